Context: an optimization exercise on an open-source flow, tuned for small area and a short achievable clock period. The choices shown serve that exercise and are no tape-out recipe.
RTL that was checked went through simulation tests only; none was proved equivalent to the original.
The runs stand in the order in which they began. Some may have run side by side, so a run need not build on the results above it, and the first need not be the original design.
Some runs may be left out. An edit can pass the tests and still lose a function that they never use.
The RTL of runs 2 to 15, 20 to 28, 36, 37, 39 to 44, 46, 48, 53 and 54 was laid out without a check of its function.
Power and IR drop assume default switching activity.

`coefficients.mem`:
```
1111111111111101
1111111111101011
1111111111011010
1111111111001011
1111111111000101
1111111111010010
1111111111111010
0000000000111110
0000000010010011
0000000011011111
0000000100000010
0000000011011010
0000000001010001
1111111101101110
1111111001010110
1111110101010001
1111110010111110
1111110011111101
1111111001010110
0000000011100011
0000010010000000
0000100011000111
0000110100100100
0001000011101001
0001001101110111
0001010001011111
0001001101110111
0001000011101001
0000110100100100
0000100011000111
0000010010000000
0000000011100011
1111111001010110
1111110011111101
1111110010111110
1111110101010001
1111111001010110
1111111101101110
0000000001010001
0000000011011010
0000000100000010
0000000011011111
0000000010010011
0000000000111110
1111111111111010
1111111111010010
1111111111000101
1111111111001011
1111111111011010
1111111111101011
1111111111111101
```
`run.sh`:
```
#!/bin/bash
# synth_recipe.tcl (not shown) runs the flow's synth.tcl, then flattens the netlist and writes it again
# the make line also repeats each setting of config.mk as NAME=value (left out here)
make -C /OpenROAD-flow-scripts/flow DESIGN_CONFIG=/design/flow/config.mk WORK_HOME=/design/flow/orfs CLKGATE_MAP_FILE= SYNTH_SCRIPT=/design/flow/synth_recipe.tcl finish
```
`config.mk`:
```
export PLATFORM = sky130hd
export DESIGN_NAME = FIR_transposed
export DESIGN_NICKNAME = FIR_transposed
export VERILOG_FILES = /design/flow/design.v
export SDC_FILE = /design/flow/constraint.sdc
export NUM_CORES = 8
export LEC_CHECK = 0
export CAP_MARGIN = 20
export CORE_MARGIN = 2
export CORE_UTILIZATION = 40
export SETUP_SLACK_MARGIN = 0.5
export SLEW_MARGIN = 20
```
`design.v`:
```
module transposed_block(clk , reset ,normal_signal ,coeff,to_register, summed_signal);
	parameter N = 16;								 
 	input clk;
 	input reset;
 	input signed [N-1:0] normal_signal;
 	input signed [N-1:0] coeff;
 	input signed [2*N-1:0] to_register;
 	output signed [2*N-1:0] summed_signal;
	wire signed [2*N-1:0] mul;
	(* preserve_for_debug *) reg signed [2*N-1:0] delayed_signal;
	always@(posedge clk) begin 
	   if(!reset)
	       delayed_signal <= 0;
	   else 
	       delayed_signal <= to_register ;
	end 
	assign mul = coeff * normal_signal ;
	assign summed_signal = mul + delayed_signal ;
endmodule
module FIR_transposed(clk , reset , noisy_signal , filtered_real );
	parameter N = 16;								 
	parameter T = 51;								 
	input 					        clk ;
	input 					        reset;				   
	input 	signed [N-1:0] 		    noisy_signal;          
	output 	signed [N-1:0] 		filtered_real; 	   
	reg signed [N-1:0] coeff [0:T-1];
	wire signed [2*N-1:0] summed_signal [0:T-1];
	wire signed [2*N-1:0] to_register [0:T-2];
	assign summed_signal[0] = noisy_signal * coeff[T-1];
  genvar i;
  generate
    for (i = 0; i < T-1; i = i + 1) begin : gen_block  
     transposed_block O_FIR (
        .clk(clk),
        .reset(reset),
        .normal_signal(noisy_signal),
        .coeff(coeff[T-2-i]),
        .to_register(summed_signal[i]),    
        .summed_signal(summed_signal[i+1])   
      );
    end
  endgenerate
  wire [31:0] filtered_signal;
  assign filtered_signal = summed_signal[T-1];
  assign filtered_real = filtered_signal[31:16];
  initial begin 
    $readmemb("coefficients.mem" , coeff);
    end 
endmodule
```
`constraint.sdc`:
```
create_clock -name core_clock -period 13.0 [get_ports {clk}]
set_input_delay 2.6000 -clock core_clock [delete_from_list [all_inputs] [get_ports {clk}]]
set_output_delay 2.6000 -clock core_clock [all_outputs]
set_load 0.01 [all_outputs]
```
==> impl_metrics.ini, run 1 <==
[job]
cap_violations = 0

[timing]
fmax_mhz = 81.1
setup_viol = 0
rsz0062_at_grt = false
tightest_slew_ps = 1310
final_hold_viol_count = 0
finalSetupTns_ps = 0
finalCriticalPeriod_ps = 12330
skew_ps = 128
max_slew_margin = 0.125
slew_viol_final = 0
finalCritPeriodShare = 0.949

[synth]
netlist_area_um2 = 242000
ys_types = 102
netlist_top_cells_count = inv_1, ha_1, fa_1
synth_edf_count = 0
synth_flop_cell = dfxtp_1
synth_top_area_share = 0.329
ys_ff_latch = 1600
syn_avg_cell_area_um2 = 9.66
synthArstFlopShare = 0
ys_seq_area_frac = 0.132
synth_top_area_cell = fa_1
synth_area_leaders = fa_1, ha_1, dfxtp_1, inv_1, xnor2_1
ys_warn_count = 2
synth_most_common_cell = inv_1
netlist_instances = 25080

[placed_design]
hpwlAfterDp_mm = 802
routabilityCongestion = 1.04
port_buffers = 33

[drt]
drtAntennaViolNets = 0
wl_per_cell_um = 28.0
via_count = 176489
dr.pass1.iters = 6
via_per_inst = 5.22
drt_first_iter_violations = 15994
routed_wl_mm = 949
route.detailed.drc = 0

[final_layout]
largest_reg_flops = 1600
reg_top3 = gen_block.O_FIR.delayed_signal (1600)
area_growth_pct = 9.28
fin_nets = 33874
largest-register = gen_block.O_FIR.delayed_signal
nFillCells = 58296
drive_above_1_share = 0.0461

[cts]
cts.clk_slew.worst_paths_ps = 60
cts_tree = built
clkLatencyLatePin_ps = 1070
clkSinkCount = 1600
post_cts_buffers = 0
clockBufferDepth = 4
numCtsBuffers = 230
htreeDepth = 4
cts_root_buf = clkbuf_16

[min_path]
holdCritStartpoint = gen_block[21].O_FIR.delayed_signal[1]
min_to = gen_block[22].O_FIR.delayed_signal[1]
min_path_cells = 1
hp-class = reg -> reg

[floorplanning]
core-area_um2 = 603000
row_count = 285
start_util = 0.402
dieArea_um2 = 612000
die_x_um = 782
ioPinCount = 34
die_y_um = 782

[global_route]
grt_overflow = 0
grt.total_usage = 0.311
antenna_found_initial = 54
grt_pass1_vias = 176815
grt_max_degree = 131
grt_pass1_wl_mm = 1350

[critical_path]
cp_num_buf_inv = 8
path_class = in -> out
start_kind = input port
path_max_fanout = 8
cp_slowest_cell = fa_4
rr_endpoint = gen_block[14].O_FIR.delayed_signal[25]
end_kind = output pin
rrSetupSlack_ps = 6010
worstPathRequired_ps = 10400
reg2reg_depth = 19
worstPathArrival_ps = 9730
worstPathCellList = buf_4 -> fa_4 -> inv_4 -> fa_2 -> buf_4 -> fa_4 -> buf_4 -> inv_1 -> fa_1 -> fa_1 -> fa_1 -> ha_1 -> nand4_1 -> buf_4 -> nor2_1 -> o21ai_2 -> buf_4 -> nand2b_1 -> nor2_1 -> xnor2_1 -> clkdlybuf4s50_1
worst_path_dominant_cell_family = adder cells
r2r-start = gen_block[13].O_FIR.delayed_signal[15]
crit_top_cell = buf_4
critical-path-max-stage-delay_ps = 1010

[outcome]
status = finished clean
cell families after synthesis:
logic type	synth area share
fa+ha+maj	0.552
buf+inv	0.105
simple gates	0.0797
compound gates	0.0869
flops	0.132
xor+xnor	0.0431
mux	0.00116
placed cells by master, fill, tap and decap left out, types with 232 or more instances in the layout:
cell type  synthesis  layout
a21o_1           558     557
a21oi_1          934     878
and2_1           357     355
buf_4              0     398
clkbuf_16          0     232
dfxtp_1         1600    1600
fa_1            3980    3959
ha_1            4322    4290
inv_1           6553    6517
nand2_1          527     526
nor2_1          1533    1532
nor3_1           337     332
o21ai_0          558     503
xnor2_1          675     671
xor2_1           517     515
area by class of cell:
| type | count | area, um^2 | share of cell area |
|---|---|---|---|
| inverters | 6554 | 24600 | 0.0930 |
| flip-flops and latches | 1600 | 32000 | 0.121 |
| repair buffers | 453 | 3740 | 0.0141 |
| clock inverters | 101 | 1520 | 0.00576 |
| multi-input cells | 16715 | 186000 | 0.703 |
| clock buffers | 322 | 6600 | 0.0249 |
| diodes | 55 | 138 | 0.000520 |
| well taps | 8036 | 10100 | 0.0380 |
how the worst max path moves through the flow:
stage	startpoint	endpoint	slack (ps)	depth (start not counted)
floorplan	noisy_signal[3]	filtered_real[15]	-2500	21
global placement	noisy_signal[3]	filtered_real[15]	-620	28
detailed placement	noisy_signal[3]	filtered_real[15]	-480	28
CTS	noisy_signal[1]	filtered_real[15]	290	25
global route	noisy_signal[2]	filtered_real[8]	510	29
finish	noisy_signal[2]	filtered_real[2]	670	21
layer usage:
metal  global-route usage  up-vias  share of wire  routed length (um)
met5                    0        -        0.00011                 103
met4                0.135       16          0.054               51200
met3               0.0597     1028          0.079               75300
met2                0.453     6191           0.42              395000
met1                0.449    89209           0.45              427000
li1                     -    80045              -                   -
through the flow:
stage	setup slack, ps	hold WS [ps]	util	instances	instance area, um^2
4_1_cts	294	426	0.439	33780	265000
3_3_place_gp	-625	416	0.425	33357	256000
6_report	665	432	0.439	33836	265000
5_1_grt	510	444	0.439	33812	265000
2_1_floorplan	-2500	412	-	25080	243000
3_5_place_dp	-478	418	0.425	33357	256000
timing repair:
action / 4_1_cts / 5_1_grt
endpoints found under the hold margin: 0 / 0
resized for setup: 16 / 21
setup endpoints to repair: 13 / 12
cloned: 0 / 0
hold buffers: 0 / 0
pin swaps: 3 / 7
Power of run 1 is left out: the tool's default activity adds up to more than one toggle a clock period on the data nets, which glitch-free logic cannot reach.
--- run 2: outline of the changes from run 1 ---
design.v: 50 -> 9526 lines; modules unchanged: 0
  FA: new, 9 lines
  FIR_transposed: edited, 31 -> 9517 lines, shown in part
  removed: transposed_block
==> module FA as of run 2 <==
module FA(a, b, c, s, co);
  input a;
  input b;
  input c;
  output s;
  output co;
  assign s = a ^ b ^ c;
  assign co = (a & b) | (a & c) | (b & c);
endmodule
==> module FIR_transposed, changes in run 2, first 26 of 9547 lines <==
@@ -1,31 +1,9517 @@
-module FIR_transposed(clk , reset , noisy_signal , filtered_real );
-	parameter N = 16;								 
-	parameter T = 51;								 
-	input 					        clk ;
-	input 					        reset;				   
-	input 	signed [N-1:0] 		    noisy_signal;          
-	output 	signed [N-1:0] 		filtered_real; 	   
-	reg signed [N-1:0] coeff [0:T-1];
-	wire signed [2*N-1:0] summed_signal [0:T-1];
-	wire signed [2*N-1:0] to_register [0:T-2];
-	assign summed_signal[0] = noisy_signal * coeff[T-1];
-  genvar i;
-  generate
-    for (i = 0; i < T-1; i = i + 1) begin : gen_block  
-     transposed_block O_FIR (
-        .clk(clk),
-        .reset(reset),
-        .normal_signal(noisy_signal),
-        .coeff(coeff[T-2-i]),
-        .to_register(summed_signal[i]),    
-        .summed_signal(summed_signal[i+1])   
-      );
+module FIR_transposed(clk, reset, noisy_signal, filtered_real);
+  input clk;
+  input reset;
removed: coefficients.mem
--- a/config.mk
+++ b/config.mk
@@ -10,3 +10,4 @@
 export CORE_UTILIZATION = 40
 export SETUP_SLACK_MARGIN = 0.5
 export SLEW_MARGIN = 20
+export SYNTH_HIERARCHICAL = 1
==> run 2 against run 1 <==
Compared with the run above: still clean on timing, DRC and antenna; clock skew is 92 ps lower; final cell count down 74%; setup slack improved by 240 ps; worst hold slack lost 74 ps; design area down 70%; register-to-register slack got worse by 3200 ps; sequential cell count shrank 723; synthesized area fell by 70%; fmax grew 2.0%; utilization rose by 0.55 points; sequential share of layout area rose by 9.7 points.
==> impl_metrics.ini, run 2 <==
[outcome]
status = finished clean

[synth]
synth_fa_ha_area_frac = 0.545
netlist_area_um2 = 73000
synth_xor_area_frac = 0.0289
synth_edf_count = 0
synth_top_family_by_area = adder cells
synth_top_area_cell = fa_1
syn_avg_cell_area_um2 = 11.9
synthArstFlopShare = 0
netlist_instances = 6126
synth_most_common_cell = fa_1
synth_top_area_share = 0.468
synth_area_leaders = fa_1, dfxtp_1, ha_1, inv_1, nor2b_1
ys_warn_count = 7
synthMuxAreaShare = 0
synth_simple_gate_area_frac = 0.0937
netlist_top_cells_count = fa_1, inv_1, dfxtp_1
ys_seq_area_frac = 0.240
ys_types = 60
synth_compound_area_frac = 0.0369
synth_flop_cell = dfxtp_1
ys_ff_latch = 877

[timing]
finalCriticalPeriod_ps = 12100
rsz0062_at_grt = false
finalSetupTns_ps = 0
tightest_slew_ps = 1230
fmax_mhz = 82.7
slew_viol_final = 0
final_hold_viol_count = 0
finalCritPeriodShare = 0.931
skew_ps = 35.8
setup_viol = 0
whs_ps = 357
max_slew_margin = 0.172

[cts]
cts.clk_slew.worst_paths_ps = 70
post_cts_buffers = 0
cts_root_buf = clkbuf_16
clkLatencyLatePin_ps = 740
cts_tree = built
htreeDepth = 3
clkSinkCount = 877
post_cts_resized = 0
cts_hold_repair.buffers = 0
clockBufferDepth = 3
numCtsBuffers = 99

[critical_path]
worstPathRequired_ps = 10400
worstPathArrival_ps = 9500
path_max_fanout = 4
cp_slowest_cell = clkdlybuf4s50_1
critical-path-max-stage-delay_ps = 620
end_kind = output pin
path_class = in -> out
start_kind = input port

[placed_design]
routabilityCongestion = 0.977
placed_area_um2 = 77100
hpwlAfterDp_mm = 201
dp.cells = 8545
port_buffers = 33

[drt]
via_count = 43851
via_per_inst = 5.02
wl_per_cell_um = 26.5
dr.pass1.iters = 7
drtAntennaViolNets = 0
routed_wl_mm = 231
drt_first_iter_violations = 2951
route.detailed.drc = 0

[global_route]
grt_max_degree = 200
antenna_found_initial = 4
grt_overflow = 0
grt_pass1_wl_mm = 339
grt.total_usage = 0.258
grt_pass1_vias = 48857

[floorplanning]
start_util = 0.403
die_y_um = 431
dieArea_um2 = 186000
die_x_um = 431
core-area_um2 = 181000
ioPinCount = 34
row_count = 156

[final_layout]
fin_util = 0.445
final_area_um2 = 80500
area_growth_pct = 10.3
nFillCells = 16732
final_cell_mix = fa_1, inv_1, dfxtp_1, nand2_1, nor2b_1
fin_nets = 8452
final_cell_count_no_fill = 8727
layout_commonest_cell = fa_1
drive_above_1_share = 0.0543
reg_top3 = Sa (31), Ta (31), Sb (18)

[power]
p_per_area_nw_per_um2 = 130
power_leakage_uw = 0.0371
peakVddDrop_mv = 0.420

[min_path]
hp-class = reg -> reg

[job]
cap_violations = 0
run 2: cell type report:
cell class              instances  area [um^2]  area share
repair buffers                148         1210      0.0151
clock inverters                35          490     0.00609
flip-flops and latches        877        17600       0.218
diodes                          3         7.51   0.0000932
multi-input cells            4180        51700       0.642
clock buffers                 144         2940      0.0365
well taps                    2370         2970      0.0368
inverters                     970         3640      0.0452
run 2: worst max-delay path: cells and delay by family:
| kind | cells | cell delay [ps] |
|---|---|---|
| AO/OA/AOI/OAI | 15 | 3620 |
| buffers and inverters | 3 | 1290 |
| XOR/XNOR | 1 | 150 |
| AND/OR/NAND/NOR | 1 | 100 |
| adder cells (fa/ha/maj) | 5 | 1700 |
run 2: modules after synthesis, one instance, submodules excluded:
module	cells	cell area, um^2
FIR_transposed	4522	40900
FA	1	20.0
run 2: metal layers:
metal / wire length [um] / up-vias / global-route usage
met5: 12 / - / 0
met4: 10500 / 2 / 0.100
met2: 108000 / 1422 / 0.411
met3: 15400 / 414 / 0.0518
met1: 98000 / 23117 / 0.345
li1: - / 18896 / -
run 2: logic make-up after synthesis:
kind of cell	after synthesis
flip-flops	877
adder cells (fa/ha/maj)	2158
AO/OA/AOI/OAI	393
buffers and inverters	1069
AND/OR/NAND/NOR	1388
XOR/XNOR	241
run 2: worst paths after layout:
check | start | end | cells past startpoint | slack [ps]
worst max-delay path | noisy_signal[3] | filtered_real[15] | 25 | 900
worst min-delay path | h36[1] | h37[1] | 1 | 360
worst max register to register | h14[0] | Ta[23] | 27 | 2790
worst min register to register | h36[1] | h37[1] | 1 | 360
run 2: stage by stage:
| stage | setup slack [ps] | power [uW] |
|---|---|---|
| floorplan | 2740 | 5570 |
| global placement | 574 | 7600 |
| detailed placement | 625 | 7640 |
| CTS | 577 | 10600 |
| global route | 533 | 11100 |
| finish | 902 | 10500 |
run 2: report_power, final:
part	switching, uW	leakage [uW]	internal [uW]
clock network	1220	0.00167	1740
logic	2620	0.0284	2060
registers	53.5	0.00711	2790
==> run 3: too many edits to list; what changed since run 2 <==
design.v: 9526 -> 5011 lines; modules unchanged: 1
  HA: new, 8 lines
  RADD: new, 6 lines
  YADD: new, 8 lines, not shown
  INV: new, 5 lines
  FIR_transposed: edited, 9517 -> 4975 lines, shown in part
==> module HA as of run 3 <==
module HA(a, b, s, co);
  input a;
  input b;
  output s;
  output co;
  assign s = a ^ b;
  assign co = a & b;
endmodule
==> module RADD as of run 3 <==
module RADD(a, b, r);
  input [31:0] a;
  input [31:0] b;
  output [31:0] r;
  assign r = a + b + 32'h9fe03134;
endmodule
==> module INV as of run 3 <==
module INV(a, y);
  input a;
  output y;
  assign y = ~a;
endmodule
==> module FIR_transposed as of run 3, first 22 of 4975 lines <==
module FIR_transposed(clk, reset, noisy_signal, filtered_real);
  input clk;
  input reset;
  input signed [15:0] noisy_signal;
  output signed [15:0] filtered_real;
  wire [15:0] x = noisy_signal;
  wire x15n = ~x[15];
  reg [15:0] h1;
  reg [15:0] h2;
  reg [15:0] h3;
  reg [15:0] h4;
  reg [15:0] h5;
  reg [15:0] h6;
  reg [15:0] h7;
  reg [15:0] h8;
  reg [15:0] h9;
  reg [15:0] h10;
  reg [15:0] h11;
  reg [15:0] h12;
  reg [15:0] h13;
  reg [15:0] h14;
  reg [15:0] h15;
--- a/config.mk
+++ b/config.mk
@@ -5,9 +5,10 @@
 export SDC_FILE = /design/flow/constraint.sdc
 export NUM_CORES = 8
 export LEC_CHECK = 0
+export ABC_CLOCK_PERIOD_IN_PS = 2000
 export CAP_MARGIN = 20
 export CORE_MARGIN = 2
 export CORE_UTILIZATION = 40
-export SETUP_SLACK_MARGIN = 0.5
+export SETUP_SLACK_MARGIN = 5
 export SLEW_MARGIN = 20
 export SYNTH_HIERARCHICAL = 1
==> run 3 against run 2 <==
Compared with the run above: still clean on timing, DRC and antenna; non-clock buffer count decreased by 62; sequential share of layout area up 0.71 points; final cell count shrank 15%; clock power down 4%; synthesized cell count is 20% lower; worst hold slack improved by 9.0 ps; largest power group unchanged; highest routed layer is now met4.
==> impl_metrics.ini, run 3 <==
[final_layout]
area_growth_pct = 9.74
seq_share = 0.225
reg_top3 = Sa (31), T1a (31), T1b (17)
final_cell_mix = fa_1, dfxtp_1, nand2_1, nor2_1, inv_1
multi_input_area_um2 = 52500
nNonClkInverters = 299
final_cell_count_no_fill = 7377
buf_share = 0.00965
multi_input_area_share = 0.671
layout_commonest_cell = fa_1
clkCellAreaFrac = 0.0423
fin_nets = 7327
drive_above_1_share = 0.0927
final_area_um2 = 78200
seq_cell_count = 879
n_all_buffers = 86
nMultiInputCombCells = 3598
regArea_um2 = 17600
clkbuf_count = 127
fin_util = 0.443
antennaDiodeCount = 0
nFillCells = 16007
largestClassByArea = multi-input gates

[cts]
numCtsBuffers = 94
clkSinkCount = 879
cts_tree = built
htreeDepth = 3
clockBufferDepth = 3
clkLatencyLatePin_ps = 730
cts_hold_repair.buffers = 0
cts.clk_slew.worst_paths_ps = 60
cts_root_buf = clkbuf_16

[floorplanning]
start_util = 0.404
die_x_um = 426
core-area_um2 = 176000
dieArea_um2 = 182000
die_y_um = 426
tap_cells = 2340
row_count = 154
ioPinCount = 34

[critical_path]
crit_path_start = noisy_signal[15]
path_max_fanout = 6
worstPathArrival_ps = 5350
rrSetupSlack_ps = 5140
path_class = in -> out
r2r-start = h26[8]
start_kind = input port
end_kind = output pin
reg2reg_depth = 17
rr_endpoint = T1a[19]
cp-endpoint = filtered_real[13]
worstPathRequired_ps = 10400

[drt]
dr.pass1.iters = 5
via_count = 38111
wl_per_cell_um = 29.0
route.detailed.drc = 0
drtAntennaViolNets = 0
via_per_inst = 5.17
drt_first_iter_violations = 2868
routed_wl_mm = 214

[synth]
synth_top_area_share = 0.609
syn_avg_cell_area_um2 = 14.6
synth_flop_cell = dfxtp_1
synth_most_common_cell = fa_1
synth_edf_count = 0
ys_ff_latch = 879
synth_area_leaders = fa_1, dfxtp_1, ha_1, nand2_1, nor2_1
netlist_instances = 4876
netlist_area_um2 = 71300
synth_top_area_cell = fa_1
netlist_top_cells_count = fa_1, dfxtp_1, nand2_1
synthArstFlopShare = 0
ys_seq_area_frac = 0.247
ys_warn_count = 7
ys_types = 60

[job]
cap_violations = 0

[timing]
rsz0062_at_grt = true
tightest_slew_ps = 994
slew_viol_final = 0
final_hold_viol_count = 0
fmax_mhz = 126
whs_ps = 366
skew_ps = 47.0
setup_viol = 0
finalSetupTns_ps = 0
finalCriticalPeriod_ps = 7950
finalCritPeriodShare = 0.611
max_slew_margin = 0.336

[power]
peakVddDrop_mv = 0.339
power_leakage_uw = 0.0308
p_per_area_nw_per_um2 = 191

[global_route]
grt_pass1_vias = 44437
grt_overflow = 0
antenna_found_initial = 0
grt_pass1_wl_mm = 310
grt.total_usage = 0.244
grt_max_degree = 175

[placed_design]
routabilityCongestion = 0.995
port_buffers = 33
placed_area_um2 = 73500
hpwlAfterDp_mm = 180
dp.cells = 7159

[outcome]
status = finished clean

[min_path]
hp-class = reg -> reg
## run 3: critical path, stage by stage
cell	delay (ps)
buf_12	80
clkinvlp_4	110
buf_12	160
fa_1	580
ha_4	220
buf_6	130
a21oi_4	140
o21ai_4	90
o311ai_4	330
o22ai_4	160
buf_6	150
a221oi_4	270
xnor2_1	150
buf_2	160
## run 3: worst min-delay path by stage
| stage | start | to | slack (ps) | cells past startpoint |
|---|---|---|---|---|
| CTS | h36[11] | h37[11] | 370 | 1 |
| finish | h36[11] | h37[11] | 370 | 1 |
| detailed placement | h36[9] | h37[9] | 350 | 1 |
| global placement | h36[8] | h37[8] | 350 | 1 |
| floorplan | h36[0] | h37[0] | 350 | 1 |
| global route | h36[11] | h37[11] | 380 | 1 |
## run 3: through the flow
stage,total power [uW],setup WS [ps]
after floorplan,8700,4830
after global routing,16200,4900
after CTS,14300,4840
after detailed placement,11000,2970
after global placement,10900,2870
final,14900,5050
## run 3: where the power goes
group,internal [uW],switching [uW]
registers,2810,33.7
clock network,1650,1200
logic,4210,5040
## run 3: cell families after synthesis
| kind of cell | synth area share |
|---|---|
| buf+inv | 0.0329 |
| other cells | 0.0000526 |
| fa+ha+maj | 0.641 |
| xor+xnor | 0.00578 |
| flops | 0.247 |
| compound gates | 0.0178 |
| simple gates | 0.0554 |
## run 3: modules after synthesis, one instance, submodules excluded
| module | area [um^2] | flops+latches | cells inside | times used |
|---|---|---|---|---|
| FA | 20.0 | 0 | 1 | 2137 |
| FIR_transposed | 22700 | 879 | 2058 | 1 |
| HA | 12.5 | 0 | 1 | 92 |
| INV | 3.75 | 0 | 1 | 1 |
| RADD | 2420 | 0 | 329 | 1 |
| YADD | 2190 | 0 | 259 | 1 |
## run 3: routing by layer
layer	GRT usage	wire, um	vias to the layer above
li1	-	-	15005
met1	0.321	85400	21176
met2	0.381	99200	1425
met3	0.0589	16400	505
met4	0.116	12700	0
met5	0	0	-
## run 3: timing repair
item,in CTS,in global routing
gates cloned,1,1
buffers inserted,18,23
setup endpoints to repair,17,17
pin swaps,31,59
resized for setup,198,185
==> run 4, diff against run 3 <==
==> flow/run.sh (new file) <==
#!/bin/bash
# Standard layout with a larger setup-repair margin.
bash standard.sh SETUP_SLACK_MARGIN=6 finish > standard.log 2>&1
==> standard.sh (new file) <==
#!/bin/bash
# synth_recipe.tcl (not shown) runs the flow's synth.tcl, then flattens the netlist and writes it again
# the make line also repeats each setting of config.mk as NAME=value (left out here)
make -C /OpenROAD-flow-scripts/flow DESIGN_CONFIG=/design/flow/config.mk WORK_HOME=/design/flow/orfs CLKGATE_MAP_FILE= SYNTH_SCRIPT=/design/flow/synth_recipe.tcl "${@:-finish}"
removed: run.sh
==> run 4 against run 3 <==
Compared with the run above: global-route usage grew 0.83 points; utilization up 2.3 points; die area stayed put; combinational power up 8%; total power up 4.8%; sequential power is essentially flat; clock skew rose by 2.9 ps; fmax rose by 0.40%; count of clock-buffer cells in the layout is 7 lower; synthesized cell count unchanged; critical path type unchanged; critical endpoint is now filtered_real[14]; largest power group unchanged; highest routed layer is now met5.
==> impl_metrics.ini, run 4 <==
[floorplanning]
core-area_um2 = 176000
dieArea_um2 = 182000
start_util = 0.404
die_y_um = 426
row_count = 154
ioPinCount = 34
die_x_um = 426

[final_layout]
fin_nets = 7580
final_cell_count_no_fill = 7629
reg_top3 = Sa (31), T1a (31), T1b (17)
drive_above_1_share = 0.232
area_growth_pct = 15.4
layout_commonest_cell = fa_1
regArea_um2 = 17700
final_cell_mix = fa_1, dfxtp_1, nand2_1, nor2_1, fa_2
multi_input_area_um2 = 54000
nFillCells = 15580

[synth]
ys_types = 60
synth_top_area_cell = fa_1
synth_edf_count = 0
synthArstFlopShare = 0
netlist_instances = 4876
synth_flop_cell = dfxtp_1
synth_most_common_cell = fa_1
ys_warn_count = 7
synth_top_area_share = 0.609
syn_avg_cell_area_um2 = 14.6
netlist_area_um2 = 71300
netlist_top_cells_count = fa_1, dfxtp_1, nand2_1
ys_ff_latch = 879
synth_area_leaders = fa_1, dfxtp_1, ha_1, nand2_1, nor2_1
ys_seq_area_frac = 0.247

[timing]
setup_viol = 0
finalSetupTns_ps = 0
finalCriticalPeriod_ps = 7920
slew_viol_final = 0
max_slew_margin = 0.299
final_hold_viol_count = 0
skew_ps = 49.9
rsz0062_at_grt = true
finalCritPeriodShare = 0.609
fmax_mhz = 126
tightest_slew_ps = 1050

[critical_path]
end_kind = output pin
start_kind = input port
worstPathArrival_ps = 5320
path_class = in -> out
worst-path-stages = 14
crit_path_start = noisy_signal[15]
crit_top_cell = buf_12
cp_num_buf_inv = 5
worstPathRequired_ps = 10400
cp_slowest_cell = fa_1
worst_path_dominant_cell_family = adder cells
reg2reg_depth = 19
worstPathCellList = buf_12 -> clkinvlp_4 -> buf_12 -> buf_4 -> fa_1 -> ha_4 -> nand4_1 -> nor3_4 -> nand2_2 -> o211ai_4 -> a21oi_4 -> o31ai_2 -> xor2_1 -> buf_2
r2r-start = h25[8]
critical-path-max-stage-delay_ps = 520
path_max_fanout = 5

[min_path]
holdCritStartpoint = h36[6]
min_path_cells = 1
hp-class = reg -> reg

[power]
peakVddDrop_mv = 0.325
p_per_area_nw_per_um2 = 191
total_power_uw = 15700
power_leakage_uw = 0.0319

[drt]
wl_per_cell_um = 29.0
drt_first_iter_violations = 3188
drtAntennaViolNets = 0
dr.pass1.iters = 5
route.detailed.drc = 0
via_per_inst = 5.13
routed_wl_mm = 221
via_count = 39120

[cts]
clockBufferDepth = 3
cts.clk_slew.worst_paths_ps = 50
clkLatencyLatePin_ps = 730
htreeDepth = 3
clkSinkCount = 879
cts_hold_repair.buffers = 0
numCtsBuffers = 94
cts_root_buf = clkbuf_16
cts_tree = built

[global_route]
antenna_found_initial = 3
grt_pass1_vias = 45540
grt_pass1_wl_mm = 321
grt_overflow = 0
grt.total_usage = 0.252
grt_max_degree = 177

[placed_design]
dp.cells = 7158
port_buffers = 33
routabilityCongestion = 0.983
hpwlAfterDp_mm = 183

[job]
cap_violations = 0

[outcome]
status = finished clean
## run 4: cell counts after synthesis
No cell type changed its count.
## run 4: cell families after synthesis
| logic type | synth area share |
|---|---|
| flops | 0.247 |
| fa+ha+maj | 0.641 |
| buf+inv | 0.0329 |
| compound gates | 0.0178 |
| xor+xnor | 0.00578 |
| simple gates | 0.0554 |
| other cells | 0.0000526 |
## run 4: final cells by class
type | count | area share
antenna | 2 | 0.0000609
timing repair buffer | 339 | 0.0393
clock inverter | 52 | 0.00715
inverter | 298 | 0.0142
multi-input combinational | 3598 | 0.656
tap | 2340 | 0.0356
timing repair inverter | 1 | 0.0000913
sequential | 879 | 0.215
clock buffer | 120 | 0.0318
## run 4: worst paths after layout
kind | slack (ps) | endpoint
setup / recovery | 5080 | filtered_real[14]
hold / removal | 370 | h37[6]
setup reg to reg | 5650 | T1a[19]
hold reg to reg | 370 | h37[6]
## run 4: what timing repair did
action | CTS | global route
setup endpoints to repair | 37 | 32
gates resized for setup | 682 | 205
setup buffers | 207 | 89
pin swaps | 216 | 186
endpoints found under the hold margin | 0 | 0
gates cloned | 1 | 0
## run 4: layer usage
layer / vias to the layer above / routed length [um] / track usage
met2: 1483 / 105000 / 0.403
met5: - / 27 / 0
li1: 15534 / - / -
met1: 21613 / 88000 / 0.331
met4: 4 / 12500 / 0.118
met3: 486 / 15400 / 0.0525
## run 4: Yosys stat by module (local to each module, per instance)
module / copies in the design / cell area [um^2]
YADD: 1 / 2190
INV: 1 / 3.75
HA: 92 / 12.5
FIR_transposed: 1 / 22700
FA: 2137 / 20.0
RADD: 1 / 2420
## run 4: power breakdown
part	switching, uW	internal, uW
combinational	5330	4700
clock	1190	1600
sequential	37.1	2810
total	6560	9110
## run 4: per-stage QoR
| stage | cell area (um^2) | setup slack, ps | hold WS, ps | util |
|---|---|---|---|---|
| 2_1_floorplan | 71800 | 4830 | 351 | - |
| 3_3_place_gp | 73900 | 2890 | 353 | 0.419 |
| 3_5_place_dp | 73900 | 2880 | 355 | 0.419 |
| 4_1_cts | 80800 | 4990 | 368 | 0.458 |
| 5_1_grt | 82200 | 4980 | 379 | 0.466 |
| 6_report | 82200 | 5080 | 367 | 0.466 |
==> run 5, diff against run 4 <==
==> flow/run.sh (replaced) <==
#!/bin/bash
# Standard layout with a larger setup-repair margin.
bash standard.sh SETUP_SLACK_MARGIN=7 finish > standard.log 2>&1
==> run 5 against run 4 <==
Compared with the run above: clock power up 6%; first-iteration DRC count decreased by 1.8%; synthesized area stayed put; sequential share of layout area down 0.34 points; sequential cell count unchanged; sequential power about the same; synthesized cell count did not move; critical endpoint is now filtered_real[13]; final cell count up 0.35%; still clean on timing, DRC and antenna.
==> impl_metrics.ini, run 5 <==
[outcome]
status = finished clean

[final_layout]
antennaDiodeCount = 0
fin_util = 0.474
reg_top3 = Sa (31), T1a (31), T1b (17)
area_growth_pct = 17.5
fin_nets = 7605
final_cell_count_no_fill = 7656
final_cell_mix = fa_1, dfxtp_1, fa_2, nand2_1, nor2_1
layout_commonest_cell = fa_1
final_area_um2 = 83700
drive_above_1_share = 0.298
nFillCells = 15399

[power]
seqPwrFrac = 0.179
switchingPower_uw = 6580
total_power_uw = 15900
p_comb_uw = 10100
power_leader = combinational cells
clk-power_uw = 2950
netSwitchingFraction = 0.414
peakVddDrop_mv = 0.336
combPwrFrac = 0.635
internal_power_uw = 9300
power_leakage_uw = 0.0319
pwr-share-clk = 0.186
p_per_area_nw_per_um2 = 190
p_seq_uw = 2850

[floorplanning]
row_count = 154
start_util = 0.404
ioPinCount = 34
core-area_um2 = 176000
die_y_um = 426
die_x_um = 426
dieArea_um2 = 182000

[cts]
clockBufferDepth = 3
clkLatencyLatePin_ps = 720
cts_root_buf = clkbuf_16
cts_tree = built
clkSinkCount = 879
htreeDepth = 3
cts.clk_slew.worst_paths_ps = 70
cts_hold_repair.buffers = 0
numCtsBuffers = 96

[critical_path]
path_class = in -> out
rrSetupSlack_ps = 5720
worst_path_dominant_cell_family = compound AO/OA/AOI/OAI gates
path_max_fanout = 7
rr_endpoint = T1a[19]
end_kind = output pin
r2r-start = h12[4]
critical-path-max-stage-delay_ps = 590
worstPathRequired_ps = 10400
crit_path_start = noisy_signal[15]
cp_num_buf_inv = 5
cp_slowest_cell = fa_2
reg2reg_depth = 16
worstPathArrival_ps = 5300
start_kind = input port
worstPathCellList = buf_12 -> clkinvlp_4 -> buf_12 -> buf_12 -> fa_2 -> ha_4 -> a21o_1 -> a21o_1 -> a21o_1 -> a21oi_1 -> o21ai_0 -> a221oi_2 -> xnor2_1 -> buf_2

[drt]
route.detailed.drc = 0
drtAntennaViolNets = 0
routed_wl_mm = 220
drt_first_iter_violations = 3132
dr.pass1.iters = 7
wl_per_cell_um = 28.7
via_count = 38974
via_per_inst = 5.09

[synth]
synth_most_common_cell = fa_1
syn_avg_cell_area_um2 = 14.6
ys_seq_area_frac = 0.247
synth_top_area_share = 0.609
netlist_area_um2 = 71300
netlist_instances = 4876
synth_edf_count = 0
synthArstFlopShare = 0
ys_ff_latch = 879
synth_flop_cell = dfxtp_1
netlist_top_cells_count = fa_1, dfxtp_1, nand2_1
synth_top_area_cell = fa_1
synth_area_leaders = fa_1, dfxtp_1, ha_1, nand2_1, nor2_1
ys_types = 60
ys_warn_count = 7

[timing]
rsz0062_at_grt = true
finalCritPeriodShare = 0.608
fmax_mhz = 127
skew_ps = 45.6
finalCriticalPeriod_ps = 7900
final_hold_viol_count = 0
setup_viol = 0
setup_ws_ps = 5100
tightest_slew_ps = 944
max_slew_margin = 0.371
whs_ps = 362
slew_viol_final = 0
finalSetupTns_ps = 0

[job]
cap_violations = 0

[placed_design]
routabilityCongestion = 0.989
hpwlAfterDp_mm = 182
dp.cells = 7156
placed_area_um2 = 74500
port_buffers = 33
place_ws_ps = 2880

[global_route]
grt_pass1_wl_mm = 318
grt_overflow = 0
grt.total_usage = 0.251
grt_max_degree = 168
grt_pass1_vias = 45340
antenna_found_initial = 3

[min_path]
min_to = h37[11]
hp-class = reg -> reg
min_path_cells = 1
holdCritStartpoint = h36[11]
==> run 5: cell counts after synthesis <==
Identical to the previous run, type by type.
==> run 5: cells by family (layout without fill, tap and decap cells) <==
logic type / Yosys count / after routing / share of synthesized area
AO/OA/AOI/OAI: 173 / 173 / 0.0178
XOR/XNOR: 47 / 47 / 0.00578
adder cells (fa/ha/maj): 2351 / 2351 / 0.641
buffers and inverters: 416 / 839 / 0.0329
flip-flops: 879 / 879 / 0.247
other: 1 / 18 / 0.0000526
AND/OR/NAND/NOR: 1009 / 1009 / 0.0554
==> run 5: area by class of cell <==
class / instances / area [um^2] / area share
repair buffers: 362 / 3620 / 0.0433
flip-flops and latches: 879 / 17800 / 0.212
well taps: 2340 / 2930 / 0.0350
clock inverters: 49 / 683 / 0.00816
multi-input cells: 3598 / 54800 / 0.655
inverters: 298 / 1140 / 0.0136
repair inverters: 1 / 7.51 / 0.0000897
clock buffers: 129 / 2770 / 0.0331
==> run 5: timing repair <==
action | 4_1_cts | 5_1_grt
endpoints found under the setup margin | 77 | 71
cloned | 2 | 0
setup buffers | 219 | 101
resized for setup | 779 | 218
pin swaps | 287 | 223
==> run 5: routing by layer <==
layer,global-route usage,vias to the layer above,wire (um)
li1,-,15569,-
met1,0.325,21477,86100
met2,0.401,1438,105000
met3,0.0583,486,16500
met4,0.118,4,12600
met5,0,-,30
==> run 5: per-module statistics from Yosys, one instance, submodules excluded <==
module          copies in the design  cells inside  area [um^2]
FIR_transposed                     1          2058        22700
YADD                               1           259         2190
INV                                1             1         3.75
HA                                92             1         12.5
RADD                               1           329         2420
FA                              2137             1         20.0
==> run 5: how the worst max path moves through the flow <==
stage                     slack [ps]                end  cells past startpoint
after floorplan                 4840  filtered_real[15]                     11
after global routing            4980  filtered_real[13]                     19
after CTS                       5070  filtered_real[14]                     21
after global placement          2890  filtered_real[14]                     12
after detailed placement        2880  filtered_real[14]                     12
final                           5100  filtered_real[13]                     14
==> run 5: worst reg2reg max path, delay by kind of cell (launching register included) <==
family | cells | cell delay [ps]
AND/OR/NAND/NOR | 1 | 40
flip-flops | 1 | 330
adder cells (fa/ha/maj) | 15 | 6790
==> run 6, diff against run 5 <==
--- a/design.v
+++ b/design.v
@@ -29,6 +29,60 @@
   wire [31:0] t = r + u + v;
   assign y = t[31:16];
 endmodule
+module YSEL(r, x, y);
+  input [31:0] r;
+  input [15:0] x;
+  output [15:0] y;
+  wire [15:0] d;
+  XOR2M u_d0 (.a(x[0]), .b(1'b1), .y(d[0]));
+  genvar i;
+  generate
+    for (i = 1; i < 16; i = i + 1) begin : g_d
+      XOR2M u_d (.a(x[i]), .b(x[i-1]), .y(d[i]));
+    end
+  endgenerate
+  wire [15:0] s = r[15:0] ^ d;
+  wire [15:0] xm1 = {x[14:0], 1'b1};
+  wire [15:0] c = (r[15:0] & ~x) | (r[15:0] & ~xm1) | (~x & ~xm1);
+  wire [15:0] A = s;
+  wire [15:0] B = {c[14:0], 1'b0};
+  wire [15:0] g0 = A & B;
+  wire [15:0] p0 = A | B;
+  wire [7:0] g1, p1;
+  wire [3:0] g2, p2;
+  wire [1:0] g3, p3;
+  generate
+    for (i = 0; i < 8; i = i + 1) begin : l1
+      assign g1[i] = g0[2*i+1] | (p0[2*i+1] & g0[2*i]);
+      assign p1[i] = p0[2*i+1] & p0[2*i];
+    end
+    for (i = 0; i < 4; i = i + 1) begin : l2
+      assign g2[i] = g1[2*i+1] | (p1[2*i+1] & g1[2*i]);
+      assign p2[i] = p1[2*i+1] & p1[2*i];
+    end
+    for (i = 0; i < 2; i = i + 1) begin : l3
+      assign g3[i] = g2[2*i+1] | (p2[2*i+1] & g2[2*i]);
+      assign p3[i] = p2[2*i+1] & p2[2*i];
+    end
+  endgenerate
+  wire b = g3[1] | (p3[1] & g3[0]);
+  wire a = c[15];
+  wire e = ~x[15];
+  wire [15:0] rh = r[31:16];
+  wire [15:0] qm2 = rh - 16'd2;
+  wire [15:0] qm1 = rh - 16'd1;
+  wire [15:0] qp1 = rh + 16'd1;
+  wire [15:0] qp2 = rh + 16'd2;
+  wire [15:0] t0 = e ? (a ? qm1 : qm2) : (a ? qp1 : rh);
+  wire [15:0] t1 = e ? (a ? rh : qm1) : (a ? qp2 : qp1);
+  assign y = b ? t1 : t0;
+endmodule
+module XOR2M(a, b, y);
+  input a;
+  input b;
+  output y;
+  assign y = a ^ b;
+endmodule
 module INV(a, y);
   input a;
   output y;
@@ -5004,8 +5058,7 @@
   wire [31:0] sb = {1'b0, ~Sb[30], 1'b0, 1'b0, 1'b0, 1'b0, 1'b0, 1'b0, Sb[23], Sb[22], ~Sb[21], 1'b0, ~Sb[19], ~Sb[18], Sb[17], 1'b0, ~Sb[15], Sb[14], 1'b0, 1'b0, 1'b0, ~Sb[10], Sb[9], Sb[8], Sb[7], 1'b0, 1'b0, Sb[4], Sb[3], 1'b0, Sb[1], 1'b0};
   wire [31:0] r;
   RADD u_radd (.a(sa), .b(sb), .r(r));
-  wire [31:0] xn = ~{{16{x[15]}}, x};
   wire [15:0] y;
-  YADD u_yadd (.r(r), .u(xn), .v({xn[30:0], 1'b0}), .y(y));
+  YSEL u_ysel (.r(r), .x(x), .y(y));
   assign filtered_real = y;
 endmodule
==> run 6 against run 5 <==
Compared with the run above: non-clock buffer count down 60; clock power down 3%; sequential power about the same; critical path type unchanged; register-to-register slack worse by 80 ps; largest power group unchanged.
==> impl_metrics.ini, run 6 <==
[synth]
ys_types = 73
synth_top_area_share = 0.602
synth_compound_area_frac = 0.0203
synth_flop_cell = dfxtp_1
synthArstFlopShare = 0
synth_simple_gate_area_frac = 0.0584
syn_avg_cell_area_um2 = 14.4
netlist_top_cells_count = fa_1, dfxtp_1, nand2_1
ys_warn_count = 7
synth_fa_ha_area_frac = 0.632
ys_seq_area_frac = 0.248
netlist_area_um2 = 71100
synthMuxAreaShare = 0.000282
ys_ff_latch = 879
synth_top_family_by_area = adder cells
synth_edf_count = 0
synth_xor_area_frac = 0.00961
netlist_instances = 4919
synth_top_area_cell = fa_1
synth_area_leaders = fa_1, dfxtp_1, ha_1, nand2_1, nor2_1
synth_most_common_cell = fa_1

[final_layout]
drive_above_1_share = 0.263
layout_commonest_cell = fa_1
area_growth_pct = 15.2
multi_input_area_um2 = 54000
fin_nets = 7515
nFillCells = 15542
regArea_um2 = 17700
final_cell_mix = fa_1, dfxtp_1, fa_2, nand2_1, nor2_1
fin_util = 0.464
antennaDiodeCount = 0
reg_top3 = Sa (31), T1a (31), T1b (17)
final_area_um2 = 81900

[drt]
drtAntennaViolNets = 0
dr.pass1.iters = 5
routed_wl_mm = 219
wl_per_cell_um = 28.7
drt_first_iter_violations = 3483
route.detailed.drc = 0
via_per_inst = 5.19
via_count = 39554

[timing]
rsz0062_at_grt = true
finalSetupTns_ps = 0
finalCritPeriodShare = 0.625
tightest_slew_ps = 1070
slew_viol_final = 0
max_slew_margin = 0.290
setup_ws_ps = 4880
final_hold_viol_count = 0
setup_viol = 0
fmax_mhz = 123
finalCriticalPeriod_ps = 8120
skew_ps = 32.1

[job]
cap_violations = 0

[min_path]
hp-class = reg -> reg

[critical_path]
cp_num_buf_inv = 6
worst_path_dominant_cell_family = buffers and inverters
worstPathArrival_ps = 5520
cp_slowest_cell = or3b_4
worstPathRequired_ps = 10400
worstPathCellList = buf_12 -> xor2_2 -> xnor2_1 -> or3b_4 -> maj3_2 -> maj3_2 -> a311o_1 -> o211ai_4 -> buf_6 -> buf_6 -> buf_16 -> buf_12 -> nand3_2 -> o2111ai_2 -> o41ai_2 -> buf_2
path_class = in -> out
start_kind = input port
path_max_fanout = 8
critical-path-max-stage-delay_ps = 410
end_kind = output pin

[placed_design]
place_ws_ps = 3500
routabilityCongestion = 0.962
placed_area_um2 = 74400
port_buffers = 33
hpwlAfterDp_mm = 181

[power]
peakVddDrop_mv = 0.420
power_leakage_uw = 0.0310
p_per_area_nw_per_um2 = 176
total_power_uw = 14400

[global_route]
grt_max_degree = 158
grt_pass1_vias = 45530
grt_pass1_wl_mm = 318
antenna_found_initial = 1
grt.total_usage = 0.249
grt_overflow = 0

[floorplanning]
die_x_um = 425
ioPinCount = 34
row_count = 154
core-area_um2 = 176000
die_y_um = 425
dieArea_um2 = 181000
start_util = 0.403

[cts]
cts_root_buf = clkbuf_16
clockBufferDepth = 3
cts_hold_repair.buffers = 0
cts_tree = built
clkSinkCount = 879
clkLatencyLatePin_ps = 730
cts.clk_slew.worst_paths_ps = 70
numCtsBuffers = 92
htreeDepth = 3

[outcome]
status = finished clean
[run 6: cell count changes after synthesis, sizes merged, moves of 6 or more]
cell,before,now
inv,298,263
fa,2168,2138
xor2,13,40
ha,183,158
nor2,448,464
clkbuf,3,16
maj3,0,12
o21ai,34,44
a211oi,9,16
a21o,26,20
nand4,17,11
nor3,6,12
[run 6: metal layers]
metal / share of wire / vias up / global-route usage / wire length [um]
met5: 0 / - / 0 / 0
met4: 0.051 / 0 / 0.102 / 11100
met3: 0.078 / 467 / 0.0490 / 17000
met2: 0.47 / 1617 / 0.398 / 103000
met1: 0.40 / 21820 / 0.333 / 87300
li1: - / 15650 / - / -
[run 6: final timing paths]
kind                   start          endpoint  slack, ps  cells past startpoint
max          noisy_signal[5]  filtered_real[2]       4880                     16
min                  h36[13]           h37[13]        360                      1
max reg2reg           h13[4]           T1a[19]       5640                     17
min reg2reg          h36[13]           h37[13]        360                      1
[run 6: area by class of cell]
class                           instances  area share
Inverter                              263      0.0122
Timing Repair Buffer                  302      0.0359
Multi-Input combinational cell       3663       0.659
Clock buffer                          121      0.0313
Sequential cell                       879       0.217
Clock inverter                         51     0.00891
Tap cell                             2340      0.0358
[run 6: where the power goes]
part           switching (uW)  internal [uW]  leakage, uW
Combinational            4600           4090       0.0223
Sequential               33.5           2810      0.00713
Clock                    1200           1650      0.00160
Total                    5830           8550       0.0310
[run 6: cell families (layout without fill, tap and decap cells)]
| logic type | count (synthesis) | in the layout |
|---|---|---|
| buffers and inverters | 393 | 737 |
| other | 1 | 17 |
| AND/OR/NAND/NOR | 1051 | 1051 |
| AO/OA/AOI/OAI | 207 | 207 |
| multiplexers | 2 | 2 |
| adder cells (fa/ha/maj) | 2308 | 2308 |
| XOR/XNOR | 78 | 78 |
| flip-flops | 879 | 879 |
[run 6: stage by stage]
step | instances | hold WS [ps]
finish | 7619 | 360
global route | 7619 | 380
CTS | 7542 | 356
detailed placement | 7195 | 355
global placement | 7195 | 354
floorplan | 4935 | 351
[run 6: timing repair]
item | in CTS | in global routing
resized for setup | 613 | 173
endpoints found under the setup margin | 76 | 71
buffers inserted | 171 | 76
gates cloned | 4 | 1
pin swaps | 238 | 137
==> run 7, diff against run 6 <==
==> run.sh (new file) <==
#!/bin/bash
# synth_recipe.tcl (not shown) runs the flow's synth.tcl, then flattens the netlist and writes it again
# the make line also repeats each setting of config.mk as NAME=value (left out here)
make -C /OpenROAD-flow-scripts/flow DESIGN_CONFIG=/design/flow/config.mk WORK_HOME=/design/flow/orfs CLKGATE_MAP_FILE= SYNTH_SCRIPT=/design/flow/synth_recipe.tcl finish
removed: flow/run.sh
removed: standard.sh
==> run 7 against run 6 <==
Compared with the run above: critical path type unchanged; total power shrank 2.5%; design area shrank 4.9%; via count shrank 0.66%; combinational power shrank 4.8%; wire length grew 6.0%; still clean; clock power grew 2%; global-route usage grew 1.6 points; register-to-register slack lost 540 ps.
==> impl_metrics.ini, run 7 <==
[power]
peakVddDrop_mv = 0.390
total_power_uw = 14000
power_leakage_uw = 0.0305
seqPwrFrac = 0.203
combPwrFrac = 0.590
internal_power_uw = 8320
p_per_area_nw_per_um2 = 180
netSwitchingFraction = 0.407
switchingPower_uw = 5700
pwr-share-clk = 0.207

[cts]
clockBufferDepth = 3
clkLatencyLatePin_ps = 750
htreeDepth = 3
clkSinkCount = 879
cts_tree = built
cts.clk_slew.worst_paths_ps = 70
cts_root_buf = clkbuf_16
numCtsBuffers = 95

[critical_path]
start_kind = input port
worstPathArrival_ps = 5410
worstPathCellList = buf_12 -> xor2_1 -> xnor2_1 -> or3b_4 -> maj3_2 -> maj3_2 -> a311o_1 -> o211ai_4 -> buf_12 -> buf_6 -> nor3_1 -> or2_4 -> a21o_1 -> buf_2
worstPathRequired_ps = 10400
path_class = in -> out
cp_num_buf_inv = 4
worst_path_dominant_cell_family = simple AND/OR/NAND/NOR gates
critical-path-max-stage-delay_ps = 400
path_max_fanout = 7
cp_slowest_cell = or3b_4
rrSetupSlack_ps = 5100
end_kind = output pin

[final_layout]
drive_above_1_share = 0.0918
area_growth_pct = 9.58
reg_top3 = Sa (31), T1a (31), T1b (17)
layout_commonest_cell = fa_1
antennaDiodeCount = 0
nFillCells = 15891
final_cell_mix = fa_1, dfxtp_1, nand2_1, nor2_1, inv_1
final_area_um2 = 77900
fin_nets = 7321

[floorplanning]
ioPinCount = 34
die_y_um = 425
dieArea_um2 = 181000
start_util = 0.403
core-area_um2 = 176000
die_x_um = 425
row_count = 154

[synth]
synthMuxAreaShare = 0.000282
synth_compound_area_frac = 0.0203
ys_ff_latch = 879
synth_fa_ha_area_frac = 0.632
synth_area_leaders = fa_1, dfxtp_1, ha_1, nand2_1, nor2_1
synth_top_area_share = 0.602
synth_top_family_by_area = adder cells
synth_top_area_cell = fa_1
ys_warn_count = 7
syn_avg_cell_area_um2 = 14.4
synth_edf_count = 0
ys_types = 73
synth_xor_area_frac = 0.00961
synth_most_common_cell = fa_1
synthArstFlopShare = 0
ys_seq_area_frac = 0.248
netlist_instances = 4919
netlist_top_cells_count = fa_1, dfxtp_1, nand2_1
synth_simple_gate_area_frac = 0.0584
synth_flop_cell = dfxtp_1
netlist_area_um2 = 71100

[timing]
finalSetupTns_ps = 0
finalCritPeriodShare = 0.616
final_hold_viol_count = 0
fmax_mhz = 125
whs_ps = 333
setup_viol = 0
tightest_slew_ps = 1060
max_slew_margin = 0.286
rsz0062_at_grt = true
skew_ps = 63.6
slew_viol_final = 0
finalCriticalPeriod_ps = 8010
setup_ws_ps = 4990

[global_route]
grt_pass1_vias = 45182
grt_pass1_wl_mm = 333
grt_overflow = 0
grt_max_degree = 169
antenna_found_initial = 4
grt.total_usage = 0.265

[drt]
drt_first_iter_violations = 3367
routed_wl_mm = 232
via_count = 39292
wl_per_cell_um = 31.2
drtAntennaViolNets = 0
route.detailed.drc = 0
via_per_inst = 5.29
dr.pass1.iters = 5

[min_path]
hp-class = reg -> reg

[outcome]
status = finished clean

[placed_design]
place_ws_ps = 3480
placed_area_um2 = 73300
routabilityCongestion = 1.02
hpwlAfterDp_mm = 197
port_buffers = 33

[job]
cap_violations = 0
==> run 7: cell counts after synthesis <==
No cell type changed its count.
==> run 7: area by class of cell <==
cell class,instances,area [um^2],share of cell area
clock inverters,44,602,0.00773
clock buffers,131,2760,0.0355
flip-flops and latches,879,17600,0.226
multi-input cells,3663,52000,0.668
well taps,2340,2930,0.0376
inverters,263,995,0.0128
repair buffers,105,937,0.0120
==> run 7: Yosys stat by module (local to each module, per instance) <==
module / cells / flip-flops and latches / times used
FIR_transposed: 2044 / 879 / 1
INV: 1 / 0 / 1
YSEL: 301 / 0 / 1
HA: 1 / 0 / 92
XOR2M: 1 / 0 / 15
RADD: 329 / 0 / 1
FA: 1 / 0 / 2137
==> run 7: power by group through the flow <==
stage / clock [uW] / sequential (uW) / combinational [uW]
after global routing: 3060 / 2850 / 9190
after detailed placement: 0 / 2910 / 7270
after CTS: 2950 / 2850 / 7890
after global placement: 0 / 2910 / 7220
after floorplan: 0 / 2890 / 5200
final: 2900 / 2850 / 8270
==> run 7: worst paths after layout <==
| check | cells after the start | startpoint | end |
|---|---|---|---|
| worst min register to register | 1 | h36[10] | h37[10] |
| worst max-delay path | 14 | noisy_signal[5] | filtered_real[10] |
| worst min-delay path | 1 | h36[10] | h37[10] |
| worst max register to register | 17 | h22[8] | T1a[21] |
==> run 7: kinds of logic after synthesis <==
kind of cell / count (synthesis)
adders and majority gates: 2308
DFF: 879
AOI/OAI and AO/OA: 207
and+or+nand+nor: 1051
muxes: 2
xor gates and xnor gates: 78
buffers and inverters: 393
other: 1
==> run 7: stage by stage <==
stage / cells / util
detailed placement: 7201 / 0.416
global placement: 7201 / 0.416
floorplan: 4935 / -
CTS: 7400 / 0.437
finish: 7425 / 0.442
global route: 7425 / 0.442
==> run 7: repair_timing <==
item,4_1_cts,5_1_grt
pin swaps,29,47
hold buffers,0,0
gates resized for setup,212,162
cloned,3,0
buffers inserted,21,25
setup endpoints to repair,18,21
==> run 7: per-layer routing <==
metal	global-route usage	vias up	wire length (um)
met5	0	-	41
met4	0.134	6	15000
met3	0.0532	545	17000
met2	0.426	1629	110000
met1	0.341	21878	89900
li1	-	15234	-
==> run 8, diff against run 7 <==
--- a/config.mk
+++ b/config.mk
@@ -5,7 +5,7 @@
 export SDC_FILE = /design/flow/constraint.sdc
 export NUM_CORES = 8
 export LEC_CHECK = 0
-export ABC_CLOCK_PERIOD_IN_PS = 2000
+export ABC_CLOCK_PERIOD_IN_PS = 500
 export CAP_MARGIN = 20
 export CORE_MARGIN = 2
 export CORE_UTILIZATION = 40
==> run 8 against run 7 <==
Compared with the run above: still clean on timing, DRC and antenna; clock skew is the same; design area is the same; synthesized area is the same; via count is the same; final cell count is the same; fmax is the same; sequential share of layout area is the same; non-clock buffer count is the same; sequential cell count is the same; combinational power is essentially flat; count of clock-buffer cells in the layout is the same; critical path depth is the same; largest power group unchanged.
==> impl_metrics.ini, run 8 <==
[final_layout]
reg_top3 = Sa (31), T1a (31), T1b (17)
layout_commonest_cell = fa_1
nFillCells = 15891
final_area_um2 = 77900
fin_nets = 7321
fin_util = 0.442
antennaDiodeCount = 0
drive_above_1_share = 0.0918
final_cell_mix = fa_1, dfxtp_1, nand2_1, nor2_1, inv_1
final_cell_count_no_fill = 7425
area_growth_pct = 9.58

[drt]
route.detailed.drc = 0
dr.pass1.iters = 5
via_per_inst = 5.29
via_count = 39292
drt_first_iter_violations = 3367
wl_per_cell_um = 31.2
routed_wl_mm = 232
drtAntennaViolNets = 0

[critical_path]
start_kind = input port
path_max_fanout = 7
cp_num_buf_inv = 4
path_class = in -> out
worst_path_dominant_cell_family = simple AND/OR/NAND/NOR gates
reg2reg_depth = 17
critical-path-max-stage-delay_ps = 400
worstPathRequired_ps = 10400
worst-path-stages = 14
end_kind = output pin
worstPathCellList = buf_12 -> xor2_1 -> xnor2_1 -> or3b_4 -> maj3_2 -> maj3_2 -> a311o_1 -> o211ai_4 -> buf_12 -> buf_6 -> nor3_1 -> or2_4 -> a21o_1 -> buf_2
cp_slowest_cell = or3b_4
worstPathArrival_ps = 5410

[floorplanning]
die_y_um = 425
ioPinCount = 34
dieArea_um2 = 181000
die_x_um = 425
core-area_um2 = 176000
start_util = 0.403
row_count = 154

[synth]
ys_warn_count = 7
synthArstFlopShare = 0
ys_types = 73
netlist_area_um2 = 71100
ys_ff_latch = 879
synth_edf_count = 0
netlist_instances = 4919
syn_avg_cell_area_um2 = 14.4
synth_top_area_cell = fa_1
netlist_top_cells_count = fa_1, dfxtp_1, nand2_1
synth_flop_cell = dfxtp_1
synth_area_leaders = fa_1, dfxtp_1, ha_1, nand2_1, nor2_1
ys_seq_area_frac = 0.248
synth_most_common_cell = fa_1
synth_top_area_share = 0.602

[placed_design]
placed_area_um2 = 73300
port_buffers = 33
routabilityCongestion = 1.02
place_ws_ps = 3480
hpwlAfterDp_mm = 197
dp.cells = 7201

[timing]
max_slew_margin = 0.286
setup_viol = 0
finalCriticalPeriod_ps = 8010
tightest_slew_ps = 1060
finalCritPeriodShare = 0.616
skew_ps = 63.6
finalSetupTns_ps = 0
fmax_mhz = 125
setup_ws_ps = 4990
rsz0062_at_grt = true
slew_viol_final = 0
final_hold_viol_count = 0

[cts]
clkSinkCount = 879
cts_root_buf = clkbuf_16
cts_tree = built
clockBufferDepth = 3
cts.clk_slew.worst_paths_ps = 70
clkLatencyLatePin_ps = 750
cts_hold_repair.buffers = 0
htreeDepth = 3
numCtsBuffers = 95

[global_route]
grt_pass1_wl_mm = 333
grt_pass1_vias = 45182
grt.total_usage = 0.265
grt_max_degree = 169
grt_overflow = 0
antenna_found_initial = 4

[power]
power_leakage_uw = 0.0305
p_per_area_nw_per_um2 = 180
peakVddDrop_mv = 0.390

[job]
cap_violations = 0

[min_path]
min_path_cells = 1
hp-class = reg -> reg

[outcome]
status = finished clean
run 8: cell counts in the layout (fill, tap and decap cells not counted):
No cell type changed its count.
run 8: timing repair:
item	in CTS	in global routing
pin swaps	29	47
resized for setup	212	162
endpoints found under the setup margin	18	21
gates cloned	3	0
setup buffers	21	25
run 8: final timing paths:
check | slack, ps | start | endpoint
worst max-delay path | 4990 | noisy_signal[5] | filtered_real[10]
worst min-delay path | 330 | h36[10] | h37[10]
worst max register to register | 5100 | h22[8] | T1a[21]
worst min register to register | 330 | h36[10] | h37[10]
run 8: kinds of logic (layout without fill, tap and decap cells):
group	Yosys count	in the layout	synth area share
AO/OA/AOI/OAI	207	207	0.0203
XOR/XNOR	78	78	0.00961
adder cells (fa/ha/maj)	2308	2308	0.632
buffers and inverters	393	543	0.0318
flip-flops	879	879	0.248
multiplexers	2	2	0.000282
other	1	17	0.0000528
AND/OR/NAND/NOR	1051	1051	0.0584
run 8: final cells by class:
cell class | instances | area [um^2] | area share
tap | 2340 | 2930 | 0.0376
timing repair buffer | 105 | 937 | 0.0120
inverter | 263 | 995 | 0.0128
clock buffer | 131 | 2760 | 0.0355
multi-input combinational | 3663 | 52000 | 0.668
clock inverter | 44 | 602 | 0.00773
sequential | 879 | 17600 | 0.226
run 8: through the flow:
stage | total power, uW | hold slack, ps
2_1_floorplan | 8100 | 351
3_3_place_gp | 10100 | 354
3_5_place_dp | 10200 | 358
4_1_cts | 13700 | 325
5_1_grt | 15100 | 346
6_report | 14000 | 333
run 8: where the power goes:
part           total (uW)  internal [uW]  switching, uW
clock network        2900           1680           1210
logic                8270           3820           4450
registers            2850           2810           33.6
run 8: metal layers:
metal | wire length, um | track usage | part of all wire
met1 | 89900 | 0.341 | 0.39
met2 | 110000 | 0.426 | 0.47
met3 | 17000 | 0.0532 | 0.074
met4 | 15000 | 0.134 | 0.065
met5 | 41 | 0 | 0.00018
==> run 9, diff against run 8 <==
--- a/config.mk
+++ b/config.mk
@@ -5,7 +5,7 @@
 export SDC_FILE = /design/flow/constraint.sdc
 export NUM_CORES = 8
 export LEC_CHECK = 0
-export ABC_CLOCK_PERIOD_IN_PS = 500
+export ABC_CLOCK_PERIOD_IN_PS = 1000
 export CAP_MARGIN = 20
 export CORE_MARGIN = 2
 export CORE_UTILIZATION = 40
==> run 9 against run 8 <==
Compared with the run above: fmax stayed put; non-clock buffer count is the same; setup slack unchanged; utilization did not move; die area unchanged; wire length unchanged; critical endpoint unchanged; register-to-register slack barely moved; global-route usage is the same.
==> impl_metrics.ini, run 9 <==
[global_route]
grt_pass1_wl_mm = 333
antenna_found_initial = 4
grt_overflow = 0
grt.total_usage = 0.265
grt_max_degree = 169
grt_pass1_vias = 45182

[drt]
via_count = 39292
route.detailed.drc = 0
routed_wl_mm = 232
drt_first_iter_violations = 3367
wl_per_cell_um = 31.2
drtAntennaViolNets = 0
dr.pass1.iters = 5
via_per_inst = 5.29

[placed_design]
port_buffers = 33
hpwlAfterDp_mm = 197
place_ws_ps = 3480
placed_area_um2 = 73300
dp.cells = 7201
routabilityCongestion = 1.02

[critical_path]
path_class = in -> out
path_max_fanout = 7
end_kind = output pin
worstPathCellList = buf_12 -> xor2_1 -> xnor2_1 -> or3b_4 -> maj3_2 -> maj3_2 -> a311o_1 -> o211ai_4 -> buf_12 -> buf_6 -> nor3_1 -> or2_4 -> a21o_1 -> buf_2
worstPathArrival_ps = 5410
cp_slowest_cell = or3b_4
worstPathRequired_ps = 10400
start_kind = input port
critical-path-max-stage-delay_ps = 400

[floorplanning]
row_count = 154
ioPinCount = 34
die_y_um = 425
die_x_um = 425
core-area_um2 = 176000
dieArea_um2 = 181000
start_util = 0.403

[synth]
netlist_top_cells_count = fa_1, dfxtp_1, nand2_1
ys_types = 73
synth_compound_area_frac = 0.0203
syn_avg_cell_area_um2 = 14.4
synth_flop_cell = dfxtp_1
synthMuxAreaShare = 0.000282
synth_fa_ha_area_frac = 0.632
synth_top_area_cell = fa_1
synthArstFlopShare = 0
synth_simple_gate_area_frac = 0.0584
synth_edf_count = 0
synth_xor_area_frac = 0.00961
netlist_instances = 4919
ys_warn_count = 7
synth_most_common_cell = fa_1
synth_top_family_by_area = adder cells
synth_top_area_share = 0.602
ys_seq_area_frac = 0.248
netlist_area_um2 = 71100
synth_area_leaders = fa_1, dfxtp_1, ha_1, nand2_1, nor2_1
ys_ff_latch = 879

[min_path]
hp-class = reg -> reg

[final_layout]
antennaDiodeCount = 0
final_cell_mix = fa_1, dfxtp_1, nand2_1, nor2_1, inv_1
nFillCells = 15891
drive_above_1_share = 0.0918
final_area_um2 = 77900
final_cell_count_no_fill = 7425
fin_nets = 7321
area_growth_pct = 9.58
fin_util = 0.442
layout_commonest_cell = fa_1
reg_top3 = Sa (31), T1a (31), T1b (17)

[timing]
setup_ws_ps = 4990
whs_ps = 333
skew_ps = 63.6
fmax_mhz = 125
slew_viol_final = 0
finalSetupTns_ps = 0
rsz0062_at_grt = true
finalCriticalPeriod_ps = 8010
finalCritPeriodShare = 0.616
setup_viol = 0
tightest_slew_ps = 1060
max_slew_margin = 0.286
final_hold_viol_count = 0

[cts]
clkLatencyLatePin_ps = 750
numCtsBuffers = 95
cts_tree = built
cts_root_buf = clkbuf_16
htreeDepth = 3
cts.clk_slew.worst_paths_ps = 70
clockBufferDepth = 3
clkSinkCount = 879

[outcome]
status = finished clean

[job]
cap_violations = 0

[power]
power_leakage_uw = 0.0305
peakVddDrop_mv = 0.390
p_per_area_nw_per_um2 = 180
total_power_uw = 14000
-- run 9: final timing paths --
path / start / to / slack (ps) / cells after the start
worst min-delay path: h36[10] / h37[10] / 330 / 1
worst max register to register: h22[8] / T1a[21] / 5100 / 17
worst max-delay path: noisy_signal[5] / filtered_real[10] / 4990 / 14
worst min register to register: h36[10] / h37[10] / 330 / 1
-- run 9: repair_timing --
item,4_1_cts,5_1_grt
endpoints found under the setup margin,18,21
hold buffers,0,0
buffers inserted,21,25
gates resized for setup,212,162
cloned,3,0
pin swaps,29,47
-- run 9: layout make-up --
type                    count  area (um^2)  area share
multi-input cells        3663        52000       0.668
flip-flops and latches    879        17600       0.226
repair buffers            105          937      0.0120
clock buffers             131         2760      0.0355
well taps                2340         2930      0.0376
inverters                 263          995      0.0128
clock inverters            44          602     0.00773
-- run 9: routing by layer --
| metal | vias to the layer above | GRT usage | share of wire |
|---|---|---|---|
| li1 | 15234 | - | - |
| met1 | 21878 | 0.341 | 0.39 |
| met2 | 1629 | 0.426 | 0.47 |
| met3 | 545 | 0.0532 | 0.074 |
| met4 | 6 | 0.134 | 0.065 |
| met5 | - | 0 | 0.00018 |
-- run 9: critical path, delay by kind of cell --
family / cells / cell delay [ps]
and+or+nand+nor: 3 / 670
AOI/OAI and AO/OA: 3 / 660
adders and majority gates: 2 / 630
buffers and inverters: 4 / 500
xor gates and xnor gates: 2 / 320
-- run 9: cells by family (layout without fill, tap and decap cells) --
family | Yosys count | count (layout)
AOI/OAI and AO/OA | 207 | 207
DFF | 879 | 879
adders and majority gates | 2308 | 2308
xor gates and xnor gates | 78 | 78
buffers and inverters | 393 | 543
muxes | 2 | 2
and+or+nand+nor | 1051 | 1051
other | 1 | 17
-- run 9: per-module statistics from Yosys (local to each module, per instance) --
module | times used | cells
HA | 92 | 1
FIR_transposed | 1 | 2044
XOR2M | 15 | 1
FA | 2137 | 1
INV | 1 | 1
RADD | 1 | 329
YSEL | 1 | 301
-- run 9: power breakdown --
part           switching (uW)  internal [uW]
Sequential               33.6           2810
Clock                    1210           1680
Combinational            4450           3820
Total                    5700           8320
==> run 10: too many edits to list; what changed since run 9 <==
design.v: 5064 -> 5487 lines; modules unchanged: 7
  G_INV: new, 5 lines
  G_XOR2: new, 6 lines
  G_XNOR2: new, 6 lines, not shown
  G_NAND2: new, 6 lines, not shown
  G_NOR2: new, 6 lines
  G_AOI21: new, 7 lines, not shown
  G_OAI21: new, 7 lines, not shown
  G_MUX2: new, 7 lines, not shown
  G_MUX4: new, 10 lines, not shown
  QCAND: new, 11 lines, not shown
  FIR_transposed: edited, 4974 -> 5326 lines, not shown
==> module G_INV as of run 10 <==
module G_INV(a, y);
  input a;
  output y;
  assign y = ~a;
endmodule
==> module G_XOR2 as of run 10 <==
module G_XOR2(a, b, y);
  input a;
  input b;
  output y;
  assign y = a ^ b;
endmodule
==> module G_NOR2 as of run 10 <==
module G_NOR2(a, b, y);
  input a;
  input b;
  output y;
  assign y = ~(a | b);
endmodule
--- a/config.mk
+++ b/config.mk
@@ -5,7 +5,7 @@
 export SDC_FILE = /design/flow/constraint.sdc
 export NUM_CORES = 8
 export LEC_CHECK = 0
-export ABC_CLOCK_PERIOD_IN_PS = 1000
+export ABC_CLOCK_PERIOD_IN_PS = 2000
 export CAP_MARGIN = 20
 export CORE_MARGIN = 2
 export CORE_UTILIZATION = 40
==> run 10 against run 9 <==
Compared with the run above: first-iteration DRC count rose by 4.8%; synthesized area rose by 1.1%; non-clock buffer count fell by 4; critical path type is now reg -> reg; critical endpoint is now T1a[19]; largest cell class unchanged.
==> impl_metrics.ini, run 10 <==
[synth]
synthArstFlopShare = 0
synth_most_common_cell = fa_1
netlist_instances = 4953
ys_ff_latch = 879
synth_top_area_cell = fa_1
netlist_top_cells_count = fa_1, dfxtp_1, nand2_1
ys_warn_count = 7
netlist_area_um2 = 71900
synth_edf_count = 0
synth_top_area_share = 0.596
synth_flop_cell = dfxtp_1
synth_area_leaders = fa_1, dfxtp_1, nand2_1, ha_1, nor2_1
ys_types = 58
ys_seq_area_frac = 0.245
syn_avg_cell_area_um2 = 14.5

[critical_path]
cp_slowest_cell = ha_1
worstPathArrival_ps = 8410
worst_path_dominant_cell_family = adder cells
crit_top_cell = fa_1
worstPathCellList = ha_1 -> fa_1 -> fa_1 -> fa_1 -> fa_1 -> fa_1 -> fa_1 -> fa_1 -> fa_1 -> fa_1 -> fa_1 -> fa_1 -> inv_1 -> fa_1 -> fa_1 -> fa_1 -> fa_1 -> nor2_1
end_kind = flop
start_kind = flop
path_class = reg -> reg
rrSetupSlack_ps = 5140
reg2reg_depth = 18
path_max_fanout = 4
critical-path-max-stage-delay_ps = 570
worst-path-stages = 18
cp_num_buf_inv = 1
worstPathRequired_ps = 13550

[power]
peakVddDrop_mv = 0.469
p_per_area_nw_per_um2 = 181
power_leakage_uw = 0.0307
total_power_uw = 14200

[drt]
dr.pass1.iters = 5
wl_per_cell_um = 29.7
route.detailed.drc = 0
drtAntennaViolNets = 0
routed_wl_mm = 222
via_count = 38890
via_per_inst = 5.21
drt_first_iter_violations = 3529

[final_layout]
final_area_um2 = 78400
fin_nets = 7344
final_cell_count_no_fill = 7460
layout_commonest_cell = fa_1
fin_util = 0.439
drive_above_1_share = 0.0896
area_growth_pct = 9.01
final_cell_mix = fa_1, dfxtp_1, nand2_1, nor2_1, inv_1
reg_top3 = Sa (31), T1a (31), T1b (17)

[timing]
setup_ws_ps = 5140
skew_ps = 42.0
fmax_mhz = 127
tightest_slew_ps = 1130
finalCritPeriodShare = 0.605
finalSetupTns_ps = 0
slew_viol_final = 0
setup_viol = 0
final_hold_viol_count = 0
rsz0062_at_grt = false
whs_ps = 350
max_slew_margin = 0.246
finalCriticalPeriod_ps = 7860

[floorplanning]
ioPinCount = 34
die_y_um = 428
start_util = 0.403
core-area_um2 = 178000
row_count = 155
die_x_um = 428
dieArea_um2 = 183000

[global_route]
grtUsageMet3 = 0.0620
grt_pass1_wl_mm = 320
use_met1 = 0.330
grt_overflow = 0
grt.total_usage = 0.248
antenna_found_initial = 0
grt_max_degree = 196
top_usage_layer = met2
grt_pass1_vias = 44504
grt_util_met2 = 0.390

[min_path]
min_path_cells = 1
hp-class = reg -> reg

[cts]
htreeDepth = 3
clkLatencyLatePin_ps = 740
clockBufferDepth = 3
clkSinkCount = 879
cts_tree = built
cts_root_buf = clkbuf_16
cts.clk_slew.worst_paths_ps = 60
numCtsBuffers = 93
cts_hold_repair.buffers = 0

[placed_design]
dp.cells = 7254
hpwlAfterDp_mm = 188
port_buffers = 33
place_ws_ps = 4600
placed_area_um2 = 74200
routabilityCongestion = 0.998

[outcome]
status = finished clean

[job]
cap_violations = 0
[run 10: cell types whose count changed in the layout (fill, tap and decap cells not counted), sizes merged, moves of 16 or more]
| cell | delta |
|---|---|
| a21oi | -19 |
| xnor2 | +24 |
| mux2 | +31 |
| mux4 | +32 |
| o21ai | -16 |
| nor2 | +19 |
| buf | -29 |
| nand2 | +27 |
[run 10: power by group]
group / leakage, uW / internal [uW] / total, uW / switching, uW
registers: 0.00712 / 2810 / 2860 / 41.7
clock network: 0.00156 / 1570 / 2750 / 1180
logic: 0.0221 / 4270 / 8550 / 4290
total: 0.0307 / 8650 / 14200 / 5510
[run 10: final timing paths]
check / start / endpoint
worst max register to register: h17[4] / T1a[19]
worst min-delay path: h36[9] / h37[9]
worst min register to register: h36[9] / h37[9]
worst max-delay path: h17[4] / T1a[19]
[run 10: what timing repair did]
item / CTS / global route
endpoints found under the setup margin: 17 / 18
pin swaps: 13 / 18
resized for setup: 82 / 143
cloned: 0 / 1
setup buffers: 7 / 28
[run 10: area by class of cell]
cell class | count | area [um^2]
sequential | 879 | 17600
inverter | 254 | 965
tap | 2355 | 2950
fill | 16083 | 100000
multi-input combinational | 3701 | 52700
antenna | 2 | 5.00
clock inverter | 40 | 498
clock buffer | 128 | 2690
timing repair buffer | 101 | 951
[run 10: per-layer routing]
metal  part of all wire  vias up
li1                   -    15317
met1               0.40    21487
met2               0.46     1633
met3              0.083      453
met4              0.050        0
met5                  0        -
[run 10: cell families (layout without fill, tap and decap cells)]
family / Yosys count / after routing / synth area share
fa+ha+maj: 2296 / 2296 / 0.623
simple gates: 1101 / 1101 / 0.0608
buf+inv: 389 / 523 / 0.0307
mux: 63 / 63 / 0.0165
xor+xnor: 114 / 114 / 0.0139
other cells: 1 / 19 / 0.0000522
flops: 879 / 879 / 0.245
compound gates: 110 / 110 / 0.0101
[run 10: worst reg2reg max path, stage by stage (launching register included)]
cell     delay, ps
dfxtp_1        310
ha_1           570
fa_1           530
fa_1           470
fa_1           450
fa_1           420
fa_1           430
fa_1           410
fa_1           410
fa_1           520
fa_1           440
fa_1           420
fa_1           520
inv_1           60
fa_1           420
fa_1           390
fa_1           390
fa_1           480
nor2_1          40
## Run 11: large edit since run 10, in outline
design.v: 5487 -> 5415 lines; modules unchanged: 16
  RADD: edited, 6 -> 6 lines
  FIR_transposed: edited, 5326 -> 5254 lines, shown in part
==> module RADD as of run 11 <==
module RADD(a, b, r);
  input [31:0] a;
  input [31:0] b;
  output [31:0] r;
  assign r = a + b + 32'ha0032461;
endmodule
==> module FIR_transposed, changes in run 11, first 60 of 7241 lines <==
@@ -428,58 +428,56 @@
   wire s734, c735;
   wire s736, c737;
   wire s738, c739;
-  wire n740;
-  wire s741, c742;
-  wire s743, c744;
-  wire s745, c746;
-  wire s747, c748;
-  wire s749, c750;
+  wire s740, c741;
+  wire s742, c743;
+  wire s744, c745;
+  wire s746, c747;
+  wire s748, c749;
+  wire n750;
   wire s751, c752;
   wire s753, c754;
-  wire n755;
-  wire s756, c757;
-  wire s758, c759;
-  wire s760, c761;
-  wire n762;
+  wire s755, c756;
+  wire s757, c758;
+  wire s759, c760;
+  wire s761, c762;
   wire s763, c764;
   wire s765, c766;
-  wire s767, c768;
-  wire s769, c770;
-  wire n771;
-  wire s772, c773;
-  wire s774, c775;
-  wire s776, c777;
-  wire n778;
+  wire n767;
+  wire s768, c769;
+  wire s770, c771;
+  wire n772;
+  wire s773, c774;
+  wire s775, c776;
+  wire s777, c778;
   wire s779, c780;
   wire s781, c782;
-  wire n783;
-  wire s784, c785;
-  wire n786;
-  wire s787, c788;
-  wire s789, c790;
-  wire s791, c792;
-  wire s793, c794;
-  wire s795, c796;
+  wire s783, c784;
+  wire s785, c786;
+  wire n787;
+  wire s788, c789;
+  wire s790, c791;
+  wire s792, c793;
+  wire s794, c795;
==> run 11 against run 10 <==
Compared with the run above: fmax is 0.76% lower; sequential cell count grew 5; count of clock-buffer cells in the layout decreased by 9; design area decreased by 1.0%; clock skew rose by 48 ps; largest cell class unchanged; non-clock buffer count up 1; via count about the same; setup slack worse by 60 ps; utilization fell by 0.31 points; sequential power up 6%; critical path depth is 1 lower; worst hold slack got worse by 9.2 ps.
==> impl_metrics.ini, run 11 <==
[synth]
synth_area_leaders = fa_1, dfxtp_1, nand2_1, ha_1, nor2_1
syn_avg_cell_area_um2 = 14.5
ys_types = 66
synthArstFlopShare = 0
ys_seq_area_frac = 0.248
ys_ff_latch = 884
synth_top_area_share = 0.593
netlist_instances = 4919
synth_most_common_cell = fa_1
netlist_top_cells_count = fa_1, dfxtp_1, nand2_1
netlist_area_um2 = 71300
synth_top_area_cell = fa_1
synth_edf_count = 0
synth_flop_cell = dfxtp_1
ys_warn_count = 7

[final_layout]
regArea_um2 = 17700
largest_reg_flops = 31
fin_util = 0.436
nFillCells = 16055
area_growth_pct = 8.68
largest-register = Sa
layout_commonest_cell = fa_1
reg_top3 = Sa (31), T1a (30), Sb (20)
final_cell_mix = fa_1, dfxtp_1, nand2_1, nor2_1, inv_1
drive_above_1_share = 0.0719
multi_input_area_um2 = 52100
fin_nets = 7274
final_cell_count_no_fill = 7420

[critical_path]
start_kind = flop
worstPathArrival_ps = 5320
worstPathRequired_ps = 10400
end_kind = output pin
path_class = reg -> out
path_max_fanout = 9

[cts]
clkSinkCount = 884
numCtsBuffers = 90
cts.clk_slew.worst_paths_ps = 70
clkLatencyLatePin_ps = 730
cts_tree = built
htreeDepth = 3
clockBufferDepth = 3
cts_root_buf = clkbuf_16
cts_hold_repair.buffers = 0

[outcome]
status = finished clean

[timing]
finalSetupTns_ps = 0
slew_viol_final = 0
max_slew_margin = 0.314
setup_ws_ps = 5080
setup_viol = 0
skew_ps = 89.5
tightest_slew_ps = 1030
fmax_mhz = 126
finalCriticalPeriod_ps = 7920
finalCritPeriodShare = 0.610
rsz0062_at_grt = true
final_hold_viol_count = 0

[power]
power_leakage_uw = 0.0307
p_per_area_nw_per_um2 = 267
total_power_uw = 20700
peakVddDrop_mv = 0.515

[placed_design]
routabilityCongestion = 0.977
port_buffers = 33
place_ws_ps = 4640
dp.cells = 7212
hpwlAfterDp_mm = 196

[drt]
route.detailed.drc = 0
dr.pass1.iters = 5
wl_per_cell_um = 30.5
drtAntennaViolNets = 0
via_per_inst = 5.24
drt_first_iter_violations = 3527
routed_wl_mm = 226
via_count = 38912

[floorplanning]
core-area_um2 = 178000
die_x_um = 426
ioPinCount = 34
start_util = 0.401
dieArea_um2 = 182000
die_y_um = 426
row_count = 155

[min_path]
hp-class = reg -> reg

[global_route]
antenna_found_initial = 3
grt_max_degree = 119
grt_pass1_vias = 44466
grt.total_usage = 0.260
grt_pass1_wl_mm = 328
grt_overflow = 0

[job]
cap_violations = 0
run 11: changes by cell type after synthesis, sizes merged, moves of 5 or more:
cell,previous run,this run
nor2,483,473
nor4,9,15
ha,158,152
dfxtp,879,884
inv,254,228
fa,2138,2113
run 11: critical path: stages (launching register included):
cell	delay [ps]
dfxtp_1	300
ha_1	280
ha_2	210
fa_2	400
a21o_1	220
a311o_1	390
a21oi_4	240
o31ai_4	140
a21o_1	230
xor2_4	180
buf_4	170
nor4_4	190
buf_6	190
nand4_1	100
xnor2_1	160
mux4_2	470
mux2_4	270
clkdlybuf4s50_1	480
run 11: cells by family after synthesis:
kind of cell             count (synthesis)  synth area share
other                                    1         0.0000526
AND/OR/NAND/NOR                       1108            0.0626
XOR/XNOR                               108            0.0133
AO/OA/AOI/OAI                          122            0.0120
buffers and inverters                  363            0.0271
flip-flops                             884             0.248
multiplexers                            68            0.0174
adder cells (fa/ha/maj)               2265             0.620
run 11: report_power, final:
group / switching (uW) / internal (uW) / total, uW
registers: 70.3 / 2950 / 3020
logic: 7930 / 7040 / 15000
clock network: 1170 / 1510 / 2690
total: 9170 / 11500 / 20700
run 11: final timing paths:
kind,startpoint,to,slack (ps),cells past startpoint
max,Sa[1],filtered_real[13],5080,17
min,h46[11],h47[11],340,1
max reg2reg,h12[12],T1a[20],5370,17
min reg2reg,h46[11],h47[11],340,1
run 11: per-layer routing:
metal / routed length, um / global-route usage
met5: 32 / 0
met4: 10800 / 0.102
met3: 16900 / 0.0509
met2: 104000 / 0.398
met1: 94600 / 0.366
run 11: repair_timing:
action | 4_1_cts | 5_1_grt
setup endpoints to repair | 16 | 16
buffers inserted | 33 | 8
gates cloned | 1 | 0
pin swaps | 19 | 6
resized for setup | 80 | 30
run 11: final cells by class:
class / instances / share of cell area
multi-input combinational: 3685 / 0.672
sequential: 884 / 0.228
tap: 2355 / 0.0380
clock buffer: 119 / 0.0321
inverter: 228 / 0.0112
timing repair buffer: 102 / 0.0110
clock inverter: 45 / 0.00762
antenna: 2 / 0.0000645
run 11: through the flow:
stage | hold WS, ps | area, um^2
final | 341 | 77500
after floorplan | 351 | 71400
after detailed placement | 355 | 73800
after global routing | 366 | 77500
after CTS | 338 | 77500
after global placement | 353 | 73800
==> run 12, diff against run 11 <==
==> flow/run.sh (new file) <==
#!/bin/bash
# Standard layout with a larger setup-repair margin.
bash standard.sh SETUP_SLACK_MARGIN=7 finish > standard.log 2>&1
==> standard.sh (new file) <==
#!/bin/bash
# synth_recipe.tcl (not shown) runs the flow's synth.tcl, then flattens the netlist and writes it again
# the make line also repeats each setting of config.mk as NAME=value (left out here)
make -C /OpenROAD-flow-scripts/flow DESIGN_CONFIG=/design/flow/config.mk WORK_HOME=/design/flow/orfs CLKGATE_MAP_FILE= SYNTH_SCRIPT=/design/flow/synth_recipe.tcl "${@:-finish}"
removed: run.sh
==> run 12 against run 11 <==
Compared with the run above: still clean on timing, DRC and antenna; fmax rose by 5.1%; utilization rose by 3.7 points; synthesized area did not move; synthesized cell count did not move; wire length rose by 3.5%; critical endpoint is now filtered_real[14]; first-iteration DRC count rose by 4.5%; critical path type unchanged; sequential cell count did not move; non-clock buffer count rose by 281; worst hold slack got worse by 7.5 ps.
==> impl_metrics.ini, run 12 <==
[synth]
synthArstFlopShare = 0
synth_top_area_share = 0.593
ys_ff_latch = 884
ys_types = 66
netlist_area_um2 = 71300
ys_warn_count = 7
synth_edf_count = 0
ys_seq_area_frac = 0.248
netlist_top_cells_count = fa_1, dfxtp_1, nand2_1
synth_area_leaders = fa_1, dfxtp_1, nand2_1, ha_1, nor2_1
synth_flop_cell = dfxtp_1
syn_avg_cell_area_um2 = 14.5
synth_top_area_cell = fa_1
synth_most_common_cell = fa_1
netlist_instances = 4919

[final_layout]
fin_nets = 7559
reg_top3 = Sa (31), T1a (30), Sb (20)
layout_commonest_cell = fa_1
final_cell_mix = fa_1, dfxtp_1, fa_2, nand2_1, nor2_1
fin_util = 0.473
area_growth_pct = 17.9
largest-register = Sa
drive_above_1_share = 0.314
antennaDiodeCount = 0
largest_reg_flops = 31

[cts]
clkLatencyLatePin_ps = 740
cts_tree = built
cts.clk_slew.worst_paths_ps = 60
clockBufferDepth = 3
cts_root_buf = clkbuf_16
numCtsBuffers = 92
clkSinkCount = 884
htreeDepth = 3
cts_hold_repair.buffers = 0

[drt]
dr.pass1.iters = 7
wl_per_cell_um = 30.4
drt_first_iter_violations = 3687
via_count = 40164
routed_wl_mm = 234
via_per_inst = 5.21
drtAntennaViolNets = 0
route.detailed.drc = 0

[timing]
final_hold_viol_count = 0
rsz0062_at_grt = true
finalCriticalPeriod_ps = 7540
finalSetupTns_ps = 0
tightest_slew_ps = 1030
fmax_mhz = 133
finalCritPeriodShare = 0.580
whs_ps = 333
setup_viol = 0
skew_ps = 64.2
slew_viol_final = 0
max_slew_margin = 0.316

[global_route]
antenna_found_initial = 1
grt_max_degree = 188
grt_overflow = 0
grt_pass1_wl_mm = 336
grt.total_usage = 0.267
grt_pass1_vias = 45738

[critical_path]
path_class = reg -> out
worstPathRequired_ps = 10400
reg2reg_depth = 16
end_kind = output pin
critical-path-max-stage-delay_ps = 470
worstPathCellList = ha_4 -> ha_4 -> fa_2 -> a21o_1 -> a311o_1 -> a21oi_4 -> buf_6 -> o21ai_4 -> xor2_4 -> buf_6 -> buf_6 -> ha_4 -> buf_4 -> nand2_1 -> nor4_4 -> xor2_1 -> mux4_2 -> mux2_4 -> buf_6
worstPathArrival_ps = 4940
start_kind = flop
path_max_fanout = 4
cp_slowest_cell = mux4_2
crit_top_cell = buf_6

[floorplanning]
die_x_um = 426
die_y_um = 426
start_util = 0.401
core-area_um2 = 178000
dieArea_um2 = 182000
row_count = 155
ioPinCount = 34

[outcome]
status = finished clean

[power]
power_leakage_uw = 0.0320
p_per_area_nw_per_um2 = 278
peakVddDrop_mv = 0.597

[min_path]
hp-class = reg -> reg
min_path_cells = 1

[job]
cap_violations = 0

[placed_design]
port_buffers = 33
hpwlAfterDp_mm = 197
routabilityCongestion = 0.957
[run 12: cell counts after synthesis]
Identical to the previous run, type by type.
[run 12: cell type report]
class	count	area [um^2]
sequential	884	17900
clock inverter	36	539
inverter	228	873
multi-input combinational	3687	55300
tap	2355	2950
clock buffer	136	2700
timing repair buffer	383	3890
fill	15386	93700
[run 12: logic make-up (layout without fill, tap and decap cells)]
family / Yosys count / in the layout / share of synthesized area
mux: 68 / 69 / 0.0174
simple gates: 1108 / 1108 / 0.0626
compound gates: 122 / 122 / 0.0120
buf+inv: 363 / 783 / 0.0271
fa+ha+maj: 2265 / 2265 / 0.620
other cells: 1 / 13 / 0.0000526
flops: 884 / 884 / 0.248
xor+xnor: 108 / 110 / 0.0133
[run 12: worst max-delay path: cells and delay by family (launching register included)]
family | cells | cell delay, ps
compound gates | 4 | 930
fa+ha+maj | 4 | 900
mux | 2 | 770
buf+inv | 5 | 650
xor+xnor | 2 | 390
flops | 1 | 330
simple gates | 2 | 260
[run 12: path summary, 6_finish.rpt]
kind | start | to | slack, ps
setup reg to reg | h40[12] | T1a[20] | 5950
hold / removal | h43[12] | h44[12] | 330
setup / recovery | Sb[1] | filtered_real[14] | 5460
hold reg to reg | h43[12] | h44[12] | 330
[run 12: layer usage]
layer	routed length, um	global-route usage
met1	97400	0.373
met2	107000	0.407
met3	17400	0.0539
met4	12600	0.116
met5	13	0
[run 12: repair_timing]
| item | 4_1_cts | 5_1_grt |
|---|---|---|
| resized for setup | 686 | 247 |
| setup buffers | 218 | 113 |
| setup endpoints to repair | 83 | 79 |
| cloned | 4 | 0 |
| pin swaps | 286 | 239 |
[run 12: per-stage QoR]
stage	std cells	worst slack [ps]	total power, uW	instance area (um^2)
2_1_floorplan	4931	6210	13600	72800
5_1_grt	7709	5330	25400	84100
3_5_place_dp	7202	4440	18100	75200
3_3_place_gp	7201	4500	17800	75200
6_report	7709	5460	23400	84100
4_1_cts	7596	5350	22700	82200
[run 12: power breakdown]
group | switching (uW) | internal, uW
registers | 69.1 | 2940
clock network | 1180 | 1600
logic | 8950 | 8640
==> run 13, diff against run 12 <==
==> run.sh (new file) <==
#!/bin/bash
# synth_recipe.tcl (not shown) runs the flow's synth.tcl, then flattens the netlist and writes it again
# the make line also repeats each setting of config.mk as NAME=value (left out here)
make -C /OpenROAD-flow-scripts/flow DESIGN_CONFIG=/design/flow/config.mk WORK_HOME=/design/flow/orfs CLKGATE_MAP_FILE= SYNTH_SCRIPT=/design/flow/synth_recipe.tcl finish
--- a/config.mk
+++ b/config.mk
@@ -9,6 +9,8 @@
 export CAP_MARGIN = 20
 export CORE_MARGIN = 2
 export CORE_UTILIZATION = 40
+export CTS_BUF_LIST = sky130_fd_sc_hd__clkbuf_4 sky130_fd_sc_hd__clkbuf_8
+export CTS_CLUSTER_SIZE = 20
 export SETUP_SLACK_MARGIN = 5
 export SLEW_MARGIN = 20
 export SYNTH_HIERARCHICAL = 1
removed: flow/run.sh
removed: standard.sh
==> run 13 against run 12 <==
Compared with the run above: fmax is 4.7% lower; design area decreased by 7.1%; sequential power about the same; still clean; die area stayed put; combinational power down 14%; total power down 10%; clock skew increased by 0.55 ps; via count down 1.7%; final cell count decreased by 2.3%; count of clock-buffer cells in the layout grew 82; register-to-register slack worse by 590 ps; critical path type unchanged; utilization decreased by 3.4 points.
==> impl_metrics.ini, run 13 <==
[final_layout]
multi_input_area_um2 = 52300
drive_above_1_share = 0.100
largest-register = Sa
layout_commonest_cell = fa_1
largest_reg_flops = 31
reg_top3 = Sa (31), T1a (30), Sb (20)
fin_nets = 7344
nFillCells = 16039
area_growth_pct = 9.48
final_area_um2 = 78100
regArea_um2 = 17700
final_cell_mix = fa_1, dfxtp_1, nand2_1, nor2_1, inv_1

[synth]
synth_fa_ha_area_frac = 0.620
synth_flop_cell = dfxtp_1
synth_simple_gate_area_frac = 0.0626
ys_warn_count = 7
synth_most_common_cell = fa_1
ys_seq_area_frac = 0.248
syn_avg_cell_area_um2 = 14.5
synth_xor_area_frac = 0.0133
synth_compound_area_frac = 0.0120
synth_area_leaders = fa_1, dfxtp_1, nand2_1, ha_1, nor2_1
synth_top_area_share = 0.593
netlist_top_cells_count = fa_1, dfxtp_1, nand2_1
synth_edf_count = 0
synth_top_family_by_area = adder cells
ys_types = 66
netlist_area_um2 = 71300
ys_ff_latch = 884
synthMuxAreaShare = 0.0174
netlist_instances = 4919
synthArstFlopShare = 0
synth_top_area_cell = fa_1

[critical_path]
path_max_fanout = 6
rr_endpoint = T1a[20]
worstPathRequired_ps = 10400
rrSetupSlack_ps = 5360
r2r-start = h12[4]
end_kind = output pin
start_kind = flop
path_class = reg -> out
crit_path_start = Sb[1]
worstPathArrival_ps = 5310
reg2reg_depth = 17
cp-endpoint = filtered_real[15]

[timing]
setup_viol = 0
finalCritPeriodShare = 0.608
whs_ps = 346
final_hold_viol_count = 0
slew_viol_final = 0
finalCriticalPeriod_ps = 7910
setup_ws_ps = 5090
rsz0062_at_grt = true
fmax_mhz = 126
finalSetupTns_ps = 0
tightest_slew_ps = 1030
skew_ps = 64.7
max_slew_margin = 0.315

[power]
peakVddDrop_mv = 0.505
power_leakage_uw = 0.0311
combPwrFrac = 0.725
seqPwrFrac = 0.144
switchingPower_uw = 9330
p_per_area_nw_per_um2 = 269
total_power_uw = 21000
netSwitchingFraction = 0.444
pwr-share-clk = 0.132
internal_power_uw = 11700

[drt]
drt_first_iter_violations = 3585
routed_wl_mm = 228
via_count = 39481
route.detailed.drc = 0
dr.pass1.iters = 6
via_per_inst = 5.24
drtAntennaViolNets = 0
wl_per_cell_um = 30.2

[cts]
cts_root_buf = clkbuf_8
clkLatencyLatePin_ps = 880
htreeDepth = 4
clockBufferDepth = 3
numCtsBuffers = 146
cts_hold_repair.buffers = 0
clkSinkCount = 884
cts.clk_slew.worst_paths_ps = 60
cts_tree = built

[global_route]
grt_overflow = 0
grt_pass1_wl_mm = 330
grt_pass1_vias = 45140
antenna_found_initial = 4
grt_max_degree = 119
grt.total_usage = 0.261

[floorplanning]
start_util = 0.401
die_y_um = 426
dieArea_um2 = 182000
die_x_um = 426
row_count = 155
core-area_um2 = 178000
ioPinCount = 34

[placed_design]
place_ws_ps = 4640
hpwlAfterDp_mm = 196
routabilityCongestion = 0.977
placed_area_um2 = 73800
port_buffers = 33

[outcome]
status = finished clean

[job]
cap_violations = 0

[min_path]
hp-class = reg -> reg
run 13: cell counts after synthesis:
No cell type changed its count.
run 13: layout make-up:
class	instances	share of cell area
flip-flops and latches	884	0.227
diodes	2	0.0000641
repair buffers	116	0.0123
inverters	228	0.0111
multi-input cells	3685	0.669
clock inverters	45	0.00774
clock buffers	218	0.0353
well taps	2355	0.0377
run 13: worst max-delay path: stages (launching register included):
cell	delay [ps]
dfxtp_1	300
ha_1	320
ha_4	190
fa_2	390
a21o_1	190
nand4_1	160
a21oi_4	120
a211oi_4	360
o21bai_4	140
xnor2_4	200
buf_4	170
nor4_4	270
buf_6	150
buf_4	130
buf_4	110
nand4_1	100
xnor2_1	160
mux4_2	500
mux2_4	280
clkdlybuf4s15_2	220
run 13: routing by layer:
layer / up-vias / wire, um / share of wire / track usage
li1: 15457 / - / - / -
met5: - / 23 / 0.00010 / 0
met2: 1524 / 104000 / 0.46 / 0.398
met1: 22069 / 96100 / 0.42 / 0.366
met3: 427 / 15900 / 0.070 / 0.0518
met4: 4 / 11100 / 0.049 / 0.110
run 13: cell families after synthesis:
group,count (synthesis)
adders and majority gates,2265
and+or+nand+nor,1108
DFF,884
buffers and inverters,363
AOI/OAI and AO/OA,122
xor gates and xnor gates,108
muxes,68
other,1
run 13: what timing repair did:
action,CTS,global route
hold endpoints to repair,0,0
buffers inserted,42,13
pin swaps,27,9
resized for setup,104,53
setup endpoints to repair,16,15
gates cloned,1,0
run 13: worst min path at each step:
stage / from / to / slack, ps / cells past startpoint
6_report: h7[15] / h8[15] / 350 / 1
5_1_grt: h48[1] / h49[1] / 370 / 1
4_1_cts: h7[15] / h8[15] / 350 / 1
3_5_place_dp: h48[1] / h49[1] / 350 / 1
3_3_place_gp: h48[3] / h49[3] / 350 / 1
2_1_floorplan: h22[0] / h23[0] / 350 / 1
run 13: through the flow:
step                std cells  utilization
floorplan                4931            -
global placement         7211        0.415
detailed placement       7212        0.415
CTS                      7518        0.438
global route             7532        0.439
finish                   7533        0.439
run 13: power by group through the flow:
stage	clock, uW	sequential [uW]	combinational [uW]
finish	2770	3020	15200
detailed placement	0	3070	14500
CTS	2820	3020	15200
global route	2940	3020	17100
floorplan	0	3040	10100
global placement	0	3070	14200
--- run 14: outline of the changes from run 13 ---
design.v: 5415 -> 5509 lines; modules unchanged: 17
  FIR_transposed: edited, 5254 -> 5348 lines, shown in part
==> module FIR_transposed, changes in run 14, first 11 of 268 lines <==
@@ -56,8 +56,6 @@
   reg [15:0] h49;
   reg [31:0] T1a;
   reg [31:0] T1b;
-  reg [31:0] Sa;
-  reg [31:0] Sb;
   wire s0, c1;
   wire s2, c3;
   wire s4, c5;
@@ -4835,8 +4833,6 @@
   wire [15:0] h49_d = {~(h48[15] | rb), ~(h48[14] & reset), ~(h48[13] & reset), ~(h48[12] & reset), ~(h48[11] & reset), ~(h48[10] & reset), ~(h48[9] & reset), ~(h48[8] & reset), ~(h48[7] & reset), ~(h48[6] & reset), ~(h48[5] & reset), ~(h48[4] & reset), ~(h48[3] & reset), ~(h48[2] & reset), ~(h48[1] & reset), ~(h48[0] & reset)};
--- a/config.mk
+++ b/config.mk
@@ -9,8 +9,6 @@
 export CAP_MARGIN = 20
 export CORE_MARGIN = 2
 export CORE_UTILIZATION = 40
-export CTS_BUF_LIST = sky130_fd_sc_hd__clkbuf_4 sky130_fd_sc_hd__clkbuf_8
-export CTS_CLUSTER_SIZE = 20
 export SETUP_SLACK_MARGIN = 5
 export SLEW_MARGIN = 20
 export SYNTH_HIERARCHICAL = 1
==> run 14 against run 13 <==
Compared with the run above: largest cell class unchanged; still clean; design area increased by 2.3%; setup slack worse by 670 ps; clock skew rose by 40 ps.
==> impl_metrics.ini, run 14 <==
[drt]
drtAntennaViolNets = 0
route.detailed.drc = 0
routed_wl_mm = 228
dr.pass1.iters = 5
wl_per_cell_um = 30.4
via_count = 39296
via_per_inst = 5.24
drt_first_iter_violations = 3373

[critical_path]
critical-path-max-stage-delay_ps = 740
start_kind = flop
worstPathCellList = ha_4 -> fa_2 -> fa_1 -> fa_1 -> fa_1 -> fa_1 -> fa_1 -> inv_1 -> fa_1 -> fa_1 -> fa_1 -> fa_1 -> fa_1 -> fa_1 -> inv_1 -> ha_1 -> ha_4 -> a211oi_2 -> o21bai_2 -> a211o_1 -> a211oi_2 -> o21ai_2 -> o211ai_1 -> and2_1
end_kind = flop
worstPathRequired_ps = 13650
worstPathArrival_ps = 9230
cp_slowest_cell = fa_2
reg2reg_depth = 24
path_max_fanout = 13
path_class = reg -> reg
crit_top_cell = fa_1

[synth]
ys_ff_latch = 865
netlist_top_cells_count = fa_1, dfxtp_1, nand2_1
synth_flop_cell = dfxtp_1
synth_edf_count = 0
syn_avg_cell_area_um2 = 14.4
ys_types = 65
ys_seq_area_frac = 0.243
synth_area_leaders = fa_1, dfxtp_1, ha_1, nand2_1, nor2_1
synthArstFlopShare = 0
synth_top_area_share = 0.594
netlist_area_um2 = 71200
netlist_instances = 4943
synth_top_area_cell = fa_1
synth_most_common_cell = fa_1
ys_warn_count = 7

[timing]
final_hold_viol_count = 0
fmax_mhz = 117
max_slew_margin = 0.241
finalCriticalPeriod_ps = 8580
setup_ws_ps = 4420
skew_ps = 105
whs_ps = 333
finalSetupTns_ps = 0
setup_viol = 0
tightest_slew_ps = 1140
rsz0062_at_grt = true
finalCritPeriodShare = 0.660
slew_viol_final = 0

[global_route]
grt_pass1_wl_mm = 328
antenna_found_initial = 5
grt_pass1_vias = 44671
grt_overflow = 0
grt_max_degree = 210
grt.total_usage = 0.260

[final_layout]
nFillCells = 15720
fin_nets = 7375
largest_reg_flops = 32
area_growth_pct = 12.3
layout_commonest_cell = fa_1
reg_top3 = R (32), T1a (30), T1b (19)
fin_util = 0.453
drive_above_1_share = 0.168
final_cell_mix = fa_1, dfxtp_1, nand2_1, nor2_1, fa_2
largest-register = R

[cts]
numCtsBuffers = 91
cts.clk_slew.worst_paths_ps = 60
htreeDepth = 3
cts_tree = built
clkSinkCount = 865
clockBufferDepth = 3
clkLatencyLatePin_ps = 720
cts_root_buf = clkbuf_16

[floorplanning]
ioPinCount = 34
die_x_um = 426
start_util = 0.403
die_y_um = 426
row_count = 154
dieArea_um2 = 181000
core-area_um2 = 176000

[min_path]
hp-class = reg -> reg
min_path_cells = 1

[placed_design]
routabilityCongestion = 0.973
port_buffers = 33
hpwlAfterDp_mm = 193
place_ws_ps = 3600

[job]
cap_violations = 0

[outcome]
status = finished clean
==> run 14: cell types whose count changed after synthesis, sizes merged, moves of 5 or more <==
cell | previous run | this run
and2 | 6 | 36
mux2 | 32 | 112
mux4 | 32 | 0
buf | 121 | 116
nand2 | 528 | 497
dfxtp | 884 | 865
inv | 228 | 245
nor2 | 473 | 453
==> run 14: worst max-delay path, delay by kind of cell (launching register included) <==
family / cells / cell delay [ps]
DFF: 1 / 400
AOI/OAI and AO/OA: 6 / 1170
and+or+nand+nor: 1 / 140
adders and majority gates: 15 / 6650
buffers and inverters: 2 / 140
==> run 14: kinds of logic after synthesis <==
family	share of synthesized area
other	0.0000527
muxes	0.0242
adders and majority gates	0.621
buffers and inverters	0.0231
xor gates and xnor gates	0.0133
DFF	0.243
AOI/OAI and AO/OA	0.0120
and+or+nand+nor	0.0629
==> run 14: final cells by class <==
| cell class | instances | area, um^2 | share of cell area |
|---|---|---|---|
| timing repair buffer | 176 | 1670 | 0.0209 |
| clock buffer | 125 | 2560 | 0.0321 |
| tap | 2340 | 2930 | 0.0366 |
| antenna | 1 | 2.50 | 0.0000313 |
| multi-input combinational | 3713 | 53900 | 0.674 |
| inverter | 245 | 932 | 0.0117 |
| sequential | 865 | 17400 | 0.218 |
| clock inverter | 37 | 515 | 0.00645 |
==> run 14: timing repair <==
action / in CTS / in global routing
setup buffers: 67 / 60
endpoints found under the setup margin: 40 / 39
pin swaps: 96 / 97
hold buffers: 0 / 0
hold endpoints to repair: 0 / 0
resized for setup: 301 / 142
==> run 14: path summary, 6_finish.rpt <==
kind            from  endpoint  slack, ps
max          h17[10]     R[31]       4420
min           h20[0]    h21[0]        330
max reg2reg  h17[10]     R[31]       4420
min reg2reg   h20[0]    h21[0]        330
==> run 14: routing by layer <==
metal	part of all wire	GRT usage	up-vias
li1	-	-	15482
met1	0.41	0.355	21839
met2	0.46	0.404	1522
met3	0.076	0.0553	445
met4	0.053	0.108	8
met5	0.00024	0	-
==> run 14: per-stage QoR <==
stage	cells	cell area [um^2]
6_report	7502	79900
5_1_grt	7501	79900
4_1_cts	7441	78800
3_5_place_dp	7212	74300
3_3_place_gp	7212	74300
2_1_floorplan	4955	71600
Power of run 14 is left out: the tool's default activity adds up to more than one toggle a clock period on the data nets, which glitch-free logic cannot reach.
==> run 15, diff against run 14 <==
==> flow/run.sh (new file) <==
#!/bin/bash
# Standard layout with a larger setup-repair margin.
bash standard.sh SETUP_SLACK_MARGIN=7 finish > standard.log 2>&1
==> standard.sh (new file) <==
#!/bin/bash
# synth_recipe.tcl (not shown) runs the flow's synth.tcl, then flattens the netlist and writes it again
# the make line also repeats each setting of config.mk as NAME=value (left out here)
make -C /OpenROAD-flow-scripts/flow DESIGN_CONFIG=/design/flow/config.mk WORK_HOME=/design/flow/orfs CLKGATE_MAP_FILE= SYNTH_SCRIPT=/design/flow/synth_recipe.tcl "${@:-finish}"
removed: run.sh
==> run 15 against run 14 <==
Compared with the run above: fmax fell by 0.28%; count of clock-buffer cells in the layout did not move; first-iteration DRC count increased by 7.4%; final cell count is 2.5% higher; critical path depth unchanged; synthesized cell count unchanged; global-route usage increased by 0.25 points; die area unchanged; clock skew is 34 ps lower; wire length rose by 0.86%; critical path type unchanged; critical endpoint is now R[27]; largest cell class unchanged.
==> impl_metrics.ini, run 15 <==
[outcome]
status = finished clean

[synth]
netlist_instances = 4943
netlist_area_um2 = 71200
synth_top_area_share = 0.594
synthArstFlopShare = 0
synth_area_leaders = fa_1, dfxtp_1, ha_1, nand2_1, nor2_1
synth_top_area_cell = fa_1
ys_warn_count = 7
synth_edf_count = 0
syn_avg_cell_area_um2 = 14.4
synth_flop_cell = dfxtp_1
synth_most_common_cell = fa_1
ys_types = 65
netlist_top_cells_count = fa_1, dfxtp_1, nand2_1
ys_seq_area_frac = 0.243
ys_ff_latch = 865

[final_layout]
seq_share = 0.209
seq_cell_count = 865
fin_nets = 7559
drive_above_1_share = 0.284
clkCellAreaFrac = 0.0376
layout_commonest_cell = fa_1
largestClassByArea = multi-input gates
clkbuf_count = 125
multi_input_area_um2 = 55300
largest-register = R
reg_top3 = R (32), T1a (30), T1b (19)
final_cell_mix = fa_1, dfxtp_1, fa_2, nand2_1, nor2_1
n_all_buffers = 361
nNonClkInverters = 245
nFillCells = 15338
fin_util = 0.474
area_growth_pct = 17.6
nMultiInputCombCells = 3713
regArea_um2 = 17500
multi_input_area_share = 0.660
largest_reg_flops = 32
buf_share = 0.0467
antennaDiodeCount = 2

[timing]
finalCriticalPeriod_ps = 8600
tightest_slew_ps = 1160
max_slew_margin = 0.227
final_hold_viol_count = 0
finalSetupTns_ps = 0
finalCritPeriodShare = 0.662
rsz0062_at_grt = true
setup_viol = 0
skew_ps = 71.4
fmax_mhz = 116
slew_viol_final = 0

[global_route]
antenna_found_initial = 5
grt_overflow = 0
grt_pass1_vias = 45882
grt_pass1_wl_mm = 332
grt_max_degree = 209
grt.total_usage = 0.262

[floorplanning]
die_y_um = 426
dieArea_um2 = 181000
tap_cells = 2340
ioPinCount = 34
core-area_um2 = 176000
die_x_um = 426
start_util = 0.403
row_count = 154

[drt]
via_per_inst = 5.24
drtAntennaViolNets = 0
via_count = 40284
wl_per_cell_um = 29.9
dr.pass1.iters = 5
routed_wl_mm = 230
drt_first_iter_violations = 3623
route.detailed.drc = 0

[cts]
cts_hold_repair.buffers = 0
cts_tree = built
clkLatencyLatePin_ps = 710
clkSinkCount = 865
cts_root_buf = clkbuf_16
cts.clk_slew.worst_paths_ps = 60
numCtsBuffers = 90
htreeDepth = 3
clockBufferDepth = 3

[placed_design]
port_buffers = 33
hpwlAfterDp_mm = 192
routabilityCongestion = 0.978

[job]
cap_violations = 0

[critical_path]
path_max_fanout = 5
end_kind = flop
start_kind = flop
worstPathRequired_ps = 13540
worstPathArrival_ps = 9150
path_class = reg -> reg

[min_path]
hp-class = reg -> reg
run 15: through the flow:
| step | setup WS (ps) | hold WS [ps] | cell area [um^2] | cells |
|---|---|---|---|---|
| after CTS | 4430 | 322 | 82300 | 7603 |
| after detailed placement | 3580 | 357 | 74900 | 7209 |
| after floorplan | 4790 | 351 | 72200 | 4955 |
| after global placement | 3610 | 354 | 74900 | 7209 |
| final | 4400 | 333 | 83700 | 7689 |
| after global routing | 4230 | 340 | 83700 | 7687 |
run 15: repair_timing:
action	in CTS	in global routing
buffers inserted	228	84
endpoints found under the setup margin	75	74
resized for setup	782	177
cloned	3	0
pin swaps	225	160
run 15: layer usage:
metal  vias up  part of all wire  GRT usage
met5         -           0.00024          0
met4         8             0.055      0.117
met3       446             0.079     0.0559
met2      1603              0.46      0.401
met1     22385              0.41      0.362
li1      15842                 -          -
run 15: critical path: stages, from the launching register on:
cell,delay [ps]
dfxtp_2,350
ha_2,200
fa_2,770
fa_1,500
fa_1,450
fa_1,410
fa_2,550
fa_2,450
fa_1,450
fa_2,550
fa_2,460
fa_2,420
fa_1,500
fa_1,510
inv_1,40
ha_1,280
inv_2,50
ha_4,160
a21oi_4,160
o21ai_2,90
or3_4,400
a211oi_4,290
o21ai_1,130
o211a_1,140
and2_1,130
run 15: final timing paths:
check	endpoint	cells past startpoint	slack, ps	startpoint
max	R[27]	24	4400	h17[5]
min	h8[11]	1	330	h7[11]
max reg2reg	R[27]	24	4400	h17[5]
min reg2reg	h8[11]	1	330	h7[11]
run 15: per-module statistics from Yosys (local to each module, per instance):
module	cells	cell area [um^2]
FIR_transposed	2026	21900
RADD	324	2430
QCAND	165	1160
FA	1	20.0
G_MUX2	1	15.0
HA	1	12.5
G_AOI21	1	8.76
G_XOR2	1	8.76
G_OAI21	1	5.00
G_INV	1	3.75
G_NAND2	1	3.75
G_NOR2	1	3.75
INV	1	3.75
run 15: cell families after synthesis:
family | count (synthesis) | share of synthesized area
compound gates | 122 | 0.0120
mux | 116 | 0.0242
buf+inv | 377 | 0.0231
fa+ha+maj | 2265 | 0.621
other cells | 1 | 0.0000527
xor+xnor | 108 | 0.0133
flops | 865 | 0.243
simple gates | 1089 | 0.0629
Power of run 15 is left out for the same reason.
==> run 16: too many edits to list; what changed since run 15 <==
design.v: 5509 -> 6066 lines; modules unchanged: 16
  RADD: edited, 6 -> 6 lines, not shown
  G_AND2: new, 6 lines
  G_OR2: new, 6 lines
  G_ANDN: new, 6 lines
  G_ORN: new, 6 lines
  G_AO21: new, 7 lines
  FIR_transposed: edited, 5348 -> 5874 lines, shown in part
==> module G_AND2 as of run 16 <==
module G_AND2(a, b, y);
  input a;
  input b;
  output y;
  assign y = a & b;
endmodule
==> module G_OR2 as of run 16 <==
module G_OR2(a, b, y);
  input a;
  input b;
  output y;
  assign y = a | b;
endmodule
==> module G_ANDN as of run 16 <==
module G_ANDN(a, b, y);
  input a;
  input b;
  output y;
  assign y = a & ~b;
endmodule
==> module G_ORN as of run 16 <==
module G_ORN(a, b, y);
  input a;
  input b;
  output y;
  assign y = a | ~b;
endmodule
==> module G_AO21 as of run 16 <==
module G_AO21(a1, a2, b1, y);
  input a1;
  input a2;
  input b1;
  output y;
  assign y = (a1 & a2) | b1;
endmodule
==> module FIR_transposed, changes in run 16, first 29 of 7205 lines <==
@@ -56,6 +56,8 @@
   reg [15:0] h49;
   reg [31:0] T1a;
   reg [31:0] T1b;
+  reg [31:0] Sa;
+  reg [31:0] Sb;
   wire s0, c1;
   wire s2, c3;
   wire s4, c5;
@@ -475,15 +477,15 @@
   wire s826, c827;
   wire s828, c829;
   wire s830, c831;
-  wire n832;
-  wire s833, c834;
-  wire s835, c836;
-  wire s837, c838;
-  wire s839, c840;
-  wire s841, c842;
-  wire s843, c844;
-  wire s845, c846;
-  wire s847, c848;
+  wire s832, c833;
+  wire s834, c835;
+  wire s836, c837;
+  wire s838, c839;
+  wire s840, c841;
+  wire s842, c843;
+  wire s844, c845;
==> run 16 against run 15 <==
Compared with the run above: count of clock-buffer cells in the layout grew 3; final cell count fell by 1.5%; utilization shrank 0.35 points; critical path type is now in -> out; critical path depth decreased by 11; sequential cell count grew 19; sequential share of layout area rose by 0.64 points; first-iteration DRC count shrank 13%.
==> impl_metrics.ini, run 16 <==
[outcome]
status = finished clean

[power]
internal_power_uw = 12600
pwr-share-clk = 0.130
p_seq_uw = 3030
power_leader = combinational cells
combPwrFrac = 0.729
clk-power_uw = 2790
seqPwrFrac = 0.141
p_comb_uw = 15700
p_per_area_nw_per_um2 = 259
switchingPower_uw = 8930
peakVddDrop_mv = 0.541
power_leakage_uw = 0.0316
netSwitchingFraction = 0.416

[cts]
numCtsBuffers = 92
cts_tree = built
clockBufferDepth = 3
cts_hold_repair.buffers = 0
clkSinkCount = 884
clkLatencyLatePin_ps = 720
cts_root_buf = clkbuf_16
htreeDepth = 3
cts.clk_slew.worst_paths_ps = 60

[synth]
ys_ff_latch = 884
syn_avg_cell_area_um2 = 14.6
netlist_area_um2 = 71000
netlist_top_cells_count = fa_1, dfxtp_1, nand2_1
synth_area_leaders = fa_1, dfxtp_1, nand2_1, nor2_1, mux2_4
synthArstFlopShare = 0
synth_flop_cell = dfxtp_1
ys_types = 39
synth_most_common_cell = fa_1
ys_seq_area_frac = 0.249
synth_top_area_cell = fa_1
netlist_instances = 4848
synth_top_area_share = 0.595
ys_warn_count = 7
synth_edf_count = 0

[drt]
drtAntennaViolNets = 0
dr.pass1.iters = 5
routed_wl_mm = 229
via_per_inst = 5.17
via_count = 39163
wl_per_cell_um = 30.3
route.detailed.drc = 0
drt_first_iter_violations = 3135

[global_route]
grt_max_degree = 184
grt_pass1_vias = 45653
grt_pass1_wl_mm = 333
grt.total_usage = 0.264
grt_overflow = 0
antenna_found_initial = 2

[final_layout]
area_growth_pct = 16.9
largest-register = Sa
nFillCells = 15187
fin_util = 0.471
final_cell_mix = fa_1, dfxtp_1, fa_2, nand2_1, nor2_1
regArea_um2 = 17900
reg_top3 = Sa (31), T1a (30), Sb (20)
drive_above_1_share = 0.316
fin_nets = 7377
largest_reg_flops = 31
layout_commonest_cell = fa_1
multi_input_area_um2 = 54800
final_area_um2 = 83000

[min_path]
min_to = h47[4]
min_path_cells = 1
hp-class = reg -> reg
holdCritStartpoint = h46[4]

[placed_design]
hpwlAfterDp_mm = 192
placed_area_um2 = 74900
port_buffers = 33
routabilityCongestion = 0.978

[floorplanning]
die_y_um = 425
row_count = 154
start_util = 0.403
ioPinCount = 34
dieArea_um2 = 181000
die_x_um = 425
core-area_um2 = 176000

[job]
cap_violations = 0

[timing]
setup_viol = 0
max_slew_margin = 0.322
finalSetupTns_ps = 0
whs_ps = 367
final_hold_viol_count = 0
skew_ps = 57.5
tightest_slew_ps = 1020
finalCritPeriodShare = 0.561
finalCriticalPeriod_ps = 7290
fmax_mhz = 137
rsz0062_at_grt = true
slew_viol_final = 0

[critical_path]
worstPathRequired_ps = 10400
path_max_fanout = 8
r2r-start = h1[12]
end_kind = output pin
reg2reg_depth = 16
path_class = in -> out
start_kind = input port
worstPathArrival_ps = 4690
rr_endpoint = Sa[17]
rrSetupSlack_ps = 5980
==> run 16: per-layer routing <==
metal  global-route usage  share of wire  vias up
met5                    0       0.000057        -
met1                0.368           0.42    21810
met3               0.0525          0.075      418
met2                0.407           0.46     1551
met4                0.109          0.050        2
li1                     -              -    15382
==> run 16: kinds of logic (layout without fill, tap and decap cells) <==
logic type | Yosys count | in the layout | share of synthesized area
adder cells (fa/ha/maj) | 2203 | 2203 | 0.611
AND/OR/NAND/NOR | 1124 | 1124 | 0.0655
flip-flops | 884 | 884 | 0.249
buffers and inverters | 288 | 668 | 0.0228
XOR/XNOR | 158 | 158 | 0.0195
multiplexers | 111 | 111 | 0.0235
AO/OA/AOI/OAI | 79 | 80 | 0.00814
other | 1 | 2 | 0.0000528
==> run 16: area by class of cell <==
| type | instances | area share |
|---|---|---|
| multi-input cells | 3677 | 0.661 |
| diodes | 1 | 0.0000302 |
| well taps | 2340 | 0.0353 |
| flip-flops and latches | 884 | 0.216 |
| repair buffers | 334 | 0.0415 |
| inverters | 167 | 0.00775 |
| clock inverters | 39 | 0.00690 |
| clock buffers | 128 | 0.0324 |
==> run 16: per-stage QoR <==
stage                     setup WS, ps  power [uW]  instances
after floorplan                   5810       13300       4848
after global placement            4490       16900       7131
after detailed placement          4450       17200       7131
after CTS                         5660       21300       7487
after global routing              5560       23500       7570
final                             5710       21500       7570
==> run 16: critical path, stage by stage <==
cell and delay [ps]:
buf_12 110, xor2_2 170, xor2_1 170, nor2_1 190
nor2_1 80, a21oi_2 210, o21ai_4 130, a21oi_2 200
buf_12 150, buf_16 130, buf_4 110, mux2_4 290
buf_6 120
==> run 16: worst max-delay path by stage <==
stage,startpoint,end,cells after the start
final,noisy_signal[3],filtered_real[11],13
after global routing,Sa[13],filtered_real[15],17
after CTS,Sb[1],filtered_real[7],20
after detailed placement,noisy_signal[6],filtered_real[15],11
after global placement,noisy_signal[6],filtered_real[13],11
after floorplan,noisy_signal[15],filtered_real[0],4
==> run 16: repair_timing <==
| item | 4_1_cts | 5_1_grt |
|---|---|---|
| endpoints found under the setup margin | 80 | 77 |
| setup buffers | 186 | 81 |
| pin swaps | 315 | 191 |
| resized for setup | 713 | 184 |
| cloned | 3 | 1 |
==> run 17, diff against run 16 <==
==> run.sh (new file) <==
#!/bin/bash
# synth_recipe.tcl (not shown) runs the flow's synth.tcl, then flattens the netlist and writes it again
# the make line also repeats each setting of config.mk as NAME=value (left out here)
make -C /OpenROAD-flow-scripts/flow DESIGN_CONFIG=/design/flow/config.mk WORK_HOME=/design/flow/orfs CLKGATE_MAP_FILE= SYNTH_SCRIPT=/design/flow/synth_recipe.tcl finish
removed: flow/run.sh
removed: standard.sh
==> run 17 against run 16 <==
Compared with the run above: final cell count shrank 3.3%; combinational power shrank 13%; synthesized cell count is the same; register-to-register slack lost 610 ps; highest routed layer unchanged.
==> impl_metrics.ini, run 17 <==
[outcome]
status = finished clean

[synth]
netlist_area_um2 = 71000
netlist_top_cells_count = fa_1, dfxtp_1, nand2_1
syn_avg_cell_area_um2 = 14.6
synth_top_area_share = 0.595
synth_edf_count = 0
synth_top_area_cell = fa_1
netlist_instances = 4848
ys_ff_latch = 884
synthArstFlopShare = 0
ys_warn_count = 7
synth_area_leaders = fa_1, dfxtp_1, nand2_1, nor2_1, mux2_4
synth_flop_cell = dfxtp_1
synth_most_common_cell = fa_1
ys_types = 39
ys_seq_area_frac = 0.249

[timing]
finalCriticalPeriod_ps = 7850
skew_ps = 81.7
setup_viol = 0
finalSetupTns_ps = 0
rsz0062_at_grt = true
max_slew_margin = 0.327
tightest_slew_ps = 1010
finalCritPeriodShare = 0.604
final_hold_viol_count = 0
setup_ws_ps = 5150
whs_ps = 295
slew_viol_final = 0
fmax_mhz = 127

[drt]
dr.pass1.iters = 5
routed_wl_mm = 220
drtAntennaViolNets = 0
via_per_inst = 5.20
wl_per_cell_um = 30.1
route.detailed.drc = 0
drt_first_iter_violations = 3581
via_count = 38115

[cts]
clockBufferDepth = 3
cts.clk_slew.worst_paths_ps = 70
cts_root_buf = clkbuf_16
numCtsBuffers = 93
htreeDepth = 3
clkSinkCount = 884
cts_hold_repair.buffers = 0
cts_tree = built
clkLatencyLatePin_ps = 730

[final_layout]
antennaDiodeCount = 0
drive_above_1_share = 0.0755
fin_util = 0.438
largest_reg_flops = 31
final_area_um2 = 77300
final_cell_count_no_fill = 7323
area_growth_pct = 8.85
fin_nets = 7124
final_cell_mix = fa_1, dfxtp_1, nand2_1, nor2_1, inv_1
nFillCells = 15825
reg_top3 = Sa (31), T1a (30), Sb (20)
largest-register = Sa
layout_commonest_cell = fa_1

[critical_path]
crit_path_start = noisy_signal[15]
end_kind = output pin
cp_slowest_cell = clkdlybuf4s50_1
critical-path-max-stage-delay_ps = 610
path_class = in -> out
worstPathCellList = clkdlybuf4s50_1 -> xor2_1 -> xor2_1 -> nor2_1 -> nor2_1 -> a21oi_2 -> o21ai_1 -> a21oi_2 -> buf_6 -> mux2_4 -> clkdlybuf4s50_1
path_max_fanout = 16
rrSetupSlack_ps = 5370
worstPathRequired_ps = 10400
start_kind = input port
r2r-start = h47[8]
worstPathArrival_ps = 5250

[placed_design]
dp.cells = 7135
placed_area_um2 = 73600
hpwlAfterDp_mm = 188
routabilityCongestion = 0.984
port_buffers = 33
place_ws_ps = 4500

[power]
total_power_uw = 19500
p_per_area_nw_per_um2 = 253
power_leakage_uw = 0.0308
peakVddDrop_mv = 0.344

[global_route]
grt.total_usage = 0.256
grt_pass1_wl_mm = 323
grt_overflow = 0
antenna_found_initial = 5
grt_pass1_vias = 44593
grt_max_degree = 124

[floorplanning]
ioPinCount = 34
die_y_um = 425
start_util = 0.403
core-area_um2 = 176000
die_x_um = 425
row_count = 154
dieArea_um2 = 181000

[min_path]
holdCritStartpoint = h48[5]
hp-class = reg -> reg

[job]
cap_violations = 0
-- run 17: logic make-up after synthesis --
family | count (synthesis) | synth area share
adders and majority gates | 2203 | 0.611
and+or+nand+nor | 1124 | 0.0655
DFF | 884 | 0.249
other | 1 | 0.0000528
xor gates and xnor gates | 158 | 0.0195
AOI/OAI and AO/OA | 79 | 0.00814
buffers and inverters | 288 | 0.0228
muxes | 111 | 0.0235
-- run 17: worst max-delay path: cells and delay by family --
family / cells / cell delay [ps]
AOI/OAI and AO/OA: 3 / 340
and+or+nand+nor: 2 / 230
buffers and inverters: 3 / 1360
xor gates and xnor gates: 2 / 310
muxes: 1 / 340
-- run 17: repair_timing --
action,CTS,global route
endpoints found under the setup margin,16,16
hold endpoints to repair,0,0
gates resized for setup,50,28
pin swaps,2,2
setup buffers,9,4
-- run 17: worst paths after layout --
path	end	depth (start not counted)
max	filtered_real[13]	11
min	h49[5]	1
max reg2reg	Sa[17]	16
min reg2reg	h49[5]	1
-- run 17: report_power, final --
part / internal, uW / switching [uW] / total [uW]
clock network: 1680 / 1210 / 2890
registers: 2930 / 103 / 3030
logic: 6780 / 6840 / 13600
-- run 17: layout make-up --
type	instances	area, um^2	share of cell area
multi-input cells	3676	51900	0.671
clock inverters	54	803	0.0104
clock buffers	121	2600	0.0337
flip-flops and latches	884	17700	0.229
inverters	167	634	0.00821
well taps	2340	2930	0.0379
repair buffers	81	729	0.00944
-- run 17: layer usage --
metal	track usage	wire (um)
met1	0.361	94200
met2	0.385	97900
met3	0.0504	16100
met4	0.112	12000
met5	0	36
-- run 17: Yosys stat by module, one instance, submodules excluded, excerpt --
module | flip-flops and latches | area [um^2]
G_INV | 0 | 3.75
G_OR2 | 0 | 6.26
FIR_transposed | 884 | 22500
G_ANDN | 0 | 13.8
G_AOI21 | 0 | 8.76
G_NOR2 | 0 | 3.75
QCAND | 0 | 1150
INV | 0 | 3.75
G_XOR2 | 0 | 8.76
G_AND2 | 0 | 6.26
G_AO21 | 0 | 7.51
G_OAI21 | 0 | 5.00
==> run 18, diff against run 17 <==
==> flow/run.sh (new file) <==
#!/bin/bash
# Standard layout with a larger setup-repair margin and power (size) recovery.
bash standard.sh SETUP_SLACK_MARGIN=7 RECOVER_POWER=100 finish > standard.log 2>&1
==> standard.sh (new file) <==
#!/bin/bash
# synth_recipe.tcl (not shown) runs the flow's synth.tcl, then flattens the netlist and writes it again
# the make line also repeats each setting of config.mk as NAME=value (left out here)
make -C /OpenROAD-flow-scripts/flow DESIGN_CONFIG=/design/flow/config.mk WORK_HOME=/design/flow/orfs CLKGATE_MAP_FILE= SYNTH_SCRIPT=/design/flow/synth_recipe.tcl "${@:-finish}"
removed: run.sh
==> run 18 against run 17 <==
Compared with the run above: sequential power about the same; wire length increased by 3.9%; sequential share of layout area decreased by 1.3 points; critical path depth decreased by 6; final cell count increased by 3.4%; design area increased by 7.0%; worst hold slack improved by 74 ps; non-clock buffer count increased by 253; setup slack got worse by 1100 ps; now fails the layout checks on capacitance limit, slew limit; global-route usage increased by 0.84 points.
==> impl_metrics.ini, run 18 <==
[outcome]
status = failed layout checks
so.violations = capacitance limit, slew limit

[final_layout]
final_cell_count_no_fill = 7570
largest-register = Sa
final_area_um2 = 82700
fin_nets = 7377
layout_commonest_cell = fa_1
largest_reg_flops = 31
reg_top3 = Sa (31), T1a (30), Sb (20)
nFillCells = 15239
area_growth_pct = 16.5
drive_above_1_share = 0.303
final_cell_mix = fa_1, dfxtp_1, fa_2, nand2_1, nor2_1

[timing]
slew_viol_final = 372
tightest_slew_ps = 4160
fmax_mhz = 111
whs_ps = 369
rsz0062_at_grt = true
setup_ws_ps = 4010
finalCritPeriodShare = 0.692
max_slew_margin = -1.78
finalSetupTns_ps = 0
finalCriticalPeriod_ps = 8990
skew_ps = 59.4
setup_viol = 0
final_hold_viol_count = 0

[synth]
ys_types = 39
ys_warn_count = 7
netlist_instances = 4848
synth_most_common_cell = fa_1
synth_edf_count = 0
synth_top_area_cell = fa_1
netlist_top_cells_count = fa_1, dfxtp_1, nand2_1
synth_top_area_share = 0.595
synthArstFlopShare = 0
synth_area_leaders = fa_1, dfxtp_1, nand2_1, nor2_1, mux2_4
ys_ff_latch = 884
synth_flop_cell = dfxtp_1
netlist_area_um2 = 71000
ys_seq_area_frac = 0.249
syn_avg_cell_area_um2 = 14.6

[global_route]
grt.total_usage = 0.264
grt_max_degree = 184
grt_pass1_wl_mm = 333
grt_pass1_vias = 45653
antenna_found_initial = 2
grt_overflow = 0

[drt]
via_per_inst = 5.16
via_count = 39089
dr.pass1.iters = 8
routed_wl_mm = 229
drtAntennaViolNets = 0
wl_per_cell_um = 30.2
drt_first_iter_violations = 3141
route.detailed.drc = 0

[cts]
cts_hold_repair.buffers = 0
numCtsBuffers = 92
cts_root_buf = clkbuf_16
clkLatencyLatePin_ps = 720
cts_tree = built
cts.clk_slew.worst_paths_ps = 60
clkSinkCount = 884
clockBufferDepth = 3
htreeDepth = 3

[power]
power_leakage_uw = 0.0316
switchingPower_uw = 8810
p_per_area_nw_per_um2 = 253
netSwitchingFraction = 0.420
pwr-share-clk = 0.133
combPwrFrac = 0.722
seqPwrFrac = 0.145
internal_power_uw = 12100
peakVddDrop_mv = 0.462

[floorplanning]
dieArea_um2 = 181000
die_x_um = 425
core-area_um2 = 176000
ioPinCount = 34
die_y_um = 425
start_util = 0.403
row_count = 154

[placed_design]
place_ws_ps = 4450
port_buffers = 33
placed_area_um2 = 74900
dp.cells = 7131
routabilityCongestion = 0.978
hpwlAfterDp_mm = 192

[critical_path]
end_kind = flop
worst_path_dominant_cell_family = buffers and inverters
rrSetupSlack_ps = 5320
path_class = in -> reg
path_max_fanout = 183
worstPathCellList = clkbuf_1 -> clkbuf_1 -> buf_12 -> buf_4 -> nand2_1
reg2reg_depth = 16
cp_num_buf_inv = 4
cp_slowest_cell = clkbuf_1
rr_endpoint = Sa[19]
worstPathArrival_ps = 9510
crit_top_cell = clkbuf_1
critical-path-max-stage-delay_ps = 2640
worstPathRequired_ps = 13520
worst-path-stages = 5
cp-endpoint = h31[3]
start_kind = input port
r2r-start = h40[12]
crit_path_start = reset

[job]
cap_violations = 5

[min_path]
min_path_cells = 1
hp-class = reg -> reg
## run 18: cell type report
| class | instances | area [um^2] | share of cell area |
|---|---|---|---|
| inverter | 167 | 643 | 0.00778 |
| antenna | 1 | 2.50 | 0.0000303 |
| multi-input combinational | 3677 | 54700 | 0.661 |
| sequential | 884 | 17900 | 0.216 |
| timing repair buffer | 334 | 3340 | 0.0404 |
| tap | 2340 | 2930 | 0.0354 |
| clock buffer | 128 | 2690 | 0.0325 |
| clock inverter | 39 | 573 | 0.00693 |
## run 18: timing repair
action                                 in CTS  in global routing
pin swaps                                 315                191
setup endpoints to repair                  80                 77
endpoints found under the hold margin       0                  0
setup buffers                             186                 81
gates cloned                                3                  1
resized for setup                         713                184
## run 18: routing by layer
layer / global-route usage / vias up / routed length, um
li1: - / 15379 / -
met1: 0.368 / 21724 / 95600
met2: 0.407 / 1560 / 105000
met3: 0.0525 / 424 / 17000
met4: 0.109 / 2 / 11600
met5: 0 / - / 13
## run 18: metrics by stage
step           total power (uW)  utilization
3_5_place_dp              17200        0.425
3_3_place_gp              16900        0.425
6_report                  20900        0.469
4_1_cts                   21300        0.463
5_1_grt                   22900        0.469
2_1_floorplan             13300            -
## run 18: worst min-delay path by stage
stage | from | end
final | h30[8] | h31[8]
after global placement | h48[9] | h49[9]
after global routing | h46[4] | h47[4]
after detailed placement | h30[8] | h31[8]
after CTS | h46[4] | h47[4]
after floorplan | h22[14] | h23[14]
## run 18: power groups by stage
| stage | logic (uW) | registers [uW] | clock network (uW) |
|---|---|---|---|
| 2_1_floorplan | 10300 | 3040 | 0 |
| 3_3_place_gp | 13800 | 3080 | 0 |
| 3_5_place_dp | 14100 | 3090 | 0 |
| 4_1_cts | 15400 | 3020 | 2830 |
| 5_1_grt | 16900 | 3050 | 2950 |
| 6_report | 15100 | 3040 | 2790 |
## run 18: cell families after synthesis
kind of cell / count (synthesis) / share of synthesized area
buffers and inverters: 288 / 0.0228
flip-flops: 884 / 0.249
other: 1 / 0.0000528
multiplexers: 111 / 0.0235
adder cells (fa/ha/maj): 2203 / 0.611
AO/OA/AOI/OAI: 79 / 0.00814
AND/OR/NAND/NOR: 1124 / 0.0655
XOR/XNOR: 158 / 0.0195
==> run 19, diff against run 18 <==
==> run.sh (new file) <==
#!/bin/bash
# synth_recipe.tcl (not shown) runs the flow's synth.tcl, then flattens the netlist and writes it again
# the make line also repeats each setting of config.mk as NAME=value (left out here)
make -C /OpenROAD-flow-scripts/flow DESIGN_CONFIG=/design/flow/config.mk WORK_HOME=/design/flow/orfs CLKGATE_MAP_FILE= SYNTH_SCRIPT=/design/flow/synth_recipe.tcl finish
--- a/config.mk
+++ b/config.mk
@@ -9,6 +9,6 @@
 export CAP_MARGIN = 20
 export CORE_MARGIN = 2
 export CORE_UTILIZATION = 40
-export SETUP_SLACK_MARGIN = 5
+export SETUP_SLACK_MARGIN = 0
 export SLEW_MARGIN = 20
 export SYNTH_HIERARCHICAL = 1
removed: flow/run.sh
removed: standard.sh
==> run 19 against run 18 <==
Compared with the run above: now clean on timing, DRC and antenna; die area unchanged; sequential power about the same; fmax decreased by 1.1%; sequential share of layout area increased by 1.4 points; first-iteration DRC count increased by 16%; combinational power decreased by 12%; critical endpoint is now filtered_real[13]; largest cell class unchanged.
==> impl_metrics.ini, run 19 <==
[outcome]
status = finished clean

[final_layout]
fin_nets = 7111
reg_top3 = Sa (31), T1a (30), Sb (20)
nFillCells = 15859
area_growth_pct = 8.40
layout_commonest_cell = fa_1
antennaDiodeCount = 0
regArea_um2 = 17700
multi_input_area_um2 = 51700
final_cell_mix = fa_1, dfxtp_1, nand2_1, nor2_1, inv_1
largest_reg_flops = 31
largest-register = Sa
drive_above_1_share = 0.0668

[min_path]
hp-class = reg -> reg
holdCritStartpoint = h48[5]

[global_route]
grt_pass1_wl_mm = 323
grt_util_met2 = 0.385
grt_max_degree = 124
grtUsageMet3 = 0.0521
grt.total_usage = 0.256
grt_overflow = 0
grt_pass1_vias = 44516
antenna_found_initial = 4
top_usage_layer = met2
use_met1 = 0.360

[cts]
cts_root_buf = clkbuf_16
clkSinkCount = 884
post_cts_resized = 0
cts_hold_repair.buffers = 0
clkLatencyLatePin_ps = 730
clockBufferDepth = 3
cts_tree = built
cts.clk_slew.worst_paths_ps = 70
post_cts_buffers = 0
numCtsBuffers = 93
htreeDepth = 3

[floorplanning]
die_y_um = 425
ioPinCount = 34
row_count = 154
die_x_um = 425
start_util = 0.403
dieArea_um2 = 181000
core-area_um2 = 176000

[critical_path]
reg2reg_depth = 17
r2r-start = h25[7]
start_kind = flop
worstPathCellList = and2_1 -> xor2_1 -> and2_1 -> a21o_1 -> a21o_1 -> a21o_1 -> a21o_1 -> xor2_1 -> ha_1 -> nand4_1 -> nor4_1 -> xor2_1 -> mux2_4 -> mux2_4 -> mux2_4 -> clkdlybuf4s50_1
end_kind = output pin
rrSetupSlack_ps = 5360
path_class = reg -> out
cp-endpoint = filtered_real[13]
crit_top_cell = a21o_1
critical-path-max-stage-delay_ps = 780
cp_slowest_cell = xor2_1
worstPathArrival_ps = 6490
path_max_fanout = 16
worstPathRequired_ps = 10400
crit_path_start = Sa[1]
rr_endpoint = T1a[18]

[drt]
via_per_inst = 5.22
drtAntennaViolNets = 0
via_count = 38150
route.detailed.drc = 0
routed_wl_mm = 220
wl_per_cell_um = 30.1
drt_first_iter_violations = 3637
dr.pass1.iters = 5

[synth]
synthArstFlopShare = 0
ys_seq_area_frac = 0.249
synth_compound_area_frac = 0.00814
ys_types = 39
ys_ff_latch = 884
synth_area_leaders = fa_1, dfxtp_1, nand2_1, nor2_1, mux2_4
synth_flop_cell = dfxtp_1
synth_fa_ha_area_frac = 0.611
synth_simple_gate_area_frac = 0.0655
netlist_area_um2 = 71000
synthMuxAreaShare = 0.0235
synth_top_family_by_area = adder cells
synth_most_common_cell = fa_1
synth_xor_area_frac = 0.0195
synth_edf_count = 0
netlist_instances = 4848
ys_warn_count = 7
syn_avg_cell_area_um2 = 14.6
synth_top_area_share = 0.595
synth_top_area_cell = fa_1
netlist_top_cells_count = fa_1, dfxtp_1, nand2_1

[power]
peakVddDrop_mv = 0.341
p_per_area_nw_per_um2 = 250
power_leakage_uw = 0.0307

[timing]
tightest_slew_ps = 1030
setup_viol = 0
finalCritPeriodShare = 0.699
finalCriticalPeriod_ps = 9090
slew_viol_final = 0
rsz0062_at_grt = false
skew_ps = 79.8
max_slew_margin = 0.312
final_hold_viol_count = 0
fmax_mhz = 110
whs_ps = 293
finalSetupTns_ps = 0

[placed_design]
hpwlAfterDp_mm = 188
port_buffers = 33
routabilityCongestion = 0.984

[job]
cap_violations = 0
[run 19: power breakdown]
part	internal, uW	switching, uW
clock	1680	1210
sequential	2930	101
combinational	6580	6710
[run 19: how the worst min path moves through the flow]
stage	endpoint	slack, ps	cells after the start
2_1_floorplan	h23[14]	350	1
3_3_place_gp	h49[3]	350	1
3_5_place_dp	h31[5]	350	1
4_1_cts	h49[5]	280	1
5_1_grt	h49[5]	320	1
6_report	h49[5]	290	1
[run 19: area by class of cell]
cell class	count	share of cell area
Multi-Input combinational cell	3676	0.672
Inverter	167	0.00824
Sequential cell	884	0.230
Timing Repair Buffer	68	0.00777
Clock buffer	121	0.0338
Tap cell	2340	0.0380
Clock inverter	54	0.0104
[run 19: worst max-delay path, delay by kind of cell, from the launching register on]
family	cells	cell delay (ps)
compound gates	4	1410
flops	1	340
mux	3	850
simple gates	4	1050
fa+ha+maj	1	440
buf+inv	1	490
xor+xnor	3	1150
[run 19: per-module statistics from Yosys, one instance, submodules excluded, excerpt]
module / copies in the design / flops+latches / cells
FA: 2112 / 0 / 1
G_AND2: 85 / 0 / 1
G_ANDN: 4 / 0 / 1
G_AO21: 62 / 0 / 1
G_AOI21: 5 / 0 / 1
G_INV: 8 / 0 / 1
G_MUX2: 111 / 0 / 1
G_NAND2: 34 / 0 / 1
G_NOR2: 40 / 0 / 1
G_OAI21: 9 / 0 / 1
G_OR2: 2 / 0 / 1
G_XNOR2: 7 / 0 / 1
G_XOR2: 97 / 0 / 1
HA: 86 / 0 / 1
QCAND: 1 / 0 / 164
[run 19: metrics by stage]
stage | std cells | util | total power, uW | area (um^2) | setup slack [ps]
final | 7310 | 0.437 | 19200 | 77000 | 3910
after global routing | 7310 | 0.437 | 21100 | 77000 | 3430
after CTS | 7310 | 0.437 | 19500 | 77000 | 3760
after detailed placement | 7135 | 0.417 | 16500 | 73600 | 4500
after global placement | 7135 | 0.417 | 16300 | 73600 | 4500
after floorplan | 4848 | - | 12900 | 71000 | 5430
[run 19: metal layers]
| metal | wire [um] | vias to the layer above |
|---|---|---|
| met5 | 22 | - |
| met4 | 12000 | 4 |
| met3 | 17500 | 495 |
| met2 | 97600 | 1614 |
| met1 | 92900 | 21180 |
| li1 | - | 14857 |
## Run 20: large edit since run 19, in outline
design.v: 6066 -> 6262 lines; modules unchanged: 22
  FIR_transposed: edited, 5874 -> 6070 lines, shown in part
==> module FIR_transposed, changes in run 20, first 68 of 8309 lines <==
@@ -54,6 +54,8 @@
   reg [15:0] h47;
   reg [15:0] h48;
   reg [15:0] h49;
+  reg [31:0] T2a;
+  reg [31:0] T2b;
   reg [31:0] T1a;
   reg [31:0] T1b;
   reg [31:0] Sa;
@@ -430,10 +432,10 @@
   wire s738, c739;
   wire s740, c741;
   wire s742, c743;
-  wire s744, c745;
-  wire s746, c747;
-  wire s748, c749;
-  wire n750;
+  wire n744;
+  wire s745, c746;
+  wire s747, c748;
+  wire s749, c750;
   wire s751, c752;
   wire s753, c754;
   wire s755, c756;
@@ -442,32 +444,31 @@
   wire s761, c762;
   wire s763, c764;
   wire s765, c766;
-  wire n767;
-  wire s768, c769;
-  wire s770, c771;
-  wire n772;
+  wire s767, c768;
+  wire s769, c770;
+  wire s771, c772;
   wire s773, c774;
-  wire s775, c776;
-  wire s777, c778;
-  wire s779, c780;
-  wire s781, c782;
+  wire n775;
+  wire s776, c777;
+  wire s778, c779;
+  wire s780, c781;
+  wire n782;
   wire s783, c784;
   wire s785, c786;
-  wire n787;
-  wire s788, c789;
-  wire s790, c791;
-  wire s792, c793;
-  wire s794, c795;
-  wire n796;
+  wire s787, c788;
+  wire s789, c790;
+  wire s791, c792;
+  wire s793, c794;
+  wire s795, c796;
   wire s797, c798;
   wire s799, c800;
   wire s801, c802;
-  wire n803;
-  wire s804, c805;
-  wire s806, c807;
-  wire s808, c809;
-  wire s810, c811;
-  wire s812, c813;
+  wire s803, c804;
==> run 20 against run 19 <==
Compared with the run above: wire length shrank 3.9%; still clean on timing, DRC and antenna; via count grew 0.54%; global-route usage shrank 1.8 points.
==> impl_metrics.ini, run 20 <==
[critical_path]
path_max_fanout = 16
start_kind = flop
r2r-start = h33[5]
worstPathArrival_ps = 6560
rrSetupSlack_ps = 5860
path_class = reg -> out
crit_path_start = Sb[3]
worstPathRequired_ps = 10400
reg2reg_depth = 15
end_kind = output pin

[timing]
final_hold_viol_count = 0
whs_ps = 312
setup_viol = 0
rsz0062_at_grt = false
max_slew_margin = 0.292
skew_ps = 70.1
finalCritPeriodShare = 0.705
slew_viol_final = 0
finalCriticalPeriod_ps = 9160
fmax_mhz = 109
tightest_slew_ps = 1060
finalSetupTns_ps = 0

[cts]
cts_hold_repair.buffers = 0
post_cts_buffers = 0
clockBufferDepth = 3
cts_root_buf = clkbuf_16
htreeDepth = 3
clkLatencyLatePin_ps = 750
clkSinkCount = 929
cts_tree = built
post_cts_resized = 0
cts.clk_slew.worst_paths_ps = 60
numCtsBuffers = 96

[synth]
ys_warn_count = 7
synth_flop_cell = dfxtp_1
synth_top_area_share = 0.585
synthArstFlopShare = 0
ys_seq_area_frac = 0.255
netlist_instances = 5034
netlist_top_cells_count = fa_1, dfxtp_1, nand2_1
synth_edf_count = 0
synth_area_leaders = fa_1, dfxtp_1, nand2_1, nor2_1, mux2_4
ys_ff_latch = 929
netlist_area_um2 = 72900
synth_top_area_cell = fa_1
synth_most_common_cell = fa_1
syn_avg_cell_area_um2 = 14.5
ys_types = 37

[global_route]
grt_pass1_wl_mm = 311
grt_max_degree = 179
grt_overflow = 0
antenna_found_initial = 2
grt.total_usage = 0.238
grt_pass1_vias = 44519

[floorplanning]
die_y_um = 431
core-area_um2 = 181000
row_count = 156
dieArea_um2 = 186000
ioPinCount = 34
die_x_um = 431
start_util = 0.403

[min_path]
hp-class = reg -> reg
min_path_cells = 1
holdCritStartpoint = h30[7]

[drt]
route.detailed.drc = 0
dr.pass1.iters = 5
via_count = 38355
routed_wl_mm = 212
via_per_inst = 5.10
wl_per_cell_um = 28.1
drt_first_iter_violations = 2986
drtAntennaViolNets = 0

[final_layout]
area_growth_pct = 7.98
final_cell_mix = fa_1, dfxtp_1, nand2_1, nor2_1, inv_1
nFillCells = 16282
fin_util = 0.435
antennaDiodeCount = 0
drive_above_1_share = 0.0631
reg_top3 = Sa (31), T1a (31), T2a (27)
fin_nets = 7315
layout_commonest_cell = fa_1
final_cell_count_no_fill = 7520

[job]
cap_violations = 0

[outcome]
status = finished clean

[placed_design]
hpwlAfterDp_mm = 183
dp.cells = 7346
routabilityCongestion = 0.948
port_buffers = 33
## run 20: cell types whose count changed in the layout (fill, tap and decap cells not counted), sizes merged, moves of 7 or more
cell,previous run,this run
a21o,62,72
clkbuf,121,133
dfxtp,884,929
fa,2112,2128
inv,172,227
nand2,513,554
nand4,17,8
nor2,464,481
nor4,10,3
xor2,111,121
## run 20: logic make-up (layout without fill, tap and decap cells)
family	after synthesis	count (layout)	share of synthesized area
mux	111	111	0.0229
fa+ha+maj	2223	2223	0.601
buf+inv	342	458	0.0257
compound gates	87	87	0.00876
simple gates	1175	1175	0.0665
flops	929	929	0.255
xor+xnor	167	167	0.0201
## run 20: path summary, 6_finish.rpt
path / endpoint
min: h31[7]
min reg2reg: h31[7]
max reg2reg: T1a[22]
max: filtered_real[15]
## run 20: worst max-delay path, stage by stage (launching register included)
cell	delay, ps
dfxtp_1	340
xnor2_1	220
xor2_1	280
and2_1	170
a21o_1	220
a21o_1	370
a21o_1	570
a21o_1	210
xor2_1	740
ha_1	390
nand4_1	250
nor2_1	420
nand4_1	160
xnor2_1	180
mux2_4	300
mux2_4	260
mux2_4	270
clkdlybuf4s50_1	480
## run 20: area by class of cell
cell class,instances,area [um^2],area share
Timing Repair Buffer,64,593,0.00754
Tap cell,2370,2970,0.0377
Multi-Input combinational cell,3763,52400,0.666
Sequential cell,929,18600,0.236
Clock inverter,41,510,0.00649
Clock buffer,133,2770,0.0352
Inverter,220,833,0.0106
## run 20: layer usage
layer  track usage  wire, um  vias up
met5       0.00781       197        -
met3        0.0596     16200      390
met2         0.383    101000     1338
met1         0.315     86300    21287
met4        0.0777      7870        2
li1              -         -    15338
## run 20: modules after synthesis (local to each module, per instance), a selection
module | flip-flops and latches | cells inside
G_OR2 | 0 | 1
FA | 0 | 1
G_AND2 | 0 | 1
HA | 0 | 1
INV | 0 | 1
G_ANDN | 0 | 1
G_XOR2 | 0 | 1
G_NOR2 | 0 | 1
## run 20: stage by stage
step	cell area, um^2	setup slack [ps]
CTS	78700	3700
detailed placement	75400	4500
finish	78700	3840
global route	78700	3240
floorplan	72900	5430
global placement	75400	4570
Power of run 20 is not shown: the default activity estimate is doubtful for this run.
==> run 21, diff against run 20 <==
==> flow/run.sh (new file) <==
#!/bin/bash
# Standard layout with a larger setup-repair margin.
bash standard.sh SETUP_SLACK_MARGIN=5.9 finish > standard.log 2>&1
==> standard.sh (new file) <==
#!/bin/bash
# synth_recipe.tcl (not shown) runs the flow's synth.tcl, then flattens the netlist and writes it again
# the make line also repeats each setting of config.mk as NAME=value (left out here)
make -C /OpenROAD-flow-scripts/flow DESIGN_CONFIG=/design/flow/config.mk WORK_HOME=/design/flow/orfs CLKGATE_MAP_FILE= SYNTH_SCRIPT=/design/flow/synth_recipe.tcl "${@:-finish}"
--- a/config.mk
+++ b/config.mk
@@ -9,6 +9,6 @@
 export CAP_MARGIN = 20
 export CORE_MARGIN = 2
 export CORE_UTILIZATION = 40
-export SETUP_SLACK_MARGIN = 0
+export SETUP_SLACK_MARGIN = 5
 export SLEW_MARGIN = 20
 export SYNTH_HIERARCHICAL = 1
removed: run.sh
==> run 21 against run 20 <==
Compared with the run above: synthesized cell count unchanged; clock skew decreased by 19 ps; worst hold slack better by 27 ps; count of clock-buffer cells in the layout rose by 2; wire length increased by 0.32%; register-to-register slack better by 150 ps; first-iteration DRC count up 5.3%; die area stayed put.
==> impl_metrics.ini, run 21 <==
[critical_path]
path_max_fanout = 6
r2r-start = h29[12]
rr_endpoint = T1a[22]
crit_path_start = Sb[4]
cp_slowest_cell = or4_4
worstPathArrival_ps = 5110
start_kind = flop
end_kind = output pin
rrSetupSlack_ps = 6010
critical-path-max-stage-delay_ps = 480
worst_path_dominant_cell_family = simple AND/OR/NAND/NOR gates
worstPathCellList = xor2_4 -> and2_4 -> a21o_1 -> a21o_1 -> a21o_4 -> a21o_4 -> buf_6 -> a21o_1 -> xor2_1 -> buf_6 -> buf_12 -> or4_4 -> or3_4 -> buf_6 -> xnor2_2 -> mux2_4 -> mux2_4 -> mux2_4 -> buf_6
crit_top_cell = buf_6
cp-endpoint = filtered_real[10]
reg2reg_depth = 15
worstPathRequired_ps = 10400
worst-path-stages = 19
cp_num_buf_inv = 5
path_class = reg -> out

[cts]
numCtsBuffers = 98
clockBufferDepth = 3
cts_root_buf = clkbuf_16
htreeDepth = 3
cts_tree = built
cts.clk_slew.worst_paths_ps = 70
clkSinkCount = 929
cts_hold_repair.buffers = 0
clkLatencyLatePin_ps = 750

[floorplanning]
ioPinCount = 34
row_count = 156
die_x_um = 431
core-area_um2 = 181000
die_y_um = 431
dieArea_um2 = 186000
start_util = 0.403

[synth]
ys_types = 37
synth_most_common_cell = fa_1
synthArstFlopShare = 0
netlist_instances = 5034
ys_seq_area_frac = 0.255
netlist_area_um2 = 72900
ys_warn_count = 7
synth_top_area_cell = fa_1
synth_edf_count = 0
synth_area_leaders = fa_1, dfxtp_1, nand2_1, nor2_1, mux2_4
ys_ff_latch = 929
syn_avg_cell_area_um2 = 14.5
synth_top_area_share = 0.585
netlist_top_cells_count = fa_1, dfxtp_1, nand2_1
synth_flop_cell = dfxtp_1

[timing]
slew_viol_final = 0
tightest_slew_ps = 968
fmax_mhz = 130
max_slew_margin = 0.354
rsz0062_at_grt = true
skew_ps = 50.6
finalCritPeriodShare = 0.593
finalCriticalPeriod_ps = 7710
setup_viol = 0
finalSetupTns_ps = 0
final_hold_viol_count = 0

[drt]
dr.pass1.iters = 5
drt_first_iter_violations = 3144
routed_wl_mm = 212
drtAntennaViolNets = 0
via_per_inst = 5.12
wl_per_cell_um = 27.9
via_count = 38935
route.detailed.drc = 0

[final_layout]
drive_above_1_share = 0.108
area_growth_pct = 10.3
layout_commonest_cell = fa_1
fin_nets = 7399
reg_top3 = Sa (31), T1a (31), T2a (27)
antennaDiodeCount = 0
final_cell_mix = fa_1, dfxtp_1, nand2_1, nor2_1, inv_1

[placed_design]
routabilityCongestion = 0.952
hpwlAfterDp_mm = 182
port_buffers = 33

[global_route]
grt_overflow = 0
grt_max_degree = 171
grt.total_usage = 0.238
antenna_found_initial = 0
grt_pass1_vias = 44964
grt_pass1_wl_mm = 312

[min_path]
hp-class = reg -> reg

[job]
cap_violations = 0

[outcome]
status = finished clean
## run 21: cell counts after synthesis
No cell type changed its count.
## run 21: kinds of logic after synthesis
| group | Yosys count | share of synthesized area |
|---|---|---|
| AO/OA/AOI/OAI | 87 | 0.00876 |
| XOR/XNOR | 167 | 0.0201 |
| adder cells (fa/ha/maj) | 2223 | 0.601 |
| buffers and inverters | 342 | 0.0257 |
| flip-flops | 929 | 0.255 |
| multiplexers | 111 | 0.0229 |
| AND/OR/NAND/NOR | 1175 | 0.0665 |
## run 21: worst min-delay path by stage
| stage | from | slack (ps) | cells after the start | end |
|---|---|---|---|---|
| global route | h31[5] | 350 | 1 | h32[5] |
| finish | T1a[30] | 340 | 1 | Sa[30] |
| CTS | h30[7] | 330 | 1 | h31[7] |
| detailed placement | h12[4] | 350 | 1 | h13[4] |
| floorplan | h12[0] | 350 | 1 | h13[0] |
| global placement | h30[3] | 350 | 1 | h31[3] |
## run 21: per-layer routing
metal  track usage  part of all wire  vias up
li1              -                 -    15495
met1         0.324              0.41    21636
met2         0.379              0.47     1397
met3        0.0464             0.072      407
met4        0.0888             0.044        0
met5             0                 0        -
## run 21: layout make-up
type / instances / area (um^2)
Clock buffer: 135 / 2810
Multi-Input combinational cell: 3763 / 53200
Clock inverter: 45 / 587
Fill cell: 16172 / 101000
Sequential cell: 929 / 18600
Inverter: 220 / 837
Timing Repair Buffer: 146 / 1370
Tap cell: 2370 / 2970
## run 21: what timing repair did
action                                 4_1_cts  5_1_grt
endpoints found under the hold margin        0        0
pin swaps                                   42       41
gates cloned                                 0        0
buffers inserted                            59       24
setup endpoints to repair                   16       24
gates resized for setup                    261      111
## run 21: per-stage QoR
| step | cells | setup WS (ps) | util | hold slack (ps) | area (um^2) |
|---|---|---|---|---|---|
| 2_1_floorplan | 5034 | 5810 | - | 351 | 72900 |
| 3_3_place_gp | 7344 | 4620 | 0.417 | 353 | 75400 |
| 3_5_place_dp | 7345 | 4480 | 0.417 | 355 | 75400 |
| 4_1_cts | 7584 | 5150 | 0.441 | 327 | 79700 |
| 5_1_grt | 7608 | 5120 | 0.444 | 346 | 80400 |
| 6_report | 7608 | 5290 | 0.444 | 339 | 80400 |
Power of run 21 is not shown: the default activity estimate is doubtful for this run.
==> run 22, diff against run 21 <==
==> flow/run.sh (replaced) <==
#!/bin/bash
# Standard layout with a larger setup-repair margin.
bash standard.sh SETUP_SLACK_MARGIN=6.3 finish > standard.log 2>&1
==> run 22 against run 21 <==
Compared with the run above: count of clock-buffer cells in the layout stayed put; non-clock buffer count up 58; wire length is 0.49% higher; critical path depth is the same; die area stayed put; fmax about the same; critical path type unchanged; critical endpoint unchanged.
==> impl_metrics.ini, run 22 <==
[final_layout]
final_area_um2 = 81600
fin_nets = 7457
fin_util = 0.451
final_cell_mix = fa_1, dfxtp_1, nand2_1, nor2_1, inv_1
final_cell_count_no_fill = 7667
layout_commonest_cell = fa_1
area_growth_pct = 11.9
drive_above_1_share = 0.161
nFillCells = 16070
reg_top3 = Sa (31), T1a (31), T2a (27)

[cts]
clockBufferDepth = 3
cts.clk_slew.worst_paths_ps = 70
numCtsBuffers = 98
cts_root_buf = clkbuf_16
clkLatencyLatePin_ps = 750
cts_tree = built
htreeDepth = 3
clkSinkCount = 929
cts_hold_repair.buffers = 0

[floorplanning]
core-area_um2 = 181000
ioPinCount = 34
row_count = 156
die_x_um = 431
die_y_um = 431
dieArea_um2 = 186000
start_util = 0.403

[global_route]
grt_overflow = 0
grt_max_degree = 171
grt_pass1_wl_mm = 313
grt_pass1_vias = 45071
antenna_found_initial = 1
grt.total_usage = 0.239

[synth]
synth_area_leaders = fa_1, dfxtp_1, nand2_1, nor2_1, mux2_4
netlist_area_um2 = 72900
synth_top_area_share = 0.585
netlist_instances = 5034
ys_seq_area_frac = 0.255
synthArstFlopShare = 0
synth_most_common_cell = fa_1
synth_top_area_cell = fa_1
synth_edf_count = 0
ys_types = 37
ys_warn_count = 7
syn_avg_cell_area_um2 = 14.5
netlist_top_cells_count = fa_1, dfxtp_1, nand2_1
synth_flop_cell = dfxtp_1
ys_ff_latch = 929

[drt]
route.detailed.drc = 0
drt_first_iter_violations = 3075
via_per_inst = 5.10
wl_per_cell_um = 27.8
routed_wl_mm = 213
wl_met1_mm = 87.1
via_count = 39116
dr.pass1.iters = 7
wl_met2_mm = 101
met3_length_mm = 15.8
routed.top_layer = met4
drtAntennaViolNets = 0

[timing]
rsz0062_at_grt = true
setup_viol = 0
finalSetupTns_ps = 0
fmax_mhz = 130
finalCriticalPeriod_ps = 7720
tightest_slew_ps = 962
final_hold_viol_count = 0
skew_ps = 50.7
finalCritPeriodShare = 0.594
whs_ps = 336
max_slew_margin = 0.358
slew_viol_final = 0
setup_ws_ps = 5280

[critical_path]
end_kind = output pin
crit_top_cell = buf_6
worstPathCellList = xor2_4 -> and2_4 -> a21o_1 -> a21o_1 -> a21o_4 -> a21o_4 -> buf_6 -> a21o_1 -> xor2_1 -> buf_6 -> buf_12 -> or4_4 -> or3_4 -> buf_6 -> xnor2_2 -> mux2_4 -> mux2_4 -> mux2_4 -> buf_6
cp_slowest_cell = or4_4
critical-path-max-stage-delay_ps = 480
path_class = reg -> out
worstPathRequired_ps = 10400
start_kind = flop
path_max_fanout = 6
worstPathArrival_ps = 5120

[placed_design]
hpwlAfterDp_mm = 182
placed_area_um2 = 75400
dp.cells = 7345
port_buffers = 33
routabilityCongestion = 0.952
place_ws_ps = 4480

[job]
cap_violations = 0

[outcome]
status = finished clean

[min_path]
hp-class = reg -> reg
==> run 22: cell counts after synthesis <==
Identical to the previous run, type by type.
==> run 22: worst paths after layout <==
kind | startpoint | endpoint | slack [ps] | depth (start not counted)
worst min-delay path | T1a[30] | Sa[30] | 340 | 1
worst max register to register | h22[9] | T1a[22] | 6350 | 14
worst max-delay path | Sb[4] | filtered_real[10] | 5280 | 19
worst min register to register | T1a[30] | Sa[30] | 340 | 1
==> run 22: what timing repair did <==
action / CTS / global route
resized for setup: 414 / 216
buffers inserted: 87 / 54
setup endpoints to repair: 37 / 31
pin swaps: 68 / 90
==> run 22: worst max-delay path, delay by kind of cell, from the launching register on <==
family          cells  cell delay (ps)
xor+xnor            3              460
simple gates        3             1090
buf+inv             5              650
compound gates      5              970
mux                 3              810
flops               1              370
==> run 22: routing by layer <==
layer | track usage | vias to the layer above
li1 | - | 15601
met1 | 0.324 | 21715
met5 | 0 | -
met4 | 0.0865 | 0
met3 | 0.0488 | 401
met2 | 0.380 | 1399
==> run 22: cell families after synthesis <==
kind of cell             Yosys count  share of synthesized area
XOR/XNOR                         167                     0.0201
adder cells (fa/ha/maj)         2223                      0.601
buffers and inverters            342                     0.0257
multiplexers                     111                     0.0229
AO/OA/AOI/OAI                     87                    0.00876
AND/OR/NAND/NOR                 1175                     0.0665
flip-flops                       929                      0.255
==> run 22: area by class of cell <==
type,instances,area [um^2],area share
Multi-Input combinational cell,3763,53700,0.658
Timing Repair Buffer,204,1970,0.0241
Antenna cell,1,2.50,0.0000307
Clock inverter,45,587,0.00719
Tap cell,2370,2970,0.0364
Inverter,220,837,0.0103
Clock buffer,135,2810,0.0345
Sequential cell,929,18700,0.230
==> run 22: modules after synthesis (local to each module, per instance), a selection <==
module	cell area [um^2]	times used	cells inside	flops+latches
FA	20.0	2128	1	0
G_ANDN	13.8	8	1	0
G_AO21	7.51	72	1	0
G_INV	3.75	8	1	0
G_MUX2	15.0	111	1	0
G_NOR2	3.75	40	1	0
G_OAI21	5.00	9	1	0
G_ORN	6.26	8	1	0
INV	3.75	1	1	0
Power of run 22 is not shown: the default activity estimate is doubtful for this run.
==> run 23: too many edits to list; what changed since run 22 <==
design.v: 6262 -> 6275 lines; modules unchanged: 22
  G_MUX2I: new, 7 lines
  QCANDN: new, 13 lines
  FIR_transposed: edited, 6070 -> 6063 lines, not shown
==> module G_MUX2I as of run 23 <==
module G_MUX2I(a0, a1, s, y);
  input a0;
  input a1;
  input s;
  output y;
  assign y = ~(s ? a1 : a0);
endmodule
==> module QCANDN as of run 23 <==
module QCANDN(rh, n0, np1, np2, nm1, nm2);
  input [15:0] rh;
  output [15:0] n0;
  output [15:0] np1;
  output [15:0] np2;
  output [15:0] nm1;
  output [15:0] nm2;
  assign n0 = ~rh;
  assign np1 = ~(rh + 16'd1);
  assign np2 = ~(rh + 16'd2);
  assign nm1 = ~(rh - 16'd1);
  assign nm2 = ~(rh - 16'd2);
endmodule
removed: flow/run.sh
removed: standard.sh
==> run.sh (new file) <==
#!/bin/bash
# synth_recipe.tcl (not shown) runs the flow's synth.tcl, then flattens the netlist and writes it again
# the make line also repeats each setting of config.mk as NAME=value (left out here)
make -C /OpenROAD-flow-scripts/flow DESIGN_CONFIG=/design/flow/config.mk WORK_HOME=/design/flow/orfs CLKGATE_MAP_FILE= SYNTH_SCRIPT=/design/flow/synth_recipe.tcl finish
==> run 23 against run 22 <==
Compared with the run above: critical path depth shrank 8; register-to-register slack got worse by 740 ps; clock skew is 13 ps higher; synthesized area decreased by 1.5%; first-iteration DRC count shrank 1.8%; utilization down 1.5 points; count of clock-buffer cells in the layout is the same; non-clock buffer count down 149; synthesized cell count shrank 0.52%; sequential cell count down 16; die area fell by 1.5%; largest cell class unchanged.
==> impl_metrics.ini, run 23 <==
[synth]
syn_avg_cell_area_um2 = 14.3
synth_area_leaders = fa_1, dfxtp_1, nand2_1, nor2_1, ha_1
netlist_instances = 5008
ys_warn_count = 7
netlist_top_cells_count = fa_1, dfxtp_1, nand2_1
synth_most_common_cell = fa_1
netlist_area_um2 = 71800
synth_top_area_cell = fa_1
synthArstFlopShare = 0
synth_flop_cell = dfxtp_1
synth_edf_count = 0
ys_seq_area_frac = 0.255
synth_top_area_share = 0.591
ys_types = 39
ys_ff_latch = 913

[timing]
final_hold_viol_count = 0
slew_viol_final = 0
skew_ps = 64.2
finalSetupTns_ps = 0
finalCriticalPeriod_ps = 7820
finalCritPeriodShare = 0.602
setup_viol = 0
rsz0062_at_grt = false
max_slew_margin = 0.305
tightest_slew_ps = 1040
fmax_mhz = 128
setup_ws_ps = 5180

[drt]
route.detailed.drc = 0
routed_wl_mm = 218
drtAntennaViolNets = 0
via_per_inst = 5.11
wl_per_cell_um = 29.2
drt_first_iter_violations = 3021
dr.pass1.iters = 5
via_count = 38246

[final_layout]
final_cell_mix = fa_1, dfxtp_1, nand2_1, nor2_1, inv_1
layout_commonest_cell = fa_1
seq_cell_count = 913
n_all_buffers = 55
drive_above_1_share = 0.0464
largestClassByArea = multi-input gates
nNonClkInverters = 264
fin_nets = 7273
multi_input_area_um2 = 51600
reg_top3 = R (32), T1a (31), T2a (30)
clkCellAreaFrac = 0.0444
nMultiInputCombCells = 3712
largest-register = R
multi_input_area_share = 0.663
nFillCells = 16136
seq_share = 0.235
clkbuf_count = 135
buf_share = 0.00634
area_growth_pct = 8.30
regArea_um2 = 18300
antennaDiodeCount = 3
largest_reg_flops = 32

[cts]
clkSinkCount = 913
htreeDepth = 3
cts.clk_slew.worst_paths_ps = 90
clockBufferDepth = 3
cts_root_buf = clkbuf_16
cts_tree = built
cts_hold_repair.buffers = 0
clkLatencyLatePin_ps = 760
numCtsBuffers = 98

[placed_design]
hpwlAfterDp_mm = 186
port_buffers = 33
routabilityCongestion = 0.999
place_ws_ps = 4500

[critical_path]
cp_slowest_cell = clkdlybuf4s50_1
rrSetupSlack_ps = 5610
worstPathRequired_ps = 10400
path_class = in -> out
start_kind = input port
path_max_fanout = 16
end_kind = output pin
worst_path_dominant_cell_family = buffers and inverters
worstPathArrival_ps = 5220
critical-path-max-stage-delay_ps = 560
cp_num_buf_inv = 3
worstPathCellList = clkdlybuf4s15_2 -> nand2_1 -> mux2_4 -> nor2_1 -> nor2_1 -> a21oi_2 -> o21ai_2 -> a21oi_2 -> buf_4 -> mux2i_1 -> clkdlybuf4s50_1

[global_route]
antenna_found_initial = 4
grt_max_degree = 148
grt_overflow = 0
grt_pass1_wl_mm = 323
grt_pass1_vias = 45339
grt.total_usage = 0.254

[floorplanning]
core-area_um2 = 178000
dieArea_um2 = 183000
start_util = 0.402
die_x_um = 428
die_y_um = 428
ioPinCount = 34
row_count = 155
tap_cells = 2355

[outcome]
status = finished clean

[min_path]
hp-class = reg -> reg

[job]
cap_violations = 0
[run 23: cell families after synthesis]
kind of cell | after synthesis | share of synthesized area
XOR/XNOR | 155 | 0.0189
AND/OR/NAND/NOR | 1151 | 0.0676
multiplexers | 111 | 0.0165
adder cells (fa/ha/maj) | 2211 | 0.607
flip-flops | 913 | 0.255
buffers and inverters | 383 | 0.0271
AO/OA/AOI/OAI | 84 | 0.00842
[run 23: path summary, 6_finish.rpt]
kind                         from           endpoint  depth (start not counted)
hold reg to reg           h42[14]            h43[14]                          1
setup reg to reg           h15[6]            T1a[23]                         17
hold / removal            h42[14]            h43[14]                          1
setup / recovery  noisy_signal[6]  filtered_real[15]                         11
[run 23: Yosys stat by module (local to each module, per instance), a selection]
module / cell area, um^2 / flip-flops and latches / cells
G_NAND2: 3.75 / 0 / 1
G_INV: 3.75 / 0 / 1
G_NOR2: 3.75 / 0 / 1
QCANDN: 1200 / 0 / 171
FIR_transposed: 23500 / 913 / 2161
G_ANDN: 13.8 / 0 / 1
FA: 20.0 / 0 / 1
G_XOR2: 8.76 / 0 / 1
[run 23: metal layers]
layer | track usage | up-vias | share of wire
met3 | 0.0639 | 339 | 0.079
li1 | - | 15244 | -
met1 | 0.338 | 21303 | 0.41
met5 | 0 | - | 0.00011
met2 | 0.408 | 1356 | 0.48
met4 | 0.0815 | 4 | 0.038
[run 23: worst reg2reg max path, stage by stage, from the launching register on]
cell     delay (ps)
dfxtp_1         330
ha_1            240
fa_1            410
fa_1            410
fa_1           1080
fa_1            570
fa_1            470
fa_1            400
fa_1            440
fa_1            410
fa_1            410
fa_1            400
fa_1            490
inv_1            50
fa_1            490
inv_1            70
fa_1            500
nor2_1           40
[run 23: per-stage QoR]
step / area (um^2) / util / instances / hold slack, ps
after floorplan: 71800 / - / 5008 / 351
after global placement: 74300 / 0.416 / 7299 / 353
after detailed placement: 74300 / 0.416 / 7299 / 355
after CTS: 77800 / 0.436 / 7479 / 304
after global routing: 77800 / 0.436 / 7480 / 339
final: 77800 / 0.436 / 7482 / 306
[run 23: repair_timing]
action / CTS / global route
endpoints found under the setup margin: 16 / 16
resized for setup: 28 / 13
buffers inserted: 0 / 0
Power of run 23 is not shown: the default activity estimate is doubtful for this run.
==> run 24, diff against run 23 <==
==> flow/run.sh (new file) <==
#!/bin/bash
# Standard layout with a larger setup-repair margin.
bash standard.sh SETUP_SLACK_MARGIN=5.8 finish > standard.log 2>&1
==> standard.sh (new file) <==
#!/bin/bash
# synth_recipe.tcl (not shown) runs the flow's synth.tcl, then flattens the netlist and writes it again
# the make line also repeats each setting of config.mk as NAME=value (left out here)
make -C /OpenROAD-flow-scripts/flow DESIGN_CONFIG=/design/flow/config.mk WORK_HOME=/design/flow/orfs CLKGATE_MAP_FILE= SYNTH_SCRIPT=/design/flow/synth_recipe.tcl "${@:-finish}"
removed: run.sh
==> run 24 against run 23 <==
Compared with the run above: count of clock-buffer cells in the layout unchanged; non-clock buffer count increased by 18; fmax increased by 9.9%; final cell count increased by 0.23%; via count about the same; register-to-register slack improved by 300 ps; global-route usage increased by 0.062 points; setup slack improved by 700 ps; largest cell class unchanged.
==> impl_metrics.ini, run 24 <==
[outcome]
status = finished clean

[synth]
netlist_area_um2 = 71800
synthArstFlopShare = 0
ys_types = 39
syn_avg_cell_area_um2 = 14.3
synth_flop_cell = dfxtp_1
ys_ff_latch = 913
netlist_top_cells_count = fa_1, dfxtp_1, nand2_1
ys_warn_count = 7
synth_top_area_cell = fa_1
synth_edf_count = 0
netlist_instances = 5008
ys_seq_area_frac = 0.255
synth_top_area_share = 0.591
synth_most_common_cell = fa_1
synth_area_leaders = fa_1, dfxtp_1, nand2_1, nor2_1, ha_1

[floorplanning]
core-area_um2 = 178000
start_util = 0.402
die_y_um = 428
die_x_um = 428
ioPinCount = 34
row_count = 155
dieArea_um2 = 183000

[critical_path]
start_kind = input port
path_class = in -> out
worstPathRequired_ps = 10400
r2r-start = h8[0]
reg2reg_depth = 16
rrSetupSlack_ps = 5910
rr_endpoint = T2a[18]
worstPathCellList = buf_6 -> nor2_1 -> mux2_4 -> nor2_1 -> nor2_2 -> a21oi_2 -> o21ai_4 -> a21oi_4 -> buf_12 -> buf_12 -> mux2i_1 -> clkdlybuf4s15_1
critical-path-max-stage-delay_ps = 270
end_kind = output pin
worstPathArrival_ps = 4520
path_max_fanout = 10
cp_slowest_cell = mux2_4

[final_layout]
fin_nets = 7291
largest-register = R
final_cell_mix = fa_1, dfxtp_1, nand2_1, nor2_1, inv_1
layout_commonest_cell = fa_1
fin_util = 0.440
reg_top3 = R (32), T1a (31), T2a (30)
area_growth_pct = 9.31
largest_reg_flops = 32
drive_above_1_share = 0.0828

[timing]
setup_viol = 0
setup_ws_ps = 5880
finalSetupTns_ps = 0
finalCritPeriodShare = 0.548
fmax_mhz = 140
max_slew_margin = 0.331
slew_viol_final = 0
final_hold_viol_count = 0
tightest_slew_ps = 1000
finalCriticalPeriod_ps = 7120
rsz0062_at_grt = true
skew_ps = 65.7

[min_path]
min_to = h43[14]
holdCritStartpoint = h42[14]
min_path_cells = 1
hp-class = reg -> reg

[cts]
cts_root_buf = clkbuf_16
cts.clk_slew.worst_paths_ps = 90
numCtsBuffers = 98
cts_tree = built
clkSinkCount = 913
clkLatencyLatePin_ps = 760
cts_hold_repair.buffers = 0
clockBufferDepth = 3
htreeDepth = 3

[placed_design]
routabilityCongestion = 0.999
place_ws_ps = 4500
hpwlAfterDp_mm = 186
port_buffers = 33

[global_route]
grt_overflow = 0
antenna_found_initial = 4
grt.total_usage = 0.254
grt_pass1_wl_mm = 324
grt_pass1_vias = 45431
grt_max_degree = 148

[drt]
wl_per_cell_um = 29.2
via_count = 38274
drt_first_iter_violations = 3036
route.detailed.drc = 0
via_per_inst = 5.10
dr.pass1.iters = 7
drtAntennaViolNets = 0
routed_wl_mm = 219

[job]
cap_violations = 0
[run 24: cell families (layout without fill, tap and decap cells)]
kind of cell | after synthesis | after routing | synth area share
compound gates | 84 | 84 | 0.00842
xor+xnor | 155 | 155 | 0.0189
fa+ha+maj | 2211 | 2211 | 0.607
buf+inv | 383 | 517 | 0.0271
flops | 913 | 913 | 0.255
mux | 111 | 111 | 0.0165
other cells | 0 | 2 | 0
simple gates | 1151 | 1151 | 0.0676
[run 24: layout make-up]
type / count / area [um^2]
clock inverters: 45 / 652
flip-flops and latches: 913 / 18300
multi-input cells: 3712 / 52000
well taps: 2355 / 2950
clock buffers: 135 / 2800
repair buffers: 73 / 746
fillers: 16061 / 99900
inverters: 264 / 998
diodes: 2 / 5.00
[run 24: timing repair]
| item | CTS | global route |
|---|---|---|
| resized for setup | 149 | 176 |
| pin swaps | 6 | 18 |
| endpoints found under the setup margin | 38 | 45 |
| buffers inserted | 4 | 11 |
| gates cloned | 3 | 0 |
[run 24: metal layers]
metal,part of all wire,global-route usage,vias to the layer above
li1,-,-,15286
met5,0.00011,0,-
met2,0.47,0.406,1288
met3,0.080,0.0654,359
met1,0.40,0.339,21337
met4,0.042,0.0875,4
[run 24: stage by stage]
step                      area, um^2  std cells  hold slack [ps]
after global routing           78500       7498              339
after detailed placement       74300       7299              355
final                          78500       7499              303
after global placement         74300       7299              353
after floorplan                71800       5008              351
after CTS                      78000       7486              304
[run 24: worst max-delay path by stage]
| stage | from | end | cells after the start |
|---|---|---|---|
| floorplan | noisy_signal[6] | filtered_real[0] | 8 |
| global placement | noisy_signal[7] | filtered_real[2] | 11 |
| detailed placement | noisy_signal[6] | filtered_real[15] | 11 |
| CTS | noisy_signal[7] | filtered_real[15] | 13 |
| global route | noisy_signal[4] | filtered_real[2] | 12 |
| finish | noisy_signal[4] | filtered_real[2] | 12 |
[run 24: worst max-delay path: cells and delay by family]
kind	cells	cell delay (ps)
buffers and inverters	4	700
AOI/OAI and AO/OA	3	490
muxes	2	450
and+or+nand+nor	3	280
Power of run 24 is not shown: the default activity estimate is doubtful for this run.
==> run 25, diff against run 24 <==
==> run.sh (new file) <==
#!/bin/bash
# synth_recipe.tcl (not shown) runs the flow's synth.tcl, then flattens the netlist and writes it again
# the make line also repeats each setting of config.mk as NAME=value (left out here)
make -C /OpenROAD-flow-scripts/flow DESIGN_CONFIG=/design/flow/config.mk WORK_HOME=/design/flow/orfs CLKGATE_MAP_FILE= SYNTH_SCRIPT=/design/flow/synth_recipe.tcl finish
--- a/config.mk
+++ b/config.mk
@@ -9,6 +9,8 @@
 export CAP_MARGIN = 20
 export CORE_MARGIN = 2
 export CORE_UTILIZATION = 40
+export CTS_CLUSTER_DIAMETER = 100
+export CTS_CLUSTER_SIZE = 22
 export SETUP_SLACK_MARGIN = 5
 export SLEW_MARGIN = 20
 export SYNTH_HIERARCHICAL = 1
removed: flow/run.sh
removed: standard.sh
==> run 25 against run 24 <==
Compared with the run above: synthesized cell count unchanged; register-to-register slack worse by 290 ps; fmax down 9.0%; worst hold slack better by 32 ps; critical endpoint is now filtered_real[15]; synthesized area unchanged; clock skew down 15 ps; via count down 1.4%; sequential cell count unchanged; final cell count down 1.7%.
==> impl_metrics.ini, run 25 <==
[final_layout]
layout_commonest_cell = fa_1
final_area_um2 = 75900
largest-register = R
nFillCells = 16328
reg_top3 = R (32), T1a (31), T2a (30)
fin_nets = 7228
drive_above_1_share = 0.0293
largest_reg_flops = 32
antennaDiodeCount = 0
final_cell_mix = fa_1, dfxtp_1, nand2_1, nor2_1, inv_1
area_growth_pct = 5.74
multi_input_area_um2 = 51600
regArea_um2 = 18300

[floorplanning]
dieArea_um2 = 183000
core-area_um2 = 178000
ioPinCount = 34
start_util = 0.402
die_x_um = 428
die_y_um = 428
row_count = 155

[drt]
routed.top_layer = met5
via_per_inst = 5.12
wl_met2_mm = 103
met3_length_mm = 16.5
route.detailed.drc = 0
dr.pass1.iters = 5
wl_per_cell_um = 29.3
drt_first_iter_violations = 3153
wl_met1_mm = 88.5
routed_wl_mm = 216
drtAntennaViolNets = 0
via_count = 37732

[global_route]
grt_max_degree = 148
grt.total_usage = 0.251
grt_overflow = 0
use_met1 = 0.339
grtUsageMet3 = 0.0568
antenna_found_initial = 2
top_usage_layer = met2
grt_pass1_wl_mm = 320
grt_pass1_vias = 44808
grt_util_met2 = 0.406

[timing]
setup_viol = 0
rsz0062_at_grt = false
finalCritPeriodShare = 0.602
finalSetupTns_ps = 0
max_slew_margin = 0.279
slew_viol_final = 0
finalCriticalPeriod_ps = 7820
final_hold_viol_count = 0
skew_ps = 50.7
fmax_mhz = 128
tightest_slew_ps = 1080

[critical_path]
path_class = in -> out
critical-path-max-stage-delay_ps = 560
worst_path_dominant_cell_family = buffers and inverters
worstPathRequired_ps = 10400
cp_num_buf_inv = 3
end_kind = output pin
path_max_fanout = 16
worstPathArrival_ps = 5220
rrSetupSlack_ps = 5620
cp_slowest_cell = clkdlybuf4s50_1
start_kind = input port
worstPathCellList = dlygate4sd2_1 -> nand2_1 -> mux2_4 -> nor2_1 -> nor2_1 -> a21oi_2 -> o21ai_1 -> a21oi_2 -> buf_4 -> mux2i_1 -> clkdlybuf4s50_1

[cts]
cts_root_buf = clkbuf_16
cts_hold_repair.buffers = 0
cts.clk_slew.worst_paths_ps = 90
post_cts_resized = 28
clockBufferDepth = 3
numCtsBuffers = 53
clkLatencyLatePin_ps = 720
cts_tree = built
htreeDepth = 2
post_cts_buffers = 0
clkSinkCount = 913

[synth]
ys_warn_count = 7
synth_edf_count = 0
synth_area_leaders = fa_1, dfxtp_1, nand2_1, nor2_1, ha_1
synth_most_common_cell = fa_1
netlist_instances = 5008
ys_types = 39
netlist_top_cells_count = fa_1, dfxtp_1, nand2_1
synth_top_area_cell = fa_1
synth_flop_cell = dfxtp_1
synth_top_area_share = 0.591
ys_ff_latch = 913
syn_avg_cell_area_um2 = 14.3
netlist_area_um2 = 71800
synthArstFlopShare = 0
ys_seq_area_frac = 0.255

[placed_design]
placed_area_um2 = 74300
hpwlAfterDp_mm = 186
port_buffers = 33
routabilityCongestion = 0.999

[job]
cap_violations = 0

[outcome]
status = finished clean

[min_path]
hp-class = reg -> reg
-- run 25: cell count changes in the layout (fill, tap and decap cells not counted), moves of 10 or more --
| cell | previous run | this run |
|---|---|---|
| fa_1 | 2031 | 2119 |
| fa_2 | 88 | 0 |
| clkbuf_16 | 99 | 53 |
| ha_1 | 56 | 92 |
| ha_2 | 31 | 0 |
| clkbuf_8 | 19 | 1 |
| clkbuf_1 | 17 | 1 |
| clkdlybuf4s50_1 | 0 | 16 |
| buf_4 | 34 | 20 |
| clkinv_2 | 10 | 0 |
| clkinvlp_4 | 10 | 0 |
-- run 25: cell families after synthesis --
logic type,Yosys count,share of synthesized area
AO/OA/AOI/OAI,84,0.00842
XOR/XNOR,155,0.0189
adder cells (fa/ha/maj),2211,0.607
buffers and inverters,383,0.0271
flip-flops,913,0.255
multiplexers,111,0.0165
AND/OR/NAND/NOR,1151,0.0676
-- run 25: per-module statistics from Yosys (local to each module, per instance), excerpt --
module	cells	area (um^2)
G_MUX2	1	15.0
G_NOR2	1	3.75
G_XNOR2	1	8.76
FIR_transposed	2161	23500
G_ORN	1	6.26
G_OAI21	1	5.00
G_NAND2	1	3.75
G_INV	1	3.75
G_ANDN	1	13.8
G_AOI21	1	8.76
QCANDN	171	1200
G_AND2	1	6.26
G_OR2	1	6.26
HA	1	12.5
-- run 25: final cells by class --
type / instances / area share
multi-input combinational: 3712 / 0.679
timing repair buffer: 55 / 0.00649
inverter: 264 / 0.0132
clock buffer: 55 / 0.0177
clock inverter: 18 / 0.00371
sequential: 913 / 0.241
tap: 2355 / 0.0388
-- run 25: through the flow --
stage / cells / utilization / hold WS (ps) / worst slack [ps]
detailed placement: 7299 / 0.416 / 355 / 4500
CTS: 7372 / 0.426 / 321 / 5020
global route: 7372 / 0.426 / 360 / 5000
floorplan: 5008 / - / 351 / 6020
global placement: 7299 / 0.416 / 353 / 4560
finish: 7372 / 0.426 / 335 / 5180
-- run 25: path summary, 6_finish.rpt --
path,start,endpoint,depth (start not counted)
setup / recovery,noisy_signal[9],filtered_real[15],11
hold / removal,h20[5],h21[5],1
hold reg to reg,h20[5],h21[5],1
setup reg to reg,h15[6],T1a[23],17
Power of run 25 is not shown: the default activity estimate is doubtful for this run.
==> run 26, diff against run 25 <==
--- a/config.mk
+++ b/config.mk
@@ -9,8 +9,8 @@
 export CAP_MARGIN = 20
 export CORE_MARGIN = 2
 export CORE_UTILIZATION = 40
-export CTS_CLUSTER_DIAMETER = 100
-export CTS_CLUSTER_SIZE = 22
+export CTS_CLUSTER_DIAMETER = 60
+export CTS_CLUSTER_SIZE = 30
 export SETUP_SLACK_MARGIN = 5
 export SLEW_MARGIN = 20
 export SYNTH_HIERARCHICAL = 1
==> run 26 against run 25 <==
Compared with the run above: still clean on timing, DRC and antenna; non-clock buffer count is the same; register-to-register slack is essentially flat; count of clock-buffer cells in the layout grew 19; via count grew 0.35%; synthesized cell count is the same; sequential share of layout area shrank 0.39 points; critical path type unchanged.
==> impl_metrics.ini, run 26 <==
[global_route]
antenna_found_initial = 3
grt_overflow = 0
grt.total_usage = 0.252
grt_max_degree = 148
grt_pass1_wl_mm = 321
grt_pass1_vias = 44976

[cts]
clockBufferDepth = 3
post_cts_buffers = 0
cts.clk_slew.worst_paths_ps = 80
cts_hold_repair.buffers = 0
cts_root_buf = clkbuf_16
post_cts_resized = 28
numCtsBuffers = 73
clkLatencyLatePin_ps = 740
htreeDepth = 3
clkSinkCount = 913
cts_tree = built

[synth]
synth_xor_area_frac = 0.0189
synth_most_common_cell = fa_1
ys_ff_latch = 913
synth_edf_count = 0
synth_simple_gate_area_frac = 0.0676
netlist_top_cells_count = fa_1, dfxtp_1, nand2_1
synth_fa_ha_area_frac = 0.607
synthMuxAreaShare = 0.0165
synth_flop_cell = dfxtp_1
ys_types = 39
synthArstFlopShare = 0
synth_compound_area_frac = 0.00842
ys_seq_area_frac = 0.255
syn_avg_cell_area_um2 = 14.3
synth_top_area_cell = fa_1
synth_top_family_by_area = adder cells
netlist_instances = 5008
synth_area_leaders = fa_1, dfxtp_1, nand2_1, nor2_1, ha_1
synth_top_area_share = 0.591
ys_warn_count = 7
netlist_area_um2 = 71800

[critical_path]
end_kind = output pin
worstPathArrival_ps = 5190
cp_num_buf_inv = 3
cp_slowest_cell = clkdlybuf4s50_1
start_kind = input port
path_class = in -> out
worstPathCellList = clkdlybuf4s15_2 -> nand2_1 -> mux2_4 -> nor2_1 -> nor2_1 -> a21oi_2 -> o21ai_2 -> a21oi_2 -> buf_4 -> mux2i_1 -> clkdlybuf4s50_1
worst_path_dominant_cell_family = buffers and inverters
worstPathRequired_ps = 10400
path_max_fanout = 16
critical-path-max-stage-delay_ps = 560

[drt]
via_per_inst = 5.09
routed_wl_mm = 217
route.detailed.drc = 0
dr.pass1.iters = 5
wl_per_cell_um = 29.1
drtAntennaViolNets = 0
drt_first_iter_violations = 3091
via_count = 37864

[timing]
rsz0062_at_grt = false
finalCritPeriodShare = 0.600
final_hold_viol_count = 0
max_slew_margin = 0.269
skew_ps = 71.2
slew_viol_final = 0
finalCriticalPeriod_ps = 7790
tightest_slew_ps = 1100
setup_viol = 0
fmax_mhz = 128
finalSetupTns_ps = 0

[final_layout]
reg_top3 = R (32), T1a (31), T2a (30)
final_cell_mix = fa_1, dfxtp_1, nand2_1, nor2_1, inv_1
layout_commonest_cell = fa_1
drive_above_1_share = 0.0415
fin_nets = 7248
nFillCells = 16190
area_growth_pct = 7.48
largest-register = R
largest_reg_flops = 32

[placed_design]
port_buffers = 33
routabilityCongestion = 0.999
hpwlAfterDp_mm = 186

[floorplanning]
ioPinCount = 34
start_util = 0.402
dieArea_um2 = 183000
die_y_um = 428
core-area_um2 = 178000
die_x_um = 428
row_count = 155

[outcome]
status = finished clean

[job]
cap_violations = 0

[min_path]
hp-class = reg -> reg
==> run 26: final timing paths <==
| path | slack, ps | depth (start not counted) | endpoint | from |
|---|---|---|---|---|
| setup / recovery | 5210 | 11 | filtered_real[15] | noisy_signal[6] |
| hold / removal | 330 | 1 | h47[13] | h46[13] |
| setup reg to reg | 5610 | 17 | T1a[23] | h15[6] |
| hold reg to reg | 330 | 1 | h47[13] | h46[13] |
==> run 26: stage by stage <==
step | instances | hold WS (ps) | utilization | worst slack [ps] | instance area [um^2]
floorplan | 5008 | 351 | - | 6020 | 71800
global placement | 7299 | 353 | 0.416 | 4560 | 74300
detailed placement | 7299 | 355 | 0.416 | 4500 | 74300
CTS | 7434 | 323 | 0.433 | 5020 | 77200
global route | 7435 | 366 | 0.432 | 5010 | 77200
finish | 7436 | 328 | 0.433 | 5210 | 77200
==> run 26: Yosys stat by module, one instance, submodules excluded, excerpt <==
| module | area, um^2 | flops+latches | times used | cells inside |
|---|---|---|---|---|
| G_AO21 | 7.51 | 0 | 65 | 1 |
| G_ANDN | 13.8 | 0 | 4 | 1 |
| G_ORN | 6.26 | 0 | 5 | 1 |
| G_MUX2 | 15.0 | 0 | 15 | 1 |
| G_AND2 | 6.26 | 0 | 78 | 1 |
| G_OR2 | 6.26 | 0 | 3 | 1 |
| G_NAND2 | 3.75 | 0 | 35 | 1 |
| G_XNOR2 | 8.76 | 0 | 9 | 1 |
| INV | 3.75 | 0 | 1 | 1 |
| G_OAI21 | 5.00 | 0 | 9 | 1 |
| QCANDN | 1200 | 0 | 1 | 171 |
==> run 26: routing by layer <==
metal / track usage / vias to the layer above / part of all wire
met5: 0 / - / 0.00011
met4: 0.0853 / 4 / 0.040
met3: 0.0644 / 332 / 0.078
met2: 0.405 / 1268 / 0.48
met1: 0.335 / 21082 / 0.41
li1: - / 15178 / -
==> run 26: cell type report <==
type,count,area [um^2],share of cell area
antenna,2,5.00,0.0000649
clock inverter,61,1020,0.0132
sequential,913,18300,0.237
multi-input combinational,3712,51600,0.668
inverter,264,998,0.0129
clock buffer,74,1850,0.0240
tap,2355,2950,0.0382
timing repair buffer,55,489,0.00634
Power of run 26 is not shown: the default activity estimate is doubtful for this run.
==> run 27, diff against run 26 <==
--- a/config.mk
+++ b/config.mk
@@ -9,8 +9,8 @@
 export CAP_MARGIN = 20
 export CORE_MARGIN = 2
 export CORE_UTILIZATION = 40
-export CTS_CLUSTER_DIAMETER = 60
-export CTS_CLUSTER_SIZE = 30
+export CTS_CLUSTER_DIAMETER = 140
+export CTS_CLUSTER_SIZE = 25
 export SETUP_SLACK_MARGIN = 5
 export SLEW_MARGIN = 20
 export SYNTH_HIERARCHICAL = 1
==> run 27 against run 26 <==
Compared with the run above: largest cell class unchanged; count of clock-buffer cells in the layout down 28; synthesized cell count unchanged; worst hold slack worse by 21 ps; critical path depth unchanged; non-clock buffer count unchanged; clock skew up 28 ps; global-route usage down 0.17 points; design area down 2.0%; still clean.
==> impl_metrics.ini, run 27 <==
[floorplanning]
ioPinCount = 34
core-area_um2 = 178000
die_y_um = 428
row_count = 155
dieArea_um2 = 183000
die_x_um = 428
start_util = 0.402

[cts]
post_cts_buffers = 0
clkSinkCount = 913
clkLatencyLatePin_ps = 730
cts_root_buf = clkbuf_16
post_cts_resized = 28
cts.clk_slew.worst_paths_ps = 110
cts_tree = built
cts_hold_repair.buffers = 0
numCtsBuffers = 45
clockBufferDepth = 3
htreeDepth = 2

[final_layout]
largest_reg_flops = 32
layout_commonest_cell = fa_1
fin_nets = 7220
area_growth_pct = 5.33
nFillCells = 16344
fin_util = 0.424
largest-register = R
drive_above_1_share = 0.0262
reg_top3 = R (32), T1a (31), T2a (30)
final_cell_mix = fa_1, dfxtp_1, nand2_1, nor2_1, inv_1

[synth]
synthArstFlopShare = 0
netlist_instances = 5008
synth_flop_cell = dfxtp_1
synth_area_leaders = fa_1, dfxtp_1, nand2_1, nor2_1, ha_1
ys_types = 39
syn_avg_cell_area_um2 = 14.3
ys_warn_count = 7
netlist_top_cells_count = fa_1, dfxtp_1, nand2_1
synth_most_common_cell = fa_1
synth_top_area_share = 0.591
netlist_area_um2 = 71800
ys_ff_latch = 913
synth_edf_count = 0
synth_top_area_cell = fa_1
ys_seq_area_frac = 0.255

[job]
cap_violations = 0

[critical_path]
path_class = in -> out
start_kind = input port
path_max_fanout = 16
r2r-start = h15[6]
end_kind = output pin
worstPathArrival_ps = 5220
crit_path_start = noisy_signal[9]
worstPathRequired_ps = 10400

[drt]
routed_wl_mm = 216
dr.pass1.iters = 5
via_count = 37675
wl_per_cell_um = 29.4
drtAntennaViolNets = 0
drt_first_iter_violations = 3028
route.detailed.drc = 0
via_per_inst = 5.12

[min_path]
hp-class = reg -> reg
holdCritStartpoint = h46[13]

[timing]
skew_ps = 99.6
fmax_mhz = 128
finalCritPeriodShare = 0.602
max_slew_margin = 0.318
slew_viol_final = 0
rsz0062_at_grt = false
finalCriticalPeriod_ps = 7820
setup_viol = 0
whs_ps = 306
finalSetupTns_ps = 0
tightest_slew_ps = 1020
final_hold_viol_count = 0

[global_route]
grt_max_degree = 148
grt_pass1_wl_mm = 320
antenna_found_initial = 0
grt.total_usage = 0.251
grt_overflow = 0
grt_pass1_vias = 44686

[placed_design]
hpwlAfterDp_mm = 186
routabilityCongestion = 0.999
port_buffers = 33

[outcome]
status = finished clean
-- run 27: cell types whose count changed in the layout (fill, tap and decap cells not counted), moves of 3 or more --
cell,previous run,this run
clkinv_8,8,0
bufinv_16,4,0
inv_12,8,0
clkinv_4,4,0
inv_6,9,1
clkbuf_16,74,45
inv_8,9,1
clkinv_16,10,4
inv_16,5,2
-- run 27: cell families after synthesis --
family,Yosys count,share of synthesized area
AO/OA/AOI/OAI,84,0.00842
multiplexers,111,0.0165
flip-flops,913,0.255
XOR/XNOR,155,0.0189
adder cells (fa/ha/maj),2211,0.607
buffers and inverters,383,0.0271
AND/OR/NAND/NOR,1151,0.0676
-- run 27: metal layers --
metal	GRT usage	wire length, um	up-vias
met5	0	0	-
met4	0.0785	8240	0
met3	0.0569	16700	313
met2	0.405	103000	1324
met1	0.338	88400	20988
li1	-	-	15050
-- run 27: critical path: stages --
cell             delay, ps
dlygate4sd2_1          530
nand2_1                130
mux2_4                 290
nor2_1                 150
nor2_1                  80
a21oi_2                130
o21ai_1                 80
a21oi_2                110
buf_4                  300
mux2i_1                230
clkdlybuf4s50_1        560
-- run 27: area by class of cell --
| type | instances | area (um^2) | area share |
|---|---|---|---|
| multi-input cells | 3712 | 51600 | 0.682 |
| flip-flops and latches | 913 | 18300 | 0.242 |
| well taps | 2355 | 2950 | 0.0390 |
| clock buffers | 46 | 1140 | 0.0151 |
| inverters | 264 | 998 | 0.0132 |
| repair buffers | 55 | 493 | 0.00652 |
| clock inverters | 10 | 191 | 0.00253 |
| diodes | 1 | 2.50 | 0.0000331 |
-- run 27: path summary, 6_finish.rpt --
check                           end  slack, ps  depth (start not counted)
hold reg to reg             h47[13]        310                          1
setup / recovery  filtered_real[15]       5180                         11
hold / removal              h47[13]        310                          1
setup reg to reg            T1a[23]       5600                         17
-- run 27: per-stage QoR --
stage | setup WS (ps) | instances | area [um^2]
2_1_floorplan | 6020 | 5008 | 71800
5_1_grt | 5000 | 7355 | 75600
3_5_place_dp | 4500 | 7299 | 74300
3_3_place_gp | 4560 | 7299 | 74300
4_1_cts | 5020 | 7355 | 75600
6_report | 5180 | 7356 | 75600
Power of run 27 is not shown: the default activity estimate is doubtful for this run.
==> run 28, diff against run 27 <==
--- a/config.mk
+++ b/config.mk
@@ -8,9 +8,9 @@
 export ABC_CLOCK_PERIOD_IN_PS = 2000
 export CAP_MARGIN = 20
 export CORE_MARGIN = 2
-export CORE_UTILIZATION = 40
-export CTS_CLUSTER_DIAMETER = 140
-export CTS_CLUSTER_SIZE = 25
+export CORE_UTILIZATION = 55
+export CTS_CLUSTER_DIAMETER = 100
+export CTS_CLUSTER_SIZE = 22
 export SETUP_SLACK_MARGIN = 5
 export SLEW_MARGIN = 20
 export SYNTH_HIERARCHICAL = 1
==> run 28 against run 27 <==
Compared with the run above: still clean; worst hold slack better by 38 ps; clock skew down 35 ps; utilization up 15 points; non-clock buffer count up 1; global-route usage up 8.9 points; synthesized area unchanged; design area down 0.93%; critical path type unchanged; largest cell class unchanged.
==> impl_metrics.ini, run 28 <==
[cts]
clkLatencyLatePin_ps = 690
numCtsBuffers = 50
cts.clk_slew.worst_paths_ps = 90
clkSinkCount = 913
cts_tree = built
htreeDepth = 2
clockBufferDepth = 3
cts_root_buf = clkbuf_16

[drt]
drtAntennaViolNets = 0
route.detailed.drc = 0
routed_wl_mm = 210
via_count = 37784
met3_length_mm = 16.8
drt_first_iter_violations = 3039
wl_met1_mm = 81.7
wl_met2_mm = 99.3
wl_per_cell_um = 31.1
routed.top_layer = met5
dr.pass1.iters = 5
via_per_inst = 5.60

[synth]
synth_flop_cell = dfxtp_1
ys_types = 39
synth_top_area_share = 0.591
netlist_top_cells_count = fa_1, dfxtp_1, nand2_1
syn_avg_cell_area_um2 = 14.3
synth_area_leaders = fa_1, dfxtp_1, nand2_1, nor2_1, ha_1
netlist_area_um2 = 71800
ys_ff_latch = 913
ys_warn_count = 7
synthArstFlopShare = 0
synth_most_common_cell = fa_1
ys_seq_area_frac = 0.255
synth_top_area_cell = fa_1
synth_edf_count = 0
netlist_instances = 5008

[critical_path]
critical-path-max-stage-delay_ps = 560
worstPathArrival_ps = 5160
cp_num_buf_inv = 3
cp_slowest_cell = clkdlybuf4s50_1
start_kind = input port
worst_path_dominant_cell_family = buffers and inverters
path_class = in -> out
worstPathCellList = dlygate4sd2_1 -> nor2_1 -> mux2_4 -> nor2_1 -> nor2_1 -> a21oi_2 -> o21ai_1 -> a21oi_2 -> buf_6 -> mux2i_1 -> clkdlybuf4s50_1
worstPathRequired_ps = 10400
crit_top_cell = nor2_1
end_kind = output pin
path_max_fanout = 16

[timing]
setup_viol = 0
max_slew_margin = 0.316
finalCritPeriodShare = 0.597
setup_ws_ps = 5240
fmax_mhz = 129
finalCriticalPeriod_ps = 7760
final_hold_viol_count = 0
rsz0062_at_grt = false
tightest_slew_ps = 1030
skew_ps = 64.4
finalSetupTns_ps = 0
slew_viol_final = 0

[floorplanning]
start_util = 0.555
dieArea_um2 = 133000
core-area_um2 = 129000
die_x_um = 365
die_y_um = 365
row_count = 132
ioPinCount = 34

[final_layout]
layout_commonest_cell = fa_1
drive_above_1_share = 0.0274
fin_nets = 7226
reg_top3 = R (32), T1a (31), T2a (30)
largest-register = R
final_area_um2 = 74900
fin_util = 0.579
largest_reg_flops = 32
regArea_um2 = 18300
area_growth_pct = 4.35
final_cell_mix = fa_1, dfxtp_1, nand2_1, nor2_1, inv_1
multi_input_area_um2 = 51600
nFillCells = 10629

[global_route]
grt_max_degree = 153
grt.total_usage = 0.340
grt_overflow = 0
antenna_found_initial = 1
grt_pass1_vias = 44891
grt_pass1_wl_mm = 313

[placed_design]
place_ws_ps = 4720
port_buffers = 33
placed_area_um2 = 73500
routabilityCongestion = 1.01
hpwlAfterDp_mm = 181

[job]
cap_violations = 0

[outcome]
status = finished clean

[min_path]
hp-class = reg -> reg
[run 28: cell counts after synthesis]
No cell type changed its count.
[run 28: area by class of cell]
class	instances	share of cell area
multi-input combinational	3712	0.688
sequential	913	0.244
tap	1742	0.0291
clock buffer	52	0.0168
inverter	264	0.0133
timing repair buffer	56	0.00631
clock inverter	10	0.00209
antenna	1	0.0000334
[run 28: repair_timing]
item,in CTS,in global routing
endpoints found under the setup margin,16,16
setup buffers,0,0
endpoints found under the hold margin,0,0
hold buffers,0,0
resized for setup,22,24
[run 28: path summary, 6_finish.rpt]
path / from / end / slack [ps] / depth (start not counted)
worst max-delay path: noisy_signal[0] / filtered_real[14] / 5240 / 11
worst min-delay path: h22[9] / h23[9] / 340 / 1
worst max register to register: h19[4] / T2a[22] / 5690 / 15
worst min register to register: h22[9] / h23[9] / 340 / 1
[run 28: modules after synthesis (local to each module, per instance), excerpt]
module | area [um^2] | flip-flops and latches
G_AO21 | 7.51 | 0
FA | 20.0 | 0
G_AND2 | 6.26 | 0
G_INV | 3.75 | 0
G_ORN | 6.26 | 0
G_NOR2 | 3.75 | 0
[run 28: cell families after synthesis]
family	synth area share
xor+xnor	0.0189
compound gates	0.00842
buf+inv	0.0271
flops	0.255
mux	0.0165
fa+ha+maj	0.607
simple gates	0.0676
[run 28: per-stage QoR]
stage	cells	hold slack [ps]
floorplan	5008	351
global placement	6687	353
detailed placement	6687	355
CTS	6749	337
global route	6749	361
finish	6750	344
[run 28: per-layer routing]
metal  GRT usage  vias up
met5           0        -
met1       0.453    20828
met3      0.0770      443
met2       0.541     1445
li1            -    15066
met4       0.150        2
Power of run 28 is not shown: the default activity estimate is doubtful for this run.
--- run 29: outline of the changes from run 28 ---
design.v: 6275 -> 6281 lines; modules unchanged: 24
  FIR_transposed: edited, 6063 -> 6069 lines, not shown
removed: run.sh
==> flow/run.sh (new file) <==
#!/bin/bash
# Standard layout with a larger setup-repair margin.
bash standard.sh SETUP_SLACK_MARGIN=6.1 finish > standard.log 2>&1
==> standard.sh (new file) <==
#!/bin/bash
# synth_recipe.tcl (not shown) runs the flow's synth.tcl, then flattens the netlist and writes it again
# the make line also repeats each setting of config.mk as NAME=value (left out here)
make -C /OpenROAD-flow-scripts/flow DESIGN_CONFIG=/design/flow/config.mk WORK_HOME=/design/flow/orfs CLKGATE_MAP_FILE= SYNTH_SCRIPT=/design/flow/synth_recipe.tcl "${@:-finish}"
==> run 29 against run 28 <==
Compared with the run above: via count increased by 2.6%; non-clock buffer count up 126; global-route usage increased by 0.29 points; critical path depth is 2 higher; critical path type unchanged; critical endpoint is now filtered_real[15].
==> impl_metrics.ini, run 29 <==
[min_path]
hp-class = reg -> reg
holdCritStartpoint = h22[7]

[final_layout]
drive_above_1_share = 0.150
reg_top3 = R (32), T1a (31), T2a (30)
antennaDiodeCount = 0
regArea_um2 = 18300
largest_reg_flops = 32
largest-register = R
layout_commonest_cell = fa_1
multi_input_area_um2 = 53200
area_growth_pct = 8.60
final_cell_mix = fa_1, dfxtp_1, nand2_1, nor2_1, fa_2
nFillCells = 10300
fin_nets = 7358

[floorplanning]
start_util = 0.555
row_count = 132
die_x_um = 365
ioPinCount = 34
die_y_um = 365
core-area_um2 = 129000
dieArea_um2 = 133000

[drt]
route.detailed.drc = 0
via_count = 38777
drt_first_iter_violations = 3225
routed_wl_mm = 215
via_per_inst = 5.63
drtAntennaViolNets = 0
dr.pass1.iters = 5
wl_per_cell_um = 31.2

[global_route]
grt_pass1_vias = 44981
top_usage_layer = met2
grt_overflow = 0
grt.total_usage = 0.343
use_met1 = 0.452
grt_pass1_wl_mm = 314
grtUsageMet3 = 0.0844
antenna_found_initial = 0
grt_util_met2 = 0.551
grt_max_degree = 192

[cts]
cts_hold_repair.buffers = 0
clkLatencyLatePin_ps = 720
clkSinkCount = 913
numCtsBuffers = 52
cts_root_buf = clkbuf_16
htreeDepth = 2
cts.clk_slew.worst_paths_ps = 90
clockBufferDepth = 3
cts_tree = built

[timing]
fmax_mhz = 140
slew_viol_final = 0
final_hold_viol_count = 0
finalSetupTns_ps = 0
skew_ps = 60.5
rsz0062_at_grt = true
max_slew_margin = 0.293
setup_viol = 0
tightest_slew_ps = 1060
finalCriticalPeriod_ps = 7170
finalCritPeriodShare = 0.551
setup_ws_ps = 5830

[synth]
synth_fa_ha_area_frac = 0.607
ys_warn_count = 7
synthArstFlopShare = 0
synth_area_leaders = fa_1, dfxtp_1, nand2_1, nor2_1, ha_1
synth_most_common_cell = fa_1
ys_ff_latch = 913
ys_seq_area_frac = 0.254
ys_types = 39
synth_top_area_share = 0.591
netlist_instances = 5011
synth_top_family_by_area = adder cells
syn_avg_cell_area_um2 = 14.3
netlist_area_um2 = 71800
netlist_top_cells_count = fa_1, dfxtp_1, nand2_1
synth_edf_count = 0
synth_compound_area_frac = 0.00878
synth_flop_cell = dfxtp_1
synthMuxAreaShare = 0.0165
synth_xor_area_frac = 0.0189
synth_simple_gate_area_frac = 0.0676
synth_top_area_cell = fa_1

[critical_path]
end_kind = output pin
start_kind = input port
path_max_fanout = 10
worstPathArrival_ps = 4570
worstPathRequired_ps = 10400
r2r-start = h7[5]
path_class = in -> out
rrSetupSlack_ps = 6160
crit_path_start = noisy_signal[9]

[placed_design]
port_buffers = 33
hpwlAfterDp_mm = 181
place_ws_ps = 4400
routabilityCongestion = 1.00

[job]
cap_violations = 0

[outcome]
status = finished clean
[run 29: what timing repair did]
action,in CTS,in global routing
pin swaps,51,96
hold endpoints to repair,0,0
endpoints found under the setup margin,55,49
resized for setup,469,255
buffers inserted,55,72
cloned,2,1
[run 29: layout make-up]
| type | count | area share |
|---|---|---|
| Multi-Input combinational cell | 3716 | 0.682 |
| Sequential cell | 913 | 0.235 |
| Tap cell | 1742 | 0.0279 |
| Timing Repair Buffer | 182 | 0.0228 |
| Clock buffer | 52 | 0.0167 |
| Inverter | 264 | 0.0128 |
| Clock inverter | 16 | 0.00302 |
[run 29: metrics by stage]
stage / utilization / instances / hold WS, ps / instance area (um^2)
6_report: 0.602 / 6885 / 344 / 78000
5_1_grt: 0.602 / 6885 / 359 / 78000
4_1_cts: 0.591 / 6812 / 347 / 76500
3_5_place_dp: 0.568 / 6687 / 355 / 73600
3_3_place_gp: 0.568 / 6687 / 353 / 73600
2_1_floorplan: - / 5011 / 351 / 71800
[run 29: routing by layer]
metal | wire length [um] | share of wire | vias to the layer above
met5 | 0 | 0 | -
met4 | 11300 | 0.053 | 0
met1 | 82400 | 0.38 | 21502
met3 | 18400 | 0.086 | 421
met2 | 102000 | 0.48 | 1509
li1 | - | - | 15345
[run 29: worst paths after layout]
| kind | end | cells past startpoint |
|---|---|---|
| worst max-delay path | filtered_real[15] | 13 |
| worst min-delay path | h23[7] | 1 |
| worst max register to register | T1a[17] | 17 |
| worst min register to register | h23[7] | 1 |
[run 29: cell families after synthesis]
family | after synthesis
AO/OA/AOI/OAI | 87
XOR/XNOR | 155
adder cells (fa/ha/maj) | 2211
buffers and inverters | 383
flip-flops | 913
multiplexers | 111
AND/OR/NAND/NOR | 1151
[run 29: critical path, stage by stage]
cell and delay (ps):
buf_8 140, nor2_1 60, mux2_4 270, nor2_1 140
nor2_1 90, a21oi_2 230, o21ai_4 80, buf_12 140
a21oi_4 230, buf_6 150, buf_6 80, mux2i_1 180
buf_2 150
Power of run 29 is not shown: the default activity estimate is doubtful for this run.
==> run 30, diff against run 29 <==
==> flow/run.sh (replaced) <==
#!/bin/bash
# Standard layout with a larger setup-repair margin.
bash standard.sh SETUP_SLACK_MARGIN=5.8 finish > standard.log 2>&1
==> run 30 against run 29 <==
Compared with the run above: global-route usage fell by 0.19 points; synthesized cell count unchanged; die area is the same; wire length is 1.3% lower; design area fell by 2.9%; sequential cell count unchanged; first-iteration DRC count fell by 3.6%; synthesized area unchanged; register-to-register slack lost 220 ps; setup slack worse by 30 ps; largest cell class unchanged; highest routed layer is now met5.
==> impl_metrics.ini, run 30 <==
[synth]
ys_ff_latch = 913
ys_warn_count = 7
synth_top_area_cell = fa_1
netlist_area_um2 = 71800
ys_seq_area_frac = 0.254
syn_avg_cell_area_um2 = 14.3
synth_flop_cell = dfxtp_1
synth_area_leaders = fa_1, dfxtp_1, nand2_1, nor2_1, ha_1
ys_types = 39
synth_most_common_cell = fa_1
synth_edf_count = 0
synthArstFlopShare = 0
synth_top_area_share = 0.591
netlist_top_cells_count = fa_1, dfxtp_1, nand2_1
netlist_instances = 5011

[timing]
finalCriticalPeriod_ps = 7200
skew_ps = 62.9
rsz0062_at_grt = true
final_hold_viol_count = 0
tightest_slew_ps = 1060
finalCritPeriodShare = 0.554
setup_ws_ps = 5800
fmax_mhz = 139
setup_viol = 0
max_slew_margin = 0.294
slew_viol_final = 0
finalSetupTns_ps = 0

[drt]
drtAntennaViolNets = 0
route.detailed.drc = 0
wl_per_cell_um = 31.2
via_count = 37937
dr.pass1.iters = 5
drt_first_iter_violations = 3108
routed_wl_mm = 212
via_per_inst = 5.60

[cts]
cts.clk_slew.worst_paths_ps = 90
post_cts_resized = 164
cts_root_buf = clkbuf_16
cts_tree = built
htreeDepth = 2
clockBufferDepth = 3
numCtsBuffers = 52
clkSinkCount = 913
post_cts_buffers = 13
clkLatencyLatePin_ps = 720
cts_hold_repair.buffers = 0

[critical_path]
path_class = in -> out
start_kind = input port
worstPathRequired_ps = 10400
worstPathArrival_ps = 4600
path_max_fanout = 7
rrSetupSlack_ps = 5940
rr_endpoint = T2a[18]
reg2reg_depth = 16
end_kind = output pin
r2r-start = h3[9]

[floorplanning]
die_x_um = 365
row_count = 132
die_y_um = 365
dieArea_um2 = 133000
ioPinCount = 34
core-area_um2 = 129000
start_util = 0.555

[min_path]
holdCritStartpoint = h22[7]
min_path_cells = 1
hp-class = reg -> reg
min_to = h23[7]

[placed_design]
routabilityCongestion = 1.00
hpwlAfterDp_mm = 181
place_ws_ps = 4400
port_buffers = 33

[final_layout]
fin_nets = 7250
multi_input_area_um2 = 52000
fin_util = 0.585
nFillCells = 10521
largest_reg_flops = 32
regArea_um2 = 18300
drive_above_1_share = 0.0630
reg_top3 = R (32), T1a (31), T2a (30)
final_cell_mix = fa_1, dfxtp_1, nand2_1, nor2_1, inv_1
antennaDiodeCount = 0
largest-register = R
layout_commonest_cell = fa_1
area_growth_pct = 5.49

[global_route]
grtUsageMet3 = 0.0851
top_usage_layer = met2
grt_util_met2 = 0.554
grt.total_usage = 0.341
grt_pass1_wl_mm = 312
grt_max_degree = 192
grt_overflow = 0
antenna_found_initial = 1
grt_pass1_vias = 44527
use_met1 = 0.449

[job]
cap_violations = 0

[outcome]
status = finished clean
-- run 30: cells by family after synthesis --
group,share of synthesized area
flops,0.254
mux,0.0165
buf+inv,0.0271
compound gates,0.00878
fa+ha+maj,0.607
xor+xnor,0.0189
simple gates,0.0676
-- run 30: worst max path at each step --
stage	start	endpoint	cells after the start	slack, ps
floorplan	h6[9]	T1a[17]	15	6350
global placement	noisy_signal[5]	filtered_real[15]	10	4490
detailed placement	noisy_signal[6]	filtered_real[15]	10	4400
CTS	noisy_signal[15]	filtered_real[15]	14	5650
global route	noisy_signal[9]	filtered_real[15]	13	5750
finish	noisy_signal[9]	filtered_real[15]	13	5800
-- run 30: area by class of cell --
cell class                      instances  share of cell area
Multi-Input combinational cell       3715               0.686
Inverter                              264              0.0132
Timing Repair Buffer                   75              0.0102
Clock buffer                           52              0.0172
Tap cell                             1742              0.0288
Sequential cell                       913               0.241
Clock inverter                         16             0.00310
-- run 30: modules after synthesis (local to each module, per instance), excerpt --
module | times used | cells | cell area [um^2] | flops+latches
G_NAND2 | 35 | 1 | 3.75 | 0
QCANDN | 1 | 171 | 1200 | 0
G_XNOR2 | 9 | 1 | 8.76 | 0
G_INV | 11 | 1 | 3.75 | 0
FA | 2119 | 1 | 20.0 | 0
G_OAI21 | 9 | 1 | 5.00 | 0
G_ORN | 5 | 1 | 6.26 | 0
G_OR2 | 3 | 1 | 6.26 | 0
G_AND2 | 78 | 1 | 6.26 | 0
G_XOR2 | 94 | 1 | 8.76 | 0
-- run 30: routing by layer --
layer	wire length [um]	vias to the layer above
li1	-	15125
met1	81100	21038
met2	102000	1386
met3	18400	386
met4	10300	2
met5	13	-
-- run 30: through the flow --
step | cell area [um^2] | hold WS, ps | instances
CTS | 75400 | 347 | 6770
floorplan | 71800 | 351 | 5011
global route | 75800 | 356 | 6777
global placement | 73600 | 353 | 6687
finish | 75800 | 349 | 6777
detailed placement | 73600 | 355 | 6687
-- run 30: worst max-delay path, stage by stage --
cell	delay, ps
buf_12	110
xor2_2	170
xor2_1	180
nor2_2	160
o21ai_2	90
a21oi_2	240
o21ai_4	100
buf_12	150
a21oi_4	230
buf_6	140
buf_4	100
mux2i_1	180
buf_2	150
Power of run 30 is not shown: the default activity estimate is doubtful for this run.
==> run 31, diff against run 30 <==
==> run.sh (new file) <==
#!/bin/bash
# synth_recipe.tcl (not shown) runs the flow's synth.tcl, then flattens the netlist and writes it again
# the make line also repeats each setting of config.mk as NAME=value (left out here)
make -C /OpenROAD-flow-scripts/flow DESIGN_CONFIG=/design/flow/config.mk WORK_HOME=/design/flow/orfs CLKGATE_MAP_FILE= SYNTH_SCRIPT=/design/flow/synth_recipe.tcl finish
--- a/config.mk
+++ b/config.mk
@@ -11,6 +11,6 @@
 export CORE_UTILIZATION = 55
 export CTS_CLUSTER_DIAMETER = 100
 export CTS_CLUSTER_SIZE = 22
-export SETUP_SLACK_MARGIN = 5
+export SETUP_SLACK_MARGIN = 0
 export SLEW_MARGIN = 20
 export SYNTH_HIERARCHICAL = 1
removed: flow/run.sh
removed: standard.sh
==> run 31 against run 30 <==
Compared with the run above: still clean on timing, DRC and antenna; via count down 0.35%; synthesized area stayed put; wire length is 0.55% lower; register-to-register slack lost 290 ps; highest routed layer is now met4.
==> impl_metrics.ini, run 31 <==
[global_route]
grt_pass1_wl_mm = 311
grtUsageMet3 = 0.0865
grt_pass1_vias = 44456
antenna_found_initial = 0
grt_max_degree = 192
grt_overflow = 0
use_met1 = 0.446
top_usage_layer = met2
grt.total_usage = 0.340
grt_util_met2 = 0.552

[final_layout]
final_cell_mix = fa_1, dfxtp_1, nand2_1, nor2_1, inv_1
largest-register = R
drive_above_1_share = 0.0263
fin_nets = 7228
reg_top3 = R (32), T1a (31), T2a (30)
largest_reg_flops = 32
area_growth_pct = 4.55
layout_commonest_cell = fa_1

[cts]
htreeDepth = 2
cts_tree = built
cts_root_buf = clkbuf_16
post_cts_buffers = 0
cts.clk_slew.worst_paths_ps = 90
clockBufferDepth = 3
clkLatencyLatePin_ps = 720
cts_hold_repair.buffers = 0
post_cts_resized = 0
numCtsBuffers = 52
clkSinkCount = 913

[critical_path]
cp_num_buf_inv = 2
worstPathArrival_ps = 5950
worstPathRequired_ps = 10400
path_class = in -> out
start_kind = input port
worst_path_dominant_cell_family = buffers and inverters
end_kind = output pin
worstPathCellList = clkdlybuf4s50_1 -> xor2_1 -> xor2_1 -> nor2_1 -> nor2_1 -> nand2_1 -> o21ai_1 -> a21oi_2 -> mux2i_1 -> clkdlybuf4s50_1
cp_slowest_cell = clkdlybuf4s50_1
path_max_fanout = 10
critical-path-max-stage-delay_ps = 820

[timing]
finalCritPeriodShare = 0.658
finalSetupTns_ps = 0
setup_viol = 0
tightest_slew_ps = 1090
skew_ps = 65.4
final_hold_viol_count = 0
fmax_mhz = 117
finalCriticalPeriod_ps = 8550
slew_viol_final = 0
rsz0062_at_grt = false
max_slew_margin = 0.275

[drt]
drtAntennaViolNets = 0
wl_per_cell_um = 31.2
dr.pass1.iters = 7
route.detailed.drc = 0
routed_wl_mm = 211
drt_first_iter_violations = 2994
via_per_inst = 5.60
via_count = 37806

[placed_design]
port_buffers = 33
hpwlAfterDp_mm = 181
routabilityCongestion = 1.00

[floorplanning]
ioPinCount = 34
row_count = 132
die_y_um = 365
start_util = 0.555
dieArea_um2 = 133000
core-area_um2 = 129000
die_x_um = 365

[synth]
synth_most_common_cell = fa_1
synth_edf_count = 0
ys_ff_latch = 913
netlist_top_cells_count = fa_1, dfxtp_1, nand2_1
ys_types = 39
synth_flop_cell = dfxtp_1
synth_top_area_cell = fa_1
netlist_instances = 5011
ys_warn_count = 7
synth_top_area_share = 0.591
synthArstFlopShare = 0
syn_avg_cell_area_um2 = 14.3
netlist_area_um2 = 71800
ys_seq_area_frac = 0.254
synth_area_leaders = fa_1, dfxtp_1, nand2_1, nor2_1, ha_1

[min_path]
hp-class = reg -> reg

[outcome]
status = finished clean

[job]
cap_violations = 0
[run 31: cell counts after synthesis]
Identical to the previous run, type by type.
[run 31: layout make-up]
class                           count  area [um^2]
Sequential cell                   913        18300
Fill cell                       10554        54400
Timing Repair Buffer               53          493
Multi-Input combinational cell   3715        51600
Tap cell                         1742         2180
Antenna cell                        2         5.00
Clock inverter                     16          235
Clock buffer                       52         1300
Inverter                          264          998
[run 31: Yosys stat by module (local to each module, per instance), a selection]
module	flops+latches	area, um^2	cells inside	copies in the design
G_OR2	0	6.26	1	3
G_INV	0	3.75	1	11
G_XOR2	0	8.76	1	94
FA	0	20.0	1	2119
G_MUX2I	0	10.0	1	96
G_AO21	0	7.51	1	65
G_NOR2	0	3.75	1	40
G_MUX2	0	15.0	1	15
HA	0	12.5	1	87
FIR_transposed	913	23500	2161	1
G_NAND2	0	3.75	1	35
INV	0	3.75	1	1
[run 31: logic make-up after synthesis]
group | share of synthesized area
AOI/OAI and AO/OA | 0.00878
muxes | 0.0165
xor gates and xnor gates | 0.0189
and+or+nand+nor | 0.0676
buffers and inverters | 0.0271
adders and majority gates | 0.607
DFF | 0.254
[run 31: routing by layer]
layer  vias up  wire, um
met5         -         0
met4         0     10000
met3       365     18700
met2      1451    102000
met1     20905     80100
li1      15085         -
[run 31: final timing paths]
| kind | start | end | slack [ps] | depth (start not counted) |
|---|---|---|---|---|
| worst max register to register | h24[4] | R[30] | 5650 | 19 |
| worst min register to register | h22[7] | h23[7] | 350 | 1 |
| worst max-delay path | noisy_signal[7] | filtered_real[15] | 4450 | 10 |
| worst min-delay path | h22[7] | h23[7] | 350 | 1 |
[run 31: per-stage QoR]
step / hold WS [ps] / utilization / std cells / instance area, um^2 / setup WS, ps
detailed placement: 355 / 0.568 / 6687 / 73600 / 4400
floorplan: 351 / - / 5011 / 71800 / 6350
finish: 347 / 0.580 / 6757 / 75100 / 4450
global placement: 353 / 0.568 / 6687 / 73600 / 4490
CTS: 347 / 0.580 / 6755 / 75100 / 4400
global route: 357 / 0.580 / 6755 / 75100 / 4220
Power of run 31 is not shown: the default activity estimate is doubtful for this run.
==> run 32, diff against run 31 <==
==> flow/run.sh (new file) <==
#!/bin/bash
# Standard layout with a larger setup-repair margin.
bash standard.sh SETUP_SLACK_MARGIN=5.8 finish > standard.log 2>&1
==> standard.sh (new file) <==
#!/bin/bash
# synth_recipe.tcl (not shown) runs the flow's synth.tcl, then flattens the netlist and writes it again
# the make line also repeats each setting of config.mk as NAME=value (left out here)
make -C /OpenROAD-flow-scripts/flow DESIGN_CONFIG=/design/flow/config.mk WORK_HOME=/design/flow/orfs CLKGATE_MAP_FILE= SYNTH_SCRIPT=/design/flow/synth_recipe.tcl "${@:-finish}"
--- a/config.mk
+++ b/config.mk
@@ -8,9 +8,9 @@
 export ABC_CLOCK_PERIOD_IN_PS = 2000
 export CAP_MARGIN = 20
 export CORE_MARGIN = 2
-export CORE_UTILIZATION = 55
+export CORE_UTILIZATION = 65
 export CTS_CLUSTER_DIAMETER = 100
 export CTS_CLUSTER_SIZE = 22
-export SETUP_SLACK_MARGIN = 0
+export SETUP_SLACK_MARGIN = 5
 export SLEW_MARGIN = 20
 export SYNTH_HIERARCHICAL = 1
removed: run.sh
==> run 32 against run 31 <==
Compared with the run above: wire length is 1.4% lower; design area is 0.18% higher; synthesized area unchanged; count of clock-buffer cells in the layout stayed put; clock skew fell by 30 ps; non-clock buffer count is 18 higher; synthesized cell count unchanged; setup slack better by 1400 ps; worst hold slack better by 20 ps; global-route usage is 5.8 points higher; final cell count decreased by 3.8%.
==> impl_metrics.ini, run 32 <==
[critical_path]
path_class = reg -> reg
cp-endpoint = T2a[22]
reg2reg_depth = 15
end_kind = flop
path_max_fanout = 4
worstPathArrival_ps = 7630
crit_path_start = h16[13]
rrSetupSlack_ps = 5870
start_kind = flop
r2r-start = h16[13]
worstPathRequired_ps = 13490
rr_endpoint = T2a[22]

[placed_design]
placed_area_um2 = 73300
place_ws_ps = 4570
dp.cells = 6428
hpwlAfterDp_mm = 178
port_buffers = 33
routabilityCongestion = 1.03

[cts]
post_cts_resized = 136
cts_root_buf = clkbuf_16
cts.clk_slew.worst_paths_ps = 90
numCtsBuffers = 51
cts_tree = built
post_cts_buffers = 7
clkLatencyLatePin_ps = 680
cts_hold_repair.buffers = 0
clockBufferDepth = 3
clkSinkCount = 913
htreeDepth = 2

[drt]
drtAntennaViolNets = 0
routed_wl_mm = 208
via_count = 38494
route.detailed.drc = 0
drt_first_iter_violations = 3145
routed.top_layer = met5
met3_length_mm = 18.6
wl_per_cell_um = 31.9
wl_met1_mm = 77.0
wl_met2_mm = 97.8
via_per_inst = 5.92
dr.pass1.iters = 7

[synth]
synth_compound_area_frac = 0.00878
synth_edf_count = 0
netlist_area_um2 = 71800
syn_avg_cell_area_um2 = 14.3
ys_seq_area_frac = 0.254
synthArstFlopShare = 0
ys_types = 39
ys_warn_count = 7
ys_ff_latch = 913
synth_top_family_by_area = adder cells
synth_top_area_cell = fa_1
synthMuxAreaShare = 0.0165
netlist_instances = 5011
synth_area_leaders = fa_1, dfxtp_1, nand2_1, nor2_1, ha_1
netlist_top_cells_count = fa_1, dfxtp_1, nand2_1
synth_fa_ha_area_frac = 0.607
synth_flop_cell = dfxtp_1
synth_most_common_cell = fa_1
synth_simple_gate_area_frac = 0.0676
synth_top_area_share = 0.591
synth_xor_area_frac = 0.0189

[final_layout]
largest-register = R
multi_input_area_um2 = 52000
regArea_um2 = 18300
final_cell_mix = fa_1, dfxtp_1, nand2_1, nor2_1, inv_1
antennaDiodeCount = 0
fin_util = 0.688
reg_top3 = R (32), T1a (31), T2a (30)
area_growth_pct = 4.74
final_area_um2 = 75200
fin_nets = 7245
drive_above_1_share = 0.0583
final_cell_count_no_fill = 6502
largest_reg_flops = 32
layout_commonest_cell = fa_1
nFillCells = 7844

[timing]
max_slew_margin = 0.291
tightest_slew_ps = 1060
skew_ps = 35.1
rsz0062_at_grt = true
setup_ws_ps = 5870
setup_viol = 0
finalCriticalPeriod_ps = 7130
fmax_mhz = 140
whs_ps = 367
finalSetupTns_ps = 0
final_hold_viol_count = 0
slew_viol_final = 0
finalCritPeriodShare = 0.549

[floorplanning]
die_y_um = 336
dieArea_um2 = 113000
row_count = 121
start_util = 0.657
die_x_um = 336
core-area_um2 = 109000
ioPinCount = 34

[global_route]
grt_pass1_wl_mm = 309
grt.total_usage = 0.398
grt_pass1_vias = 45305
grt_overflow = 0
grt_max_degree = 105
antenna_found_initial = 2

[min_path]
hp-class = reg -> reg

[outcome]
status = finished clean

[job]
cap_violations = 0
==> run 32: cell count changes in the layout (fill, tap and decap cells not counted), moves of 9 or more <==
cell,change
fa_1,-82
clkdlybuf4s50_1,-31
fa_2,+82
buf_4,+19
ha_1,-29
ha_2,+24
buf_6,+9
==> run 32: Yosys stat by module, one instance, submodules excluded, a selection <==
| module | flip-flops and latches | cells inside | copies in the design |
|---|---|---|---|
| G_NOR2 | 0 | 1 | 40 |
| G_INV | 0 | 1 | 11 |
| HA | 0 | 1 | 87 |
| G_AO21 | 0 | 1 | 65 |
| G_AOI21 | 0 | 1 | 8 |
| G_MUX2 | 0 | 1 | 15 |
| FA | 0 | 1 | 2119 |
| G_OAI21 | 0 | 1 | 9 |
| G_ANDN | 0 | 1 | 4 |
| INV | 0 | 1 | 1 |
| G_ORN | 0 | 1 | 5 |
| G_XNOR2 | 0 | 1 | 9 |
| QCANDN | 0 | 171 | 1 |
| G_OR2 | 0 | 1 | 3 |
| G_XOR2 | 0 | 1 | 94 |
| G_AND2 | 0 | 1 | 78 |
==> run 32: worst min path at each step <==
stage	startpoint	to	slack, ps	depth (start not counted)
6_report	h46[4]	h47[4]	370	1
3_5_place_dp	h22[8]	h23[8]	350	1
3_3_place_gp	h20[0]	h21[0]	350	1
4_1_cts	h22[5]	h23[5]	360	1
2_1_floorplan	h4[0]	h5[0]	350	1
5_1_grt	h29[5]	h30[5]	370	1
==> run 32: final cells by class <==
class / instances / area share
tap: 1476 / 0.0245
timing repair buffer: 71 / 0.00852
clock buffer: 52 / 0.0171
multi-input combinational: 3715 / 0.691
inverter: 264 / 0.0133
clock inverter: 11 / 0.00213
sequential: 913 / 0.243
==> run 32: metal layers <==
layer / global-route usage / up-vias
met5: 0 / -
met4: 0.207 / 4
met2: 0.627 / 1635
met1: 0.518 / 21166
li1: - / 15147
met3: 0.103 / 542
==> run 32: critical path: stages (launching register included) <==
cell and delay [ps]:
dfxtp_1 380, ha_1 250, fa_1 910, fa_1 570
fa_1 520, fa_1 480, fa_1 430, fa_1 460
fa_1 430, fa_1 510, fa_1 490, inv_1 50
fa_1 450, fa_1 410, fa_1 500, nand2_1 130
Power of run 32 is not shown: the default activity estimate is doubtful for this run.
==> run 33, diff against run 32 <==
--- a/config.mk
+++ b/config.mk
@@ -8,7 +8,7 @@
 export ABC_CLOCK_PERIOD_IN_PS = 2000
 export CAP_MARGIN = 20
 export CORE_MARGIN = 2
-export CORE_UTILIZATION = 65
+export CORE_UTILIZATION = 75
 export CTS_CLUSTER_DIAMETER = 100
 export CTS_CLUSTER_SIZE = 22
 export SETUP_SLACK_MARGIN = 5
==> run 33 against run 32 <==
Compared with the run above: non-clock buffer count rose by 11; synthesized area did not move; global-route usage rose by 6.6 points; worst hold slack got worse by 24 ps; final cell count fell by 3.1%; wire length rose by 2.3%; count of clock-buffer cells in the layout did not move.
==> impl_metrics.ini, run 33 <==
[outcome]
status = finished clean

[synth]
netlist_instances = 5011
synth_top_area_cell = fa_1
netlist_area_um2 = 71800
synth_edf_count = 0
ys_types = 39
synth_area_leaders = fa_1, dfxtp_1, nand2_1, nor2_1, ha_1
ys_warn_count = 7
synth_flop_cell = dfxtp_1
ys_ff_latch = 913
synth_most_common_cell = fa_1
syn_avg_cell_area_um2 = 14.3
netlist_top_cells_count = fa_1, dfxtp_1, nand2_1
ys_seq_area_frac = 0.254
synth_top_area_share = 0.591
synthArstFlopShare = 0

[timing]
finalCritPeriodShare = 0.561
skew_ps = 67.9
rsz0062_at_grt = true
finalSetupTns_ps = 0
max_slew_margin = 0.211
setup_viol = 0
tightest_slew_ps = 1180
slew_viol_final = 0
final_hold_viol_count = 0
finalCriticalPeriod_ps = 7290
fmax_mhz = 137

[cts]
cts_tree = built
clkLatencyLatePin_ps = 690
cts_root_buf = clkbuf_16
htreeDepth = 2
cts.clk_slew.worst_paths_ps = 90
clockBufferDepth = 3
numCtsBuffers = 50
cts_hold_repair.buffers = 0
clkSinkCount = 913

[final_layout]
largest-register = R
reg_top3 = R (32), T1a (31), T2a (30)
largest_reg_flops = 32
fin_nets = 7255
area_growth_pct = 4.62
drive_above_1_share = 0.0645
final_cell_mix = fa_1, dfxtp_1, nand2_1, nor2_1, inv_1
layout_commonest_cell = fa_1

[floorplanning]
die_x_um = 313
row_count = 113
dieArea_um2 = 98300
die_y_um = 313
start_util = 0.756
ioPinCount = 34
core-area_um2 = 95000

[critical_path]
cp-endpoint = filtered_real[10]
rrSetupSlack_ps = 5880
reg2reg_depth = 16
path_max_fanout = 10
worstPathRequired_ps = 10400
rr_endpoint = T2a[18]
start_kind = input port
r2r-start = h3[9]
crit_top_cell = buf_6
worstPathArrival_ps = 4690
worstPathCellList = buf_6 -> xor2_2 -> xor2_1 -> nor2_1 -> o21ai_1 -> a21oi_2 -> o21ai_4 -> buf_12 -> a21oi_4 -> buf_6 -> buf_6 -> buf_6 -> buf_6 -> mux2i_1 -> buf_2
end_kind = output pin
critical-path-max-stage-delay_ps = 260
crit_path_start = noisy_signal[4]
path_class = in -> out
cp_slowest_cell = a21oi_4

[drt]
drtAntennaViolNets = 0
wl_met1_mm = 69.2
routed_wl_mm = 212
wl_met2_mm = 98.1
dr.pass1.iters = 5
via_count = 40128
route.detailed.drc = 0
routed.top_layer = met5
wl_per_cell_um = 33.7
via_per_inst = 6.37
drt_first_iter_violations = 4312
met3_length_mm = 24.9

[placed_design]
hpwlAfterDp_mm = 176
port_buffers = 33
routabilityCongestion = 1.04

[min_path]
min_path_cells = 1
holdCritStartpoint = h22[4]
hp-class = reg -> reg
min_to = h23[4]

[global_route]
grt.total_usage = 0.464
grt_max_degree = 200
grt_overflow = 0
grt_pass1_vias = 47317
grt_pass1_wl_mm = 313
antenna_found_initial = 1

[job]
cap_violations = 0
run 33: repair_timing:
action | in CTS | in global routing
setup buffers | 14 | 14
endpoints found under the setup margin | 37 | 39
pin swaps | 14 | 9
gates resized for setup | 159 | 154
gates cloned | 2 | 0
run 33: layout make-up:
cell class                      instances  area [um^2]
Sequential cell                       913        18300
Inverter                              264          998
Tap cell                             1265         1580
Antenna cell                            1         2.50
Fill cell                            5341        19900
Clock buffer                           52         1260
Clock inverter                          9          121
Multi-Input combinational cell       3715        52100
Timing Repair Buffer                   82          805
run 33: kinds of logic after synthesis:
family	after synthesis	synth area share
adders and majority gates	2211	0.607
and+or+nand+nor	1151	0.0676
DFF	913	0.254
buffers and inverters	383	0.0271
xor gates and xnor gates	155	0.0189
muxes	111	0.0165
AOI/OAI and AO/OA	87	0.00878
run 33: per-layer routing:
metal  vias up  global-route usage
li1      15168                   -
met1     21546               0.576
met2      2508               0.712
met3       904               0.143
met4         2               0.321
met5         -                   0
run 33: stage by stage:
step                      instances  hold slack [ps]  utilization  worst slack [ps]  instance area [um^2]
after detailed placement       6209              355        0.768              4590                 73000
final                          6301              342        0.791              5710                 75100
after floorplan                5011              351            -              6350                 71800
after CTS                      6286              340        0.786              5690                 74700
after global placement         6209              353        0.768              4630                 73000
after global routing           6300              359        0.791              5580                 75100
run 33: critical path, delay by kind of cell:
family / cells / cell delay, ps
muxes: 1 / 170
and+or+nand+nor: 1 / 160
AOI/OAI and AO/OA: 4 / 610
buffers and inverters: 7 / 800
xor gates and xnor gates: 2 / 340
run 33: Yosys stat by module, one instance, submodules excluded, a selection:
module / cell area, um^2 / flip-flops and latches / copies in the design
QCANDN: 1200 / 0 / 1
FA: 20.0 / 0 / 2119
G_MUX2I: 10.0 / 0 / 96
G_XNOR2: 8.76 / 0 / 9
G_XOR2: 8.76 / 0 / 94
G_AOI21: 8.76 / 0 / 8
G_AO21: 7.51 / 0 / 65
G_ORN: 6.26 / 0 / 5
G_AND2: 6.26 / 0 / 78
G_NAND2: 3.75 / 0 / 35
INV: 3.75 / 0 / 1
Power of run 33 is not shown: the default activity estimate is doubtful for this run.
--- run 34: outline of the changes from run 33 ---
design.v: 6281 -> 6279 lines; modules unchanged: 24
  FIR_transposed: edited, 6069 -> 6067 lines, not shown
--- a/config.mk
+++ b/config.mk
@@ -8,7 +8,7 @@
 export ABC_CLOCK_PERIOD_IN_PS = 2000
 export CAP_MARGIN = 20
 export CORE_MARGIN = 2
-export CORE_UTILIZATION = 75
+export CORE_UTILIZATION = 65
 export CTS_CLUSTER_DIAMETER = 100
 export CTS_CLUSTER_SIZE = 22
 export SETUP_SLACK_MARGIN = 5
==> run 34 against run 33 <==
Compared with the run above: global-route usage down 6.8 points; final cell count up 3.3%; utilization down 10 points; worst hold slack worse by 3.2 ps; synthesized cell count about the same; clock skew down 27 ps; sequential cell count unchanged; non-clock buffer count down 9; synthesized area down 0.10%.
==> impl_metrics.ini, run 34 <==
[critical_path]
crit_top_cell = fa_1
path_max_fanout = 5
path_class = reg -> reg
reg2reg_depth = 15
start_kind = flop
worstPathArrival_ps = 7640
worstPathRequired_ps = 13550
rr_endpoint = T1b[18]
end_kind = flop
cp-endpoint = T1b[18]
cp_slowest_cell = fa_1
rrSetupSlack_ps = 5900
cp_num_buf_inv = 1
crit_path_start = h27[12]
r2r-start = h27[12]
worst_path_dominant_cell_family = adder cells
critical-path-max-stage-delay_ps = 920
worstPathCellList = ha_2 -> fa_1 -> fa_1 -> fa_1 -> fa_1 -> fa_1 -> fa_1 -> fa_1 -> fa_1 -> fa_1 -> fa_1 -> inv_1 -> fa_1 -> fa_1 -> nand2_1
worst-path-stages = 15

[placed_design]
placed_area_um2 = 73200
routabilityCongestion = 1.03
port_buffers = 33
hpwlAfterDp_mm = 177

[drt]
dr.pass1.iters = 5
route.detailed.drc = 0
drt_first_iter_violations = 3266
routed_wl_mm = 206
drtAntennaViolNets = 0
via_count = 38370
via_per_inst = 5.90
wl_per_cell_um = 31.7

[floorplanning]
die_x_um = 336
dieArea_um2 = 113000
ioPinCount = 34
start_util = 0.657
row_count = 121
die_y_um = 336
core-area_um2 = 109000

[final_layout]
layout_commonest_cell = fa_1
fin_nets = 7245
largest-register = R
drive_above_1_share = 0.0569
final_area_um2 = 75300
reg_top3 = R (32), T1a (31), T2a (30)
area_growth_pct = 4.93
final_cell_mix = fa_1, dfxtp_1, nand2_1, nor2_1, inv_1
largest_reg_flops = 32

[timing]
final_hold_viol_count = 0
finalCriticalPeriod_ps = 7100
tightest_slew_ps = 1120
rsz0062_at_grt = false
max_slew_margin = 0.253
setup_viol = 0
finalCritPeriodShare = 0.546
finalSetupTns_ps = 0
slew_viol_final = 0
fmax_mhz = 141
skew_ps = 40.6

[cts]
numCtsBuffers = 50
cts.clk_slew.worst_paths_ps = 90
clkSinkCount = 913
cts_tree = built
htreeDepth = 2
clkLatencyLatePin_ps = 680
clockBufferDepth = 3
cts_root_buf = clkbuf_16

[synth]
synth_most_common_cell = fa_1
ys_warn_count = 7
synth_edf_count = 0
synth_top_area_cell = fa_1
synthArstFlopShare = 0
netlist_top_cells_count = fa_1, dfxtp_1, nand2_1
synth_area_leaders = fa_1, dfxtp_1, nand2_1, nor2_1, ha_1
netlist_instances = 5010
synth_flop_cell = dfxtp_1
ys_ff_latch = 913
synth_top_area_share = 0.591
ys_seq_area_frac = 0.255
netlist_area_um2 = 71800
ys_types = 38
syn_avg_cell_area_um2 = 14.3

[min_path]
hp-class = reg -> reg
holdCritStartpoint = h42[11]

[global_route]
grt_overflow = 0
grt_pass1_wl_mm = 307
grt.total_usage = 0.397
grt_pass1_vias = 44866
antenna_found_initial = 3
grt_max_degree = 165

[outcome]
status = finished clean

[job]
cap_violations = 0
## run 34: cell types whose count changed in the layout (fill, tap and decap cells not counted), sizes merged, moves of 2 or more
cell	change
clkbuf	+2
clkdlybuf4s15	-2
nand2	+4
xor2	-15
mux2i	+15
clkinv	+3
mux2	-15
inv	-3
dlygate4sd2	+9
buf	-14
nor2	-5
xnor2	+15
## run 34: worst min path at each step
stage          cells past startpoint       to  slack, ps
4_1_cts                            1  h43[11]        340
6_report                           1  h43[11]        340
5_1_grt                            1   h30[6]        360
3_3_place_gp                       1   h23[3]        350
3_5_place_dp                       1  h21[12]        350
2_1_floorplan                      1    h5[0]        350
## run 34: cell families after synthesis
logic type      Yosys count  synth area share
fa+ha+maj              2211             0.607
flops                   913             0.255
compound gates           87           0.00884
simple gates           1151            0.0677
mux                     111            0.0155
buf+inv                 382            0.0271
xor+xnor                155            0.0189
## run 34: per-layer routing
layer	vias up	share of wire	track usage
met3	594	0.095	0.110
li1	15130	-	-
met1	20904	0.37	0.515
met4	6	0.066	0.201
met5	-	0.00019	0
met2	1736	0.47	0.622
## run 34: layout make-up
cell class / instances / area, um^2
Antenna cell: 2 / 5.00
Clock buffer: 55 / 1290
Clock inverter: 10 / 148
Fill cell: 7792 / 33900
Inverter: 263 / 995
Multi-Input combinational cell: 3715 / 52000
Sequential cell: 913 / 18300
Tap cell: 1476 / 1850
Timing Repair Buffer: 73 / 698
## run 34: timing repair
item | CTS | global route
setup buffers | 10 | 4
gates resized for setup | 127 | 150
endpoints found under the setup margin | 38 | 42
pin swaps | 7 | 11
gates cloned | 2 | 0
endpoints found under the hold margin | 0 | 0
hold buffers | 0 | 0
## run 34: stage by stage
stage / std cells / utilization / setup WS [ps] / hold WS (ps)
final: 6507 / 0.690 / 5900 / 339
after global routing: 6505 / 0.690 / 5800 / 355
after detailed placement: 6424 / 0.670 / 4600 / 355
after floorplan: 5010 / - / 6350 / 351
after global placement: 6424 / 0.670 / 4650 / 353
after CTS: 6501 / 0.686 / 5710 / 342
Power of run 34 is not shown: the default activity estimate is doubtful for this run.
==> run 35, diff against run 34 <==
==> flow/run.sh (replaced) <==
#!/bin/bash
# Standard layout with a larger setup-repair margin.
bash standard.sh SETUP_SLACK_MARGIN=6.2 finish > standard.log 2>&1
==> run 35 against run 34 <==
Compared with the run above: still clean on timing, DRC and antenna; clock skew down 1.9 ps; worst hold slack better by 7.0 ps; sequential cell count unchanged; critical path depth down 2; register-to-register slack better by 230 ps; global-route usage up 0.54 points; fmax up 1.4%; utilization up 3.1 points; synthesized area unchanged; first-iteration DRC count up 2.3%; count of clock-buffer cells in the layout unchanged; highest routed layer unchanged.
==> impl_metrics.ini, run 35 <==
[outcome]
status = finished clean

[floorplanning]
die_y_um = 336
dieArea_um2 = 113000
die_x_um = 336
row_count = 121
ioPinCount = 34
start_util = 0.657
core-area_um2 = 109000

[synth]
synth_top_area_cell = fa_1
ys_ff_latch = 913
netlist_area_um2 = 71800
ys_seq_area_frac = 0.255
synth_area_leaders = fa_1, dfxtp_1, nand2_1, nor2_1, ha_1
syn_avg_cell_area_um2 = 14.3
netlist_instances = 5010
synth_flop_cell = dfxtp_1
synth_edf_count = 0
synth_top_area_share = 0.591
ys_types = 38
ys_warn_count = 7
netlist_top_cells_count = fa_1, dfxtp_1, nand2_1
synth_most_common_cell = fa_1
synthArstFlopShare = 0

[critical_path]
cp_slowest_cell = xnor2_1
rrSetupSlack_ps = 6130
worstPathCellList = buf_8 -> xor2_2 -> xnor2_1 -> nand2_1 -> a21oi_2 -> o21ai_2 -> a21oi_4 -> buf_12 -> o21ai_4 -> buf_6 -> buf_6 -> mux2i_1 -> buf_2
cp_num_buf_inv = 5
worst_path_dominant_cell_family = buffers and inverters
path_max_fanout = 10
start_kind = input port
rr_endpoint = T2a[18]
reg2reg_depth = 16
worstPathRequired_ps = 10400
worst-path-stages = 13
worstPathArrival_ps = 4400
critical-path-max-stage-delay_ps = 200
r2r-start = h34[13]
end_kind = output pin
path_class = in -> out
cp-endpoint = filtered_real[2]
crit_path_start = noisy_signal[6]
crit_top_cell = buf_6

[drt]
route.detailed.drc = 0
dr.pass1.iters = 5
wl_per_cell_um = 31.5
routed_wl_mm = 211
via_count = 39290
via_per_inst = 5.87
drtAntennaViolNets = 0
drt_first_iter_violations = 3341

[final_layout]
reg_top3 = R (32), T1a (31), T2a (30)
largest_reg_flops = 32
layout_commonest_cell = fa_1
final_cell_mix = fa_1, dfxtp_1, nand2_1, nor2_1, fa_2
drive_above_1_share = 0.180
nFillCells = 7389
antennaDiodeCount = 0
largest-register = R
fin_nets = 7433
area_growth_pct = 9.68

[min_path]
hp-class = reg -> reg
min_path_cells = 1

[cts]
clkLatencyLatePin_ps = 680
clockBufferDepth = 3
htreeDepth = 2
cts_hold_repair.buffers = 0
cts_tree = built
cts.clk_slew.worst_paths_ps = 90
numCtsBuffers = 50
cts_root_buf = clkbuf_16
clkSinkCount = 913

[timing]
finalSetupTns_ps = 0
final_hold_viol_count = 0
skew_ps = 38.7
max_slew_margin = 0.256
fmax_mhz = 143
finalCritPeriodShare = 0.538
finalCriticalPeriod_ps = 7000
rsz0062_at_grt = true
slew_viol_final = 0
setup_viol = 0
tightest_slew_ps = 1120

[job]
cap_violations = 0

[global_route]
grt_overflow = 0
grt_pass1_wl_mm = 311
use_met1 = 0.526
grt_max_degree = 165
grtUsageMet3 = 0.106
top_usage_layer = met2
grt.total_usage = 0.402
grt_util_met2 = 0.627
grt_pass1_vias = 45312
antenna_found_initial = 2

[placed_design]
hpwlAfterDp_mm = 177
routabilityCongestion = 1.03
port_buffers = 33
-- run 35: worst min-delay path by stage --
stage            start  endpoint  slack, ps
2_1_floorplan    h4[0]     h5[0]        350
3_3_place_gp    h22[3]    h23[3]        350
3_5_place_dp   h20[12]   h21[12]        350
4_1_cts        h42[11]   h43[11]        340
5_1_grt         h29[6]    h30[6]        360
6_report        h22[7]    h23[7]        350
-- run 35: final cells by class --
cell class | instances | area, um^2 | share of cell area
multi-input cells | 3716 | 53400 | 0.679
flip-flops and latches | 913 | 18400 | 0.234
repair buffers | 260 | 2610 | 0.0332
well taps | 1476 | 1850 | 0.0235
clock buffers | 55 | 1290 | 0.0164
inverters | 263 | 998 | 0.0127
clock inverters | 10 | 148 | 0.00188
-- run 35: metrics by stage --
step	std cells	util	worst slack (ps)	instance area, um^2	hold WS [ps]
final	6693	0.721	6000	78700	346
after CTS	6560	0.703	6030	76700	342
after detailed placement	6424	0.670	4600	73200	355
after global routing	6693	0.721	5880	78700	359
after global placement	6424	0.670	4650	73200	353
after floorplan	5010	-	6350	71800	351
-- run 35: per-layer routing --
| layer | share of wire | vias up |
|---|---|---|
| met1 | 0.36 | 21342 |
| li1 | - | 15508 |
| met2 | 0.47 | 1831 |
| met3 | 0.097 | 605 |
| met4 | 0.067 | 4 |
| met5 | 0.00013 | - |
-- run 35: cells by family after synthesis --
logic type	share of synthesized area
buffers and inverters	0.0271
flip-flops	0.255
XOR/XNOR	0.0189
adder cells (fa/ha/maj)	0.607
AND/OR/NAND/NOR	0.0677
AO/OA/AOI/OAI	0.00884
multiplexers	0.0155
-- run 35: per-module statistics from Yosys, one instance, submodules excluded, excerpt --
module   cells  flops+latches
G_NAND2      1              0
G_AOI21      1              0
G_AND2       1              0
G_ANDN       1              0
G_NOR2       1              0
G_OR2        1              0
G_AO21       1              0
G_MUX2I      1              0
-- run 35: repair_timing --
action	CTS	global route
setup endpoints to repair	64	50
gates resized for setup	609	244
gates cloned	3	0
buffers inserted	68	133
pin swaps	99	138
-- run 35: worst reg2reg max path: cells and delay by family (launching register included) --
family	cells	cell delay, ps
adder cells (fa/ha/maj)	13	6140
buffers and inverters	2	140
flip-flops	1	350
AND/OR/NAND/NOR	1	110
Power of run 35 is not shown: the default activity estimate is doubtful for this run.
==> run 36, diff against run 35 <==
--- a/design.v
+++ b/design.v
@@ -199,6 +199,32 @@
   assign nm1 = ~(rh - 16'd1);
   assign nm2 = ~(rh - 16'd2);
 endmodule
+module QCANDR(rh, n0, np1, np2, nm1, nm2);
+  input [15:0] rh;
+  output [15:0] n0;
+  output [15:0] np1;
+  output [15:0] np2;
+  output [15:0] nm1;
+  output [15:0] nm2;
+  wire [15:0] a;    
+  wire [15:0] z;    
+  assign a[0] = 1'b1;
+  assign z[0] = 1'b1;
+  assign a[1] = 1'b1;
+  assign z[1] = 1'b1;
+  genvar i;
+  generate
+    for (i = 2; i < 16; i = i + 1) begin : g_chain
+      assign a[i] = a[i-1] & rh[i-1];
+      assign z[i] = z[i-1] & ~rh[i-1];
+    end
+  endgenerate
+  assign n0 = ~rh;
+  assign np1 = ~(rh ^ {a[15:1] & {15{rh[0]}}, 1'b1});
+  assign np2 = ~(rh ^ {a[15:1], 1'b0});
+  assign nm1 = ~(rh ^ {z[15:1] & {15{~rh[0]}}, 1'b1});
+  assign nm2 = ~(rh ^ {z[15:1], 1'b0});
+endmodule
 module QCAND(rh, qp1, qp2, qm1, qm2);
   input [15:0] rh;
   output [15:0] qp1;
@@ -6098,7 +6124,7 @@
   G_OAI21 u_yq136 (.a1(yq132), .a2(yq130), .b1(yq131), .y(yq136));
   wire [15:0] rh = r[31:16];
   wire [15:0] n0, np1, np2, nm1, nm2;
-  QCANDN u_qc (.rh(rh), .n0(n0), .np1(np1), .np2(np2), .nm1(nm1), .nm2(nm2));
+  QCANDR u_qc (.rh(rh), .n0(n0), .np1(np1), .np2(np2), .nm1(nm1), .nm2(nm2));
   wire yq137;
   G_MUX2I u_yq137 (.a0(nm2[0]), .a1(n0[0]), .s(x[15]), .y(yq137));
   wire yq138;
==> flow/run.sh (replaced) <==
#!/bin/bash
# Standard layout with a larger setup-repair margin.
bash standard.sh SETUP_SLACK_MARGIN=5.9 finish > standard.log 2>&1
==> run 36 against run 35 <==
Compared with the run above: die area shrank 0.39%; clock skew grew 37 ps; critical path depth grew 4; worst hold slack lost 25 ps; non-clock buffer count shrank 150; utilization shrank 2.5 points; final cell count shrank 3.7%; register-to-register slack lost 130 ps; via count shrank 2.7%; design area shrank 3.6%; fmax shrank 2.9%; synthesized cell count shrank 0.98%.
==> impl_metrics.ini, run 36 <==
[synth]
ys_types = 22
synth_area_leaders = fa_1, dfxtp_1, nand2_1, nor2_1, ha_1
synth_top_area_cell = fa_1
synth_xor_area_frac = 0.0163
synthMuxAreaShare = 0.0155
synth_top_family_by_area = adder cells
netlist_top_cells_count = fa_1, dfxtp_1, nand2_1
ys_ff_latch = 913
synth_edf_count = 0
ys_seq_area_frac = 0.256
syn_avg_cell_area_um2 = 14.4
synth_compound_area_frac = 0.00849
synth_simple_gate_area_frac = 0.0633
synth_fa_ha_area_frac = 0.614
synth_flop_cell = dfxtp_1
synthArstFlopShare = 0
netlist_instances = 4961
netlist_area_um2 = 71500
ys_warn_count = 7
synth_most_common_cell = fa_1
synth_top_area_share = 0.594

[job]
cap_violations = 0

[critical_path]
crit_top_cell = buf_12
end_kind = output pin
start_kind = input port
cp_num_buf_inv = 9
cp_slowest_cell = xnor2_1
worstPathRequired_ps = 10400
worstPathArrival_ps = 4610
critical-path-max-stage-delay_ps = 190
path_max_fanout = 4
worst_path_dominant_cell_family = buffers and inverters
worstPathCellList = buf_12 -> buf_12 -> xor2_2 -> xnor2_1 -> buf_4 -> nor2_2 -> a21oi_2 -> o21ai_2 -> a21oi_4 -> buf_12 -> o21ai_4 -> buf_12 -> buf_6 -> buf_6 -> buf_6 -> mux2i_1 -> buf_2
path_class = in -> out

[global_route]
grt_overflow = 0
grt_pass1_wl_mm = 303
grt_max_degree = 181
grt_util_met2 = 0.613
grtUsageMet3 = 0.101
use_met1 = 0.516
grt.total_usage = 0.393
top_usage_layer = met2
grt_pass1_vias = 44449
antenna_found_initial = 0

[timing]
finalSetupTns_ps = 0
max_slew_margin = 0.347
finalCritPeriodShare = 0.555
whs_ps = 321
fmax_mhz = 139
setup_ws_ps = 5790
setup_viol = 0
final_hold_viol_count = 0
rsz0062_at_grt = true
slew_viol_final = 0
skew_ps = 75.2
finalCriticalPeriod_ps = 7210
tightest_slew_ps = 980

[final_layout]
largest_reg_flops = 32
regArea_um2 = 18300
drive_above_1_share = 0.0893
fin_util = 0.696
fin_nets = 7268
largest-register = R
multi_input_area_um2 = 52200
layout_commonest_cell = fa_1
area_growth_pct = 6.17
final_cell_mix = fa_1, dfxtp_1, nand2_1, nor2_1, inv_1
final_area_um2 = 75900
nFillCells = 7740
final_cell_count_no_fill = 6445
reg_top3 = R (32), T1a (31), T2a (30)

[floorplanning]
start_util = 0.656
row_count = 121
die_y_um = 336
ioPinCount = 34
core-area_um2 = 109000
die_x_um = 336
dieArea_um2 = 113000

[drt]
wl_per_cell_um = 31.8
wl_met2_mm = 96.2
via_per_inst = 5.93
via_count = 38222
drt_first_iter_violations = 2993
dr.pass1.iters = 5
wl_met1_mm = 74.7
routed.top_layer = met4
route.detailed.drc = 0
met3_length_mm = 19.6
drtAntennaViolNets = 0
routed_wl_mm = 205

[cts]
clkSinkCount = 913
clkLatencyLatePin_ps = 730
cts.clk_slew.worst_paths_ps = 80
cts_root_buf = clkbuf_16
htreeDepth = 2
cts_tree = built
numCtsBuffers = 51
clockBufferDepth = 3

[placed_design]
hpwlAfterDp_mm = 175
place_ws_ps = 4590
dp.cells = 6325
port_buffers = 33
placed_area_um2 = 72900
routabilityCongestion = 1.01

[outcome]
status = finished clean

[min_path]
hp-class = reg -> reg
## run 36: cell count changes in the layout (fill, tap and decap cells not counted), moves of 16 or more
cell	before	now
buf_4	171	61
buf_12	41	10
xnor2_1	73	51
ha_1	25	50
nand4_1	16	0
ha_2	27	51
dfxtp_2	55	11
dfxtp_1	848	900
fa_1	1702	1967
fa_2	417	152
ha_4	40	14
## run 36: Yosys stat by module, one instance, submodules excluded, excerpt
| module | cells | area, um^2 | flops+latches |
|---|---|---|---|
| FA | 1 | 20.0 | 0 |
| G_ANDN | 1 | 13.8 | 0 |
| HA | 1 | 12.5 | 0 |
| G_MUX2I | 1 | 10.0 | 0 |
| G_AOI21 | 1 | 8.76 | 0 |
| G_XNOR2 | 1 | 8.76 | 0 |
| G_XOR2 | 1 | 8.76 | 0 |
| G_AO21 | 1 | 7.51 | 0 |
| G_AND2 | 1 | 6.26 | 0 |
| G_OR2 | 1 | 6.26 | 0 |
| G_ORN | 1 | 6.26 | 0 |
| G_INV | 1 | 3.75 | 0 |
| INV | 1 | 3.75 | 0 |
| G_NAND2 | 1 | 3.75 | 0 |
## run 36: what timing repair did
item / 4_1_cts / 5_1_grt
resized for setup: 253 / 206
gates cloned: 2 / 1
endpoints found under the setup margin: 42 / 45
pin swaps: 19 / 28
hold buffers: 0 / 0
setup buffers: 20 / 27
## run 36: final timing paths
path,endpoint,slack [ps],from,cells after the start
setup / recovery,filtered_real[5],5790,noisy_signal[15],17
hold / removal,h21[7],320,h20[7],1
hold reg to reg,h21[7],320,h20[7],1
setup reg to reg,T2a[18],6000,h3[9],16
## run 36: cell families (layout without fill, tap and decap cells)
logic type      Yosys count  in the layout
other cells               0              1
xor+xnor                133            133
compound gates           82             83
fa+ha+maj              2234           2234
simple gates           1104           1104
flops                   913            913
buf+inv                 384            452
mux                     111            111
## run 36: cell type report
class,instances,area share
repair buffers,110,0.0142
flip-flops and latches,913,0.241
inverters,275,0.0137
clock buffers,52,0.0169
multi-input cells,3665,0.688
well taps,1414,0.0233
clock inverters,15,0.00313
diodes,1,0.0000330
Power of run 36 is left out: the tool's default activity adds up to more than one toggle a clock period on the data nets, which glitch-free logic cannot reach.
==> run 37, diff against run 36 <==
==> flow/run.sh (replaced) <==
#!/bin/bash
# Standard layout with a larger setup-repair margin.
bash standard.sh SETUP_SLACK_MARGIN=6.0 finish > standard.log 2>&1
==> run 37 against run 36 <==
Compared with the run above: critical path depth down 4; utilization up 0.74 points; sequential share of layout area down 0.22 points; setup slack better by 180 ps; wire length up 0.43%; global-route usage up 0.083 points.
==> impl_metrics.ini, run 37 <==
[outcome]
status = finished clean

[synth]
ys_seq_area_frac = 0.256
synth_top_area_share = 0.594
synth_edf_count = 0
netlist_instances = 4961
synth_top_area_cell = fa_1
synth_area_leaders = fa_1, dfxtp_1, nand2_1, nor2_1, ha_1
syn_avg_cell_area_um2 = 14.4
synth_most_common_cell = fa_1
ys_ff_latch = 913
ys_types = 22
ys_warn_count = 7
synthArstFlopShare = 0
synth_flop_cell = dfxtp_1
netlist_area_um2 = 71500
netlist_top_cells_count = fa_1, dfxtp_1, nand2_1

[final_layout]
reg_top3 = R (32), T1a (31), T2a (30)
layout_commonest_cell = fa_1
fin_nets = 7305
largest-register = R
area_growth_pct = 7.30
largest_reg_flops = 32
final_cell_count_no_fill = 6482
final_cell_mix = fa_1, dfxtp_1, nand2_1, nor2_1, inv_1
drive_above_1_share = 0.123

[global_route]
grt_pass1_vias = 44609
grt_pass1_wl_mm = 303
antenna_found_initial = 0
grt.total_usage = 0.394
grt_max_degree = 181
grt_overflow = 0

[cts]
numCtsBuffers = 51
cts_hold_repair.buffers = 0
cts.clk_slew.worst_paths_ps = 100
clkSinkCount = 913
cts_tree = built
htreeDepth = 2
cts_root_buf = clkbuf_16
clkLatencyLatePin_ps = 730
clockBufferDepth = 3

[critical_path]
worstPathRequired_ps = 10400
r2r-start = h40[6]
start_kind = input port
path_class = in -> out
worstPathArrival_ps = 4430
path_max_fanout = 6
crit_path_start = noisy_signal[4]
end_kind = output pin

[drt]
dr.pass1.iters = 7
wl_per_cell_um = 31.7
drtAntennaViolNets = 0
drt_first_iter_violations = 3165
via_count = 38358
via_per_inst = 5.92
routed_wl_mm = 206
route.detailed.drc = 0

[floorplanning]
row_count = 121
core-area_um2 = 109000
dieArea_um2 = 113000
die_x_um = 336
ioPinCount = 34
start_util = 0.656
die_y_um = 336

[placed_design]
port_buffers = 33
place_ws_ps = 4590
routabilityCongestion = 1.01
dp.cells = 6325
hpwlAfterDp_mm = 175

[timing]
final_hold_viol_count = 0
slew_viol_final = 0
whs_ps = 318
tightest_slew_ps = 1110
finalCriticalPeriod_ps = 7030
fmax_mhz = 142
setup_ws_ps = 5970
finalCritPeriodShare = 0.541
setup_viol = 0
rsz0062_at_grt = true
finalSetupTns_ps = 0
max_slew_margin = 0.259
skew_ps = 76.9

[job]
cap_violations = 0

[min_path]
holdCritStartpoint = h4[7]
hp-class = reg -> reg
run 37: cell counts after synthesis:
No cell type changed its count.
run 37: metal layers:
| metal | part of all wire | wire length [um] | vias to the layer above | GRT usage |
|---|---|---|---|---|
| met2 | 0.47 | 96400 | 1715 | 0.612 |
| met5 | 0 | 0 | - | 0 |
| met1 | 0.37 | 75100 | 21003 | 0.514 |
| met4 | 0.071 | 14600 | 0 | 0.213 |
| li1 | - | - | 15071 | - |
| met3 | 0.095 | 19600 | 569 | 0.102 |
run 37: final timing paths:
| kind | endpoint | slack, ps | cells past startpoint |
|---|---|---|---|
| worst max-delay path | filtered_real[11] | 5970 | 13 |
| worst min-delay path | h5[7] | 320 | 1 |
| worst max register to register | T1a[17] | 6060 | 16 |
| worst min register to register | h5[7] | 320 | 1 |
run 37: worst max-delay path, cell delays in order:
cell     delay (ps)
buf_12          120
xor2_4          180
xnor2_2         140
nor2_2          140
a21oi_2          70
o21ai_2         180
a21oi_4          50
buf_12          140
o21ai_4         250
buf_6           150
buf_6            80
mux2i_1         170
buf_2           150
run 37: layout make-up:
type | count | area [um^2]
clock inverters | 15 | 238
clock buffers | 52 | 1280
well taps | 1414 | 1770
diodes | 1 | 2.50
fillers | 7622 | 32300
inverters | 275 | 1040
repair buffers | 147 | 1400
multi-input cells | 3665 | 52600
flip-flops and latches | 913 | 18300
run 37: cell families after synthesis:
kind of cell	after synthesis	share of synthesized area
mux	111	0.0155
flops	913	0.256
simple gates	1104	0.0633
buf+inv	384	0.0270
compound gates	82	0.00849
xor+xnor	133	0.0163
fa+ha+maj	2234	0.614
run 37: metrics by stage:
step	utilization	cell area [um^2]
6_report	0.704	76700
5_1_grt	0.704	76700
4_1_cts	0.692	75400
3_5_place_dp	0.669	72900
3_3_place_gp	0.669	72900
2_1_floorplan	-	71500
run 37: timing repair:
action | in CTS | in global routing
setup buffers | 26 | 59
hold endpoints to repair | 0 | 0
endpoints found under the setup margin | 48 | 48
resized for setup | 375 | 253
cloned | 2 | 1
pin swaps | 39 | 64
Power of run 37 is not shown: the default activity estimate is doubtful for this run.
==> run 38, diff against run 37 <==
--- a/design.v
+++ b/design.v
@@ -199,32 +199,6 @@
   assign nm1 = ~(rh - 16'd1);
   assign nm2 = ~(rh - 16'd2);
 endmodule
-module QCANDR(rh, n0, np1, np2, nm1, nm2);
-  input [15:0] rh;
-  output [15:0] n0;
-  output [15:0] np1;
-  output [15:0] np2;
-  output [15:0] nm1;
-  output [15:0] nm2;
-  wire [15:0] a;    
-  wire [15:0] z;    
-  assign a[0] = 1'b1;
-  assign z[0] = 1'b1;
-  assign a[1] = 1'b1;
-  assign z[1] = 1'b1;
-  genvar i;
-  generate
-    for (i = 2; i < 16; i = i + 1) begin : g_chain
-      assign a[i] = a[i-1] & rh[i-1];
-      assign z[i] = z[i-1] & ~rh[i-1];
-    end
-  endgenerate
-  assign n0 = ~rh;
-  assign np1 = ~(rh ^ {a[15:1] & {15{rh[0]}}, 1'b1});
-  assign np2 = ~(rh ^ {a[15:1], 1'b0});
-  assign nm1 = ~(rh ^ {z[15:1] & {15{~rh[0]}}, 1'b1});
-  assign nm2 = ~(rh ^ {z[15:1], 1'b0});
-endmodule
 module QCAND(rh, qp1, qp2, qm1, qm2);
   input [15:0] rh;
   output [15:0] qp1;
@@ -6124,7 +6098,7 @@
   G_OAI21 u_yq136 (.a1(yq132), .a2(yq130), .b1(yq131), .y(yq136));
   wire [15:0] rh = r[31:16];
   wire [15:0] n0, np1, np2, nm1, nm2;
-  QCANDR u_qc (.rh(rh), .n0(n0), .np1(np1), .np2(np2), .nm1(nm1), .nm2(nm2));
+  QCANDN u_qc (.rh(rh), .n0(n0), .np1(np1), .np2(np2), .nm1(nm1), .nm2(nm2));
   wire yq137;
   G_MUX2I u_yq137 (.a0(nm2[0]), .a1(n0[0]), .s(x[15]), .y(yq137));
   wire yq138;
==> run 38 against run 37 <==
Compared with the run above: setup slack improved by 38 ps; wire length increased by 1.2%; sequential share of layout area increased by 0.080 points; die area increased by 0.39%; worst hold slack improved by 19 ps; critical path type unchanged; largest cell class unchanged; highest routed layer is now met5.
==> impl_metrics.ini, run 38 <==
[drt]
wl_met1_mm = 75.8
drt_first_iter_violations = 3331
via_per_inst = 5.89
drtAntennaViolNets = 0
via_count = 38613
wl_met2_mm = 97.4
dr.pass1.iters = 5
routed_wl_mm = 208
route.detailed.drc = 0
routed.top_layer = met5
met3_length_mm = 20.2
wl_per_cell_um = 31.8

[synth]
ys_warn_count = 7
netlist_instances = 5010
ys_seq_area_frac = 0.255
synth_area_leaders = fa_1, dfxtp_1, nand2_1, nor2_1, ha_1
ys_types = 38
netlist_top_cells_count = fa_1, dfxtp_1, nand2_1
synth_edf_count = 0
syn_avg_cell_area_um2 = 14.3
synth_most_common_cell = fa_1
synth_flop_cell = dfxtp_1
synth_top_area_share = 0.591
synth_top_area_cell = fa_1
ys_ff_latch = 913
netlist_area_um2 = 71800
synthArstFlopShare = 0

[floorplanning]
dieArea_um2 = 113000
row_count = 121
ioPinCount = 34
die_x_um = 336
core-area_um2 = 109000
start_util = 0.657
die_y_um = 336

[critical_path]
path_class = in -> out
cp_slowest_cell = xnor2_1
crit_top_cell = buf_12
end_kind = output pin
worstPathCellList = buf_12 -> buf_16 -> xor2_2 -> xnor2_1 -> nand2_1 -> a21oi_2 -> o21ai_2 -> a21oi_4 -> buf_12 -> buf_6 -> o21ai_4 -> buf_12 -> mux2i_1 -> buf_2
cp_num_buf_inv = 6
r2r-start = h41[4]
crit_path_start = noisy_signal[15]
critical-path-max-stage-delay_ps = 190
start_kind = input port
path_max_fanout = 4
worstPathArrival_ps = 4390
worst_path_dominant_cell_family = buffers and inverters
worstPathRequired_ps = 10400

[global_route]
grt_pass1_vias = 45048
grt_overflow = 0
use_met1 = 0.516
grt_util_met2 = 0.620
top_usage_layer = met2
grt_pass1_wl_mm = 308
grtUsageMet3 = 0.110
grt.total_usage = 0.398
grt_max_degree = 165
antenna_found_initial = 3

[final_layout]
drive_above_1_share = 0.104
largest_reg_flops = 32
antennaDiodeCount = 0
area_growth_pct = 6.45
largest-register = R
final_cell_mix = fa_1, dfxtp_1, nand2_1, nor2_1, inv_1
reg_top3 = R (32), T1a (31), T2a (30)
fin_nets = 7297
layout_commonest_cell = fa_1

[placed_design]
hpwlAfterDp_mm = 177
routabilityCongestion = 1.03
place_ws_ps = 4600
port_buffers = 33

[timing]
finalCriticalPeriod_ps = 6990
tightest_slew_ps = 1080
final_hold_viol_count = 0
skew_ps = 44.2
finalSetupTns_ps = 0
slew_viol_final = 0
setup_ws_ps = 6010
fmax_mhz = 143
finalCritPeriodShare = 0.538
max_slew_margin = 0.275
setup_viol = 0
rsz0062_at_grt = true

[min_path]
holdCritStartpoint = h42[11]
hp-class = reg -> reg

[cts]
clkSinkCount = 913
cts_root_buf = clkbuf_16
clockBufferDepth = 3
numCtsBuffers = 50
cts.clk_slew.worst_paths_ps = 90
cts_tree = built
htreeDepth = 2
clkLatencyLatePin_ps = 680
cts_hold_repair.buffers = 0

[job]
cap_violations = 0

[outcome]
status = finished clean
## run 38: changes by cell type in the layout (fill, tap and decap cells not counted), moves of 9 or more
cell and delta:
fa_1 +32, fa_2 -32, ha_2 -24, xnor2_1 +23, buf_4 -17, nand4_1 +16
ha_1 +11, inv_1 -11, nor3_1 +11, ha_4 -10, nand3_1 +10, nor2_1 +10
nor2b_1 -9
## run 38: cells by family after synthesis
kind of cell             Yosys count  share of synthesized area
adder cells (fa/ha/maj)         2211                      0.607
AND/OR/NAND/NOR                 1151                     0.0677
flip-flops                       913                      0.255
buffers and inverters            382                     0.0271
XOR/XNOR                         155                     0.0189
multiplexers                     111                     0.0155
AO/OA/AOI/OAI                     87                    0.00884
## run 38: final cells by class
class	count	area [um^2]
Clock buffer	55	1290
Clock inverter	10	148
Fill cell	7637	32800
Inverter	263	995
Multi-Input combinational cell	3716	52600
Sequential cell	913	18300
Tap cell	1476	1850
Timing Repair Buffer	124	1190
## run 38: per-module statistics from Yosys (local to each module, per instance), a selection
module,copies in the design,flip-flops and latches,cells inside
G_NOR2,35,0,1
INV,1,0,1
G_XNOR2,24,0,1
G_OR2,3,0,1
G_OAI21,8,0,1
G_AO21,65,0,1
FIR_transposed,1,913,2161
G_XOR2,79,0,1
QCANDN,1,0,171
G_ORN,6,0,1
G_MUX2I,111,0,1
G_ANDN,4,0,1
G_NAND2,39,0,1
G_INV,10,0,1
HA,87,0,1
FA,2119,0,1
## run 38: what timing repair did
item	CTS	global route
buffers inserted	18	47
cloned	2	1
pin swaps	27	45
endpoints found under the setup margin	50	50
resized for setup	325	196
## run 38: metrics by stage
stage / area, um^2 / util / hold slack, ps / std cells
after floorplan: 71800 / - / 351 / 5010
after global placement: 73200 / 0.670 / 353 / 6424
after detailed placement: 73200 / 0.670 / 355 / 6424
after CTS: 75300 / 0.690 / 342 / 6509
after global routing: 76400 / 0.700 / 358 / 6557
final: 76400 / 0.700 / 337 / 6557
## run 38: worst paths after layout
kind         slack (ps)  cells after the start          endpoint
max                6010                     14  filtered_real[9]
min                 340                      1           h43[11]
max reg2reg        6040                     16           T1a[17]
min reg2reg         340                      1           h43[11]
Power of run 38 is not shown: the default activity estimate is doubtful for this run.
==> run 39: too many edits to list; what changed since run 38 <==
design.v: 6279 -> 6743 lines; modules unchanged: 24
  QCANDR: new, 26 lines, not shown
  FIR_transposed: edited, 6067 -> 6505 lines, shown in part
==> module FIR_transposed, changes in run 39, first 66 of 9226 lines <==
@@ -426,123 +426,127 @@
   wire s730, c731;
   wire s732, c733;
   wire s734, c735;
-  wire n736;
-  wire s737, c738;
-  wire s739, c740;
-  wire s741, c742;
-  wire n743;
+  wire s736, c737;
+  wire s738, c739;
+  wire s740, c741;
+  wire s742, c743;
   wire s744, c745;
-  wire n746;
-  wire s747, c748;
-  wire s749, c750;
-  wire s751, c752;
-  wire s753, c754;
-  wire s755, c756;
-  wire n757;
+  wire s746, c747;
+  wire s748, c749;
+  wire s750, c751;
+  wire s752, c753;
+  wire s754, c755;
+  wire s756, c757;
   wire s758, c759;
   wire s760, c761;
-  wire n762;
-  wire s763, c764;
-  wire s765, c766;
-  wire s767, c768;
-  wire s769, c770;
+  wire s762, c763;
+  wire s764, c765;
+  wire s766, c767;
+  wire s768, c769;
+  wire n770;
   wire s771, c772;
-  wire s773, c774;
-  wire s775, c776;
-  wire s777, c778;
-  wire n779;
+  wire n773;
+  wire s774, c775;
+  wire s776, c777;
+  wire s778, c779;
   wire s780, c781;
   wire s782, c783;
   wire s784, c785;
-  wire s786, c787;
-  wire s788, c789;
+  wire n786;
+  wire s787, c788;
+  wire n789;
   wire s790, c791;
-  wire s792, c793;
-  wire s794, c795;
-  wire s796, c797;
-  wire s798, c799;
-  wire s800, c801;
-  wire s802, c803;
-  wire s804, c805;
+  wire n792;
+  wire s793, c794;
==> run 39 against run 38 <==
Compared with the run above: largest cell class unchanged; clock skew fell by 4.1 ps; critical path depth decreased by 1; critical endpoint is now filtered_real[14]; sequential cell count rose by 6; setup slack got worse by 56 ps; global-route usage rose by 2.2 points.
==> impl_metrics.ini, run 39 <==
[outcome]
status = finished clean

[synth]
synth_top_area_cell = fa_1
ys_ff_latch = 919
ys_seq_area_frac = 0.255
netlist_top_cells_count = fa_1, dfxtp_1, inv_1
netlist_area_um2 = 72000
synth_flop_cell = dfxtp_1
synthArstFlopShare = 0
ys_warn_count = 7
synth_area_leaders = fa_1, dfxtp_1, inv_1, nand2_1, nor2_1
synth_most_common_cell = fa_1
syn_avg_cell_area_um2 = 13.9
netlist_instances = 5191
synth_top_area_share = 0.577
synth_edf_count = 0
ys_types = 24

[cts]
clockBufferDepth = 3
cts.clk_slew.worst_paths_ps = 90
cts_tree = built
htreeDepth = 2
numCtsBuffers = 52
clkSinkCount = 919
cts_hold_repair.buffers = 0
clkLatencyLatePin_ps = 700
cts_root_buf = clkbuf_16

[floorplanning]
dieArea_um2 = 114000
die_y_um = 337
start_util = 0.653
core-area_um2 = 110000
die_x_um = 337
row_count = 122
ioPinCount = 34

[timing]
fmax_mhz = 142
finalCriticalPeriod_ps = 7050
tightest_slew_ps = 1020
final_hold_viol_count = 0
max_slew_margin = 0.318
setup_viol = 0
finalCritPeriodShare = 0.542
slew_viol_final = 0
finalSetupTns_ps = 0
rsz0062_at_grt = true
skew_ps = 40.1

[critical_path]
start_kind = input port
path_max_fanout = 4
end_kind = output pin
worstPathArrival_ps = 4450
rrSetupSlack_ps = 6060
worstPathRequired_ps = 10400
path_class = in -> out

[job]
cap_violations = 0

[final_layout]
area_growth_pct = 5.20
fin_nets = 7439
nFillCells = 7849
largest-register = R
regArea_um2 = 18400
largest_reg_flops = 32
multi_input_area_um2 = 51100
final_area_um2 = 75800
reg_top3 = R (32), T1a (31), T2a (31)
final_cell_mix = fa_1, dfxtp_1, inv_1, nand2_1, nor2_1
layout_commonest_cell = fa_1
drive_above_1_share = 0.0698

[drt]
via_per_inst = 5.83
routed_wl_mm = 223
wl_per_cell_um = 33.2
via_count = 39204
drtAntennaViolNets = 0
drt_first_iter_violations = 3261
dr.pass1.iters = 8
route.detailed.drc = 0

[global_route]
grt_max_degree = 203
grt.total_usage = 0.420
antenna_found_initial = 2
grt_overflow = 0
grt_pass1_wl_mm = 320
grt_pass1_vias = 44939

[placed_design]
hpwlAfterDp_mm = 193
routabilityCongestion = 1.05
placed_area_um2 = 73200
port_buffers = 33

[min_path]
hp-class = reg -> reg
==> run 39: cell count changes after synthesis, moves of 15 or more <==
cell / before / now
inv_1: 262 / 540
nand4_1: 16 / 0
buf_2: 22 / 7
buf_4: 60 / 8
nor2_1: 469 / 451
buf_6: 34 / 65
clkbuf_8: 0 / 28
fa_1: 2119 / 2075
nand2_1: 501 / 529
xnor2_1: 76 / 52
ha_1: 92 / 127
==> run 39: critical path: stages <==
cell and delay (ps):
buf_12 110, xor2_2 180, xnor2_1 140, nor2_1 150, a21oi_2 90, o21ai_4 170, a21oi_4 50, buf_12 150
o21ai_4 230, buf_6 140, buf_12 100, mux2i_1 160, buf_2 150
==> run 39: path summary, 6_finish.rpt <==
path                    from                end  cells past startpoint
max reg2reg          h30[12]            T2b[15]                     14
max          noisy_signal[3]  filtered_real[14]                     13
min                   h41[7]             h42[7]                      1
min reg2reg           h41[7]             h42[7]                      1
==> run 39: timing repair <==
| item | 4_1_cts | 5_1_grt |
|---|---|---|
| gates resized for setup | 277 | 139 |
| setup endpoints to repair | 46 | 41 |
| pin swaps | 34 | 32 |
| setup buffers | 20 | 9 |
| cloned | 0 | 1 |
==> run 39: area by class of cell <==
cell class / count / area share
flip-flops and latches: 919 / 0.243
multi-input cells: 3623 / 0.675
inverters: 540 / 0.0268
repair buffers: 83 / 0.0108
clock inverters: 13 / 0.00282
well taps: 1488 / 0.0246
diodes: 1 / 0.0000330
clock buffers: 52 / 0.0172
==> run 39: cell families after synthesis <==
kind of cell    after synthesis  synth area share
buf+inv                     650            0.0451
mux                         111            0.0154
flops                       919             0.255
fa+ha+maj                  2202             0.599
xor+xnor                    126            0.0153
simple gates               1105            0.0621
compound gates               78           0.00801
==> run 39: layer usage <==
metal / GRT usage / vias to the layer above / routed length (um)
met2: 0.668 / 1863 / 107000
met1: 0.517 / 21315 / 77100
met5: 0 / - / 0
met4: 0.278 / 0 / 19300
met3: 0.102 / 653 / 19600
li1: - / 15373 / -
==> run 39: stage by stage <==
stage	utilization	hold WS (ps)	cells	worst slack, ps
detailed placement	0.663	356	6623	4300
global route	0.687	372	6718	5840
CTS	0.682	358	6708	5980
floorplan	-	351	5191	6320
finish	0.687	353	6719	5950
global placement	0.663	353	6623	4330
Power of run 39 is not shown: the default activity estimate is doubtful for this run.
## Run 40: large edit since run 39, in outline
design.v: 6743 -> 6255 lines; modules unchanged: 25
  FIR_transposed: edited, 6505 -> 6017 lines, shown in part
==> module FIR_transposed, changes in run 40, first 68 of 8469 lines <==
@@ -454,52 +454,48 @@
   wire s784, c785;
   wire n786;
   wire s787, c788;
-  wire n789;
-  wire s790, c791;
-  wire n792;
+  wire s789, c790;
+  wire s791, c792;
   wire s793, c794;
   wire s795, c796;
   wire s797, c798;
   wire s799, c800;
   wire s801, c802;
   wire s803, c804;
-  wire n805;
-  wire s806, c807;
-  wire s808, c809;
-  wire s810, c811;
-  wire s812, c813;
-  wire n814;
+  wire s805, c806;
+  wire s807, c808;
+  wire s809, c810;
+  wire s811, c812;
+  wire s813, c814;
   wire s815, c816;
   wire s817, c818;
-  wire n819;
-  wire s820, c821;
-  wire n822;
+  wire s819, c820;
+  wire s821, c822;
   wire s823, c824;
   wire s825, c826;
-  wire n827;
-  wire s828, c829;
-  wire s830, c831;
-  wire s832, c833;
-  wire s834, c835;
-  wire s836, c837;
-  wire s838, c839;
-  wire s840, c841;
-  wire s842, c843;
-  wire s844, c845;
-  wire s846, c847;
-  wire s848, c849;
+  wire s827, c828;
+  wire s829, c830;
+  wire s831, c832;
+  wire s833, c834;
+  wire s835, c836;
+  wire s837, c838;
+  wire s839, c840;
+  wire s841, c842;
+  wire s843, c844;
+  wire s845, c846;
+  wire s847, c848;
+  wire n849;
   wire s850, c851;
   wire s852, c853;
-  wire s854, c855;
-  wire n856;
+  wire n854;
+  wire s855, c856;
   wire s857, c858;
-  wire n859;
-  wire s860, c861;
==> run 40 against run 39 <==
Compared with the run above: still clean; fmax fell by 0.23%; sequential share of layout area up 0.072 points; synthesized cell count down 4.7%; register-to-register slack about the same; synthesized area decreased by 1.8%; sequential cell count stayed put; critical path type unchanged.
==> impl_metrics.ini, run 40 <==
[outcome]
status = finished clean

[cts]
cts_root_buf = clkbuf_16
post_cts_buffers = 26
post_cts_resized = 337
clkSinkCount = 919
clockBufferDepth = 3
cts.clk_slew.worst_paths_ps = 90
numCtsBuffers = 54
clkLatencyLatePin_ps = 750
cts_tree = built
htreeDepth = 2
cts_hold_repair.buffers = 0

[floorplanning]
die_y_um = 334
start_util = 0.652
die_x_um = 334
core-area_um2 = 108000
ioPinCount = 34
row_count = 121
dieArea_um2 = 111000

[critical_path]
start_kind = input port
worstPathRequired_ps = 10400
rrSetupSlack_ps = 6060
end_kind = output pin
path_max_fanout = 8
worstPathArrival_ps = 4460
path_class = in -> out

[timing]
finalCriticalPeriod_ps = 7060
finalCritPeriodShare = 0.543
skew_ps = 78.1
rsz0062_at_grt = true
setup_viol = 0
whs_ps = 329
final_hold_viol_count = 0
max_slew_margin = 0.315
fmax_mhz = 142
setup_ws_ps = 5940
finalSetupTns_ps = 0
slew_viol_final = 0
tightest_slew_ps = 1030

[placed_design]
placed_area_um2 = 72300
port_buffers = 33
routabilityCongestion = 1.01
hpwlAfterDp_mm = 185
dp.cells = 6313
place_ws_ps = 4260

[drt]
via_per_inst = 5.95
drt_first_iter_violations = 3177
route.detailed.drc = 0
wl_per_cell_um = 33.2
drtAntennaViolNets = 0
dr.pass1.iters = 7
via_count = 38370
routed_wl_mm = 214

[final_layout]
final_cell_mix = fa_1, dfxtp_1, nand2_1, nor2_1, inv_1
drive_above_1_share = 0.105
area_growth_pct = 7.12
fin_nets = 7233
layout_commonest_cell = fa_1
reg_top3 = R (32), T1a (31), T2a (31)
nFillCells = 7565
final_cell_count_no_fill = 6449
largest_reg_flops = 32
fin_util = 0.699
final_area_um2 = 75800
largest-register = R

[global_route]
antenna_found_initial = 5
grt_max_degree = 175
grt_pass1_vias = 43789
grt_pass1_wl_mm = 309
grt_overflow = 0
grt.total_usage = 0.407

[synth]
ys_warn_count = 7
ys_ff_latch = 919
synth_flop_cell = dfxtp_1
synth_area_leaders = fa_1, dfxtp_1, nand2_1, nor2_1, ha_1
netlist_area_um2 = 70700
synth_top_area_share = 0.587
synthArstFlopShare = 0
netlist_top_cells_count = fa_1, dfxtp_1, nand2_1
netlist_instances = 4947
ys_types = 22
synth_most_common_cell = fa_1
synth_top_area_cell = fa_1
synth_edf_count = 0
syn_avg_cell_area_um2 = 14.3
ys_seq_area_frac = 0.260

[min_path]
hp-class = reg -> reg

[job]
cap_violations = 0
-- run 40: path summary, 6_finish.rpt --
kind | start | endpoint | cells after the start
worst min-delay path | h43[7] | h44[7] | 1
worst max register to register | h19[0] | T1a[14] | 15
worst min register to register | h43[7] | h44[7] | 1
worst max-delay path | noisy_signal[7] | filtered_real[14] | 13
-- run 40: kinds of logic (layout without fill, tap and decap cells) --
kind of cell	Yosys count	in the layout	share of synthesized area
flip-flops	919	919	0.260
AO/OA/AOI/OAI	82	83	0.00858
adder cells (fa/ha/maj)	2199	2199	0.609
XOR/XNOR	130	130	0.0161
other	0	1	0
multiplexers	111	111	0.0157
AND/OR/NAND/NOR	1106	1106	0.0637
buffers and inverters	400	486	0.0265
-- run 40: area by class of cell --
type	instances	area, um^2	area share
clock buffers	57	1380	0.0183
repair buffers	122	1120	0.0148
inverters	290	1100	0.0145
well taps	1414	1770	0.0234
clock inverters	17	277	0.00365
multi-input cells	3629	51600	0.682
flip-flops and latches	919	18500	0.244
diodes	1	2.50	0.0000330
-- run 40: layer usage --
layer  wire, um  global-route usage
met1      73500               0.501
met2     104000               0.653
met3      18300              0.0953
met4      18700               0.268
met5         46                   0
-- run 40: critical path, cell delays in order --
cell and delay (ps):
buf_16 120, xor2_4 180, xnor2_2 160, nand2_2 130, nand2_4 90, o21ai_4 180
a21oi_4 50, buf_12 160, o21ai_4 230, buf_6 140, buf_6 90, mux2i_1 160
buf_2 160
-- run 40: Yosys stat by module (local to each module, per instance), a selection --
module	area [um^2]	flops+latches	cells	copies in the design
G_OAI21	5.00	0	1	8
G_ANDN	13.8	0	1	2
G_AO21	7.51	0	1	65
G_NAND2	3.75	0	1	39
G_XOR2	8.76	0	1	78
FA	20.0	0	1	2074
G_INV	3.75	0	1	15
G_ORN	6.26	0	1	9
FIR_transposed	23600	919	2184	1
G_XNOR2	8.76	0	1	22
QCANDR	920	0	122	1
INV	3.75	0	1	1
G_NOR2	3.75	0	1	35
G_AOI21	8.76	0	1	9
G_MUX2I	10.0	0	1	111
G_OR2	6.26	0	1	3
Power of run 40 is not shown: the default activity estimate is doubtful for this run.
==> run 41, diff against run 40 <==
--- a/design.v
+++ b/design.v
@@ -6067,189 +6067,207 @@
   wire yq133;
   G_OAI21 u_yq133 (.a1(yq132), .a2(yq126), .b1(yq131), .y(yq133));
   wire yq134;
-  G_OAI21 u_yq134 (.a1(yq132), .a2(yq126), .b1(yq131), .y(yq134));
+  G_AOI21 u_yq134 (.a1(yq125), .a2(yq123), .b1(yq124), .y(yq134));
   wire yq135;
-  G_OAI21 u_yq135 (.a1(yq132), .a2(yq126), .b1(yq131), .y(yq135));
+  G_AOI21 u_yq135 (.a1(yq130), .a2(yq127), .b1(yq129), .y(yq135));
   wire yq136;
-  G_OAI21 u_yq136 (.a1(yq132), .a2(yq126), .b1(yq131), .y(yq136));
-  wire [15:0] rh = r[31:16];
-  wire [15:0] n0, np1, np2, nm1, nm2;
-  QCANDR u_qc (.rh(rh), .n0(n0), .np1(np1), .np2(np2), .nm1(nm1), .nm2(nm2));
+  G_NAND2 u_yq136 (.a(yq130), .b(yq128), .y(yq136));
   wire yq137;
-  G_MUX2I u_yq137 (.a0(nm2[0]), .a1(n0[0]), .s(x[15]), .y(yq137));
+  G_OAI21 u_yq137 (.a1(yq136), .a2(yq134), .b1(yq135), .y(yq137));
   wire yq138;
-  G_MUX2I u_yq138 (.a0(nm1[0]), .a1(np1[0]), .s(x[15]), .y(yq138));
+  G_AOI21 u_yq138 (.a1(yq125), .a2(yq123), .b1(yq124), .y(yq138));
   wire yq139;
-  G_MUX2I u_yq139 (.a0(n0[0]), .a1(np2[0]), .s(x[15]), .y(yq139));
+  G_AOI21 u_yq139 (.a1(yq130), .a2(yq127), .b1(yq129), .y(yq139));
   wire yq140;
-  G_MUX2I u_yq140 (.a0(yq138), .a1(yq137), .s(yq77), .y(yq140));
+  G_NAND2 u_yq140 (.a(yq130), .b(yq128), .y(yq140));
   wire yq141;
-  G_MUX2I u_yq141 (.a0(yq139), .a1(yq138), .s(yq77), .y(yq141));
-  G_MUX2I u_yo0 (.a0(yq140), .a1(yq141), .s(yq133), .y(y[0]));
+  G_OAI21 u_yq141 (.a1(yq140), .a2(yq138), .b1(yq139), .y(yq141));
   wire yq142;
-  G_MUX2I u_yq142 (.a0(nm2[1]), .a1(n0[1]), .s(x[15]), .y(yq142));
+  G_AOI21 u_yq142 (.a1(yq125), .a2(yq123), .b1(yq124), .y(yq142));
   wire yq143;
-  G_MUX2I u_yq143 (.a0(nm1[1]), .a1(np1[1]), .s(x[15]), .y(yq143));
+  G_AOI21 u_yq143 (.a1(yq130), .a2(yq127), .b1(yq129), .y(yq143));
   wire yq144;
-  G_MUX2I u_yq144 (.a0(n0[1]), .a1(np2[1]), .s(x[15]), .y(yq144));
+  G_NAND2 u_yq144 (.a(yq130), .b(yq128), .y(yq144));
   wire yq145;
-  G_MUX2I u_yq145 (.a0(yq143), .a1(yq142), .s(yq77), .y(yq145));
+  G_OAI21 u_yq145 (.a1(yq144), .a2(yq142), .b1(yq143), .y(yq145));
+  wire [15:0] rh = r[31:16];
+  wire [15:0] n0, np1, np2, nm1, nm2;
+  QCANDR u_qc (.rh(rh), .n0(n0), .np1(np1), .np2(np2), .nm1(nm1), .nm2(nm2));
   wire yq146;
-  G_MUX2I u_yq146 (.a0(yq144), .a1(yq143), .s(yq77), .y(yq146));
-  G_MUX2I u_yo1 (.a0(yq145), .a1(yq146), .s(yq133), .y(y[1]));
+  G_MUX2I u_yq146 (.a0(nm2[0]), .a1(n0[0]), .s(x[15]), .y(yq146));
   wire yq147;
-  G_MUX2I u_yq147 (.a0(nm2[2]), .a1(n0[2]), .s(x[15]), .y(yq147));
+  G_MUX2I u_yq147 (.a0(nm1[0]), .a1(np1[0]), .s(x[15]), .y(yq147));
   wire yq148;
-  G_MUX2I u_yq148 (.a0(nm1[2]), .a1(np1[2]), .s(x[15]), .y(yq148));
+  G_MUX2I u_yq148 (.a0(n0[0]), .a1(np2[0]), .s(x[15]), .y(yq148));
   wire yq149;
-  G_MUX2I u_yq149 (.a0(n0[2]), .a1(np2[2]), .s(x[15]), .y(yq149));
+  G_MUX2I u_yq149 (.a0(yq147), .a1(yq146), .s(yq77), .y(yq149));
   wire yq150;
   G_MUX2I u_yq150 (.a0(yq148), .a1(yq147), .s(yq77), .y(yq150));
+  G_MUX2I u_yo0 (.a0(yq149), .a1(yq150), .s(yq133), .y(y[0]));
   wire yq151;
-  G_MUX2I u_yq151 (.a0(yq149), .a1(yq148), .s(yq77), .y(yq151));
-  G_MUX2I u_yo2 (.a0(yq150), .a1(yq151), .s(yq133), .y(y[2]));
+  G_MUX2I u_yq151 (.a0(nm2[1]), .a1(n0[1]), .s(x[15]), .y(yq151));
   wire yq152;
-  G_MUX2I u_yq152 (.a0(nm2[3]), .a1(n0[3]), .s(x[15]), .y(yq152));
+  G_MUX2I u_yq152 (.a0(nm1[1]), .a1(np1[1]), .s(x[15]), .y(yq152));
   wire yq153;
-  G_MUX2I u_yq153 (.a0(nm1[3]), .a1(np1[3]), .s(x[15]), .y(yq153));
+  G_MUX2I u_yq153 (.a0(n0[1]), .a1(np2[1]), .s(x[15]), .y(yq153));
   wire yq154;
-  G_MUX2I u_yq154 (.a0(n0[3]), .a1(np2[3]), .s(x[15]), .y(yq154));
+  G_MUX2I u_yq154 (.a0(yq152), .a1(yq151), .s(yq77), .y(yq154));
   wire yq155;
   G_MUX2I u_yq155 (.a0(yq153), .a1(yq152), .s(yq77), .y(yq155));
+  G_MUX2I u_yo1 (.a0(yq154), .a1(yq155), .s(yq133), .y(y[1]));
   wire yq156;
-  G_MUX2I u_yq156 (.a0(yq154), .a1(yq153), .s(yq77), .y(yq156));
-  G_MUX2I u_yo3 (.a0(yq155), .a1(yq156), .s(yq133), .y(y[3]));
+  G_MUX2I u_yq156 (.a0(nm2[2]), .a1(n0[2]), .s(x[15]), .y(yq156));
   wire yq157;
-  G_MUX2I u_yq157 (.a0(nm2[4]), .a1(n0[4]), .s(x[15]), .y(yq157));
+  G_MUX2I u_yq157 (.a0(nm1[2]), .a1(np1[2]), .s(x[15]), .y(yq157));
   wire yq158;
-  G_MUX2I u_yq158 (.a0(nm1[4]), .a1(np1[4]), .s(x[15]), .y(yq158));
+  G_MUX2I u_yq158 (.a0(n0[2]), .a1(np2[2]), .s(x[15]), .y(yq158));
   wire yq159;
-  G_MUX2I u_yq159 (.a0(n0[4]), .a1(np2[4]), .s(x[15]), .y(yq159));
+  G_MUX2I u_yq159 (.a0(yq157), .a1(yq156), .s(yq77), .y(yq159));
   wire yq160;
   G_MUX2I u_yq160 (.a0(yq158), .a1(yq157), .s(yq77), .y(yq160));
+  G_MUX2I u_yo2 (.a0(yq159), .a1(yq160), .s(yq133), .y(y[2]));
   wire yq161;
-  G_MUX2I u_yq161 (.a0(yq159), .a1(yq158), .s(yq77), .y(yq161));
-  G_MUX2I u_yo4 (.a0(yq160), .a1(yq161), .s(yq134), .y(y[4]));
+  G_MUX2I u_yq161 (.a0(nm2[3]), .a1(n0[3]), .s(x[15]), .y(yq161));
   wire yq162;
-  G_MUX2I u_yq162 (.a0(nm2[5]), .a1(n0[5]), .s(x[15]), .y(yq162));
+  G_MUX2I u_yq162 (.a0(nm1[3]), .a1(np1[3]), .s(x[15]), .y(yq162));
   wire yq163;
-  G_MUX2I u_yq163 (.a0(nm1[5]), .a1(np1[5]), .s(x[15]), .y(yq163));
+  G_MUX2I u_yq163 (.a0(n0[3]), .a1(np2[3]), .s(x[15]), .y(yq163));
   wire yq164;
-  G_MUX2I u_yq164 (.a0(n0[5]), .a1(np2[5]), .s(x[15]), .y(yq164));
+  G_MUX2I u_yq164 (.a0(yq162), .a1(yq161), .s(yq77), .y(yq164));
   wire yq165;
   G_MUX2I u_yq165 (.a0(yq163), .a1(yq162), .s(yq77), .y(yq165));
+  G_MUX2I u_yo3 (.a0(yq164), .a1(yq165), .s(yq133), .y(y[3]));
   wire yq166;
-  G_MUX2I u_yq166 (.a0(yq164), .a1(yq163), .s(yq77), .y(yq166));
-  G_MUX2I u_yo5 (.a0(yq165), .a1(yq166), .s(yq134), .y(y[5]));
+  G_MUX2I u_yq166 (.a0(nm2[4]), .a1(n0[4]), .s(x[15]), .y(yq166));
   wire yq167;
-  G_MUX2I u_yq167 (.a0(nm2[6]), .a1(n0[6]), .s(x[15]), .y(yq167));
+  G_MUX2I u_yq167 (.a0(nm1[4]), .a1(np1[4]), .s(x[15]), .y(yq167));
   wire yq168;
-  G_MUX2I u_yq168 (.a0(nm1[6]), .a1(np1[6]), .s(x[15]), .y(yq168));
+  G_MUX2I u_yq168 (.a0(n0[4]), .a1(np2[4]), .s(x[15]), .y(yq168));
   wire yq169;
-  G_MUX2I u_yq169 (.a0(n0[6]), .a1(np2[6]), .s(x[15]), .y(yq169));
+  G_MUX2I u_yq169 (.a0(yq167), .a1(yq166), .s(yq77), .y(yq169));
   wire yq170;
   G_MUX2I u_yq170 (.a0(yq168), .a1(yq167), .s(yq77), .y(yq170));
+  G_MUX2I u_yo4 (.a0(yq169), .a1(yq170), .s(yq137), .y(y[4]));
   wire yq171;
-  G_MUX2I u_yq171 (.a0(yq169), .a1(yq168), .s(yq77), .y(yq171));
-  G_MUX2I u_yo6 (.a0(yq170), .a1(yq171), .s(yq134), .y(y[6]));
+  G_MUX2I u_yq171 (.a0(nm2[5]), .a1(n0[5]), .s(x[15]), .y(yq171));
   wire yq172;
-  G_MUX2I u_yq172 (.a0(nm2[7]), .a1(n0[7]), .s(x[15]), .y(yq172));
+  G_MUX2I u_yq172 (.a0(nm1[5]), .a1(np1[5]), .s(x[15]), .y(yq172));
   wire yq173;
-  G_MUX2I u_yq173 (.a0(nm1[7]), .a1(np1[7]), .s(x[15]), .y(yq173));
+  G_MUX2I u_yq173 (.a0(n0[5]), .a1(np2[5]), .s(x[15]), .y(yq173));
   wire yq174;
-  G_MUX2I u_yq174 (.a0(n0[7]), .a1(np2[7]), .s(x[15]), .y(yq174));
+  G_MUX2I u_yq174 (.a0(yq172), .a1(yq171), .s(yq77), .y(yq174));
   wire yq175;
   G_MUX2I u_yq175 (.a0(yq173), .a1(yq172), .s(yq77), .y(yq175));
+  G_MUX2I u_yo5 (.a0(yq174), .a1(yq175), .s(yq137), .y(y[5]));
   wire yq176;
-  G_MUX2I u_yq176 (.a0(yq174), .a1(yq173), .s(yq77), .y(yq176));
-  G_MUX2I u_yo7 (.a0(yq175), .a1(yq176), .s(yq134), .y(y[7]));
+  G_MUX2I u_yq176 (.a0(nm2[6]), .a1(n0[6]), .s(x[15]), .y(yq176));
   wire yq177;
-  G_MUX2I u_yq177 (.a0(nm2[8]), .a1(n0[8]), .s(x[15]), .y(yq177));
+  G_MUX2I u_yq177 (.a0(nm1[6]), .a1(np1[6]), .s(x[15]), .y(yq177));
   wire yq178;
-  G_MUX2I u_yq178 (.a0(nm1[8]), .a1(np1[8]), .s(x[15]), .y(yq178));
+  G_MUX2I u_yq178 (.a0(n0[6]), .a1(np2[6]), .s(x[15]), .y(yq178));
   wire yq179;
-  G_MUX2I u_yq179 (.a0(n0[8]), .a1(np2[8]), .s(x[15]), .y(yq179));
+  G_MUX2I u_yq179 (.a0(yq177), .a1(yq176), .s(yq77), .y(yq179));
   wire yq180;
   G_MUX2I u_yq180 (.a0(yq178), .a1(yq177), .s(yq77), .y(yq180));
+  G_MUX2I u_yo6 (.a0(yq179), .a1(yq180), .s(yq137), .y(y[6]));
   wire yq181;
-  G_MUX2I u_yq181 (.a0(yq179), .a1(yq178), .s(yq77), .y(yq181));
-  G_MUX2I u_yo8 (.a0(yq180), .a1(yq181), .s(yq135), .y(y[8]));
+  G_MUX2I u_yq181 (.a0(nm2[7]), .a1(n0[7]), .s(x[15]), .y(yq181));
   wire yq182;
-  G_MUX2I u_yq182 (.a0(nm2[9]), .a1(n0[9]), .s(x[15]), .y(yq182));
+  G_MUX2I u_yq182 (.a0(nm1[7]), .a1(np1[7]), .s(x[15]), .y(yq182));
   wire yq183;
-  G_MUX2I u_yq183 (.a0(nm1[9]), .a1(np1[9]), .s(x[15]), .y(yq183));
+  G_MUX2I u_yq183 (.a0(n0[7]), .a1(np2[7]), .s(x[15]), .y(yq183));
   wire yq184;
-  G_MUX2I u_yq184 (.a0(n0[9]), .a1(np2[9]), .s(x[15]), .y(yq184));
+  G_MUX2I u_yq184 (.a0(yq182), .a1(yq181), .s(yq77), .y(yq184));
   wire yq185;
   G_MUX2I u_yq185 (.a0(yq183), .a1(yq182), .s(yq77), .y(yq185));
+  G_MUX2I u_yo7 (.a0(yq184), .a1(yq185), .s(yq137), .y(y[7]));
   wire yq186;
-  G_MUX2I u_yq186 (.a0(yq184), .a1(yq183), .s(yq77), .y(yq186));
-  G_MUX2I u_yo9 (.a0(yq185), .a1(yq186), .s(yq135), .y(y[9]));
+  G_MUX2I u_yq186 (.a0(nm2[8]), .a1(n0[8]), .s(x[15]), .y(yq186));
   wire yq187;
-  G_MUX2I u_yq187 (.a0(nm2[10]), .a1(n0[10]), .s(x[15]), .y(yq187));
+  G_MUX2I u_yq187 (.a0(nm1[8]), .a1(np1[8]), .s(x[15]), .y(yq187));
   wire yq188;
-  G_MUX2I u_yq188 (.a0(nm1[10]), .a1(np1[10]), .s(x[15]), .y(yq188));
+  G_MUX2I u_yq188 (.a0(n0[8]), .a1(np2[8]), .s(x[15]), .y(yq188));
   wire yq189;
-  G_MUX2I u_yq189 (.a0(n0[10]), .a1(np2[10]), .s(x[15]), .y(yq189));
+  G_MUX2I u_yq189 (.a0(yq187), .a1(yq186), .s(yq77), .y(yq189));
   wire yq190;
   G_MUX2I u_yq190 (.a0(yq188), .a1(yq187), .s(yq77), .y(yq190));
+  G_MUX2I u_yo8 (.a0(yq189), .a1(yq190), .s(yq141), .y(y[8]));
   wire yq191;
-  G_MUX2I u_yq191 (.a0(yq189), .a1(yq188), .s(yq77), .y(yq191));
-  G_MUX2I u_yo10 (.a0(yq190), .a1(yq191), .s(yq135), .y(y[10]));
+  G_MUX2I u_yq191 (.a0(nm2[9]), .a1(n0[9]), .s(x[15]), .y(yq191));
   wire yq192;
-  G_MUX2I u_yq192 (.a0(nm2[11]), .a1(n0[11]), .s(x[15]), .y(yq192));
+  G_MUX2I u_yq192 (.a0(nm1[9]), .a1(np1[9]), .s(x[15]), .y(yq192));
   wire yq193;
-  G_MUX2I u_yq193 (.a0(nm1[11]), .a1(np1[11]), .s(x[15]), .y(yq193));
+  G_MUX2I u_yq193 (.a0(n0[9]), .a1(np2[9]), .s(x[15]), .y(yq193));
   wire yq194;
-  G_MUX2I u_yq194 (.a0(n0[11]), .a1(np2[11]), .s(x[15]), .y(yq194));
+  G_MUX2I u_yq194 (.a0(yq192), .a1(yq191), .s(yq77), .y(yq194));
   wire yq195;
   G_MUX2I u_yq195 (.a0(yq193), .a1(yq192), .s(yq77), .y(yq195));
+  G_MUX2I u_yo9 (.a0(yq194), .a1(yq195), .s(yq141), .y(y[9]));
   wire yq196;
-  G_MUX2I u_yq196 (.a0(yq194), .a1(yq193), .s(yq77), .y(yq196));
-  G_MUX2I u_yo11 (.a0(yq195), .a1(yq196), .s(yq135), .y(y[11]));
+  G_MUX2I u_yq196 (.a0(nm2[10]), .a1(n0[10]), .s(x[15]), .y(yq196));
   wire yq197;
-  G_MUX2I u_yq197 (.a0(nm2[12]), .a1(n0[12]), .s(x[15]), .y(yq197));
+  G_MUX2I u_yq197 (.a0(nm1[10]), .a1(np1[10]), .s(x[15]), .y(yq197));
   wire yq198;
-  G_MUX2I u_yq198 (.a0(nm1[12]), .a1(np1[12]), .s(x[15]), .y(yq198));
+  G_MUX2I u_yq198 (.a0(n0[10]), .a1(np2[10]), .s(x[15]), .y(yq198));
   wire yq199;
-  G_MUX2I u_yq199 (.a0(n0[12]), .a1(np2[12]), .s(x[15]), .y(yq199));
+  G_MUX2I u_yq199 (.a0(yq197), .a1(yq196), .s(yq77), .y(yq199));
   wire yq200;
   G_MUX2I u_yq200 (.a0(yq198), .a1(yq197), .s(yq77), .y(yq200));
+  G_MUX2I u_yo10 (.a0(yq199), .a1(yq200), .s(yq141), .y(y[10]));
   wire yq201;
-  G_MUX2I u_yq201 (.a0(yq199), .a1(yq198), .s(yq77), .y(yq201));
-  G_MUX2I u_yo12 (.a0(yq200), .a1(yq201), .s(yq136), .y(y[12]));
+  G_MUX2I u_yq201 (.a0(nm2[11]), .a1(n0[11]), .s(x[15]), .y(yq201));
   wire yq202;
-  G_MUX2I u_yq202 (.a0(nm2[13]), .a1(n0[13]), .s(x[15]), .y(yq202));
+  G_MUX2I u_yq202 (.a0(nm1[11]), .a1(np1[11]), .s(x[15]), .y(yq202));
   wire yq203;
-  G_MUX2I u_yq203 (.a0(nm1[13]), .a1(np1[13]), .s(x[15]), .y(yq203));
+  G_MUX2I u_yq203 (.a0(n0[11]), .a1(np2[11]), .s(x[15]), .y(yq203));
   wire yq204;
-  G_MUX2I u_yq204 (.a0(n0[13]), .a1(np2[13]), .s(x[15]), .y(yq204));
+  G_MUX2I u_yq204 (.a0(yq202), .a1(yq201), .s(yq77), .y(yq204));
   wire yq205;
   G_MUX2I u_yq205 (.a0(yq203), .a1(yq202), .s(yq77), .y(yq205));
+  G_MUX2I u_yo11 (.a0(yq204), .a1(yq205), .s(yq141), .y(y[11]));
   wire yq206;
-  G_MUX2I u_yq206 (.a0(yq204), .a1(yq203), .s(yq77), .y(yq206));
-  G_MUX2I u_yo13 (.a0(yq205), .a1(yq206), .s(yq136), .y(y[13]));
+  G_MUX2I u_yq206 (.a0(nm2[12]), .a1(n0[12]), .s(x[15]), .y(yq206));
   wire yq207;
-  G_MUX2I u_yq207 (.a0(nm2[14]), .a1(n0[14]), .s(x[15]), .y(yq207));
+  G_MUX2I u_yq207 (.a0(nm1[12]), .a1(np1[12]), .s(x[15]), .y(yq207));
   wire yq208;
-  G_MUX2I u_yq208 (.a0(nm1[14]), .a1(np1[14]), .s(x[15]), .y(yq208));
+  G_MUX2I u_yq208 (.a0(n0[12]), .a1(np2[12]), .s(x[15]), .y(yq208));
   wire yq209;
-  G_MUX2I u_yq209 (.a0(n0[14]), .a1(np2[14]), .s(x[15]), .y(yq209));
+  G_MUX2I u_yq209 (.a0(yq207), .a1(yq206), .s(yq77), .y(yq209));
   wire yq210;
   G_MUX2I u_yq210 (.a0(yq208), .a1(yq207), .s(yq77), .y(yq210));
+  G_MUX2I u_yo12 (.a0(yq209), .a1(yq210), .s(yq145), .y(y[12]));
   wire yq211;
-  G_MUX2I u_yq211 (.a0(yq209), .a1(yq208), .s(yq77), .y(yq211));
-  G_MUX2I u_yo14 (.a0(yq210), .a1(yq211), .s(yq136), .y(y[14]));
+  G_MUX2I u_yq211 (.a0(nm2[13]), .a1(n0[13]), .s(x[15]), .y(yq211));
   wire yq212;
-  G_MUX2I u_yq212 (.a0(nm2[15]), .a1(n0[15]), .s(x[15]), .y(yq212));
+  G_MUX2I u_yq212 (.a0(nm1[13]), .a1(np1[13]), .s(x[15]), .y(yq212));
   wire yq213;
-  G_MUX2I u_yq213 (.a0(nm1[15]), .a1(np1[15]), .s(x[15]), .y(yq213));
+  G_MUX2I u_yq213 (.a0(n0[13]), .a1(np2[13]), .s(x[15]), .y(yq213));
   wire yq214;
-  G_MUX2I u_yq214 (.a0(n0[15]), .a1(np2[15]), .s(x[15]), .y(yq214));
+  G_MUX2I u_yq214 (.a0(yq212), .a1(yq211), .s(yq77), .y(yq214));
   wire yq215;
   G_MUX2I u_yq215 (.a0(yq213), .a1(yq212), .s(yq77), .y(yq215));
+  G_MUX2I u_yo13 (.a0(yq214), .a1(yq215), .s(yq145), .y(y[13]));
   wire yq216;
-  G_MUX2I u_yq216 (.a0(yq214), .a1(yq213), .s(yq77), .y(yq216));
-  G_MUX2I u_yo15 (.a0(yq215), .a1(yq216), .s(yq136), .y(y[15]));
+  G_MUX2I u_yq216 (.a0(nm2[14]), .a1(n0[14]), .s(x[15]), .y(yq216));
+  wire yq217;
+  G_MUX2I u_yq217 (.a0(nm1[14]), .a1(np1[14]), .s(x[15]), .y(yq217));
+  wire yq218;
+  G_MUX2I u_yq218 (.a0(n0[14]), .a1(np2[14]), .s(x[15]), .y(yq218));
+  wire yq219;
+  G_MUX2I u_yq219 (.a0(yq217), .a1(yq216), .s(yq77), .y(yq219));
+  wire yq220;
+  G_MUX2I u_yq220 (.a0(yq218), .a1(yq217), .s(yq77), .y(yq220));
+  G_MUX2I u_yo14 (.a0(yq219), .a1(yq220), .s(yq145), .y(y[14]));
+  wire yq221;
+  G_MUX2I u_yq221 (.a0(nm2[15]), .a1(n0[15]), .s(x[15]), .y(yq221));
+  wire yq222;
+  G_MUX2I u_yq222 (.a0(nm1[15]), .a1(np1[15]), .s(x[15]), .y(yq222));
+  wire yq223;
+  G_MUX2I u_yq223 (.a0(n0[15]), .a1(np2[15]), .s(x[15]), .y(yq223));
+  wire yq224;
+  G_MUX2I u_yq224 (.a0(yq222), .a1(yq221), .s(yq77), .y(yq224));
+  wire yq225;
+  G_MUX2I u_yq225 (.a0(yq223), .a1(yq222), .s(yq77), .y(yq225));
+  G_MUX2I u_yo15 (.a0(yq224), .a1(yq225), .s(yq145), .y(y[15]));
   assign filtered_real = y;
 endmodule
==> run 41 against run 40 <==
Compared with the run above: design area grew 0.19%; final cell count grew 0.12%; highest routed layer is now met4; synthesized area is essentially flat; largest cell class unchanged; clock skew shrank 1.1 ps; critical path depth shrank 1.
==> impl_metrics.ini, run 41 <==
[outcome]
status = finished clean

[timing]
final_hold_viol_count = 0
finalCritPeriodShare = 0.541
finalCriticalPeriod_ps = 7040
setup_viol = 0
tightest_slew_ps = 991
max_slew_margin = 0.339
finalSetupTns_ps = 0
rsz0062_at_grt = true
slew_viol_final = 0
skew_ps = 77.1
fmax_mhz = 142

[job]
cap_violations = 0

[critical_path]
rrSetupSlack_ps = 6040
path_class = in -> out
reg2reg_depth = 14
worst-path-stages = 12
path_max_fanout = 7
critical-path-max-stage-delay_ps = 290
worstPathArrival_ps = 4440
worst_path_dominant_cell_family = buffers and inverters
cp_slowest_cell = o21ai_4
cp_num_buf_inv = 4
worstPathRequired_ps = 10400
end_kind = output pin
start_kind = input port
worstPathCellList = buf_12 -> xor2_4 -> xnor2_2 -> nor2_1 -> a21oi_2 -> o21ai_4 -> buf_6 -> a21oi_4 -> o21ai_4 -> buf_12 -> mux2i_4 -> buf_2

[final_layout]
reg_top3 = R (32), T1a (31), T2a (31)
final_cell_mix = fa_1, dfxtp_1, nand2_1, nor2_1, inv_1
area_growth_pct = 7.22
layout_commonest_cell = fa_1
regArea_um2 = 18500
largest_reg_flops = 32
multi_input_area_um2 = 51800
largest-register = R
fin_nets = 7240
drive_above_1_share = 0.107
nFillCells = 7619

[synth]
synth_flop_cell = dfxtp_1
netlist_instances = 4956
ys_seq_area_frac = 0.260
ys_ff_latch = 919
synth_edf_count = 0
syn_avg_cell_area_um2 = 14.3
synthArstFlopShare = 0
synth_top_area_cell = fa_1
ys_warn_count = 7
synth_most_common_cell = fa_1
synth_top_area_share = 0.587
netlist_area_um2 = 70800
ys_types = 22
netlist_top_cells_count = fa_1, dfxtp_1, nand2_1
synth_area_leaders = fa_1, dfxtp_1, nand2_1, nor2_1, ha_1

[cts]
cts_tree = built
clkSinkCount = 919
cts_hold_repair.buffers = 0
cts_root_buf = clkbuf_16
htreeDepth = 2
numCtsBuffers = 53
clockBufferDepth = 3
clkLatencyLatePin_ps = 730
cts.clk_slew.worst_paths_ps = 90

[drt]
dr.pass1.iters = 5
route.detailed.drc = 0
routed_wl_mm = 214
drtAntennaViolNets = 0
wl_per_cell_um = 33.2
via_per_inst = 5.96
drt_first_iter_violations = 3087
via_count = 38465

[global_route]
grt_max_degree = 166
use_met1 = 0.495
grt_pass1_wl_mm = 310
antenna_found_initial = 3
grtUsageMet3 = 0.0953
top_usage_layer = met2
grt_overflow = 0
grt.total_usage = 0.408
grt_pass1_vias = 44435
grt_util_met2 = 0.650

[placed_design]
port_buffers = 33
hpwlAfterDp_mm = 185
routabilityCongestion = 1.04

[min_path]
hp-class = reg -> reg
min_path_cells = 1

[floorplanning]
ioPinCount = 34
core-area_um2 = 108000
die_x_um = 334
start_util = 0.653
row_count = 121
die_y_um = 334
dieArea_um2 = 112000
[run 41: path summary, 6_finish.rpt]
check                  startpoint           endpoint
setup reg to reg           h35[7]            T1a[14]
hold reg to reg             h3[4]              h4[4]
hold / removal              h3[4]              h4[4]
setup / recovery  noisy_signal[3]  filtered_real[11]
[run 41: through the flow]
step	util	instances	cell area (um^2)	hold slack, ps	setup WS [ps]
final	0.700	6457	75900	331	5960
after floorplan	-	4956	70800	351	6020
after global placement	0.668	6327	72400	352	3980
after CTS	0.691	6429	74900	342	5980
after detailed placement	0.668	6328	72400	355	3950
after global routing	0.700	6455	75900	354	5900
[run 41: cell families after synthesis]
kind of cell,synth area share
and+or+nand+nor,0.0638
muxes,0.0157
buffers and inverters,0.0265
adders and majority gates,0.609
xor gates and xnor gates,0.0161
DFF,0.260
AOI/OAI and AO/OA,0.00932
[run 41: layout make-up]
type,count,area share
multi-input cells,3638,0.683
flip-flops and latches,919,0.243
well taps,1414,0.0233
clock buffers,59,0.0180
repair buffers,121,0.0148
inverters,290,0.0144
clock inverters,14,0.00330
diodes,2,0.0000659
[run 41: layer usage]
| metal | part of all wire | up-vias |
|---|---|---|
| met5 | 0 | - |
| met2 | 0.48 | 1775 |
| met3 | 0.083 | 737 |
| met4 | 0.096 | 0 |
| li1 | - | 15022 |
| met1 | 0.34 | 20931 |
[run 41: per-module statistics from Yosys, one instance, submodules excluded, excerpt]
module	cells	cell area, um^2	copies in the design	flops+latches
G_AO21	1	7.51	65	0
FIR_transposed	2184	23600	1	919
G_NAND2	1	3.75	42	0
G_AOI21	1	8.76	15	0
HA	1	12.5	97	0
G_ANDN	1	13.8	2	0
G_XOR2	1	8.76	78	0
QCANDR	122	920	1	0
G_OR2	1	6.26	3	0
G_NOR2	1	3.75	35	0
G_ORN	1	6.26	9	0
G_AND2	1	6.26	73	0
[run 41: timing repair]
item / CTS / global route
buffers inserted: 27 / 26
gates resized for setup: 373 / 206
cloned: 1 / 0
pin swaps: 34 / 57
setup endpoints to repair: 51 / 44
Power of run 41 is not shown: the default activity estimate is doubtful for this run.
--- run 42: outline of the changes from run 41 ---
design.v: 6273 -> 6305 lines; modules unchanged: 25
  FIR_transposed: edited, 6035 -> 6067 lines, not shown
==> run 42 against run 41 <==
Compared with the run above: still clean; sequential share of layout area fell by 0.18 points; critical path depth did not move; synthesized area rose by 0.15%; via count rose by 1.2%; non-clock buffer count rose by 45; global-route usage rose by 2.4 points; sequential cell count did not move; wire length rose by 5.0%; design area rose by 0.97%; worst hold slack improved by 8.6 ps; critical path type unchanged.
==> impl_metrics.ini, run 42 <==
[outcome]
status = finished clean

[timing]
max_slew_margin = 0.312
tightest_slew_ps = 1030
skew_ps = 47.0
slew_viol_final = 0
setup_viol = 0
finalSetupTns_ps = 0
rsz0062_at_grt = true
fmax_mhz = 141
final_hold_viol_count = 0
finalCritPeriodShare = 0.545
finalCriticalPeriod_ps = 7090

[cts]
numCtsBuffers = 54
clkLatencyLatePin_ps = 710
clockBufferDepth = 3
clkSinkCount = 919
cts.clk_slew.worst_paths_ps = 90
cts_root_buf = clkbuf_16
htreeDepth = 2
cts_tree = built

[critical_path]
start_kind = input port
cp-endpoint = filtered_real[11]
rrSetupSlack_ps = 6050
path_class = in -> out
path_max_fanout = 7
rr_endpoint = T2b[16]
r2r-start = h30[12]
crit_path_start = noisy_signal[3]
end_kind = output pin
reg2reg_depth = 16
worstPathArrival_ps = 4490
worstPathRequired_ps = 10400

[drt]
dr.pass1.iters = 5
via_count = 38936
routed_wl_mm = 225
drtAntennaViolNets = 0
route.detailed.drc = 0
wl_per_cell_um = 34.5
drt_first_iter_violations = 2969
via_per_inst = 5.97

[final_layout]
drive_above_1_share = 0.138
final_cell_mix = fa_1, dfxtp_1, nand2_1, nor2_1, inv_1
largest_reg_flops = 32
layout_commonest_cell = fa_1
area_growth_pct = 8.10
fin_nets = 7302
reg_top3 = R (32), T1a (31), T2a (31)
largest-register = R

[synth]
ys_ff_latch = 919
netlist_instances = 4972
synth_area_leaders = fa_1, dfxtp_1, nand2_1, nor2_1, ha_1
ys_seq_area_frac = 0.260
syn_avg_cell_area_um2 = 14.3
ys_warn_count = 7
netlist_area_um2 = 70900
ys_types = 22
synthArstFlopShare = 0
netlist_top_cells_count = fa_1, dfxtp_1, nand2_1
synth_most_common_cell = fa_1
synth_top_area_cell = fa_1
synth_top_area_share = 0.586
synth_flop_cell = dfxtp_1
synth_edf_count = 0

[floorplanning]
die_y_um = 334
row_count = 121
dieArea_um2 = 112000
start_util = 0.653
core-area_um2 = 109000
ioPinCount = 34
die_x_um = 334

[placed_design]
routabilityCongestion = 1.04
port_buffers = 33
hpwlAfterDp_mm = 194

[global_route]
grt_pass1_vias = 45386
grt_pass1_wl_mm = 325
grt.total_usage = 0.432
antenna_found_initial = 7
grt_overflow = 0
grt_max_degree = 202

[job]
cap_violations = 0

[min_path]
hp-class = reg -> reg
[run 42: changes by cell type after synthesis, sizes merged]
cell / previous run / this run
a21oi: 15 / 23
nand2: 534 / 538
o21ai: 8 / 12
[run 42: area by class of cell]
class                           instances  area, um^2
Sequential cell                       919       18500
Antenna cell                            3        7.51
Timing Repair Buffer                  166        1530
Clock inverter                         19         290
Multi-Input combinational cell       3654       52100
Tap cell                             1414        1770
Clock buffer                           54        1350
Inverter                              290        1100
Fill cell                            7438       31900
[run 42: how the worst min path moves through the flow]
stage / start / end / cells after the start / slack [ps]
after floorplan: h10[0] / h11[0] / 1 / 350
after global placement: h22[0] / h23[0] / 1 / 350
after detailed placement: h46[0] / h47[0] / 1 / 360
after CTS: h41[8] / h42[8] / 1 / 340
after global routing: h41[8] / h42[8] / 1 / 360
final: h41[8] / h42[8] / 1 / 340
[run 42: logic make-up after synthesis]
logic type / share of synthesized area
buf+inv: 0.0265
mux: 0.0157
compound gates: 0.0106
flops: 0.260
fa+ha+maj: 0.608
simple gates: 0.0639
xor+xnor: 0.0161
[run 42: metrics by stage]
step                hold slack (ps)  instances  setup WS [ps]  instance area, um^2  utilization
finish                          340       6519           5910                76600        0.706
global route                    356       6516           5830                76600        0.706
floorplan                       351       4972           6020                70900            -
detailed placement              355       6342           4190                72500        0.668
global placement                353       6342           4280                72500        0.668
CTS                             339       6471           5970                75600        0.696
[run 42: layer usage]
| metal | up-vias | part of all wire | global-route usage |
|---|---|---|---|
| met1 | 21325 | 0.33 | 0.496 |
| met4 | 10 | 0.11 | 0.366 |
| met2 | 1716 | 0.48 | 0.693 |
| met5 | - | 0.00031 | 0 |
| met3 | 706 | 0.077 | 0.0986 |
| li1 | 15179 | - | - |
[run 42: repair_timing]
item / CTS / global route
cloned: 3 / 0
setup endpoints to repair: 60 / 46
setup buffers: 53 / 45
hold buffers: 0 / 0
pin swaps: 58 / 84
gates resized for setup: 504 / 197
[run 42: critical path: stages]
cell,delay (ps)
buf_12,110
xor2_2,170
xnor2_1,140
nand2_1,110
nand2_1,70
o21ai_2,130
buf_6,200
buf_6,130
a21oi_2,60
o21ai_4,250
mux2i_2,310
buf_2,180
Power of run 42 is left out: the tool's default activity adds up to more than one toggle a clock period on the data nets, which glitch-free logic cannot reach.
==> run 43, diff against run 42 <==
==> design.v: back to that of run 40 <==
--- a/config.mk
+++ b/config.mk
@@ -9,8 +9,9 @@
 export CAP_MARGIN = 20
 export CORE_MARGIN = 2
 export CORE_UTILIZATION = 65
+export CTS_BUF_LIST = sky130_fd_sc_hd__clkbuf_8
 export CTS_CLUSTER_DIAMETER = 100
-export CTS_CLUSTER_SIZE = 22
+export CTS_CLUSTER_SIZE = 16
 export SETUP_SLACK_MARGIN = 5
 export SLEW_MARGIN = 20
 export SYNTH_HIERARCHICAL = 1
==> run 43 against run 42 <==
Compared with the run above: still clean on timing, DRC and antenna; synthesized cell count decreased by 0.50%; global-route usage decreased by 2.4 points; worst hold slack improved by 20 ps; sequential share of layout area rose by 0.26 points; critical path depth stayed put; critical endpoint is now filtered_real[10].
==> impl_metrics.ini, run 43 <==
[outcome]
status = finished clean

[final_layout]
final_cell_mix = fa_1, dfxtp_1, nand2_1, nor2_1, inv_1
nFillCells = 7579
regArea_um2 = 18500
largest-register = R
drive_above_1_share = 0.115
multi_input_area_um2 = 51900
area_growth_pct = 7.05
reg_top3 = R (32), T1a (31), T2a (31)
largest_reg_flops = 32
fin_nets = 7267
layout_commonest_cell = fa_1

[drt]
wl_per_cell_um = 33.1
via_count = 38485
dr.pass1.iters = 6
drt_first_iter_violations = 2982
drtAntennaViolNets = 0
route.detailed.drc = 0
routed_wl_mm = 214
via_per_inst = 5.94

[synth]
synth_edf_count = 0
synth_compound_area_frac = 0.00858
synth_simple_gate_area_frac = 0.0637
syn_avg_cell_area_um2 = 14.3
ys_seq_area_frac = 0.260
synth_xor_area_frac = 0.0161
synth_flop_cell = dfxtp_1
ys_types = 22
ys_ff_latch = 919
netlist_top_cells_count = fa_1, dfxtp_1, nand2_1
synth_top_family_by_area = adder cells
ys_warn_count = 7
synth_area_leaders = fa_1, dfxtp_1, nand2_1, nor2_1, ha_1
netlist_area_um2 = 70700
synthMuxAreaShare = 0.0157
netlist_instances = 4947
synthArstFlopShare = 0
synth_top_area_cell = fa_1
synth_most_common_cell = fa_1
synth_top_area_share = 0.587
synth_fa_ha_area_frac = 0.609

[floorplanning]
start_util = 0.652
die_y_um = 334
row_count = 121
ioPinCount = 34
core-area_um2 = 108000
dieArea_um2 = 111000
die_x_um = 334

[critical_path]
worstPathRequired_ps = 10400
worstPathArrival_ps = 4450
path_max_fanout = 8
start_kind = input port
path_class = in -> out
end_kind = output pin

[timing]
tightest_slew_ps = 1030
skew_ps = 71.2
final_hold_viol_count = 0
finalCriticalPeriod_ps = 7050
max_slew_margin = 0.312
finalCritPeriodShare = 0.542
setup_viol = 0
slew_viol_final = 0
finalSetupTns_ps = 0
rsz0062_at_grt = true
fmax_mhz = 142

[cts]
cts.clk_slew.worst_paths_ps = 100
clkSinkCount = 919
cts_tree = built
clockBufferDepth = 3
cts_hold_repair.buffers = 0
numCtsBuffers = 71
htreeDepth = 3
clkLatencyLatePin_ps = 790
cts_root_buf = clkbuf_8

[global_route]
grt_pass1_vias = 43963
grt_pass1_wl_mm = 309
grt.total_usage = 0.408
grt_overflow = 0
antenna_found_initial = 10
grt_max_degree = 175

[placed_design]
port_buffers = 33
routabilityCongestion = 1.01
hpwlAfterDp_mm = 185

[min_path]
hp-class = reg -> reg

[job]
cap_violations = 0
## run 43: worst paths after layout
check | from | to | slack, ps | cells after the start
max | noisy_signal[7] | filtered_real[10] | 5950 | 12
min | h26[11] | h27[11] | 360 | 1
max reg2reg | h35[3] | T2b[14] | 6080 | 15
min reg2reg | h26[11] | h27[11] | 360 | 1
## run 43: what timing repair did
item                       in CTS  in global routing
hold endpoints to repair        0                  0
gates cloned                    1                  0
gates resized for setup       366                245
pin swaps                      31                 84
setup endpoints to repair      47                 48
buffers inserted               20                 57
## run 43: through the flow
| stage | util | area (um^2) | instances | hold slack [ps] | setup slack [ps] |
|---|---|---|---|---|---|
| 3_5_place_dp | 0.667 | 72300 | 6313 | 355 | 4260 |
| 4_1_cts | 0.685 | 74300 | 6422 | 355 | 5950 |
| 2_1_floorplan | - | 70700 | 4947 | 351 | 6020 |
| 3_3_place_gp | 0.667 | 72300 | 6313 | 352 | 4290 |
| 6_report | 0.698 | 75700 | 6482 | 359 | 5950 |
| 5_1_grt | 0.698 | 75700 | 6482 | 359 | 5870 |
## run 43: worst max-delay path, cell delays in order
cell     delay [ps]
buf_16          130
xor2_4          180
xnor2_2         160
nand2_2         110
nand2_2          80
nor2_2          170
a21oi_4          90
buf_12          160
o21ai_4         210
buf_6           160
mux2i_4         240
buf_2           160
## run 43: per-module statistics from Yosys (local to each module, per instance), excerpt
module          flops+latches  cells
FIR_transposed            919   2184
G_AND2                      0      1
G_ANDN                      0      1
G_AOI21                     0      1
G_NAND2                     0      1
G_NOR2                      0      1
G_OAI21                     0      1
G_OR2                       0      1
G_ORN                       0      1
G_XNOR2                     0      1
G_XOR2                      0      1
## run 43: area by class of cell
cell class,count,share of cell area
repair buffers,139,0.0172
well taps,1414,0.0234
flip-flops and latches,919,0.244
inverters,290,0.0145
multi-input cells,3629,0.685
diodes,3,0.0000992
clock buffers,73,0.0133
clock inverters,15,0.00225
## run 43: layer usage
metal | vias to the layer above | track usage | part of all wire
li1 | 15026 | - | -
met1 | 21154 | 0.499 | 0.34
met2 | 1622 | 0.652 | 0.48
met3 | 665 | 0.0989 | 0.084
met4 | 18 | 0.269 | 0.088
met5 | - | 0.00695 | 0.0010
Power of run 43 is not shown: the default activity estimate is doubtful for this run.
## Run 44: large edit since run 43, in outline
design.v: 6255 -> 6167 lines; modules unchanged: 25
  FA1: new, 8 lines
  FIR_transposed: edited, 6017 -> 5921 lines, shown in part
==> module FA1 as of run 44 <==
module FA1(a, b, s, co);
  input a;
  input b;
  output s;
  output co;
  assign s = ~(a ^ b);
  assign co = a | b;
endmodule
==> module FIR_transposed, changes in run 44, first 38 of 2062 lines <==
@@ -2109,69 +2109,66 @@
   wire n3950;
   wire s3951, c3952;
   wire s3953, c3954;
-  wire n3955;
-  wire s3956, c3957;
-  wire n3958;
-  wire s3959, c3960;
-  wire n3961;
-  wire s3962, c3963;
-  wire s3964, c3965;
-  wire s3966, c3967;
-  wire s3968, c3969;
-  wire s3970, c3971;
-  wire n3972;
+  wire s3955, c3956;
+  wire n3957;
+  wire s3958, c3959;
+  wire n3960;
+  wire s3961, c3962;
+  wire s3963, c3964;
+  wire s3965, c3966;
+  wire s3967, c3968;
+  wire s3969, c3970;
+  wire s3971, c3972;
   wire s3973, c3974;
-  wire s3975, c3976;
-  wire n3977;
+  wire n3975;
+  wire s3976, c3977;
   wire s3978, c3979;
-  wire n3980;
-  wire s3981, c3982;
-  wire s3983, c3984;
-  wire n3985;
+  wire s3980, c3981;
+  wire s3982, c3983;
+  wire s3984, c3985;
--- a/config.mk
+++ b/config.mk
@@ -9,9 +9,8 @@
 export CAP_MARGIN = 20
 export CORE_MARGIN = 2
 export CORE_UTILIZATION = 65
-export CTS_BUF_LIST = sky130_fd_sc_hd__clkbuf_8
 export CTS_CLUSTER_DIAMETER = 100
-export CTS_CLUSTER_SIZE = 16
+export CTS_CLUSTER_SIZE = 22
 export SETUP_SLACK_MARGIN = 5
 export SLEW_MARGIN = 20
 export SYNTH_HIERARCHICAL = 1
==> run 44 against run 43 <==
Compared with the run above: register-to-register slack worse by 40 ps; synthesized area up 0.11%; first-iteration DRC count is 4.9% higher; sequential share of layout area is 0.091 points lower; critical path depth up 3; wire length down 4.1%; largest cell class unchanged.
==> impl_metrics.ini, run 44 <==
[outcome]
status = finished clean

[timing]
finalCriticalPeriod_ps = 7210
setup_ws_ps = 5790
slew_viol_final = 0
finalSetupTns_ps = 0
finalCritPeriodShare = 0.555
whs_ps = 358
max_slew_margin = 0.315
final_hold_viol_count = 0
fmax_mhz = 139
setup_viol = 0
tightest_slew_ps = 1030
skew_ps = 74.6
rsz0062_at_grt = true

[global_route]
grt_pass1_vias = 44670
grt_overflow = 0
grt.total_usage = 0.395
grt_max_degree = 171
antenna_found_initial = 1
grt_pass1_wl_mm = 303

[synth]
netlist_area_um2 = 70800
synth_edf_count = 0
netlist_instances = 4960
synth_top_area_share = 0.586
synth_most_common_cell = fa_1
netlist_top_cells_count = fa_1, dfxtp_1, nand2_1
synthArstFlopShare = 0
ys_seq_area_frac = 0.260
ys_types = 21
ys_warn_count = 7
ys_ff_latch = 919
synth_top_area_cell = fa_1
synth_area_leaders = fa_1, dfxtp_1, nand2_1, ha_1, nor2_1
syn_avg_cell_area_um2 = 14.3
synth_flop_cell = dfxtp_1

[final_layout]
final_cell_count_no_fill = 6471
largest-register = R
regArea_um2 = 18500
final_cell_mix = fa_1, dfxtp_1, nand2_1, nor2_1, inv_1
drive_above_1_share = 0.113
fin_util = 0.701
nFillCells = 7475
multi_input_area_um2 = 51600
largest_reg_flops = 32
layout_commonest_cell = fa_1
final_area_um2 = 76000
area_growth_pct = 7.38
reg_top3 = R (32), T1a (31), T2a (31)
fin_nets = 7274

[placed_design]
port_buffers = 33
place_ws_ps = 4240
placed_area_um2 = 72400
dp.cells = 6325
hpwlAfterDp_mm = 175
routabilityCongestion = 1.03

[floorplanning]
start_util = 0.653
core-area_um2 = 108000
ioPinCount = 34
die_x_um = 334
row_count = 121
die_y_um = 334
dieArea_um2 = 112000

[drt]
via_per_inst = 5.90
dr.pass1.iters = 5
via_count = 38155
drtAntennaViolNets = 0
routed_wl_mm = 206
wl_per_cell_um = 31.8
drt_first_iter_violations = 3129
route.detailed.drc = 0

[cts]
cts_hold_repair.buffers = 0
cts_tree = built
cts_root_buf = clkbuf_16
clkLatencyLatePin_ps = 720
clkSinkCount = 919
htreeDepth = 2
numCtsBuffers = 53
clockBufferDepth = 3
cts.clk_slew.worst_paths_ps = 90

[job]
cap_violations = 0

[critical_path]
crit_path_start = noisy_signal[6]
cp_slowest_cell = o21ai_4
worst_path_dominant_cell_family = buffers and inverters
path_class = in -> out
path_max_fanout = 4
worstPathArrival_ps = 4610
rrSetupSlack_ps = 6040
rr_endpoint = T2b[19]
cp-endpoint = filtered_real[10]
end_kind = output pin
cp_num_buf_inv = 7
critical-path-max-stage-delay_ps = 260
worst-path-stages = 15
worstPathCellList = buf_6 -> buf_12 -> buf_4 -> nor2_1 -> mux2i_1 -> nand2_2 -> nand2_4 -> o21ai_4 -> a21oi_4 -> buf_12 -> o21ai_4 -> buf_6 -> buf_6 -> mux2i_1 -> buf_2
start_kind = input port
r2r-start = h19[5]
crit_top_cell = buf_6
reg2reg_depth = 14
worstPathRequired_ps = 10400

[min_path]
hp-class = reg -> reg
-- run 44: changes by cell type after synthesis, sizes merged, moves of 2 or more --
cell    delta
and2       -6
nand2      -2
nor2b      +5
xor2      -20
ha        +20
a21o      -12
or2        -3
inv       +38
nand2b     -7
-- run 44: logic make-up (layout without fill, tap and decap cells) --
logic type / Yosys count / after routing / synth area share
flops: 919 / 919 / 0.260
other cells: 0 / 2 / 0
xor+xnor: 110 / 110 / 0.0136
fa+ha+maj: 2218 / 2218 / 0.612
buf+inv: 438 / 533 / 0.0285
mux: 111 / 111 / 0.0157
simple gates: 1094 / 1094 / 0.0631
compound gates: 70 / 70 / 0.00730
-- run 44: worst min path at each step --
stage	slack, ps	depth (start not counted)	start	end
final	360	1	h26[8]	h27[8]
after global routing	380	1	h26[8]	h27[8]
after CTS	360	1	h26[8]	h27[8]
after detailed placement	350	1	h32[8]	h33[8]
after global placement	350	1	h32[1]	h33[1]
after floorplan	350	1	h10[0]	h11[0]
-- run 44: repair_timing --
item / 4_1_cts / 5_1_grt
cloned: 2 / 0
pin swaps: 29 / 87
gates resized for setup: 361 / 227
setup endpoints to repair: 55 / 51
setup buffers: 26 / 44
-- run 44: metal layers --
| metal | vias to the layer above | GRT usage | wire length (um) | part of all wire |
|---|---|---|---|---|
| met1 | 20824 | 0.506 | 74400 | 0.36 |
| met2 | 1674 | 0.629 | 98100 | 0.48 |
| met3 | 630 | 0.0856 | 17300 | 0.084 |
| li1 | 15025 | - | - | - |
| met4 | 2 | 0.234 | 16000 | 0.078 |
| met5 | - | 0 | 11 | 0.000053 |
-- run 44: worst reg2reg max path, stage by stage (launching register included) --
cell	delay, ps
dfxtp_1	410
ha_4	200
fa_2	830
fa_1	530
fa_1	520
fa_1	610
fa_1	450
fa_1	590
fa_1	440
fa_1	420
fa_1	590
inv_1	120
fa_1	470
fa_1	500
nand2_1	100
-- run 44: cell type report --
type                    count  area share
clock buffers              55      0.0178
well taps                1414      0.0233
inverters                 328      0.0163
multi-input cells        3603       0.678
clock inverters            17     0.00402
repair buffers            133      0.0170
flip-flops and latches    919       0.243
diodes                      2   0.0000658
Power of run 44 is not shown: the default activity estimate is doubtful for this run.
--- run 45: outline of the changes from run 44 ---
design.v: 6167 -> 6266 lines; modules unchanged: 26
  FIR_transposed: edited, 5921 -> 6020 lines, not shown
==> flow/run.sh (replaced) <==
#!/bin/bash
# Standard layout with a larger setup-repair margin.
bash standard.sh SETUP_SLACK_MARGIN=6.15 finish > standard.log 2>&1
==> run 45 against run 44 <==
Compared with the run above: still clean; final cell count rose by 0.59%; via count rose by 0.94%; setup slack improved by 190 ps; wire length is 0.75% lower; non-clock buffer count is 44 higher; critical endpoint is now filtered_real[13].
==> impl_metrics.ini, run 45 <==
[critical_path]
path_max_fanout = 7
worstPathArrival_ps = 4420
worstPathRequired_ps = 10400
start_kind = input port
end_kind = output pin
path_class = in -> out

[final_layout]
antennaDiodeCount = 0
area_growth_pct = 7.73
multi_input_area_um2 = 52000
largest-register = R
reg_top3 = R (32), T1a (31), T2a (31)
largest_reg_flops = 32
nFillCells = 7506
final_cell_mix = fa_1, dfxtp_1, nand2_1, nor2_1, inv_1
drive_above_1_share = 0.147
fin_nets = 7296
layout_commonest_cell = fa_1
regArea_um2 = 18500
final_cell_count_no_fill = 6509

[synth]
synth_top_area_share = 0.582
synth_simple_gate_area_frac = 0.0641
synth_top_area_cell = fa_1
synth_flop_cell = dfxtp_1
ys_warn_count = 7
synth_area_leaders = fa_1, dfxtp_1, nand2_1, nor2_1, ha_1
synthArstFlopShare = 0
ys_types = 25
ys_seq_area_frac = 0.258
synthMuxAreaShare = 0.0156
netlist_area_um2 = 71200
synth_fa_ha_area_frac = 0.605
synth_most_common_cell = fa_1
netlist_instances = 4955
netlist_top_cells_count = fa_1, dfxtp_1, nand2_1
syn_avg_cell_area_um2 = 14.4
synth_compound_area_frac = 0.00852
synth_xor_area_frac = 0.0165
synth_top_family_by_area = adder cells
ys_ff_latch = 919
synth_edf_count = 0

[placed_design]
port_buffers = 33
dp.cells = 6319
hpwlAfterDp_mm = 174
place_ws_ps = 4540
routabilityCongestion = 1.02

[timing]
fmax_mhz = 142
setup_ws_ps = 5980
finalSetupTns_ps = 0
whs_ps = 361
final_hold_viol_count = 0
skew_ps = 41.6
max_slew_margin = 0.394
rsz0062_at_grt = true
finalCritPeriodShare = 0.540
slew_viol_final = 0
setup_viol = 0
finalCriticalPeriod_ps = 7020
tightest_slew_ps = 908

[global_route]
grt.total_usage = 0.388
antenna_found_initial = 3
grtUsageMet3 = 0.0852
grt_util_met2 = 0.624
use_met1 = 0.502
grt_pass1_vias = 44586
grt_max_degree = 100
grt_pass1_wl_mm = 301
top_usage_layer = met2
grt_overflow = 0

[drt]
drtAntennaViolNets = 0
wl_per_cell_um = 31.4
drt_first_iter_violations = 3289
via_count = 38514
wl_met1_mm = 74.9
dr.pass1.iters = 7
via_per_inst = 5.92
routed.top_layer = met5
met3_length_mm = 17.4
wl_met2_mm = 97.7
routed_wl_mm = 204
route.detailed.drc = 0

[cts]
numCtsBuffers = 54
clkLatencyLatePin_ps = 710
htreeDepth = 2
clkSinkCount = 919
cts_tree = built
cts_hold_repair.buffers = 0
cts_root_buf = clkbuf_16
cts.clk_slew.worst_paths_ps = 90
clockBufferDepth = 3

[floorplanning]
die_x_um = 335
start_util = 0.655
row_count = 121
core-area_um2 = 109000
ioPinCount = 34
dieArea_um2 = 112000
die_y_um = 335

[outcome]
status = finished clean

[min_path]
hp-class = reg -> reg

[job]
cap_violations = 0
==> run 45: kinds of logic (layout without fill, tap and decap cells) <==
group                    Yosys count  after routing
flip-flops                       919            919
XOR/XNOR                         134            134
buffers and inverters            400            539
adder cells (fa/ha/maj)         2199           2199
AND/OR/NAND/NOR                 1110           1110
AO/OA/AOI/OAI                     82             83
multiplexers                     111            111
==> run 45: worst max-delay path, cell delays in order <==
cell     delay (ps)
buf_6           120
xor2_1          160
xnor2_1         200
nor2_1           80
a21oi_2         220
o21ai_4         110
a21oi_4         180
buf_12          140
o21ai_4          80
buf_6           130
buf_6           110
mux2i_1         130
buf_2           140
==> run 45: path summary, 6_finish.rpt <==
kind,from,to,slack [ps],cells past startpoint
worst min-delay path,h41[12],h42[12],360,1
worst max-delay path,noisy_signal[7],filtered_real[13],5980,13
worst max register to register,h30[6],T2b[16],6180,14
worst min register to register,h41[12],h42[12],360,1
==> run 45: modules after synthesis, one instance, submodules excluded, a selection <==
module          copies in the design  cell area (um^2)
G_XNOR2                           24              8.76
G_AO21                            65              7.51
G_AND2                            75              6.26
G_OAI21                            8              5.00
HA                               101              12.5
G_NOR2                            34              3.75
FA                              2070              20.0
G_NAND2                           37              3.75
INV                                1              3.75
FIR_transposed                     1             24000
==> run 45: area by class of cell <==
| type | count | area share |
|---|---|---|
| Clock buffer | 57 | 0.0182 |
| Clock inverter | 15 | 0.00333 |
| Inverter | 290 | 0.0143 |
| Multi-Input combinational cell | 3637 | 0.678 |
| Sequential cell | 919 | 0.242 |
| Tap cell | 1414 | 0.0231 |
| Timing Repair Buffer | 177 | 0.0211 |
==> run 45: metrics by stage <==
stage,cell area (um^2),utilization
detailed placement,72400,0.666
global route,76700,0.706
floorplan,71300,-
CTS,75600,0.696
finish,76700,0.706
global placement,72400,0.666
==> run 45: what timing repair did <==
action / in CTS / in global routing
resized for setup: 501 / 201
hold endpoints to repair: 0 / 0
cloned: 0 / 1
buffers inserted: 63 / 54
endpoints found under the setup margin: 58 / 49
pin swaps: 85 / 78
Power of run 45 is not shown: the default activity estimate is doubtful for this run.
==> run 46: too many edits to list; what changed since run 45 <==
design.v: 6266 -> 6160 lines; modules unchanged: 26
  FIR_transposed: edited, 6020 -> 5914 lines, shown in part
==> module FIR_transposed, changes in run 46, first 58 of 2096 lines <==
@@ -2128,199 +2128,195 @@
   wire n3950;
   wire s3951, c3952;
   wire s3953, c3954;
-  wire n3955;
-  wire s3956, c3957;
-  wire n3958;
-  wire s3959, c3960;
+  wire s3955, c3956;
+  wire n3957;
+  wire s3958, c3959;
+  wire n3960;
   wire s3961, c3962;
   wire s3963, c3964;
   wire s3965, c3966;
   wire s3967, c3968;
   wire s3969, c3970;
-  wire n3971;
-  wire s3972, c3973;
-  wire s3974, c3975;
-  wire n3976;
-  wire s3977, c3978;
-  wire n3979;
+  wire s3971, c3972;
+  wire s3973, c3974;
+  wire n3975;
+  wire s3976, c3977;
+  wire s3978, c3979;
   wire s3980, c3981;
   wire s3982, c3983;
-  wire n3984;
-  wire s3985, c3986;
-  wire s3987, c3988;
-  wire n3989;
-  wire s3990, c3991;
-  wire n3992;
-  wire s3993, c3994;
-  wire s3995, c3996;
-  wire s3997, c3998;
-  wire n3999;
+  wire s3984, c3985;
+  wire s3986, c3987;
+  wire n3988;
+  wire s3989, c3990;
+  wire s3991, c3992;
+  wire n3993;
+  wire s3994, c3995;
+  wire s3996, c3997;
+  wire s3998, c3999;
   wire s4000, c4001;
   wire s4002, c4003;
   wire s4004, c4005;
   wire s4006, c4007;
   wire s4008, c4009;
   wire s4010, c4011;
-  wire s4012, c4013;
-  wire s4014, c4015;
+  wire n4012;
==> flow/run.sh (replaced) <==
#!/bin/bash
# Standard layout with a larger setup-repair margin.
bash standard.sh SETUP_SLACK_MARGIN=6.0 finish > standard.log 2>&1
==> run 46 against run 45 <==
Compared with the run above: global-route usage grew 1.7 points; critical path type unchanged; via count shrank 0.80%; count of clock-buffer cells in the layout shrank 3; sequential cell count is the same; utilization shrank 1.3 points; synthesized cell count grew 0.24%; die area is essentially flat.
==> impl_metrics.ini, run 46 <==
[synth]
synth_area_leaders = fa_1, dfxtp_1, nand2_1, ha_1, nor2_1
ys_types = 24
ys_seq_area_frac = 0.258
netlist_instances = 4967
ys_warn_count = 7
synthArstFlopShare = 0
syn_avg_cell_area_um2 = 14.3
synth_top_area_share = 0.582
netlist_top_cells_count = fa_1, dfxtp_1, nand2_1
synth_edf_count = 0
ys_ff_latch = 919
synth_flop_cell = dfxtp_1
synth_most_common_cell = fa_1
netlist_area_um2 = 71300
synth_top_area_cell = fa_1

[min_path]
hp-class = reg -> reg

[timing]
finalCriticalPeriod_ps = 7070
rsz0062_at_grt = true
max_slew_margin = 0.255
fmax_mhz = 141
skew_ps = 58.5
finalSetupTns_ps = 0
tightest_slew_ps = 1120
slew_viol_final = 0
setup_viol = 0
finalCritPeriodShare = 0.544
final_hold_viol_count = 0

[drt]
via_per_inst = 5.94
route.detailed.drc = 0
drtAntennaViolNets = 0
routed.top_layer = met4
wl_met2_mm = 104
via_count = 38204
wl_met1_mm = 73.7
met3_length_mm = 17.8
drt_first_iter_violations = 3215
routed_wl_mm = 214
wl_per_cell_um = 33.2
dr.pass1.iters = 6

[cts]
clkLatencyLatePin_ps = 730
cts_root_buf = clkbuf_16
cts.clk_slew.worst_paths_ps = 90
clkSinkCount = 919
numCtsBuffers = 53
cts_tree = built
clockBufferDepth = 3
htreeDepth = 2

[final_layout]
drive_above_1_share = 0.0978
reg_top3 = R (32), T1a (31), T2a (31)
area_growth_pct = 5.80
layout_commonest_cell = fa_1
largest-register = R
fin_nets = 7245
final_cell_mix = fa_1, dfxtp_1, nand2_1, nor2_1, inv_1
largest_reg_flops = 32

[critical_path]
worstPathArrival_ps = 4470
worstPathRequired_ps = 10400
end_kind = output pin
path_max_fanout = 7
critical-path-max-stage-delay_ps = 240
worstPathCellList = buf_6 -> xor2_2 -> xnor2_2 -> nand2_2 -> nand2_2 -> o21ai_2 -> a21oi_4 -> buf_12 -> o21ai_4 -> buf_6 -> mux2i_1 -> buf_2
cp_slowest_cell = o21ai_4
start_kind = input port
path_class = in -> out

[job]
cap_violations = 0

[global_route]
grtUsageMet3 = 0.0969
grt_max_degree = 178
grt_overflow = 0
grt_util_met2 = 0.652
grt_pass1_vias = 43711
use_met1 = 0.499
grt_pass1_wl_mm = 310
top_usage_layer = met2
grt.total_usage = 0.405
antenna_found_initial = 3

[floorplanning]
ioPinCount = 34
row_count = 121
die_x_um = 335
core-area_um2 = 109000
start_util = 0.655
die_y_um = 335
dieArea_um2 = 112000

[placed_design]
port_buffers = 33
routabilityCongestion = 1.03
hpwlAfterDp_mm = 185

[outcome]
status = finished clean
-- run 46: cells by family after synthesis --
group,count (synthesis),share of synthesized area
buffers and inverters,443,0.0347
muxes,111,0.0156
xor gates and xnor gates,109,0.0134
adders and majority gates,2221,0.608
AOI/OAI and AO/OA,73,0.00757
and+or+nand+nor,1091,0.0623
DFF,919,0.258
-- run 46: final cells by class --
type / instances / area, um^2
Timing Repair Buffer: 94 / 808
Multi-Input combinational cell: 3605 / 51500
Clock inverter: 17 / 251
Fill cell: 7708 / 33500
Clock buffer: 54 / 1340
Inverter: 333 / 1260
Tap cell: 1414 / 1770
Sequential cell: 919 / 18500
Antenna cell: 1 / 2.50
-- run 46: worst max-delay path, delay by kind of cell --
family / cells / cell delay (ps)
multiplexers: 1 / 230
AO/OA/AOI/OAI: 3 / 490
buffers and inverters: 4 / 620
AND/OR/NAND/NOR: 2 / 190
XOR/XNOR: 2 / 340
-- run 46: per-stage QoR --
step | hold WS [ps] | area (um^2) | instances | utilization | setup slack (ps)
3_5_place_dp | 355 | 72400 | 6328 | 0.665 | 4480
4_1_cts | 363 | 74400 | 6412 | 0.684 | 5920
6_report | 358 | 75400 | 6437 | 0.693 | 5930
3_3_place_gp | 353 | 72400 | 6328 | 0.665 | 4500
5_1_grt | 379 | 75400 | 6437 | 0.693 | 5890
2_1_floorplan | 351 | 71300 | 4967 | - | 5990
-- run 46: final timing paths --
path / from / to / slack, ps / cells past startpoint
setup / recovery: noisy_signal[6] / filtered_real[15] / 5930 / 12
hold / removal: h10[8] / h11[8] / 360 / 1
setup reg to reg: h6[12] / T2a[17] / 6010 / 14
hold reg to reg: h10[8] / h11[8] / 360 / 1
-- run 46: repair_timing --
action                     in CTS  in global routing
pin swaps                      31                 60
setup buffers                  13                 24
setup endpoints to repair      51                 43
gates resized for setup       295                215
hold buffers                    0                  0
-- run 46: Yosys stat by module (local to each module, per instance), excerpt --
module   copies in the design  flops+latches  cell area [um^2]  cells inside
G_AOI21                     9              0              8.76             1
FA1                        16              0              27.5             5
G_AND2                     75              0              6.26             1
G_ORN                       1              0              6.26             1
G_OAI21                     8              0              5.00             1
G_XNOR2                    15              0              8.76             1
Power of run 46 is not shown: the default activity estimate is doubtful for this run.
==> run 47, diff against run 46 <==
==> design.v: back to that of run 45 <==
==> run 47 against run 46 <==
Compared with the run above: utilization grew 0.50 points; count of clock-buffer cells in the layout is the same; final cell count grew 0.23%; wire length shrank 4.8%; sequential cell count is the same; synthesized area is essentially flat; first-iteration DRC count grew 6.6%; design area grew 0.59%; worst hold slack lost 11 ps; die area is essentially flat; critical path type unchanged; largest cell class unchanged.
==> impl_metrics.ini, run 47 <==
[outcome]
status = finished clean

[final_layout]
layout_commonest_cell = fa_1
fin_util = 0.698
largest_reg_flops = 32
largest-register = R
reg_top3 = R (32), T1a (31), T2a (31)
area_growth_pct = 6.49
drive_above_1_share = 0.113
final_cell_mix = fa_1, dfxtp_1, nand2_1, nor2_1, inv_1
fin_nets = 7239
nFillCells = 7583

[synth]
netlist_instances = 4955
synth_xor_area_frac = 0.0165
ys_seq_area_frac = 0.258
synthArstFlopShare = 0
synth_area_leaders = fa_1, dfxtp_1, nand2_1, nor2_1, ha_1
synth_compound_area_frac = 0.00852
synth_top_area_share = 0.582
synth_flop_cell = dfxtp_1
synth_simple_gate_area_frac = 0.0641
ys_warn_count = 7
synthMuxAreaShare = 0.0156
ys_types = 25
netlist_top_cells_count = fa_1, dfxtp_1, nand2_1
synth_top_area_cell = fa_1
ys_ff_latch = 919
synth_top_family_by_area = adder cells
syn_avg_cell_area_um2 = 14.4
synth_fa_ha_area_frac = 0.605
synth_most_common_cell = fa_1
synth_edf_count = 0
netlist_area_um2 = 71200

[drt]
route.detailed.drc = 0
via_per_inst = 5.93
via_count = 38283
routed_wl_mm = 203
drt_first_iter_violations = 3428
wl_per_cell_um = 31.5
dr.pass1.iters = 5
drtAntennaViolNets = 0

[timing]
setup_viol = 0
skew_ps = 57.3
fmax_mhz = 143
finalCritPeriodShare = 0.537
tightest_slew_ps = 1170
finalSetupTns_ps = 0
slew_viol_final = 0
final_hold_viol_count = 0
finalCriticalPeriod_ps = 6980
max_slew_margin = 0.218
rsz0062_at_grt = true

[floorplanning]
die_y_um = 335
row_count = 121
start_util = 0.655
die_x_um = 335
core-area_um2 = 109000
dieArea_um2 = 112000
ioPinCount = 34

[critical_path]
rrSetupSlack_ps = 6080
worstPathArrival_ps = 4380
start_kind = input port
cp_slowest_cell = a21oi_2
path_class = in -> out
critical-path-max-stage-delay_ps = 220
path_max_fanout = 7
cp-endpoint = filtered_real[4]
reg2reg_depth = 15
crit_path_start = noisy_signal[9]
r2r-start = h24[4]
worstPathRequired_ps = 10400
end_kind = output pin
worstPathCellList = buf_4 -> xor2_2 -> xnor2_1 -> nand2_1 -> a21oi_2 -> o21ai_4 -> a21oi_4 -> buf_12 -> o21ai_4 -> buf_4 -> mux2i_1 -> buf_2
rr_endpoint = T2a[15]

[global_route]
grt_max_degree = 157
grt_overflow = 0
grt.total_usage = 0.387
grt_pass1_wl_mm = 299
grt_pass1_vias = 43997
antenna_found_initial = 3

[job]
cap_violations = 0

[placed_design]
routabilityCongestion = 1.02
port_buffers = 33
hpwlAfterDp_mm = 175

[cts]
cts_tree = built
numCtsBuffers = 52
clkLatencyLatePin_ps = 720
clkSinkCount = 919
clockBufferDepth = 3
cts_hold_repair.buffers = 0
htreeDepth = 2
cts_root_buf = clkbuf_16
cts.clk_slew.worst_paths_ps = 90

[min_path]
hp-class = reg -> reg
holdCritStartpoint = h43[10]
[run 47: logic make-up (layout without fill, tap and decap cells)]
group           count (synthesis)  after routing
fa+ha+maj                    2199           2199
simple gates                 1110           1110
flops                         919            919
buf+inv                       400            481
xor+xnor                      134            134
mux                           111            111
compound gates                 82             82
other cells                     0              2
[run 47: what timing repair did]
item                                    in CTS  in global routing
resized for setup                          291                283
endpoints found under the setup margin      48                 46
pin swaps                                   34                 72
hold endpoints to repair                     0                  0
setup buffers                               19                 48
[run 47: worst min path at each step]
stage                          to  cells past startpoint  slack (ps)
after detailed placement   h33[0]                      1         350
after global placement     h47[7]                      1         350
final                     h44[10]                      1         350
after global routing      h42[12]                      1         370
after floorplan            h11[0]                      1         350
after CTS                 h44[10]                      1         350
[run 47: final cells by class]
cell class | instances | area, um^2 | area share
tap | 1414 | 1770 | 0.0233
timing repair buffer | 123 | 1100 | 0.0146
multi-input combinational | 3636 | 51800 | 0.683
clock inverter | 14 | 230 | 0.00304
antenna | 2 | 5.00 | 0.0000660
sequential | 919 | 18500 | 0.244
inverter | 290 | 1100 | 0.0145
clock buffer | 54 | 1310 | 0.0173
[run 47: worst max-delay path: cells and delay by family]
| family | cells | cell delay (ps) |
|---|---|---|
| AO/OA/AOI/OAI | 4 | 570 |
| multiplexers | 1 | 150 |
| XOR/XNOR | 2 | 350 |
| AND/OR/NAND/NOR | 1 | 120 |
| buffers and inverters | 4 | 590 |
[run 47: through the flow]
stage          setup slack, ps  area [um^2]  instances  hold WS (ps)
2_1_floorplan             5730        71300       4955           351
6_report                  6020        75800       6452           347
5_1_grt                   5950        75800       6450           366
3_3_place_gp              4560        72400       6315           352
3_5_place_dp              4540        72400       6315           355
4_1_cts                   6000        74500       6402           355
[run 47: routing by layer]
metal | GRT usage | wire, um | share of wire
met5 | 0 | 28 | 0.00014
met4 | 0.195 | 13400 | 0.066
met3 | 0.0819 | 17100 | 0.084
met2 | 0.617 | 96600 | 0.47
met1 | 0.511 | 76300 | 0.38
Power of run 47 is not shown: the default activity estimate is doubtful for this run.
==> run 48, diff against run 47 <==
--- a/design.v
+++ b/design.v
@@ -6079,188 +6079,184 @@
   G_OAI21 u_yq133 (.a1(yq132), .a2(yq126), .b1(yq131), .y(yq133));
   wire yq134;
   G_OAI21 u_yq134 (.a1(yq132), .a2(yq126), .b1(yq131), .y(yq134));
-  wire yq135;
-  G_OAI21 u_yq135 (.a1(yq132), .a2(yq126), .b1(yq131), .y(yq135));
-  wire yq136;
-  G_OAI21 u_yq136 (.a1(yq132), .a2(yq126), .b1(yq131), .y(yq136));
   wire [15:0] rh = r[31:16];
   wire [15:0] n0, np1, np2, nm1, nm2;
   QCANDR u_qc (.rh(rh), .n0(n0), .np1(np1), .np2(np2), .nm1(nm1), .nm2(nm2));
+  wire yq135;
+  G_MUX2I u_yq135 (.a0(n0[0]), .a1(nm2[0]), .s(xs15), .y(yq135));
+  wire yq136;
+  G_MUX2I u_yq136 (.a0(np1[0]), .a1(nm1[0]), .s(xs15), .y(yq136));
   wire yq137;
-  G_MUX2I u_yq137 (.a0(n0[0]), .a1(nm2[0]), .s(xs15), .y(yq137));
+  G_MUX2I u_yq137 (.a0(np2[0]), .a1(n0[0]), .s(xs15), .y(yq137));
   wire yq138;
-  G_MUX2I u_yq138 (.a0(np1[0]), .a1(nm1[0]), .s(xs15), .y(yq138));
+  G_MUX2I u_yq138 (.a0(yq136), .a1(yq135), .s(yq77), .y(yq138));
   wire yq139;
-  G_MUX2I u_yq139 (.a0(np2[0]), .a1(n0[0]), .s(xs15), .y(yq139));
+  G_MUX2I u_yq139 (.a0(yq137), .a1(yq136), .s(yq77), .y(yq139));
+  G_MUX2I u_yo0 (.a0(yq138), .a1(yq139), .s(yq133), .y(y[0]));
   wire yq140;
-  G_MUX2I u_yq140 (.a0(yq138), .a1(yq137), .s(yq77), .y(yq140));
+  G_MUX2I u_yq140 (.a0(n0[1]), .a1(nm2[1]), .s(xs15), .y(yq140));
   wire yq141;
-  G_MUX2I u_yq141 (.a0(yq139), .a1(yq138), .s(yq77), .y(yq141));
-  G_MUX2I u_yo0 (.a0(yq140), .a1(yq141), .s(yq133), .y(y[0]));
+  G_MUX2I u_yq141 (.a0(np1[1]), .a1(nm1[1]), .s(xs15), .y(yq141));
   wire yq142;
-  G_MUX2I u_yq142 (.a0(n0[1]), .a1(nm2[1]), .s(xs15), .y(yq142));
+  G_MUX2I u_yq142 (.a0(np2[1]), .a1(n0[1]), .s(xs15), .y(yq142));
   wire yq143;
-  G_MUX2I u_yq143 (.a0(np1[1]), .a1(nm1[1]), .s(xs15), .y(yq143));
+  G_MUX2I u_yq143 (.a0(yq141), .a1(yq140), .s(yq77), .y(yq143));
   wire yq144;
-  G_MUX2I u_yq144 (.a0(np2[1]), .a1(n0[1]), .s(xs15), .y(yq144));
+  G_MUX2I u_yq144 (.a0(yq142), .a1(yq141), .s(yq77), .y(yq144));
+  G_MUX2I u_yo1 (.a0(yq143), .a1(yq144), .s(yq133), .y(y[1]));
   wire yq145;
-  G_MUX2I u_yq145 (.a0(yq143), .a1(yq142), .s(yq77), .y(yq145));
+  G_MUX2I u_yq145 (.a0(n0[2]), .a1(nm2[2]), .s(xs15), .y(yq145));
   wire yq146;
-  G_MUX2I u_yq146 (.a0(yq144), .a1(yq143), .s(yq77), .y(yq146));
-  G_MUX2I u_yo1 (.a0(yq145), .a1(yq146), .s(yq133), .y(y[1]));
+  G_MUX2I u_yq146 (.a0(np1[2]), .a1(nm1[2]), .s(xs15), .y(yq146));
   wire yq147;
-  G_MUX2I u_yq147 (.a0(n0[2]), .a1(nm2[2]), .s(xs15), .y(yq147));
+  G_MUX2I u_yq147 (.a0(np2[2]), .a1(n0[2]), .s(xs15), .y(yq147));
   wire yq148;
-  G_MUX2I u_yq148 (.a0(np1[2]), .a1(nm1[2]), .s(xs15), .y(yq148));
+  G_MUX2I u_yq148 (.a0(yq146), .a1(yq145), .s(yq77), .y(yq148));
   wire yq149;
-  G_MUX2I u_yq149 (.a0(np2[2]), .a1(n0[2]), .s(xs15), .y(yq149));
+  G_MUX2I u_yq149 (.a0(yq147), .a1(yq146), .s(yq77), .y(yq149));
+  G_MUX2I u_yo2 (.a0(yq148), .a1(yq149), .s(yq133), .y(y[2]));
   wire yq150;
-  G_MUX2I u_yq150 (.a0(yq148), .a1(yq147), .s(yq77), .y(yq150));
+  G_MUX2I u_yq150 (.a0(n0[3]), .a1(nm2[3]), .s(xs15), .y(yq150));
   wire yq151;
-  G_MUX2I u_yq151 (.a0(yq149), .a1(yq148), .s(yq77), .y(yq151));
-  G_MUX2I u_yo2 (.a0(yq150), .a1(yq151), .s(yq133), .y(y[2]));
+  G_MUX2I u_yq151 (.a0(np1[3]), .a1(nm1[3]), .s(xs15), .y(yq151));
   wire yq152;
-  G_MUX2I u_yq152 (.a0(n0[3]), .a1(nm2[3]), .s(xs15), .y(yq152));
+  G_MUX2I u_yq152 (.a0(np2[3]), .a1(n0[3]), .s(xs15), .y(yq152));
   wire yq153;
-  G_MUX2I u_yq153 (.a0(np1[3]), .a1(nm1[3]), .s(xs15), .y(yq153));
+  G_MUX2I u_yq153 (.a0(yq151), .a1(yq150), .s(yq77), .y(yq153));
   wire yq154;
-  G_MUX2I u_yq154 (.a0(np2[3]), .a1(n0[3]), .s(xs15), .y(yq154));
+  G_MUX2I u_yq154 (.a0(yq152), .a1(yq151), .s(yq77), .y(yq154));
+  G_MUX2I u_yo3 (.a0(yq153), .a1(yq154), .s(yq133), .y(y[3]));
   wire yq155;
-  G_MUX2I u_yq155 (.a0(yq153), .a1(yq152), .s(yq77), .y(yq155));
+  G_MUX2I u_yq155 (.a0(n0[4]), .a1(nm2[4]), .s(xs15), .y(yq155));
   wire yq156;
-  G_MUX2I u_yq156 (.a0(yq154), .a1(yq153), .s(yq77), .y(yq156));
-  G_MUX2I u_yo3 (.a0(yq155), .a1(yq156), .s(yq133), .y(y[3]));
+  G_MUX2I u_yq156 (.a0(np1[4]), .a1(nm1[4]), .s(xs15), .y(yq156));
   wire yq157;
-  G_MUX2I u_yq157 (.a0(n0[4]), .a1(nm2[4]), .s(xs15), .y(yq157));
+  G_MUX2I u_yq157 (.a0(np2[4]), .a1(n0[4]), .s(xs15), .y(yq157));
   wire yq158;
-  G_MUX2I u_yq158 (.a0(np1[4]), .a1(nm1[4]), .s(xs15), .y(yq158));
+  G_MUX2I u_yq158 (.a0(yq156), .a1(yq155), .s(yq77), .y(yq158));
   wire yq159;
-  G_MUX2I u_yq159 (.a0(np2[4]), .a1(n0[4]), .s(xs15), .y(yq159));
+  G_MUX2I u_yq159 (.a0(yq157), .a1(yq156), .s(yq77), .y(yq159));
+  G_MUX2I u_yo4 (.a0(yq158), .a1(yq159), .s(yq133), .y(y[4]));
   wire yq160;
-  G_MUX2I u_yq160 (.a0(yq158), .a1(yq157), .s(yq77), .y(yq160));
+  G_MUX2I u_yq160 (.a0(n0[5]), .a1(nm2[5]), .s(xs15), .y(yq160));
   wire yq161;
-  G_MUX2I u_yq161 (.a0(yq159), .a1(yq158), .s(yq77), .y(yq161));
-  G_MUX2I u_yo4 (.a0(yq160), .a1(yq161), .s(yq134), .y(y[4]));
+  G_MUX2I u_yq161 (.a0(np1[5]), .a1(nm1[5]), .s(xs15), .y(yq161));
   wire yq162;
-  G_MUX2I u_yq162 (.a0(n0[5]), .a1(nm2[5]), .s(xs15), .y(yq162));
+  G_MUX2I u_yq162 (.a0(np2[5]), .a1(n0[5]), .s(xs15), .y(yq162));
   wire yq163;
-  G_MUX2I u_yq163 (.a0(np1[5]), .a1(nm1[5]), .s(xs15), .y(yq163));
+  G_MUX2I u_yq163 (.a0(yq161), .a1(yq160), .s(yq77), .y(yq163));
   wire yq164;
-  G_MUX2I u_yq164 (.a0(np2[5]), .a1(n0[5]), .s(xs15), .y(yq164));
+  G_MUX2I u_yq164 (.a0(yq162), .a1(yq161), .s(yq77), .y(yq164));
+  G_MUX2I u_yo5 (.a0(yq163), .a1(yq164), .s(yq133), .y(y[5]));
   wire yq165;
-  G_MUX2I u_yq165 (.a0(yq163), .a1(yq162), .s(yq77), .y(yq165));
+  G_MUX2I u_yq165 (.a0(n0[6]), .a1(nm2[6]), .s(xs15), .y(yq165));
   wire yq166;
-  G_MUX2I u_yq166 (.a0(yq164), .a1(yq163), .s(yq77), .y(yq166));
-  G_MUX2I u_yo5 (.a0(yq165), .a1(yq166), .s(yq134), .y(y[5]));
+  G_MUX2I u_yq166 (.a0(np1[6]), .a1(nm1[6]), .s(xs15), .y(yq166));
   wire yq167;
-  G_MUX2I u_yq167 (.a0(n0[6]), .a1(nm2[6]), .s(xs15), .y(yq167));
+  G_MUX2I u_yq167 (.a0(np2[6]), .a1(n0[6]), .s(xs15), .y(yq167));
   wire yq168;
-  G_MUX2I u_yq168 (.a0(np1[6]), .a1(nm1[6]), .s(xs15), .y(yq168));
+  G_MUX2I u_yq168 (.a0(yq166), .a1(yq165), .s(yq77), .y(yq168));
   wire yq169;
-  G_MUX2I u_yq169 (.a0(np2[6]), .a1(n0[6]), .s(xs15), .y(yq169));
+  G_MUX2I u_yq169 (.a0(yq167), .a1(yq166), .s(yq77), .y(yq169));
+  G_MUX2I u_yo6 (.a0(yq168), .a1(yq169), .s(yq133), .y(y[6]));
   wire yq170;
-  G_MUX2I u_yq170 (.a0(yq168), .a1(yq167), .s(yq77), .y(yq170));
+  G_MUX2I u_yq170 (.a0(n0[7]), .a1(nm2[7]), .s(xs15), .y(yq170));
   wire yq171;
-  G_MUX2I u_yq171 (.a0(yq169), .a1(yq168), .s(yq77), .y(yq171));
-  G_MUX2I u_yo6 (.a0(yq170), .a1(yq171), .s(yq134), .y(y[6]));
+  G_MUX2I u_yq171 (.a0(np1[7]), .a1(nm1[7]), .s(xs15), .y(yq171));
   wire yq172;
-  G_MUX2I u_yq172 (.a0(n0[7]), .a1(nm2[7]), .s(xs15), .y(yq172));
+  G_MUX2I u_yq172 (.a0(np2[7]), .a1(n0[7]), .s(xs15), .y(yq172));
   wire yq173;
-  G_MUX2I u_yq173 (.a0(np1[7]), .a1(nm1[7]), .s(xs15), .y(yq173));
+  G_MUX2I u_yq173 (.a0(yq171), .a1(yq170), .s(yq77), .y(yq173));
   wire yq174;
-  G_MUX2I u_yq174 (.a0(np2[7]), .a1(n0[7]), .s(xs15), .y(yq174));
+  G_MUX2I u_yq174 (.a0(yq172), .a1(yq171), .s(yq77), .y(yq174));
+  G_MUX2I u_yo7 (.a0(yq173), .a1(yq174), .s(yq133), .y(y[7]));
   wire yq175;
-  G_MUX2I u_yq175 (.a0(yq173), .a1(yq172), .s(yq77), .y(yq175));
+  G_MUX2I u_yq175 (.a0(n0[8]), .a1(nm2[8]), .s(xs15), .y(yq175));
   wire yq176;
-  G_MUX2I u_yq176 (.a0(yq174), .a1(yq173), .s(yq77), .y(yq176));
-  G_MUX2I u_yo7 (.a0(yq175), .a1(yq176), .s(yq134), .y(y[7]));
+  G_MUX2I u_yq176 (.a0(np1[8]), .a1(nm1[8]), .s(xs15), .y(yq176));
   wire yq177;
-  G_MUX2I u_yq177 (.a0(n0[8]), .a1(nm2[8]), .s(xs15), .y(yq177));
+  G_MUX2I u_yq177 (.a0(np2[8]), .a1(n0[8]), .s(xs15), .y(yq177));
   wire yq178;
-  G_MUX2I u_yq178 (.a0(np1[8]), .a1(nm1[8]), .s(xs15), .y(yq178));
+  G_MUX2I u_yq178 (.a0(yq176), .a1(yq175), .s(yq77), .y(yq178));
   wire yq179;
-  G_MUX2I u_yq179 (.a0(np2[8]), .a1(n0[8]), .s(xs15), .y(yq179));
+  G_MUX2I u_yq179 (.a0(yq177), .a1(yq176), .s(yq77), .y(yq179));
+  G_MUX2I u_yo8 (.a0(yq178), .a1(yq179), .s(yq134), .y(y[8]));
   wire yq180;
-  G_MUX2I u_yq180 (.a0(yq178), .a1(yq177), .s(yq77), .y(yq180));
+  G_MUX2I u_yq180 (.a0(n0[9]), .a1(nm2[9]), .s(xs15), .y(yq180));
   wire yq181;
-  G_MUX2I u_yq181 (.a0(yq179), .a1(yq178), .s(yq77), .y(yq181));
-  G_MUX2I u_yo8 (.a0(yq180), .a1(yq181), .s(yq135), .y(y[8]));
+  G_MUX2I u_yq181 (.a0(np1[9]), .a1(nm1[9]), .s(xs15), .y(yq181));
   wire yq182;
-  G_MUX2I u_yq182 (.a0(n0[9]), .a1(nm2[9]), .s(xs15), .y(yq182));
+  G_MUX2I u_yq182 (.a0(np2[9]), .a1(n0[9]), .s(xs15), .y(yq182));
   wire yq183;
-  G_MUX2I u_yq183 (.a0(np1[9]), .a1(nm1[9]), .s(xs15), .y(yq183));
+  G_MUX2I u_yq183 (.a0(yq181), .a1(yq180), .s(yq77), .y(yq183));
   wire yq184;
-  G_MUX2I u_yq184 (.a0(np2[9]), .a1(n0[9]), .s(xs15), .y(yq184));
+  G_MUX2I u_yq184 (.a0(yq182), .a1(yq181), .s(yq77), .y(yq184));
+  G_MUX2I u_yo9 (.a0(yq183), .a1(yq184), .s(yq134), .y(y[9]));
   wire yq185;
-  G_MUX2I u_yq185 (.a0(yq183), .a1(yq182), .s(yq77), .y(yq185));
+  G_MUX2I u_yq185 (.a0(n0[10]), .a1(nm2[10]), .s(xs15), .y(yq185));
   wire yq186;
-  G_MUX2I u_yq186 (.a0(yq184), .a1(yq183), .s(yq77), .y(yq186));
-  G_MUX2I u_yo9 (.a0(yq185), .a1(yq186), .s(yq135), .y(y[9]));
+  G_MUX2I u_yq186 (.a0(np1[10]), .a1(nm1[10]), .s(xs15), .y(yq186));
   wire yq187;
-  G_MUX2I u_yq187 (.a0(n0[10]), .a1(nm2[10]), .s(xs15), .y(yq187));
+  G_MUX2I u_yq187 (.a0(np2[10]), .a1(n0[10]), .s(xs15), .y(yq187));
   wire yq188;
-  G_MUX2I u_yq188 (.a0(np1[10]), .a1(nm1[10]), .s(xs15), .y(yq188));
+  G_MUX2I u_yq188 (.a0(yq186), .a1(yq185), .s(yq77), .y(yq188));
   wire yq189;
-  G_MUX2I u_yq189 (.a0(np2[10]), .a1(n0[10]), .s(xs15), .y(yq189));
+  G_MUX2I u_yq189 (.a0(yq187), .a1(yq186), .s(yq77), .y(yq189));
+  G_MUX2I u_yo10 (.a0(yq188), .a1(yq189), .s(yq134), .y(y[10]));
   wire yq190;
-  G_MUX2I u_yq190 (.a0(yq188), .a1(yq187), .s(yq77), .y(yq190));
+  G_MUX2I u_yq190 (.a0(n0[11]), .a1(nm2[11]), .s(xs15), .y(yq190));
   wire yq191;
-  G_MUX2I u_yq191 (.a0(yq189), .a1(yq188), .s(yq77), .y(yq191));
-  G_MUX2I u_yo10 (.a0(yq190), .a1(yq191), .s(yq135), .y(y[10]));
+  G_MUX2I u_yq191 (.a0(np1[11]), .a1(nm1[11]), .s(xs15), .y(yq191));
   wire yq192;
-  G_MUX2I u_yq192 (.a0(n0[11]), .a1(nm2[11]), .s(xs15), .y(yq192));
+  G_MUX2I u_yq192 (.a0(np2[11]), .a1(n0[11]), .s(xs15), .y(yq192));
   wire yq193;
-  G_MUX2I u_yq193 (.a0(np1[11]), .a1(nm1[11]), .s(xs15), .y(yq193));
+  G_MUX2I u_yq193 (.a0(yq191), .a1(yq190), .s(yq77), .y(yq193));
   wire yq194;
-  G_MUX2I u_yq194 (.a0(np2[11]), .a1(n0[11]), .s(xs15), .y(yq194));
+  G_MUX2I u_yq194 (.a0(yq192), .a1(yq191), .s(yq77), .y(yq194));
+  G_MUX2I u_yo11 (.a0(yq193), .a1(yq194), .s(yq134), .y(y[11]));
   wire yq195;
-  G_MUX2I u_yq195 (.a0(yq193), .a1(yq192), .s(yq77), .y(yq195));
+  G_MUX2I u_yq195 (.a0(n0[12]), .a1(nm2[12]), .s(xs15), .y(yq195));
   wire yq196;
-  G_MUX2I u_yq196 (.a0(yq194), .a1(yq193), .s(yq77), .y(yq196));
-  G_MUX2I u_yo11 (.a0(yq195), .a1(yq196), .s(yq135), .y(y[11]));
+  G_MUX2I u_yq196 (.a0(np1[12]), .a1(nm1[12]), .s(xs15), .y(yq196));
   wire yq197;
-  G_MUX2I u_yq197 (.a0(n0[12]), .a1(nm2[12]), .s(xs15), .y(yq197));
+  G_MUX2I u_yq197 (.a0(np2[12]), .a1(n0[12]), .s(xs15), .y(yq197));
   wire yq198;
-  G_MUX2I u_yq198 (.a0(np1[12]), .a1(nm1[12]), .s(xs15), .y(yq198));
+  G_MUX2I u_yq198 (.a0(yq196), .a1(yq195), .s(yq77), .y(yq198));
   wire yq199;
-  G_MUX2I u_yq199 (.a0(np2[12]), .a1(n0[12]), .s(xs15), .y(yq199));
+  G_MUX2I u_yq199 (.a0(yq197), .a1(yq196), .s(yq77), .y(yq199));
+  G_MUX2I u_yo12 (.a0(yq198), .a1(yq199), .s(yq134), .y(y[12]));
   wire yq200;
-  G_MUX2I u_yq200 (.a0(yq198), .a1(yq197), .s(yq77), .y(yq200));
+  G_MUX2I u_yq200 (.a0(n0[13]), .a1(nm2[13]), .s(xs15), .y(yq200));
   wire yq201;
-  G_MUX2I u_yq201 (.a0(yq199), .a1(yq198), .s(yq77), .y(yq201));
-  G_MUX2I u_yo12 (.a0(yq200), .a1(yq201), .s(yq136), .y(y[12]));
+  G_MUX2I u_yq201 (.a0(np1[13]), .a1(nm1[13]), .s(xs15), .y(yq201));
   wire yq202;
-  G_MUX2I u_yq202 (.a0(n0[13]), .a1(nm2[13]), .s(xs15), .y(yq202));
+  G_MUX2I u_yq202 (.a0(np2[13]), .a1(n0[13]), .s(xs15), .y(yq202));
   wire yq203;
-  G_MUX2I u_yq203 (.a0(np1[13]), .a1(nm1[13]), .s(xs15), .y(yq203));
+  G_MUX2I u_yq203 (.a0(yq201), .a1(yq200), .s(yq77), .y(yq203));
   wire yq204;
-  G_MUX2I u_yq204 (.a0(np2[13]), .a1(n0[13]), .s(xs15), .y(yq204));
+  G_MUX2I u_yq204 (.a0(yq202), .a1(yq201), .s(yq77), .y(yq204));
+  G_MUX2I u_yo13 (.a0(yq203), .a1(yq204), .s(yq134), .y(y[13]));
   wire yq205;
-  G_MUX2I u_yq205 (.a0(yq203), .a1(yq202), .s(yq77), .y(yq205));
+  G_MUX2I u_yq205 (.a0(n0[14]), .a1(nm2[14]), .s(xs15), .y(yq205));
   wire yq206;
-  G_MUX2I u_yq206 (.a0(yq204), .a1(yq203), .s(yq77), .y(yq206));
-  G_MUX2I u_yo13 (.a0(yq205), .a1(yq206), .s(yq136), .y(y[13]));
+  G_MUX2I u_yq206 (.a0(np1[14]), .a1(nm1[14]), .s(xs15), .y(yq206));
   wire yq207;
-  G_MUX2I u_yq207 (.a0(n0[14]), .a1(nm2[14]), .s(xs15), .y(yq207));
+  G_MUX2I u_yq207 (.a0(np2[14]), .a1(n0[14]), .s(xs15), .y(yq207));
   wire yq208;
-  G_MUX2I u_yq208 (.a0(np1[14]), .a1(nm1[14]), .s(xs15), .y(yq208));
+  G_MUX2I u_yq208 (.a0(yq206), .a1(yq205), .s(yq77), .y(yq208));
   wire yq209;
-  G_MUX2I u_yq209 (.a0(np2[14]), .a1(n0[14]), .s(xs15), .y(yq209));
+  G_MUX2I u_yq209 (.a0(yq207), .a1(yq206), .s(yq77), .y(yq209));
+  G_MUX2I u_yo14 (.a0(yq208), .a1(yq209), .s(yq134), .y(y[14]));
   wire yq210;
-  G_MUX2I u_yq210 (.a0(yq208), .a1(yq207), .s(yq77), .y(yq210));
+  G_MUX2I u_yq210 (.a0(n0[15]), .a1(nm2[15]), .s(xs15), .y(yq210));
   wire yq211;
-  G_MUX2I u_yq211 (.a0(yq209), .a1(yq208), .s(yq77), .y(yq211));
-  G_MUX2I u_yo14 (.a0(yq210), .a1(yq211), .s(yq136), .y(y[14]));
+  G_MUX2I u_yq211 (.a0(np1[15]), .a1(nm1[15]), .s(xs15), .y(yq211));
   wire yq212;
-  G_MUX2I u_yq212 (.a0(n0[15]), .a1(nm2[15]), .s(xs15), .y(yq212));
+  G_MUX2I u_yq212 (.a0(np2[15]), .a1(n0[15]), .s(xs15), .y(yq212));
   wire yq213;
-  G_MUX2I u_yq213 (.a0(np1[15]), .a1(nm1[15]), .s(xs15), .y(yq213));
+  G_MUX2I u_yq213 (.a0(yq211), .a1(yq210), .s(yq77), .y(yq213));
   wire yq214;
-  G_MUX2I u_yq214 (.a0(np2[15]), .a1(n0[15]), .s(xs15), .y(yq214));
-  wire yq215;
-  G_MUX2I u_yq215 (.a0(yq213), .a1(yq212), .s(yq77), .y(yq215));
-  wire yq216;
-  G_MUX2I u_yq216 (.a0(yq214), .a1(yq213), .s(yq77), .y(yq216));
-  G_MUX2I u_yo15 (.a0(yq215), .a1(yq216), .s(yq136), .y(y[15]));
+  G_MUX2I u_yq214 (.a0(yq212), .a1(yq211), .s(yq77), .y(yq214));
+  G_MUX2I u_yo15 (.a0(yq213), .a1(yq214), .s(yq134), .y(y[15]));
   assign filtered_real = y;
 endmodule
==> run 48 against run 47 <==
Compared with the run above: count of clock-buffer cells in the layout is 5 higher; final cell count hardly changed; global-route usage is 0.47 points lower; die area hardly changed; critical path depth is 1 higher; wire length is 0.91% lower; first-iteration DRC count is 11% lower; fmax is 1.7% lower; design area is 0.27% lower; largest cell class unchanged; utilization is 0.19 points lower; sequential share of layout area hardly changed; worst hold slack better by 4.6 ps; still clean on timing, DRC and antenna.
==> impl_metrics.ini, run 48 <==
[drt]
drt_first_iter_violations = 3067
via_count = 38144
drtAntennaViolNets = 0
dr.pass1.iters = 5
wl_per_cell_um = 31.2
via_per_inst = 5.91
routed_wl_mm = 202
route.detailed.drc = 0

[floorplanning]
dieArea_um2 = 112000
die_y_um = 335
die_x_um = 335
ioPinCount = 34
row_count = 121
start_util = 0.655
core-area_um2 = 109000

[timing]
fmax_mhz = 141
slew_viol_final = 0
final_hold_viol_count = 0
finalCritPeriodShare = 0.546
rsz0062_at_grt = true
finalCriticalPeriod_ps = 7100
finalSetupTns_ps = 0
max_slew_margin = 0.336
tightest_slew_ps = 997
setup_viol = 0
skew_ps = 45.6
setup_ws_ps = 5900
whs_ps = 352

[final_layout]
area_growth_pct = 6.22
largest_reg_flops = 32
reg_top3 = R (32), T1a (31), T2a (31)
final_cell_count_no_fill = 6453
drive_above_1_share = 0.108
final_area_um2 = 75600
fin_util = 0.696
final_cell_mix = fa_1, dfxtp_1, nand2_1, nor2_1, inv_1
layout_commonest_cell = fa_1
fin_nets = 7236
largest-register = R

[synth]
synth_edf_count = 0
synth_simple_gate_area_frac = 0.0641
netlist_instances = 4953
ys_seq_area_frac = 0.258
synth_top_family_by_area = adder cells
ys_types = 25
synth_flop_cell = dfxtp_1
ys_ff_latch = 919
synthMuxAreaShare = 0.0156
synth_top_area_cell = fa_1
synth_top_area_share = 0.582
ys_warn_count = 7
synth_xor_area_frac = 0.0165
synthArstFlopShare = 0
synth_fa_ha_area_frac = 0.605
netlist_top_cells_count = fa_1, dfxtp_1, nand2_1
syn_avg_cell_area_um2 = 14.4
synth_most_common_cell = fa_1
synth_compound_area_frac = 0.00838
synth_area_leaders = fa_1, dfxtp_1, nand2_1, nor2_1, ha_1
netlist_area_um2 = 71200

[placed_design]
routabilityCongestion = 1.02
placed_area_um2 = 72400
dp.cells = 6316
place_ws_ps = 4490
hpwlAfterDp_mm = 173
port_buffers = 33

[cts]
clockBufferDepth = 3
cts_root_buf = clkbuf_16
cts.clk_slew.worst_paths_ps = 90
clkLatencyLatePin_ps = 710
clkSinkCount = 919
cts_tree = built
htreeDepth = 2
cts_hold_repair.buffers = 0
numCtsBuffers = 54

[critical_path]
cp_num_buf_inv = 5
r2r-start = h7[8]
critical-path-max-stage-delay_ps = 250
end_kind = output pin
rr_endpoint = T2a[23]
start_kind = input port
reg2reg_depth = 16
rrSetupSlack_ps = 6020
cp_slowest_cell = a21oi_2
worstPathRequired_ps = 10400
path_max_fanout = 7
worstPathCellList = buf_4 -> xor2_1 -> xnor2_1 -> nor2_1 -> a21oi_2 -> o21ai_2 -> a21oi_2 -> o21ai_4 -> buf_6 -> buf_6 -> buf_6 -> mux2i_1 -> buf_2
worst_path_dominant_cell_family = buffers and inverters
crit_top_cell = buf_6
path_class = in -> out
worstPathArrival_ps = 4500

[global_route]
grt_pass1_wl_mm = 297
grt_pass1_vias = 43945
antenna_found_initial = 4
grt_max_degree = 138
grt.total_usage = 0.382
grt_overflow = 0

[min_path]
hp-class = reg -> reg
min_path_cells = 1
holdCritStartpoint = h3[11]
min_to = h4[11]

[job]
cap_violations = 0

[outcome]
status = finished clean
-- run 48: Yosys stat by module, one instance, submodules excluded, excerpt --
| module | times used | cell area [um^2] | flip-flops and latches | cells inside |
|---|---|---|---|---|
| G_NAND2 | 37 | 3.75 | 0 | 1 |
| G_NOR2 | 34 | 3.75 | 0 | 1 |
| G_ORN | 10 | 6.26 | 0 | 1 |
| G_XNOR2 | 24 | 8.76 | 0 | 1 |
| G_XOR2 | 80 | 8.76 | 0 | 1 |
| INV | 1 | 3.75 | 0 | 1 |
| G_ANDN | 1 | 13.8 | 0 | 1 |
| G_OR2 | 8 | 6.26 | 0 | 1 |
| G_AND2 | 75 | 6.26 | 0 | 1 |
| G_MUX2I | 111 | 10.0 | 0 | 1 |
| FIR_transposed | 1 | 24000 | 919 | 2176 |
-- run 48: layout make-up --
class / count / area (um^2)
Antenna cell: 1 / 2.50
Sequential cell: 919 / 18500
Tap cell: 1414 / 1770
Clock inverter: 16 / 244
Multi-Input combinational cell: 3635 / 51700
Timing Repair Buffer: 119 / 990
Fill cell: 7562 / 33100
Inverter: 290 / 1100
Clock buffer: 59 / 1390
-- run 48: what timing repair did --
item                                    in CTS  in global routing
resized for setup                          319                208
endpoints found under the setup margin      46                 45
setup buffers                               15                 45
pin swaps                                   38                 44
gates cloned                                 0                  1
-- run 48: per-layer routing --
layer / share of wire / GRT usage / up-vias
met3: 0.085 / 0.0914 / 593
met5: 0.00013 / 0 / -
met2: 0.47 / 0.602 / 1697
met4: 0.067 / 0.196 / 4
li1: - / - / 15013
met1: 0.38 / 0.503 / 20837
-- run 48: worst max path at each step --
| stage | from | slack, ps | to | depth (start not counted) |
|---|---|---|---|---|
| floorplan | noisy_signal[15] | 5730 | R[26] | 17 |
| global placement | noisy_signal[6] | 4620 | filtered_real[3] | 10 |
| detailed placement | noisy_signal[11] | 4490 | filtered_real[3] | 10 |
| CTS | noisy_signal[4] | 5960 | filtered_real[13] | 14 |
| global route | noisy_signal[3] | 5810 | filtered_real[14] | 14 |
| finish | noisy_signal[9] | 5900 | filtered_real[13] | 13 |
Power of run 48 is not shown: the default activity estimate is doubtful for this run.
==> run 49, diff against run 48 <==
==> design.v: back to that of run 45 <==
--- a/config.mk
+++ b/config.mk
@@ -8,7 +8,7 @@
 export ABC_CLOCK_PERIOD_IN_PS = 2000
 export CAP_MARGIN = 20
 export CORE_MARGIN = 2
-export CORE_UTILIZATION = 65
+export CORE_UTILIZATION = 70
 export CTS_CLUSTER_DIAMETER = 100
 export CTS_CLUSTER_SIZE = 22
 export SETUP_SLACK_MARGIN = 5
==> run 49 against run 48 <==
Compared with the run above: global-route usage is 5.7 points higher; die area is 7.0% lower; utilization is 5.9 points higher; sequential share of layout area is 0.067 points lower; first-iteration DRC count is 11% higher; clock skew is 19 ps lower; register-to-register slack worse by 80 ps; critical path depth stayed put; worst hold slack better by 16 ps; design area is 0.27% higher; synthesized area hardly changed; fmax hardly changed; critical endpoint is now filtered_real[14]; highest routed layer unchanged.
==> impl_metrics.ini, run 49 <==
[timing]
fmax_mhz = 141
whs_ps = 368
setup_viol = 0
final_hold_viol_count = 0
finalSetupTns_ps = 0
rsz0062_at_grt = true
setup_ws_ps = 5900
max_slew_margin = 0.276
tightest_slew_ps = 1090
finalCriticalPeriod_ps = 7100
slew_viol_final = 0
skew_ps = 27.0
finalCritPeriodShare = 0.546

[floorplanning]
ioPinCount = 34
start_util = 0.709
die_x_um = 323
core-area_um2 = 100000
dieArea_um2 = 104000
row_count = 116
die_y_um = 323

[drt]
via_per_inst = 6.08
dr.pass1.iters = 5
routed_wl_mm = 213
drt_first_iter_violations = 3390
drtAntennaViolNets = 0
via_count = 38849
wl_per_cell_um = 33.4
route.detailed.drc = 0

[synth]
netlist_area_um2 = 71200
synth_edf_count = 0
ys_ff_latch = 919
netlist_instances = 4955
ys_seq_area_frac = 0.258
synth_flop_cell = dfxtp_1
synth_top_area_share = 0.582
ys_warn_count = 7
ys_types = 25
netlist_top_cells_count = fa_1, dfxtp_1, nand2_1
syn_avg_cell_area_um2 = 14.4
synthArstFlopShare = 0
synth_area_leaders = fa_1, dfxtp_1, nand2_1, nor2_1, ha_1
synth_most_common_cell = fa_1
synth_top_area_cell = fa_1

[critical_path]
worstPathRequired_ps = 10400
start_kind = input port
cp-endpoint = filtered_real[14]
r2r-start = h7[12]
path_max_fanout = 7
crit_path_start = noisy_signal[12]
worstPathArrival_ps = 4500
reg2reg_depth = 15
rrSetupSlack_ps = 5940
end_kind = output pin
path_class = in -> out
rr_endpoint = T2b[16]

[cts]
cts_root_buf = clkbuf_16
cts_tree = built
cts.clk_slew.worst_paths_ps = 90
clkLatencyLatePin_ps = 690
clkSinkCount = 919
htreeDepth = 2
clockBufferDepth = 3
cts_hold_repair.buffers = 0
numCtsBuffers = 53

[global_route]
grt_overflow = 0
grt.total_usage = 0.439
grt_pass1_wl_mm = 309
grt_max_degree = 197
grt_pass1_vias = 45125
antenna_found_initial = 4

[placed_design]
hpwlAfterDp_mm = 185
port_buffers = 33
routabilityCongestion = 1.05
dp.cells = 6258
placed_area_um2 = 72300
place_ws_ps = 4220

[final_layout]
layout_commonest_cell = fa_1
reg_top3 = R (32), T1a (31), T2a (31)
nFillCells = 6268
fin_util = 0.755
drive_above_1_share = 0.113
final_area_um2 = 75800
largest-register = R
area_growth_pct = 6.49
multi_input_area_um2 = 51900
regArea_um2 = 18500
fin_nets = 7230
final_cell_count_no_fill = 6389
final_cell_mix = fa_1, dfxtp_1, nand2_1, nor2_1, inv_1
largest_reg_flops = 32

[outcome]
status = finished clean

[min_path]
hp-class = reg -> reg

[job]
cap_violations = 0
run 49: cell count changes after synthesis, sizes merged:
| cell | change |
|---|---|
| o21ai | +2 |
run 49: layout make-up:
type	count	share of cell area
multi-input cells	3636	0.684
well taps	1357	0.0224
flip-flops and latches	919	0.244
clock inverters	18	0.00342
diodes	1	0.0000330
inverters	290	0.0145
repair buffers	113	0.0140
clock buffers	55	0.0180
run 49: repair_timing:
| action | CTS | global route |
|---|---|---|
| gates resized for setup | 385 | 205 |
| pin swaps | 43 | 60 |
| setup buffers | 23 | 34 |
| endpoints found under the setup margin | 50 | 46 |
| endpoints found under the hold margin | 0 | 0 |
run 49: cell families after synthesis:
| group | Yosys count | share of synthesized area |
|---|---|---|
| XOR/XNOR | 134 | 0.0165 |
| adder cells (fa/ha/maj) | 2199 | 0.605 |
| flip-flops | 919 | 0.258 |
| buffers and inverters | 400 | 0.0323 |
| AND/OR/NAND/NOR | 1110 | 0.0641 |
| multiplexers | 111 | 0.0156 |
| AO/OA/AOI/OAI | 82 | 0.00852 |
run 49: worst max-delay path: stages:
cell and delay, ps:
buf_8 110, xor2_2 190, xnor2_2 160, nand2_2 100
nand2_2 80, nor2_4 130, buf_4 130, nand2_4 70
buf_4 150, o21ai_4 160, buf_12 160, mux2i_4 270
buf_2 170
run 49: modules after synthesis, one instance, submodules excluded, a selection:
module | area, um^2 | copies in the design
FIR_transposed | 24000 | 1
G_INV | 3.75 | 23
G_MUX2I | 10.0 | 111
G_XNOR2 | 8.76 | 24
INV | 3.75 | 1
QCANDR | 920 | 1
run 49: layer usage:
metal  wire, um  vias to the layer above  track usage
met3      19200                      775        0.120
met5         25                        -            0
met1      68900                    21105        0.509
met4      22400                        4        0.342
met2     103000                     1963        0.702
li1           -                    15002            -
run 49: how the worst min path moves through the flow:
stage / startpoint / endpoint / slack, ps / depth (start not counted)
2_1_floorplan: h10[0] / h11[0] / 350 / 1
3_3_place_gp: h46[3] / h47[3] / 350 / 1
3_5_place_dp: h22[10] / h23[10] / 360 / 1
4_1_cts: h3[13] / h4[13] / 370 / 1
5_1_grt: h41[0] / h42[0] / 380 / 1
6_report: h43[8] / h44[8] / 370 / 1
Power of run 49 is not shown: the default activity estimate is doubtful for this run.
==> run 50, diff against run 49 <==
--- a/config.mk
+++ b/config.mk
@@ -8,9 +8,10 @@
 export ABC_CLOCK_PERIOD_IN_PS = 2000
 export CAP_MARGIN = 20
 export CORE_MARGIN = 2
-export CORE_UTILIZATION = 70
+export CORE_UTILIZATION = 65
 export CTS_CLUSTER_DIAMETER = 100
 export CTS_CLUSTER_SIZE = 22
+export GPL_ROUTABILITY_DRIVEN = 0
 export SETUP_SLACK_MARGIN = 5
 export SLEW_MARGIN = 20
 export SYNTH_HIERARCHICAL = 1
==> run 50 against run 49 <==
Compared with the run above: synthesized cell count unchanged; largest cell class unchanged; wire length decreased by 7.7%; critical path depth unchanged; still clean; sequential share of layout area increased by 0.14 points; worst hold slack got worse by 3.0 ps; fmax increased by 0.31%; synthesized area unchanged; design area decreased by 0.62%; sequential cell count unchanged.
==> impl_metrics.ini, run 50 <==
[synth]
netlist_area_um2 = 71200
synth_edf_count = 0
synthArstFlopShare = 0
synth_area_leaders = fa_1, dfxtp_1, nand2_1, nor2_1, ha_1
netlist_instances = 4955
ys_seq_area_frac = 0.258
syn_avg_cell_area_um2 = 14.4
synth_top_area_cell = fa_1
netlist_top_cells_count = fa_1, dfxtp_1, nand2_1
ys_types = 25
synth_most_common_cell = fa_1
synth_top_area_share = 0.582
ys_ff_latch = 919
ys_warn_count = 7
synth_flop_cell = dfxtp_1

[timing]
finalSetupTns_ps = 0
finalCriticalPeriod_ps = 7080
skew_ps = 35.2
rsz0062_at_grt = true
setup_ws_ps = 5920
final_hold_viol_count = 0
fmax_mhz = 141
tightest_slew_ps = 1040
max_slew_margin = 0.305
whs_ps = 365
slew_viol_final = 0
setup_viol = 0
finalCritPeriodShare = 0.544

[drt]
routed_wl_mm = 197
met3_length_mm = 18.1
via_count = 37882
wl_met1_mm = 74.5
drtAntennaViolNets = 0
wl_per_cell_um = 30.7
via_per_inst = 5.90
drt_first_iter_violations = 3178
routed.top_layer = met5
route.detailed.drc = 0
wl_met2_mm = 91.5
dr.pass1.iters = 5

[floorplanning]
core-area_um2 = 109000
start_util = 0.655
row_count = 121
die_x_um = 335
die_y_um = 335
dieArea_um2 = 112000
ioPinCount = 34

[critical_path]
rr_endpoint = T2b[16]
r2r-start = h7[5]
worst-path-stages = 13
worstPathArrival_ps = 4480
critical-path-max-stage-delay_ps = 270
path_class = in -> out
cp-endpoint = filtered_real[15]
worst_path_dominant_cell_family = buffers and inverters
end_kind = output pin
worstPathRequired_ps = 10400
path_max_fanout = 5
reg2reg_depth = 17
worstPathCellList = buf_12 -> xor2_4 -> xnor2_2 -> nand2_2 -> nand2_2 -> o21ai_4 -> a21oi_4 -> buf_12 -> o21ai_4 -> buf_6 -> buf_6 -> mux2i_1 -> buf_2
rrSetupSlack_ps = 6070
crit_path_start = noisy_signal[6]
cp_num_buf_inv = 5
start_kind = input port
cp_slowest_cell = o21ai_4

[cts]
clockBufferDepth = 3
numCtsBuffers = 52
htreeDepth = 2
cts_tree = built
clkLatencyLatePin_ps = 710
cts_hold_repair.buffers = 0
clkSinkCount = 919
cts_root_buf = clkbuf_16
cts.clk_slew.worst_paths_ps = 90

[min_path]
holdCritStartpoint = h46[13]
min_path_cells = 1
min_to = h47[13]
hp-class = reg -> reg

[final_layout]
fin_nets = 7210
fin_util = 0.693
final_cell_count_no_fill = 6423
final_cell_mix = fa_1, dfxtp_1, nand2_1, nor2_1, inv_1
final_area_um2 = 75400
drive_above_1_share = 0.0983
largest_reg_flops = 32
largest-register = R
reg_top3 = R (32), T1a (31), T2a (31)
area_growth_pct = 5.84
layout_commonest_cell = fa_1

[placed_design]
dp.cells = 6316
place_ws_ps = 4590
port_buffers = 33
placed_area_um2 = 72400
hpwlAfterDp_mm = 169

[job]
cap_violations = 0

[global_route]
antenna_found_initial = 7
grt_pass1_vias = 43796
grt_max_degree = 184
grt_pass1_wl_mm = 292
grt_overflow = 0
grt.total_usage = 0.374

[outcome]
status = finished clean
## run 50: cell count changes in the layout (fill, tap and decap cells not counted), moves of 7 or more
cell,previous run,this run
ha_1,53,62
fa_2,177,159
buf_2,8,17
dfxtp_2,36,29
fa_1,1893,1911
buf_4,66,44
mux2i_1,103,110
## run 50: routing by layer
metal  GRT usage  up-vias
li1            -    14956
met1       0.497    20524
met2       0.588     1771
met3      0.0877      627
met4       0.189        4
met5           0        -
## run 50: what timing repair did
action	CTS	global route
pin swaps	33	45
buffers inserted	16	21
setup endpoints to repair	46	46
gates resized for setup	307	213
## run 50: cell type report
type / instances / area (um^2)
multi-input combinational: 3636 / 51600
fill: 7790 / 33300
sequential: 919 / 18500
tap: 1414 / 1770
clock buffer: 53 / 1310
inverter: 290 / 1100
timing repair buffer: 94 / 865
clock inverter: 14 / 209
antenna: 3 / 7.51
## run 50: per-module statistics from Yosys, one instance, submodules excluded, excerpt
module,times used,flops+latches
G_MUX2I,111,0
G_XNOR2,24,0
G_AND2,75,0
G_NOR2,34,0
G_AO21,65,0
G_XOR2,80,0
G_INV,23,0
G_NAND2,37,0
INV,1,0
G_AOI21,9,0
QCANDR,1,0
G_OAI21,8,0
G_ANDN,1,0
HA,101,0
G_OR2,8,0
## run 50: cell families (layout without fill, tap and decap cells)
logic type               Yosys count  in the layout  share of synthesized area
XOR/XNOR                         134            134                     0.0165
adder cells (fa/ha/maj)         2199           2199                      0.605
multiplexers                     111            111                     0.0156
AO/OA/AOI/OAI                     82             82                    0.00852
buffers and inverters            400            451                     0.0323
other                              0              3                          0
flip-flops                       919            919                      0.258
AND/OR/NAND/NOR                 1110           1110                     0.0641
## run 50: worst register-to-register path, stage by stage (launching register included)
cell and delay (ps):
dfxtp_1 340, ha_2 190, fa_2 520, buf_4 190
fa_1 440, fa_1 390, fa_1 450, fa_1 490
fa_1 450, fa_1 430, fa_1 440, fa_1 440
fa_2 380, fa_2 380, fa_1 570, inv_1 70
fa_1 520, nor2_1 80
Power of run 50 is not shown: the default activity estimate is doubtful for this run.
==> run 51, diff against run 50 <==
--- a/config.mk
+++ b/config.mk
@@ -11,7 +11,7 @@
 export CORE_UTILIZATION = 65
 export CTS_CLUSTER_DIAMETER = 100
 export CTS_CLUSTER_SIZE = 22
-export GPL_ROUTABILITY_DRIVEN = 0
+export PLACE_DENSITY_LB_ADDON = 0.1
 export SETUP_SLACK_MARGIN = 5
 export SLEW_MARGIN = 20
 export SYNTH_HIERARCHICAL = 1
==> run 51 against run 50 <==
Compared with the run above: still clean; final cell count hardly changed; register-to-register slack worse by 30 ps; design area hardly changed; sequential cell count stayed put; synthesized cell count stayed put; non-clock buffer count is 8 higher; clock skew is 8.8 ps lower; fmax is 0.45% lower; synthesized area stayed put; die area stayed put; critical endpoint is now filtered_real[6]; largest cell class unchanged.
==> impl_metrics.ini, run 51 <==
[cts]
numCtsBuffers = 51
clkSinkCount = 919
htreeDepth = 2
clockBufferDepth = 3
cts_root_buf = clkbuf_16
cts_tree = built
clkLatencyLatePin_ps = 700
cts.clk_slew.worst_paths_ps = 90

[floorplanning]
row_count = 121
core-area_um2 = 109000
ioPinCount = 34
start_util = 0.655
die_x_um = 335
dieArea_um2 = 112000
die_y_um = 335

[global_route]
grtUsageMet3 = 0.0957
grt_max_degree = 183
top_usage_layer = met2
grt_overflow = 0
grt_util_met2 = 0.665
grt_pass1_vias = 43909
antenna_found_initial = 0
grt_pass1_wl_mm = 314
grt.total_usage = 0.415
use_met1 = 0.497

[critical_path]
worst-path-stages = 14
critical-path-max-stage-delay_ps = 220
path_max_fanout = 6
worst_path_dominant_cell_family = buffers and inverters
reg2reg_depth = 15
cp_slowest_cell = o21ai_4
cp_num_buf_inv = 6
worstPathCellList = buf_12 -> xor2_4 -> xnor2_2 -> nor2_1 -> a21oi_2 -> o21ai_2 -> a21oi_4 -> buf_12 -> buf_6 -> o21ai_4 -> buf_6 -> buf_6 -> mux2i_1 -> buf_2
worstPathRequired_ps = 10400
crit_top_cell = buf_6
worstPathArrival_ps = 4510
path_class = in -> out
end_kind = output pin
start_kind = input port

[synth]
ys_types = 25
synth_edf_count = 0
netlist_area_um2 = 71200
syn_avg_cell_area_um2 = 14.4
ys_ff_latch = 919
synth_most_common_cell = fa_1
synth_flop_cell = dfxtp_1
ys_warn_count = 7
netlist_instances = 4955
synth_area_leaders = fa_1, dfxtp_1, nand2_1, nor2_1, ha_1
synth_top_area_cell = fa_1
synthArstFlopShare = 0
ys_seq_area_frac = 0.258
netlist_top_cells_count = fa_1, dfxtp_1, nand2_1
synth_top_area_share = 0.582

[final_layout]
drive_above_1_share = 0.102
largest_reg_flops = 32
final_area_um2 = 75400
fin_nets = 7217
final_cell_mix = fa_1, dfxtp_1, nand2_1, nor2_1, inv_1
antennaDiodeCount = 0
largest-register = R
nFillCells = 7652
reg_top3 = R (32), T1a (31), T2a (31)
area_growth_pct = 5.94
layout_commonest_cell = fa_1

[drt]
via_per_inst = 5.95
routed_wl_mm = 220
routed.top_layer = met4
met3_length_mm = 17.5
dr.pass1.iters = 6
drtAntennaViolNets = 0
drt_first_iter_violations = 3114
wl_met1_mm = 74.9
via_count = 38239
wl_met2_mm = 105
wl_per_cell_um = 34.2
route.detailed.drc = 0

[placed_design]
routabilityCongestion = 1.04
placed_area_um2 = 72400
hpwlAfterDp_mm = 192
port_buffers = 33

[timing]
finalSetupTns_ps = 0
final_hold_viol_count = 0
finalCritPeriodShare = 0.547
slew_viol_final = 0
skew_ps = 26.4
tightest_slew_ps = 987
finalCriticalPeriod_ps = 7110
fmax_mhz = 141
whs_ps = 372
setup_viol = 0
max_slew_margin = 0.342
rsz0062_at_grt = true

[job]
cap_violations = 0

[min_path]
min_path_cells = 1
hp-class = reg -> reg

[outcome]
status = finished clean
## run 51: path summary, 6_finish.rpt
path	from	to	slack (ps)
setup reg to reg	h38[12]	T2b[16]	6040
hold / removal	h3[13]	h4[13]	370
hold reg to reg	h3[13]	h4[13]	370
setup / recovery	noisy_signal[4]	filtered_real[6]	5890
## run 51: metrics by stage
stage	std cells	setup WS, ps	util
2_1_floorplan	4955	5730	-
3_3_place_gp	6321	4320	0.666
3_5_place_dp	6321	4250	0.666
4_1_cts	6403	5890	0.685
5_1_grt	6428	5770	0.694
6_report	6428	5890	0.694
## run 51: timing repair
| action | in CTS | in global routing |
|---|---|---|
| setup buffers | 15 | 25 |
| endpoints found under the hold margin | 0 | 0 |
| pin swaps | 35 | 51 |
| hold buffers | 0 | 0 |
| gates resized for setup | 314 | 219 |
| setup endpoints to repair | 53 | 45 |
## run 51: Yosys stat by module, one instance, submodules excluded, a selection
module	times used	cell area, um^2	flops+latches	cells inside
G_XOR2	80	8.76	0	1
G_AO21	65	7.51	0	1
HA	101	12.5	0	1
INV	1	3.75	0	1
G_AOI21	9	8.76	0	1
G_NAND2	37	3.75	0	1
G_ANDN	1	13.8	0	1
## run 51: worst register-to-register path: stages (launching register included)
cell     delay (ps)
dfxtp_1         350
ha_4            170
fa_2            350
fa_1            780
fa_2            540
fa_2            550
fa_2            440
fa_1            650
fa_1            470
fa_1            460
fa_1            410
fa_1            440
fa_2            560
inv_2            60
fa_1            550
nor2_1           50
## run 51: final cells by class
cell class                 count  area [um^2]  area share
clock buffer                  54         1310      0.0173
clock inverter                13          210     0.00279
inverter                     290         1100      0.0146
multi-input combinational   3636        51700       0.685
sequential                   919        18500       0.245
tap                         1414         1770      0.0235
timing repair buffer         102          893      0.0118
## run 51: cells by family after synthesis
| kind of cell | count (synthesis) | synth area share |
|---|---|---|
| XOR/XNOR | 134 | 0.0165 |
| multiplexers | 111 | 0.0156 |
| AO/OA/AOI/OAI | 82 | 0.00852 |
| AND/OR/NAND/NOR | 1110 | 0.0641 |
| buffers and inverters | 400 | 0.0323 |
| adder cells (fa/ha/maj) | 2199 | 0.605 |
| flip-flops | 919 | 0.258 |
Power of run 51 is not shown: the default activity estimate is doubtful for this run.
==> run 52, diff against run 51 <==
==> flow/run.sh (replaced) <==
#!/bin/bash
# Standard layout with a larger setup-repair margin.
bash standard.sh SETUP_SLACK_MARGIN=5.95 finish > standard.log 2>&1
--- a/config.mk
+++ b/config.mk
@@ -11,7 +11,6 @@
 export CORE_UTILIZATION = 65
 export CTS_CLUSTER_DIAMETER = 100
 export CTS_CLUSTER_SIZE = 22
-export PLACE_DENSITY_LB_ADDON = 0.1
 export SETUP_SLACK_MARGIN = 5
 export SLEW_MARGIN = 20
 export SYNTH_HIERARCHICAL = 1
==> run 52 against run 51 <==
Compared with the run above: register-to-register slack worse by 30 ps; first-iteration DRC count increased by 2.8%; utilization fell by 0.31 points; design area decreased by 0.45%; critical path depth is 1 lower; clock skew is 16 ps higher; count of clock-buffer cells in the layout unchanged; fmax is 0.93% higher; synthesized cell count is the same; final cell count fell by 0.16%.
==> impl_metrics.ini, run 52 <==
[outcome]
status = finished clean

[timing]
max_slew_margin = 0.297
finalCritPeriodShare = 0.542
fmax_mhz = 142
final_hold_viol_count = 0
slew_viol_final = 0
rsz0062_at_grt = true
setup_viol = 0
finalCriticalPeriod_ps = 7040
finalSetupTns_ps = 0
setup_ws_ps = 5960
skew_ps = 42.5
tightest_slew_ps = 1050

[critical_path]
worstPathCellList = buf_4 -> xor2_1 -> xnor2_1 -> nand2_1 -> a21oi_2 -> o21ai_4 -> a21oi_4 -> buf_12 -> o21ai_4 -> buf_6 -> buf_6 -> mux2i_1 -> buf_2
worst_path_dominant_cell_family = buffers and inverters
worstPathRequired_ps = 10400
start_kind = input port
path_max_fanout = 7
end_kind = output pin
path_class = in -> out
rrSetupSlack_ps = 6010
cp_slowest_cell = a21oi_2
critical-path-max-stage-delay_ps = 220
cp_num_buf_inv = 5
worstPathArrival_ps = 4440

[synth]
ys_warn_count = 7
syn_avg_cell_area_um2 = 14.4
synth_edf_count = 0
synth_compound_area_frac = 0.00852
synth_flop_cell = dfxtp_1
ys_seq_area_frac = 0.258
synth_top_area_share = 0.582
netlist_area_um2 = 71200
synth_xor_area_frac = 0.0165
ys_types = 25
synth_simple_gate_area_frac = 0.0641
synthMuxAreaShare = 0.0156
synth_most_common_cell = fa_1
ys_ff_latch = 919
netlist_top_cells_count = fa_1, dfxtp_1, nand2_1
synth_top_family_by_area = adder cells
netlist_instances = 4955
synth_fa_ha_area_frac = 0.605
synth_area_leaders = fa_1, dfxtp_1, nand2_1, nor2_1, ha_1
synthArstFlopShare = 0
synth_top_area_cell = fa_1

[drt]
drt_first_iter_violations = 3201
routed_wl_mm = 201
dr.pass1.iters = 5
route.detailed.drc = 0
drtAntennaViolNets = 0
via_per_inst = 5.91
wl_per_cell_um = 31.3
via_count = 37948

[global_route]
grt.total_usage = 0.382
grt_pass1_wl_mm = 296
grt_util_met2 = 0.606
top_usage_layer = met2
grt_max_degree = 117
grtUsageMet3 = 0.0893
grt_overflow = 0
use_met1 = 0.500
grt_pass1_vias = 43976
antenna_found_initial = 2

[final_layout]
final_cell_count_no_fill = 6418
multi_input_area_um2 = 51400
largest_reg_flops = 32
area_growth_pct = 5.46
final_area_um2 = 75100
fin_nets = 7202
layout_commonest_cell = fa_1
nFillCells = 7690
final_cell_mix = fa_1, dfxtp_1, nand2_1, nor2_1, inv_1
reg_top3 = R (32), T1a (31), T2a (31)
regArea_um2 = 18500
largest-register = R
drive_above_1_share = 0.0882

[placed_design]
place_ws_ps = 4550
placed_area_um2 = 72300
dp.cells = 6315
port_buffers = 33
hpwlAfterDp_mm = 173
routabilityCongestion = 1.03

[floorplanning]
die_x_um = 335
row_count = 121
core-area_um2 = 109000
start_util = 0.655
die_y_um = 335
dieArea_um2 = 112000
ioPinCount = 34

[min_path]
hp-class = reg -> reg

[cts]
clkLatencyLatePin_ps = 710
numCtsBuffers = 51
cts_hold_repair.buffers = 0
clockBufferDepth = 3
htreeDepth = 2
cts_tree = built
cts.clk_slew.worst_paths_ps = 90
clkSinkCount = 919
cts_root_buf = clkbuf_16

[job]
cap_violations = 0
-- run 52: cell counts after synthesis --
Identical to the previous run, type by type.
-- run 52: worst register-to-register path, cell delays in order, from the launching register on --
cell and delay [ps]:
dfxtp_1 330, ha_2 190, fa_2 360, fa_2 350, fa_1 820, fa_1 530, fa_1 430, fa_1 550
fa_1 570, fa_1 430, fa_1 590, fa_1 450, fa_1 560, inv_1 70, fa_1 530, nor2_1 80
-- run 52: metal layers --
metal  wire length [um]  share of wire
met1              75100           0.37
met2              95000           0.47
met3              17300          0.086
met4              13800          0.069
met5                  0              0
-- run 52: final cells by class --
class,count,share of cell area
inverter,290,0.0146
multi-input combinational,3637,0.685
sequential,919,0.246
antenna,5,0.000167
tap,1414,0.0236
timing repair buffer,86,0.0104
clock buffer,54,0.0174
clock inverter,13,0.00290
-- run 52: cell families after synthesis --
kind of cell	count (synthesis)
AO/OA/AOI/OAI	82
XOR/XNOR	134
adder cells (fa/ha/maj)	2199
buffers and inverters	400
flip-flops	919
multiplexers	111
AND/OR/NAND/NOR	1110
-- run 52: worst paths after layout --
check	from	depth (start not counted)	to
hold reg to reg	h22[15]	1	h23[15]
setup reg to reg	h6[12]	15	T2b[16]
setup / recovery	noisy_signal[8]	13	filtered_real[15]
hold / removal	h22[15]	1	h23[15]
-- run 52: what timing repair did --
action	4_1_cts	5_1_grt
gates resized for setup	257	190
endpoints found under the hold margin	0	0
buffers inserted	14	16
pin swaps	31	41
cloned	0	1
setup endpoints to repair	47	50
-- run 52: Yosys stat by module, one instance, submodules excluded, excerpt --
module	flip-flops and latches	copies in the design	cells
G_AO21	0	65	1
HA	0	101	1
G_ANDN	0	1	1
G_OAI21	0	8	1
QCANDR	0	1	122
G_MUX2I	0	111	1
G_OR2	0	8	1
G_XNOR2	0	24	1
G_XOR2	0	80	1
G_AND2	0	75	1
G_INV	0	23	1
G_ORN	0	10	1
G_AOI21	0	9	1
FIR_transposed	919	1	2176
G_NAND2	0	37	1
-- run 52: stage by stage --
stage / util / hold slack [ps]
2_1_floorplan: - / 351
3_3_place_gp: 0.665 / 353
3_5_place_dp: 0.665 / 355
4_1_cts: 0.684 / 362
5_1_grt: 0.691 / 372
6_report: 0.691 / 364
Power of run 52 is not shown: the default activity estimate is doubtful for this run.
==> run 53, diff against run 52 <==
==> design.v: back to that of run 46 <==
==> run 53 against run 52 <==
Compared with the run above: still clean; count of clock-buffer cells in the layout up 2; critical path depth up 2; setup slack better by 33 ps; design area up 0.32%; utilization up 0.13 points; clock skew down 9.0 ps; non-clock buffer count up 1; die area about the same; sequential cell count unchanged; first-iteration DRC count down 5.9%; fmax up 0.48%; largest cell class unchanged; highest routed layer unchanged.
==> impl_metrics.ini, run 53 <==
[floorplanning]
dieArea_um2 = 112000
die_y_um = 335
ioPinCount = 34
start_util = 0.655
row_count = 121
die_x_um = 335
core-area_um2 = 109000

[global_route]
top_usage_layer = met2
grtUsageMet3 = 0.0836
antenna_found_initial = 3
grt_max_degree = 155
grt_pass1_vias = 44119
grt.total_usage = 0.404
use_met1 = 0.504
grt_pass1_wl_mm = 310
grt_overflow = 0
grt_util_met2 = 0.652

[final_layout]
final_cell_count_no_fill = 6432
largest_reg_flops = 32
reg_top3 = R (32), T1a (31), T2a (31)
drive_above_1_share = 0.0885
layout_commonest_cell = fa_1
final_area_um2 = 75300
largest-register = R
area_growth_pct = 5.73
final_cell_mix = fa_1, dfxtp_1, nand2_1, nor2_1, inv_1
fin_util = 0.692
fin_nets = 7239

[timing]
whs_ps = 363
max_slew_margin = 0.364
final_hold_viol_count = 0
tightest_slew_ps = 954
finalSetupTns_ps = 0
skew_ps = 33.5
setup_ws_ps = 5990
slew_viol_final = 0
rsz0062_at_grt = true
fmax_mhz = 143
finalCritPeriodShare = 0.539
setup_viol = 0
finalCriticalPeriod_ps = 7010

[cts]
clkLatencyLatePin_ps = 710
cts_hold_repair.buffers = 0
cts_root_buf = clkbuf_16
clkSinkCount = 919
numCtsBuffers = 54
htreeDepth = 2
cts.clk_slew.worst_paths_ps = 90
cts_tree = built
clockBufferDepth = 3

[critical_path]
path_class = reg -> reg
worstPathArrival_ps = 7580
start_kind = flop
worstPathRequired_ps = 13570
end_kind = flop
path_max_fanout = 4

[drt]
via_per_inst = 5.92
route.detailed.drc = 0
met3_length_mm = 16.2
wl_met2_mm = 103
via_count = 38090
drtAntennaViolNets = 0
wl_met1_mm = 75.1
wl_per_cell_um = 33.0
drt_first_iter_violations = 3012
routed_wl_mm = 212
routed.top_layer = met4
dr.pass1.iters = 5

[placed_design]
dp.cells = 6337
routabilityCongestion = 1.02
hpwlAfterDp_mm = 186
place_ws_ps = 4470
port_buffers = 33
placed_area_um2 = 72400

[min_path]
hp-class = reg -> reg

[outcome]
status = finished clean

[synth]
ys_types = 24
synth_top_area_cell = fa_1
netlist_area_um2 = 71300
synth_area_leaders = fa_1, dfxtp_1, nand2_1, ha_1, nor2_1
ys_ff_latch = 919
netlist_instances = 4967
synth_most_common_cell = fa_1
syn_avg_cell_area_um2 = 14.3
synthArstFlopShare = 0
netlist_top_cells_count = fa_1, dfxtp_1, nand2_1
synth_top_area_share = 0.582
ys_seq_area_frac = 0.258
ys_warn_count = 7
synth_flop_cell = dfxtp_1
synth_edf_count = 0

[job]
cap_violations = 0
## run 53: cell count changes in the layout (fill, tap and decap cells not counted), sizes merged, moves of 4 or more
cell / before / now
a21o: 66 / 56
buf: 77 / 84
dlygate4sd2: 4 / 0
ha: 129 / 150
inv: 293 / 341
nand2b: 12 / 3
or2: 23 / 15
xnor2: 54 / 45
xor2: 80 / 64
## run 53: cells by family after synthesis
family                   synth area share
AO/OA/AOI/OAI                     0.00757
AND/OR/NAND/NOR                    0.0623
XOR/XNOR                           0.0134
flip-flops                          0.258
multiplexers                       0.0156
buffers and inverters              0.0347
adder cells (fa/ha/maj)             0.608
## run 53: critical path, stage by stage, from the launching register on
cell     delay [ps]
dfxtp_1         370
ha_2            220
fa_2            330
fa_1            770
fa_1            520
fa_1            420
fa_1            450
fa_1            580
fa_1            450
fa_1            470
fa_1            420
fa_1            620
inv_1            80
fa_1            460
fa_2            650
nand2_1          70
## run 53: Yosys stat by module, one instance, submodules excluded, a selection
module / copies in the design / flip-flops and latches / area [um^2] / cells
FIR_transposed: 1 / 919 / 24000 / 2160
FA1: 16 / 0 / 27.5 / 5
G_MUX2I: 111 / 0 / 10.0 / 1
G_XOR2: 64 / 0 / 8.76 / 1
G_XNOR2: 15 / 0 / 8.76 / 1
G_AO21: 56 / 0 / 7.51 / 1
G_ORN: 1 / 0 / 6.26 / 1
G_AND2: 75 / 0 / 6.26 / 1
G_NAND2: 37 / 0 / 3.75 / 1
G_NOR2: 33 / 0 / 3.75 / 1
## run 53: path summary, 6_finish.rpt
kind           from       to  slack, ps  cells past startpoint
max reg2reg  h16[8]  T2b[19]       5990                     15
min          h46[6]   h47[6]        360                      1
min reg2reg  h46[6]   h47[6]        360                      1
max          h16[8]  T2b[19]       5990                     15
## run 53: final cells by class
cell class	count	area [um^2]
Inverter	333	1260
Clock buffer	56	1380
Multi-Input combinational cell	3605	51500
Tap cell	1414	1770
Timing Repair Buffer	87	717
Sequential cell	919	18500
Fill cell	7757	33500
Antenna cell	2	5.00
Clock inverter	16	283
## run 53: repair_timing
action | in CTS | in global routing
setup buffers | 16 | 5
pin swaps | 25 | 44
endpoints found under the setup margin | 48 | 47
gates resized for setup | 265 | 218
Power of run 53 is not shown: the default activity estimate is doubtful for this run.
--- run 54: outline of the changes from run 53 ---
design.v: 6160 -> 6660 lines; modules unchanged: 26
  FIR_transposed: edited, 5914 -> 6414 lines, shown in part
==> module FIR_transposed, changes in run 54, first 68 of 8266 lines <==
@@ -473,48 +473,52 @@
   wire s784, c785;
   wire n786;
   wire s787, c788;
-  wire s789, c790;
-  wire s791, c792;
+  wire n789;
+  wire s790, c791;
+  wire n792;
   wire s793, c794;
   wire s795, c796;
   wire s797, c798;
   wire s799, c800;
   wire s801, c802;
   wire s803, c804;
-  wire s805, c806;
-  wire s807, c808;
-  wire s809, c810;
-  wire s811, c812;
-  wire s813, c814;
+  wire n805;
+  wire s806, c807;
+  wire s808, c809;
+  wire s810, c811;
+  wire s812, c813;
+  wire n814;
   wire s815, c816;
   wire s817, c818;
-  wire s819, c820;
-  wire s821, c822;
+  wire n819;
+  wire s820, c821;
+  wire n822;
   wire s823, c824;
   wire s825, c826;
-  wire s827, c828;
-  wire s829, c830;
-  wire s831, c832;
-  wire s833, c834;
-  wire s835, c836;
-  wire s837, c838;
-  wire s839, c840;
-  wire s841, c842;
-  wire s843, c844;
-  wire s845, c846;
-  wire s847, c848;
-  wire n849;
+  wire n827;
+  wire s828, c829;
+  wire s830, c831;
+  wire s832, c833;
+  wire s834, c835;
+  wire s836, c837;
+  wire s838, c839;
+  wire s840, c841;
+  wire s842, c843;
+  wire s844, c845;
+  wire s846, c847;
+  wire s848, c849;
   wire s850, c851;
   wire s852, c853;
-  wire n854;
-  wire s855, c856;
+  wire s854, c855;
+  wire n856;
   wire s857, c858;
-  wire s859, c860;
-  wire n861;
==> run 54 against run 53 <==
Compared with the run above: final cell count grew 3.2%; clock skew is 24 ps higher; fmax rose by 0.14%; die area is 0.49% higher; synthesized area grew 0.50%; non-clock buffer count fell by 17; sequential share of layout area shrank 0.12 points; utilization is 0.098 points higher; design area rose by 0.28%; critical path type is now in -> out; wire length rose by 5.4%; critical path depth shrank 3; first-iteration DRC count increased by 14%.
==> impl_metrics.ini, run 54 <==
[synth]
synth_fa_ha_area_frac = 0.604
synth_area_leaders = fa_1, dfxtp_1, inv_1, nand2_1, ha_1
synth_most_common_cell = fa_1
netlist_area_um2 = 71600
synth_compound_area_frac = 0.00847
synth_top_area_share = 0.578
synthMuxAreaShare = 0.0155
netlist_top_cells_count = fa_1, dfxtp_1, inv_1
ys_types = 23
syn_avg_cell_area_um2 = 13.8
netlist_instances = 5186
synth_top_area_cell = fa_1
ys_warn_count = 7
synthArstFlopShare = 0
ys_ff_latch = 919
synth_edf_count = 0
synth_xor_area_frac = 0.0141
ys_seq_area_frac = 0.257
synth_simple_gate_area_frac = 0.0621
synth_top_family_by_area = adder cells
synth_flop_cell = dfxtp_1

[cts]
post_cts_buffers = 14
clockBufferDepth = 3
htreeDepth = 2
cts_tree = built
cts_root_buf = clkbuf_16
post_cts_resized = 213
cts.clk_slew.worst_paths_ps = 90
numCtsBuffers = 55
clkSinkCount = 919
clkLatencyLatePin_ps = 730
cts_hold_repair.buffers = 0

[timing]
finalCriticalPeriod_ps = 7000
final_hold_viol_count = 0
finalCritPeriodShare = 0.538
finalSetupTns_ps = 0
slew_viol_final = 0
fmax_mhz = 143
rsz0062_at_grt = true
max_slew_margin = 0.312
tightest_slew_ps = 1030
setup_viol = 0
skew_ps = 57.4

[global_route]
top_usage_layer = met2
grtUsageMet3 = 0.102
grt.total_usage = 0.425
grt_pass1_wl_mm = 324
use_met1 = 0.520
antenna_found_initial = 3
grt_max_degree = 177
grt_pass1_vias = 45456
grt_util_met2 = 0.680
grt_overflow = 0

[critical_path]
rrSetupSlack_ps = 6000
rr_endpoint = T2a[13]
worstPathRequired_ps = 10400
path_max_fanout = 7
end_kind = output pin
r2r-start = h16[8]
start_kind = input port
path_class = in -> out
reg2reg_depth = 16
worstPathArrival_ps = 4400

[drt]
routed.top_layer = met5
wl_per_cell_um = 33.7
via_per_inst = 5.92
wl_met2_mm = 108
via_count = 39312
wl_met1_mm = 77.4
met3_length_mm = 18.8
route.detailed.drc = 0
routed_wl_mm = 224
drtAntennaViolNets = 0
drt_first_iter_violations = 3429
dr.pass1.iters = 5

[floorplanning]
dieArea_um2 = 113000
ioPinCount = 34
core-area_um2 = 109000
row_count = 121
die_y_um = 336
start_util = 0.657
die_x_um = 336

[min_path]
hp-class = reg -> reg
min_to = h33[3]
min_path_cells = 1
holdCritStartpoint = h32[3]

[final_layout]
largest_reg_flops = 32
area_growth_pct = 5.51
drive_above_1_share = 0.0617
fin_nets = 7437
final_cell_mix = fa_1, dfxtp_1, inv_1, nand2_1, nor2_1
reg_top3 = R (32), T1a (31), T2a (31)
layout_commonest_cell = fa_1
largest-register = R

[placed_design]
routabilityCongestion = 1.05
port_buffers = 33
hpwlAfterDp_mm = 194

[job]
cap_violations = 0

[outcome]
status = finished clean
==> run 54: per-module statistics from Yosys, one instance, submodules excluded, excerpt <==
module | times used | cell area [um^2] | flops+latches | cells
G_AOI21 | 9 | 8.76 | 0 | 1
G_ANDN | 1 | 13.8 | 0 | 1
G_MUX2I | 111 | 10.0 | 0 | 1
G_XNOR2 | 16 | 8.76 | 0 | 1
G_AO21 | 65 | 7.51 | 0 | 1
G_NAND2 | 37 | 3.75 | 0 | 1
G_INV | 18 | 3.75 | 0 | 1
G_NOR2 | 33 | 3.75 | 0 | 1
HA | 114 | 12.5 | 0 | 1
G_XOR2 | 69 | 8.76 | 0 | 1
==> run 54: stage by stage <==
stage / instances / util / hold slack, ps / setup WS [ps] / area, um^2
after floorplan: 5186 / - / 351 / 5960 / 71600
after global placement: 6543 / 0.671 / 353 / 4460 / 73100
after detailed placement: 6543 / 0.671 / 355 / 4470 / 73100
after CTS: 6631 / 0.689 / 359 / 5950 / 75100
after global routing: 6634 / 0.693 / 355 / 5870 / 75500
final: 6635 / 0.693 / 359 / 6000 / 75500
==> run 54: final cells by class <==
type                            count  area, um^2
Antenna cell                        1        2.50
Clock buffer                       56        1380
Clock inverter                     18         318
Fill cell                        7676       33500
Inverter                          541        2040
Multi-Input combinational cell   3616       51000
Sequential cell                   919       18400
Tap cell                         1414        1770
Timing Repair Buffer               70         584
==> run 54: how the worst max path moves through the flow <==
| stage | from | to | slack (ps) | cells past startpoint |
|---|---|---|---|---|
| floorplan | noisy_signal[15] | R[30] | 5960 | 14 |
| global route | R[17] | filtered_real[15] | 5870 | 20 |
| finish | noisy_signal[9] | filtered_real[9] | 6000 | 12 |
| global placement | noisy_signal[7] | filtered_real[8] | 4460 | 10 |
| detailed placement | noisy_signal[7] | filtered_real[9] | 4470 | 10 |
| CTS | noisy_signal[0] | filtered_real[8] | 5950 | 12 |
==> run 54: worst max-delay path, cell delays in order <==
cell and delay, ps:
buf_6 110, xor2_2 170, xnor2_1 230, nand2_1 150
a21oi_2 210, o21ai_4 90, a21oi_4 150, buf_12 140
o21ai_4 90, buf_6 140, mux2i_1 150, buf_2 160
Power of run 54 is not shown: the default activity estimate is doubtful for this run.
==> run 55, diff against run 54 <==
==> design.v: back to that of run 45 <==
--- a/config.mk
+++ b/config.mk
@@ -9,8 +9,8 @@
 export CAP_MARGIN = 20
 export CORE_MARGIN = 2
 export CORE_UTILIZATION = 65
-export CTS_CLUSTER_DIAMETER = 100
-export CTS_CLUSTER_SIZE = 22
+export CTS_CLUSTER_DIAMETER = 110
+export CTS_CLUSTER_SIZE = 26
 export SETUP_SLACK_MARGIN = 5
 export SLEW_MARGIN = 20
 export SYNTH_HIERARCHICAL = 1
==> run 55 against run 54 <==
Compared with the run above: register-to-register slack is essentially flat; non-clock buffer count grew 18; die area shrank 0.55%; synthesized cell count shrank 4.5%; synthesized area shrank 0.55%; critical path type unchanged; still clean; count of clock-buffer cells in the layout shrank 7; first-iteration DRC count shrank 5.8%.
==> impl_metrics.ini, run 55 <==
[placed_design]
place_ws_ps = 4550
port_buffers = 33
hpwlAfterDp_mm = 173
placed_area_um2 = 72300
dp.cells = 6315
routabilityCongestion = 1.03

[synth]
ys_ff_latch = 919
synth_flop_cell = dfxtp_1
netlist_instances = 4955
synth_most_common_cell = fa_1
synth_area_leaders = fa_1, dfxtp_1, nand2_1, nor2_1, ha_1
synth_top_area_cell = fa_1
synth_edf_count = 0
synthArstFlopShare = 0
netlist_area_um2 = 71200
syn_avg_cell_area_um2 = 14.4
ys_types = 25
synth_top_area_share = 0.582
netlist_top_cells_count = fa_1, dfxtp_1, nand2_1
ys_seq_area_frac = 0.258
ys_warn_count = 7

[critical_path]
start_kind = input port
worstPathRequired_ps = 10400
critical-path-max-stage-delay_ps = 220
end_kind = output pin
path_class = in -> out
cp_slowest_cell = a21oi_2
worstPathArrival_ps = 4440
cp_num_buf_inv = 5
worstPathCellList = buf_4 -> xor2_1 -> xnor2_1 -> nand2_1 -> a21oi_2 -> o21ai_4 -> a21oi_4 -> buf_12 -> o21ai_4 -> buf_6 -> buf_6 -> mux2i_1 -> buf_2
worst_path_dominant_cell_family = buffers and inverters
path_max_fanout = 7

[timing]
finalCriticalPeriod_ps = 7040
finalCritPeriodShare = 0.542
slew_viol_final = 0
final_hold_viol_count = 0
max_slew_margin = 0.300
rsz0062_at_grt = true
setup_ws_ps = 5960
finalSetupTns_ps = 0
setup_viol = 0
tightest_slew_ps = 1050
skew_ps = 35.6
fmax_mhz = 142
whs_ps = 351

[final_layout]
largest_reg_flops = 32
final_cell_mix = fa_1, dfxtp_1, nand2_1, nor2_1, inv_1
final_cell_count_no_fill = 6413
nFillCells = 7695
drive_above_1_share = 0.0909
area_growth_pct = 5.42
fin_nets = 7199
largest-register = R
reg_top3 = R (32), T1a (31), T2a (31)
fin_util = 0.691
final_area_um2 = 75100
layout_commonest_cell = fa_1

[cts]
htreeDepth = 2
clkSinkCount = 919
clkLatencyLatePin_ps = 690
clockBufferDepth = 3
cts.clk_slew.worst_paths_ps = 110
cts_hold_repair.buffers = 0
cts_root_buf = clkbuf_16
cts_tree = built
numCtsBuffers = 46

[global_route]
grt.total_usage = 0.382
grt_pass1_wl_mm = 296
grt_max_degree = 117
grt_pass1_vias = 43984
antenna_found_initial = 5
grt_overflow = 0

[drt]
wl_per_cell_um = 31.4
routed_wl_mm = 201
route.detailed.drc = 0
dr.pass1.iters = 5
drtAntennaViolNets = 0
via_per_inst = 5.92
drt_first_iter_violations = 3230
via_count = 37954

[job]
cap_violations = 0

[floorplanning]
core-area_um2 = 109000
ioPinCount = 34
row_count = 121
dieArea_um2 = 112000
die_x_um = 335
die_y_um = 335
start_util = 0.655

[min_path]
hp-class = reg -> reg

[outcome]
status = finished clean
run 55: cell types whose count changed in the layout (fill, tap and decap cells not counted), moves of 10 or more:
| cell | change |
|---|---|
| fa_1 | -75 |
| fa_2 | +79 |
| ha_4 | +10 |
| dfxtp_2 | +25 |
| dfxtp_1 | -31 |
| inv_1 | -251 |
| ha_1 | -41 |
| ha_2 | +10 |
| buf_4 | +17 |
| xor2_1 | +11 |
run 55: final timing paths:
kind | from | endpoint | slack (ps) | cells past startpoint
hold / removal | h46[14] | h47[14] | 350 | 1
setup reg to reg | h6[12] | T2b[16] | 6000 | 15
setup / recovery | noisy_signal[8] | filtered_real[15] | 5960 | 13
hold reg to reg | h46[14] | h47[14] | 350 | 1
run 55: modules after synthesis (local to each module, per instance), excerpt:
module          cells  cell area, um^2
G_OAI21             1             5.00
G_XNOR2             1             8.76
G_XOR2              1             8.76
FIR_transposed   2176            24000
G_NAND2             1             3.75
G_NOR2              1             3.75
FA                  1             20.0
G_AO21              1             7.51
G_OR2               1             6.26
G_MUX2I             1             10.0
G_AND2              1             6.26
QCANDR            122              920
G_AOI21             1             8.76
HA                  1             12.5
run 55: cells by family (layout without fill, tap and decap cells):
group,count (synthesis),after routing,share of synthesized area
AOI/OAI and AO/OA,82,83,0.00852
and+or+nand+nor,1110,1110,0.0641
buffers and inverters,400,441,0.0323
muxes,111,111,0.0156
xor gates and xnor gates,134,134,0.0165
DFF,919,919,0.258
other,0,2,0
adders and majority gates,2199,2199,0.605
run 55: routing by layer:
layer	global-route usage	routed length (um)
met5	0	13
met4	0.195	13500
met3	0.0897	17100
met2	0.609	95400
met1	0.499	75200
run 55: repair_timing:
action	CTS	global route
pin swaps	31	50
setup endpoints to repair	47	46
setup buffers	14	18
resized for setup	259	209
cloned	0	1
run 55: layout make-up:
type / instances / area (um^2) / share of cell area
Antenna cell: 2 / 5.00 / 0.0000667
Multi-Input combinational cell: 3637 / 51500 / 0.686
Clock inverter: 14 / 265 / 0.00353
Inverter: 290 / 1100 / 0.0147
Sequential cell: 919 / 18500 / 0.246
Timing Repair Buffer: 88 / 777 / 0.0104
Clock buffer: 49 / 1180 / 0.0158
Tap cell: 1414 / 1770 / 0.0236
Power of run 55 is not shown: the default activity estimate is doubtful for this run.
==> run 56, diff against run 55 <==
==> flow/run.sh (replaced) <==
#!/bin/bash
# Standard layout with a larger setup-repair margin; after the standard pin
# placement the data pins are placed again as one group (flow/pins.tcl).
set -e
R=$PWD/orfs/results/sky130hd/FIR_transposed/base
bash standard.sh SETUP_SLACK_MARGIN=6.0 $R/3_2_place_iop.odb > standard_1.log 2>&1
IOP_ODB=$R/3_2_place_iop.odb IO_PLACER_H=met3 IO_PLACER_V=met2 openroad -no_init -exit flow/pins.tcl > pins.log 2>&1
bash standard.sh SETUP_SLACK_MARGIN=6.0 finish > standard_2.log 2>&1
==> flow/pins.tcl (new file) <==
# Re-place the pins of the placed design with the data ports kept together,
# input and output bits interleaved in bit order, on one edge.
read_db $::env(IOP_ODB)
set names {}
for {set i 0} {$i < 16} {incr i} {
  lappend names "noisy_signal\[$i\]" "filtered_real\[$i\]"
}
set_io_pin_constraint -pin_names $names -region right:* -group -order
place_pins -hor_layers $::env(IO_PLACER_H) -ver_layers $::env(IO_PLACER_V)
write_db $::env(IOP_ODB)
--- a/config.mk
+++ b/config.mk
@@ -9,8 +9,8 @@
 export CAP_MARGIN = 20
 export CORE_MARGIN = 2
 export CORE_UTILIZATION = 65
-export CTS_CLUSTER_DIAMETER = 110
-export CTS_CLUSTER_SIZE = 26
+export CTS_CLUSTER_DIAMETER = 100
+export CTS_CLUSTER_SIZE = 22
 export SETUP_SLACK_MARGIN = 5
 export SLEW_MARGIN = 20
 export SYNTH_HIERARCHICAL = 1
==> run 56 against run 55 <==
Compared with the run above: still clean on timing, DRC and antenna; die area stayed put; critical path depth stayed put; via count is 0.88% lower; fmax is 0.31% lower; sequential cell count stayed put; setup slack worse by 22 ps; count of clock-buffer cells in the layout is 5 higher; utilization is 0.53 points higher; clock skew is 1.6 ps higher; global-route usage is 0.70 points higher; sequential share of layout area is 0.22 points lower; first-iteration DRC count is 5.2% lower; critical path type unchanged; critical endpoint is now filtered_real[6].
==> impl_metrics.ini, run 56 <==
[outcome]
status = finished clean

[timing]
rsz0062_at_grt = true
finalCritPeriodShare = 0.544
final_hold_viol_count = 0
fmax_mhz = 142
slew_viol_final = 0
setup_viol = 0
skew_ps = 37.2
finalCriticalPeriod_ps = 7070
tightest_slew_ps = 1050
max_slew_margin = 0.299
finalSetupTns_ps = 0

[synth]
synth_area_leaders = fa_1, dfxtp_1, nand2_1, nor2_1, ha_1
synth_most_common_cell = fa_1
syn_avg_cell_area_um2 = 14.4
netlist_area_um2 = 71200
netlist_instances = 4955
synthArstFlopShare = 0
synth_flop_cell = dfxtp_1
ys_ff_latch = 919
netlist_top_cells_count = fa_1, dfxtp_1, nand2_1
synth_top_area_share = 0.582
synth_top_area_cell = fa_1
synth_edf_count = 0
ys_seq_area_frac = 0.258
ys_types = 25
ys_warn_count = 7

[floorplanning]
die_y_um = 335
die_x_um = 335
core-area_um2 = 109000
row_count = 121
dieArea_um2 = 112000
ioPinCount = 34
start_util = 0.655

[final_layout]
reg_top3 = R (32), T1a (31), T2a (31)
fin_nets = 7227
final_cell_mix = fa_1, dfxtp_1, nand2_1, nor2_1, inv_1
layout_commonest_cell = fa_1
area_growth_pct = 6.22
antennaDiodeCount = 0
drive_above_1_share = 0.104
nFillCells = 7699
largest-register = R
largest_reg_flops = 32
final_area_um2 = 75600

[cts]
cts_root_buf = clkbuf_16
cts_hold_repair.buffers = 0
numCtsBuffers = 53
cts.clk_slew.worst_paths_ps = 90
clkSinkCount = 919
clockBufferDepth = 3
htreeDepth = 2
clkLatencyLatePin_ps = 700
cts_tree = built

[job]
cap_violations = 0

[placed_design]
hpwlAfterDp_mm = 173
port_buffers = 33
routabilityCongestion = 1.01
placed_area_um2 = 72400

[critical_path]
worstPathCellList = buf_2 -> xor2_1 -> xnor2_1 -> nor2_1 -> inv_1 -> o21ai_2 -> a21oi_4 -> buf_12 -> o21ai_4 -> buf_6 -> buf_6 -> mux2i_4 -> buf_6
worst_path_dominant_cell_family = buffers and inverters
r2r-start = h35[12]
rr_endpoint = T2b[16]
crit_top_cell = buf_6
crit_path_start = noisy_signal[0]
cp_slowest_cell = mux2i_4
path_class = in -> out
critical-path-max-stage-delay_ps = 270
reg2reg_depth = 15
worst-path-stages = 13
worstPathArrival_ps = 4470
end_kind = output pin
worstPathRequired_ps = 10400
path_max_fanout = 5
rrSetupSlack_ps = 6010
cp-endpoint = filtered_real[6]
start_kind = input port
cp_num_buf_inv = 6

[min_path]
hp-class = reg -> reg

[drt]
via_count = 37620
met3_length_mm = 18.5
drtAntennaViolNets = 0
route.detailed.drc = 0
wl_met1_mm = 74.3
via_per_inst = 5.84
routed.top_layer = met5
routed_wl_mm = 201
drt_first_iter_violations = 3061
dr.pass1.iters = 5
wl_met2_mm = 95.7
wl_per_cell_um = 31.3

[global_route]
grt_pass1_wl_mm = 302
grt_max_degree = 122
grt_pass1_vias = 44481
top_usage_layer = met2
use_met1 = 0.503
grtUsageMet3 = 0.109
antenna_found_initial = 1
grt_util_met2 = 0.616
grt.total_usage = 0.390
grt_overflow = 0
==> run 56: cell counts after synthesis <==
Identical to the previous run, type by type.
==> run 56: modules after synthesis, one instance, submodules excluded, a selection <==
module | flops+latches | cells inside
G_MUX2I | 0 | 1
G_AND2 | 0 | 1
G_OAI21 | 0 | 1
QCANDR | 0 | 122
G_XNOR2 | 0 | 1
G_AO21 | 0 | 1
==> run 56: how the worst min path moves through the flow <==
stage | from | to | slack, ps | cells past startpoint
6_report | h46[8] | h47[8] | 360 | 1
3_3_place_gp | h22[6] | h23[6] | 350 | 1
3_5_place_dp | h26[14] | h27[14] | 350 | 1
4_1_cts | h46[8] | h47[8] | 360 | 1
5_1_grt | h46[7] | h47[7] | 370 | 1
2_1_floorplan | h10[0] | h11[0] | 350 | 1
==> run 56: worst register-to-register path: cells and delay by family (launching register included) <==
| family | cells | cell delay [ps] |
|---|---|---|
| simple gates | 1 | 60 |
| flops | 1 | 370 |
| fa+ha+maj | 13 | 6360 |
| buf+inv | 1 | 80 |
==> run 56: metrics by stage <==
stage,setup WS [ps],utilization,hold WS (ps),instances
2_1_floorplan,5730,-,351,4955
3_3_place_gp,4830,0.666,353,6328
3_5_place_dp,4830,0.666,355,6328
4_1_cts,5960,0.687,356,6415
5_1_grt,5860,0.696,367,6438
6_report,5930,0.696,357,6438
==> run 56: area by class of cell <==
cell class              instances  area (um^2)  area share
multi-input cells            3636        51800       0.684
flip-flops and latches        919        18400       0.244
well taps                    1414         1770      0.0234
clock buffers                  54         1340      0.0177
inverters                     290         1100      0.0146
repair buffers                110          970      0.0128
clock inverters                15          251     0.00332
==> run 56: logic make-up after synthesis <==
| group | share of synthesized area |
|---|---|
| and+or+nand+nor | 0.0641 |
| buffers and inverters | 0.0323 |
| muxes | 0.0156 |
| DFF | 0.258 |
| xor gates and xnor gates | 0.0165 |
| AOI/OAI and AO/OA | 0.00852 |
| adders and majority gates | 0.605 |
==> run 56: repair_timing <==
item                                    CTS  global route
pin swaps                                37            67
setup buffers                            18            23
resized for setup                       337           208
cloned                                    0             0
endpoints found under the setup margin   51            45
Power of run 56 is not shown: the default activity estimate is doubtful for this run.
==> run 57, diff against run 56 <==
==> flow/run.sh (replaced) <==
#!/bin/bash
# Standard layout with a larger setup-repair margin and another repair move order.
bash standard.sh SETUP_SLACK_MARGIN=6.0 SETUP_MOVE_SEQUENCE=unbuffer,sizeup,swap,clone,buffer,split finish > standard.log 2>&1
removed: flow/pins.tcl
==> run 57 against run 56 <==
Compared with the run above: largest cell class unchanged; highest routed layer unchanged; clock skew rose by 20 ps; count of clock-buffer cells in the layout did not move; register-to-register slack better by 70 ps; wire length is 1.1% higher.
==> impl_metrics.ini, run 57 <==
[outcome]
status = finished clean

[critical_path]
worst_path_dominant_cell_family = buffers and inverters
reg2reg_depth = 15
cp_num_buf_inv = 4
critical-path-max-stage-delay_ps = 220
worstPathCellList = buf_4 -> xor2_2 -> xnor2_1 -> nand2_1 -> a21oi_2 -> o21ai_4 -> a21oi_4 -> buf_12 -> o21ai_4 -> buf_4 -> mux2i_1 -> buf_2
r2r-start = h24[4]
rr_endpoint = T2a[15]
cp_slowest_cell = a21oi_2
worstPathRequired_ps = 10400
end_kind = output pin
start_kind = input port
rrSetupSlack_ps = 6080
path_class = in -> out
worstPathArrival_ps = 4380
path_max_fanout = 7

[final_layout]
largest-register = R
final_cell_mix = fa_1, dfxtp_1, nand2_1, nor2_1, inv_1
fin_nets = 7239
drive_above_1_share = 0.113
nFillCells = 7583
multi_input_area_um2 = 51800
regArea_um2 = 18500
layout_commonest_cell = fa_1
area_growth_pct = 6.49
reg_top3 = R (32), T1a (31), T2a (31)
largest_reg_flops = 32

[synth]
synth_most_common_cell = fa_1
synth_area_leaders = fa_1, dfxtp_1, nand2_1, nor2_1, ha_1
netlist_area_um2 = 71200
synth_top_area_cell = fa_1
ys_seq_area_frac = 0.258
synth_edf_count = 0
netlist_instances = 4955
netlist_top_cells_count = fa_1, dfxtp_1, nand2_1
synthArstFlopShare = 0
synth_flop_cell = dfxtp_1
syn_avg_cell_area_um2 = 14.4
ys_types = 25
synth_top_area_share = 0.582
ys_ff_latch = 919
ys_warn_count = 7

[cts]
htreeDepth = 2
cts.clk_slew.worst_paths_ps = 90
cts_hold_repair.buffers = 0
numCtsBuffers = 52
clkLatencyLatePin_ps = 720
clockBufferDepth = 3
clkSinkCount = 919
cts_tree = built
cts_root_buf = clkbuf_16

[timing]
setup_viol = 0
fmax_mhz = 143
slew_viol_final = 0
finalSetupTns_ps = 0
max_slew_margin = 0.218
tightest_slew_ps = 1170
rsz0062_at_grt = true
finalCritPeriodShare = 0.537
finalCriticalPeriod_ps = 6980
final_hold_viol_count = 0
skew_ps = 57.3

[global_route]
grt_overflow = 0
grt_util_met2 = 0.617
grt_pass1_wl_mm = 299
grt_max_degree = 157
grt.total_usage = 0.387
use_met1 = 0.511
grtUsageMet3 = 0.0819
grt_pass1_vias = 43997
antenna_found_initial = 3
top_usage_layer = met2

[drt]
wl_per_cell_um = 31.5
dr.pass1.iters = 5
drt_first_iter_violations = 3428
drtAntennaViolNets = 0
route.detailed.drc = 0
via_per_inst = 5.93
via_count = 38283
routed_wl_mm = 203

[placed_design]
routabilityCongestion = 1.02
hpwlAfterDp_mm = 175
port_buffers = 33

[min_path]
min_path_cells = 1
min_to = h44[10]
hp-class = reg -> reg
holdCritStartpoint = h43[10]

[floorplanning]
start_util = 0.655
die_y_um = 335
row_count = 121
dieArea_um2 = 112000
die_x_um = 335
core-area_um2 = 109000
ioPinCount = 34

[job]
cap_violations = 0
## run 57: final cells by class
type / instances / area share
well taps: 1414 / 0.0233
multi-input cells: 3636 / 0.683
clock inverters: 14 / 0.00304
diodes: 2 / 0.0000660
repair buffers: 123 / 0.0146
inverters: 290 / 0.0145
flip-flops and latches: 919 / 0.244
clock buffers: 54 / 0.0173
## run 57: modules after synthesis (local to each module, per instance), a selection
module  times used  flops+latches
G_AND2          75              0
G_AO21          65              0
QCANDR           1              0
G_INV           23              0
G_XOR2          80              0
FA            2070              0
G_NOR2          34              0
## run 57: what timing repair did
action                     4_1_cts  5_1_grt
setup buffers                   19       48
pin swaps                       34       72
setup endpoints to repair       48       46
resized for setup              291      283
## run 57: through the flow
step	cells	setup WS (ps)	instance area (um^2)	hold WS, ps	utilization
finish	6452	6020	75800	347	0.698
global route	6450	5950	75800	366	0.698
CTS	6402	6000	74500	355	0.686
detailed placement	6315	4540	72400	355	0.666
global placement	6315	4560	72400	352	0.666
floorplan	4955	5730	71300	351	-
## run 57: routing by layer
metal	vias up	part of all wire	wire [um]
met1	20938	0.38	76300
met3	562	0.084	17100
met4	4	0.066	13400
met5	-	0.00014	28
li1	15026	-	-
met2	1753	0.47	96600
## run 57: worst max-delay path by stage
| stage | from | endpoint | cells after the start |
|---|---|---|---|
| 6_report | noisy_signal[9] | filtered_real[4] | 12 |
| 5_1_grt | h24[4] | T2a[15] | 15 |
| 4_1_cts | h35[12] | T2a[23] | 15 |
| 3_5_place_dp | noisy_signal[6] | filtered_real[14] | 10 |
| 3_3_place_gp | noisy_signal[6] | filtered_real[12] | 10 |
| 2_1_floorplan | noisy_signal[15] | R[26] | 17 |
## run 57: kinds of logic after synthesis
kind of cell             after synthesis  share of synthesized area
adder cells (fa/ha/maj)             2199                      0.605
AND/OR/NAND/NOR                     1110                     0.0641
flip-flops                           919                      0.258
buffers and inverters                400                     0.0323
XOR/XNOR                             134                     0.0165
multiplexers                         111                     0.0156
AO/OA/AOI/OAI                         82                    0.00852
Power of run 57 is not shown: the default activity estimate is doubtful for this run.
==> run 58, diff against run 57 <==
==> flow/run.sh (replaced) <==
#!/bin/bash
# Standard layout with a larger setup-repair margin and another repair move order.
bash standard.sh SETUP_SLACK_MARGIN=6.0 SETUP_MOVE_SEQUENCE=sizeup,swap,clone,split,buffer finish > standard.log 2>&1
==> run 58 against run 57 <==
Compared with the run above: still clean on timing, DRC and antenna; sequential cell count stayed put; register-to-register slack hardly changed; non-clock buffer count stayed put; synthesized area stayed put; design area stayed put; final cell count stayed put; wire length stayed put; critical path depth stayed put; clock skew stayed put; synthesized cell count stayed put; critical path type unchanged.
==> impl_metrics.ini, run 58 <==
[outcome]
status = finished clean

[timing]
skew_ps = 57.3
rsz0062_at_grt = true
whs_ps = 347
final_hold_viol_count = 0
fmax_mhz = 143
setup_viol = 0
finalCriticalPeriod_ps = 6980
finalCritPeriodShare = 0.537
finalSetupTns_ps = 0
slew_viol_final = 0
tightest_slew_ps = 1170
max_slew_margin = 0.218

[cts]
cts.clk_slew.worst_paths_ps = 90
clkLatencyLatePin_ps = 720
cts_tree = built
clockBufferDepth = 3
numCtsBuffers = 52
htreeDepth = 2
cts_root_buf = clkbuf_16
clkSinkCount = 919

[drt]
drt_first_iter_violations = 3428
dr.pass1.iters = 5
drtAntennaViolNets = 0
via_per_inst = 5.93
wl_met2_mm = 96.6
routed.top_layer = met5
wl_met1_mm = 76.3
met3_length_mm = 17.1
via_count = 38283
route.detailed.drc = 0
routed_wl_mm = 203
wl_per_cell_um = 31.5

[floorplanning]
die_y_um = 335
core-area_um2 = 109000
ioPinCount = 34
row_count = 121
die_x_um = 335
start_util = 0.655
dieArea_um2 = 112000

[synth]
ys_seq_area_frac = 0.258
synth_top_area_share = 0.582
synth_flop_cell = dfxtp_1
netlist_area_um2 = 71200
ys_warn_count = 7
ys_types = 25
netlist_instances = 4955
synthArstFlopShare = 0
synth_top_area_cell = fa_1
syn_avg_cell_area_um2 = 14.4
synth_most_common_cell = fa_1
synth_edf_count = 0
netlist_top_cells_count = fa_1, dfxtp_1, nand2_1
synth_area_leaders = fa_1, dfxtp_1, nand2_1, nor2_1, ha_1
ys_ff_latch = 919

[critical_path]
end_kind = output pin
start_kind = input port
worstPathArrival_ps = 4380
path_max_fanout = 7
rrSetupSlack_ps = 6080
worstPathRequired_ps = 10400
path_class = in -> out

[final_layout]
largest-register = R
reg_top3 = R (32), T1a (31), T2a (31)
drive_above_1_share = 0.113
final_cell_mix = fa_1, dfxtp_1, nand2_1, nor2_1, inv_1
layout_commonest_cell = fa_1
fin_nets = 7239
area_growth_pct = 6.49
largest_reg_flops = 32

[global_route]
grt_pass1_vias = 43997
antenna_found_initial = 3
grt_overflow = 0
grt_pass1_wl_mm = 299
grt_max_degree = 157
grt.total_usage = 0.387

[job]
cap_violations = 0

[placed_design]
routabilityCongestion = 1.02
port_buffers = 33
hpwlAfterDp_mm = 175

[min_path]
hp-class = reg -> reg
[run 58: path summary, 6_finish.rpt]
| kind | from | end | cells after the start |
|---|---|---|---|
| min | h43[10] | h44[10] | 1 |
| max reg2reg | h24[4] | T2a[15] | 15 |
| max | noisy_signal[9] | filtered_real[4] | 12 |
| min reg2reg | h43[10] | h44[10] | 1 |
[run 58: critical path: stages]
cell and delay [ps]:
buf_4 150, xor2_2 140, xnor2_1 210, nand2_1 120
a21oi_2 220, o21ai_4 120, a21oi_4 170, buf_12 140
o21ai_4 60, buf_4 140, mux2i_1 150, buf_2 160
[run 58: per-layer routing]
layer,up-vias,track usage
li1,15026,-
met1,20938,0.511
met2,1753,0.617
met3,562,0.0819
met4,4,0.195
met5,-,0
[run 58: timing repair]
item / CTS / global route
gates resized for setup: 291 / 283
setup buffers: 19 / 48
hold buffers: 0 / 0
endpoints found under the setup margin: 48 / 46
pin swaps: 34 / 72
[run 58: stage by stage]
step / std cells / cell area (um^2) / utilization / worst slack (ps)
global placement: 6315 / 72400 / 0.666 / 4560
finish: 6452 / 75800 / 0.698 / 6020
floorplan: 4955 / 71300 / - / 5730
global route: 6450 / 75800 / 0.698 / 5950
CTS: 6402 / 74500 / 0.686 / 6000
detailed placement: 6315 / 72400 / 0.666 / 4540
[run 58: cells by family (layout without fill, tap and decap cells)]
kind of cell / count (synthesis) / count (layout) / synth area share
other: 0 / 2 / 0
xor gates and xnor gates: 134 / 134 / 0.0165
buffers and inverters: 400 / 481 / 0.0323
AOI/OAI and AO/OA: 82 / 82 / 0.00852
and+or+nand+nor: 1110 / 1110 / 0.0641
DFF: 919 / 919 / 0.258
adders and majority gates: 2199 / 2199 / 0.605
muxes: 111 / 111 / 0.0156
[run 58: area by class of cell]
class	instances	area (um^2)
diodes	2	5.00
clock buffers	54	1310
clock inverters	14	230
fillers	7583	32900
inverters	290	1100
multi-input cells	3636	51800
flip-flops and latches	919	18500
well taps	1414	1770
repair buffers	123	1100
Power of run 58 is not shown: the default activity estimate is doubtful for this run.

## afterwards: timing with drivers on the ports
How much do the figures lean on ideal ports? The routed layouts below were timed once more, with nothing changed but the port constraints.
Step 1: set_driving_cell puts a clkbuf_16 on clk and a buf_2 on each other input, an assumption about the parent block.
Step 2 times the ports against the registers' clock, not the clock port: input delays grow and output delays shrink by t, the midpoint of the rising clock arrivals with the driver on.
Three values: no drivers, after step 1, after step 2; two values: the first two.
run | t (ns) | slack for setup (ns) | hold slack, ns | clock arrival spread, ns
run 1 | 1.145 | 0.665 / 0.575 / 0.575 | 0.432 / 0.432 / 0.432 | 0.134 / 0.134
run 2 | 0.804 | 0.902 / 0.875 / 0.875 | 0.357 / 0.357 / 0.357 | 0.038 / 0.038
run 3 | 0.786 | 5.053 / 4.983 / 4.983 | 0.366 / 0.366 / 0.366 | 0.047 / 0.047
run 4 | 0.794 | 5.084 / 5.013 / 5.013 | 0.367 / 0.367 / 0.367 | 0.064 / 0.064
run 5 | 0.781 | 5.102 / 5.035 / 5.035 | 0.362 / 0.362 / 0.362 | 0.048 / 0.048
run 6 | 0.797 | 4.877 / 4.821 / 4.821 | 0.360 / 0.360 / 0.360 | 0.033 / 0.033
run 7 | 0.799 | 4.988 / 4.940 / 4.940 | 0.333 / 0.333 / 0.333 | 0.065 / 0.066
run 8 | 0.799 | 4.988 / 4.940 / 4.940 | 0.333 / 0.333 / 0.333 | 0.065 / 0.066
run 9 | 0.799 | 4.988 / 4.940 / 4.940 | 0.333 / 0.333 / 0.333 | 0.065 / 0.066
run 10 | 0.795 | 5.137 / 5.137 / 5.137 | 0.350 / 0.350 / 0.350 | 0.054 / 0.054
run 11 | 0.769 | 5.076 / 4.996 / 5.232 | 0.341 / 0.341 / 0.341 | 0.094 / 0.095
run 12 | 0.789 | 5.463 / 5.381 / 5.691 | 0.333 / 0.333 / 0.333 | 0.065 / 0.066
run 13 | 0.924 | 5.090 / 5.010 / 5.259 | 0.346 / 0.346 / 0.346 | 0.065 / 0.065
run 14 | 0.752 | 4.421 / 4.421 / 4.302 | 0.333 / 0.333 / 0.333 | 0.116 / 0.116
run 15 | 0.751 | 4.397 / 4.397 / 4.397 | 0.333 / 0.333 / 0.333 | 0.072 / 0.072
run 16 | 0.770 | 5.712 / 5.661 / 5.661 | 0.367 / 0.367 / 0.367 | 0.062 / 0.062
run 17 | 0.768 | 5.154 / 5.110 / 5.123 | 0.295 / 0.295 / 0.295 | 0.085 / 0.086
run 18 | 0.769 | 4.010 / 4.011 / 3.242 | 0.369 / 0.369 / 0.369 | 0.063 / 0.064
run 19 | 0.770 | 3.908 / 3.829 / 4.555 | 0.293 / 0.293 / 0.293 | 0.085 / 0.084
run 20 | 0.802 | 3.838 / 3.753 / 4.555 | 0.312 / 0.312 / 0.312 | 0.071 / 0.072
run 21 | 0.809 | 5.285 / 5.201 / 5.694 | 0.339 / 0.339 / 0.339 | 0.051 / 0.052
run 22 | 0.805 | 5.284 / 5.200 / 5.700 | 0.336 / 0.336 / 0.336 | 0.051 / 0.051
run 23 | 0.799 | 5.178 / 5.151 / 5.151 | 0.306 / 0.306 / 0.306 | 0.068 / 0.068
run 24 | 0.799 | 5.881 / 5.831 / 5.681 | 0.303 / 0.303 / 0.303 | 0.070 / 0.069
run 25 | 0.772 | 5.176 / 5.154 / 5.154 | 0.335 / 0.335 / 0.335 | 0.063 / 0.063
run 26 | 0.779 | 5.206 / 5.179 / 5.179 | 0.328 / 0.328 / 0.328 | 0.079 / 0.078
run 27 | 0.752 | 5.179 / 5.157 / 5.157 | 0.306 / 0.306 / 0.306 | 0.115 / 0.115
run 28 | 0.738 | 5.237 / 5.215 / 5.215 | 0.344 / 0.344 / 0.344 | 0.067 / 0.066
run 29 | 0.765 | 5.832 / 5.770 / 5.606 | 0.344 / 0.344 / 0.344 | 0.064 / 0.064
run 30 | 0.766 | 5.802 / 5.739 / 5.583 | 0.349 / 0.349 / 0.349 | 0.065 / 0.066
run 31 | 0.766 | 4.449 / 4.422 / 4.422 | 0.347 / 0.347 / 0.347 | 0.067 / 0.067
run 32 | 0.744 | 5.866 / 5.863 / 5.492 | 0.367 / 0.367 / 0.367 | 0.035 / 0.036
run 33 | 0.734 | 5.705 / 5.660 / 5.652 | 0.342 / 0.342 / 0.342 | 0.068 / 0.067
run 34 | 0.743 | 5.902 / 5.879 / 5.662 | 0.339 / 0.339 / 0.339 | 0.042 / 0.042
run 35 | 0.740 | 6.000 / 5.939 / 5.731 | 0.346 / 0.346 / 0.346 | 0.040 / 0.040
run 36 | 0.772 | 5.788 / 5.730 / 5.564 | 0.321 / 0.321 / 0.321 | 0.076 / 0.077
run 37 | 0.770 | 5.970 / 5.920 / 5.560 | 0.318 / 0.318 / 0.318 | 0.079 / 0.080
run 38 | 0.740 | 6.007 / 5.959 / 5.551 | 0.337 / 0.337 / 0.337 | 0.046 / 0.047
run 39 | 0.754 | 5.952 / 5.906 / 5.873 | 0.353 / 0.353 / 0.353 | 0.044 / 0.045
run 40 | 0.784 | 5.935 / 5.874 / 5.538 | 0.329 / 0.329 / 0.329 | 0.079 / 0.079
run 41 | 0.774 | 5.963 / 5.907 / 5.655 | 0.331 / 0.331 / 0.331 | 0.084 / 0.084
run 42 | 0.764 | 5.914 / 5.868 / 5.613 | 0.340 / 0.340 / 0.340 | 0.047 / 0.047
run 43 | 0.833 | 5.950 / 5.889 / 5.489 | 0.359 / 0.359 / 0.359 | 0.072 / 0.071
run 44 | 0.760 | 5.787 / 5.754 / 5.582 | 0.358 / 0.358 / 0.358 | 0.075 / 0.075
run 45 | 0.760 | 5.979 / 5.937 / 5.823 | 0.361 / 0.361 / 0.361 | 0.047 / 0.047
run 46 | 0.781 | 5.927 / 5.894 / 5.739 | 0.358 / 0.358 / 0.358 | 0.062 / 0.063
run 47 | 0.766 | 6.018 / 5.986 / 5.852 | 0.347 / 0.347 / 0.347 | 0.058 / 0.058
run 48 | 0.766 | 5.899 / 5.875 / 5.685 | 0.352 / 0.352 / 0.352 | 0.055 / 0.055
run 49 | 0.748 | 5.902 / 5.858 / 5.645 | 0.368 / 0.368 / 0.368 | 0.030 / 0.030
run 50 | 0.758 | 5.924 / 5.875 / 5.672 | 0.365 / 0.365 / 0.365 | 0.044 / 0.044
run 51 | 0.762 | 5.892 / 5.841 / 5.695 | 0.372 / 0.372 / 0.372 | 0.030 / 0.029
run 52 | 0.760 | 5.957 / 5.923 / 5.788 | 0.364 / 0.364 / 0.364 | 0.044 / 0.044
run 53 | 0.778 | 5.991 / 5.957 / 5.808 | 0.363 / 0.363 / 0.363 | 0.040 / 0.039
run 54 | 0.780 | 6.001 / 5.955 / 5.690 | 0.359 / 0.359 / 0.359 | 0.061 / 0.061
run 55 | 0.738 | 5.955 / 5.928 / 5.800 | 0.351 / 0.351 / 0.351 | 0.045 / 0.045
run 56 | 0.759 | 5.933 / 5.883 / 5.655 | 0.357 / 0.357 / 0.357 | 0.037 / 0.038
run 57 | 0.766 | 6.018 / 5.986 / 5.852 | 0.347 / 0.347 / 0.347 | 0.058 / 0.058
run 58 | 0.766 | 6.018 / 5.986 / 5.852 | 0.347 / 0.347 / 0.347 | 0.058 / 0.058
For run 18, which loses most, drivers alone change the setup slack by +0.001 ns; drivers and shift together by -0.768 ns.
